What follows belongs to an exercise in optimizing a design on an open flow for small area and few clock cycles per item; a production flow would make more cautious choices.
Where RTL was checked, it was by simulation tests only, not by an equivalence proof against the original.
Order is by start time. A run may have started before the one above it ended, and the first run may already hold edits.
Some runs may be left out. An edit can pass the tests and still lose a function that they never use.
Only the layout flow was run in runs 2, 7, 13 to 17, 19, 20, 22 and 25 to 28; the RTL was not checked for function there.

--- design.v ---
    module md5(input [63:0] test, input clk, output[127:0] hash, output [0:63]  out
);
localparam h0 = 32'h67452301,
           h1 = 32'hefcdab89,
           h2 = 32'h98badcfe,
           h3 = 32'h10325476;
reg [0:63] w, w0, w1, w2, w3, w4, w5, w6, w7, w8, w9, w10, w11, w12, w13, w14, w15, w16, w17, w18, w19, w20, w21, w22, w23, w24, w25, w26, w27, w28, w29, w30, w31, w32, w33, w34, w35, w36, w37, w38, w39, w40, w41, w42, w43, w44, w45, w46, w47, w48, w49, w50, w51, w52, w53, w54, w55, w56, w57, w58, w59, w60, w61, w62, w63, w64;
reg [0:31]    A0, A1, A2, A3, A4, A5, A6, A7, A8, A9, A10, A11, A12, A13, A14, A15, A16, A17, A18, A19, A20, A21, A22, A23, A24, A25, A26, A27, A28, A29, A30, A31, A32, A33, A34, A35, A36, A37, A38, A39, A40, A41, A42, A43, A44, A45, A46, A47, A48, A49, A50, A51, A52, A53, A54, A55, A56, A57, A58, A59, A60, A61, A62, A63, A64;
reg [0:31]    B0, B1, B2, B3, B4, B5, B6, B7, B8, B9, B10, B11, B12, B13, B14, B15, B16, B17, B18, B19, B20, B21, B22, B23, B24, B25, B26, B27, B28, B29, B30, B31, B32, B33, B34, B35, B36, B37, B38, B39, B40, B41, B42, B43, B44, B45, B46, B47, B48, B49, B50, B51, B52, B53, B54, B55, B56, B57, B58, B59, B60, B61, B62, B63, B64;
reg [0:31]    C0, C1, C2, C3, C4, C5, C6, C7, C8, C9, C10, C11, C12, C13, C14, C15, C16, C17, C18, C19, C20, C21, C22, C23, C24, C25, C26, C27, C28, C29, C30, C31, C32, C33, C34, C35, C36, C37, C38, C39, C40, C41, C42, C43, C44, C45, C46, C47, C48, C49, C50, C51, C52, C53, C54, C55, C56, C57, C58, C59, C60, C61, C62, C63, C64;
reg [0:31]    D0, D1, D2, D3, D4, D5, D6, D7, D8, D9, D10, D11, D12, D13, D14, D15, D16, D17, D18, D19, D20, D21, D22, D23, D24, D25, D26, D27, D28, D29, D30, D31, D32, D33, D34, D35, D36, D37, D38, D39, D40, D41, D42, D43, D44, D45, D46, D47, D48, D49, D50, D51, D52, D53, D54, D55, D56, D57, D58, D59, D60, D61, D62, D63, D64;
reg [127:0] hash_reg;
reg [0:63] out_reg;
assign hash = hash_reg;
assign out = out_reg;
always@(posedge clk)
begin
    w0<=w;  w1<=w0; w2<=w1; w3<=w2; w4<=w3; w5<=w4; w6<=w5; w7<=w6; w8<=w7; w9 <=w8; w10<=w9;  w11<=w10; w12<=w11; w13<=w12; w14<=w13; w15<=w14; w16<=w15; w17<=w16; w18<=w17; w19<=w18; w20<=w19; w21<=w20; w22<=w21; w23<=w22; w24<=w23; w25<=w24; w26<=w25; w27<=w26; w28<=w27; w29<=w28; w30<=w29; w31<=w30; w32<=w31; w33<=w32; w34<=w33; w35<=w34; w36<=w35; w37<=w36; w38<=w37; w39<=w38; w40<=w39; w41<=w40; w42<=w41; w43<=w42; w44<=w43; w45<=w44; w46<=w45; w47<=w46; w48<=w47; w49<=w48; w50<=w49; w51<=w50; w52<=w51; w53<=w52; w54<=w53; w55<=w54; w56<=w55; w57<=w56; w58<=w57; w59<=w58; w60<=w59; w61<=w60; w62<=w61; w63<=w62;
    A3<=D2; A4<=D3; A5<=D4; A6<=D5; A7<=D6; A8<=D7; A9<=D8; A10<=D9; A11<=D10; A12<=D11; A13<=D12; A14<=D13; A15<=D14; A16<=D15; A17<=D16; A18<=D17; A19<=D18; A20<=D19; A21<=D20; A22<=D21; A23<=D22; A24<=D23; A25<=D24; A26<=D25; A27<=D26; A28<=D27; A29<=D28; A30<=D29; A31<=D30; A32<=D31; A33<=D32; A34<=D33; A35<=D34; A36<=D35; A37<=D36; A38<=D37; A39<=D38; A40<=D39; A41<=D40; A42<=D41; A43<=D42; A44<=D43; A45<=D44; A46<=D45; A47<=D46; A48<=D47; A49<=D48; A50<=D49; A51<=D50; A52<=D51; A53<=D52; A54<=D53; A55<=D54; A56<=D55; A57<=D56; A58<=D57; A59<=D58; A60<=D59; A61<=D60; A62<=D61;
    w[0+:8] <= test[32+:8];
    w[8+:8] <= test[40+:8];
   w[16+:8] <= test[48+:8];
   w[24+:8] <= test[56+:8];
   w[32+:8] <= test[0+:8];
   w[40+:8] <= test[8+:8];
   w[48+:8] <= test[16+:8];
   w[56+:8] <= test[24+:8];
    out_reg[56+:8] <= w63[32+:8];
    out_reg[48+:8] <= w63[40+:8];
   out_reg[40+:8] <= w63[48+:8];
   out_reg[32+:8] <= w63[56+:8];
   out_reg[24+:8] <= w63[0+:8];
   out_reg[16+:8] <= w63[8+:8];
   out_reg[8+:8] <= w63[16+:8];
   out_reg[0+:8] <= w63[24+:8];
     A0 <= h0; A1 <= D0; A2 <= D1; A3 <= D2; A4 <= D3; A5 <= D4; A6 <= D5; A7 <= D6; A8 <= D7; A9 <= D8; A10 <= D9; A11 <= D10; A12 <= D11; A13 <= D12; A14 <= D13; A15 <= D14; A16 <= D15; A17 <= D16; A18 <= D17; A19 <= D18; A20 <= D19; A21 <= D20; A22 <= D21; A23 <= D22; A24 <= D23; A25 <= D24; A26 <= D25; A27 <= D26; A28 <= D27; A29 <= D28; A30 <= D29; A31 <= D30; A32 <= D31; A33 <= D32; A34 <= D33; A35 <= D34; A36 <= D35; A37 <= D36; A38 <= D37; A39 <= D38; A40 <= D39; A41 <= D40; A42 <= D41; A43 <= D42; A44 <= D43; A45 <= D44; A46 <= D45; A47 <= D46; A48 <= D47; A49 <= D48; A50 <= D49; A51 <= D50; A52 <= D51; A53 <= D52; A54 <= D53; A55 <= D54; A56 <= D55; A57 <= D56; A58 <= D57; A59 <= D58; A60 <= D59; A61 <= D60; A62 <= D61; A63 <= D62; A64 <= D63+h0;
    B0 <= h1;
    C0 <= h2; C1 <= B0; C2 <= B1; C3 <= B2; C4 <= B3; C5 <= B4; C6 <= B5; C7 <= B6; C8 <= B7; C9 <= B8; C10 <= B9; C11 <= B10; C12 <= B11; C13 <= B12; C14 <= B13; C15 <= B14; C16 <= B15; C17 <= B16; C18 <= B17; C19 <= B18; C20 <= B19; C21 <= B20; C22 <= B21; C23 <= B22; C24 <= B23; C25 <= B24; C26 <= B25; C27 <= B26; C28 <= B27; C29 <= B28; C30 <= B29; C31 <= B30; C32 <= B31; C33 <= B32; C34 <= B33; C35 <= B34; C36 <= B35; C37 <= B36; C38 <= B37; C39 <= B38; C40 <= B39; C41 <= B40; C42 <= B41; C43 <= B42; C44 <= B43; C45 <= B44; C46 <= B45; C47 <= B46; C48 <= B47; C49 <= B48; C50 <= B49; C51 <= B50; C52 <= B51; C53 <= B52; C54 <= B53; C55 <= B54; C56 <= B55; C57 <= B56; C58 <= B57; C59 <= B58; C60 <= B59; C61 <= B60; C62 <= B61; C63 <= B62; C64 <= B63+h2;
    D0 <= h3; D1 <= C0; D2 <= C1; D3 <= C2; D4 <= C3; D5 <= C4; D6 <= C5; D7 <= C6; D8 <= C7; D9 <= C8; D10 <= C9; D11 <= C10; D12 <= C11; D13 <= C12; D14 <= C13; D15 <= C14; D16 <= C15; D17 <= C16; D18 <= C17; D19 <= C18; D20 <= C19; D21 <= C20; D22 <= C21; D23 <= C22; D24 <= C23; D25 <= C24; D26 <= C25; D27 <= C26; D28 <= C27; D29 <= C28; D30 <= C29; D31 <= C30; D32 <= C31; D33 <= C32; D34 <= C33; D35 <= C34; D36 <= C35; D37 <= C36; D38 <= C37; D39 <= C38; D40 <= C39; D41 <= C40; D42 <= C41; D43 <= C42; D44 <= C43; D45 <= C44; D46 <= C45; D47 <= C46; D48 <= C47; D49 <= C48; D50 <= C49; D51 <= C50; D52 <= C51; D53 <= C52; D54 <= C53; D55 <= C54; D56 <= C55; D57 <= C56; D58 <= C57; D59 <= C58; D60 <= C59; D61 <= C60; D62 <= C61; D63 <= C62; D64 <= C63+h3;
    hash_reg <= {A64[24 +: 8], A64[16 +: 8], A64[ 8 +: 8], A64[ 0 +: 8],
                 B64[24 +: 8], B64[16 +: 8], B64[ 8 +: 8], B64[ 0 +: 8],
                 C64[24 +: 8], C64[16 +: 8], C64[ 8 +: 8], C64[ 0 +: 8],
                 D64[24 +: 8], D64[16 +: 8], D64[ 8 +: 8], D64[ 0 +: 8]};
    B1 <= B0+(((A0+((B0&C0)|((~B0)&D0))+32'hd76aa478+w[0+:32])<<7)|((A0+((B0&C0)|((~B0)&D0))+32'hd76aa478+w[0+:32])>>25));
    B2 <= B1+(((A1+((B1&C1)|((~B1)&D1))+32'he8c7b756+w0[32+:32])<<12)|((A1+((B1&C1)|((~B1)&D1))+32'he8c7b756+w0[32+:32])>>20));
    B3 <= B2+(((A2+((B2&C2)|((~B2)&D2))+32'h242070db+32'h00000080)<<17)|((A2+((B2&C2)|((~B2)&D2))+32'h242070db+32'h00000080)>>15));
    B4 <= B3+(((A3+((B3&C3)|((~B3)&D3))+32'hc1bdceee)<<22)|((A3+((B3&C3)|((~B3)&D3))+32'hc1bdceee)>>10));
    B5 <= B4+(((A4+((B4&C4)|((~B4)&D4))+32'hf57c0faf)<<7)|((A4+((B4&C4)|((~B4)&D4))+32'hf57c0faf)>>25));
    B6 <= B5+(((A5+((B5&C5)|((~B5)&D5))+32'h4787c62a)<<12)|((A5+((B5&C5)|((~B5)&D5))+32'h4787c62a)>>20));
    B7 <= B6+(((A6+((B6&C6)|((~B6)&D6))+32'ha8304613)<<17)|((A6+((B6&C6)|((~B6)&D6))+32'ha8304613)>>15));
    B8 <= B7+(((A7+((B7&C7)|((~B7)&D7))+32'hfd469501)<<22)|((A7+((B7&C7)|((~B7)&D7))+32'hfd469501)>>10));
    B9 <= B8+(((A8+((B8&C8)|((~B8)&D8))+32'h698098d8)<<7)|((A8+((B8&C8)|((~B8)&D8))+32'h698098d8)>>25));
    B10 <= B9+(((A9+((B9&C9)|((~B9)&D9))+32'h8b44f7af)<<12)|((A9+((B9&C9)|((~B9)&D9))+32'h8b44f7af)>>20));
    B11 <= B10+(((A10+((B10&C10)|((~B10)&D10))+32'hffff5bb1)<<17)|((A10+((B10&C10)|((~B10)&D10))+32'hffff5bb1)>>15));
    B12 <= B11+(((A11+((B11&C11)|((~B11)&D11))+32'h895cd7be)<<22)|((A11+((B11&C11)|((~B11)&D11))+32'h895cd7be)>>10));
    B13 <= B12+(((A12+((B12&C12)|((~B12)&D12))+32'h6b901122)<<7)|((A12+((B12&C12)|((~B12)&D12))+32'h6b901122)>>25));
    B14 <= B13+(((A13+((B13&C13)|((~B13)&D13))+32'hfd987193)<<12)|((A13+((B13&C13)|((~B13)&D13))+32'hfd987193)>>20));
    B15 <= B14+(((A14+((B14&C14)|((~B14)&D14))+32'ha679438e+32'h00000040)<<17)|((A14+((B14&C14)|((~B14)&D14))+32'ha679438e+32'h00000040)>>15));
    B16 <= B15+(((A15+((B15&C15)|((~B15)&D15))+32'h49b40821)<<22)|((A15+((B15&C15)|((~B15)&D15))+32'h49b40821)>>10));
    B17 <= B16+(((A16+((B16&D16)|((~D16)&C16))+32'hf61e2562+w15[32+:32])<<5)|((A16+((B16&D16)|((~D16)&C16))+32'hf61e2562+w15[32+:32])>>27));
    B18 <= B17+(((A17+((B17&D17)|((~D17)&C17))+32'hc040b340)<<9)|((A17+((B17&D17)|((~D17)&C17))+32'hc040b340)>>23));
    B19 <= B18+(((A18+((B18&D18)|((~D18)&C18))+32'h265e5a51)<<14)|((A18+((B18&D18)|((~D18)&C18))+32'h265e5a51)>>18));
    B20 <= B19+(((A19+((B19&D19)|((~D19)&C19))+32'he9b6c7aa+w18[0+:32])<<20)|((A19+((B19&D19)|((~D19)&C19))+32'he9b6c7aa+w18[0+:32])>>12));
    B21 <= B20+(((A20+((B20&D20)|((~D20)&C20))+32'hd62f105d)<<5)|((A20+((B20&D20)|((~D20)&C20))+32'hd62f105d)>>27));
    B22 <= B21+(((A21+((B21&D21)|((~D21)&C21))+32'h02441453)<<9)|((A21+((B21&D21)|((~D21)&C21))+32'h02441453)>>23));
    B23 <= B22+(((A22+((B22&D22)|((~D22)&C22))+32'hd8a1e681)<<14)|((A22+((B22&D22)|((~D22)&C22))+32'hd8a1e681)>>18));
    B24 <= B23+(((A23+((B23&D23)|((~D23)&C23))+32'he7d3fbc8)<<20)|((A23+((B23&D23)|((~D23)&C23))+32'he7d3fbc8)>>12));
    B25 <= B24+(((A24+((B24&D24)|((~D24)&C24))+32'h21e1cde6)<<5)|((A24+((B24&D24)|((~D24)&C24))+32'h21e1cde6)>>27));
    B26 <= B25+(((A25+((B25&D25)|((~D25)&C25))+32'hc33707d6+32'h00000040)<<9)|((A25+((B25&D25)|((~D25)&C25))+32'hc33707d6+32'h00000040)>>23));
    B27 <= B26+(((A26+((B26&D26)|((~D26)&C26))+32'hf4d50d87)<<14)|((A26+((B26&D26)|((~D26)&C26))+32'hf4d50d87)>>18));
    B28 <= B27+(((A27+((B27&D27)|((~D27)&C27))+32'h455a14ed)<<20)|((A27+((B27&D27)|((~D27)&C27))+32'h455a14ed)>>12));
    B29 <= B28+(((A28+((B28&D28)|((~D28)&C28))+32'ha9e3e905)<<5)|((A28+((B28&D28)|((~D28)&C28))+32'ha9e3e905)>>27));
    B30 <= B29+(((A29+((B29&D29)|((~D29)&C29))+32'hfcefa3f8+32'h00000080)<<9)|((A29+((B29&D29)|((~D29)&C29))+32'hfcefa3f8+32'h00000080)>>23));
    B31 <= B30+(((A30+((B30&D30)|((~D30)&C30))+32'h676f02d9)<<14)|((A30+((B30&D30)|((~D30)&C30))+32'h676f02d9)>>18));
    B32 <= B31+(((A31+((B31&D31)|((~D31)&C31))+32'h8d2a4c8a)<<20)|((A31+((B31&D31)|((~D31)&C31))+32'h8d2a4c8a)>>12));
    B33 <= B32+(((A32+(B32^C32^D32)+32'hfffa3942)<<4)|((A32+(B32^C32^D32)+32'hfffa3942)>>28));
    B34 <= B33+(((A33+(B33^C33^D33)+32'h8771f681)<<11)|((A33+(B33^C33^D33)+32'h8771f681)>>21));
    B35 <= B34+(((A34+(B34^C34^D34)+32'h6d9d6122)<<16)|((A34+(B34^C34^D34)+32'h6d9d6122)>>16));
    B36 <= B35+(((A35+(B35^C35^D35)+32'hfde5380c+32'h00000040)<<23)|((A35+(B35^C35^D35)+32'hfde5380c+32'h00000040)>>9));
    B37 <= B36+(((A36+(B36^C36^D36)+32'ha4beea44+w35[32+:32])<<4)|((A36+(B36^C36^D36)+32'ha4beea44+w35[32+:32])>>28));
    B38 <= B37+(((A37+(B37^C37^D37)+32'h4bdecfa9)<<11)|((A37+(B37^C37^D37)+32'h4bdecfa9)>>21));
    B39 <= B38+(((A38+(B38^C38^D38)+32'hf6bb4b60)<<16)|((A38+(B38^C38^D38)+32'hf6bb4b60)>>16));
    B40 <= B39+(((A39+(B39^C39^D39)+32'hbebfbc70)<<23)|((A39+(B39^C39^D39)+32'hbebfbc70)>>9));
    B41 <= B40+(((A40+(B40^C40^D40)+32'h289b7ec6)<<4)|((A40+(B40^C40^D40)+32'h289b7ec6)>>28));
    B42 <= B41+(((A41+(B41^C41^D41)+32'heaa127fa+w40[0+:32])<<11)|((A41+(B41^C41^D41)+32'heaa127fa+w40[0+:32])>>21));
    B43 <= B42+(((A42+(B42^C42^D42)+32'hd4ef3085)<<16)|((A42+(B42^C42^D42)+32'hd4ef3085)>>16));
    B44 <= B43+(((A43+(B43^C43^D43)+32'h04881d05)<<23)|((A43+(B43^C43^D43)+32'h04881d05)>>9));
    B45 <= B44+(((A44+(B44^C44^D44)+32'hd9d4d039)<<4)|((A44+(B44^C44^D44)+32'hd9d4d039)>>28));
    B46 <= B45+(((A45+(B45^C45^D45)+32'he6db99e5)<<11)|((A45+(B45^C45^D45)+32'he6db99e5)>>21));
    B47 <= B46+(((A46+(B46^C46^D46)+32'h1fa27cf8)<<16)|((A46+(B46^C46^D46)+32'h1fa27cf8)>>16));
    B48 <= B47+(((A47+(B47^C47^D47)+32'hc4ac5665+32'h00000080)<<23)|((A47+(B47^C47^D47)+32'hc4ac5665+32'h00000080)>>9));
    B49 <= B48+(((A48+(C48^(B48|(~D48)))+32'hf4292244+w47[0+:32])<<6)|((A48+(C48^(B48|(~D48)))+32'hf4292244+w47[0+:32])>>26));
    B50 <= B49+(((A49+(C49^(B49|(~D49)))+32'h432aff97)<<10)|((A49+(C49^(B49|(~D49)))+32'h432aff97)>>22));
    B51 <= B50+(((A50+(C50^(B50|(~D50)))+32'hab9423a7+32'h00000040)<<15)|((A50+(C50^(B50|(~D50)))+32'hab9423a7+32'h00000040)>>17));
    B52 <= B51+(((A51+(C51^(B51|(~D51)))+32'hfc93a039)<<21)|((A51+(C51^(B51|(~D51)))+32'hfc93a039)>>11));
    B53 <= B52+(((A52+(C52^(B52|(~D52)))+32'h655b59c3)<<6)|((A52+(C52^(B52|(~D52)))+32'h655b59c3)>>26));
    B54 <= B53+(((A53+(C53^(B53|(~D53)))+32'h8f0ccc92)<<10)|((A53+(C53^(B53|(~D53)))+32'h8f0ccc92)>>22));
    B55 <= B54+(((A54+(C54^(B54|(~D54)))+32'hffeff47d)<<15)|((A54+(C54^(B54|(~D54)))+32'hffeff47d)>>17));
    B56 <= B55+(((A55+(C55^(B55|(~D55)))+32'h85845dd1+w54[32+:32])<<21)|((A55+(C55^(B55|(~D55)))+32'h85845dd1+w54[32+:32])>>11));
    B57 <= B56+(((A56+(C56^(B56|(~D56)))+32'h6fa87e4f)<<6)|((A56+(C56^(B56|(~D56)))+32'h6fa87e4f)>>26));
    B58 <= B57+(((A57+(C57^(B57|(~D57)))+32'hfe2ce6e0)<<10)|((A57+(C57^(B57|(~D57)))+32'hfe2ce6e0)>>22));
    B59 <= B58+(((A58+(C58^(B58|(~D58)))+32'ha3014314)<<15)|((A58+(C58^(B58|(~D58)))+32'ha3014314)>>17));
    B60 <= B59+(((A59+(C59^(B59|(~D59)))+32'h4e0811a1)<<21)|((A59+(C59^(B59|(~D59)))+32'h4e0811a1)>>11));
    B61 <= B60+(((A60+(C60^(B60|(~D60)))+32'hf7537e82)<<6)|((A60+(C60^(B60|(~D60)))+32'hf7537e82)>>26));
    B62 <= B61+(((A61+(C61^(B61|(~D61)))+32'hbd3af235)<<10)|((A61+(C61^(B61|(~D61)))+32'hbd3af235)>>22));
    B63 <= B62+(((A62+(C62^(B62|(~D62)))+32'h2ad7d2bb+32'h00000080)<<15)|((A62+(C62^(B62|(~D62)))+32'h2ad7d2bb+32'h00000080)>>17));
    B64 <= h1+B63+(((A63+(C63^(B63|(~D63)))+32'heb86d391)<<21)|((A63+(C63^(B63|(~D63)))+32'heb86d391)>>11));
end
endmodule
module md5_pipe (
    input          clk,
    input          rst_n,       
    input          in_valid,
    output         in_ready,
    input  [63:0]  msg,         
    output         out_valid,
    output [127:0] hash,        
    output [63:0]  out_msg      
);
localparam LAT = 66;
reg [LAT-1:0] vpipe;
always @(posedge clk) begin
    if (!rst_n) vpipe <= {LAT{1'b0}};
    else        vpipe <= {vpipe[LAT-2:0], in_valid};
end
assign in_ready  = 1'b1;
assign out_valid = vpipe[LAT-1];
md5 core (
    .test(msg),
    .clk (clk),
    .hash(hash),
    .out (out_msg)
);
endmodule
--- config.mk ---
export PLATFORM = sky130hd
export DESIGN_NAME = md5_pipe
export DESIGN_NICKNAME = md5_pipe
export VERILOG_FILES = /design/flow/design.v
export SDC_FILE = /design/flow/constraint.sdc
export NUM_CORES = 8
export LEC_CHECK = 0
export CAP_MARGIN = 20
export CORE_MARGIN = 2
export CORE_UTILIZATION = 50
export SLEW_MARGIN = 20
--- constraint.sdc ---
create_clock -name core_clock -period 12.5 [get_ports {clk}]
set_input_delay 2.5000 -clock core_clock [delete_from_list [all_inputs] [get_ports {clk}]]
set_output_delay 2.5000 -clock core_clock [all_outputs]
set_load 0.01 [all_outputs]
--- run.sh ---
#!/bin/bash
# synth_recipe.tcl (not shown) runs the flow's synth.tcl, then flattens the netlist and writes it again
# the make line also repeats each setting of config.mk as NAME=value (left out here)
make -C /OpenROAD-flow-scripts/flow DESIGN_CONFIG=/design/flow/config.mk WORK_HOME=/design/flow/orfs CLKGATE_MAP_FILE= SYNTH_SCRIPT=/design/flow/synth_recipe.tcl finish
==> impl_metrics.tcl, run 1 <==
set metrics [dict create \
    status "no timing/DRC/antenna violations" \
    start_kind "flip-flop" \
    io_buffers 259 \
    critPathMaxFanout 3 \
    worstMarginPinSlew_ns 1.21 \
    synth_top_area_cell "dfxtp_1" \
    cts_tree "built" \
    start_util_pct 50.1 \
    postCtsHoldBufs 0 \
    grt_antenna_before_repair 197 \
    grt_max_degree 67 \
    hold_violations 0 \
    yosysWarningCount 2 \
    ctsLongestPathBuffers 5 \
    synth_top_cells_by_area "dfxtp_1 (51%), ha_1 (15%), xnor2_1 (7.1%)" \
    period_minus_slack_ns 8.91 \
    yosys.cell_types.count 106 \
    setup_viol 0 \
    dp_hpwl_mm 1280 \
    synth-seq-cells 12418 \
    drv_cap 0 \
    h-tree-depth 7 \
    grt_pass1_wl_mm 2150 \
    gp_congestion 0.988 \
    path_class "reg2reg" \
    fill_cells 82622 \
    hold_slack_ns 0.279 \
    end_kind "flip-flop" \
    syn2layout_area_growth_pct 13.1 \
    synth_edf_count 0 \
    netlist_instances 44403 \
    synth-xor-area-share_pct 9.28 \
    layout.cells.non_filler 60188 \
    clkSinkCount 12418 \
    finalSetupTns_ns 0 \
    firstDrtPassIters 9 \
    grtUsageTotal_pct 30.1 \
    synth_compound_area_share_pct 11.2 \
    grt-ovfl-total 0 \
    placed_cells 57544 \
    cts_resized 0 \
    initialDrtViolationCount 22191 \
    clock.fmax_mhz 112 \
    crit_path_frequent_cell "a21oi_1" \
    stdcell_area_mm2 0.551 \
    rsz0062_at_grt "false" \
    vias 319307 \
    synth_top_family_by_area "adder cells" \
    dr_wl_met3_mm 79.5 \
    rows 362 \
    top_layer "met5" \
    clock-root-buffer "clkbuf_16" \
    critical_path_arrival_ns 9.93 \
    die_h_um 991 \
    synth_adder_area_share_pct 15.9 \
    grt_pass1_vias 311738 \
    critPathRequiredTime_ns 13.52 \
    dr_wl_met2_mm 717 \
    ios 261 \
    clk_latency_ns 1.17 \
    drt-vias-per-instance 5.31 \
    wl_per_cell_um 25.4 \
    synth_ff_type "dfxtp_1" \
    drive_gt1_share_pct 6.07 \
    largest_register_ffs 128 \
    maxSlewHeadroom_pct 18.2 \
    place_area_mm2 0.506 \
    drc 0 \
    drt.antenna.violating_nets 0 \
    cpPeakStageDelay_ns 0.85 \
    netlist.area_leader.share_pct 51.0 \
    avgSynthCellArea_um2 11.0 \
    syn_area_mm2 0.487 \
    cp_slowest_cell "a2111oi_0" \
    min_period_over_period_pct 71.2 \
    wl_met1_mm 625 \
    path_delay_family "compound AO/OA/AOI/OAI gates" \
    synthMuxAreaShare_pct 2.04 \
    cts_inserted_buffers 1265 \
    fp.dieW_um 991 \
    holdCritPathClass "reg2reg" \
    async_flop_share_pct 0 \
    crit_buf_inv 0 \
    dieArea_mm2 0.982 \
    synth_seq_area_share_pct 51.0 \
    synthSimpleGateAreaFrac_pct 7.44 \
    timing.final.max_slew_violations 0 \
    clkTransAtPathRegs_ns 0.07 \
    synth_nets 50471 \
    wl_mm 1530 \
    layout.nets 51957 \
    post_cts_buffers 0 \
    fp.coreArea_mm2 0.972 \
    fin_skew_ns 0.0902 \
]
path summary, 6_finish.rpt:
kind                                           start                   end  slack (ns)  cells after the start
worst max-delay path            core.D24[31]$_DFF_P_   core.B25[1]$_DFF_P_        3.59                     28
worst min-delay path            core.w34[35]$_DFF_P_  core.w35[35]$_DFF_P_        0.28                      0
worst max register to register  core.D24[31]$_DFF_P_   core.B25[1]$_DFF_P_        3.59                     28
worst min register to register  core.w34[35]$_DFF_P_  core.w35[35]$_DFF_P_        0.28                      0
logic make-up (layout without fill, tap and decap cells):
family                     Yosys count  count (layout)
AOI/OAI and AO/OA                 8515            8515
xor gates and xnor gates          5160            5160
adders and majority gates         6001            6001
buffers and inverters             4025            6533
DFF                              12418           12418
muxes                              939             939
other                                1             356
and+or+nand+nor                   7344            7344
stage by stage:
stage | setup WS, ns | utilization [%]
floorplan | 5.28 | -
global placement | 3.45 | 52.1
detailed placement | 3.81 | 52.1
CTS | 3.70 | 56.6
global route | 3.04 | 56.7
finish | 3.59 | 56.7
metal layers:
metal / vias up / global-route usage, %
met2: 9358 / 50.9
met3: 2987 / 4.60
met5: - / 0
met4: 56 / 17.9
met1: 151923 / 36.3
li1: 154983 / -
layout make-up:
class	count	area [µm²]	share of cell area, %
Sequential cell	12418	249000	45.1
Antenna cell	355	888	0.161
Timing Repair Buffer	284	2780	0.504
Tap cell	12922	16200	2.93
Multi-Input combinational cell	27960	223000	40.5
Clock buffer	1671	35300	6.40
Clock inverter	618	9130	1.66
Inverter	3960	14900	2.70
Yosys cell counts, types with 601 or more instances:
cell type      n
inv_1       3960
dfxtp_1    12418
nand2b_1     737
xor2_1      1206
nor2_1      2182
o21ai_0     1495
nand2_1     1301
o21a_1       641
ha_1        5692
nor2b_1      696
a21oi_1     2770
nor3_1       601
xnor2_1     3953
a21o_1      1201
cell usage in the layout (no fill, tap or decap), types with 444 or more instances in the layout:
master / synthesis / routed
dfxtp_1: 12418 / 12418
xor2_1: 1206 / 1206
nand2b_1: 737 / 737
xnor2_1: 3953 / 3953
clkbuf_16: 0 / 1272
o21ai_0: 1495 / 1495
o21bai_1: 444 / 444
inv_1: 3960 / 3960
nand2_1: 1301 / 1301
mux2i_1: 498 / 498
a21o_1: 1201 / 1201
nor3_1: 601 / 601
nor2b_1: 696 / 696
ha_1: 5692 / 5692
nand3_1: 560 / 560
a21oi_1: 2770 / 2770
nor2_1: 2182 / 2182
o21a_1: 641 / 641
Testbench counts, summed over its fixed seeds: cycles 6,396, items 6,000.
Power of run 1 is not shown: default switching activity piles up to over one toggle a cycle in this logic, so the estimate is an artifact.
==> inputs of run 2 (changes only) <==
==> design.v (replaced) <==
module md5 (
    input          clk,
    input          rst_n,
    input          in_valid,
    input  [63:0]  msg,
    output         out_valid,
    output [127:0] hash,
    output [63:0]  out_msg
);
wire [31:0] m0_in = {msg[39:32], msg[47:40], msg[55:48], msg[63:56]};
wire [31:0] m1_in = {msg[7:0], msg[15:8], msg[23:16], msg[31:24]};
wire [31:0] f0 = ((32'hefcdab89 & 32'h98badcfe) | (~32'hefcdab89 & 32'h10325476));
wire [31:0] x0 = 32'h67452301 + 32'hd76aa478 + m0_in;
wire [31:0] t0 = x0 + f0;
wire [31:0] b1 = 32'hefcdab89 + {t0[24:0], t0[31:25]};
wire [31:0] f1 = ((b1 & 32'hefcdab89) | (~b1 & 32'h98badcfe));
wire [31:0] x1 = 32'h10325476 + 32'he8c7b756 + m1_in;
wire [31:0] t1 = x1 + f1;
wire [31:0] b2 = b1 + {t1[19:0], t1[31:20]};
reg [31:0] s1_b1;
reg [31:0] s1_b2;
reg [31:0] s1_m0, s1_m1;
reg        s1_v;
always @(posedge clk) begin
    s1_b1 <= b1;
    s1_b2 <= b2;
    s1_m0 <= m0_in;
    s1_m1 <= m1_in;
    s1_v  <= rst_n & in_valid;
end
wire [31:0] f2 = ((s1_b2 & s1_b1) | (~s1_b2 & 32'hefcdab89));
wire [31:0] x2 = 32'h98badcfe + 32'h2420715b;
wire [31:0] t2 = x2 + f2;
wire [31:0] b3 = s1_b2 + {t2[14:0], t2[31:15]};
wire [31:0] f3 = ((b3 & s1_b2) | (~b3 & s1_b1));
wire [31:0] x3 = 32'hefcdab89 + 32'hc1bdceee;
wire [31:0] t3 = x3 + f3;
wire [31:0] b4 = b3 + {t3[9:0], t3[31:10]};
wire [31:0] f4 = ((b4 & b3) | (~b4 & s1_b2));
wire [31:0] x4 = s1_b1 + 32'hf57c0faf;
wire [31:0] t4 = x4 + f4;
wire [31:0] b5 = b4 + {t4[24:0], t4[31:25]};
reg [31:0] s2_b2;
reg [31:0] s2_b3;
reg [31:0] s2_b4;
reg [31:0] s2_b5;
reg [31:0] s2_m0, s2_m1;
reg        s2_v;
always @(posedge clk) begin
    s2_b2 <= s1_b2;
    s2_b3 <= b3;
    s2_b4 <= b4;
    s2_b5 <= b5;
    s2_m0 <= s1_m0;
    s2_m1 <= s1_m1;
    s2_v  <= rst_n & s1_v;
end
wire [31:0] f5 = ((s2_b5 & s2_b4) | (~s2_b5 & s2_b3));
wire [31:0] x5 = s2_b2 + 32'h4787c62a;
wire [31:0] t5 = x5 + f5;
wire [31:0] b6 = s2_b5 + {t5[19:0], t5[31:20]};
wire [31:0] f6 = ((b6 & s2_b5) | (~b6 & s2_b4));
wire [31:0] x6 = s2_b3 + 32'ha8304613;
wire [31:0] t6 = x6 + f6;
wire [31:0] b7 = b6 + {t6[14:0], t6[31:15]};
wire [31:0] f7 = ((b7 & b6) | (~b7 & s2_b5));
wire [31:0] x7 = s2_b4 + 32'hfd469501;
wire [31:0] t7 = x7 + f7;
wire [31:0] b8 = b7 + {t7[9:0], t7[31:10]};
reg [31:0] s3_b5;
reg [31:0] s3_b6;
reg [31:0] s3_b7;
reg [31:0] s3_b8;
reg [31:0] s3_m0, s3_m1;
reg        s3_v;
always @(posedge clk) begin
    s3_b5 <= s2_b5;
    s3_b6 <= b6;
    s3_b7 <= b7;
    s3_b8 <= b8;
    s3_m0 <= s2_m0;
    s3_m1 <= s2_m1;
    s3_v  <= rst_n & s2_v;
end
wire [31:0] f8 = ((s3_b8 & s3_b7) | (~s3_b8 & s3_b6));
wire [31:0] x8 = s3_b5 + 32'h698098d8;
wire [31:0] t8 = x8 + f8;
wire [31:0] b9 = s3_b8 + {t8[24:0], t8[31:25]};
wire [31:0] f9 = ((b9 & s3_b8) | (~b9 & s3_b7));
wire [31:0] x9 = s3_b6 + 32'h8b44f7af;
wire [31:0] t9 = x9 + f9;
wire [31:0] b10 = b9 + {t9[19:0], t9[31:20]};
wire [31:0] f10 = ((b10 & b9) | (~b10 & s3_b8));
wire [31:0] x10 = s3_b7 + 32'hffff5bb1;
wire [31:0] t10 = x10 + f10;
wire [31:0] b11 = b10 + {t10[14:0], t10[31:15]};
reg [31:0] s4_b8;
reg [31:0] s4_b9;
reg [31:0] s4_b10;
reg [31:0] s4_b11;
reg [31:0] s4_m0, s4_m1;
reg        s4_v;
always @(posedge clk) begin
    s4_b8 <= s3_b8;
    s4_b9 <= b9;
    s4_b10 <= b10;
    s4_b11 <= b11;
    s4_m0 <= s3_m0;
    s4_m1 <= s3_m1;
    s4_v  <= rst_n & s3_v;
end
wire [31:0] f11 = ((s4_b11 & s4_b10) | (~s4_b11 & s4_b9));
wire [31:0] x11 = s4_b8 + 32'h895cd7be;
wire [31:0] t11 = x11 + f11;
wire [31:0] b12 = s4_b11 + {t11[9:0], t11[31:10]};
wire [31:0] f12 = ((b12 & s4_b11) | (~b12 & s4_b10));
wire [31:0] x12 = s4_b9 + 32'h6b901122;
wire [31:0] t12 = x12 + f12;
wire [31:0] b13 = b12 + {t12[24:0], t12[31:25]};
wire [31:0] f13 = ((b13 & b12) | (~b13 & s4_b11));
wire [31:0] x13 = s4_b10 + 32'hfd987193;
wire [31:0] t13 = x13 + f13;
wire [31:0] b14 = b13 + {t13[19:0], t13[31:20]};
reg [31:0] s5_b11;
reg [31:0] s5_b12;
reg [31:0] s5_b13;
reg [31:0] s5_b14;
reg [31:0] s5_m0, s5_m1;
reg        s5_v;
always @(posedge clk) begin
    s5_b11 <= s4_b11;
    s5_b12 <= b12;
    s5_b13 <= b13;
    s5_b14 <= b14;
    s5_m0 <= s4_m0;
    s5_m1 <= s4_m1;
    s5_v  <= rst_n & s4_v;
end
wire [31:0] f14 = ((s5_b14 & s5_b13) | (~s5_b14 & s5_b12));
wire [31:0] x14 = s5_b11 + 32'ha67943ce;
wire [31:0] t14 = x14 + f14;
wire [31:0] b15 = s5_b14 + {t14[14:0], t14[31:15]};
wire [31:0] f15 = ((b15 & s5_b14) | (~b15 & s5_b13));
wire [31:0] x15 = s5_b12 + 32'h49b40821;
wire [31:0] t15 = x15 + f15;
wire [31:0] b16 = b15 + {t15[9:0], t15[31:10]};
wire [31:0] f16 = ((s5_b14 & b16) | (b15 & ~s5_b14));
wire [31:0] x16 = s5_b13 + 32'hf61e2562 + s5_m1;
wire [31:0] t16 = x16 + f16;
wire [31:0] b17 = b16 + {t16[26:0], t16[31:27]};
reg [31:0] s6_b14;
reg [31:0] s6_b15;
reg [31:0] s6_b16;
reg [31:0] s6_b17;
reg [31:0] s6_m0, s6_m1;
reg        s6_v;
always @(posedge clk) begin
    s6_b14 <= s5_b14;
    s6_b15 <= b15;
    s6_b16 <= b16;
    s6_b17 <= b17;
    s6_m0 <= s5_m0;
    s6_m1 <= s5_m1;
    s6_v  <= rst_n & s5_v;
end
wire [31:0] f17 = ((s6_b15 & s6_b17) | (s6_b16 & ~s6_b15));
wire [31:0] x17 = s6_b14 + 32'hc040b340;
wire [31:0] t17 = x17 + f17;
wire [31:0] b18 = s6_b17 + {t17[22:0], t17[31:23]};
wire [31:0] f18 = ((s6_b16 & b18) | (s6_b17 & ~s6_b16));
wire [31:0] x18 = s6_b15 + 32'h265e5a51;
wire [31:0] t18 = x18 + f18;
wire [31:0] b19 = b18 + {t18[17:0], t18[31:18]};
wire [31:0] f19 = ((s6_b17 & b19) | (b18 & ~s6_b17));
wire [31:0] x19 = s6_b16 + 32'he9b6c7aa + s6_m0;
wire [31:0] t19 = x19 + f19;
wire [31:0] b20 = b19 + {t19[11:0], t19[31:12]};
reg [31:0] s7_b17;
reg [31:0] s7_b18;
reg [31:0] s7_b19;
reg [31:0] s7_b20;
reg [31:0] s7_m0, s7_m1;
reg        s7_v;
always @(posedge clk) begin
    s7_b17 <= s6_b17;
    s7_b18 <= b18;
    s7_b19 <= b19;
    s7_b20 <= b20;
    s7_m0 <= s6_m0;
    s7_m1 <= s6_m1;
    s7_v  <= rst_n & s6_v;
end
wire [31:0] f20 = ((s7_b18 & s7_b20) | (s7_b19 & ~s7_b18));
wire [31:0] x20 = s7_b17 + 32'hd62f105d;
wire [31:0] t20 = x20 + f20;
wire [31:0] b21 = s7_b20 + {t20[26:0], t20[31:27]};
wire [31:0] f21 = ((s7_b19 & b21) | (s7_b20 & ~s7_b19));
wire [31:0] x21 = s7_b18 + 32'h02441453;
wire [31:0] t21 = x21 + f21;
wire [31:0] b22 = b21 + {t21[22:0], t21[31:23]};
wire [31:0] f22 = ((s7_b20 & b22) | (b21 & ~s7_b20));
wire [31:0] x22 = s7_b19 + 32'hd8a1e681;
wire [31:0] t22 = x22 + f22;
wire [31:0] b23 = b22 + {t22[17:0], t22[31:18]};
reg [31:0] s8_b20;
reg [31:0] s8_b21;
reg [31:0] s8_b22;
reg [31:0] s8_b23;
reg [31:0] s8_m0, s8_m1;
reg        s8_v;
always @(posedge clk) begin
    s8_b20 <= s7_b20;
    s8_b21 <= b21;
    s8_b22 <= b22;
    s8_b23 <= b23;
    s8_m0 <= s7_m0;
    s8_m1 <= s7_m1;
    s8_v  <= rst_n & s7_v;
end
wire [31:0] f23 = ((s8_b21 & s8_b23) | (s8_b22 & ~s8_b21));
wire [31:0] x23 = s8_b20 + 32'he7d3fbc8;
wire [31:0] t23 = x23 + f23;
wire [31:0] b24 = s8_b23 + {t23[11:0], t23[31:12]};
wire [31:0] f24 = ((s8_b22 & b24) | (s8_b23 & ~s8_b22));
wire [31:0] x24 = s8_b21 + 32'h21e1cde6;
wire [31:0] t24 = x24 + f24;
wire [31:0] b25 = b24 + {t24[26:0], t24[31:27]};
wire [31:0] f25 = ((s8_b23 & b25) | (b24 & ~s8_b23));
wire [31:0] x25 = s8_b22 + 32'hc3370816;
wire [31:0] t25 = x25 + f25;
wire [31:0] b26 = b25 + {t25[22:0], t25[31:23]};
reg [31:0] s9_b23;
reg [31:0] s9_b24;
reg [31:0] s9_b25;
reg [31:0] s9_b26;
reg [31:0] s9_m0, s9_m1;
reg        s9_v;
always @(posedge clk) begin
    s9_b23 <= s8_b23;
    s9_b24 <= b24;
    s9_b25 <= b25;
    s9_b26 <= b26;
    s9_m0 <= s8_m0;
    s9_m1 <= s8_m1;
    s9_v  <= rst_n & s8_v;
end
wire [31:0] f26 = ((s9_b24 & s9_b26) | (s9_b25 & ~s9_b24));
wire [31:0] x26 = s9_b23 + 32'hf4d50d87;
wire [31:0] t26 = x26 + f26;
wire [31:0] b27 = s9_b26 + {t26[17:0], t26[31:18]};
wire [31:0] f27 = ((s9_b25 & b27) | (s9_b26 & ~s9_b25));
wire [31:0] x27 = s9_b24 + 32'h455a14ed;
wire [31:0] t27 = x27 + f27;
wire [31:0] b28 = b27 + {t27[11:0], t27[31:12]};
wire [31:0] f28 = ((s9_b26 & b28) | (b27 & ~s9_b26));
wire [31:0] x28 = s9_b25 + 32'ha9e3e905;
wire [31:0] t28 = x28 + f28;
wire [31:0] b29 = b28 + {t28[26:0], t28[31:27]};
reg [31:0] s10_b26;
reg [31:0] s10_b27;
reg [31:0] s10_b28;
reg [31:0] s10_b29;
reg [31:0] s10_m0, s10_m1;
reg        s10_v;
always @(posedge clk) begin
    s10_b26 <= s9_b26;
    s10_b27 <= b27;
    s10_b28 <= b28;
    s10_b29 <= b29;
    s10_m0 <= s9_m0;
    s10_m1 <= s9_m1;
    s10_v  <= rst_n & s9_v;
end
wire [31:0] f29 = ((s10_b27 & s10_b29) | (s10_b28 & ~s10_b27));
wire [31:0] x29 = s10_b26 + 32'hfcefa478;
wire [31:0] t29 = x29 + f29;
wire [31:0] b30 = s10_b29 + {t29[22:0], t29[31:23]};
wire [31:0] f30 = ((s10_b28 & b30) | (s10_b29 & ~s10_b28));
wire [31:0] x30 = s10_b27 + 32'h676f02d9;
wire [31:0] t30 = x30 + f30;
wire [31:0] b31 = b30 + {t30[17:0], t30[31:18]};
wire [31:0] f31 = ((s10_b29 & b31) | (b30 & ~s10_b29));
wire [31:0] x31 = s10_b28 + 32'h8d2a4c8a;
wire [31:0] t31 = x31 + f31;
wire [31:0] b32 = b31 + {t31[11:0], t31[31:12]};
reg [31:0] s11_b29;
reg [31:0] s11_b30;
reg [31:0] s11_b31;
reg [31:0] s11_b32;
reg [31:0] s11_m0, s11_m1;
reg        s11_v;
always @(posedge clk) begin
    s11_b29 <= s10_b29;
    s11_b30 <= b30;
    s11_b31 <= b31;
    s11_b32 <= b32;
    s11_m0 <= s10_m0;
    s11_m1 <= s10_m1;
    s11_v  <= rst_n & s10_v;
end
wire [31:0] f32 = (s11_b32 ^ s11_b31 ^ s11_b30);
wire [31:0] x32 = s11_b29 + 32'hfffa3942;
wire [31:0] t32 = x32 + f32;
wire [31:0] b33 = s11_b32 + {t32[27:0], t32[31:28]};
wire [31:0] f33 = (b33 ^ s11_b32 ^ s11_b31);
wire [31:0] x33 = s11_b30 + 32'h8771f681;
wire [31:0] t33 = x33 + f33;
wire [31:0] b34 = b33 + {t33[20:0], t33[31:21]};
wire [31:0] f34 = (b34 ^ b33 ^ s11_b32);
wire [31:0] x34 = s11_b31 + 32'h6d9d6122;
wire [31:0] t34 = x34 + f34;
wire [31:0] b35 = b34 + {t34[15:0], t34[31:16]};
reg [31:0] s12_b32;
reg [31:0] s12_b33;
reg [31:0] s12_b34;
reg [31:0] s12_b35;
reg [31:0] s12_m0, s12_m1;
reg        s12_v;
always @(posedge clk) begin
    s12_b32 <= s11_b32;
    s12_b33 <= b33;
    s12_b34 <= b34;
    s12_b35 <= b35;
    s12_m0 <= s11_m0;
    s12_m1 <= s11_m1;
    s12_v  <= rst_n & s11_v;
end
wire [31:0] f35 = (s12_b35 ^ s12_b34 ^ s12_b33);
wire [31:0] x35 = s12_b32 + 32'hfde5384c;
wire [31:0] t35 = x35 + f35;
wire [31:0] b36 = s12_b35 + {t35[8:0], t35[31:9]};
wire [31:0] f36 = (b36 ^ s12_b35 ^ s12_b34);
wire [31:0] x36 = s12_b33 + 32'ha4beea44 + s12_m1;
wire [31:0] t36 = x36 + f36;
wire [31:0] b37 = b36 + {t36[27:0], t36[31:28]};
wire [31:0] f37 = (b37 ^ b36 ^ s12_b35);
wire [31:0] x37 = s12_b34 + 32'h4bdecfa9;
wire [31:0] t37 = x37 + f37;
wire [31:0] b38 = b37 + {t37[20:0], t37[31:21]};
reg [31:0] s13_b35;
reg [31:0] s13_b36;
reg [31:0] s13_b37;
reg [31:0] s13_b38;
reg [31:0] s13_m0, s13_m1;
reg        s13_v;
always @(posedge clk) begin
    s13_b35 <= s12_b35;
    s13_b36 <= b36;
    s13_b37 <= b37;
    s13_b38 <= b38;
    s13_m0 <= s12_m0;
    s13_m1 <= s12_m1;
    s13_v  <= rst_n & s12_v;
end
wire [31:0] f38 = (s13_b38 ^ s13_b37 ^ s13_b36);
wire [31:0] x38 = s13_b35 + 32'hf6bb4b60;
wire [31:0] t38 = x38 + f38;
wire [31:0] b39 = s13_b38 + {t38[15:0], t38[31:16]};
wire [31:0] f39 = (b39 ^ s13_b38 ^ s13_b37);
wire [31:0] x39 = s13_b36 + 32'hbebfbc70;
wire [31:0] t39 = x39 + f39;
wire [31:0] b40 = b39 + {t39[8:0], t39[31:9]};
wire [31:0] f40 = (b40 ^ b39 ^ s13_b38);
wire [31:0] x40 = s13_b37 + 32'h289b7ec6;
wire [31:0] t40 = x40 + f40;
wire [31:0] b41 = b40 + {t40[27:0], t40[31:28]};
reg [31:0] s14_b38;
reg [31:0] s14_b39;
reg [31:0] s14_b40;
reg [31:0] s14_b41;
reg [31:0] s14_m0, s14_m1;
reg        s14_v;
always @(posedge clk) begin
    s14_b38 <= s13_b38;
    s14_b39 <= b39;
    s14_b40 <= b40;
    s14_b41 <= b41;
    s14_m0 <= s13_m0;
    s14_m1 <= s13_m1;
    s14_v  <= rst_n & s13_v;
end
wire [31:0] f41 = (s14_b41 ^ s14_b40 ^ s14_b39);
wire [31:0] x41 = s14_b38 + 32'heaa127fa + s14_m0;
wire [31:0] t41 = x41 + f41;
wire [31:0] b42 = s14_b41 + {t41[20:0], t41[31:21]};
wire [31:0] f42 = (b42 ^ s14_b41 ^ s14_b40);
wire [31:0] x42 = s14_b39 + 32'hd4ef3085;
wire [31:0] t42 = x42 + f42;
wire [31:0] b43 = b42 + {t42[15:0], t42[31:16]};
wire [31:0] f43 = (b43 ^ b42 ^ s14_b41);
wire [31:0] x43 = s14_b40 + 32'h04881d05;
wire [31:0] t43 = x43 + f43;
wire [31:0] b44 = b43 + {t43[8:0], t43[31:9]};
reg [31:0] s15_b41;
reg [31:0] s15_b42;
reg [31:0] s15_b43;
reg [31:0] s15_b44;
reg [31:0] s15_m0, s15_m1;
reg        s15_v;
always @(posedge clk) begin
    s15_b41 <= s14_b41;
    s15_b42 <= b42;
    s15_b43 <= b43;
    s15_b44 <= b44;
    s15_m0 <= s14_m0;
    s15_m1 <= s14_m1;
    s15_v  <= rst_n & s14_v;
end
wire [31:0] f44 = (s15_b44 ^ s15_b43 ^ s15_b42);
wire [31:0] x44 = s15_b41 + 32'hd9d4d039;
wire [31:0] t44 = x44 + f44;
wire [31:0] b45 = s15_b44 + {t44[27:0], t44[31:28]};
wire [31:0] f45 = (b45 ^ s15_b44 ^ s15_b43);
wire [31:0] x45 = s15_b42 + 32'he6db99e5;
wire [31:0] t45 = x45 + f45;
wire [31:0] b46 = b45 + {t45[20:0], t45[31:21]};
wire [31:0] f46 = (b46 ^ b45 ^ s15_b44);
wire [31:0] x46 = s15_b43 + 32'h1fa27cf8;
wire [31:0] t46 = x46 + f46;
wire [31:0] b47 = b46 + {t46[15:0], t46[31:16]};
reg [31:0] s16_b44;
reg [31:0] s16_b45;
reg [31:0] s16_b46;
reg [31:0] s16_b47;
reg [31:0] s16_m0, s16_m1;
reg        s16_v;
always @(posedge clk) begin
    s16_b44 <= s15_b44;
    s16_b45 <= b45;
    s16_b46 <= b46;
    s16_b47 <= b47;
    s16_m0 <= s15_m0;
    s16_m1 <= s15_m1;
    s16_v  <= rst_n & s15_v;
end
wire [31:0] f47 = (s16_b47 ^ s16_b46 ^ s16_b45);
wire [31:0] x47 = s16_b44 + 32'hc4ac56e5;
wire [31:0] t47 = x47 + f47;
wire [31:0] b48 = s16_b47 + {t47[8:0], t47[31:9]};
wire [31:0] f48 = (s16_b47 ^ (b48 | ~s16_b46));
wire [31:0] x48 = s16_b45 + 32'hf4292244 + s16_m0;
wire [31:0] t48 = x48 + f48;
wire [31:0] b49 = b48 + {t48[25:0], t48[31:26]};
wire [31:0] f49 = (b48 ^ (b49 | ~s16_b47));
wire [31:0] x49 = s16_b46 + 32'h432aff97;
wire [31:0] t49 = x49 + f49;
wire [31:0] b50 = b49 + {t49[21:0], t49[31:22]};
reg [31:0] s17_b47;
reg [31:0] s17_b48;
reg [31:0] s17_b49;
reg [31:0] s17_b50;
reg [31:0] s17_m0, s17_m1;
reg        s17_v;
always @(posedge clk) begin
    s17_b47 <= s16_b47;
    s17_b48 <= b48;
    s17_b49 <= b49;
    s17_b50 <= b50;
    s17_m0 <= s16_m0;
    s17_m1 <= s16_m1;
    s17_v  <= rst_n & s16_v;
end
wire [31:0] f50 = (s17_b49 ^ (s17_b50 | ~s17_b48));
wire [31:0] x50 = s17_b47 + 32'hab9423e7;
wire [31:0] t50 = x50 + f50;
wire [31:0] b51 = s17_b50 + {t50[16:0], t50[31:17]};
wire [31:0] f51 = (s17_b50 ^ (b51 | ~s17_b49));
wire [31:0] x51 = s17_b48 + 32'hfc93a039;
wire [31:0] t51 = x51 + f51;
wire [31:0] b52 = b51 + {t51[10:0], t51[31:11]};
wire [31:0] f52 = (b51 ^ (b52 | ~s17_b50));
wire [31:0] x52 = s17_b49 + 32'h655b59c3;
wire [31:0] t52 = x52 + f52;
wire [31:0] b53 = b52 + {t52[25:0], t52[31:26]};
reg [31:0] s18_b50;
reg [31:0] s18_b51;
reg [31:0] s18_b52;
reg [31:0] s18_b53;
reg [31:0] s18_m0, s18_m1;
reg        s18_v;
always @(posedge clk) begin
    s18_b50 <= s17_b50;
    s18_b51 <= b51;
    s18_b52 <= b52;
    s18_b53 <= b53;
    s18_m0 <= s17_m0;
    s18_m1 <= s17_m1;
    s18_v  <= rst_n & s17_v;
end
wire [31:0] f53 = (s18_b52 ^ (s18_b53 | ~s18_b51));
wire [31:0] x53 = s18_b50 + 32'h8f0ccc92;
wire [31:0] t53 = x53 + f53;
wire [31:0] b54 = s18_b53 + {t53[21:0], t53[31:22]};
wire [31:0] f54 = (s18_b53 ^ (b54 | ~s18_b52));
wire [31:0] x54 = s18_b51 + 32'hffeff47d;
wire [31:0] t54 = x54 + f54;
wire [31:0] b55 = b54 + {t54[16:0], t54[31:17]};
wire [31:0] f55 = (b54 ^ (b55 | ~s18_b53));
wire [31:0] x55 = s18_b52 + 32'h85845dd1 + s18_m1;
wire [31:0] t55 = x55 + f55;
wire [31:0] b56 = b55 + {t55[10:0], t55[31:11]};
reg [31:0] s19_b53;
reg [31:0] s19_b54;
reg [31:0] s19_b55;
reg [31:0] s19_b56;
reg [31:0] s19_m0, s19_m1;
reg        s19_v;
always @(posedge clk) begin
    s19_b53 <= s18_b53;
    s19_b54 <= b54;
    s19_b55 <= b55;
    s19_b56 <= b56;
    s19_m0 <= s18_m0;
    s19_m1 <= s18_m1;
    s19_v  <= rst_n & s18_v;
end
wire [31:0] f56 = (s19_b55 ^ (s19_b56 | ~s19_b54));
wire [31:0] x56 = s19_b53 + 32'h6fa87e4f;
wire [31:0] t56 = x56 + f56;
wire [31:0] b57 = s19_b56 + {t56[25:0], t56[31:26]};
wire [31:0] f57 = (s19_b56 ^ (b57 | ~s19_b55));
wire [31:0] x57 = s19_b54 + 32'hfe2ce6e0;
wire [31:0] t57 = x57 + f57;
wire [31:0] b58 = b57 + {t57[21:0], t57[31:22]};
wire [31:0] f58 = (b57 ^ (b58 | ~s19_b56));
wire [31:0] x58 = s19_b55 + 32'ha3014314;
wire [31:0] t58 = x58 + f58;
wire [31:0] b59 = b58 + {t58[16:0], t58[31:17]};
reg [31:0] s20_b56;
reg [31:0] s20_b57;
reg [31:0] s20_b58;
reg [31:0] s20_b59;
reg [31:0] s20_m0, s20_m1;
reg        s20_v;
always @(posedge clk) begin
    s20_b56 <= s19_b56;
    s20_b57 <= b57;
    s20_b58 <= b58;
    s20_b59 <= b59;
    s20_m0 <= s19_m0;
    s20_m1 <= s19_m1;
    s20_v  <= rst_n & s19_v;
end
wire [31:0] f59 = (s20_b58 ^ (s20_b59 | ~s20_b57));
wire [31:0] x59 = s20_b56 + 32'h4e0811a1;
wire [31:0] t59 = x59 + f59;
wire [31:0] b60 = s20_b59 + {t59[10:0], t59[31:11]};
wire [31:0] f60 = (s20_b59 ^ (b60 | ~s20_b58));
wire [31:0] x60 = s20_b57 + 32'hf7537e82;
wire [31:0] t60 = x60 + f60;
wire [31:0] b61 = b60 + {t60[25:0], t60[31:26]};
wire [31:0] f61 = (b60 ^ (b61 | ~s20_b59));
wire [31:0] x61 = s20_b58 + 32'hbd3af235;
wire [31:0] t61 = x61 + f61;
wire [31:0] b62 = b61 + {t61[21:0], t61[31:22]};
reg [31:0] s21_b59;
reg [31:0] s21_b60;
reg [31:0] s21_b61;
reg [31:0] s21_b62;
reg [31:0] s21_m0, s21_m1;
reg        s21_v;
always @(posedge clk) begin
    s21_b59 <= s20_b59;
    s21_b60 <= b60;
    s21_b61 <= b61;
    s21_b62 <= b62;
    s21_m0 <= s20_m0;
    s21_m1 <= s20_m1;
    s21_v  <= rst_n & s20_v;
end
wire [31:0] f62 = (s21_b61 ^ (s21_b62 | ~s21_b60));
wire [31:0] x62 = s21_b59 + 32'h2ad7d33b;
wire [31:0] t62 = x62 + f62;
wire [31:0] b63 = s21_b62 + {t62[16:0], t62[31:17]};
wire [31:0] f63 = (s21_b62 ^ (b63 | ~s21_b61));
wire [31:0] x63 = s21_b60 + 32'heb86d391;
wire [31:0] t63 = x63 + f63;
wire [31:0] b64 = b63 + {t63[10:0], t63[31:11]};
wire [31:0] ha = s21_b61 + 32'h67452301;
wire [31:0] hb = b64 + 32'hefcdab89;
wire [31:0] hc = b63 + 32'h98badcfe;
wire [31:0] hd = s21_b62 + 32'h10325476;
assign hash = {{ha[7:0], ha[15:8], ha[23:16], ha[31:24]}, {hb[7:0], hb[15:8], hb[23:16], hb[31:24]}, {hc[7:0], hc[15:8], hc[23:16], hc[31:24]}, {hd[7:0], hd[15:8], hd[23:16], hd[31:24]}};
assign out_msg = {s21_m0[7:0], s21_m0[15:8], s21_m0[23:16], s21_m0[31:24], s21_m1[7:0], s21_m1[15:8], s21_m1[23:16], s21_m1[31:24]};
assign out_valid = s21_v;
endmodule
module md5_pipe (
    input          clk,
    input          rst_n,       
    input          in_valid,
    output         in_ready,
    input  [63:0]  msg,         
    output         out_valid,
    output [127:0] hash,        
    output [63:0]  out_msg      
);
assign in_ready = 1'b1;
md5 core (
    .clk      (clk),
    .rst_n    (rst_n),
    .in_valid (in_valid),
    .msg      (msg),
    .out_valid(out_valid),
    .hash     (hash),
    .out_msg  (out_msg)
);
endmodule
==> run 2 against run 1 <==
Against the previous run: global-route usage rose by 12 points; via count rose by 1.7%; the layout now fails its checks (setup timing); critical path depth rose by 52; final cell count fell by 2.2%; largest cell class is now multi-input gates; critical endpoint is now core.s12_b35[31]$_DFF_P_; synthesized cell count fell by 19%; setup slack got worse by 7.2 ns; critical path type unchanged; clock skew rose by 0.047 ns; clock-buffer cell count fell by 1134.
==> impl_metrics.tcl, run 2 <==
set metrics [dict create \
    synth_top_cells_by_area "dfxtp_1 (25%), ha_1 (23%), xnor2_1 (10%)" \
    start_kind "flip-flop" \
    synth_compound_area_share_pct 17.5 \
    synth_ff_type "dfxtp_1" \
    dp_hpwl_mm 1170 \
    critPathRequiredTime_ns 13.40 \
    drt.antenna.violating_nets 0 \
    synthSimpleGateAreaFrac_pct 10.8 \
    syn_area_mm2 0.316 \
    synth_nets 41934 \
    clk_latency_ns 1.13 \
    drt-vias-per-instance 5.52 \
    synth_edf_count 0 \
    critPathMaxFanout 5 \
    netlist.area_leader.share_pct 25.3 \
    drc 0 \
    synth_top_family_by_area "adder cells" \
    postCtsHoldBufs 0 \
    holdCritPathClass "reg2reg" \
    finish.utilization_pct 74.0 \
    start_util_pct 50.1 \
    fp.dieW_um 799 \
    synth-xor-area-share_pct 14.1 \
    drv_cap 0 \
    initialDrtViolationCount 26238 \
    rows 292 \
    synth_seq_area_share_pct 25.3 \
    async_flop_share_pct 0 \
    cp_slowest_cell "or4b_4" \
    period_minus_slack_ns 16.13 \
    setup_viol 643 \
    firstDrtPassIters 11 \
    grt_pass1_vias 326598 \
    avgSynthCellArea_um2 8.82 \
    cts_tree "built" \
    layout_common_cells "buf_4 (13,447), ha_1 (5,243), inv_1 (4,228)" \
    grtUsageTotal_pct 41.7 \
    wl_per_cell_um 23.8 \
    seqCellArea_mm2 0.0800 \
    wl_mm 1400 \
    path_class "reg2reg" \
    grt_antenna_before_repair 112 \
    grt-ovfl-total 0 \
    end_kind "flip-flop" \
    fin_skew_ns 0.137 \
    gp_congestion 1.07 \
    io_buffers 259 \
    worst_slack_ns -3.63 \
    fill_cells 46311 \
    so.violations "setup timing" \
    synthMuxAreaShare_pct 2.64 \
    clkTransAtPathRegs_ns 0.07 \
    maxSlewHeadroom_pct 14.5 \
    cpPeakStageDelay_ns 0.58 \
    synthTopCellsByCount "ha_1 (5,693), inv_1 (4,311), dfxtp_1 (3,989)" \
    drive_gt1_share_pct 35.7 \
    status "failed layout checks" \
    min_period_over_period_pct 129 \
    crit_path_frequent_cell "a21oi_2" \
    clkSinkCount 3989 \
    multiInputGateArea_mm2 0.240 \
    fp.coreArea_mm2 0.631 \
    timing.final.max_slew_violations 0 \
    netlist_instances 35865 \
    yosysWarningCount 1 \
    critical_path_arrival_ns 17.03 \
    ctsLongestPathBuffers 4 \
    clock.fmax_mhz 62.0 \
    clock-root-buffer "clkbuf_16" \
    syn2layout_area_growth_pct 47.8 \
    cts_inserted_buffers 424 \
    synth_top_area_cell "dfxtp_1" \
    hold_violations 0 \
    ios 261 \
    worstMarginPinSlew_ns 1.27 \
    grt_max_degree 24 \
    layout_commonest_cell "buf_4" \
    layout.nets 56106 \
    h-tree-depth 5 \
    vias 324823 \
    dieArea_mm2 0.639 \
    synth-seq-cells 3989 \
    yosys.cell_types.count 130 \
    synth_adder_area_share_pct 24.5 \
    synth.most_common_cell "ha_1" \
    die_h_um 799 \
    rsz0062_at_grt "true" \
    grt_pass1_wl_mm 2010 \
]
-- run 2: cell count changes after synthesis, moves of 102 or more --
cell,previous run,this run
dfxtp_1,12418,3989
inv_1,3960,4311
a21o_1,1201,1421
xnor2_1,3953,3740
nor2_1,2182,2021
nand2_1,1301,1458
mux2_2,441,308
o21a_1,641,539
-- run 2: kinds of logic (layout without fill, tap and decap cells) --
logic type | count (synthesis) | after routing
other | 1 | 84
DFF | 3989 | 3989
and+or+nand+nor | 6976 | 6976
xor gates and xnor gates | 5060 | 5060
muxes | 795 | 795
AOI/OAI and AO/OA | 8649 | 8649
adders and majority gates | 6006 | 6006
buffers and inverters | 4389 | 18935
-- run 2: worst max-delay path: cells and delay by family, from the launching register on --
kind	cells	cell delay (ns)
AO/OA/AOI/OAI	45	9.17
adder cells (fa/ha/maj)	9	2.40
XOR/XNOR	10	1.85
AND/OR/NAND/NOR	11	1.66
buffers and inverters	5	0.60
flip-flops	1	0.35
-- run 2: repair_timing --
action,CTS,global route
resized for setup,1369,1244
endpoints found under the setup margin,652,678
pin swaps,1141,1265
hold endpoints to repair,0,0
gates cloned,0,0
buffers inserted,611,283
-- run 2: final timing paths --
path	from	endpoint	slack (ns)	cells after the start
setup / recovery	core.s11_b32[1]$_DFF_P_	core.s12_b35[31]$_DFF_P_	-3.63	80
hold / removal	core.s6_m1[4]$_DFF_P_	core.s7_m1[4]$_DFF_P_	0.23	0
setup reg to reg	core.s11_b32[1]$_DFF_P_	core.s12_b35[31]$_DFF_P_	-3.63	80
hold reg to reg	core.s6_m1[4]$_DFF_P_	core.s7_m1[4]$_DFF_P_	0.23	0
-- run 2: stage by stage --
step / setup TNS (ns) / hold WS [ns] / setup WS, ns / area, µm² / std cells
after global routing: -1576.83 / 0.238 / -4.35 / 467000 / 58828
after floorplan: -195.15 / 0.310 / -1.89 / 323000 / 35865
after CTS: -1038.43 / 0.240 / -3.32 / 459000 / 58534
after global placement: -1241.76 / 0.310 / -3.81 / 432000 / 57145
after detailed placement: -1376.21 / 0.312 / -4.09 / 432000 / 57145
final: -1180.18 / 0.234 / -3.63 / 467000 / 58873
-- run 2: routing by layer --
metal  vias up  track usage [%]  share of wire (%)
li1     152954                -                  -
met3      4659             8.05                8.0
met2     13129             67.1                 44
met5         -                0              0.036
met1    154007             49.2                 39
met4        74             31.8                9.5
-- run 2: area by class of cell --
class	count	area share [%]
clock buffer	537	2.52
clock inverter	263	0.740
antenna	83	0.0444
multi-input combinational	27487	51.3
sequential	3989	17.1
tap	8379	2.24
timing repair buffer	13824	22.5
inverter	4311	3.46
Power of run 2 is left out for the same reason.
==> run 3: too many edits to list; what changed since run 2 <==
design.v: 607 -> 989 lines; modules unchanged: 1
  md5: edited, 586 -> 872 lines, shown in part
  add_pfx: new, 82 lines
  add_const: new, 14 lines
==> module md5, changes in run 3, first 47 of 1284 lines <==
@@ -9,578 +9,864 @@
 );
 wire [31:0] m0_in = {msg[39:32], msg[47:40], msg[55:48], msg[63:56]};
 wire [31:0] m1_in = {msg[7:0], msg[15:8], msg[23:16], msg[31:24]};
-wire [31:0] f0 = ((32'hefcdab89 & 32'h98badcfe) | (~32'hefcdab89 & 32'h10325476));
-wire [31:0] x0 = 32'h67452301 + 32'hd76aa478 + m0_in;
-wire [31:0] t0 = x0 + f0;
+wire [31:0] f0 = (32'hefcdab89 & 32'h98badcfe) | (~32'hefcdab89 & 32'h10325476);
+wire [31:0] x0 = m0_in + 32'h3eafc779;
+wire [31:0] t0;
+add_pfx #(1) u_t0 (.a(x0), .b(f0), .s(t0));
 wire [31:0] b1 = 32'hefcdab89 + {t0[24:0], t0[31:25]};
-wire [31:0] f1 = ((b1 & 32'hefcdab89) | (~b1 & 32'h98badcfe));
-wire [31:0] x1 = 32'h10325476 + 32'he8c7b756 + m1_in;
-wire [31:0] t1 = x1 + f1;
-wire [31:0] b2 = b1 + {t1[19:0], t1[31:20]};
+wire [31:0] px1 = m1_in + 32'hf8fa0bcc;
 reg [31:0] s1_b1;
-reg [31:0] s1_b2;
+reg [31:0] s1_x1;
 reg [31:0] s1_m0, s1_m1;
 reg        s1_v;
 always @(posedge clk) begin
     s1_b1 <= b1;
-    s1_b2 <= b2;
+    s1_x1 <= px1;
     s1_m0 <= m0_in;
     s1_m1 <= m1_in;
     s1_v  <= rst_n & in_valid;
 end
-wire [31:0] f2 = ((s1_b2 & s1_b1) | (~s1_b2 & 32'hefcdab89));
-wire [31:0] x2 = 32'h98badcfe + 32'h2420715b;
-wire [31:0] t2 = x2 + f2;
-wire [31:0] b3 = s1_b2 + {t2[14:0], t2[31:15]};
-wire [31:0] f3 = ((b3 & s1_b2) | (~b3 & s1_b1));
-wire [31:0] x3 = 32'hefcdab89 + 32'hc1bdceee;
-wire [31:0] t3 = x3 + f3;
-wire [31:0] b4 = b3 + {t3[9:0], t3[31:10]};
-wire [31:0] f4 = ((b4 & b3) | (~b4 & s1_b2));
-wire [31:0] x4 = s1_b1 + 32'hf57c0faf;
-wire [31:0] t4 = x4 + f4;
-wire [31:0] b5 = b4 + {t4[24:0], t4[31:25]};
-reg [31:0] s2_b2;
+wire [31:0] f1 = (s1_b1 & 32'hefcdab89) | (~s1_b1 & 32'h98badcfe);
+wire [31:0] t1;
+add_pfx #(1) u_t1 (.a(s1_x1), .b(f1), .s(t1));
+wire [31:0] b2;
==> module add_pfx as of run 3 <==
module add_pfx #(parameter TYPE = 0) (input [31:0] a, input [31:0] b, output [31:0] s);
  wire [31:0] p0 = a ^ b;
  wire [31:0] g0 = a & b;
  wire [31:0] G [0:10];
  wire [31:0] P [0:10];
  assign G[0] = g0;
  assign P[0] = p0;
  genvar l, i;
  generate
    if (TYPE == 2) begin : ks
      for (l = 0; l < 5; l = l + 1) begin : lv
        for (i = 0; i < 32; i = i + 1) begin : b
          if (i >= (1 << l)) begin
            assign G[l+1][i] = G[l][i] | (P[l][i] & G[l][i - (1 << l)]);
            assign P[l+1][i] = P[l][i] & P[l][i - (1 << l)];
          end else begin
            assign G[l+1][i] = G[l][i];
            assign P[l+1][i] = P[l][i];
          end
        end
      end
      assign s = p0 ^ {G[5][30:0], 1'b0};
    end else if (TYPE == 1) begin : sk
      for (l = 0; l < 5; l = l + 1) begin : lv
        for (i = 0; i < 32; i = i + 1) begin : b
          if ((i >> l) & 1) begin
            assign G[l+1][i] = G[l][i] | (P[l][i] & G[l][((i >> l) << l) - 1]);
            assign P[l+1][i] = P[l][i] & P[l][((i >> l) << l) - 1];
          end else begin
            assign G[l+1][i] = G[l][i];
            assign P[l+1][i] = P[l][i];
          end
        end
      end
      assign s = p0 ^ {G[5][30:0], 1'b0};
    end else if (TYPE == 0) begin : bk
      for (l = 0; l < 5; l = l + 1) begin : up
        for (i = 0; i < 32; i = i + 1) begin : b
          if (((i + 1) % (2 << l)) == 0) begin
            assign G[l+1][i] = G[l][i] | (P[l][i] & G[l][i - (1 << l)]);
            assign P[l+1][i] = P[l][i] & P[l][i - (1 << l)];
          end else begin
            assign G[l+1][i] = G[l][i];
            assign P[l+1][i] = P[l][i];
          end
        end
      end
      for (l = 3; l >= 0; l = l - 1) begin : dn
        for (i = 0; i < 32; i = i + 1) begin : b
          if (((i + 1) % (2 << l)) == (1 << l) && i >= (2 << l)) begin
            assign G[9-l][i] = G[8-l][i] | (P[8-l][i] & G[8-l][i - (1 << l)]);
            assign P[9-l][i] = P[8-l][i] & P[8-l][i - (1 << l)];
          end else begin
            assign G[9-l][i] = G[8-l][i];
            assign P[9-l][i] = P[8-l][i];
          end
        end
      end
      assign s = p0 ^ {G[9][30:0], 1'b0};
    end else begin : hc
      for (l = 0; l < 5; l = l + 1) begin : lv
        for (i = 0; i < 32; i = i + 1) begin : b
          if ((i % 2 == 1) && (l == 0 ? 1 : (i >= (1 << l)))) begin
            assign G[l+1][i] = G[l][i] | (P[l][i] & G[l][i - (1 << l)]);
            assign P[l+1][i] = P[l][i] & P[l][i - (1 << l)];
          end else begin
            assign G[l+1][i] = G[l][i];
            assign P[l+1][i] = P[l][i];
          end
        end
      end
      for (i = 0; i < 32; i = i + 1) begin : fin
        if (i % 2 == 0 && i > 0) begin
          assign G[6][i] = G[5][i] | (P[5][i] & G[5][i-1]);
        end else begin
          assign G[6][i] = G[5][i];
        end
      end
      assign s = p0 ^ {G[6][30:0], 1'b0};
    end
  endgenerate
endmodule
==> module add_const as of run 3 <==
module add_const #(parameter [31:0] C = 32'h0) (input [31:0] a, output [31:0] s);
  wire [32:0] c;
  assign c[0] = 1'b0;
  genvar i;
  generate for (i = 0; i < 32; i = i + 1) begin : g
    if (C[i]) begin
      assign s[i] = ~(a[i] ^ c[i]);
      assign c[i+1] = a[i] | c[i];
    end else begin
      assign s[i] = a[i] ^ c[i];
      assign c[i+1] = a[i] & c[i];
    end
  end endgenerate
endmodule
==> run 3 against run 2 <==
Against the previous run: the run now finishes clean; synthesized area is 5.3% higher; highest routed layer unchanged; synthesized cell count shrank 6.5%; clock skew shrank 0.055 ns; sequential cell count grew 2089.
==> impl_metrics.tcl, run 3 <==
set metrics [dict create \
    maxSlewHeadroom_pct 13.0 \
    r2r_slack_ns 0.38 \
    drive_gt1_share_pct 10.9 \
    synth-seq-cells 6078 \
    grt_max_degree 33 \
    hold_violations 0 \
    fill_cells 58012 \
    start_kind "flip-flop" \
    dieArea_mm2 0.673 \
    pre_cts_ws_ns -0.733 \
    synth_edf_count 0 \
    critPathMaxFanout 5 \
    ctsLongestPathBuffers 4 \
    timing.final.max_slew_violations 0 \
    h-tree-depth 6 \
    initialDrtViolationCount 20322 \
    yosysWarningCount 2 \
    syn2layout_area_growth_pct 15.1 \
    end_kind "flip-flop" \
    reg2reg_depth 60 \
    cpPeakStageDelay_ns 0.48 \
    fp.dieW_um 820 \
    drt.antenna.violating_nets 0 \
    drt-vias-per-instance 5.56 \
    layout_common_cells "dfxtp_1 (6,064), ha_1 (4,147), xnor2_1 (4,067)" \
    rows 299 \
    clk_latency_ns 1.17 \
    syn_area_mm2 0.333 \
    clock-root-buffer "clkbuf_16" \
    multiInputGateArea_mm2 0.207 \
    grt_pass1_vias 243352 \
    netlist_instances 33539 \
    path_class "reg2reg" \
    layout_commonest_cell "dfxtp_1" \
    gp_congestion 1.00 \
    min_period_over_period_pct 97.0 \
    synth_ff_type "dfxtp_1" \
    wl_mm 1160 \
    synth.most_common_cell "dfxtp_1" \
    rsz0062_at_grt "true" \
    seqCellArea_mm2 0.122 \
    yosys.cell_types.count 102 \
    status "no timing/DRC/antenna violations" \
    postCtsHoldBufs 0 \
    cts_inserted_buffers 652 \
    netlist.area_leader.share_pct 36.5 \
    regToRegEndpoint "core.s30_b59[31]$_DFF_P_" \
    drc 0 \
    fin_skew_ns 0.0814 \
    layout.nets 40595 \
    worst_slack_ns 0.378 \
    drv_cap 0 \
    synth_top_area_cell "dfxtp_1" \
    clkTransAtPathRegs_ns 0.06 \
    fp.coreArea_mm2 0.663 \
    grt_antenna_before_repair 134 \
    holdCritPathClass "reg2reg" \
    async_flop_share_pct 0 \
    io_buffers 259 \
    crit_path_frequent_cell "buf_4" \
    synth_top_cells_by_area "dfxtp_1 (37%), ha_1 (16%), xnor2_1 (11%)" \
    grtUsageTotal_pct 33.5 \
    crit_start "core.s29_b55[0]$_DFF_P_" \
    grt_pass1_wl_mm 1650 \
    start_util_pct 50.2 \
    die_h_um 820 \
    ios 261 \
    vias 252331 \
    wl_per_cell_um 25.7 \
    r2r_start "core.s29_b55[0]$_DFF_P_" \
    dp_hpwl_mm 995 \
    synthTopCellsByCount "dfxtp_1 (6,078), ha_1 (4,151), xnor2_1 (4,129)" \
    critPathRequiredTime_ns 13.47 \
    avgSynthCellArea_um2 9.93 \
    grt-ovfl-total 0 \
    critical_path_arrival_ns 13.09 \
    setup_viol 0 \
    firstDrtPassIters 6 \
    critPathCapture "core.s30_b59[31]$_DFF_P_" \
    period_minus_slack_ns 12.12 \
    clock.fmax_mhz 82.5 \
    worstMarginPinSlew_ns 1.30 \
    cp_slowest_cell "or4_4" \
    synth_seq_area_share_pct 36.5 \
    synth_nets 38383 \
    cts_tree "built" \
    clkSinkCount 6078 \
]
-- run 3: cell types whose count changed in the layout (fill, tap and decap cells not counted), sizes merged, moves of 324 or more --
cell | before | now
o21ai | 1624 | 990
inv | 4367 | 1893
a21o | 1421 | 939
buf | 13565 | 1379
mux2 | 308 | 741
nor2 | 2022 | 2729
dfxtp | 3989 | 6078
xnor2 | 3748 | 4129
xor2 | 1306 | 1797
nor3 | 541 | 865
a21oi | 2817 | 1621
clkbuf | 537 | 861
ha | 5693 | 4151
mux2i | 487 | 120
-- run 3: how the worst min path moves through the flow --
stage | start | endpoint | slack (ns) | depth (start not counted)
6_report | core.s9_m1[3]$_DFF_P_ | core.s10_m1[3]$_DFF_P_ | 0.25 | 0
5_1_grt | core.s9_m1[3]$_DFF_P_ | core.s10_m1[3]$_DFF_P_ | 0.26 | 0
4_1_cts | core.s9_m1[3]$_DFF_P_ | core.s10_m1[3]$_DFF_P_ | 0.26 | 0
3_5_place_dp | core.s7_m0[27]$_DFF_P_ | core.s8_m0[27]$_DFF_P_ | 0.31 | 0
3_3_place_gp | core.s5_m0[2]$_DFF_P_ | core.s6_m0[2]$_DFF_P_ | 0.31 | 0
2_1_floorplan | core.s9_m1[0]$_DFF_P_ | core.s10_m1[0]$_DFF_P_ | 0.31 | 0
-- run 3: cells by family after synthesis --
logic type / share of synthesized area, %
AND/OR/NAND/NOR: 11.9
flip-flops: 36.5
XOR/XNOR: 15.6
AO/OA/AOI/OAI: 11.5
adder cells (fa/ha/maj): 19.4
buffers and inverters: 2.18
multiplexers: 2.87
other: 0.00113
-- run 3: area by class of cell --
type | instances | share of cell area (%)
inverter | 1847 | 1.81
tap | 8879 | 2.90
antenna | 205 | 0.134
sequential | 6078 | 31.7
multi-input combinational | 25534 | 53.9
timing repair buffer | 1638 | 3.38
clock buffer | 861 | 4.79
clock inverter | 339 | 1.33
-- run 3: through the flow --
stage	setup TNS, ns	area, µm²	hold WS [ns]	instances	utilization (%)
after floorplan	0	333000	0.310	33539	-
after global placement	-3.12	356000	0.310	43940	53.7
after detailed placement	-4.14	356000	0.312	43940	53.7
after CTS	0	380000	0.257	45141	57.3
after global routing	-1.07	383000	0.259	45318	57.8
final	0	383000	0.246	45381	57.8
-- run 3: critical path: cells and delay by family, from the launching register on --
family / cells / cell delay [ns]
fa+ha+maj: 6 / 1.84
xor+xnor: 6 / 0.87
flops: 1 / 0.31
simple gates: 14 / 2.15
buf+inv: 5 / 0.88
compound gates: 29 / 5.95
-- run 3: what timing repair did --
action / 4_1_cts / 5_1_grt
endpoints found under the setup margin: 46 / 349
resized for setup: 48 / 571
gates cloned: 0 / 0
hold endpoints to repair: 0 / 0
pin swaps: 6 / 114
setup buffers: 1 / 36
-- run 3: routing by layer --
metal / track usage [%] / part of all wire (%)
met1: 46.2 / 45
met2: 52.5 / 44
met3: 4.95 / 6.9
met4: 13.8 / 4.6
met5: 0 / 0.020
Testbench counts for the RTL of run 3, summed over its fixed seeds: cycles 6,192, items 6,000.
Power of run 3 is left out for the same reason.
==> inputs of run 4 (changes only) <==
--- a/config.mk
+++ b/config.mk
@@ -5,7 +5,7 @@
 export SDC_FILE = /design/flow/constraint.sdc
 export NUM_CORES = 8
 export LEC_CHECK = 0
-export CAP_MARGIN = 20
+export CAP_MARGIN = 5
 export CORE_MARGIN = 2
 export CORE_UTILIZATION = 50
-export SLEW_MARGIN = 20
+export SLEW_MARGIN = 5
==> run 4 against run 3 <==
Against the previous run: first-iteration DRC count down 0.95%; utilization down 0.066 points; critical path depth down 1; via count about the same; final cell count about the same; wire length up 0.11%; non-clock buffer count unchanged; clock skew down 0.011 ns; synthesized cell count unchanged; worst hold slack better by 0.037 ns; maximum frequency down 0.58%; critical path type unchanged; largest cell class unchanged; highest routed layer unchanged.
==> impl_metrics.tcl, run 4 <==
set metrics [dict create \
    clock.fmax_mhz 82.0 \
    postCtsHoldBufs 0 \
    grt_pass1_wl_mm 1650 \
    maxSlewHeadroom_pct 5.55 \
    critPathMaxFanout 5 \
    placed_cells 43940 \
    regToRegEndpoint "core.s30_b59[31]$_DFF_P_" \
    synth_top_area_cell "dfxtp_1" \
    synth-seq-cells 6078 \
    ctsLongestPathBuffers 4 \
    initialDrtViolationCount 20129 \
    start_kind "flip-flop" \
    min_period_over_period_pct 97.5 \
    grt_antenna_before_repair 138 \
    holdCritPathClass "reg2reg" \
    h-tree-depth 6 \
    async_flop_share_pct 0 \
    rows 299 \
    gp_congestion 1.00 \
    synth_compound_area_share_pct 11.5 \
    synth_ff_type "dfxtp_1" \
    min_to "core.s10_m1[3]$_DFF_P_" \
    firstDrtPassIters 6 \
    drt.antenna.violating_nets 0 \
    synth_seq_area_share_pct 36.5 \
    layout.cells.non_filler 45385 \
    synth_top_family_by_area "adder cells" \
    clkSinkCount 6078 \
    grt_pass1_vias 243067 \
    synthSimpleGateAreaFrac_pct 11.9 \
    synth.most_common_cell "dfxtp_1" \
    netlist_instances 33539 \
    setup_viol 0 \
    cp_slowest_cell "or4_4" \
    synth_top_cells_by_area "dfxtp_1 (37%), ha_1 (16%), xnor2_1 (11%)" \
    clkTransAtPathRegs_ns 0.06 \
    ios 261 \
    layout_commonest_cell "dfxtp_1" \
    die_h_um 820 \
    clock-root-buffer "clkbuf_16" \
    drt-vias-per-instance 5.56 \
    cts_tree "built" \
    worstMarginPinSlew_ns 1.40 \
    finish.utilization_pct 57.7 \
    fill_cells 58046 \
    critical_path_arrival_ns 13.15 \
    synth_adder_area_share_pct 19.4 \
    yosysWarningCount 2 \
    r2r_slack_ns 0.31 \
    grt-ovfl-total 0 \
    vias 252189 \
    avgSynthCellArea_um2 9.93 \
    cpPeakStageDelay_ns 0.48 \
    grt_max_degree 33 \
    drc 0 \
    yosys.cell_types.count 102 \
    dieArea_mm2 0.673 \
    fp.coreArea_mm2 0.663 \
    synthTopCellsByCount "dfxtp_1 (6,078), ha_1 (4,151), xnor2_1 (4,129)" \
    netlist.area_leader.share_pct 36.5 \
    reg2reg_depth 59 \
    grtUsageTotal_pct 33.5 \
    synth_nets 38383 \
    layout.nets 40590 \
    synth_edf_count 0 \
    syn2layout_area_growth_pct 15.0 \
    clk_latency_ns 1.13 \
    timing.final.max_slew_violations 0 \
    path_class "reg2reg" \
    use_met2_pct 52.4 \
    status "no timing/DRC/antenna violations" \
    rsz0062_at_grt "true" \
    synthMuxAreaShare_pct 2.87 \
    hold_violations 0 \
    use_met3_pct 4.82 \
    grt.met1_usage_pct 46.3 \
    crit_path_frequent_cell "buf_4" \
    r2r_start "core.s29_b55[0]$_DFF_P_" \
    drv_cap 0 \
    syn_area_mm2 0.333 \
    hold_start "core.s9_m1[3]$_DFF_P_" \
    layout_common_cells "dfxtp_1 (6,064), ha_1 (4,148), xnor2_1 (4,065)" \
    cts_inserted_buffers 647 \
    holdPathStages 0 \
    period_minus_slack_ns 12.19 \
    fin_skew_ns 0.0708 \
    dp_hpwl_mm 995 \
    synth-xor-area-share_pct 15.6 \
    end_kind "flip-flop" \
    wl_mm 1170 \
    grt-busiest-layer "met2" \
    fp.dieW_um 820 \
    critPathRequiredTime_ns 13.45 \
    wl_per_cell_um 25.7 \
    drive_gt1_share_pct 10.8 \
    start_util_pct 50.2 \
    io_buffers 259 \
]
-- run 4: critical path, delay by kind of cell, from the launching register on --
family,cells,cell delay [ns]
buffers and inverters,4,0.68
flip-flops,1,0.31
XOR/XNOR,6,0.97
AO/OA/AOI/OAI,29,6.17
adder cells (fa/ha/maj),6,1.85
AND/OR/NAND/NOR,14,2.03
-- run 4: how the worst max path moves through the flow --
stage	start	endpoint	slack [ns]	cells after the start
5_1_grt	core.s29_b55[0]$_DFF_P_	core.s30_b59[31]$_DFF_P_	-0.17	59
3_3_place_gp	core.s29_b55[0]$_DFF_P_	core.s30_b59[31]$_DFF_P_	-0.73	60
6_report	core.s29_b55[0]$_DFF_P_	core.s30_b59[31]$_DFF_P_	0.31	59
3_5_place_dp	core.s29_b55[0]$_DFF_P_	core.s30_b59[31]$_DFF_P_	-0.72	60
2_1_floorplan	core.s23_b44[0]$_DFF_P_	core.s24_b47[31]$_DFF_P_	0.80	52
4_1_cts	core.s26_b49[0]$_DFF_P_	core.s27_b53[31]$_DFF_P_	0.008	55
-- run 4: metrics by stage --
stage	setup slack, ns	setup TNS [ns]	hold WS (ns)	instance area (µm²)
after floorplan	0.796	0	0.310	333000
after global placement	-0.729	-3.12	0.310	356000
after detailed placement	-0.719	-4.15	0.312	356000
after CTS	0.00781	0	0.284	380000
after global routing	-0.174	-1.34	0.276	383000
final	0.307	0	0.283	383000
-- run 4: logic make-up after synthesis --
group	after synthesis
AND/OR/NAND/NOR	8135
flip-flops	6078
XOR/XNOR	5935
AO/OA/AOI/OAI	5825
adder cells (fa/ha/maj)	4777
buffers and inverters	1927
multiplexers	861
other	1
-- run 4: final cells by class --
class	instances	area [µm²]	share of cell area (%)
antenna	217	543	0.142
multi-input combinational	25534	207000	54.0
tap	8879	11100	2.90
inverter	1847	6930	1.81
timing repair buffer	1638	13000	3.39
sequential	6078	122000	31.8
clock buffer	856	18200	4.76
clock inverter	336	4780	1.25
-- run 4: timing repair --
| item | 4_1_cts | 5_1_grt |
|---|---|---|
| pin swaps | 6 | 123 |
| buffers inserted | 2 | 35 |
| resized for setup | 49 | 564 |
| setup endpoints to repair | 45 | 335 |
-- run 4: per-layer routing --
| metal | part of all wire, % | up-vias |
|---|---|---|
| li1 | - | 120667 |
| met4 | 4.8 | 38 |
| met3 | 6.8 | 1824 |
| met2 | 43 | 8085 |
| met1 | 45 | 121575 |
| met5 | 0.021 | - |
Power of run 4 is left out for the same reason.
==> inputs of run 5 (changes only) <==
--- a/config.mk
+++ b/config.mk
@@ -5,7 +5,10 @@
 export SDC_FILE = /design/flow/constraint.sdc
 export NUM_CORES = 8
 export LEC_CHECK = 0
-export CAP_MARGIN = 5
+export CAP_MARGIN = 20
 export CORE_MARGIN = 2
 export CORE_UTILIZATION = 50
-export SLEW_MARGIN = 5
+export CTS_BUF_LIST = sky130_fd_sc_hd__clkbuf_8
+export CTS_CLUSTER_DIAMETER = 60
+export CTS_CLUSTER_SIZE = 16
+export SLEW_MARGIN = 20
==> run 5 against run 4 <==
Against the previous run: critical path type unchanged; clock skew grew 0.022 ns; utilization shrank 1.6 points; global-route usage shrank 0.18 points; final area shrank 2.8%; sequential share of layout area grew 0.93 points; critical endpoint unchanged; final cell count shrank 0.61%; non-clock buffer count shrank 1; clock-buffer cell count shrank 250; highest routed layer unchanged; worst hold slack lost 0.017 ns; first-iteration DRC count grew 2.3%.
==> impl_metrics.tcl, run 5 <==
set metrics [dict create \
    status "no timing/DRC/antenna violations" \
    rows 299 \
    top_layer "met5" \
    grt_antenna_before_repair 129 \
    finish.utilization_pct 56.1 \
    worst_slack_ns 0.399 \
    r2r_start "core.s29_b55[0]$_DFF_P_" \
    yosysWarningCount 2 \
    synth-seq-cells 6078 \
    drt-vias-per-instance 5.56 \
    hold_slack_ns 0.267 \
    cts_tree "built" \
    place_area_mm2 0.356 \
    ios 261 \
    crit_start "core.s29_b55[0]$_DFF_P_" \
    clkSinkCount 6078 \
    die_h_um 820 \
    grt-ovfl-total 0 \
    worstMarginPinSlew_ns 1.27 \
    setup_viol 0 \
    netlist_instances 33539 \
    synth_nets 38383 \
    drc 0 \
    dr_wl_met2_mm 505 \
    yosys.cell_types.count 102 \
    layout_common_cells "dfxtp_1 (6,061), ha_1 (4,147), xnor2_1 (4,067)" \
    io_buffers 259 \
    grt_pass1_vias 241710 \
    grt_pass1_wl_mm 1640 \
    clock.fmax_mhz 82.6 \
    rsz0062_at_grt "true" \
    period_minus_slack_ns 12.10 \
    maxSlewHeadroom_pct 15.0 \
    synthSimpleGateAreaFrac_pct 11.9 \
    fp.coreArea_mm2 0.663 \
    layout.nets 40519 \
    syn2layout_area_growth_pct 11.7 \
    dieArea_mm2 0.673 \
    reg2reg_depth 57 \
    synth_edf_count 0 \
    path_class "reg2reg" \
    start_util_pct 50.2 \
    start_kind "flip-flop" \
    clk_latency_ns 1.35 \
    synth_top_area_cell "dfxtp_1" \
    stdcell_area_mm2 0.372 \
    wl_per_cell_um 25.7 \
    cpPeakStageDelay_ns 0.48 \
    critical_path_arrival_ns 13.29 \
    cp_slowest_cell "or4_4" \
    holdPathStages 0 \
    drive_gt1_share_pct 10.4 \
    vias 250949 \
    h-tree-depth 6 \
    layout_commonest_cell "dfxtp_1" \
    synthMuxAreaShare_pct 2.87 \
    synth_top_family_by_area "adder cells" \
    critPathMaxFanout 5 \
    netlist.area_leader.share_pct 36.5 \
    cts_inserted_buffers 577 \
    timing.final.max_slew_violations 0 \
    syn_area_mm2 0.333 \
    synth_top_cells_by_area "dfxtp_1 (37%), ha_1 (16%), xnor2_1 (11%)" \
    wl_met1_mm 521 \
    wl_mm 1160 \
    avgSynthCellArea_um2 9.93 \
    dr_wl_met3_mm 78.9 \
    fin_skew_ns 0.0932 \
    critPathRequiredTime_ns 13.69 \
    drv_cap 0 \
    holdCritPathClass "reg2reg" \
    clock-root-buffer "clkbuf_8" \
    synth_compound_area_share_pct 11.5 \
    firstDrtPassIters 8 \
    initialDrtViolationCount 20600 \
    synth-xor-area-share_pct 15.6 \
    pre_cts_ws_ns -0.733 \
    min_period_over_period_pct 96.8 \
    async_flop_share_pct 0 \
    synth_seq_area_share_pct 36.5 \
    regToRegEndpoint "core.s30_b59[31]$_DFF_P_" \
    synth.most_common_cell "dfxtp_1" \
    hold_violations 0 \
    dp_hpwl_mm 995 \
    ctsLongestPathBuffers 4 \
    postCtsHoldBufs 0 \
    gp_congestion 1.00 \
    critPathCapture "core.s30_b59[31]$_DFF_P_" \
    fp.dieW_um 820 \
    synthTopCellsByCount "dfxtp_1 (6,078), ha_1 (4,151), xnor2_1 (4,129)" \
    grtUsageTotal_pct 33.3 \
    grt_max_degree 33 \
    synth_ff_type "dfxtp_1" \
    drt.antenna.violating_nets 0 \
    end_kind "flip-flop" \
    r2r_slack_ns 0.40 \
    synth_adder_area_share_pct 19.4 \
    clkTransAtPathRegs_ns 0.10 \
]
-- run 5: cell count changes in the layout (fill, tap and decap cells not counted), moves of 24 or more --
cell,before,now
inv_8,6,56
inv_1,1847,1880
bufinv_16,74,25
diode_2,217,193
clkinv_16,25,0
clkbuf_16,653,0
clkbuf_1,91,0
clkinv_2,100,33
clkbuf_8,112,606
clkinv_8,10,49
-- run 5: per-layer routing --
layer / track usage, % / up-vias
met5: 0 / -
met4: 13.4 / 40
met3: 4.71 / 1803
met2: 52.3 / 7877
met1: 46.2 / 120997
li1: - / 120232
-- run 5: repair_timing --
| action | in CTS | in global routing |
|---|---|---|
| pin swaps | 6 | 111 |
| setup buffers | 2 | 34 |
| gates resized for setup | 53 | 584 |
| setup endpoints to repair | 47 | 348 |
-- run 5: worst max-delay path: cells and delay by family, from the launching register on --
family	cells	cell delay [ns]
AO/OA/AOI/OAI	31	6.31
XOR/XNOR	6	1.04
adder cells (fa/ha/maj)	6	1.80
buffers and inverters	3	0.51
flip-flops	1	0.32
AND/OR/NAND/NOR	11	1.99
-- run 5: worst min-delay path by stage --
stage	startpoint	endpoint	slack, ns
2_1_floorplan	core.s9_m1[0]$_DFF_P_	core.s10_m1[0]$_DFF_P_	0.31
3_3_place_gp	core.s5_m0[2]$_DFF_P_	core.s6_m0[2]$_DFF_P_	0.31
3_5_place_dp	core.s7_m0[27]$_DFF_P_	core.s8_m0[27]$_DFF_P_	0.31
4_1_cts	core.s10_m1[30]$_DFF_P_	core.s11_m1[30]$_DFF_P_	0.28
5_1_grt	core.s28_m1[3]$_DFF_P_	core.s29_m1[3]$_DFF_P_	0.30
6_report	core.s17_m1[7]$_DFF_P_	core.s18_m1[7]$_DFF_P_	0.27
-- run 5: logic make-up (layout without fill, tap and decap cells) --
family,count (synthesis),in the layout
xor gates and xnor gates,5935,5935
and+or+nand+nor,8135,8135
DFF,6078,6078
other,1,194
muxes,861,861
AOI/OAI and AO/OA,5825,5825
buffers and inverters,1927,4425
adders and majority gates,4777,4777
-- run 5: stage by stage --
step,TNS [ns],instances
finish,0,45109
detailed placement,-4.14,43940
floorplan,0,33539
CTS,0,44883
global route,-1.22,45051
global placement,-3.12,43940
-- run 5: final cells by class --
cell class	count	area, µm²
fillers	59406	291000
diodes	193	483
clock inverters	335	3770
well taps	8879	11100
flip-flops and latches	6078	122000
multi-input cells	25534	207000
repair buffers	1637	13000
inverters	1847	6930
clock buffers	606	8340
Power of run 5 is left out for the same reason.
==> inputs of run 6 (changes only) <==
--- a/config.mk
+++ b/config.mk
@@ -11,4 +11,5 @@
 export CTS_BUF_LIST = sky130_fd_sc_hd__clkbuf_8
 export CTS_CLUSTER_DIAMETER = 60
 export CTS_CLUSTER_SIZE = 16
+export GPL_TIMING_DRIVEN = 0
 export SLEW_MARGIN = 20
==> run 6 against run 5 <==
Against the previous run: synthesized area did not move; critical endpoint is now core.s10_b19[31]$_DFF_P_; still clean on timing, DRC and antenna; global-route usage fell by 1.7 points; first-iteration DRC count fell by 5.3%; die area did not move.
==> impl_metrics.tcl, run 6 <==
set metrics [dict create \
    wl_per_cell_um 25.1 \
    grt-busiest-layer "met2" \
    grt_pass1_vias 234375 \
    start_kind "flip-flop" \
    grt-ovfl-total 0 \
    ctsLongestPathBuffers 4 \
    grt_antenna_before_repair 158 \
    synthTopCellsByCount "dfxtp_1 (6,078), ha_1 (4,151), xnor2_1 (4,129)" \
    synth_ff_type "dfxtp_1" \
    vias 244813 \
    layout.cells.non_filler 44036 \
    use_met2_pct 49.8 \
    critPathMaxFanout 5 \
    min_period_over_period_pct 97.7 \
    dp_hpwl_mm 942 \
    use_met3_pct 4.75 \
    status "no timing/DRC/antenna violations" \
    clkTransAtPathRegs_ns 0.09 \
    clkSinkCount 6078 \
    synth_nets 38383 \
    avgSynthCellArea_um2 9.93 \
    fp.coreArea_mm2 0.663 \
    maxSlewHeadroom_pct 16.9 \
    synth.most_common_cell "dfxtp_1" \
    drive_gt1_share_pct 9.04 \
    ios 261 \
    worstMarginPinSlew_ns 1.24 \
    setup_viol 0 \
    dieArea_mm2 0.673 \
    fin_skew_ns 0.0811 \
    synth_top_area_cell "dfxtp_1" \
    drt-vias-per-instance 5.56 \
    drv_cap 0 \
    yosysWarningCount 2 \
    layout_commonest_cell "dfxtp_1" \
    synth_edf_count 0 \
    grt_pass1_wl_mm 1570 \
    grt_max_degree 17 \
    crit_path_frequent_cell "a21oi_2" \
    synth-seq-cells 6078 \
    period_minus_slack_ns 12.21 \
    drt.antenna.violating_nets 0 \
    synth_top_cells_by_area "dfxtp_1 (37%), ha_1 (16%), xnor2_1 (11%)" \
    clock-root-buffer "clkbuf_8" \
    timing.final.max_slew_violations 0 \
    cts_inserted_buffers 583 \
    holdCritPathClass "reg2reg" \
    cts_tree "built" \
    h-tree-depth 6 \
    hold_violations 0 \
    yosys.cell_types.count 102 \
    finish.utilization_pct 55.6 \
    layout_common_cells "dfxtp_1 (6,043), ha_1 (4,129), xnor2_1 (3,925)" \
    netlist_instances 33539 \
    crit_buf_inv 2 \
    fp.dieW_um 820 \
    layout.nets 39447 \
    start_util_pct 50.2 \
    async_flop_share_pct 0 \
    rows 299 \
    stdcell_area_mm2 0.369 \
    end_kind "flip-flop" \
    clk_latency_ns 1.34 \
    initialDrtViolationCount 19514 \
    placed_cells 42679 \
    critical_path_arrival_ns 13.40 \
    gp_congestion 1.00 \
    postCtsHoldBufs 0 \
    cpPeakStageDelay_ns 0.44 \
    grtUsageTotal_pct 31.6 \
    wl_mm 1100 \
    synth_seq_area_share_pct 36.5 \
    critPathRequiredTime_ns 13.70 \
    drc 0 \
    die_h_um 820 \
    netlist.area_leader.share_pct 36.5 \
    firstDrtPassIters 8 \
    path_delay_family "compound AO/OA/AOI/OAI gates" \
    io_buffers 259 \
    clock.fmax_mhz 81.9 \
    syn_area_mm2 0.333 \
    grt.met1_usage_pct 44.3 \
    syn2layout_area_growth_pct 10.8 \
    path_class "reg2reg" \
    place_area_mm2 0.347 \
    cp_slowest_cell "a2111oi_2" \
]
==> run 6: cell counts after synthesis <==
Identical to the previous run, type by type.
==> run 6: cell families (layout without fill, tap and decap cells) <==
logic type / count (synthesis) / in the layout / synth area share [%]
adders and majority gates: 4777 / 4777 / 19.4
other: 1 / 200 / 0.00113
DFF: 6078 / 6078 / 36.5
AOI/OAI and AO/OA: 5825 / 5825 / 11.5
and+or+nand+nor: 8135 / 8135 / 11.9
buffers and inverters: 1927 / 3346 / 2.18
muxes: 861 / 861 / 2.87
xor gates and xnor gates: 5935 / 5935 / 15.6
==> run 6: through the flow <==
step	setup TNS [ns]	setup slack, ns	hold WS, ns
global route	-1.30	-0.159	0.291
global placement	-344.97	-2.73	0.309
floorplan	0	0.796	0.310
finish	0	0.293	0.286
detailed placement	-344.11	-2.78	0.312
CTS	0	0.00113	0.282
==> run 6: final cells by class <==
cell class,instances,area (µm²)
fillers,59209,294000
multi-input cells,25534,211000
flip-flops and latches,6078,122000
well taps,8879,11100
clock buffers,619,8520
inverters,1847,6930
repair buffers,482,4310
clock inverters,321,3910
diodes,199,498
plain buffers,77,322
==> run 6: routing by layer <==
layer	up-vias	share of wire, %
met5	-	0.041
met4	68	3.4
met3	1464	6.9
met2	7088	44
met1	118202	46
li1	117991	-
==> run 6: timing repair <==
action,in CTS,in global routing
endpoints found under the setup margin,478,381
setup buffers,55,165
pin swaps,81,299
gates resized for setup,602,786
cloned,0,0
==> run 6: path summary, 6_finish.rpt <==
path                            slack, ns              startpoint  cells after the start                        to
worst max-delay path                 0.29  core.s9_b15[0]$_DFF_P_                     55  core.s10_b19[31]$_DFF_P_
worst min-delay path                 0.29  core.s15_m0[0]$_DFF_P_                      0    core.s16_m0[0]$_DFF_P_
worst max register to register       0.29  core.s9_b15[0]$_DFF_P_                     55  core.s10_b19[31]$_DFF_P_
worst min register to register       0.29  core.s15_m0[0]$_DFF_P_                      0    core.s16_m0[0]$_DFF_P_
==> run 6: worst reg2reg max path, delay by kind of cell, from the launching register on <==
family / cells / cell delay [ns]
AO/OA/AOI/OAI: 30 / 7.14
adder cells (fa/ha/maj): 5 / 1.37
AND/OR/NAND/NOR: 11 / 1.23
XOR/XNOR: 5 / 1.07
multiplexers: 2 / 0.64
flip-flops: 1 / 0.39
buffers and inverters: 2 / 0.26
Power of run 6 is left out for the same reason.
==> inputs of run 7 (changes only) <==
==> design.v (replaced) <==
module md5 (
    input          clk,
    input          rst_n,
    input          in_valid,
    input  [63:0]  msg,
    output         out_valid,
    output [127:0] hash,
    output [63:0]  out_msg
);
wire [31:0] m0_in = {msg[39:32], msg[47:40], msg[55:48], msg[63:56]};
wire [31:0] m1_in = {msg[7:0], msg[15:8], msg[23:16], msg[31:24]};
reg [31:0] s1_b1, s1_x1, s1_m0, s1_m1;
reg [31:0] s2_b3, s2_b2, s2_b1, s2_m0, s2_m1;
reg [31:0] s3_b5, s3_b4, s3_b3, s3_x5, s3_m0, s3_m1;
reg [31:0] s4_b7, s4_b6, s4_b5, s4_x7, s4_m0, s4_m1;
reg [31:0] s5_b9, s5_b8, s5_b7, s5_x9, s5_m0, s5_m1;
reg [31:0] s6_b11, s6_b10, s6_b9, s6_x11, s6_m0, s6_m1;
reg [31:0] s7_b13, s7_b12, s7_b11, s7_x13, s7_m0, s7_m1;
reg [31:0] s8_b15, s8_b14, s8_b13, s8_x15, s8_m0, s8_m1;
reg [31:0] s9_b17, s9_b16, s9_b15, s9_x17, s9_m0, s9_m1;
reg [31:0] s10_b19, s10_b18, s10_b17, s10_x19, s10_m0, s10_m1;
reg [31:0] s11_b21, s11_b20, s11_b19, s11_x21, s11_m0, s11_m1;
reg [31:0] s12_b23, s12_b22, s12_b21, s12_x23, s12_m0, s12_m1;
reg [31:0] s13_b25, s13_b24, s13_b23, s13_x25, s13_m0, s13_m1;
reg [31:0] s14_b27, s14_b26, s14_b25, s14_x27, s14_m0, s14_m1;
reg [31:0] s15_b29, s15_b28, s15_b27, s15_x29, s15_m0, s15_m1;
reg [31:0] s16_b31, s16_b30, s16_b29, s16_x31, s16_m0, s16_m1;
reg [31:0] s17_b33, s17_b32, s17_b31, s17_x33, s17_m0, s17_m1;
reg [31:0] s18_b35, s18_b34, s18_b33, s18_x35, s18_m0, s18_m1;
reg [31:0] s19_b37, s19_b36, s19_b35, s19_x37, s19_m0, s19_m1;
reg [31:0] s20_b39, s20_b38, s20_b37, s20_x39, s20_m0, s20_m1;
reg [31:0] s21_b41, s21_b40, s21_b39, s21_x41, s21_m0, s21_m1;
reg [31:0] s22_b43, s22_b42, s22_b41, s22_x43, s22_m0, s22_m1;
reg [31:0] s23_b45, s23_b44, s23_b43, s23_x45, s23_m0, s23_m1;
reg [31:0] s24_b47, s24_b46, s24_b45, s24_x47, s24_m0, s24_m1;
reg [31:0] s25_b49, s25_b48, s25_b47, s25_x49, s25_m0, s25_m1;
reg [31:0] s26_b51, s26_b50, s26_b49, s26_x51, s26_m0, s26_m1;
reg [31:0] s27_b53, s27_b52, s27_b51, s27_x53, s27_m0, s27_m1;
reg [31:0] s28_b55, s28_b54, s28_b53, s28_x55, s28_m0, s28_m1;
reg [31:0] s29_b57, s29_b56, s29_b55, s29_x57, s29_m0, s29_m1;
reg [31:0] s30_b59, s30_b58, s30_b57, s30_x59, s30_m0, s30_m1;
reg [31:0] s31_b61, s31_b60, s31_b59, s31_x61, s31_m0, s31_m1;
reg [31:0] s32_b63, s32_b62, s32_b61, s32_x63, s32_m0, s32_m1;
reg [32:1] v;
always @(posedge clk) begin
    v <= {v[31:1], in_valid} & {32{rst_n}};
end
wire [31:0] f0 = (32'hefcdab89 & 32'h98badcfe) | (~32'hefcdab89 & 32'h10325476);
wire [31:0] x0 = m0_in + 32'h3eafc779;
wire [31:0] t0 = add32(x0, f0);
wire [31:0] b1 = 32'hefcdab89 + {t0[24:0], t0[31:25]};
wire [31:0] px1 = m1_in + 32'hf8fa0bcc;
always @(posedge clk) begin
    s1_b1 <= b1;
    s1_x1 <= px1;
    s1_m0 <= m0_in;
    s1_m1 <= m1_in;
end
wire [31:0] f1 = (s1_b1 & 32'hefcdab89) | (~s1_b1 & 32'h98badcfe);
wire [31:0] t1 = add32(s1_x1, f1);
wire [31:0] b2 = add32(s1_b1, {t1[19:0], t1[31:20]});
wire [31:0] f2 = (b2 & s1_b1) | (~b2 & 32'hefcdab89);
wire [31:0] t2 = 32'hbcdb4e59 + f2;
wire [31:0] b3 = add32(b2, {t2[14:0], t2[31:15]});
always @(posedge clk) begin
    s2_b3 <= b3;
    s2_b2 <= b2;
    s2_b1 <= s1_b1;
    s2_m0 <= s1_m0;
    s2_m1 <= s1_m1;
end
wire [31:0] f3 = (s2_b3 & s2_b2) | (~s2_b3 & s2_b1);
wire [31:0] t3 = 32'hb18b7a77 + f3;
wire [31:0] b4 = add32(s2_b3, {t3[9:0], t3[31:10]});
wire [31:0] f4 = (b4 & s2_b3) | (~b4 & s2_b2);
wire [31:0] x4 = s2_b1 + 32'hf57c0faf;
wire [31:0] t4 = add32(x4, f4);
wire [31:0] b5 = add32(b4, {t4[24:0], t4[31:25]});
wire [31:0] px5 = s2_b2 + 32'h4787c62a;
always @(posedge clk) begin
    s3_b5 <= b5;
    s3_b4 <= b4;
    s3_b3 <= s2_b3;
    s3_x5 <= px5;
    s3_m0 <= s2_m0;
    s3_m1 <= s2_m1;
end
wire [31:0] f5 = (s3_b5 & s3_b4) | (~s3_b5 & s3_b3);
wire [31:0] t5 = add32(s3_x5, f5);
wire [31:0] b6 = add32(s3_b5, {t5[19:0], t5[31:20]});
wire [31:0] f6 = (b6 & s3_b5) | (~b6 & s3_b4);
wire [31:0] x6 = s3_b3 + 32'ha8304613;
wire [31:0] t6 = add32(x6, f6);
wire [31:0] b7 = add32(b6, {t6[14:0], t6[31:15]});
wire [31:0] px7 = s3_b4 + 32'hfd469501;
always @(posedge clk) begin
    s4_b7 <= b7;
    s4_b6 <= b6;
    s4_b5 <= s3_b5;
    s4_x7 <= px7;
    s4_m0 <= s3_m0;
    s4_m1 <= s3_m1;
end
wire [31:0] f7 = (s4_b7 & s4_b6) | (~s4_b7 & s4_b5);
wire [31:0] t7 = add32(s4_x7, f7);
wire [31:0] b8 = add32(s4_b7, {t7[9:0], t7[31:10]});
wire [31:0] f8 = (b8 & s4_b7) | (~b8 & s4_b6);
wire [31:0] x8 = s4_b5 + 32'h698098d8;
wire [31:0] t8 = add32(x8, f8);
wire [31:0] b9 = add32(b8, {t8[24:0], t8[31:25]});
wire [31:0] px9 = s4_b6 + 32'h8b44f7af;
always @(posedge clk) begin
    s5_b9 <= b9;
    s5_b8 <= b8;
    s5_b7 <= s4_b7;
    s5_x9 <= px9;
    s5_m0 <= s4_m0;
    s5_m1 <= s4_m1;
end
wire [31:0] f9 = (s5_b9 & s5_b8) | (~s5_b9 & s5_b7);
wire [31:0] t9 = add32(s5_x9, f9);
wire [31:0] b10 = add32(s5_b9, {t9[19:0], t9[31:20]});
wire [31:0] f10 = (b10 & s5_b9) | (~b10 & s5_b8);
wire [31:0] x10 = s5_b7 + 32'hffff5bb1;
wire [31:0] t10 = add32(x10, f10);
wire [31:0] b11 = add32(b10, {t10[14:0], t10[31:15]});
wire [31:0] px11 = s5_b8 + 32'h895cd7be;
always @(posedge clk) begin
    s6_b11 <= b11;
    s6_b10 <= b10;
    s6_b9 <= s5_b9;
    s6_x11 <= px11;
    s6_m0 <= s5_m0;
    s6_m1 <= s5_m1;
end
wire [31:0] f11 = (s6_b11 & s6_b10) | (~s6_b11 & s6_b9);
wire [31:0] t11 = add32(s6_x11, f11);
wire [31:0] b12 = add32(s6_b11, {t11[9:0], t11[31:10]});
wire [31:0] f12 = (b12 & s6_b11) | (~b12 & s6_b10);
wire [31:0] x12 = s6_b9 + 32'h6b901122;
wire [31:0] t12 = add32(x12, f12);
wire [31:0] b13 = add32(b12, {t12[24:0], t12[31:25]});
wire [31:0] px13 = s6_b10 + 32'hfd987193;
always @(posedge clk) begin
    s7_b13 <= b13;
    s7_b12 <= b12;
    s7_b11 <= s6_b11;
    s7_x13 <= px13;
    s7_m0 <= s6_m0;
    s7_m1 <= s6_m1;
end
wire [31:0] f13 = (s7_b13 & s7_b12) | (~s7_b13 & s7_b11);
wire [31:0] t13 = add32(s7_x13, f13);
wire [31:0] b14 = add32(s7_b13, {t13[19:0], t13[31:20]});
wire [31:0] f14 = (b14 & s7_b13) | (~b14 & s7_b12);
wire [31:0] x14 = s7_b11 + 32'ha67943ce;
wire [31:0] t14 = add32(x14, f14);
wire [31:0] b15 = add32(b14, {t14[14:0], t14[31:15]});
wire [31:0] px15 = s7_b12 + 32'h49b40821;
always @(posedge clk) begin
    s8_b15 <= b15;
    s8_b14 <= b14;
    s8_b13 <= s7_b13;
    s8_x15 <= px15;
    s8_m0 <= s7_m0;
    s8_m1 <= s7_m1;
end
wire [31:0] f15 = (s8_b15 & s8_b14) | (~s8_b15 & s8_b13);
wire [31:0] t15 = add32(s8_x15, f15);
wire [31:0] b16 = add32(s8_b15, {t15[9:0], t15[31:10]});
wire [31:0] f16 = (s8_b14 & b16) | (s8_b15 & ~s8_b14);
wire [31:0] x16 = s8_b13 + 32'hf61e2562 + s8_m1;
wire [31:0] t16 = add32(x16, f16);
wire [31:0] b17 = add32(b16, {t16[26:0], t16[31:27]});
wire [31:0] px17 = s8_b14 + 32'hc040b340;
always @(posedge clk) begin
    s9_b17 <= b17;
    s9_b16 <= b16;
    s9_b15 <= s8_b15;
    s9_x17 <= px17;
    s9_m0 <= s8_m0;
    s9_m1 <= s8_m1;
end
wire [31:0] f17 = (s9_b15 & s9_b17) | (s9_b16 & ~s9_b15);
wire [31:0] t17 = add32(s9_x17, f17);
wire [31:0] b18 = add32(s9_b17, {t17[22:0], t17[31:23]});
wire [31:0] f18 = (s9_b16 & b18) | (s9_b17 & ~s9_b16);
wire [31:0] x18 = s9_b15 + 32'h265e5a51;
wire [31:0] t18 = add32(x18, f18);
wire [31:0] b19 = add32(b18, {t18[17:0], t18[31:18]});
wire [31:0] px19 = s9_b16 + 32'he9b6c7aa + s9_m0;
always @(posedge clk) begin
    s10_b19 <= b19;
    s10_b18 <= b18;
    s10_b17 <= s9_b17;
    s10_x19 <= px19;
    s10_m0 <= s9_m0;
    s10_m1 <= s9_m1;
end
wire [31:0] f19 = (s10_b17 & s10_b19) | (s10_b18 & ~s10_b17);
wire [31:0] t19 = add32(s10_x19, f19);
wire [31:0] b20 = add32(s10_b19, {t19[11:0], t19[31:12]});
wire [31:0] f20 = (s10_b18 & b20) | (s10_b19 & ~s10_b18);
wire [31:0] x20 = s10_b17 + 32'hd62f105d;
wire [31:0] t20 = add32(x20, f20);
wire [31:0] b21 = add32(b20, {t20[26:0], t20[31:27]});
wire [31:0] px21 = s10_b18 + 32'h02441453;
always @(posedge clk) begin
    s11_b21 <= b21;
    s11_b20 <= b20;
    s11_b19 <= s10_b19;
    s11_x21 <= px21;
    s11_m0 <= s10_m0;
    s11_m1 <= s10_m1;
end
wire [31:0] f21 = (s11_b19 & s11_b21) | (s11_b20 & ~s11_b19);
wire [31:0] t21 = add32(s11_x21, f21);
wire [31:0] b22 = add32(s11_b21, {t21[22:0], t21[31:23]});
wire [31:0] f22 = (s11_b20 & b22) | (s11_b21 & ~s11_b20);
wire [31:0] x22 = s11_b19 + 32'hd8a1e681;
wire [31:0] t22 = add32(x22, f22);
wire [31:0] b23 = add32(b22, {t22[17:0], t22[31:18]});
wire [31:0] px23 = s11_b20 + 32'he7d3fbc8;
always @(posedge clk) begin
    s12_b23 <= b23;
    s12_b22 <= b22;
    s12_b21 <= s11_b21;
    s12_x23 <= px23;
    s12_m0 <= s11_m0;
    s12_m1 <= s11_m1;
end
wire [31:0] f23 = (s12_b21 & s12_b23) | (s12_b22 & ~s12_b21);
wire [31:0] t23 = add32(s12_x23, f23);
wire [31:0] b24 = add32(s12_b23, {t23[11:0], t23[31:12]});
wire [31:0] f24 = (s12_b22 & b24) | (s12_b23 & ~s12_b22);
wire [31:0] x24 = s12_b21 + 32'h21e1cde6;
wire [31:0] t24 = add32(x24, f24);
wire [31:0] b25 = add32(b24, {t24[26:0], t24[31:27]});
wire [31:0] px25 = s12_b22 + 32'hc3370816;
always @(posedge clk) begin
    s13_b25 <= b25;
    s13_b24 <= b24;
    s13_b23 <= s12_b23;
    s13_x25 <= px25;
    s13_m0 <= s12_m0;
    s13_m1 <= s12_m1;
end
wire [31:0] f25 = (s13_b23 & s13_b25) | (s13_b24 & ~s13_b23);
wire [31:0] t25 = add32(s13_x25, f25);
wire [31:0] b26 = add32(s13_b25, {t25[22:0], t25[31:23]});
wire [31:0] f26 = (s13_b24 & b26) | (s13_b25 & ~s13_b24);
wire [31:0] x26 = s13_b23 + 32'hf4d50d87;
wire [31:0] t26 = add32(x26, f26);
wire [31:0] b27 = add32(b26, {t26[17:0], t26[31:18]});
wire [31:0] px27 = s13_b24 + 32'h455a14ed;
always @(posedge clk) begin
    s14_b27 <= b27;
    s14_b26 <= b26;
    s14_b25 <= s13_b25;
    s14_x27 <= px27;
    s14_m0 <= s13_m0;
    s14_m1 <= s13_m1;
end
wire [31:0] f27 = (s14_b25 & s14_b27) | (s14_b26 & ~s14_b25);
wire [31:0] t27 = add32(s14_x27, f27);
wire [31:0] b28 = add32(s14_b27, {t27[11:0], t27[31:12]});
wire [31:0] f28 = (s14_b26 & b28) | (s14_b27 & ~s14_b26);
wire [31:0] x28 = s14_b25 + 32'ha9e3e905;
wire [31:0] t28 = add32(x28, f28);
wire [31:0] b29 = add32(b28, {t28[26:0], t28[31:27]});
wire [31:0] px29 = s14_b26 + 32'hfcefa478;
always @(posedge clk) begin
    s15_b29 <= b29;
    s15_b28 <= b28;
    s15_b27 <= s14_b27;
    s15_x29 <= px29;
    s15_m0 <= s14_m0;
    s15_m1 <= s14_m1;
end
wire [31:0] f29 = (s15_b27 & s15_b29) | (s15_b28 & ~s15_b27);
wire [31:0] t29 = add32(s15_x29, f29);
wire [31:0] b30 = add32(s15_b29, {t29[22:0], t29[31:23]});
wire [31:0] f30 = (s15_b28 & b30) | (s15_b29 & ~s15_b28);
wire [31:0] x30 = s15_b27 + 32'h676f02d9;
wire [31:0] t30 = add32(x30, f30);
wire [31:0] b31 = add32(b30, {t30[17:0], t30[31:18]});
wire [31:0] px31 = s15_b28 + 32'h8d2a4c8a;
always @(posedge clk) begin
    s16_b31 <= b31;
    s16_b30 <= b30;
    s16_b29 <= s15_b29;
    s16_x31 <= px31;
    s16_m0 <= s15_m0;
    s16_m1 <= s15_m1;
end
wire [31:0] f31 = (s16_b29 & s16_b31) | (s16_b30 & ~s16_b29);
wire [31:0] t31 = add32(s16_x31, f31);
wire [31:0] b32 = add32(s16_b31, {t31[11:0], t31[31:12]});
wire [31:0] f32 = b32 ^ s16_b31 ^ s16_b30;
wire [31:0] x32 = s16_b29 + 32'hfffa3942;
wire [31:0] t32 = add32(x32, f32);
wire [31:0] b33 = add32(b32, {t32[27:0], t32[31:28]});
wire [31:0] px33 = s16_b30 + 32'h8771f681;
always @(posedge clk) begin
    s17_b33 <= b33;
    s17_b32 <= b32;
    s17_b31 <= s16_b31;
    s17_x33 <= px33;
    s17_m0 <= s16_m0;
    s17_m1 <= s16_m1;
end
wire [31:0] f33 = s17_b33 ^ s17_b32 ^ s17_b31;
wire [31:0] t33 = add32(s17_x33, f33);
wire [31:0] b34 = add32(s17_b33, {t33[20:0], t33[31:21]});
wire [31:0] f34 = b34 ^ s17_b33 ^ s17_b32;
wire [31:0] x34 = s17_b31 + 32'h6d9d6122;
wire [31:0] t34 = add32(x34, f34);
wire [31:0] b35 = add32(b34, {t34[15:0], t34[31:16]});
wire [31:0] px35 = s17_b32 + 32'hfde5384c;
always @(posedge clk) begin
    s18_b35 <= b35;
    s18_b34 <= b34;
    s18_b33 <= s17_b33;
    s18_x35 <= px35;
    s18_m0 <= s17_m0;
    s18_m1 <= s17_m1;
end
wire [31:0] f35 = s18_b35 ^ s18_b34 ^ s18_b33;
wire [31:0] t35 = add32(s18_x35, f35);
wire [31:0] b36 = add32(s18_b35, {t35[8:0], t35[31:9]});
wire [31:0] f36 = b36 ^ s18_b35 ^ s18_b34;
wire [31:0] x36 = s18_b33 + 32'ha4beea44 + s18_m1;
wire [31:0] t36 = add32(x36, f36);
wire [31:0] b37 = add32(b36, {t36[27:0], t36[31:28]});
wire [31:0] px37 = s18_b34 + 32'h4bdecfa9;
always @(posedge clk) begin
    s19_b37 <= b37;
    s19_b36 <= b36;
    s19_b35 <= s18_b35;
    s19_x37 <= px37;
    s19_m0 <= s18_m0;
    s19_m1 <= s18_m1;
end
wire [31:0] f37 = s19_b37 ^ s19_b36 ^ s19_b35;
wire [31:0] t37 = add32(s19_x37, f37);
wire [31:0] b38 = add32(s19_b37, {t37[20:0], t37[31:21]});
wire [31:0] f38 = b38 ^ s19_b37 ^ s19_b36;
wire [31:0] x38 = s19_b35 + 32'hf6bb4b60;
wire [31:0] t38 = add32(x38, f38);
wire [31:0] b39 = add32(b38, {t38[15:0], t38[31:16]});
wire [31:0] px39 = s19_b36 + 32'hbebfbc70;
always @(posedge clk) begin
    s20_b39 <= b39;
    s20_b38 <= b38;
    s20_b37 <= s19_b37;
    s20_x39 <= px39;
    s20_m0 <= s19_m0;
    s20_m1 <= s19_m1;
end
wire [31:0] f39 = s20_b39 ^ s20_b38 ^ s20_b37;
wire [31:0] t39 = add32(s20_x39, f39);
wire [31:0] b40 = add32(s20_b39, {t39[8:0], t39[31:9]});
wire [31:0] f40 = b40 ^ s20_b39 ^ s20_b38;
wire [31:0] x40 = s20_b37 + 32'h289b7ec6;
wire [31:0] t40 = add32(x40, f40);
wire [31:0] b41 = add32(b40, {t40[27:0], t40[31:28]});
wire [31:0] px41 = s20_b38 + 32'heaa127fa + s20_m0;
always @(posedge clk) begin
    s21_b41 <= b41;
    s21_b40 <= b40;
    s21_b39 <= s20_b39;
    s21_x41 <= px41;
    s21_m0 <= s20_m0;
    s21_m1 <= s20_m1;
end
wire [31:0] f41 = s21_b41 ^ s21_b40 ^ s21_b39;
wire [31:0] t41 = add32(s21_x41, f41);
wire [31:0] b42 = add32(s21_b41, {t41[20:0], t41[31:21]});
wire [31:0] f42 = b42 ^ s21_b41 ^ s21_b40;
wire [31:0] x42 = s21_b39 + 32'hd4ef3085;
wire [31:0] t42 = add32(x42, f42);
wire [31:0] b43 = add32(b42, {t42[15:0], t42[31:16]});
wire [31:0] px43 = s21_b40 + 32'h04881d05;
always @(posedge clk) begin
    s22_b43 <= b43;
    s22_b42 <= b42;
    s22_b41 <= s21_b41;
    s22_x43 <= px43;
    s22_m0 <= s21_m0;
    s22_m1 <= s21_m1;
end
wire [31:0] f43 = s22_b43 ^ s22_b42 ^ s22_b41;
wire [31:0] t43 = add32(s22_x43, f43);
wire [31:0] b44 = add32(s22_b43, {t43[8:0], t43[31:9]});
wire [31:0] f44 = b44 ^ s22_b43 ^ s22_b42;
wire [31:0] x44 = s22_b41 + 32'hd9d4d039;
wire [31:0] t44 = add32(x44, f44);
wire [31:0] b45 = add32(b44, {t44[27:0], t44[31:28]});
wire [31:0] px45 = s22_b42 + 32'he6db99e5;
always @(posedge clk) begin
    s23_b45 <= b45;
    s23_b44 <= b44;
    s23_b43 <= s22_b43;
    s23_x45 <= px45;
    s23_m0 <= s22_m0;
    s23_m1 <= s22_m1;
end
wire [31:0] f45 = s23_b45 ^ s23_b44 ^ s23_b43;
wire [31:0] t45 = add32(s23_x45, f45);
wire [31:0] b46 = add32(s23_b45, {t45[20:0], t45[31:21]});
wire [31:0] f46 = b46 ^ s23_b45 ^ s23_b44;
wire [31:0] x46 = s23_b43 + 32'h1fa27cf8;
wire [31:0] t46 = add32(x46, f46);
wire [31:0] b47 = add32(b46, {t46[15:0], t46[31:16]});
wire [31:0] px47 = s23_b44 + 32'hc4ac56e5;
always @(posedge clk) begin
    s24_b47 <= b47;
    s24_b46 <= b46;
    s24_b45 <= s23_b45;
    s24_x47 <= px47;
    s24_m0 <= s23_m0;
    s24_m1 <= s23_m1;
end
wire [31:0] f47 = s24_b47 ^ s24_b46 ^ s24_b45;
wire [31:0] t47 = add32(s24_x47, f47);
wire [31:0] b48 = add32(s24_b47, {t47[8:0], t47[31:9]});
wire [31:0] f48 = s24_b47 ^ (b48 | ~s24_b46);
wire [31:0] x48 = s24_b45 + 32'hf4292244 + s24_m0;
wire [31:0] t48 = add32(x48, f48);
wire [31:0] b49 = add32(b48, {t48[25:0], t48[31:26]});
wire [31:0] px49 = s24_b46 + 32'h432aff97;
always @(posedge clk) begin
    s25_b49 <= b49;
    s25_b48 <= b48;
    s25_b47 <= s24_b47;
    s25_x49 <= px49;
    s25_m0 <= s24_m0;
    s25_m1 <= s24_m1;
end
wire [31:0] f49 = s25_b48 ^ (s25_b49 | ~s25_b47);
wire [31:0] t49 = add32(s25_x49, f49);
wire [31:0] b50 = add32(s25_b49, {t49[21:0], t49[31:22]});
wire [31:0] f50 = s25_b49 ^ (b50 | ~s25_b48);
wire [31:0] x50 = s25_b47 + 32'hab9423e7;
wire [31:0] t50 = add32(x50, f50);
wire [31:0] b51 = add32(b50, {t50[16:0], t50[31:17]});
wire [31:0] px51 = s25_b48 + 32'hfc93a039;
always @(posedge clk) begin
    s26_b51 <= b51;
    s26_b50 <= b50;
    s26_b49 <= s25_b49;
    s26_x51 <= px51;
    s26_m0 <= s25_m0;
    s26_m1 <= s25_m1;
end
wire [31:0] f51 = s26_b50 ^ (s26_b51 | ~s26_b49);
wire [31:0] t51 = add32(s26_x51, f51);
wire [31:0] b52 = add32(s26_b51, {t51[10:0], t51[31:11]});
wire [31:0] f52 = s26_b51 ^ (b52 | ~s26_b50);
wire [31:0] x52 = s26_b49 + 32'h655b59c3;
wire [31:0] t52 = add32(x52, f52);
wire [31:0] b53 = add32(b52, {t52[25:0], t52[31:26]});
wire [31:0] px53 = s26_b50 + 32'h8f0ccc92;
always @(posedge clk) begin
    s27_b53 <= b53;
    s27_b52 <= b52;
    s27_b51 <= s26_b51;
    s27_x53 <= px53;
    s27_m0 <= s26_m0;
    s27_m1 <= s26_m1;
end
wire [31:0] f53 = s27_b52 ^ (s27_b53 | ~s27_b51);
wire [31:0] t53 = add32(s27_x53, f53);
wire [31:0] b54 = add32(s27_b53, {t53[21:0], t53[31:22]});
wire [31:0] f54 = s27_b53 ^ (b54 | ~s27_b52);
wire [31:0] x54 = s27_b51 + 32'hffeff47d;
wire [31:0] t54 = add32(x54, f54);
wire [31:0] b55 = add32(b54, {t54[16:0], t54[31:17]});
wire [31:0] px55 = s27_b52 + 32'h85845dd1 + s27_m1;
always @(posedge clk) begin
    s28_b55 <= b55;
    s28_b54 <= b54;
    s28_b53 <= s27_b53;
    s28_x55 <= px55;
    s28_m0 <= s27_m0;
    s28_m1 <= s27_m1;
end
wire [31:0] f55 = s28_b54 ^ (s28_b55 | ~s28_b53);
wire [31:0] t55 = add32(s28_x55, f55);
wire [31:0] b56 = add32(s28_b55, {t55[10:0], t55[31:11]});
wire [31:0] f56 = s28_b55 ^ (b56 | ~s28_b54);
wire [31:0] x56 = s28_b53 + 32'h6fa87e4f;
wire [31:0] t56 = add32(x56, f56);
wire [31:0] b57 = add32(b56, {t56[25:0], t56[31:26]});
wire [31:0] px57 = s28_b54 + 32'hfe2ce6e0;
always @(posedge clk) begin
    s29_b57 <= b57;
    s29_b56 <= b56;
    s29_b55 <= s28_b55;
    s29_x57 <= px57;
    s29_m0 <= s28_m0;
    s29_m1 <= s28_m1;
end
wire [31:0] f57 = s29_b56 ^ (s29_b57 | ~s29_b55);
wire [31:0] t57 = add32(s29_x57, f57);
wire [31:0] b58 = add32(s29_b57, {t57[21:0], t57[31:22]});
wire [31:0] f58 = s29_b57 ^ (b58 | ~s29_b56);
wire [31:0] x58 = s29_b55 + 32'ha3014314;
wire [31:0] t58 = add32(x58, f58);
wire [31:0] b59 = add32(b58, {t58[16:0], t58[31:17]});
wire [31:0] px59 = s29_b56 + 32'h4e0811a1;
always @(posedge clk) begin
    s30_b59 <= b59;
    s30_b58 <= b58;
    s30_b57 <= s29_b57;
    s30_x59 <= px59;
    s30_m0 <= s29_m0;
    s30_m1 <= s29_m1;
end
wire [31:0] f59 = s30_b58 ^ (s30_b59 | ~s30_b57);
wire [31:0] t59 = add32(s30_x59, f59);
wire [31:0] b60 = add32(s30_b59, {t59[10:0], t59[31:11]});
wire [31:0] f60 = s30_b59 ^ (b60 | ~s30_b58);
wire [31:0] x60 = s30_b57 + 32'hf7537e82;
wire [31:0] t60 = add32(x60, f60);
wire [31:0] b61 = add32(b60, {t60[25:0], t60[31:26]});
wire [31:0] px61 = s30_b58 + 32'hbd3af235;
always @(posedge clk) begin
    s31_b61 <= b61;
    s31_b60 <= b60;
    s31_b59 <= s30_b59;
    s31_x61 <= px61;
    s31_m0 <= s30_m0;
    s31_m1 <= s30_m1;
end
wire [31:0] f61 = s31_b60 ^ (s31_b61 | ~s31_b59);
wire [31:0] t61 = add32(s31_x61, f61);
wire [31:0] b62 = add32(s31_b61, {t61[21:0], t61[31:22]});
wire [31:0] f62 = s31_b61 ^ (b62 | ~s31_b60);
wire [31:0] x62 = s31_b59 + 32'h2ad7d33b;
wire [31:0] t62 = add32(x62, f62);
wire [31:0] b63 = add32(b62, {t62[16:0], t62[31:17]});
wire [31:0] px63 = s31_b60 + 32'heb86d391;
always @(posedge clk) begin
    s32_b63 <= b63;
    s32_b62 <= b62;
    s32_b61 <= s31_b61;
    s32_x63 <= px63;
    s32_m0 <= s31_m0;
    s32_m1 <= s31_m1;
end
wire [31:0] f63 = s32_b62 ^ (s32_b63 | ~s32_b61);
wire [31:0] t63 = add32(s32_x63, f63);
wire [31:0] b64 = add32(s32_b63, {t63[10:0], t63[31:11]});
wire [31:0] ha = s32_b61 + 32'h67452301;
wire [31:0] hb = b64 + 32'hefcdab89;
wire [31:0] hc = s32_b63 + 32'h98badcfe;
wire [31:0] hd = s32_b62 + 32'h10325476;
assign hash = {{ha[7:0], ha[15:8], ha[23:16], ha[31:24]}, {hb[7:0], hb[15:8], hb[23:16], hb[31:24]}, {hc[7:0], hc[15:8], hc[23:16], hc[31:24]}, {hd[7:0], hd[15:8], hd[23:16], hd[31:24]}};
assign out_msg = {{s32_m0[7:0], s32_m0[15:8], s32_m0[23:16], s32_m0[31:24]}, {s32_m1[7:0], s32_m1[15:8], s32_m1[23:16], s32_m1[31:24]}};
assign out_valid = v[32];
function [31:0] add32;    
    input [31:0] a, b;
    reg [31:0] g, p, gn, pn;
    integer l, i, j;
    begin
        g = a & b; p = a ^ b;
        for (l = 0; l < 5; l = l + 1) begin
            gn = g; pn = p;
            for (i = 0; i < 32; i = i + 1)
                if ((i >> l) & 1) begin
                    j = ((i >> l) << l) - 1;
                    gn[i] = g[i] | (p[i] & g[j]);
                    pn[i] = p[i] & p[j];
                end
            g = gn; p = pn;
        end
        add32 = a ^ b ^ {g[30:0], 1'b0};
    end
endfunction
endmodule
module md5_pipe (
    input          clk,
    input          rst_n,       
    input          in_valid,
    output         in_ready,
    input  [63:0]  msg,         
    output         out_valid,
    output [127:0] hash,        
    output [63:0]  out_msg      
);
assign in_ready = 1'b1;
md5 core (
    .clk      (clk),
    .rst_n    (rst_n),
    .in_valid (in_valid),
    .msg      (msg),
    .out_valid(out_valid),
    .hash     (hash),
    .out_msg  (out_msg)
);
endmodule
--- a/config.mk
+++ b/config.mk
@@ -8,8 +8,8 @@
 export CAP_MARGIN = 20
 export CORE_MARGIN = 2
 export CORE_UTILIZATION = 50
-export CTS_BUF_LIST = sky130_fd_sc_hd__clkbuf_8
-export CTS_CLUSTER_DIAMETER = 60
-export CTS_CLUSTER_SIZE = 16
+export CTS_BUF_LIST = sky130_fd_sc_hd__clkbuf_16
+export CTS_CLUSTER_DIAMETER = 100
+export CTS_CLUSTER_SIZE = 24
 export GPL_TIMING_DRIVEN = 0
 export SLEW_MARGIN = 20
==> run 7 against run 6 <==
Against the previous run: still clean on timing, DRC and antenna; sequential share of layout area grew 0.41 points; die area grew 0.31%; wire length grew 3.0%; global-route usage grew 0.82 points; synthesized cell count grew 0.32%; register-to-register slack lost 0.13 ns; sequential cell count is the same; worst hold slack gained 0.0073 ns; clock-buffer cell count shrank 296; final cell count shrank 1.1%; first-iteration DRC count grew 1.7%; final area shrank 1.2%; critical path type unchanged; critical endpoint unchanged.
==> impl_metrics.tcl, run 7 <==
set metrics [dict create \
    status "no timing/DRC/antenna violations" \
    dieArea_mm2 0.675 \
    synth_seq_area_share_pct 36.4 \
    ios 261 \
    netlist.area_leader.share_pct 36.4 \
    syn2layout_area_growth_pct 9.09 \
    clock.fmax_mhz 81.1 \
    vias 244494 \
    path_delay_family "compound AO/OA/AOI/OAI gates" \
    clkTransAtPathRegs_ns 0.09 \
    async_flop_share_pct 0 \
    synth_nets 38490 \
    die_h_um 821 \
    initialDrtViolationCount 19845 \
    cts_tree "built" \
    drt-vias-per-instance 5.61 \
    h-tree-depth 5 \
    setup_viol 0 \
    finish.utilization_pct 54.7 \
    synth_top_area_cell "dfxtp_1" \
    worstMarginPinSlew_ns 1.11 \
    dp_hpwl_mm 976 \
    ctsLongestPathBuffers 4 \
    holdCritPathClass "reg2reg" \
    drv_cap 0 \
    hold_slack_ns 0.294 \
    fp.dieW_um 821 \
    wl_per_cell_um 26.1 \
    synthTopCellsByCount "dfxtp_1 (6,078), ha_1 (4,151), xnor2_1 (4,094)" \
    synth_ff_type "dfxtp_1" \
    io_buffers 259 \
    critPathMaxFanout 4 \
    postCtsHoldBufs 0 \
    fin_skew_ns 0.0691 \
    synth.most_common_cell "dfxtp_1" \
    hold_violations 0 \
    cp_slowest_cell "or4_4" \
    critical_path_arrival_ns 13.28 \
    path_class "reg2reg" \
    drt.antenna.violating_nets 0 \
    synth-seq-cells 6078 \
    cpPeakStageDelay_ns 0.54 \
    clk_latency_ns 1.07 \
    rsz0062_at_grt "true" \
    layout.nets 39226 \
    grt-ovfl-total 0 \
    maxSlewHeadroom_pct 25.4 \
    avgSynthCellArea_um2 9.93 \
    wl_mm 1140 \
    crit_buf_inv 4 \
    netlist_instances 33646 \
    clock-root-buffer "clkbuf_16" \
    grtUsageTotal_pct 32.4 \
    rows 300 \
    drc 0 \
    syn_area_mm2 0.334 \
    clkSinkCount 6078 \
    firstDrtPassIters 7 \
    grt_antenna_before_repair 116 \
    start_kind "flip-flop" \
    grt_pass1_wl_mm 1610 \
    finalSetupTns_ns 0 \
    synth_top_cells_by_area "dfxtp_1 (36%), ha_1 (16%), xnor2_1 (11%)" \
    synth_edf_count 0 \
    timing.final.max_slew_violations 0 \
    end_kind "flip-flop" \
    grt_max_degree 25 \
    drive_gt1_share_pct 6.87 \
    min_period_over_period_pct 98.7 \
    layout_common_cells "dfxtp_1 (6,029), ha_1 (4,142), xnor2_1 (3,944)" \
    start_util_pct 50.1 \
    cts_inserted_buffers 317 \
    period_minus_slack_ns 12.33 \
    layout_commonest_cell "dfxtp_1" \
    yosys.cell_types.count 104 \
    grt_pass1_vias 234454 \
    gp_congestion 0.994 \
    yosysWarningCount 1 \
    fp.coreArea_mm2 0.667 \
    critPathRequiredTime_ns 13.44 \
]
-- run 7: cell families (layout without fill, tap and decap cells) --
group	count (synthesis)	count (layout)	share of synthesized area [%]
other	1	176	0.00112
XOR/XNOR	5952	5952	15.7
adder cells (fa/ha/maj)	4779	4779	19.3
multiplexers	857	857	2.85
flip-flops	6078	6078	36.4
buffers and inverters	1981	2824	2.24
AO/OA/AOI/OAI	6106	6106	12.0
AND/OR/NAND/NOR	7892	7892	11.5
-- run 7: worst paths after layout --
| kind | slack [ns] | end | cells after the start | startpoint |
|---|---|---|---|---|
| min | 0.29 | core.s27_m1[23]$_DFF_P_ | 0 | core.s26_m1[23]$_DFF_P_ |
| max reg2reg | 0.17 | core.s10_b19[31]$_DFF_P_ | 55 | core.s9_b15[0]$_DFF_P_ |
| max | 0.17 | core.s10_b19[31]$_DFF_P_ | 55 | core.s9_b15[0]$_DFF_P_ |
| min reg2reg | 0.29 | core.s27_m1[23]$_DFF_P_ | 0 | core.s26_m1[23]$_DFF_P_ |
-- run 7: routing by layer --
layer  track usage (%)  up-vias  part of all wire, %
li1                  -   117743                    -
met1              44.6   118554                   45
met2              52.6     6735                   45
met3              3.77     1424                  5.9
met4              11.6       38                  4.3
met5                 0        -                0.019
-- run 7: what timing repair did --
action,in CTS,in global routing
setup endpoints to repair,366,312
pin swaps,58,219
buffers inserted,38,117
gates resized for setup,441,633
-- run 7: cell type report --
cell class / instances / area (µm²)
flip-flops and latches: 6078 / 122000
multi-input cells: 25587 / 210000
fillers: 59924 / 302000
repair buffers: 420 / 3810
well taps: 8909 / 11100
inverters: 1901 / 7140
diodes: 175 / 438
clock inverters: 103 / 1350
plain buffers: 77 / 319
clock buffers: 323 / 8080
-- run 7: stage by stage --
stage          worst slack, ns  area (µm²)  instances
2_1_floorplan            0.415      334000      33646
3_3_place_gp             -3.09      348000      42814
3_5_place_dp             -3.15      348000      42820
4_1_cts                0.00124      360000      43283
5_1_grt                 -0.155      364000      43529
6_report                 0.166      364000      43573
Power of run 7 is left out for the same reason.
==> inputs of run 8 (changes only) <==
==> design.v (replaced) <==
module md5 (
    input          clk,
    input          rst_n,
    input          in_valid,
    input  [63:0]  msg,
    output         out_valid,
    output [127:0] hash,
    output [63:0]  out_msg
);
wire [31:0] m0_in = {msg[39:32], msg[47:40], msg[55:48], msg[63:56]};
wire [31:0] m1_in = {msg[7:0], msg[15:8], msg[23:16], msg[31:24]};
reg [31:0] s1_b2, s1_b1, s1_m0, s1_m1;
reg [31:0] s2_t4, s2_b4, s2_b3, s2_x5, s2_m0, s2_m1;
reg [31:0] s3_t6, s3_b6, s3_b5, s3_x7, s3_m0, s3_m1;
reg [31:0] s4_t8, s4_b8, s4_b7, s4_x9, s4_m0, s4_m1;
reg [31:0] s5_t10, s5_b10, s5_b9, s5_x11, s5_m0, s5_m1;
reg [31:0] s6_t12, s6_b12, s6_b11, s6_x13, s6_m0, s6_m1;
reg [31:0] s7_t14, s7_b14, s7_b13, s7_x15, s7_m0, s7_m1;
reg [31:0] s8_t16, s8_b16, s8_b15, s8_x17, s8_m0, s8_m1;
reg [31:0] s9_t18, s9_b18, s9_b17, s9_x19, s9_m0, s9_m1;
reg [31:0] s10_t20, s10_b20, s10_b19, s10_x21, s10_m0, s10_m1;
reg [31:0] s11_t22, s11_b22, s11_b21, s11_x23, s11_m0, s11_m1;
reg [31:0] s12_t24, s12_b24, s12_b23, s12_x25, s12_m0, s12_m1;
reg [31:0] s13_t26, s13_b26, s13_b25, s13_x27, s13_m0, s13_m1;
reg [31:0] s14_t28, s14_b28, s14_b27, s14_x29, s14_m0, s14_m1;
reg [31:0] s15_t30, s15_b30, s15_b29, s15_x31, s15_m0, s15_m1;
reg [31:0] s16_t32, s16_b32, s16_b31, s16_x33, s16_m0, s16_m1;
reg [31:0] s17_t34, s17_b34, s17_b33, s17_x35, s17_m0, s17_m1;
reg [31:0] s18_t36, s18_b36, s18_b35, s18_x37, s18_m0, s18_m1;
reg [31:0] s19_t38, s19_b38, s19_b37, s19_x39, s19_m0, s19_m1;
reg [31:0] s20_t40, s20_b40, s20_b39, s20_x41, s20_m0, s20_m1;
reg [31:0] s21_t42, s21_b42, s21_b41, s21_x43, s21_m0, s21_m1;
reg [31:0] s22_t44, s22_b44, s22_b43, s22_x45, s22_m0, s22_m1;
reg [31:0] s23_t46, s23_b46, s23_b45, s23_x47, s23_m0, s23_m1;
reg [31:0] s24_t48, s24_b48, s24_b47, s24_x49, s24_m0, s24_m1;
reg [31:0] s25_t50, s25_b50, s25_b49, s25_x51, s25_m0, s25_m1;
reg [31:0] s26_t52, s26_b52, s26_b51, s26_x53, s26_m0, s26_m1;
reg [31:0] s27_t54, s27_b54, s27_b53, s27_x55, s27_m0, s27_m1;
reg [31:0] s28_t56, s28_b56, s28_b55, s28_x57, s28_m0, s28_m1;
reg [31:0] s29_t58, s29_b58, s29_b57, s29_x59, s29_m0, s29_m1;
reg [31:0] s30_t60, s30_b60, s30_b59, s30_x61, s30_m0, s30_m1;
reg [31:0] s31_t62, s31_b62, s31_b61, s31_x63, s31_m0, s31_m1;
reg [31:1] v;
always @(posedge clk) begin
    v <= {v[30:1], in_valid} & {31{rst_n}};
end
wire [31:0] f0 = (32'hefcdab89 & 32'h98badcfe) | (~32'hefcdab89 & 32'h10325476);
wire [31:0] x0 = m0_in + 32'h3eafc779;
wire [31:0] t0 = add32(x0, f0);
wire [31:0] b1 = 32'hefcdab89 + {t0[24:0], t0[31:25]};
wire [31:0] f1 = (b1 & 32'hefcdab89) | (~b1 & 32'h98badcfe);
wire [31:0] x1 = m1_in + 32'hf8fa0bcc;
wire [31:0] t1 = add32(x1, f1);
wire [31:0] b2 = add32(b1, {t1[19:0], t1[31:20]});
always @(posedge clk) begin
    s1_b2 <= b2;
    s1_b1 <= b1;
    s1_m0 <= m0_in;
    s1_m1 <= m1_in;
end
wire [31:0] f2 = (s1_b2 & s1_b1) | (~s1_b2 & 32'hefcdab89);
wire [31:0] t2 = 32'hbcdb4e59 + f2;
wire [31:0] b3 = add32(s1_b2, {t2[14:0], t2[31:15]});
wire [31:0] f3 = (b3 & s1_b2) | (~b3 & s1_b1);
wire [31:0] t3 = 32'hb18b7a77 + f3;
wire [31:0] b4 = add32(b3, {t3[9:0], t3[31:10]});
wire [31:0] f4 = (b4 & b3) | (~b4 & s1_b2);
wire [31:0] x4 = s1_b1 + 32'hf57c0faf;
wire [31:0] t4 = add32(x4, f4);
wire [31:0] px5 = s1_b2 + 32'h4787c62a;
always @(posedge clk) begin
    s2_t4 <= t4;
    s2_b4 <= b4;
    s2_b3 <= b3;
    s2_x5 <= px5;
    s2_m0 <= s1_m0;
    s2_m1 <= s1_m1;
end
wire [31:0] b5 = add32(s2_b4, {s2_t4[24:0], s2_t4[31:25]});
wire [31:0] f5 = (b5 & s2_b4) | (~b5 & s2_b3);
wire [31:0] t5 = add32(s2_x5, f5);
wire [31:0] b6 = add32(b5, {t5[19:0], t5[31:20]});
wire [31:0] f6 = (b6 & b5) | (~b6 & s2_b4);
wire [31:0] x6 = s2_b3 + 32'ha8304613;
wire [31:0] t6 = add32(x6, f6);
wire [31:0] px7 = s2_b4 + 32'hfd469501;
always @(posedge clk) begin
    s3_t6 <= t6;
    s3_b6 <= b6;
    s3_b5 <= b5;
    s3_x7 <= px7;
    s3_m0 <= s2_m0;
    s3_m1 <= s2_m1;
end
wire [31:0] b7 = add32(s3_b6, {s3_t6[14:0], s3_t6[31:15]});
wire [31:0] f7 = (b7 & s3_b6) | (~b7 & s3_b5);
wire [31:0] t7 = add32(s3_x7, f7);
wire [31:0] b8 = add32(b7, {t7[9:0], t7[31:10]});
wire [31:0] f8 = (b8 & b7) | (~b8 & s3_b6);
wire [31:0] x8 = s3_b5 + 32'h698098d8;
wire [31:0] t8 = add32(x8, f8);
wire [31:0] px9 = s3_b6 + 32'h8b44f7af;
always @(posedge clk) begin
    s4_t8 <= t8;
    s4_b8 <= b8;
    s4_b7 <= b7;
    s4_x9 <= px9;
    s4_m0 <= s3_m0;
    s4_m1 <= s3_m1;
end
wire [31:0] b9 = add32(s4_b8, {s4_t8[24:0], s4_t8[31:25]});
wire [31:0] f9 = (b9 & s4_b8) | (~b9 & s4_b7);
wire [31:0] t9 = add32(s4_x9, f9);
wire [31:0] b10 = add32(b9, {t9[19:0], t9[31:20]});
wire [31:0] f10 = (b10 & b9) | (~b10 & s4_b8);
wire [31:0] x10 = s4_b7 + 32'hffff5bb1;
wire [31:0] t10 = add32(x10, f10);
wire [31:0] px11 = s4_b8 + 32'h895cd7be;
always @(posedge clk) begin
    s5_t10 <= t10;
    s5_b10 <= b10;
    s5_b9 <= b9;
    s5_x11 <= px11;
    s5_m0 <= s4_m0;
    s5_m1 <= s4_m1;
end
wire [31:0] b11 = add32(s5_b10, {s5_t10[14:0], s5_t10[31:15]});
wire [31:0] f11 = (b11 & s5_b10) | (~b11 & s5_b9);
wire [31:0] t11 = add32(s5_x11, f11);
wire [31:0] b12 = add32(b11, {t11[9:0], t11[31:10]});
wire [31:0] f12 = (b12 & b11) | (~b12 & s5_b10);
wire [31:0] x12 = s5_b9 + 32'h6b901122;
wire [31:0] t12 = add32(x12, f12);
wire [31:0] px13 = s5_b10 + 32'hfd987193;
always @(posedge clk) begin
    s6_t12 <= t12;
    s6_b12 <= b12;
    s6_b11 <= b11;
    s6_x13 <= px13;
    s6_m0 <= s5_m0;
    s6_m1 <= s5_m1;
end
wire [31:0] b13 = add32(s6_b12, {s6_t12[24:0], s6_t12[31:25]});
wire [31:0] f13 = (b13 & s6_b12) | (~b13 & s6_b11);
wire [31:0] t13 = add32(s6_x13, f13);
wire [31:0] b14 = add32(b13, {t13[19:0], t13[31:20]});
wire [31:0] f14 = (b14 & b13) | (~b14 & s6_b12);
wire [31:0] x14 = s6_b11 + 32'ha67943ce;
wire [31:0] t14 = add32(x14, f14);
wire [31:0] px15 = s6_b12 + 32'h49b40821;
always @(posedge clk) begin
    s7_t14 <= t14;
    s7_b14 <= b14;
    s7_b13 <= b13;
    s7_x15 <= px15;
    s7_m0 <= s6_m0;
    s7_m1 <= s6_m1;
end
wire [31:0] b15 = add32(s7_b14, {s7_t14[14:0], s7_t14[31:15]});
wire [31:0] f15 = (b15 & s7_b14) | (~b15 & s7_b13);
wire [31:0] t15 = add32(s7_x15, f15);
wire [31:0] b16 = add32(b15, {t15[9:0], t15[31:10]});
wire [31:0] f16 = (s7_b14 & b16) | (b15 & ~s7_b14);
wire [31:0] x16 = s7_b13 + 32'hf61e2562 + s7_m1;
wire [31:0] t16 = add32(x16, f16);
wire [31:0] px17 = s7_b14 + 32'hc040b340;
always @(posedge clk) begin
    s8_t16 <= t16;
    s8_b16 <= b16;
    s8_b15 <= b15;
    s8_x17 <= px17;
    s8_m0 <= s7_m0;
    s8_m1 <= s7_m1;
end
wire [31:0] b17 = add32(s8_b16, {s8_t16[26:0], s8_t16[31:27]});
wire [31:0] f17 = (s8_b15 & b17) | (s8_b16 & ~s8_b15);
wire [31:0] t17 = add32(s8_x17, f17);
wire [31:0] b18 = add32(b17, {t17[22:0], t17[31:23]});
wire [31:0] f18 = (s8_b16 & b18) | (b17 & ~s8_b16);
wire [31:0] x18 = s8_b15 + 32'h265e5a51;
wire [31:0] t18 = add32(x18, f18);
wire [31:0] px19 = s8_b16 + 32'he9b6c7aa + s8_m0;
always @(posedge clk) begin
    s9_t18 <= t18;
    s9_b18 <= b18;
    s9_b17 <= b17;
    s9_x19 <= px19;
    s9_m0 <= s8_m0;
    s9_m1 <= s8_m1;
end
wire [31:0] b19 = add32(s9_b18, {s9_t18[17:0], s9_t18[31:18]});
wire [31:0] f19 = (s9_b17 & b19) | (s9_b18 & ~s9_b17);
wire [31:0] t19 = add32(s9_x19, f19);
wire [31:0] b20 = add32(b19, {t19[11:0], t19[31:12]});
wire [31:0] f20 = (s9_b18 & b20) | (b19 & ~s9_b18);
wire [31:0] x20 = s9_b17 + 32'hd62f105d;
wire [31:0] t20 = add32(x20, f20);
wire [31:0] px21 = s9_b18 + 32'h02441453;
always @(posedge clk) begin
    s10_t20 <= t20;
    s10_b20 <= b20;
    s10_b19 <= b19;
    s10_x21 <= px21;
    s10_m0 <= s9_m0;
    s10_m1 <= s9_m1;
end
wire [31:0] b21 = add32(s10_b20, {s10_t20[26:0], s10_t20[31:27]});
wire [31:0] f21 = (s10_b19 & b21) | (s10_b20 & ~s10_b19);
wire [31:0] t21 = add32(s10_x21, f21);
wire [31:0] b22 = add32(b21, {t21[22:0], t21[31:23]});
wire [31:0] f22 = (s10_b20 & b22) | (b21 & ~s10_b20);
wire [31:0] x22 = s10_b19 + 32'hd8a1e681;
wire [31:0] t22 = add32(x22, f22);
wire [31:0] px23 = s10_b20 + 32'he7d3fbc8;
always @(posedge clk) begin
    s11_t22 <= t22;
    s11_b22 <= b22;
    s11_b21 <= b21;
    s11_x23 <= px23;
    s11_m0 <= s10_m0;
    s11_m1 <= s10_m1;
end
wire [31:0] b23 = add32(s11_b22, {s11_t22[17:0], s11_t22[31:18]});
wire [31:0] f23 = (s11_b21 & b23) | (s11_b22 & ~s11_b21);
wire [31:0] t23 = add32(s11_x23, f23);
wire [31:0] b24 = add32(b23, {t23[11:0], t23[31:12]});
wire [31:0] f24 = (s11_b22 & b24) | (b23 & ~s11_b22);
wire [31:0] x24 = s11_b21 + 32'h21e1cde6;
wire [31:0] t24 = add32(x24, f24);
wire [31:0] px25 = s11_b22 + 32'hc3370816;
always @(posedge clk) begin
    s12_t24 <= t24;
    s12_b24 <= b24;
    s12_b23 <= b23;
    s12_x25 <= px25;
    s12_m0 <= s11_m0;
    s12_m1 <= s11_m1;
end
wire [31:0] b25 = add32(s12_b24, {s12_t24[26:0], s12_t24[31:27]});
wire [31:0] f25 = (s12_b23 & b25) | (s12_b24 & ~s12_b23);
wire [31:0] t25 = add32(s12_x25, f25);
wire [31:0] b26 = add32(b25, {t25[22:0], t25[31:23]});
wire [31:0] f26 = (s12_b24 & b26) | (b25 & ~s12_b24);
wire [31:0] x26 = s12_b23 + 32'hf4d50d87;
wire [31:0] t26 = add32(x26, f26);
wire [31:0] px27 = s12_b24 + 32'h455a14ed;
always @(posedge clk) begin
    s13_t26 <= t26;
    s13_b26 <= b26;
    s13_b25 <= b25;
    s13_x27 <= px27;
    s13_m0 <= s12_m0;
    s13_m1 <= s12_m1;
end
wire [31:0] b27 = add32(s13_b26, {s13_t26[17:0], s13_t26[31:18]});
wire [31:0] f27 = (s13_b25 & b27) | (s13_b26 & ~s13_b25);
wire [31:0] t27 = add32(s13_x27, f27);
wire [31:0] b28 = add32(b27, {t27[11:0], t27[31:12]});
wire [31:0] f28 = (s13_b26 & b28) | (b27 & ~s13_b26);
wire [31:0] x28 = s13_b25 + 32'ha9e3e905;
wire [31:0] t28 = add32(x28, f28);
wire [31:0] px29 = s13_b26 + 32'hfcefa478;
always @(posedge clk) begin
    s14_t28 <= t28;
    s14_b28 <= b28;
    s14_b27 <= b27;
    s14_x29 <= px29;
    s14_m0 <= s13_m0;
    s14_m1 <= s13_m1;
end
wire [31:0] b29 = add32(s14_b28, {s14_t28[26:0], s14_t28[31:27]});
wire [31:0] f29 = (s14_b27 & b29) | (s14_b28 & ~s14_b27);
wire [31:0] t29 = add32(s14_x29, f29);
wire [31:0] b30 = add32(b29, {t29[22:0], t29[31:23]});
wire [31:0] f30 = (s14_b28 & b30) | (b29 & ~s14_b28);
wire [31:0] x30 = s14_b27 + 32'h676f02d9;
wire [31:0] t30 = add32(x30, f30);
wire [31:0] px31 = s14_b28 + 32'h8d2a4c8a;
always @(posedge clk) begin
    s15_t30 <= t30;
    s15_b30 <= b30;
    s15_b29 <= b29;
    s15_x31 <= px31;
    s15_m0 <= s14_m0;
    s15_m1 <= s14_m1;
end
wire [31:0] b31 = add32(s15_b30, {s15_t30[17:0], s15_t30[31:18]});
wire [31:0] f31 = (s15_b29 & b31) | (s15_b30 & ~s15_b29);
wire [31:0] t31 = add32(s15_x31, f31);
wire [31:0] b32 = add32(b31, {t31[11:0], t31[31:12]});
wire [31:0] f32 = b32 ^ b31 ^ s15_b30;
wire [31:0] x32 = s15_b29 + 32'hfffa3942;
wire [31:0] t32 = add32(x32, f32);
wire [31:0] px33 = s15_b30 + 32'h8771f681;
always @(posedge clk) begin
    s16_t32 <= t32;
    s16_b32 <= b32;
    s16_b31 <= b31;
    s16_x33 <= px33;
    s16_m0 <= s15_m0;
    s16_m1 <= s15_m1;
end
wire [31:0] b33 = add32(s16_b32, {s16_t32[27:0], s16_t32[31:28]});
wire [31:0] f33 = b33 ^ s16_b32 ^ s16_b31;
wire [31:0] t33 = add32(s16_x33, f33);
wire [31:0] b34 = add32(b33, {t33[20:0], t33[31:21]});
wire [31:0] f34 = b34 ^ b33 ^ s16_b32;
wire [31:0] x34 = s16_b31 + 32'h6d9d6122;
wire [31:0] t34 = add32(x34, f34);
wire [31:0] px35 = s16_b32 + 32'hfde5384c;
always @(posedge clk) begin
    s17_t34 <= t34;
    s17_b34 <= b34;
    s17_b33 <= b33;
    s17_x35 <= px35;
    s17_m0 <= s16_m0;
    s17_m1 <= s16_m1;
end
wire [31:0] b35 = add32(s17_b34, {s17_t34[15:0], s17_t34[31:16]});
wire [31:0] f35 = b35 ^ s17_b34 ^ s17_b33;
wire [31:0] t35 = add32(s17_x35, f35);
wire [31:0] b36 = add32(b35, {t35[8:0], t35[31:9]});
wire [31:0] f36 = b36 ^ b35 ^ s17_b34;
wire [31:0] x36 = s17_b33 + 32'ha4beea44 + s17_m1;
wire [31:0] t36 = add32(x36, f36);
wire [31:0] px37 = s17_b34 + 32'h4bdecfa9;
always @(posedge clk) begin
    s18_t36 <= t36;
    s18_b36 <= b36;
    s18_b35 <= b35;
    s18_x37 <= px37;
    s18_m0 <= s17_m0;
    s18_m1 <= s17_m1;
end
wire [31:0] b37 = add32(s18_b36, {s18_t36[27:0], s18_t36[31:28]});
wire [31:0] f37 = b37 ^ s18_b36 ^ s18_b35;
wire [31:0] t37 = add32(s18_x37, f37);
wire [31:0] b38 = add32(b37, {t37[20:0], t37[31:21]});
wire [31:0] f38 = b38 ^ b37 ^ s18_b36;
wire [31:0] x38 = s18_b35 + 32'hf6bb4b60;
wire [31:0] t38 = add32(x38, f38);
wire [31:0] px39 = s18_b36 + 32'hbebfbc70;
always @(posedge clk) begin
    s19_t38 <= t38;
    s19_b38 <= b38;
    s19_b37 <= b37;
    s19_x39 <= px39;
    s19_m0 <= s18_m0;
    s19_m1 <= s18_m1;
end
wire [31:0] b39 = add32(s19_b38, {s19_t38[15:0], s19_t38[31:16]});
wire [31:0] f39 = b39 ^ s19_b38 ^ s19_b37;
wire [31:0] t39 = add32(s19_x39, f39);
wire [31:0] b40 = add32(b39, {t39[8:0], t39[31:9]});
wire [31:0] f40 = b40 ^ b39 ^ s19_b38;
wire [31:0] x40 = s19_b37 + 32'h289b7ec6;
wire [31:0] t40 = add32(x40, f40);
wire [31:0] px41 = s19_b38 + 32'heaa127fa + s19_m0;
always @(posedge clk) begin
    s20_t40 <= t40;
    s20_b40 <= b40;
    s20_b39 <= b39;
    s20_x41 <= px41;
    s20_m0 <= s19_m0;
    s20_m1 <= s19_m1;
end
wire [31:0] b41 = add32(s20_b40, {s20_t40[27:0], s20_t40[31:28]});
wire [31:0] f41 = b41 ^ s20_b40 ^ s20_b39;
wire [31:0] t41 = add32(s20_x41, f41);
wire [31:0] b42 = add32(b41, {t41[20:0], t41[31:21]});
wire [31:0] f42 = b42 ^ b41 ^ s20_b40;
wire [31:0] x42 = s20_b39 + 32'hd4ef3085;
wire [31:0] t42 = add32(x42, f42);
wire [31:0] px43 = s20_b40 + 32'h04881d05;
always @(posedge clk) begin
    s21_t42 <= t42;
    s21_b42 <= b42;
    s21_b41 <= b41;
    s21_x43 <= px43;
    s21_m0 <= s20_m0;
    s21_m1 <= s20_m1;
end
wire [31:0] b43 = add32(s21_b42, {s21_t42[15:0], s21_t42[31:16]});
wire [31:0] f43 = b43 ^ s21_b42 ^ s21_b41;
wire [31:0] t43 = add32(s21_x43, f43);
wire [31:0] b44 = add32(b43, {t43[8:0], t43[31:9]});
wire [31:0] f44 = b44 ^ b43 ^ s21_b42;
wire [31:0] x44 = s21_b41 + 32'hd9d4d039;
wire [31:0] t44 = add32(x44, f44);
wire [31:0] px45 = s21_b42 + 32'he6db99e5;
always @(posedge clk) begin
    s22_t44 <= t44;
    s22_b44 <= b44;
    s22_b43 <= b43;
    s22_x45 <= px45;
    s22_m0 <= s21_m0;
    s22_m1 <= s21_m1;
end
wire [31:0] b45 = add32(s22_b44, {s22_t44[27:0], s22_t44[31:28]});
wire [31:0] f45 = b45 ^ s22_b44 ^ s22_b43;
wire [31:0] t45 = add32(s22_x45, f45);
wire [31:0] b46 = add32(b45, {t45[20:0], t45[31:21]});
wire [31:0] f46 = b46 ^ b45 ^ s22_b44;
wire [31:0] x46 = s22_b43 + 32'h1fa27cf8;
wire [31:0] t46 = add32(x46, f46);
wire [31:0] px47 = s22_b44 + 32'hc4ac56e5;
always @(posedge clk) begin
    s23_t46 <= t46;
    s23_b46 <= b46;
    s23_b45 <= b45;
    s23_x47 <= px47;
    s23_m0 <= s22_m0;
    s23_m1 <= s22_m1;
end
wire [31:0] b47 = add32(s23_b46, {s23_t46[15:0], s23_t46[31:16]});
wire [31:0] f47 = b47 ^ s23_b46 ^ s23_b45;
wire [31:0] t47 = add32(s23_x47, f47);
wire [31:0] b48 = add32(b47, {t47[8:0], t47[31:9]});
wire [31:0] f48 = b47 ^ (b48 | ~s23_b46);
wire [31:0] x48 = s23_b45 + 32'hf4292244 + s23_m0;
wire [31:0] t48 = add32(x48, f48);
wire [31:0] px49 = s23_b46 + 32'h432aff97;
always @(posedge clk) begin
    s24_t48 <= t48;
    s24_b48 <= b48;
    s24_b47 <= b47;
    s24_x49 <= px49;
    s24_m0 <= s23_m0;
    s24_m1 <= s23_m1;
end
wire [31:0] b49 = add32(s24_b48, {s24_t48[25:0], s24_t48[31:26]});
wire [31:0] f49 = s24_b48 ^ (b49 | ~s24_b47);
wire [31:0] t49 = add32(s24_x49, f49);
wire [31:0] b50 = add32(b49, {t49[21:0], t49[31:22]});
wire [31:0] f50 = b49 ^ (b50 | ~s24_b48);
wire [31:0] x50 = s24_b47 + 32'hab9423e7;
wire [31:0] t50 = add32(x50, f50);
wire [31:0] px51 = s24_b48 + 32'hfc93a039;
always @(posedge clk) begin
    s25_t50 <= t50;
    s25_b50 <= b50;
    s25_b49 <= b49;
    s25_x51 <= px51;
    s25_m0 <= s24_m0;
    s25_m1 <= s24_m1;
end
wire [31:0] b51 = add32(s25_b50, {s25_t50[16:0], s25_t50[31:17]});
wire [31:0] f51 = s25_b50 ^ (b51 | ~s25_b49);
wire [31:0] t51 = add32(s25_x51, f51);
wire [31:0] b52 = add32(b51, {t51[10:0], t51[31:11]});
wire [31:0] f52 = b51 ^ (b52 | ~s25_b50);
wire [31:0] x52 = s25_b49 + 32'h655b59c3;
wire [31:0] t52 = add32(x52, f52);
wire [31:0] px53 = s25_b50 + 32'h8f0ccc92;
always @(posedge clk) begin
    s26_t52 <= t52;
    s26_b52 <= b52;
    s26_b51 <= b51;
    s26_x53 <= px53;
    s26_m0 <= s25_m0;
    s26_m1 <= s25_m1;
end
wire [31:0] b53 = add32(s26_b52, {s26_t52[25:0], s26_t52[31:26]});
wire [31:0] f53 = s26_b52 ^ (b53 | ~s26_b51);
wire [31:0] t53 = add32(s26_x53, f53);
wire [31:0] b54 = add32(b53, {t53[21:0], t53[31:22]});
wire [31:0] f54 = b53 ^ (b54 | ~s26_b52);
wire [31:0] x54 = s26_b51 + 32'hffeff47d;
wire [31:0] t54 = add32(x54, f54);
wire [31:0] px55 = s26_b52 + 32'h85845dd1 + s26_m1;
always @(posedge clk) begin
    s27_t54 <= t54;
    s27_b54 <= b54;
    s27_b53 <= b53;
    s27_x55 <= px55;
    s27_m0 <= s26_m0;
    s27_m1 <= s26_m1;
end
wire [31:0] b55 = add32(s27_b54, {s27_t54[16:0], s27_t54[31:17]});
wire [31:0] f55 = s27_b54 ^ (b55 | ~s27_b53);
wire [31:0] t55 = add32(s27_x55, f55);
wire [31:0] b56 = add32(b55, {t55[10:0], t55[31:11]});
wire [31:0] f56 = b55 ^ (b56 | ~s27_b54);
wire [31:0] x56 = s27_b53 + 32'h6fa87e4f;
wire [31:0] t56 = add32(x56, f56);
wire [31:0] px57 = s27_b54 + 32'hfe2ce6e0;
always @(posedge clk) begin
    s28_t56 <= t56;
    s28_b56 <= b56;
    s28_b55 <= b55;
    s28_x57 <= px57;
    s28_m0 <= s27_m0;
    s28_m1 <= s27_m1;
end
wire [31:0] b57 = add32(s28_b56, {s28_t56[25:0], s28_t56[31:26]});
wire [31:0] f57 = s28_b56 ^ (b57 | ~s28_b55);
wire [31:0] t57 = add32(s28_x57, f57);
wire [31:0] b58 = add32(b57, {t57[21:0], t57[31:22]});
wire [31:0] f58 = b57 ^ (b58 | ~s28_b56);
wire [31:0] x58 = s28_b55 + 32'ha3014314;
wire [31:0] t58 = add32(x58, f58);
wire [31:0] px59 = s28_b56 + 32'h4e0811a1;
always @(posedge clk) begin
    s29_t58 <= t58;
    s29_b58 <= b58;
    s29_b57 <= b57;
    s29_x59 <= px59;
    s29_m0 <= s28_m0;
    s29_m1 <= s28_m1;
end
wire [31:0] b59 = add32(s29_b58, {s29_t58[16:0], s29_t58[31:17]});
wire [31:0] f59 = s29_b58 ^ (b59 | ~s29_b57);
wire [31:0] t59 = add32(s29_x59, f59);
wire [31:0] b60 = add32(b59, {t59[10:0], t59[31:11]});
wire [31:0] f60 = b59 ^ (b60 | ~s29_b58);
wire [31:0] x60 = s29_b57 + 32'hf7537e82;
wire [31:0] t60 = add32(x60, f60);
wire [31:0] px61 = s29_b58 + 32'hbd3af235;
always @(posedge clk) begin
    s30_t60 <= t60;
    s30_b60 <= b60;
    s30_b59 <= b59;
    s30_x61 <= px61;
    s30_m0 <= s29_m0;
    s30_m1 <= s29_m1;
end
wire [31:0] b61 = add32(s30_b60, {s30_t60[25:0], s30_t60[31:26]});
wire [31:0] f61 = s30_b60 ^ (b61 | ~s30_b59);
wire [31:0] t61 = add32(s30_x61, f61);
wire [31:0] b62 = add32(b61, {t61[21:0], t61[31:22]});
wire [31:0] f62 = b61 ^ (b62 | ~s30_b60);
wire [31:0] x62 = s30_b59 + 32'h2ad7d33b;
wire [31:0] t62 = add32(x62, f62);
wire [31:0] px63 = s30_b60 + 32'heb86d391;
always @(posedge clk) begin
    s31_t62 <= t62;
    s31_b62 <= b62;
    s31_b61 <= b61;
    s31_x63 <= px63;
    s31_m0 <= s30_m0;
    s31_m1 <= s30_m1;
end
wire [31:0] b63 = add32(s31_b62, {s31_t62[16:0], s31_t62[31:17]});
wire [31:0] f63 = s31_b62 ^ (b63 | ~s31_b61);
wire [31:0] t63 = add32(s31_x63, f63);
wire [31:0] hb = b63 + {t63[10:0], t63[31:11]} + 32'hefcdab89;
wire [31:0] ha = s31_b61 + 32'h67452301;
wire [31:0] hc = b63 + 32'h98badcfe;
wire [31:0] hd = s31_b62 + 32'h10325476;
assign hash = {{ha[7:0], ha[15:8], ha[23:16], ha[31:24]}, {hb[7:0], hb[15:8], hb[23:16], hb[31:24]}, {hc[7:0], hc[15:8], hc[23:16], hc[31:24]}, {hd[7:0], hd[15:8], hd[23:16], hd[31:24]}};
assign out_msg = {{s31_m0[7:0], s31_m0[15:8], s31_m0[23:16], s31_m0[31:24]}, {s31_m1[7:0], s31_m1[15:8], s31_m1[23:16], s31_m1[31:24]}};
assign out_valid = v[31];
function [31:0] add32;    
    input [31:0] a, b;
    reg [31:0] g, p, gn, pn;
    integer l, i, j;
    begin
        g = a & b; p = a ^ b;
        for (l = 0; l < 5; l = l + 1) begin
            gn = g; pn = p;
            for (i = 0; i < 32; i = i + 1)
                if ((i >> l) & 1) begin
                    j = ((i >> l) << l) - 1;
                    gn[i] = g[i] | (p[i] & g[j]);
                    pn[i] = p[i] & p[j];
                end
            g = gn; p = pn;
        end
        add32 = a ^ b ^ {g[30:0], 1'b0};
    end
endfunction
endmodule
module md5_pipe (
    input          clk,
    input          rst_n,       
    input          in_valid,
    output         in_ready,
    input  [63:0]  msg,         
    output         out_valid,
    output [127:0] hash,        
    output [63:0]  out_msg      
);
assign in_ready = 1'b1;
md5 core (
    .clk      (clk),
    .rst_n    (rst_n),
    .in_valid (in_valid),
    .msg      (msg),
    .out_valid(out_valid),
    .hash     (hash),
    .out_msg  (out_msg)
);
endmodule
==> run 8 against run 7 <==
Against the previous run: still clean; die area about the same; synthesized cell count up 2.0%; maximum frequency up 2.3%; global-route usage down 0.51 points; largest cell class unchanged; setup slack better by 0.27 ns; utilization down 0.68 points.
==> impl_metrics.tcl, run 8 <==
set metrics [dict create \
    drc 0 \
    clkTransAtPathRegs_ns 0.09 \
    layout_common_cells "dfxtp_1 (5,905), ha_1 (4,180), xnor2_1 (3,576)" \
    synthTopCellsByCount "dfxtp_1 (5,919), ha_1 (4,180), xnor2_1 (3,632)" \
    hold_violations 0 \
    layout_commonest_cell "dfxtp_1" \
    clkSinkCount 5919 \
    die_h_um 822 \
    pre_cts_ws_ns -1.87 \
    syn_area_mm2 0.334 \
    dp_hpwl_mm 960 \
    hold_start "core.s16_m1[25]$_DFF_P_" \
    end_kind "flip-flop" \
    layout.cells.non_filler 44080 \
    regToRegEndpoint "core.s2_t4[31]$_DFF_P_" \
    status "no timing/DRC/antenna violations" \
    worstMarginPinSlew_ns 1.30 \
    start_kind "flip-flop" \
    dieArea_mm2 0.675 \
    finish.utilization_pct 54.0 \
    period_minus_slack_ns 12.06 \
    r2r_slack_ns 0.44 \
    h-tree-depth 5 \
    fin_skew_ns 0.0666 \
    critPathMaxFanout 7 \
    setup_viol 0 \
    critical_path_arrival_ns 12.96 \
    wl_per_cell_um 25.4 \
    ios 261 \
    drive_gt1_share_pct 4.89 \
    synth_seq_area_share_pct 35.4 \
    postCtsHoldBufs 0 \
    min_to "core.s17_m1[25]$_DFF_P_" \
    grtUsageTotal_pct 31.9 \
    fill_cells 60687 \
    placed_cells 43475 \
    netlist_instances 34305 \
    cp_slowest_cell "fa_2" \
    synth-seq-cells 5919 \
    grt_pass1_vias 236925 \
    clock-root-buffer "clkbuf_16" \
    syn2layout_area_growth_pct 7.69 \
    grt_max_degree 25 \
    synth.most_common_cell "dfxtp_1" \
    grt_pass1_wl_mm 1600 \
    netlist.area_leader.share_pct 35.4 \
    min_period_over_period_pct 96.5 \
    firstDrtPassIters 6 \
    path_class "reg2reg" \
    holdPathStages 0 \
    ctsLongestPathBuffers 4 \
    synth_top_cells_by_area "dfxtp_1 (35%), ha_1 (16%), xnor2_1 (9.5%)" \
    synth_ff_type "dfxtp_1" \
    cts_inserted_buffers 315 \
    initialDrtViolationCount 19149 \
    grt_antenna_before_repair 132 \
    yosys.cell_types.count 112 \
    reg2reg_depth 45 \
    drv_cap 0 \
    vias 246196 \
    multiInputGateArea_mm2 0.209 \
    async_flop_share_pct 0 \
    start_util_pct 50.1 \
    holdCritPathClass "reg2reg" \
    synth_edf_count 0 \
    maxSlewHeadroom_pct 12.4 \
    avgSynthCellArea_um2 9.75 \
    fp.dieW_um 822 \
    cpPeakStageDelay_ns 0.69 \
    fp.coreArea_mm2 0.667 \
    clk_latency_ns 1.05 \
    r2r_start "core.s1_b2[3]$_DFF_P_" \
    drt.antenna.violating_nets 0 \
    yosysWarningCount 1 \
    synth_top_area_cell "dfxtp_1" \
    grt-ovfl-total 0 \
    worst_slack_ns 0.439 \
    cts_tree "built" \
    drt-vias-per-instance 5.59 \
    layout.nets 39770 \
    clock.fmax_mhz 82.9 \
    critPathRequiredTime_ns 13.40 \
    timing.final.max_slew_violations 0 \
    synth_nets 39174 \
    wl_mm 1120 \
    io_buffers 259 \
    seqCellArea_mm2 0.119 \
    rows 300 \
    gp_congestion 0.973 \
]
-- run 8: changes by cell type in the layout (fill, tap and decap cells not counted), sizes merged, moves of 69 or more --
| cell | before | now |
|---|---|---|
| a21o | 975 | 878 |
| a21oi | 1650 | 1769 |
| inv | 1950 | 2308 |
| dfxtp | 6078 | 5919 |
| nor2b | 840 | 738 |
| xnor2 | 4095 | 3633 |
| nand2 | 1376 | 1538 |
| buf | 168 | 38 |
| xor2 | 1847 | 2282 |
| o21ai | 1082 | 1167 |
| mux2 | 743 | 674 |
-- run 8: worst max path at each step --
stage | start | endpoint | slack, ns
finish | core.s1_b2[3]$_DFF_P_ | core.s2_t4[31]$_DFF_P_ | 0.44
CTS | core.s1_b2[0]$_DFF_P_ | core.s2_t4[31]$_DFF_P_ | -0.04
global route | core.s1_b2[3]$_DFF_P_ | core.s2_t4[31]$_DFF_P_ | -0.03
detailed placement | msg[56] | core.s1_b2[31]$_DFF_P_ | -1.87
global placement | msg[54] | core.s1_b2[31]$_DFF_P_ | -1.91
floorplan | msg[59] | core.s1_b2[22]$_DFF_P_ | 1.59
-- run 8: timing repair --
item	CTS	global route
resized for setup	94	250
hold endpoints to repair	0	0
buffers inserted	1	18
setup endpoints to repair	69	152
pin swaps	4	24
-- run 8: routing by layer --
layer / GRT usage, % / vias to the layer above / share of wire (%)
li1: - / 119326 / -
met1: 44.7 / 118915 / 46
met2: 51.4 / 6591 / 44
met3: 3.66 / 1324 / 6.0
met4: 10.2 / 40 / 3.7
met5: 0 / - / 0.024
-- run 8: cells by family after synthesis --
logic type | share of synthesized area, %
simple gates | 12.0
compound gates | 12.2
xor+xnor | 15.7
flops | 35.4
fa+ha+maj | 19.4
buf+inv | 2.66
mux | 2.61
other cells | 0.00112
-- run 8: layout make-up --
class                   instances  share of cell area, %
clock inverters               113                  0.440
plain buffers                 108                  0.121
inverters                    2254                   2.35
clock buffers                 319                   2.22
multi-input cells           26022                   58.0
diodes                        155                  0.108
flip-flops and latches       5919                   32.9
repair buffers                281                  0.772
well taps                    8909                   3.10
-- run 8: worst max-delay path: cells and delay by family (launching register included) --
kind                       cells  cell delay (ns)
DFF                            1             0.56
muxes                          2             0.68
AOI/OAI and AO/OA             21             5.04
xor gates and xnor gates       4             1.06
adders and majority gates      4             1.65
and+or+nand+nor               14             2.94
-- run 8: metrics by stage --
stage	area, µm²	hold WS, ns	TNS (ns)
final	360000	0.286	0
after global routing	360000	0.281	-0.119
after CTS	358000	0.253	-0.0427
after detailed placement	348000	0.312	-38.48
after global placement	348000	0.309	-42.87
after floorplan	334000	0.310	0
Testbench counts for the RTL of run 8, summed over its fixed seeds: cycles 6,186, items 6,000.
Power of run 8 is left out for the same reason.
==> inputs of run 9 (changes only) <==
==> flow/run.sh (new file) <==
#!/bin/bash
# Own layout flow: the standard ORFS flow (standard.sh, all steps from
# synthesis to the final layout), with one change: synthesis maps the logic
# with the ABC script in flow/abc.script instead of ORFS's abc_speed.script.
# Yosys, register mapping, flattening and renaming are the standard flow's own
# (synth_recipe.tcl), so the registers are the standard synthesis's.
set -euo pipefail
W=$PWD
rm -rf "$W/scripts_mod"
cp -r "$FLOW_HOME/scripts" "$W/scripts_mod"
cp "$W/flow/abc.script" "$W/scripts_mod/abc_speed.script"
bash "$W/standard.sh" SCRIPTS_DIR="$W/scripts_mod" SYNTH_ARGS=-noabc finish > "$W/orfs_make.log" 2>&1
==> flow/abc.script (new file) <==
&get -n
&st
&dch
&nf -R 40
&put
buffer -c
topo
stime -c
upsize -c
dnsize -c
==> standard.sh (new file) <==
#!/bin/bash
# synth_recipe.tcl (not shown) runs the flow's synth.tcl, then flattens the netlist and writes it again
# the make line also repeats each setting of config.mk as NAME=value (left out here)
make -C /OpenROAD-flow-scripts/flow DESIGN_CONFIG=/design/flow/config.mk WORK_HOME=/design/flow/orfs CLKGATE_MAP_FILE= SYNTH_SCRIPT=/design/flow/synth_recipe.tcl "${@:-finish}"
removed: run.sh
==> run 9 against run 8 <==
Against the previous run: final cell count decreased by 7.1%; critical endpoint is now hash[75]; setup slack got worse by 0.014 ns; global-route usage decreased by 1.6 points; sequential share of layout area increased by 1.5 points.
==> impl_metrics.tcl, run 9 <==
set metrics [dict create \
    initialDrtViolationCount 16584 \
    grt-ovfl-total 0 \
    fin_skew_ns 0.0633 \
    vias 223683 \
    synth_seq_area_share_pct 37.3 \
    async_flop_share_pct 0 \
    clkTransAtPathRegs_ns 0.09 \
    r2r_start "core.s18_b36[0]$_DFF_P_" \
    regToRegEndpoint "core.s19_t38[26]$_DFF_P_" \
    maxSlewHeadroom_pct 12.5 \
    crit_path_frequent_cell "buf_4" \
    gp_congestion 0.972 \
    synth_top_area_cell "dfxtp_1" \
    rsz0062_at_grt "true" \
    clock.fmax_mhz 82.8 \
    hold_slack_ns 0.309 \
    yosysWarningCount 1 \
    synth.most_common_cell "dfxtp_1" \
    fill_cells 57157 \
    rows 292 \
    synth_edf_count 0 \
    end_kind "output port" \
    holdPathStages 0 \
    use_met3_pct 3.10 \
    worst_slack_ns 0.425 \
    hold_start "core.s24_m1[28]$_DFF_P_" \
    ctsLongestPathBuffers 4 \
    synth-seq-cells 5919 \
    dieArea_mm2 0.642 \
    cts_tree "built" \
    grt.met1_usage_pct 42.5 \
    drt.antenna.violating_nets 0 \
    postCtsHoldBufs 0 \
    synth_top_cells_by_area "dfxtp_1 (37%), ha_1 (17%), xnor2_1 (11%)" \
    use_met2_pct 50.0 \
    layout_common_cells "dfxtp_1 (5,908), ha_1 (4,195), xnor2_1 (3,722)" \
    synthTopCellsByCount "dfxtp_1 (5,919), ha_1 (4,202), xnor2_1 (3,841)" \
    grtUsageTotal_pct 30.3 \
    avgSynthCellArea_um2 10.0 \
    dp_hpwl_mm 860 \
    worstMarginPinSlew_ns 1.31 \
    cpPeakStageDelay_ns 0.42 \
    finalSetupTns_ns 0 \
    netlist_instances 31646 \
    cts_inserted_buffers 308 \
    period_minus_slack_ns 12.08 \
    setup_viol 0 \
    grt_antenna_before_repair 132 \
    reg2reg_depth 51 \
    h-tree-depth 5 \
    wl_mm 1010 \
    synth_ff_type "dfxtp_1" \
    clock-root-buffer "clkbuf_16" \
    min_to "core.s25_m1[28]$_DFF_P_" \
    fp.coreArea_mm2 0.633 \
    cp_slowest_cell "fa_2" \
    start_util_pct 50.2 \
    syn_area_mm2 0.318 \
    grt_pass1_vias 217306 \
    status "no timing/DRC/antenna violations" \
    firstDrtPassIters 6 \
    fp.dieW_um 801 \
    path_class "reg2out" \
    grt-busiest-layer "met2" \
    layout_commonest_cell "dfxtp_1" \
    synth_nets 36537 \
    grt_pass1_wl_mm 1450 \
    netlist.area_leader.share_pct 37.3 \
    layout.cells.non_filler 40948 \
    placed_cells 40285 \
    clkSinkCount 5919 \
    critical_path_arrival_ns 9.58 \
    critPathMaxFanout 4 \
    critPathRequiredTime_ns 10.00 \
    clk_latency_ns 1.04 \
    drive_gt1_share_pct 4.86 \
    yosys.cell_types.count 97 \
    holdCritPathClass "reg2reg" \
    hold_violations 0 \
    grt_max_degree 25 \
    pre_cts_ws_ns -1.93 \
    r2r_slack_ns 0.57 \
    ios 261 \
    io_buffers 259 \
    min_period_over_period_pct 96.6 \
    drc 0 \
    drv_cap 0 \
    drt-vias-per-instance 5.46 \
    layout.nets 37184 \
    start_kind "flip-flop" \
    syn2layout_area_growth_pct 8.21 \
    timing.final.max_slew_violations 0 \
    die_h_um 801 \
    wl_per_cell_um 24.6 \
]
run 9: cell type report:
class	instances	area [µm²]	share of cell area [%]
multi-input combinational	23895	195000	56.8
sequential	5919	119000	34.4
tap	8379	10500	3.05
clock buffer	313	7830	2.28
inverter	1666	6260	1.82
timing repair buffer	339	3180	0.925
clock inverter	101	1310	0.382
buffer	164	642	0.187
antenna	172	430	0.125
run 9: logic make-up after synthesis:
kind of cell / share of synthesized area (%)
simple gates: 8.95
mux: 1.69
fa+ha+maj: 20.5
buf+inv: 2.17
other cells: 0.00118
compound gates: 11.2
xor+xnor: 18.3
flops: 37.3
run 9: layer usage:
layer	routed length (µm)	up-vias
met4	31000	28
li1	-	109502
met2	457000	5040
met1	465000	108073
met3	54400	1040
met5	219	-
run 9: timing repair:
action,in CTS,in global routing
pin swaps,21,74
setup endpoints to repair,85,235
buffers inserted,24,55
gates resized for setup,136,419
run 9: per-stage QoR:
step,area (µm²),util (%)
final,344000,54.4
after global routing,344000,54.4
after CTS,341000,53.9
after detailed placement,331000,52.3
after global placement,331000,52.3
after floorplan,318000,-
run 9: how the worst max path moves through the flow:
stage,end,depth (start not counted),from,slack (ns)
final,hash[75],47,core.s31_b62[0]$_DFF_P_,0.42
after global routing,hash[75],47,core.s31_b62[0]$_DFF_P_,-0.07
after CTS,hash[71],42,core.s31_b62[0]$_DFF_P_,0.005
after detailed placement,core.s1_b2[31]$_DFF_P_,55,msg[57],-1.93
after global placement,core.s1_b2[29]$_DFF_P_,58,msg[57],-1.95
after floorplan,core.s1_b2[30]$_DFF_P_,54,msg[56],0.65
run 9: worst max-delay path: cells and delay by family, from the launching register on:
| kind | cells | cell delay (ns) |
|---|---|---|
| adders and majority gates | 5 | 1.59 |
| and+or+nand+nor | 6 | 0.91 |
| xor gates and xnor gates | 4 | 0.82 |
| buffers and inverters | 18 | 2.15 |
| AOI/OAI and AO/OA | 14 | 2.71 |
| DFF | 1 | 0.36 |
Power of run 9 is left out for the same reason.
==> inputs of run 10 (changes only) <==
--- a/flow/run.sh
+++ b/flow/run.sh
@@ -9,4 +9,4 @@
 rm -rf "$W/scripts_mod"
 cp -r "$FLOW_HOME/scripts" "$W/scripts_mod"
 cp "$W/flow/abc.script" "$W/scripts_mod/abc_speed.script"
-bash "$W/standard.sh" SCRIPTS_DIR="$W/scripts_mod" SYNTH_ARGS=-noabc finish > "$W/orfs_make.log" 2>&1
+bash "$W/standard.sh" SCRIPTS_DIR="$W/scripts_mod" finish > "$W/orfs_make.log" 2>&1
==> run 10 against run 9 <==
Against the previous run: clock-buffer cell count increased by 6; critical endpoint is now hash[66]; maximum frequency increased by 0.39%; sequential share of layout area decreased by 0.38 points; register-to-register slack got worse by 0.02 ns; utilization decreased by 0.073 points; synthesized cell count increased by 4.1%; worst hold slack got worse by 0.016 ns; non-clock buffer count decreased by 10; setup slack improved by 0.047 ns; clock skew increased by 0.0035 ns; largest cell class unchanged.
==> impl_metrics.tcl, run 10 <==
set metrics [dict create \
    status "no timing/DRC/antenna violations" \
    period_minus_slack_ns 12.03 \
    synth_ff_type "dfxtp_1" \
    io_buffers 259 \
    gp_congestion 0.976 \
    maxSlewHeadroom_pct 15.7 \
    layout_common_cells "dfxtp_1 (5,900), ha_1 (4,180), xnor2_1 (3,556)" \
    min_period_over_period_pct 96.2 \
    regToRegEndpoint "core.s7_t14[31]$_DFF_P_" \
    dieArea_mm2 0.650 \
    synth_nets 37814 \
    synth_top_area_cell "dfxtp_1" \
    cts_inserted_buffers 308 \
    postCtsHoldBufs 0 \
    critPathRequiredTime_ns 10.00 \
    grt-ovfl-total 0 \
    path_delay_family "compound AO/OA/AOI/OAI gates" \
    synth.most_common_cell "dfxtp_1" \
    yosys.cell_types.count 102 \
    synth-seq-cells 5919 \
    wl_per_cell_um 24.3 \
    layout_commonest_cell "dfxtp_1" \
    clkTransAtPathRegs_ns 0.08 \
    async_flop_share_pct 0 \
    cts_tree "built" \
    grtUsageTotal_pct 30.7 \
    critPathMaxFanout 5 \
    fp.dieW_um 806 \
    drv_cap 0 \
    path_class "reg2out" \
    die_h_um 806 \
    dp_hpwl_mm 882 \
    cp_slowest_cell "xor2_1" \
    initialDrtViolationCount 17812 \
    crit_path_frequent_cell "ha_1" \
    grt_antenna_before_repair 144 \
    clk_latency_ns 1.07 \
    r2r_slack_ns 0.55 \
    clkSinkCount 5919 \
    crit_buf_inv 3 \
    drt.antenna.violating_nets 0 \
    firstDrtPassIters 6 \
    hold_slack_ns 0.293 \
    finalSetupTns_ns 0 \
    grt_pass1_vias 222402 \
    setup_viol 0 \
    synth_seq_area_share_pct 36.8 \
    ios 261 \
    wl_mm 1030 \
    synth_edf_count 0 \
    drt-vias-per-instance 5.44 \
    fill_cells 58380 \
    critical_path_arrival_ns 9.53 \
    clock.fmax_mhz 83.1 \
    clock-root-buffer "clkbuf_16" \
    synthTopCellsByCount "dfxtp_1 (5,919), ha_1 (4,180), xnor2_1 (3,688)" \
    h-tree-depth 5 \
    holdCritPathClass "reg2reg" \
    worstMarginPinSlew_ns 1.26 \
    start_kind "flip-flop" \
    yosysWarningCount 1 \
    layout.nets 38455 \
    fin_skew_ns 0.0669 \
    holdPathStages 0 \
    synth_top_cells_by_area "dfxtp_1 (37%), ha_1 (16%), xnor2_1 (10%)" \
    r2r_start "core.s6_b12[0]$_DFF_P_" \
    vias 230169 \
    netlist_instances 32945 \
    timing.final.max_slew_violations 0 \
    reg2reg_depth 47 \
    ctsLongestPathBuffers 4 \
    drc 0 \
    fp.coreArea_mm2 0.641 \
    rows 294 \
    syn_area_mm2 0.322 \
    grt_max_degree 25 \
    min_to "core.s13_m1[26]$_DFF_P_" \
    netlist.area_leader.share_pct 36.8 \
    avgSynthCellArea_um2 9.76 \
    end_kind "output port" \
    cpPeakStageDelay_ns 0.79 \
    hold_start "core.s12_m1[26]$_DFF_P_" \
    start_util_pct 50.2 \
    drive_gt1_share_pct 4.33 \
    grt_pass1_wl_mm 1480 \
    syn2layout_area_growth_pct 8.20 \
    hold_violations 0 \
]
## run 10: cell families (layout without fill, tap and decap cells)
kind of cell,count (synthesis),count (layout),share of synthesized area [%]
mux,483,483,1.65
buf+inv,2585,3320,3.03
xor+xnor,6422,6422,17.5
simple gates,6754,6754,9.83
other cells,1,80,0.00117
compound gates,5979,5979,11.0
fa+ha+maj,4802,4802,20.1
flops,5919,5919,36.8
## run 10: cell type report
class                           instances  area (µm²)  area share, %
Multi-Input combinational cell      24441      196000           56.5
Clock buffer                          319        7980           2.29
Buffer                                161         647          0.186
Clock inverter                         85        1120          0.323
Timing Repair Buffer                  332        3170          0.911
Tap cell                             8584       10700           3.09
Inverter                             2423        9100           2.62
Sequential cell                      5919      119000           34.1
Antenna cell                           79         198         0.0568
## run 10: worst max path at each step
stage                             start  cells past startpoint                  endpoint
5_1_grt        core.s16_t32[29]$_DFF_P_                     55  core.s17_t34[26]$_DFF_P_
2_1_floorplan                   msg[58]                     54    core.s1_b2[30]$_DFF_P_
3_5_place_dp                    msg[56]                     57    core.s1_b2[29]$_DFF_P_
6_report        core.s31_b62[0]$_DFF_P_                     34                  hash[66]
3_3_place_gp    core.s18_b36[0]$_DFF_P_                     53  core.s19_t38[31]$_DFF_P_
4_1_cts          core.s8_b16[0]$_DFF_P_                     49   core.s9_t18[24]$_DFF_P_
## run 10: repair_timing
action,4_1_cts,5_1_grt
resized for setup,215,374
setup endpoints to repair,125,225
pin swaps,23,76
buffers inserted,18,53
## run 10: per-stage QoR
| step | std cells | utilization [%] | instance area (µm²) | setup WS [ns] |
|---|---|---|---|---|
| 6_report | 42343 | 54.3 | 348000 | 0.472 |
| 4_1_cts | 42211 | 53.9 | 345000 | -0.0204 |
| 3_3_place_gp | 41788 | 52.3 | 335000 | -3.11 |
| 5_1_grt | 42299 | 54.3 | 348000 | -0.0614 |
| 2_1_floorplan | 32945 | - | 322000 | 0.558 |
| 3_5_place_dp | 41790 | 52.3 | 335000 | -2.89 |
## run 10: metal layers
| metal | vias up | GRT usage (%) | routed length [µm] |
|---|---|---|---|
| met3 | 1165 | 3.80 | 59000 |
| met5 | - | 0 | 375 |
| met1 | 110736 | 42.7 | 473000 |
| met4 | 60 | 7.65 | 30900 |
| met2 | 5593 | 50.7 | 466000 |
| li1 | 112615 | - | - |
Power of run 10 is left out for the same reason.
==> inputs of run 11 (changes only) <==
--- a/flow/run.sh
+++ b/flow/run.sh
@@ -9,4 +9,4 @@
 rm -rf "$W/scripts_mod"
 cp -r "$FLOW_HOME/scripts" "$W/scripts_mod"
 cp "$W/flow/abc.script" "$W/scripts_mod/abc_speed.script"
-bash "$W/standard.sh" SCRIPTS_DIR="$W/scripts_mod" finish > "$W/orfs_make.log" 2>&1
+bash "$W/standard.sh" SCRIPTS_DIR="$W/scripts_mod" SYNTH_ARGS=-noabc RECOVER_POWER=100 finish > "$W/orfs_make.log" 2>&1
==> run 11 against run 10 <==
Against the previous run: still clean; synthesized area fell by 1.1%; via count is 2.9% lower; utilization grew 0.067 points; maximum frequency decreased by 0.40%; clock-buffer cell count fell by 6; setup slack worse by 0.049 ns; final cell count decreased by 3.3%.
==> impl_metrics.tcl, run 11 <==
set metrics [dict create \
    maxSlewHeadroom_pct 12.1 \
    place_area_mm2 0.331 \
    fp.dieW_um 801 \
    firstDrtPassIters 6 \
    stdcell_area_mm2 0.344 \
    end_kind "output port" \
    multiInputGateArea_mm2 0.195 \
    fill_cells 57145 \
    cp_slowest_cell "fa_2" \
    netlist_instances 31646 \
    status "no timing/DRC/antenna violations" \
    clock.fmax_mhz 82.8 \
    cts_inserted_buffers 308 \
    yosysWarningCount 1 \
    synth_top_cells_by_area "dfxtp_1 (37%), ha_1 (17%), xnor2_1 (11%)" \
    use_met2_pct 50.0 \
    layout.nets 37184 \
    io_buffers 259 \
    hold_slack_ns 0.309 \
    fp.coreArea_mm2 0.633 \
    syn_area_mm2 0.318 \
    dp_hpwl_mm 860 \
    initialDrtViolationCount 16839 \
    layout_common_cells "dfxtp_1 (5,909), ha_1 (4,195), xnor2_1 (3,722)" \
    yosys.cell_types.count 97 \
    die_h_um 801 \
    synth_ff_type "dfxtp_1" \
    grt_pass1_vias 217306 \
    wl_per_cell_um 24.6 \
    path_class "reg2out" \
    h-tree-depth 5 \
    period_minus_slack_ns 12.08 \
    critical_path_arrival_ns 9.58 \
    netlist.area_leader.share_pct 37.3 \
    worstMarginPinSlew_ns 1.32 \
    clk_latency_ns 1.07 \
    drv_cap 0 \
    grt_pass1_wl_mm 1450 \
    setup_viol 0 \
    synth-seq-cells 5919 \
    syn2layout_area_growth_pct 8.20 \
    rows 292 \
    cts_tree "built" \
    grtUsageTotal_pct 30.3 \
    async_flop_share_pct 0 \
    drc 0 \
    critPathRequiredTime_ns 10.00 \
    ios 261 \
    min_period_over_period_pct 96.6 \
    hold_violations 0 \
    avgSynthCellArea_um2 10.0 \
    layout_commonest_cell "dfxtp_1" \
    synth_nets 36537 \
    critPathMaxFanout 4 \
    synthTopCellsByCount "dfxtp_1 (5,919), ha_1 (4,202), xnor2_1 (3,841)" \
    seqCellArea_mm2 0.119 \
    synth_seq_area_share_pct 37.3 \
    finalSetupTns_ns 0 \
    fin_skew_ns 0.0625 \
    wl_mm 1010 \
    clock-root-buffer "clkbuf_16" \
    layout.cells.non_filler 40943 \
    timing.final.max_slew_violations 0 \
    use_met3_pct 3.10 \
    synth_top_area_cell "dfxtp_1" \
    drt-vias-per-instance 5.46 \
    drt.antenna.violating_nets 0 \
    grt_max_degree 25 \
    crit_path_frequent_cell "buf_4" \
    grt-busiest-layer "met2" \
    clkSinkCount 5919 \
    grt-ovfl-total 0 \
    gp_congestion 0.972 \
    grt_antenna_before_repair 132 \
    synth.most_common_cell "dfxtp_1" \
    grt.met1_usage_pct 42.5 \
    drive_gt1_share_pct 4.85 \
    rsz0062_at_grt "true" \
    cpPeakStageDelay_ns 0.42 \
    synth_edf_count 0 \
    clkTransAtPathRegs_ns 0.10 \
    ctsLongestPathBuffers 4 \
    holdCritPathClass "reg2reg" \
    placed_cells 40285 \
    start_kind "flip-flop" \
    start_util_pct 50.2 \
    vias 223481 \
    dieArea_mm2 0.642 \
    postCtsHoldBufs 0 \
]
-- run 11: changes by cell type after synthesis, moves of 60 or more --
cell	delta
nor2b_1	+76
nand3_1	+103
nor2_1	-419
a21o_1	+60
and3_1	-71
nor3_1	-108
o21ai_0	-69
a21oi_1	+92
a31o_2	+89
nand2_1	-294
inv_1	-759
xor2_1	+67
xnor2_1	+153
-- run 11: final timing paths --
| check | startpoint | to | slack [ns] | cells past startpoint |
|---|---|---|---|---|
| worst max-delay path | core.s31_b62[0]$_DFF_P_ | hash[75] | 0.42 | 47 |
| worst min-delay path | core.s16_m1[31]$_DFF_P_ | core.s17_m1[31]$_DFF_P_ | 0.31 | 0 |
| worst max register to register | core.s30_t60[26]$_DFF_P_ | core.s31_t62[31]$_DFF_P_ | 0.57 | 49 |
| worst min register to register | core.s16_m1[31]$_DFF_P_ | core.s17_m1[31]$_DFF_P_ | 0.31 | 0 |
-- run 11: cell families (layout without fill, tap and decap cells) --
family                     after synthesis  in the layout  share of synthesized area (%)
xor gates and xnor gates              6639           6639                           18.3
AOI/OAI and AO/OA                     5982           5982                           11.2
and+or+nand+nor                       5964           5964                           8.95
DFF                                   5919           5919                           37.3
adders and majority gates             4824           4824                           20.5
buffers and inverters                 1832           2583                           2.17
muxes                                  485            485                           1.69
other                                    1            168                        0.00118
-- run 11: worst max-delay path: cells and delay by family, from the launching register on --
family	cells	cell delay, ns
simple gates	6	0.89
fa+ha+maj	5	1.60
flops	1	0.36
compound gates	14	2.73
buf+inv	18	2.15
xor+xnor	4	0.83
-- run 11: final cells by class --
type	count	share of cell area (%)
buffer	164	0.187
inverter	1666	1.82
sequential	5919	34.5
antenna	167	0.121
clock inverter	101	0.382
clock buffer	313	2.28
timing repair buffer	339	0.920
multi-input combinational	23895	56.8
tap	8379	3.05
-- run 11: per-layer routing --
metal	vias up	share of wire [%]
li1	109492	-
met5	-	0.024
met4	26	3.1
met1	107783	46
met3	1025	5.4
met2	5155	45
-- run 11: per-stage QoR --
step | utilization (%) | worst slack, ns
5_1_grt | 54.3 | -0.146
6_report | 54.4 | 0.423
3_3_place_gp | 52.3 | -1.95
4_1_cts | 53.9 | 0.00476
3_5_place_dp | 52.3 | -1.93
2_1_floorplan | - | 0.651
-- run 11: timing repair --
item                       CTS  global route
gates cloned                 0             0
resized for setup          136           419
pin swaps                   21            74
setup endpoints to repair   85           235
buffers inserted            24            55
Power of run 11 is left out for the same reason.
==> inputs of run 12 (changes only) <==
--- a/flow/run.sh
+++ b/flow/run.sh
@@ -9,4 +9,4 @@
 rm -rf "$W/scripts_mod"
 cp -r "$FLOW_HOME/scripts" "$W/scripts_mod"
 cp "$W/flow/abc.script" "$W/scripts_mod/abc_speed.script"
-bash "$W/standard.sh" SCRIPTS_DIR="$W/scripts_mod" SYNTH_ARGS=-noabc RECOVER_POWER=100 finish > "$W/orfs_make.log" 2>&1
+bash "$W/standard.sh" SCRIPTS_DIR="$W/scripts_mod" SYNTH_ARGS=-noabc "CTS_ARGS=-sink_clustering_enable -repair_clock_nets -dont_use_dummy_load -buf_list sky130_fd_sc_hd__clkbuf_8 -sink_clustering_size 15 -sink_clustering_max_diameter 70" finish > "$W/orfs_make.log" 2>&1
==> run 12 against run 11 <==
Against the previous run: clock-buffer cell count rose by 227; utilization down 0.25 points; critical path type unchanged; setup slack better by 0.040 ns; synthesized cell count did not move; final cell count up 0.30%; critical path depth unchanged; register-to-register slack worse by 0.09 ns; maximum frequency rose by 0.33%.
==> impl_metrics.tcl, run 12 <==
set metrics [dict create \
    drv_cap 0 \
    postCtsHoldBufs 0 \
    end_kind "output port" \
    start_kind "flip-flop" \
    grt_antenna_before_repair 131 \
    timing.final.max_slew_violations 0 \
    layout_common_cells "dfxtp_1 (5,908), ha_1 (4,191), xnor2_1 (3,721)" \
    yosysWarningCount 1 \
    vias 224560 \
    synth_ff_type "dfxtp_1" \
    gp_congestion 0.972 \
    layout_commonest_cell "dfxtp_1" \
    synth_top_area_cell "dfxtp_1" \
    synth_seq_area_share_pct 37.3 \
    wl_per_cell_um 24.6 \
    netlist_instances 31646 \
    worstMarginPinSlew_ns 1.20 \
    drive_gt1_share_pct 5.30 \
    io_buffers 259 \
    placed_cells 40285 \
    synth_nets 36537 \
    synth_top_cells_by_area "dfxtp_1 (37%), ha_1 (17%), xnor2_1 (11%)" \
    synthTopCellsByCount "dfxtp_1 (5,919), ha_1 (4,202), xnor2_1 (3,841)" \
    critPathRequiredTime_ns 10.00 \
    worst_slack_ns 0.463 \
    ios 261 \
    layout.cells.non_filler 41066 \
    synth_edf_count 0 \
    grt_max_degree 17 \
    period_minus_slack_ns 12.04 \
    die_h_um 801 \
    drt-vias-per-instance 5.47 \
    cp_slowest_cell "fa_2" \
    fill_cells 57467 \
    layout.nets 37419 \
    hold_violations 0 \
    maxSlewHeadroom_pct 19.6 \
    initialDrtViolationCount 16352 \
    syn2layout_area_growth_pct 7.69 \
    synth.most_common_cell "dfxtp_1" \
    yosys.cell_types.count 97 \
    cts_tree "built" \
    start_util_pct 50.2 \
    pre_cts_ws_ns -1.93 \
    h-tree-depth 6 \
    drt.antenna.violating_nets 0 \
    holdCritPathClass "reg2reg" \
    fp.dieW_um 801 \
    critical_path_arrival_ns 9.54 \
    rows 292 \
    grtUsageTotal_pct 30.4 \
    crit_path_frequent_cell "buf_4" \
    cpPeakStageDelay_ns 0.63 \
    min_period_over_period_pct 96.3 \
    status "no timing/DRC/antenna violations" \
    clkTransAtPathRegs_ns 0.09 \
    avgSynthCellArea_um2 10.0 \
    critPathMaxFanout 3 \
    synth-seq-cells 5919 \
    path_class "reg2out" \
    setup_viol 0 \
    netlist.area_leader.share_pct 37.3 \
    fin_skew_ns 0.138 \
    wl_mm 1010 \
    syn_area_mm2 0.318 \
    drc 0 \
    async_flop_share_pct 0 \
    grt_pass1_wl_mm 1450 \
    clkSinkCount 5919 \
    grt-ovfl-total 0 \
    dieArea_mm2 0.642 \
    grt_pass1_vias 219098 \
    clk_latency_ns 1.34 \
    clock.fmax_mhz 83.1 \
    ctsLongestPathBuffers 4 \
    fp.coreArea_mm2 0.633 \
    clock-root-buffer "clkbuf_8" \
    firstDrtPassIters 6 \
    dp_hpwl_mm 860 \
    hold_slack_ns 0.258 \
    cts_inserted_buffers 540 \
]
[run 12: cell families (layout without fill, tap and decap cells)]
family / Yosys count / in the layout / synth area share [%]
AOI/OAI and AO/OA: 5982 / 5982 / 11.2
xor gates and xnor gates: 6639 / 6639 / 18.3
DFF: 5919 / 5919 / 37.3
other: 1 / 162 / 0.00118
muxes: 485 / 485 / 1.69
buffers and inverters: 1832 / 2712 / 2.17
adders and majority gates: 4824 / 4824 / 20.5
and+or+nand+nor: 5964 / 5964 / 8.95
[run 12: routing by layer]
metal	wire [µm]	vias to the layer above	GRT usage, %
li1	-	109813	-
met1	465000	108295	42.4
met2	457000	5179	49.9
met3	56500	1245	3.54
met4	32400	28	8.38
met5	164	-	0
[run 12: path summary, 6_finish.rpt]
check             depth (start not counted)                  endpoint                    start  slack, ns
hold reg to reg                           0   core.s19_m0[16]$_DFF_P_  core.s18_m0[16]$_DFF_P_       0.26
hold / removal                            0   core.s19_m0[16]$_DFF_P_  core.s18_m0[16]$_DFF_P_       0.26
setup reg to reg                         49  core.s19_t38[26]$_DFF_P_  core.s18_b36[0]$_DFF_P_       0.48
setup / recovery                         47                  hash[75]  core.s31_b62[0]$_DFF_P_       0.46
[run 12: timing repair]
item / 4_1_cts / 5_1_grt
pin swaps: 29 / 83
buffers inserted: 30 / 52
resized for setup: 148 / 407
cloned: 0 / 0
endpoints found under the setup margin: 79 / 236
[run 12: per-stage QoR]
step / setup TNS, ns / util, % / cell area [µm²]
after floorplan: 0 / - / 318000
after global placement: -41.82 / 52.3 / 331000
after detailed placement: -43.58 / 52.3 / 331000
after CTS: 0 / 53.6 / 339000
after global routing: -0.545 / 54.1 / 342000
final: 0 / 54.1 / 342000
[run 12: layout make-up]
class                      count  area (µm²)  share of cell area (%)
inverter                    1666        6260                    1.83
sequential                  5919      119000                    34.6
antenna                      161         403                   0.118
buffer                       164         642                   0.187
timing repair buffer         342        3220                   0.941
tap                         8379       10500                    3.06
clock buffer                 540        7430                    2.17
multi-input combinational  23895      195000                    57.1
[run 12: worst max-delay path: cells and delay by family, from the launching register on]
| kind | cells | cell delay, ns |
|---|---|---|
| compound gates | 17 | 2.63 |
| fa+ha+maj | 7 | 2.32 |
| buf+inv | 14 | 1.71 |
| simple gates | 6 | 0.68 |
| xor+xnor | 3 | 0.56 |
| flops | 1 | 0.35 |
Power of run 12 is left out for the same reason.
==> inputs of run 13 (changes only) <==
==> design.v (replaced) <==
module md5 (
    input          clk,
    input          rst_n,
    input          in_valid,
    input  [63:0]  msg,
    output         out_valid,
    output [127:0] hash,
    output [63:0]  out_msg
);
wire [31:0] m0_in = {msg[39:32], msg[47:40], msg[55:48], msg[63:56]};
wire [31:0] m1_in = {msg[7:0], msg[15:8], msg[23:16], msg[31:24]};
reg [31:0] s1_b2, s1_b1, s1_m0, s1_m1;
reg [31:0] s2_b5, s2_b4, s2_b3, s2_x5, s2_m0, s2_m1;
reg [31:0] s3_t7, s3_b7, s3_b6, s3_x8, s3_m0, s3_m1;
reg [31:0] s4_b10, s4_b9, s4_b8, s4_x10, s4_m0, s4_m1;
reg [31:0] s5_t12, s5_b12, s5_b11, s5_x13, s5_m0, s5_m1;
reg [31:0] s6_b15, s6_b14, s6_b13, s6_x15, s6_m0, s6_m1;
reg [31:0] s7_t17, s7_b17, s7_b16, s7_x18, s7_m0, s7_m1;
reg [31:0] s8_b20, s8_b19, s8_b18, s8_x20, s8_m0, s8_m1;
reg [31:0] s9_t22, s9_b22, s9_b21, s9_x23, s9_m0, s9_m1;
reg [31:0] s10_b25, s10_b24, s10_b23, s10_x25, s10_m0, s10_m1;
reg [31:0] s11_t27, s11_b27, s11_b26, s11_x28, s11_m0, s11_m1;
reg [31:0] s12_b30, s12_b29, s12_b28, s12_x30, s12_m0, s12_m1;
reg [31:0] s13_t32, s13_b32, s13_b31, s13_x33, s13_m0, s13_m1;
reg [31:0] s14_b35, s14_b34, s14_b33, s14_x35, s14_m0, s14_m1;
reg [31:0] s15_t37, s15_b37, s15_b36, s15_x38, s15_m0, s15_m1;
reg [31:0] s16_b40, s16_b39, s16_b38, s16_x40, s16_m0, s16_m1;
reg [31:0] s17_t42, s17_b42, s17_b41, s17_x43, s17_m0, s17_m1;
reg [31:0] s18_b45, s18_b44, s18_b43, s18_x45, s18_m0, s18_m1;
reg [31:0] s19_t47, s19_b47, s19_b46, s19_x48, s19_m0, s19_m1;
reg [31:0] s20_b50, s20_b49, s20_b48, s20_x50, s20_m0, s20_m1;
reg [31:0] s21_t52, s21_b52, s21_b51, s21_x53, s21_m0, s21_m1;
reg [31:0] s22_b55, s22_b54, s22_b53, s22_x55, s22_m0, s22_m1;
reg [31:0] s23_t57, s23_b57, s23_b56, s23_x58, s23_m0, s23_m1;
reg [31:0] s24_b60, s24_b59, s24_b58, s24_x60, s24_m0, s24_m1;
reg [31:0] s25_t62, s25_b62, s25_b61, s25_x63, s25_m0, s25_m1;
reg [25:1] v;
always @(posedge clk) begin
    v <= {v[24:1], in_valid} & {25{rst_n}};
end
wire [31:0] f0 = (32'hefcdab89 & 32'h98badcfe) | (~32'hefcdab89 & 32'h10325476);
wire [31:0] x0 = m0_in + 32'h3eafc779;
wire [31:0] t0 = add32(x0, f0);
wire [31:0] b1 = 32'hefcdab89 + {t0[24:0], t0[31:25]};
wire [31:0] f1 = (b1 & 32'hefcdab89) | (~b1 & 32'h98badcfe);
wire [31:0] x1 = m1_in + 32'hf8fa0bcc;
wire [31:0] t1 = add32(x1, f1);
wire [31:0] b2 = add32(b1, {t1[19:0], t1[31:20]});
always @(posedge clk) begin
    s1_b2 <= b2;
    s1_b1 <= b1;
    s1_m0 <= m0_in;
    s1_m1 <= m1_in;
end
wire [31:0] f2 = (s1_b2 & s1_b1) | (~s1_b2 & 32'hefcdab89);
wire [31:0] t2 = 32'hbcdb4e59 + f2;
wire [31:0] b3 = add32(s1_b2, {t2[14:0], t2[31:15]});
wire [31:0] f3 = (b3 & s1_b2) | (~b3 & s1_b1);
wire [31:0] t3 = 32'hb18b7a77 + f3;
wire [31:0] b4 = add32(b3, {t3[9:0], t3[31:10]});
wire [31:0] f4 = (b4 & b3) | (~b4 & s1_b2);
wire [31:0] x4 = s1_b1 + 32'hf57c0faf;
wire [31:0] t4 = add32(x4, f4);
wire [31:0] b5 = add32(b4, {t4[24:0], t4[31:25]});
wire [31:0] px5 = s1_b2 + 32'h4787c62a;
always @(posedge clk) begin
    s2_b5 <= b5;
    s2_b4 <= b4;
    s2_b3 <= b3;
    s2_x5 <= px5;
    s2_m0 <= s1_m0;
    s2_m1 <= s1_m1;
end
wire [31:0] f5 = (s2_b5 & s2_b4) | (~s2_b5 & s2_b3);
wire [31:0] t5 = add32(s2_x5, f5);
wire [31:0] b6 = add32(s2_b5, {t5[19:0], t5[31:20]});
wire [31:0] f6 = (b6 & s2_b5) | (~b6 & s2_b4);
wire [31:0] x6 = s2_b3 + 32'ha8304613;
wire [31:0] t6 = add32(x6, f6);
wire [31:0] b7 = add32(b6, {t6[14:0], t6[31:15]});
wire [31:0] f7 = (b7 & b6) | (~b7 & s2_b5);
wire [31:0] x7 = s2_b4 + 32'hfd469501;
wire [31:0] t7 = add32(x7, f7);
wire [31:0] px8 = s2_b5 + 32'h698098d8;
always @(posedge clk) begin
    s3_t7 <= t7;
    s3_b7 <= b7;
    s3_b6 <= b6;
    s3_x8 <= px8;
    s3_m0 <= s2_m0;
    s3_m1 <= s2_m1;
end
wire [31:0] b8 = add32(s3_b7, {s3_t7[9:0], s3_t7[31:10]});
wire [31:0] f8 = (b8 & s3_b7) | (~b8 & s3_b6);
wire [31:0] t8 = add32(s3_x8, f8);
wire [31:0] b9 = add32(b8, {t8[24:0], t8[31:25]});
wire [31:0] f9 = (b9 & b8) | (~b9 & s3_b7);
wire [31:0] x9 = s3_b6 + 32'h8b44f7af;
wire [31:0] t9 = add32(x9, f9);
wire [31:0] b10 = add32(b9, {t9[19:0], t9[31:20]});
wire [31:0] px10 = s3_b7 + 32'hffff5bb1;
always @(posedge clk) begin
    s4_b10 <= b10;
    s4_b9 <= b9;
    s4_b8 <= b8;
    s4_x10 <= px10;
    s4_m0 <= s3_m0;
    s4_m1 <= s3_m1;
end
wire [31:0] f10 = (s4_b10 & s4_b9) | (~s4_b10 & s4_b8);
wire [31:0] t10 = add32(s4_x10, f10);
wire [31:0] b11 = add32(s4_b10, {t10[14:0], t10[31:15]});
wire [31:0] f11 = (b11 & s4_b10) | (~b11 & s4_b9);
wire [31:0] x11 = s4_b8 + 32'h895cd7be;
wire [31:0] t11 = add32(x11, f11);
wire [31:0] b12 = add32(b11, {t11[9:0], t11[31:10]});
wire [31:0] f12 = (b12 & b11) | (~b12 & s4_b10);
wire [31:0] x12 = s4_b9 + 32'h6b901122;
wire [31:0] t12 = add32(x12, f12);
wire [31:0] px13 = s4_b10 + 32'hfd987193;
always @(posedge clk) begin
    s5_t12 <= t12;
    s5_b12 <= b12;
    s5_b11 <= b11;
    s5_x13 <= px13;
    s5_m0 <= s4_m0;
    s5_m1 <= s4_m1;
end
wire [31:0] b13 = add32(s5_b12, {s5_t12[24:0], s5_t12[31:25]});
wire [31:0] f13 = (b13 & s5_b12) | (~b13 & s5_b11);
wire [31:0] t13 = add32(s5_x13, f13);
wire [31:0] b14 = add32(b13, {t13[19:0], t13[31:20]});
wire [31:0] f14 = (b14 & b13) | (~b14 & s5_b12);
wire [31:0] x14 = s5_b11 + 32'ha67943ce;
wire [31:0] t14 = add32(x14, f14);
wire [31:0] b15 = add32(b14, {t14[14:0], t14[31:15]});
wire [31:0] px15 = s5_b12 + 32'h49b40821;
always @(posedge clk) begin
    s6_b15 <= b15;
    s6_b14 <= b14;
    s6_b13 <= b13;
    s6_x15 <= px15;
    s6_m0 <= s5_m0;
    s6_m1 <= s5_m1;
end
wire [31:0] f15 = (s6_b15 & s6_b14) | (~s6_b15 & s6_b13);
wire [31:0] t15 = add32(s6_x15, f15);
wire [31:0] b16 = add32(s6_b15, {t15[9:0], t15[31:10]});
wire [31:0] f16 = (s6_b14 & b16) | (s6_b15 & ~s6_b14);
wire [31:0] x16 = s6_b13 + 32'hf61e2562 + s6_m1;
wire [31:0] t16 = add32(x16, f16);
wire [31:0] b17 = add32(b16, {t16[26:0], t16[31:27]});
wire [31:0] f17 = (s6_b15 & b17) | (b16 & ~s6_b15);
wire [31:0] x17 = s6_b14 + 32'hc040b340;
wire [31:0] t17 = add32(x17, f17);
wire [31:0] px18 = s6_b15 + 32'h265e5a51;
always @(posedge clk) begin
    s7_t17 <= t17;
    s7_b17 <= b17;
    s7_b16 <= b16;
    s7_x18 <= px18;
    s7_m0 <= s6_m0;
    s7_m1 <= s6_m1;
end
wire [31:0] b18 = add32(s7_b17, {s7_t17[22:0], s7_t17[31:23]});
wire [31:0] f18 = (s7_b16 & b18) | (s7_b17 & ~s7_b16);
wire [31:0] t18 = add32(s7_x18, f18);
wire [31:0] b19 = add32(b18, {t18[17:0], t18[31:18]});
wire [31:0] f19 = (s7_b17 & b19) | (b18 & ~s7_b17);
wire [31:0] x19 = s7_b16 + 32'he9b6c7aa + s7_m0;
wire [31:0] t19 = add32(x19, f19);
wire [31:0] b20 = add32(b19, {t19[11:0], t19[31:12]});
wire [31:0] px20 = s7_b17 + 32'hd62f105d;
always @(posedge clk) begin
    s8_b20 <= b20;
    s8_b19 <= b19;
    s8_b18 <= b18;
    s8_x20 <= px20;
    s8_m0 <= s7_m0;
    s8_m1 <= s7_m1;
end
wire [31:0] f20 = (s8_b18 & s8_b20) | (s8_b19 & ~s8_b18);
wire [31:0] t20 = add32(s8_x20, f20);
wire [31:0] b21 = add32(s8_b20, {t20[26:0], t20[31:27]});
wire [31:0] f21 = (s8_b19 & b21) | (s8_b20 & ~s8_b19);
wire [31:0] x21 = s8_b18 + 32'h02441453;
wire [31:0] t21 = add32(x21, f21);
wire [31:0] b22 = add32(b21, {t21[22:0], t21[31:23]});
wire [31:0] f22 = (s8_b20 & b22) | (b21 & ~s8_b20);
wire [31:0] x22 = s8_b19 + 32'hd8a1e681;
wire [31:0] t22 = add32(x22, f22);
wire [31:0] px23 = s8_b20 + 32'he7d3fbc8;
always @(posedge clk) begin
    s9_t22 <= t22;
    s9_b22 <= b22;
    s9_b21 <= b21;
    s9_x23 <= px23;
    s9_m0 <= s8_m0;
    s9_m1 <= s8_m1;
end
wire [31:0] b23 = add32(s9_b22, {s9_t22[17:0], s9_t22[31:18]});
wire [31:0] f23 = (s9_b21 & b23) | (s9_b22 & ~s9_b21);
wire [31:0] t23 = add32(s9_x23, f23);
wire [31:0] b24 = add32(b23, {t23[11:0], t23[31:12]});
wire [31:0] f24 = (s9_b22 & b24) | (b23 & ~s9_b22);
wire [31:0] x24 = s9_b21 + 32'h21e1cde6;
wire [31:0] t24 = add32(x24, f24);
wire [31:0] b25 = add32(b24, {t24[26:0], t24[31:27]});
wire [31:0] px25 = s9_b22 + 32'hc3370816;
always @(posedge clk) begin
    s10_b25 <= b25;
    s10_b24 <= b24;
    s10_b23 <= b23;
    s10_x25 <= px25;
    s10_m0 <= s9_m0;
    s10_m1 <= s9_m1;
end
wire [31:0] f25 = (s10_b23 & s10_b25) | (s10_b24 & ~s10_b23);
wire [31:0] t25 = add32(s10_x25, f25);
wire [31:0] b26 = add32(s10_b25, {t25[22:0], t25[31:23]});
wire [31:0] f26 = (s10_b24 & b26) | (s10_b25 & ~s10_b24);
wire [31:0] x26 = s10_b23 + 32'hf4d50d87;
wire [31:0] t26 = add32(x26, f26);
wire [31:0] b27 = add32(b26, {t26[17:0], t26[31:18]});
wire [31:0] f27 = (s10_b25 & b27) | (b26 & ~s10_b25);
wire [31:0] x27 = s10_b24 + 32'h455a14ed;
wire [31:0] t27 = add32(x27, f27);
wire [31:0] px28 = s10_b25 + 32'ha9e3e905;
always @(posedge clk) begin
    s11_t27 <= t27;
    s11_b27 <= b27;
    s11_b26 <= b26;
    s11_x28 <= px28;
    s11_m0 <= s10_m0;
    s11_m1 <= s10_m1;
end
wire [31:0] b28 = add32(s11_b27, {s11_t27[11:0], s11_t27[31:12]});
wire [31:0] f28 = (s11_b26 & b28) | (s11_b27 & ~s11_b26);
wire [31:0] t28 = add32(s11_x28, f28);
wire [31:0] b29 = add32(b28, {t28[26:0], t28[31:27]});
wire [31:0] f29 = (s11_b27 & b29) | (b28 & ~s11_b27);
wire [31:0] x29 = s11_b26 + 32'hfcefa478;
wire [31:0] t29 = add32(x29, f29);
wire [31:0] b30 = add32(b29, {t29[22:0], t29[31:23]});
wire [31:0] px30 = s11_b27 + 32'h676f02d9;
always @(posedge clk) begin
    s12_b30 <= b30;
    s12_b29 <= b29;
    s12_b28 <= b28;
    s12_x30 <= px30;
    s12_m0 <= s11_m0;
    s12_m1 <= s11_m1;
end
wire [31:0] f30 = (s12_b28 & s12_b30) | (s12_b29 & ~s12_b28);
wire [31:0] t30 = add32(s12_x30, f30);
wire [31:0] b31 = add32(s12_b30, {t30[17:0], t30[31:18]});
wire [31:0] f31 = (s12_b29 & b31) | (s12_b30 & ~s12_b29);
wire [31:0] x31 = s12_b28 + 32'h8d2a4c8a;
wire [31:0] t31 = add32(x31, f31);
wire [31:0] b32 = add32(b31, {t31[11:0], t31[31:12]});
wire [31:0] f32 = b32 ^ b31 ^ s12_b30;
wire [31:0] x32 = s12_b29 + 32'hfffa3942;
wire [31:0] t32 = add32(x32, f32);
wire [31:0] px33 = s12_b30 + 32'h8771f681;
always @(posedge clk) begin
    s13_t32 <= t32;
    s13_b32 <= b32;
    s13_b31 <= b31;
    s13_x33 <= px33;
    s13_m0 <= s12_m0;
    s13_m1 <= s12_m1;
end
wire [31:0] b33 = add32(s13_b32, {s13_t32[27:0], s13_t32[31:28]});
wire [31:0] f33 = b33 ^ s13_b32 ^ s13_b31;
wire [31:0] t33 = add32(s13_x33, f33);
wire [31:0] b34 = add32(b33, {t33[20:0], t33[31:21]});
wire [31:0] f34 = b34 ^ b33 ^ s13_b32;
wire [31:0] x34 = s13_b31 + 32'h6d9d6122;
wire [31:0] t34 = add32(x34, f34);
wire [31:0] b35 = add32(b34, {t34[15:0], t34[31:16]});
wire [31:0] px35 = s13_b32 + 32'hfde5384c;
always @(posedge clk) begin
    s14_b35 <= b35;
    s14_b34 <= b34;
    s14_b33 <= b33;
    s14_x35 <= px35;
    s14_m0 <= s13_m0;
    s14_m1 <= s13_m1;
end
wire [31:0] f35 = s14_b35 ^ s14_b34 ^ s14_b33;
wire [31:0] t35 = add32(s14_x35, f35);
wire [31:0] b36 = add32(s14_b35, {t35[8:0], t35[31:9]});
wire [31:0] f36 = b36 ^ s14_b35 ^ s14_b34;
wire [31:0] x36 = s14_b33 + 32'ha4beea44 + s14_m1;
wire [31:0] t36 = add32(x36, f36);
wire [31:0] b37 = add32(b36, {t36[27:0], t36[31:28]});
wire [31:0] f37 = b37 ^ b36 ^ s14_b35;
wire [31:0] x37 = s14_b34 + 32'h4bdecfa9;
wire [31:0] t37 = add32(x37, f37);
wire [31:0] px38 = s14_b35 + 32'hf6bb4b60;
always @(posedge clk) begin
    s15_t37 <= t37;
    s15_b37 <= b37;
    s15_b36 <= b36;
    s15_x38 <= px38;
    s15_m0 <= s14_m0;
    s15_m1 <= s14_m1;
end
wire [31:0] b38 = add32(s15_b37, {s15_t37[20:0], s15_t37[31:21]});
wire [31:0] f38 = b38 ^ s15_b37 ^ s15_b36;
wire [31:0] t38 = add32(s15_x38, f38);
wire [31:0] b39 = add32(b38, {t38[15:0], t38[31:16]});
wire [31:0] f39 = b39 ^ b38 ^ s15_b37;
wire [31:0] x39 = s15_b36 + 32'hbebfbc70;
wire [31:0] t39 = add32(x39, f39);
wire [31:0] b40 = add32(b39, {t39[8:0], t39[31:9]});
wire [31:0] px40 = s15_b37 + 32'h289b7ec6;
always @(posedge clk) begin
    s16_b40 <= b40;
    s16_b39 <= b39;
    s16_b38 <= b38;
    s16_x40 <= px40;
    s16_m0 <= s15_m0;
    s16_m1 <= s15_m1;
end
wire [31:0] f40 = s16_b40 ^ s16_b39 ^ s16_b38;
wire [31:0] t40 = add32(s16_x40, f40);
wire [31:0] b41 = add32(s16_b40, {t40[27:0], t40[31:28]});
wire [31:0] f41 = b41 ^ s16_b40 ^ s16_b39;
wire [31:0] x41 = s16_b38 + 32'heaa127fa + s16_m0;
wire [31:0] t41 = add32(x41, f41);
wire [31:0] b42 = add32(b41, {t41[20:0], t41[31:21]});
wire [31:0] f42 = b42 ^ b41 ^ s16_b40;
wire [31:0] x42 = s16_b39 + 32'hd4ef3085;
wire [31:0] t42 = add32(x42, f42);
wire [31:0] px43 = s16_b40 + 32'h04881d05;
always @(posedge clk) begin
    s17_t42 <= t42;
    s17_b42 <= b42;
    s17_b41 <= b41;
    s17_x43 <= px43;
    s17_m0 <= s16_m0;
    s17_m1 <= s16_m1;
end
wire [31:0] b43 = add32(s17_b42, {s17_t42[15:0], s17_t42[31:16]});
wire [31:0] f43 = b43 ^ s17_b42 ^ s17_b41;
wire [31:0] t43 = add32(s17_x43, f43);
wire [31:0] b44 = add32(b43, {t43[8:0], t43[31:9]});
wire [31:0] f44 = b44 ^ b43 ^ s17_b42;
wire [31:0] x44 = s17_b41 + 32'hd9d4d039;
wire [31:0] t44 = add32(x44, f44);
wire [31:0] b45 = add32(b44, {t44[27:0], t44[31:28]});
wire [31:0] px45 = s17_b42 + 32'he6db99e5;
always @(posedge clk) begin
    s18_b45 <= b45;
    s18_b44 <= b44;
    s18_b43 <= b43;
    s18_x45 <= px45;
    s18_m0 <= s17_m0;
    s18_m1 <= s17_m1;
end
wire [31:0] f45 = s18_b45 ^ s18_b44 ^ s18_b43;
wire [31:0] t45 = add32(s18_x45, f45);
wire [31:0] b46 = add32(s18_b45, {t45[20:0], t45[31:21]});
wire [31:0] f46 = b46 ^ s18_b45 ^ s18_b44;
wire [31:0] x46 = s18_b43 + 32'h1fa27cf8;
wire [31:0] t46 = add32(x46, f46);
wire [31:0] b47 = add32(b46, {t46[15:0], t46[31:16]});
wire [31:0] f47 = b47 ^ b46 ^ s18_b45;
wire [31:0] x47 = s18_b44 + 32'hc4ac56e5;
wire [31:0] t47 = add32(x47, f47);
wire [31:0] px48 = s18_b45 + 32'hf4292244 + s18_m0;
always @(posedge clk) begin
    s19_t47 <= t47;
    s19_b47 <= b47;
    s19_b46 <= b46;
    s19_x48 <= px48;
    s19_m0 <= s18_m0;
    s19_m1 <= s18_m1;
end
wire [31:0] b48 = add32(s19_b47, {s19_t47[8:0], s19_t47[31:9]});
wire [31:0] f48 = s19_b47 ^ (b48 | ~s19_b46);
wire [31:0] t48 = add32(s19_x48, f48);
wire [31:0] b49 = add32(b48, {t48[25:0], t48[31:26]});
wire [31:0] f49 = b48 ^ (b49 | ~s19_b47);
wire [31:0] x49 = s19_b46 + 32'h432aff97;
wire [31:0] t49 = add32(x49, f49);
wire [31:0] b50 = add32(b49, {t49[21:0], t49[31:22]});
wire [31:0] px50 = s19_b47 + 32'hab9423e7;
always @(posedge clk) begin
    s20_b50 <= b50;
    s20_b49 <= b49;
    s20_b48 <= b48;
    s20_x50 <= px50;
    s20_m0 <= s19_m0;
    s20_m1 <= s19_m1;
end
wire [31:0] f50 = s20_b49 ^ (s20_b50 | ~s20_b48);
wire [31:0] t50 = add32(s20_x50, f50);
wire [31:0] b51 = add32(s20_b50, {t50[16:0], t50[31:17]});
wire [31:0] f51 = s20_b50 ^ (b51 | ~s20_b49);
wire [31:0] x51 = s20_b48 + 32'hfc93a039;
wire [31:0] t51 = add32(x51, f51);
wire [31:0] b52 = add32(b51, {t51[10:0], t51[31:11]});
wire [31:0] f52 = b51 ^ (b52 | ~s20_b50);
wire [31:0] x52 = s20_b49 + 32'h655b59c3;
wire [31:0] t52 = add32(x52, f52);
wire [31:0] px53 = s20_b50 + 32'h8f0ccc92;
always @(posedge clk) begin
    s21_t52 <= t52;
    s21_b52 <= b52;
    s21_b51 <= b51;
    s21_x53 <= px53;
    s21_m0 <= s20_m0;
    s21_m1 <= s20_m1;
end
wire [31:0] b53 = add32(s21_b52, {s21_t52[25:0], s21_t52[31:26]});
wire [31:0] f53 = s21_b52 ^ (b53 | ~s21_b51);
wire [31:0] t53 = add32(s21_x53, f53);
wire [31:0] b54 = add32(b53, {t53[21:0], t53[31:22]});
wire [31:0] f54 = b53 ^ (b54 | ~s21_b52);
wire [31:0] x54 = s21_b51 + 32'hffeff47d;
wire [31:0] t54 = add32(x54, f54);
wire [31:0] b55 = add32(b54, {t54[16:0], t54[31:17]});
wire [31:0] px55 = s21_b52 + 32'h85845dd1 + s21_m1;
always @(posedge clk) begin
    s22_b55 <= b55;
    s22_b54 <= b54;
    s22_b53 <= b53;
    s22_x55 <= px55;
    s22_m0 <= s21_m0;
    s22_m1 <= s21_m1;
end
wire [31:0] f55 = s22_b54 ^ (s22_b55 | ~s22_b53);
wire [31:0] t55 = add32(s22_x55, f55);
wire [31:0] b56 = add32(s22_b55, {t55[10:0], t55[31:11]});
wire [31:0] f56 = s22_b55 ^ (b56 | ~s22_b54);
wire [31:0] x56 = s22_b53 + 32'h6fa87e4f;
wire [31:0] t56 = add32(x56, f56);
wire [31:0] b57 = add32(b56, {t56[25:0], t56[31:26]});
wire [31:0] f57 = b56 ^ (b57 | ~s22_b55);
wire [31:0] x57 = s22_b54 + 32'hfe2ce6e0;
wire [31:0] t57 = add32(x57, f57);
wire [31:0] px58 = s22_b55 + 32'ha3014314;
always @(posedge clk) begin
    s23_t57 <= t57;
    s23_b57 <= b57;
    s23_b56 <= b56;
    s23_x58 <= px58;
    s23_m0 <= s22_m0;
    s23_m1 <= s22_m1;
end
wire [31:0] b58 = add32(s23_b57, {s23_t57[21:0], s23_t57[31:22]});
wire [31:0] f58 = s23_b57 ^ (b58 | ~s23_b56);
wire [31:0] t58 = add32(s23_x58, f58);
wire [31:0] b59 = add32(b58, {t58[16:0], t58[31:17]});
wire [31:0] f59 = b58 ^ (b59 | ~s23_b57);
wire [31:0] x59 = s23_b56 + 32'h4e0811a1;
wire [31:0] t59 = add32(x59, f59);
wire [31:0] b60 = add32(b59, {t59[10:0], t59[31:11]});
wire [31:0] px60 = s23_b57 + 32'hf7537e82;
always @(posedge clk) begin
    s24_b60 <= b60;
    s24_b59 <= b59;
    s24_b58 <= b58;
    s24_x60 <= px60;
    s24_m0 <= s23_m0;
    s24_m1 <= s23_m1;
end
wire [31:0] f60 = s24_b59 ^ (s24_b60 | ~s24_b58);
wire [31:0] t60 = add32(s24_x60, f60);
wire [31:0] b61 = add32(s24_b60, {t60[25:0], t60[31:26]});
wire [31:0] f61 = s24_b60 ^ (b61 | ~s24_b59);
wire [31:0] x61 = s24_b58 + 32'hbd3af235;
wire [31:0] t61 = add32(x61, f61);
wire [31:0] b62 = add32(b61, {t61[21:0], t61[31:22]});
wire [31:0] f62 = b61 ^ (b62 | ~s24_b60);
wire [31:0] x62 = s24_b59 + 32'h2ad7d33b;
wire [31:0] t62 = add32(x62, f62);
wire [31:0] px63 = s24_b60 + 32'heb86d391;
always @(posedge clk) begin
    s25_t62 <= t62;
    s25_b62 <= b62;
    s25_b61 <= b61;
    s25_x63 <= px63;
    s25_m0 <= s24_m0;
    s25_m1 <= s24_m1;
end
wire [31:0] b63 = add32(s25_b62, {s25_t62[16:0], s25_t62[31:17]});
wire [31:0] f63 = s25_b62 ^ (b63 | ~s25_b61);
wire [31:0] t63 = add32(s25_x63, f63);
wire [31:0] hb = b63 + {t63[10:0], t63[31:11]} + 32'hefcdab89;
wire [31:0] ha = s25_b61 + 32'h67452301;
wire [31:0] hc = b63 + 32'h98badcfe;
wire [31:0] hd = s25_b62 + 32'h10325476;
assign hash = {{ha[7:0], ha[15:8], ha[23:16], ha[31:24]}, {hb[7:0], hb[15:8], hb[23:16], hb[31:24]}, {hc[7:0], hc[15:8], hc[23:16], hc[31:24]}, {hd[7:0], hd[15:8], hd[23:16], hd[31:24]}};
assign out_msg = {{s25_m0[7:0], s25_m0[15:8], s25_m0[23:16], s25_m0[31:24]}, {s25_m1[7:0], s25_m1[15:8], s25_m1[23:16], s25_m1[31:24]}};
assign out_valid = v[25];
function [31:0] add32;    
    input [31:0] a, b;
    reg [31:0] g, p, gn, pn;
    integer l, i, j;
    begin
        g = a & b; p = a ^ b;
        for (l = 0; l < 5; l = l + 1) begin
            gn = g; pn = p;
            for (i = 0; i < 32; i = i + 1)
                if ((i >> l) & 1) begin
                    j = ((i >> l) << l) - 1;
                    gn[i] = g[i] | (p[i] & g[j]);
                    pn[i] = p[i] & p[j];
                end
            g = gn; p = pn;
        end
        add32 = a ^ b ^ {g[30:0], 1'b0};
    end
endfunction
endmodule
module md5_pipe (
    input          clk,
    input          rst_n,       
    input          in_valid,
    output         in_ready,
    input  [63:0]  msg,         
    output         out_valid,
    output [127:0] hash,        
    output [63:0]  out_msg      
);
assign in_ready = 1'b1;
md5 core (
    .clk      (clk),
    .rst_n    (rst_n),
    .in_valid (in_valid),
    .msg      (msg),
    .out_valid(out_valid),
    .hash     (hash),
    .out_msg  (out_msg)
);
endmodule
--- a/flow/run.sh
+++ b/flow/run.sh
@@ -9,4 +9,4 @@
 rm -rf "$W/scripts_mod"
 cp -r "$FLOW_HOME/scripts" "$W/scripts_mod"
 cp "$W/flow/abc.script" "$W/scripts_mod/abc_speed.script"
-bash "$W/standard.sh" SCRIPTS_DIR="$W/scripts_mod" SYNTH_ARGS=-noabc "CTS_ARGS=-sink_clustering_enable -repair_clock_nets -dont_use_dummy_load -buf_list sky130_fd_sc_hd__clkbuf_8 -sink_clustering_size 15 -sink_clustering_max_diameter 70" finish > "$W/orfs_make.log" 2>&1
+bash "$W/standard.sh" SCRIPTS_DIR="$W/scripts_mod" SYNTH_ARGS=-noabc ADDER_MAP_FILE= "CTS_ARGS=-sink_clustering_enable -repair_clock_nets -dont_use_dummy_load -buf_list sky130_fd_sc_hd__clkbuf_8 -sink_clustering_size 15 -sink_clustering_max_diameter 70" finish > "$W/orfs_make.log" 2>&1
==> run 13 against run 12 <==
Against the previous run: maximum frequency decreased by 4.8%; setup slack got worse by 0.61 ns; critical path depth unchanged; sequential cell count decreased by 1158; largest cell class unchanged; now fails the layout checks on setup timing; final area decreased by 1.4%; synthesized area decreased by 3.6%; register-to-register slack got worse by 0.13 ns; clock-buffer cell count decreased by 105; wire length increased by 4.2%; first-iteration DRC count increased by 25%; via count increased by 12%; highest routed layer unchanged; worst hold slack got worse by 0.038 ns.
==> impl_metrics.tcl, run 13 <==
set metrics [dict create \
    synth_ff_type "dfxtp_1" \
    avgSynthCellArea_um2 8.26 \
    clkSinkCount 4761 \
    cp_slowest_cell "dfxtp_4" \
    grt_antenna_before_repair 98 \
    netlist_instances 37127 \
    r2r_slack_ns 0.35 \
    holdCritPathClass "reg2reg" \
    clock.fmax_mhz 79.1 \
    wl_mm 1050 \
    grtUsageTotal_pct 32.3 \
    path_delay_family "adder cells" \
    dieArea_mm2 0.619 \
    crit_path_frequent_cell "maj3_2" \
    drive_gt1_share_pct 8.45 \
    rsz0062_at_grt "true" \
    cts_inserted_buffers 435 \
    path_class "reg2out" \
    async_flop_share_pct 0 \
    setup_viol 5 \
    ctsLongestPathBuffers 4 \
    clk_latency_ns 1.37 \
    status "failed layout checks" \
    postCtsHoldBufs 0 \
    synthTopCellsByCount "xnor2_1 (6,264), dfxtp_1 (4,761), xor2_1 (4,007)" \
    gp_congestion 0.989 \
    fp.coreArea_mm2 0.611 \
    io_buffers 259 \
    start_kind "flip-flop" \
    cpPeakStageDelay_ns 0.37 \
    drt.antenna.violating_nets 0 \
    fill_cells 57402 \
    drt-vias-per-instance 5.43 \
    so.violations "setup timing" \
    worst_slack_ns -0.146 \
    clkTransAtPathRegs_ns 0.09 \
    end_kind "output port" \
    period_minus_slack_ns 12.65 \
    yosysWarningCount 1 \
    synth_top_cells_by_area "dfxtp_1 (31%), xnor2_1 (18%), xor2_1 (11%)" \
    grt_pass1_vias 233338 \
    ios 261 \
    synth.most_common_cell "xnor2_1" \
    vias 250718 \
    synth_edf_count 0 \
    maxSlewHeadroom_pct 10.9 \
    layout.nets 38143 \
    netlist.area_leader.share_pct 31.1 \
    synth_seq_area_share_pct 31.1 \
    cts_tree "built" \
    grt_pass1_wl_mm 1510 \
    synth_nets 37194 \
    critical_path_arrival_ns 10.15 \
    clock-root-buffer "clkbuf_8" \
    timing.final.max_slew_violations 0 \
    syn2layout_area_growth_pct 10.2 \
    min_period_over_period_pct 101 \
    wl_per_cell_um 22.8 \
    layout_commonest_cell "xnor2_1" \
    h-tree-depth 5 \
    drc 0 \
    start_util_pct 50.2 \
    synth_top_area_cell "dfxtp_1" \
    crit_buf_inv 2 \
    pre_cts_ws_ns -2.83 \
    syn_area_mm2 0.307 \
    layout_common_cells "xnor2_1 (5,825), dfxtp_1 (4,723), nand2_1 (3,807)" \
    grt-ovfl-total 0 \
    hold_violations 0 \
    yosys.cell_types.count 181 \
    grt_max_degree 19 \
    critPathRequiredTime_ns 10.00 \
    rows 287 \
    die_h_um 787 \
    critPathMaxFanout 3 \
    fin_skew_ns 0.211 \
    initialDrtViolationCount 20413 \
    fp.dieW_um 787 \
    synth-seq-cells 4761 \
    worstMarginPinSlew_ns 1.33 \
    firstDrtPassIters 9 \
    dp_hpwl_mm 889 \
    drv_cap 0 \
]
[run 13: changes by cell type after synthesis, moves of 622 or more]
cell / previous run / this run
a21oi_1: 2834 / 1689
fa_1: 622 / 0
xnor2_1: 3841 / 6264
a21o_1: 878 / 203
nand2_1: 2008 / 3815
ha_1: 4202 / 0
nand2b_1: 124 / 866
maj3_1: 0 / 828
nor2_1: 1270 / 3648
xor2_1: 2797 / 4007
dfxtp_1: 5919 / 4761
[run 13: area by class of cell]
cell class                      instances  area (µm²)  area share (%)
Clock buffer                          435        5990            1.77
Inverter                             1880        7060            2.09
Sequential cell                      4761       95400            28.2
Buffer                                647        3030           0.897
Multi-Input combinational cell      29761      211000            62.4
Timing Repair Buffer                  590        5350            1.59
Tap cell                             8092       10100            3.00
Antenna cell                           49         123          0.0363
[run 13: per-layer routing]
metal  up-vias  part of all wire, %  global-route usage [%]
li1     122631                    -                       -
met1    119503                   44                    44.1
met2      7124                   45                    53.2
met3      1440                  7.0                    4.48
met4        20                  3.6                    9.48
met5         -                0.012                       0
[run 13: per-stage QoR]
stage                     hold WS [ns]  instances  util, %  cell area, µm²  setup TNS, ns
after global placement           0.310      45478     52.3          319000        -378.31
final                            0.220      46215     55.3          338000         -0.535
after floorplan                  0.310      37127        -          307000              0
after CTS                        0.221      45993     54.0          330000          -1.94
after detailed placement         0.312      45480     52.3          320000        -321.68
after global routing             0.210      46169     55.3          338000          -7.07
[run 13: cell families (layout without fill, tap and decap cells)]
family / Yosys count / count (layout) / synth area share (%)
fa+ha+maj: 892 / 892 / 2.94
simple gates: 12295 / 12295 / 18.8
other cells: 1 / 50 / 0.00122
flops: 4761 / 4761 / 31.1
mux: 568 / 568 / 1.89
buf+inv: 2605 / 3552 / 3.38
compound gates: 5577 / 5577 / 11.5
xor+xnor: 10428 / 10428 / 30.4
[run 13: repair_timing]
| item | 4_1_cts | 5_1_grt |
|---|---|---|
| endpoints found under the setup margin | 423 | 510 |
| pin swaps | 99 | 196 |
| setup buffers | 110 | 221 |
| gates cloned | 0 | 0 |
| resized for setup | 611 | 910 |
[run 13: path summary, 6_finish.rpt]
| kind | from | to | depth (start not counted) |
|---|---|---|---|
| worst max register to register | core.s5_t12[26]$_DFF_P_ | core.s6_b15[30]$_DFF_P_ | 49 |
| worst min-delay path | core.s22_m0[28]$_DFF_P_ | core.s23_m0[28]$_DFF_P_ | 0 |
| worst max-delay path | core.s25_b62[1]$_DFF_P_ | hash[70] | 47 |
| worst min register to register | core.s22_m0[28]$_DFF_P_ | core.s23_m0[28]$_DFF_P_ | 0 |
[run 13: worst reg2reg max path, delay by kind of cell (launching register included)]
kind            cells  cell delay [ns]
flops               1             0.56
fa+ha+maj           2             0.67
simple gates       11             1.83
mux                 2             0.77
xor+xnor            9             2.20
buf+inv             4             0.68
compound gates     21             5.38
Power of run 13 is left out for the same reason.
==> inputs of run 14 (changes only) <==
==> design.v (replaced) <==
module md5 (
    input          clk,
    input          rst_n,
    input          in_valid,
    input  [63:0]  msg,
    output         out_valid,
    output [127:0] hash,
    output [63:0]  out_msg
);
wire [31:0] m0_in = {msg[39:32], msg[47:40], msg[55:48], msg[63:56]};
wire [31:0] m1_in = {msg[7:0], msg[15:8], msg[23:16], msg[31:24]};
reg [31:0] s1_b2, s1_b1, s1_m0, s1_m1;
reg [31:0] s2_t4, s2_b4, s2_b3, s2_x5, s2_m0, s2_m1;
reg [31:0] s3_b7, s3_b6, s3_b5, s3_x7, s3_m0, s3_m1;
reg [31:0] s4_t9, s4_b9, s4_b8, s4_x10, s4_m0, s4_m1;
reg [31:0] s5_b12, s5_b11, s5_b10, s5_x12, s5_m0, s5_m1;
reg [31:0] s6_t14, s6_b14, s6_b13, s6_x15, s6_m0, s6_m1;
reg [31:0] s7_b17, s7_b16, s7_b15, s7_x17, s7_m0, s7_m1;
reg [31:0] s8_t19, s8_b19, s8_b18, s8_x20, s8_m0, s8_m1;
reg [31:0] s9_b22, s9_b21, s9_b20, s9_x22, s9_m0, s9_m1;
reg [31:0] s10_t24, s10_b24, s10_b23, s10_x25, s10_m0, s10_m1;
reg [31:0] s11_b27, s11_b26, s11_b25, s11_x27, s11_m0, s11_m1;
reg [31:0] s12_t29, s12_b29, s12_b28, s12_x30, s12_m0, s12_m1;
reg [31:0] s13_b32, s13_b31, s13_b30, s13_x32, s13_m0, s13_m1;
reg [31:0] s14_t34, s14_b34, s14_b33, s14_x35, s14_m0, s14_m1;
reg [31:0] s15_b37, s15_b36, s15_b35, s15_x37, s15_m0, s15_m1;
reg [31:0] s16_t39, s16_b39, s16_b38, s16_x40, s16_m0, s16_m1;
reg [31:0] s17_b42, s17_b41, s17_b40, s17_x42, s17_m0, s17_m1;
reg [31:0] s18_t44, s18_b44, s18_b43, s18_x45, s18_m0, s18_m1;
reg [31:0] s19_b47, s19_b46, s19_b45, s19_x47, s19_m0, s19_m1;
reg [31:0] s20_t49, s20_b49, s20_b48, s20_x50, s20_m0, s20_m1;
reg [31:0] s21_b52, s21_b51, s21_b50, s21_x52, s21_m0, s21_m1;
reg [31:0] s22_t54, s22_b54, s22_b53, s22_x55, s22_m0, s22_m1;
reg [31:0] s23_b57, s23_b56, s23_b55, s23_x57, s23_m0, s23_m1;
reg [31:0] s24_t59, s24_b59, s24_b58, s24_x60, s24_m0, s24_m1;
reg [31:0] s25_b62, s25_b61, s25_b60, s25_x62, s25_m0, s25_m1;
reg [31:0] s26_b63, s26_b62, s26_b61, s26_x63, s26_m0, s26_m1;
reg [26:1] v;
always @(posedge clk) begin
    v <= {v[25:1], in_valid} & {26{rst_n}};
end
wire [31:0] f0 = (32'hefcdab89 & 32'h98badcfe) | (~32'hefcdab89 & 32'h10325476);
wire [31:0] x0 = m0_in + 32'h3eafc779;
wire [31:0] t0 = add32(x0, f0);
wire [31:0] b1 = 32'hefcdab89 + {t0[24:0], t0[31:25]};
wire [31:0] f1 = (b1 & 32'hefcdab89) | (~b1 & 32'h98badcfe);
wire [31:0] x1 = m1_in + 32'hf8fa0bcc;
wire [31:0] t1 = add32(x1, f1);
wire [31:0] b2 = add32(b1, {t1[19:0], t1[31:20]});
always @(posedge clk) begin
    s1_b2 <= b2;
    s1_b1 <= b1;
    s1_m0 <= m0_in;
    s1_m1 <= m1_in;
end
wire [31:0] f2 = (s1_b2 & s1_b1) | (~s1_b2 & 32'hefcdab89);
wire [31:0] t2 = 32'hbcdb4e59 + f2;
wire [31:0] b3 = add32(s1_b2, {t2[14:0], t2[31:15]});
wire [31:0] f3 = (b3 & s1_b2) | (~b3 & s1_b1);
wire [31:0] t3 = 32'hb18b7a77 + f3;
wire [31:0] b4 = add32(b3, {t3[9:0], t3[31:10]});
wire [31:0] f4 = (b4 & b3) | (~b4 & s1_b2);
wire [31:0] x4 = s1_b1 + 32'hf57c0faf;
wire [31:0] t4 = add32(x4, f4);
wire [31:0] px5 = s1_b2 + 32'h4787c62a;
always @(posedge clk) begin
    s2_t4 <= t4;
    s2_b4 <= b4;
    s2_b3 <= b3;
    s2_x5 <= px5;
    s2_m0 <= s1_m0;
    s2_m1 <= s1_m1;
end
wire [31:0] b5 = add32(s2_b4, {s2_t4[24:0], s2_t4[31:25]});
wire [31:0] f5 = (b5 & s2_b4) | (~b5 & s2_b3);
wire [31:0] t5 = add32(s2_x5, f5);
wire [31:0] b6 = add32(b5, {t5[19:0], t5[31:20]});
wire [31:0] f6 = (b6 & b5) | (~b6 & s2_b4);
wire [31:0] x6 = s2_b3 + 32'ha8304613;
wire [31:0] t6 = add32(x6, f6);
wire [31:0] b7 = add32(b6, {t6[14:0], t6[31:15]});
wire [31:0] px7 = s2_b4 + 32'hfd469501;
always @(posedge clk) begin
    s3_b7 <= b7;
    s3_b6 <= b6;
    s3_b5 <= b5;
    s3_x7 <= px7;
    s3_m0 <= s2_m0;
    s3_m1 <= s2_m1;
end
wire [31:0] f7 = (s3_b7 & s3_b6) | (~s3_b7 & s3_b5);
wire [31:0] t7 = add32(s3_x7, f7);
wire [31:0] b8 = add32(s3_b7, {t7[9:0], t7[31:10]});
wire [31:0] f8 = (b8 & s3_b7) | (~b8 & s3_b6);
wire [31:0] x8 = s3_b5 + 32'h698098d8;
wire [31:0] t8 = add32(x8, f8);
wire [31:0] b9 = add32(b8, {t8[24:0], t8[31:25]});
wire [31:0] f9 = (b9 & b8) | (~b9 & s3_b7);
wire [31:0] x9 = s3_b6 + 32'h8b44f7af;
wire [31:0] t9 = add32(x9, f9);
wire [31:0] px10 = s3_b7 + 32'hffff5bb1;
always @(posedge clk) begin
    s4_t9 <= t9;
    s4_b9 <= b9;
    s4_b8 <= b8;
    s4_x10 <= px10;
    s4_m0 <= s3_m0;
    s4_m1 <= s3_m1;
end
wire [31:0] b10 = add32(s4_b9, {s4_t9[19:0], s4_t9[31:20]});
wire [31:0] f10 = (b10 & s4_b9) | (~b10 & s4_b8);
wire [31:0] t10 = add32(s4_x10, f10);
wire [31:0] b11 = add32(b10, {t10[14:0], t10[31:15]});
wire [31:0] f11 = (b11 & b10) | (~b11 & s4_b9);
wire [31:0] x11 = s4_b8 + 32'h895cd7be;
wire [31:0] t11 = add32(x11, f11);
wire [31:0] b12 = add32(b11, {t11[9:0], t11[31:10]});
wire [31:0] px12 = s4_b9 + 32'h6b901122;
always @(posedge clk) begin
    s5_b12 <= b12;
    s5_b11 <= b11;
    s5_b10 <= b10;
    s5_x12 <= px12;
    s5_m0 <= s4_m0;
    s5_m1 <= s4_m1;
end
wire [31:0] f12 = (s5_b12 & s5_b11) | (~s5_b12 & s5_b10);
wire [31:0] t12 = add32(s5_x12, f12);
wire [31:0] b13 = add32(s5_b12, {t12[24:0], t12[31:25]});
wire [31:0] f13 = (b13 & s5_b12) | (~b13 & s5_b11);
wire [31:0] x13 = s5_b10 + 32'hfd987193;
wire [31:0] t13 = add32(x13, f13);
wire [31:0] b14 = add32(b13, {t13[19:0], t13[31:20]});
wire [31:0] f14 = (b14 & b13) | (~b14 & s5_b12);
wire [31:0] x14 = s5_b11 + 32'ha67943ce;
wire [31:0] t14 = add32(x14, f14);
wire [31:0] px15 = s5_b12 + 32'h49b40821;
always @(posedge clk) begin
    s6_t14 <= t14;
    s6_b14 <= b14;
    s6_b13 <= b13;
    s6_x15 <= px15;
    s6_m0 <= s5_m0;
    s6_m1 <= s5_m1;
end
wire [31:0] b15 = add32(s6_b14, {s6_t14[14:0], s6_t14[31:15]});
wire [31:0] f15 = (b15 & s6_b14) | (~b15 & s6_b13);
wire [31:0] t15 = add32(s6_x15, f15);
wire [31:0] b16 = add32(b15, {t15[9:0], t15[31:10]});
wire [31:0] f16 = (s6_b14 & b16) | (b15 & ~s6_b14);
wire [31:0] x16 = s6_b13 + 32'hf61e2562 + s6_m1;
wire [31:0] t16 = add32(x16, f16);
wire [31:0] b17 = add32(b16, {t16[26:0], t16[31:27]});
wire [31:0] px17 = s6_b14 + 32'hc040b340;
always @(posedge clk) begin
    s7_b17 <= b17;
    s7_b16 <= b16;
    s7_b15 <= b15;
    s7_x17 <= px17;
    s7_m0 <= s6_m0;
    s7_m1 <= s6_m1;
end
wire [31:0] f17 = (s7_b15 & s7_b17) | (s7_b16 & ~s7_b15);
wire [31:0] t17 = add32(s7_x17, f17);
wire [31:0] b18 = add32(s7_b17, {t17[22:0], t17[31:23]});
wire [31:0] f18 = (s7_b16 & b18) | (s7_b17 & ~s7_b16);
wire [31:0] x18 = s7_b15 + 32'h265e5a51;
wire [31:0] t18 = add32(x18, f18);
wire [31:0] b19 = add32(b18, {t18[17:0], t18[31:18]});
wire [31:0] f19 = (s7_b17 & b19) | (b18 & ~s7_b17);
wire [31:0] x19 = s7_b16 + 32'he9b6c7aa + s7_m0;
wire [31:0] t19 = add32(x19, f19);
wire [31:0] px20 = s7_b17 + 32'hd62f105d;
always @(posedge clk) begin
    s8_t19 <= t19;
    s8_b19 <= b19;
    s8_b18 <= b18;
    s8_x20 <= px20;
    s8_m0 <= s7_m0;
    s8_m1 <= s7_m1;
end
wire [31:0] b20 = add32(s8_b19, {s8_t19[11:0], s8_t19[31:12]});
wire [31:0] f20 = (s8_b18 & b20) | (s8_b19 & ~s8_b18);
wire [31:0] t20 = add32(s8_x20, f20);
wire [31:0] b21 = add32(b20, {t20[26:0], t20[31:27]});
wire [31:0] f21 = (s8_b19 & b21) | (b20 & ~s8_b19);
wire [31:0] x21 = s8_b18 + 32'h02441453;
wire [31:0] t21 = add32(x21, f21);
wire [31:0] b22 = add32(b21, {t21[22:0], t21[31:23]});
wire [31:0] px22 = s8_b19 + 32'hd8a1e681;
always @(posedge clk) begin
    s9_b22 <= b22;
    s9_b21 <= b21;
    s9_b20 <= b20;
    s9_x22 <= px22;
    s9_m0 <= s8_m0;
    s9_m1 <= s8_m1;
end
wire [31:0] f22 = (s9_b20 & s9_b22) | (s9_b21 & ~s9_b20);
wire [31:0] t22 = add32(s9_x22, f22);
wire [31:0] b23 = add32(s9_b22, {t22[17:0], t22[31:18]});
wire [31:0] f23 = (s9_b21 & b23) | (s9_b22 & ~s9_b21);
wire [31:0] x23 = s9_b20 + 32'he7d3fbc8;
wire [31:0] t23 = add32(x23, f23);
wire [31:0] b24 = add32(b23, {t23[11:0], t23[31:12]});
wire [31:0] f24 = (s9_b22 & b24) | (b23 & ~s9_b22);
wire [31:0] x24 = s9_b21 + 32'h21e1cde6;
wire [31:0] t24 = add32(x24, f24);
wire [31:0] px25 = s9_b22 + 32'hc3370816;
always @(posedge clk) begin
    s10_t24 <= t24;
    s10_b24 <= b24;
    s10_b23 <= b23;
    s10_x25 <= px25;
    s10_m0 <= s9_m0;
    s10_m1 <= s9_m1;
end
wire [31:0] b25 = add32(s10_b24, {s10_t24[26:0], s10_t24[31:27]});
wire [31:0] f25 = (s10_b23 & b25) | (s10_b24 & ~s10_b23);
wire [31:0] t25 = add32(s10_x25, f25);
wire [31:0] b26 = add32(b25, {t25[22:0], t25[31:23]});
wire [31:0] f26 = (s10_b24 & b26) | (b25 & ~s10_b24);
wire [31:0] x26 = s10_b23 + 32'hf4d50d87;
wire [31:0] t26 = add32(x26, f26);
wire [31:0] b27 = add32(b26, {t26[17:0], t26[31:18]});
wire [31:0] px27 = s10_b24 + 32'h455a14ed;
always @(posedge clk) begin
    s11_b27 <= b27;
    s11_b26 <= b26;
    s11_b25 <= b25;
    s11_x27 <= px27;
    s11_m0 <= s10_m0;
    s11_m1 <= s10_m1;
end
wire [31:0] f27 = (s11_b25 & s11_b27) | (s11_b26 & ~s11_b25);
wire [31:0] t27 = add32(s11_x27, f27);
wire [31:0] b28 = add32(s11_b27, {t27[11:0], t27[31:12]});
wire [31:0] f28 = (s11_b26 & b28) | (s11_b27 & ~s11_b26);
wire [31:0] x28 = s11_b25 + 32'ha9e3e905;
wire [31:0] t28 = add32(x28, f28);
wire [31:0] b29 = add32(b28, {t28[26:0], t28[31:27]});
wire [31:0] f29 = (s11_b27 & b29) | (b28 & ~s11_b27);
wire [31:0] x29 = s11_b26 + 32'hfcefa478;
wire [31:0] t29 = add32(x29, f29);
wire [31:0] px30 = s11_b27 + 32'h676f02d9;
always @(posedge clk) begin
    s12_t29 <= t29;
    s12_b29 <= b29;
    s12_b28 <= b28;
    s12_x30 <= px30;
    s12_m0 <= s11_m0;
    s12_m1 <= s11_m1;
end
wire [31:0] b30 = add32(s12_b29, {s12_t29[22:0], s12_t29[31:23]});
wire [31:0] f30 = (s12_b28 & b30) | (s12_b29 & ~s12_b28);
wire [31:0] t30 = add32(s12_x30, f30);
wire [31:0] b31 = add32(b30, {t30[17:0], t30[31:18]});
wire [31:0] f31 = (s12_b29 & b31) | (b30 & ~s12_b29);
wire [31:0] x31 = s12_b28 + 32'h8d2a4c8a;
wire [31:0] t31 = add32(x31, f31);
wire [31:0] b32 = add32(b31, {t31[11:0], t31[31:12]});
wire [31:0] px32 = s12_b29 + 32'hfffa3942;
always @(posedge clk) begin
    s13_b32 <= b32;
    s13_b31 <= b31;
    s13_b30 <= b30;
    s13_x32 <= px32;
    s13_m0 <= s12_m0;
    s13_m1 <= s12_m1;
end
wire [31:0] f32 = s13_b32 ^ s13_b31 ^ s13_b30;
wire [31:0] t32 = add32(s13_x32, f32);
wire [31:0] b33 = add32(s13_b32, {t32[27:0], t32[31:28]});
wire [31:0] f33 = b33 ^ s13_b32 ^ s13_b31;
wire [31:0] x33 = s13_b30 + 32'h8771f681;
wire [31:0] t33 = add32(x33, f33);
wire [31:0] b34 = add32(b33, {t33[20:0], t33[31:21]});
wire [31:0] f34 = b34 ^ b33 ^ s13_b32;
wire [31:0] x34 = s13_b31 + 32'h6d9d6122;
wire [31:0] t34 = add32(x34, f34);
wire [31:0] px35 = s13_b32 + 32'hfde5384c;
always @(posedge clk) begin
    s14_t34 <= t34;
    s14_b34 <= b34;
    s14_b33 <= b33;
    s14_x35 <= px35;
    s14_m0 <= s13_m0;
    s14_m1 <= s13_m1;
end
wire [31:0] b35 = add32(s14_b34, {s14_t34[15:0], s14_t34[31:16]});
wire [31:0] f35 = b35 ^ s14_b34 ^ s14_b33;
wire [31:0] t35 = add32(s14_x35, f35);
wire [31:0] b36 = add32(b35, {t35[8:0], t35[31:9]});
wire [31:0] f36 = b36 ^ b35 ^ s14_b34;
wire [31:0] x36 = s14_b33 + 32'ha4beea44 + s14_m1;
wire [31:0] t36 = add32(x36, f36);
wire [31:0] b37 = add32(b36, {t36[27:0], t36[31:28]});
wire [31:0] px37 = s14_b34 + 32'h4bdecfa9;
always @(posedge clk) begin
    s15_b37 <= b37;
    s15_b36 <= b36;
    s15_b35 <= b35;
    s15_x37 <= px37;
    s15_m0 <= s14_m0;
    s15_m1 <= s14_m1;
end
wire [31:0] f37 = s15_b37 ^ s15_b36 ^ s15_b35;
wire [31:0] t37 = add32(s15_x37, f37);
wire [31:0] b38 = add32(s15_b37, {t37[20:0], t37[31:21]});
wire [31:0] f38 = b38 ^ s15_b37 ^ s15_b36;
wire [31:0] x38 = s15_b35 + 32'hf6bb4b60;
wire [31:0] t38 = add32(x38, f38);
wire [31:0] b39 = add32(b38, {t38[15:0], t38[31:16]});
wire [31:0] f39 = b39 ^ b38 ^ s15_b37;
wire [31:0] x39 = s15_b36 + 32'hbebfbc70;
wire [31:0] t39 = add32(x39, f39);
wire [31:0] px40 = s15_b37 + 32'h289b7ec6;
always @(posedge clk) begin
    s16_t39 <= t39;
    s16_b39 <= b39;
    s16_b38 <= b38;
    s16_x40 <= px40;
    s16_m0 <= s15_m0;
    s16_m1 <= s15_m1;
end
wire [31:0] b40 = add32(s16_b39, {s16_t39[8:0], s16_t39[31:9]});
wire [31:0] f40 = b40 ^ s16_b39 ^ s16_b38;
wire [31:0] t40 = add32(s16_x40, f40);
wire [31:0] b41 = add32(b40, {t40[27:0], t40[31:28]});
wire [31:0] f41 = b41 ^ b40 ^ s16_b39;
wire [31:0] x41 = s16_b38 + 32'heaa127fa + s16_m0;
wire [31:0] t41 = add32(x41, f41);
wire [31:0] b42 = add32(b41, {t41[20:0], t41[31:21]});
wire [31:0] px42 = s16_b39 + 32'hd4ef3085;
always @(posedge clk) begin
    s17_b42 <= b42;
    s17_b41 <= b41;
    s17_b40 <= b40;
    s17_x42 <= px42;
    s17_m0 <= s16_m0;
    s17_m1 <= s16_m1;
end
wire [31:0] f42 = s17_b42 ^ s17_b41 ^ s17_b40;
wire [31:0] t42 = add32(s17_x42, f42);
wire [31:0] b43 = add32(s17_b42, {t42[15:0], t42[31:16]});
wire [31:0] f43 = b43 ^ s17_b42 ^ s17_b41;
wire [31:0] x43 = s17_b40 + 32'h04881d05;
wire [31:0] t43 = add32(x43, f43);
wire [31:0] b44 = add32(b43, {t43[8:0], t43[31:9]});
wire [31:0] f44 = b44 ^ b43 ^ s17_b42;
wire [31:0] x44 = s17_b41 + 32'hd9d4d039;
wire [31:0] t44 = add32(x44, f44);
wire [31:0] px45 = s17_b42 + 32'he6db99e5;
always @(posedge clk) begin
    s18_t44 <= t44;
    s18_b44 <= b44;
    s18_b43 <= b43;
    s18_x45 <= px45;
    s18_m0 <= s17_m0;
    s18_m1 <= s17_m1;
end
wire [31:0] b45 = add32(s18_b44, {s18_t44[27:0], s18_t44[31:28]});
wire [31:0] f45 = b45 ^ s18_b44 ^ s18_b43;
wire [31:0] t45 = add32(s18_x45, f45);
wire [31:0] b46 = add32(b45, {t45[20:0], t45[31:21]});
wire [31:0] f46 = b46 ^ b45 ^ s18_b44;
wire [31:0] x46 = s18_b43 + 32'h1fa27cf8;
wire [31:0] t46 = add32(x46, f46);
wire [31:0] b47 = add32(b46, {t46[15:0], t46[31:16]});
wire [31:0] px47 = s18_b44 + 32'hc4ac56e5;
always @(posedge clk) begin
    s19_b47 <= b47;
    s19_b46 <= b46;
    s19_b45 <= b45;
    s19_x47 <= px47;
    s19_m0 <= s18_m0;
    s19_m1 <= s18_m1;
end
wire [31:0] f47 = s19_b47 ^ s19_b46 ^ s19_b45;
wire [31:0] t47 = add32(s19_x47, f47);
wire [31:0] b48 = add32(s19_b47, {t47[8:0], t47[31:9]});
wire [31:0] f48 = s19_b47 ^ (b48 | ~s19_b46);
wire [31:0] x48 = s19_b45 + 32'hf4292244 + s19_m0;
wire [31:0] t48 = add32(x48, f48);
wire [31:0] b49 = add32(b48, {t48[25:0], t48[31:26]});
wire [31:0] f49 = b48 ^ (b49 | ~s19_b47);
wire [31:0] x49 = s19_b46 + 32'h432aff97;
wire [31:0] t49 = add32(x49, f49);
wire [31:0] px50 = s19_b47 + 32'hab9423e7;
always @(posedge clk) begin
    s20_t49 <= t49;
    s20_b49 <= b49;
    s20_b48 <= b48;
    s20_x50 <= px50;
    s20_m0 <= s19_m0;
    s20_m1 <= s19_m1;
end
wire [31:0] b50 = add32(s20_b49, {s20_t49[21:0], s20_t49[31:22]});
wire [31:0] f50 = s20_b49 ^ (b50 | ~s20_b48);
wire [31:0] t50 = add32(s20_x50, f50);
wire [31:0] b51 = add32(b50, {t50[16:0], t50[31:17]});
wire [31:0] f51 = b50 ^ (b51 | ~s20_b49);
wire [31:0] x51 = s20_b48 + 32'hfc93a039;
wire [31:0] t51 = add32(x51, f51);
wire [31:0] b52 = add32(b51, {t51[10:0], t51[31:11]});
wire [31:0] px52 = s20_b49 + 32'h655b59c3;
always @(posedge clk) begin
    s21_b52 <= b52;
    s21_b51 <= b51;
    s21_b50 <= b50;
    s21_x52 <= px52;
    s21_m0 <= s20_m0;
    s21_m1 <= s20_m1;
end
wire [31:0] f52 = s21_b51 ^ (s21_b52 | ~s21_b50);
wire [31:0] t52 = add32(s21_x52, f52);
wire [31:0] b53 = add32(s21_b52, {t52[25:0], t52[31:26]});
wire [31:0] f53 = s21_b52 ^ (b53 | ~s21_b51);
wire [31:0] x53 = s21_b50 + 32'h8f0ccc92;
wire [31:0] t53 = add32(x53, f53);
wire [31:0] b54 = add32(b53, {t53[21:0], t53[31:22]});
wire [31:0] f54 = b53 ^ (b54 | ~s21_b52);
wire [31:0] x54 = s21_b51 + 32'hffeff47d;
wire [31:0] t54 = add32(x54, f54);
wire [31:0] px55 = s21_b52 + 32'h85845dd1 + s21_m1;
always @(posedge clk) begin
    s22_t54 <= t54;
    s22_b54 <= b54;
    s22_b53 <= b53;
    s22_x55 <= px55;
    s22_m0 <= s21_m0;
    s22_m1 <= s21_m1;
end
wire [31:0] b55 = add32(s22_b54, {s22_t54[16:0], s22_t54[31:17]});
wire [31:0] f55 = s22_b54 ^ (b55 | ~s22_b53);
wire [31:0] t55 = add32(s22_x55, f55);
wire [31:0] b56 = add32(b55, {t55[10:0], t55[31:11]});
wire [31:0] f56 = b55 ^ (b56 | ~s22_b54);
wire [31:0] x56 = s22_b53 + 32'h6fa87e4f;
wire [31:0] t56 = add32(x56, f56);
wire [31:0] b57 = add32(b56, {t56[25:0], t56[31:26]});
wire [31:0] px57 = s22_b54 + 32'hfe2ce6e0;
always @(posedge clk) begin
    s23_b57 <= b57;
    s23_b56 <= b56;
    s23_b55 <= b55;
    s23_x57 <= px57;
    s23_m0 <= s22_m0;
    s23_m1 <= s22_m1;
end
wire [31:0] f57 = s23_b56 ^ (s23_b57 | ~s23_b55);
wire [31:0] t57 = add32(s23_x57, f57);
wire [31:0] b58 = add32(s23_b57, {t57[21:0], t57[31:22]});
wire [31:0] f58 = s23_b57 ^ (b58 | ~s23_b56);
wire [31:0] x58 = s23_b55 + 32'ha3014314;
wire [31:0] t58 = add32(x58, f58);
wire [31:0] b59 = add32(b58, {t58[16:0], t58[31:17]});
wire [31:0] f59 = b58 ^ (b59 | ~s23_b57);
wire [31:0] x59 = s23_b56 + 32'h4e0811a1;
wire [31:0] t59 = add32(x59, f59);
wire [31:0] px60 = s23_b57 + 32'hf7537e82;
always @(posedge clk) begin
    s24_t59 <= t59;
    s24_b59 <= b59;
    s24_b58 <= b58;
    s24_x60 <= px60;
    s24_m0 <= s23_m0;
    s24_m1 <= s23_m1;
end
wire [31:0] b60 = add32(s24_b59, {s24_t59[10:0], s24_t59[31:11]});
wire [31:0] f60 = s24_b59 ^ (b60 | ~s24_b58);
wire [31:0] t60 = add32(s24_x60, f60);
wire [31:0] b61 = add32(b60, {t60[25:0], t60[31:26]});
wire [31:0] f61 = b60 ^ (b61 | ~s24_b59);
wire [31:0] x61 = s24_b58 + 32'hbd3af235;
wire [31:0] t61 = add32(x61, f61);
wire [31:0] b62 = add32(b61, {t61[21:0], t61[31:22]});
wire [31:0] px62 = s24_b59 + 32'h2ad7d33b;
always @(posedge clk) begin
    s25_b62 <= b62;
    s25_b61 <= b61;
    s25_b60 <= b60;
    s25_x62 <= px62;
    s25_m0 <= s24_m0;
    s25_m1 <= s24_m1;
end
wire [31:0] f62 = s25_b61 ^ (s25_b62 | ~s25_b60);
wire [31:0] t62 = add32(s25_x62, f62);
wire [31:0] b63 = add32(s25_b62, {t62[16:0], t62[31:17]});
wire [31:0] px63 = s25_b60 + 32'heb86d391;
always @(posedge clk) begin
    s26_b63 <= b63;
    s26_b62 <= s25_b62;
    s26_b61 <= s25_b61;
    s26_x63 <= px63;
    s26_m0 <= s25_m0;
    s26_m1 <= s25_m1;
end
wire [31:0] f63 = s26_b62 ^ (s26_b63 | ~s26_b61);
wire [31:0] t63 = add32(s26_x63, f63);
wire [31:0] hb = s26_b63 + {t63[10:0], t63[31:11]} + 32'hefcdab89;
wire [31:0] ha = s26_b61 + 32'h67452301;
wire [31:0] hc = s26_b63 + 32'h98badcfe;
wire [31:0] hd = s26_b62 + 32'h10325476;
assign hash = {{ha[7:0], ha[15:8], ha[23:16], ha[31:24]}, {hb[7:0], hb[15:8], hb[23:16], hb[31:24]}, {hc[7:0], hc[15:8], hc[23:16], hc[31:24]}, {hd[7:0], hd[15:8], hd[23:16], hd[31:24]}};
assign out_msg = {{s26_m0[7:0], s26_m0[15:8], s26_m0[23:16], s26_m0[31:24]}, {s26_m1[7:0], s26_m1[15:8], s26_m1[23:16], s26_m1[31:24]}};
assign out_valid = v[26];
function [31:0] add32;    
    input [31:0] a, b;
    reg [31:0] g, p, gn, pn;
    integer l, i, j;
    begin
        g = a & b; p = a ^ b;
        for (l = 0; l < 5; l = l + 1) begin
            gn = g; pn = p;
            for (i = 0; i < 32; i = i + 1)
                if ((i >> l) & 1) begin
                    j = ((i >> l) << l) - 1;
                    gn[i] = g[i] | (p[i] & g[j]);
                    pn[i] = p[i] & p[j];
                end
            g = gn; p = pn;
        end
        add32 = a ^ b ^ {g[30:0], 1'b0};
    end
endfunction
endmodule
module md5_pipe (
    input          clk,
    input          rst_n,       
    input          in_valid,
    output         in_ready,
    input  [63:0]  msg,         
    output         out_valid,
    output [127:0] hash,        
    output [63:0]  out_msg      
);
assign in_ready = 1'b1;
md5 core (
    .clk      (clk),
    .rst_n    (rst_n),
    .in_valid (in_valid),
    .msg      (msg),
    .out_valid(out_valid),
    .hash     (hash),
    .out_msg  (out_msg)
);
endmodule
==> run 14 against run 13 <==
Against the previous run: clock-buffer cell count up 11; maximum frequency is 5.8% lower; largest cell class unchanged; highest routed layer unchanged; first-iteration DRC count shrank 9.9%; critical path depth increased by 1; setup slack lost 0.77 ns; register-to-register slack got worse by 0.11 ns; still fails the layout checks on setup timing.
==> impl_metrics.tcl, run 14 <==
set metrics [dict create \
    status "failed layout checks" \
    so.violations "setup timing" \
    grt.met1_usage_pct 43.4 \
    grt-busiest-layer "met2" \
    firstDrtPassIters 8 \
    io_buffers 259 \
    placed_cells 45270 \
    yosysWarningCount 1 \
    multiInputGateArea_mm2 0.209 \
    async_flop_share_pct 0 \
    crit_buf_inv 2 \
    clkSinkCount 4954 \
    crit_path_frequent_cell "maj3_2" \
    clkTransAtPathRegs_ns 0.09 \
    layout.nets 38113 \
    synth_top_area_cell "dfxtp_1" \
    path_class "reg2out" \
    period_minus_slack_ns 13.42 \
    syn_area_mm2 0.305 \
    grt_antenna_before_repair 90 \
    synthTopCellsByCount "xnor2_1 (6,420), dfxtp_1 (4,954), xor2_1 (3,969)" \
    min_period_over_period_pct 107 \
    drt-vias-per-instance 5.36 \
    die_h_um 786 \
    holdCritPathClass "reg2reg" \
    vias 247549 \
    rows 287 \
    clock.fmax_mhz 74.5 \
    synth_seq_area_share_pct 32.5 \
    drt.antenna.violating_nets 0 \
    fp.dieW_um 786 \
    grt_pass1_wl_mm 1470 \
    fin_skew_ns 0.163 \
    critPathMaxFanout 3 \
    finalSetupTns_ns -6.33 \
    use_met3_pct 4.38 \
    initialDrtViolationCount 18388 \
    ios 261 \
    path_delay_family "adder cells" \
    fp.coreArea_mm2 0.610 \
    critPathRequiredTime_ns 10.00 \
    synth.most_common_cell "xnor2_1" \
    drive_gt1_share_pct 8.95 \
    end_kind "output port" \
    layout_commonest_cell "xnor2_1" \
    wl_mm 1030 \
    syn2layout_area_growth_pct 11.6 \
    timing.final.max_slew_violations 0 \
    synth_top_cells_by_area "dfxtp_1 (32%), xnor2_1 (18%), xor2_1 (11%)" \
    grt-ovfl-total 0 \
    use_met2_pct 52.6 \
    layout_common_cells "xnor2_1 (5,859), dfxtp_1 (4,894), nand2_1 (3,812)" \
    layout.cells.non_filler 46183 \
    hold_violations 0 \
    gp_congestion 0.980 \
    synth_ff_type "dfxtp_1" \
    start_util_pct 50.1 \
    ctsLongestPathBuffers 4 \
    synth_nets 36985 \
    synth_edf_count 0 \
    grt_max_degree 24 \
    drc 0 \
    cpPeakStageDelay_ns 0.39 \
    maxSlewHeadroom_pct 13.1 \
    avgSynthCellArea_um2 8.27 \
    critical_path_arrival_ns 10.92 \
    postCtsHoldBufs 0 \
    wl_per_cell_um 22.2 \
    yosys.cell_types.count 137 \
    start_kind "flip-flop" \
    grtUsageTotal_pct 31.7 \
    worst_slack_ns -0.917 \
    cts_inserted_buffers 446 \
    clock-root-buffer "clkbuf_8" \
    fill_cells 56743 \
    h-tree-depth 5 \
    cp_slowest_cell "a221o_1" \
    netlist_instances 36918 \
    synth-seq-cells 4954 \
    clk_latency_ns 1.34 \
    cts_tree "built" \
    grt_pass1_vias 230494 \
    netlist.area_leader.share_pct 32.5 \
    rsz0062_at_grt "true" \
    seqCellArea_mm2 0.0993 \
    drv_cap 0 \
    worstMarginPinSlew_ns 1.29 \
    dieArea_mm2 0.617 \
    setup_viol 10 \
    dp_hpwl_mm 866 \
]
[run 14: cell count changes in the layout (fill, tap and decap cells not counted), sizes merged, moves of 31 or more]
cell and change:
xnor2 +119, nand4 -44, and2 -58, xnor3 -37
dfxtp +193, nor2 -37, xor2 -53, nand2b -64
buf +135, nand3 -53, a21oi -31
[run 14: final timing paths]
kind	startpoint	endpoint	slack, ns	depth (start not counted)
worst min register to register	core.s5_m0[30]$_DFF_P_	core.s6_m0[30]$_DFF_P_	0.25	0
worst max register to register	core.s13_b32[11]$_DFF_P_	core.s14_t34[18]$_DFF_P_	0.24	47
worst max-delay path	core.s26_b61[0]$_DFF_P_	hash[70]	-0.92	48
worst min-delay path	core.s5_m0[30]$_DFF_P_	core.s6_m0[30]$_DFF_P_	0.25	0
[run 14: repair_timing]
action | in CTS | in global routing
buffers inserted | 178 | 333
resized for setup | 746 | 1215
pin swaps | 129 | 298
setup endpoints to repair | 523 | 528
[run 14: metrics by stage]
stage	area [µm²]	worst slack, ns	hold WS [ns]	util (%)
floorplan	306000	-0.00442	0.310	-
global placement	318000	-2.86	0.309	52.2
detailed placement	319000	-2.87	0.312	52.2
CTS	331000	-0.916	0.223	54.3
global route	341000	-1.37	0.244	55.9
finish	341000	-0.917	0.250	55.9
[run 14: final cells by class]
class | count | share of cell area [%]
clock buffers | 446 | 1.80
well taps | 8092 | 2.97
multi-input cells | 29385 | 61.3
flip-flops and latches | 4954 | 29.1
repair buffers | 763 | 2.00
inverters | 1873 | 2.06
plain buffers | 623 | 0.756
diodes | 47 | 0.0345
[run 14: cell families (layout without fill, tap and decap cells)]
kind of cell | count (synthesis) | count (layout) | synth area share [%]
AOI/OAI and AO/OA | 5496 | 5496 | 11.1
xor gates and xnor gates | 10449 | 10449 | 30.2
adders and majority gates | 899 | 899 | 2.96
buffers and inverters | 2579 | 3705 | 3.24
DFF | 4954 | 4954 | 32.5
muxes | 570 | 570 | 1.90
other | 1 | 48 | 0.00123
and+or+nand+nor | 11970 | 11970 | 18.1
[run 14: metal layers]
layer  wire, µm  up-vias
li1           -   121886
met1     463000   118029
met2     468000     6303
met3      65300     1311
met4      30300       20
met5        136        -
[run 14: worst register-to-register path, delay by kind of cell (launching register included)]
kind                       cells  cell delay, ns
DFF                            1            0.33
and+or+nand+nor                7            1.91
xor gates and xnor gates      11            3.05
buffers and inverters          8            1.34
adders and majority gates      2            0.77
AOI/OAI and AO/OA             19            4.66
Power of run 14 is left out for the same reason.
==> inputs of run 15 (changes only) <==
--- a/design.v
+++ b/design.v
@@ -34,7 +34,7 @@
 reg [31:0] s23_b57, s23_b56, s23_b55, s23_x57, s23_m0, s23_m1;
 reg [31:0] s24_t59, s24_b59, s24_b58, s24_x60, s24_m0, s24_m1;
 reg [31:0] s25_b62, s25_b61, s25_b60, s25_x62, s25_m0, s25_m1;
-reg [31:0] s26_b63, s26_b62, s26_b61, s26_x63, s26_m0, s26_m1;
+reg [31:0] s26_ha, s26_hb, s26_hc, s26_hd, s26_m0, s26_m1;
 reg [26:1] v;
 always @(posedge clk) begin
     v <= {v[25:1], in_valid} & {26{rst_n}};
@@ -487,22 +487,22 @@
 wire [31:0] f62 = s25_b61 ^ (s25_b62 | ~s25_b60);
 wire [31:0] t62 = add32(s25_x62, f62);
 wire [31:0] b63 = add32(s25_b62, {t62[16:0], t62[31:17]});
-wire [31:0] px63 = s25_b60 + 32'heb86d391;
-always @(posedge clk) begin
-    s26_b63 <= b63;
-    s26_b62 <= s25_b62;
-    s26_b61 <= s25_b61;
-    s26_x63 <= px63;
+wire [31:0] f63 = s25_b62 ^ (b63 | ~s25_b61);
+wire [31:0] x63 = s25_b60 + 32'heb86d391;
+wire [31:0] t63 = add32(x63, f63);
+wire [31:0] hb = b63 + {t63[10:0], t63[31:11]} + 32'hefcdab89;
+wire [31:0] ha = s25_b61 + 32'h67452301;
+wire [31:0] hc = b63 + 32'h98badcfe;
+wire [31:0] hd = s25_b62 + 32'h10325476;
+always @(posedge clk) begin
+    s26_ha <= ha;
+    s26_hb <= hb;
+    s26_hc <= hc;
+    s26_hd <= hd;
     s26_m0 <= s25_m0;
     s26_m1 <= s25_m1;
 end
-wire [31:0] f63 = s26_b62 ^ (s26_b63 | ~s26_b61);
-wire [31:0] t63 = add32(s26_x63, f63);
-wire [31:0] hb = s26_b63 + {t63[10:0], t63[31:11]} + 32'hefcdab89;
-wire [31:0] ha = s26_b61 + 32'h67452301;
-wire [31:0] hc = s26_b63 + 32'h98badcfe;
-wire [31:0] hd = s26_b62 + 32'h10325476;
-assign hash = {{ha[7:0], ha[15:8], ha[23:16], ha[31:24]}, {hb[7:0], hb[15:8], hb[23:16], hb[31:24]}, {hc[7:0], hc[15:8], hc[23:16], hc[31:24]}, {hd[7:0], hd[15:8], hd[23:16], hd[31:24]}};
+assign hash = {{s26_ha[7:0], s26_ha[15:8], s26_ha[23:16], s26_ha[31:24]}, {s26_hb[7:0], s26_hb[15:8], s26_hb[23:16], s26_hb[31:24]}, {s26_hc[7:0], s26_hc[15:8], s26_hc[23:16], s26_hc[31:24]}, {s26_hd[7:0], s26_hd[15:8], s26_hd[23:16], s26_hd[31:24]}};
 assign out_msg = {{s26_m0[7:0], s26_m0[15:8], s26_m0[23:16], s26_m0[31:24]}, {s26_m1[7:0], s26_m1[15:8], s26_m1[23:16], s26_m1[31:24]}};
 assign out_valid = v[26];
 function [31:0] add32;    
==> flow/abc.script (replaced) <==
strash
dch
amap
buffer -c
topo
stime -c
upsize -c
dnsize -c
==> run 15 against run 14 <==
Against the previous run: still fails the layout checks on setup timing; synthesized area down 5.8%; wire length up 10%; sequential share of layout area up 0.64 points; via count up 24%; die area down 5.7%; register-to-register slack worse by 0.02 ns; non-clock buffer count down 222; critical endpoint is now core.s1_b2[27]$_DFF_P_; largest cell class unchanged.
==> impl_metrics.tcl, run 15 <==
set metrics [dict create \
    status "failed layout checks" \
    so.violations "setup timing" \
    synth_top_cells_by_area "dfxtp_1 (34%), nor2_1 (11%), o21ai_0 (10%)" \
    crit_buf_inv 17 \
    synth_seq_area_share_pct 34.4 \
    grt-ovfl-total 0 \
    synth.most_common_cell "nor2_1" \
    clkTransAtPathRegs_ns 0.09 \
    clock-root-buffer "clkbuf_8" \
    clk_latency_ns 1.34 \
    h-tree-depth 5 \
    dieArea_mm2 0.582 \
    worstMarginPinSlew_ns 1.26 \
    placed_cells 52045 \
    grt_pass1_vias 262497 \
    setup_viol 1 \
    ios 261 \
    min_period_over_period_pct 100 \
    drc 0 \
    syn2layout_area_growth_pct 16.0 \
    synth_nets 44287 \
    grtUsageTotal_pct 35.9 \
    synthTopCellsByCount "nor2_1 (8,115), nand2_1 (6,318), o21ai_0 (5,798)" \
    fin_skew_ns 0.209 \
    end_kind "flip-flop" \
    async_flop_share_pct 0 \
    die_h_um 763 \
    synth_ff_type "dfxtp_1" \
    io_buffers 259 \
    start_kind "input pin" \
    wl_per_cell_um 21.2 \
    rsz0062_at_grt "true" \
    yosysWarningCount 1 \
    netlist.area_leader.share_pct 34.4 \
    drt.antenna.violating_nets 0 \
    r2r_start "core.s24_b59[1]$_DFF_P_" \
    path_delay_family "simple AND/OR/NAND/NOR gates" \
    drive_gt1_share_pct 13.2 \
    dr_wl_met3_mm 102 \
    period_minus_slack_ns 12.53 \
    clock.fmax_mhz 79.8 \
    drt-vias-per-instance 5.76 \
    top_layer "met5" \
    rows 278 \
    dr_wl_met2_mm 492 \
    clkSinkCount 4954 \
    cts_inserted_buffers 443 \
    netlist_instances 44220 \
    critPathRequiredTime_ns 13.70 \
    maxSlewHeadroom_pct 16.1 \
    layout.cells.non_filler 53410 \
    fp.coreArea_mm2 0.574 \
    syn_area_mm2 0.288 \
    wl_mm 1130 \
    finish.utilization_pct 58.2 \
    hold_violations 0 \
    synth_top_area_cell "dfxtp_1" \
    dp_hpwl_mm 932 \
    critPathMaxFanout 8 \
    postCtsHoldBufs 0 \
    fp.dieW_um 763 \
    grt_antenna_before_repair 102 \
    avgSynthCellArea_um2 6.51 \
    wl_met1_mm 477 \
    holdCritPathClass "reg2reg" \
    layout_commonest_cell "nor2_1" \
    timing.final.max_slew_violations 0 \
    vias 307847 \
    grt_pass1_wl_mm 1590 \
    synth-seq-cells 4954 \
    drv_cap 0 \
    worst_slack_ns -0.0339 \
    ctsLongestPathBuffers 4 \
    yosys.cell_types.count 143 \
    synth_edf_count 0 \
    grt_max_degree 23 \
    hold_start "core.s1_m1[29]$_DFF_P_" \
    firstDrtPassIters 12 \
    cpPeakStageDelay_ns 0.45 \
    gp_congestion 1.02 \
    cts_tree "built" \
    crit_path_frequent_cell "nor2_4" \
    path_class "in2reg" \
    layout_common_cells "nor2_1 (7,871), nand2_1 (6,254), inv_1 (5,221)" \
    crit_start "msg[59]" \
    critical_path_arrival_ns 13.73 \
    layout.nets 45861 \
    cp_slowest_cell "o41a_2" \
    start_util_pct 50.2 \
    initialDrtViolationCount 29182 \
]
run 15: cell count changes after synthesis, sizes merged, moves of 1419 or more:
| cell | previous run | this run |
|---|---|---|
| a21oi | 1686 | 5657 |
| inv | 1871 | 5594 |
| nand2 | 3827 | 6354 |
| nor2 | 3632 | 8244 |
| o21ai | 1710 | 6808 |
| o22ai | 58 | 1477 |
| xnor2 | 6435 | 17 |
| xor2 | 3975 | 110 |
run 15: path summary, 6_finish.rpt:
| kind | endpoint | slack (ns) | cells after the start |
|---|---|---|---|
| setup / recovery | core.s1_b2[27]$_DFF_P_ | -0.03 | 88 |
| hold / removal | core.s2_m1[29]$_DFF_P_ | 0.18 | 0 |
| setup reg to reg | core.s25_b62[26]$_DFF_P_ | 0.22 | 65 |
| hold reg to reg | core.s2_m1[29]$_DFF_P_ | 0.18 | 0 |
run 15: repair_timing:
item | in CTS | in global routing
pin swaps | 70 | 679
resized for setup | 908 | 4004
buffers inserted | 108 | 759
endpoints found under the setup margin | 545 | 631
run 15: worst reg2reg max path, delay by kind of cell (launching register included):
| family | cells | cell delay (ns) |
|---|---|---|
| simple gates | 22 | 2.94 |
| flops | 1 | 0.40 |
| buf+inv | 10 | 1.27 |
| compound gates | 33 | 7.49 |
run 15: final cells by class:
cell class              instances  area (µm²)
fillers                     54664      240000
multi-input cells           33631      188000
flip-flops and latches       4954       99300
inverters                    5600       21100
repair buffers               1133        9830
well taps                    7560        9460
clock buffers                 443        6100
plain buffers                  31         220
diodes                         58         145
run 15: metal layers:
| layer | global-route usage, % | up-vias |
|---|---|---|
| li1 | - | 155437 |
| met1 | 48.3 | 138535 |
| met2 | 57.3 | 11484 |
| met3 | 5.78 | 2353 |
| met4 | 15.2 | 38 |
| met5 | 0 | - |
run 15: per-stage QoR:
stage	cell area [µm²]	TNS, ns	hold WS [ns]	worst slack, ns
3_3_place_gp	300000	-461.90	0.310	-2.52
6_report	334000	-0.0339	0.176	-0.0339
3_5_place_dp	300000	-523.85	0.312	-2.85
2_1_floorplan	288000	0	0.310	0.291
5_1_grt	334000	-56.88	0.180	-0.828
4_1_cts	311000	-0.0172	0.178	-0.0172
run 15: logic make-up (layout without fill, tap and decap cells):
group	Yosys count	in the layout	share of synthesized area [%]
AOI/OAI and AO/OA	17042	17042	34.4
and+or+nand+nor	16461	16461	23.4
buffers and inverters	5635	7207	7.38
DFF	4954	4954	34.4
xor gates and xnor gates	127	127	0.394
other	1	59	0.00130
Power of run 15 is left out for the same reason.
==> inputs of run 16 (changes only) <==
==> flow/abc.script (replaced) <==
strash
dc2
dch
amap
buffer -c
topo
stime -c
upsize -c
dnsize -c
==> run 16 against run 15 <==
Against the previous run: setup slack got worse by 5.2 ns; still fails the layout checks on setup timing; clock skew fell by 0.021 ns; wire length fell by 11%; sequential cell count did not move; first-iteration DRC count fell by 20%; critical path depth rose by 46; highest routed layer unchanged; largest cell class unchanged; synthesized area fell by 8.9%.
==> impl_metrics.tcl, run 16 <==
set metrics [dict create \
    synth_ff_type "dfxtp_1" \
    finish.utilization_pct 60.7 \
    critical_path_arrival_ns 18.82 \
    synth-xor-area-share_pct 0.234 \
    synth_adder_area_share_pct 0 \
    drt.antenna.violating_nets 0 \
    r2r_start "core.s8_b19[0]$_DFF_P_" \
    wl_per_cell_um 20.3 \
    grt_max_degree 24 \
    crit_buf_inv 35 \
    start_kind "flip-flop" \
    status "failed layout checks" \
    yosys.cell_types.count 90 \
    min_to "core.s9_m0[8]$_DFF_P_" \
    grt.met1_usage_pct 46.5 \
    period_minus_slack_ns 17.69 \
    path_delay_family "compound AO/OA/AOI/OAI gates" \
    r2r_slack_ns -5.19 \
    timing.final.max_slew_violations 0 \
    netlist_instances 40059 \
    die_h_um 728 \
    layout.nets 42644 \
    clock.fmax_mhz 56.5 \
    crit_start "core.s8_b19[0]$_DFF_P_" \
    drv_cap 0 \
    rows 266 \
    hold_start "core.s8_m0[8]$_DFF_P_" \
    synth_top_area_cell "dfxtp_1" \
    drt-vias-per-instance 5.52 \
    worstMarginPinSlew_ns 1.38 \
    synth_nets 40126 \
    crit_path_frequent_cell "buf_4" \
    hold_violations 0 \
    clk_latency_ns 1.32 \
    synth_seq_area_share_pct 37.8 \
    maxSlewHeadroom_pct 7.00 \
    path_class "reg2reg" \
    syn2layout_area_growth_pct 21.1 \
    use_met2_pct 59.0 \
    netlist.area_leader.share_pct 37.8 \
    avgSynthCellArea_um2 6.55 \
    setup_viol 869 \
    synth_top_cells_by_area "dfxtp_1 (38%), nor2_1 (12%), o21ai_0 (9.8%)" \
    holdCritPathClass "reg2reg" \
    synth_top_family_by_area "compound AO/OA/AOI/OAI gates" \
    reg2reg_depth 134 \
    cts_tree "built" \
    place_area_mm2 0.280 \
    clkSinkCount 4954 \
    drive_gt1_share_pct 17.4 \
    critPathMaxFanout 7 \
    so.violations "setup timing" \
    io_buffers 259 \
    grtUsageTotal_pct 35.5 \
    yosysWarningCount 1 \
    synthTopCellsByCount "nor2_1 (8,194), nand2_1 (6,648), o21ai_0 (5,147)" \
    grt_pass1_wl_mm 1420 \
    layout_common_cells "nor2_1 (7,749), nand2_1 (6,155), dfxtp_1 (4,875)" \
    wl_mm 1010 \
    grt_pass1_vias 235902 \
    fp.dieW_um 728 \
    cp.depth 134 \
    end_kind "flip-flop" \
    regToRegEndpoint "core.s9_b22[12]$_DFF_P_" \
    start_util_pct 50.1 \
    dp_hpwl_mm 820 \
    cpPeakStageDelay_ns 0.37 \
    h-tree-depth 5 \
    holdPathStages 0 \
    pre_cts_ws_ns -7.22 \
    synth.most_common_cell "nor2_1" \
    initialDrtViolationCount 23389 \
    ios 261 \
    min_period_over_period_pct 141 \
    firstDrtPassIters 11 \
    use_met3_pct 5.11 \
    dieArea_mm2 0.531 \
    clock-root-buffer "clkbuf_8" \
    finalSetupTns_ns -1877.02 \
    postCtsHoldBufs 0 \
    synthMuxAreaShare_pct 0 \
    grt-busiest-layer "met2" \
    vias 274120 \
    synth-seq-cells 4954 \
    gp_congestion 1.00 \
    drc 0 \
    synth_compound_area_share_pct 31.5 \
    grt-ovfl-total 0 \
    async_flop_share_pct 0 \
    fp.coreArea_mm2 0.524 \
    cts_inserted_buffers 427 \
    critPathRequiredTime_ns 13.63 \
    synthSimpleGateAreaFrac_pct 23.9 \
    worst_slack_ns -5.19 \
    layout_commonest_cell "nor2_1" \
    stdcell_area_mm2 0.318 \
    rsz0062_at_grt "true" \
    cp_slowest_cell "dfxtp_2" \
    clkTransAtPathRegs_ns 0.09 \
    grt_antenna_before_repair 105 \
    fin_skew_ns 0.187 \
    ctsLongestPathBuffers 4 \
    syn_area_mm2 0.262 \
    synth_edf_count 0 \
]
-- run 16: how the worst max path moves through the flow --
stage | to
floorplan | core.s14_t34[31]$_DFF_P_
global placement | core.s17_b42[31]$_DFF_P_
detailed placement | core.s17_b42[31]$_DFF_P_
CTS | core.s17_b42[31]$_DFF_P_
global route | core.s9_b22[31]$_DFF_P_
finish | core.s9_b22[12]$_DFF_P_
-- run 16: area by class of cell --
cell class	instances	area, µm²
flip-flops and latches	4954	99400
fillers	48080	206000
clock buffers	427	5880
repair buffers	2089	17100
well taps	6968	8720
inverters	4536	17100
multi-input cells	30535	169000
diodes	89	223
plain buffers	34	193
-- run 16: cell families (layout without fill, tap and decap cells) --
family / after synthesis / in the layout
AOI/OAI and AO/OA: 14542 / 14542
DFF: 4954 / 4954
other: 1 / 90
buffers and inverters: 4570 / 7086
and+or+nand+nor: 15922 / 15922
xor gates and xnor gates: 70 / 70
-- run 16: stage by stage --
stage / hold slack (ns) / cells
floorplan: 0.310 / 40059
global placement: 0.310 / 47286
detailed placement: 0.312 / 47296
CTS: 0.171 / 48944
global route: 0.162 / 49597
finish: 0.182 / 49632
-- run 16: timing repair --
item,4_1_cts,5_1_grt
setup endpoints to repair,999,1239
buffers inserted,1221,600
resized for setup,1896,2772
pin swaps,803,915
-- run 16: per-layer routing --
layer / part of all wire, % / wire, µm / vias up
met5: 0.023 / 228 / -
met4: 4.9 / 49100 / 31
met3: 7.8 / 78800 / 2161
met2: 45 / 455000 / 8969
met1: 42 / 424000 / 122925
li1: - / - / 140034
-- run 16: worst register-to-register path: cells and delay by family (launching register included) --
family	cells	cell delay, ns
flops	1	0.37
compound gates	54	7.94
simple gates	45	5.11
buf+inv	35	4.17
Power of run 16 is left out for the same reason.
==> inputs of run 17 (changes only) <==
==> flow/abc.script (replaced) <==
&get -n
&st
&dch
&nf -R 40
&put
buffer -c
topo
stime -c
upsize -c
dnsize -c
==> run 17 against run 16 <==
Against the previous run: now clean on timing, DRC and antenna; synthesized area increased by 17%; largest cell class unchanged; final cell count shrank 6.6%; global-route usage down 3.6 points; register-to-register slack better by 5.6 ns; synthesized cell count fell by 7.2%; highest routed layer unchanged; critical path depth is 81 lower; clock skew decreased by 0.033 ns; critical path type is now in2reg; final area is 7.1% higher; clock-buffer cell count rose by 16; utilization is 5.3 points lower; die area increased by 17%.
==> impl_metrics.tcl, run 17 <==
set metrics [dict create \
    wl_per_cell_um 22.4 \
    drc 0 \
    start_kind "input pin" \
    end_kind "flip-flop" \
    use_met3_pct 4.30 \
    status "no timing/DRC/antenna violations" \
    grtUsageTotal_pct 31.8 \
    synth_compound_area_share_pct 11.1 \
    start_util_pct 50.1 \
    vias 249093 \
    fp.dieW_um 789 \
    worstMarginPinSlew_ns 1.29 \
    fill_cells 57371 \
    use_met2_pct 52.2 \
    layout_commonest_cell "xnor2_1" \
    grt_max_degree 21 \
    io_buffers 259 \
    initialDrtViolationCount 19498 \
    synthSimpleGateAreaFrac_pct 18.5 \
    place_area_mm2 0.321 \
    drv_cap 0 \
    netlist_instances 37189 \
    die_h_um 789 \
    clkTransAtPathRegs_ns 0.11 \
    ios 261 \
    synth_top_family_by_area "XOR/XNOR gates" \
    synth_ff_type "dfxtp_1" \
    cp_slowest_cell "o41ai_4" \
    synth_top_cells_by_area "dfxtp_1 (32%), xnor2_1 (18%), xor2_1 (11%)" \
    fp.coreArea_mm2 0.615 \
    yosys.cell_types.count 167 \
    syn_area_mm2 0.308 \
    synth_adder_area_share_pct 2.88 \
    critPathRequiredTime_ns 13.69 \
    cts_tree "built" \
    critPathMaxFanout 8 \
    clock-root-buffer "clkbuf_8" \
    cts_inserted_buffers 443 \
    layout.nets 38219 \
    gp_congestion 0.985 \
    period_minus_slack_ns 12.06 \
    async_flop_share_pct 0 \
    firstDrtPassIters 6 \
    layout_common_cells "xnor2_1 (5,930), dfxtp_1 (4,924), nand2_1 (3,886)" \
    synth_top_area_cell "dfxtp_1" \
    cpPeakStageDelay_ns 0.45 \
    rows 288 \
    min_period_over_period_pct 96.5 \
    stdcell_area_mm2 0.340 \
    yosysWarningCount 1 \
    critical_path_arrival_ns 13.25 \
    grt_antenna_before_repair 109 \
    holdCritPathClass "reg2reg" \
    netlist.area_leader.share_pct 32.2 \
    path_class "in2reg" \
    dieArea_mm2 0.623 \
    clkSinkCount 4954 \
    synthTopCellsByCount "xnor2_1 (6,394), dfxtp_1 (4,954), xor2_1 (3,938)" \
    grt.met1_usage_pct 43.9 \
    drt.antenna.violating_nets 0 \
    syn2layout_area_growth_pct 10.5 \
    reg2reg_depth 51 \
    synth-xor-area-share_pct 30.1 \
    avgSynthCellArea_um2 8.29 \
    drive_gt1_share_pct 7.97 \
    crit_path_frequent_cell "nand2_1" \
    dp_hpwl_mm 880 \
    drt-vias-per-instance 5.37 \
    synth-seq-cells 4954 \
    h-tree-depth 5 \
    grt_pass1_wl_mm 1490 \
    synth_edf_count 0 \
    maxSlewHeadroom_pct 13.7 \
    synth_nets 37256 \
    grt-busiest-layer "met2" \
    wl_mm 1040 \
    seqCellArea_mm2 0.0992 \
    clk_latency_ns 1.34 \
    holdPathStages 0 \
    clock.fmax_mhz 82.9 \
    grt_pass1_vias 232317 \
    synth_seq_area_share_pct 32.2 \
    synthMuxAreaShare_pct 1.88 \
    hold_violations 0 \
    grt-ovfl-total 0 \
    synth.most_common_cell "xnor2_1" \
    multiInputGateArea_mm2 0.209 \
    hold_slack_ns 0.248 \
    timing.final.max_slew_violations 0 \
    fin_skew_ns 0.154 \
    setup_viol 0 \
    ctsLongestPathBuffers 4 \
]
run 17: worst paths after layout:
path / slack (ns) / startpoint / end
worst max-delay path: 0.44 / msg[60] / core.s1_b2[27]$_DFF_P_
worst max register to register: 0.46 / core.s8_b19[0]$_DFF_P_ / core.s9_b22[31]$_DFF_P_
worst min-delay path: 0.25 / core.s9_m0[20]$_DFF_P_ / core.s10_m0[20]$_DFF_P_
worst min register to register: 0.25 / core.s9_m0[20]$_DFF_P_ / core.s10_m0[20]$_DFF_P_
run 17: kinds of logic after synthesis:
| family | count (synthesis) |
|---|---|
| compound gates | 5494 |
| xor+xnor | 10450 |
| fa+ha+maj | 878 |
| buf+inv | 2591 |
| flops | 4954 |
| mux | 570 |
| other cells | 1 |
| simple gates | 12251 |
run 17: timing repair:
| action | in CTS | in global routing |
|---|---|---|
| setup buffers | 56 | 287 |
| pin swaps | 31 | 205 |
| setup endpoints to repair | 435 | 527 |
| hold endpoints to repair | 0 | 0 |
| resized for setup | 519 | 982 |
| hold buffers | 0 | 0 |
| cloned | 0 | 0 |
run 17: metrics by stage:
step	util (%)	cells	worst slack [ns]	TNS, ns
floorplan	-	37189	0.364	0
global placement	52.2	45568	-2.40	-367.88
detailed placement	52.2	45570	-2.36	-374.37
CTS	53.9	46053	0.000377	0
global route	55.4	46286	-0.154	-3.57
finish	55.4	46344	0.441	0
run 17: area by class of cell:
type                    count  area share [%]
plain buffers             644           0.819
well taps                8120            2.98
diodes                     74          0.0544
multi-input cells       29644            61.5
clock buffers             443            1.79
inverters                1861            2.05
flip-flops and latches   4954            29.1
repair buffers            604            1.68
run 17: metal layers:
metal  vias up  share of wire (%)
met2      6808                 45
met5         -              0.010
met4        18                3.4
li1     122689                  -
met1    118269                 45
met3      1309                7.0
run 17: worst max-delay path, delay by kind of cell:
kind            cells  cell delay, ns
simple gates       27            4.92
compound gates     16            3.11
fa+ha+maj           3            1.19
xor+xnor            4            0.84
buf+inv             3            0.68
Power of run 17 is left out for the same reason.
==> inputs of run 18 (changes only) <==
==> design.v: back to that of run 8 <==
==> flow/abc.script (replaced) <==
strash
dch
amap
buffer -c
topo
stime -c
upsize -c
dnsize -c
==> run 18 against run 17 <==
Against the previous run: highest routed layer unchanged; clock skew fell by 0.012 ns; sequential share of layout area is 7.2 points higher; still clean; setup slack improved by 0.030 ns; largest cell class unchanged; global-route usage up 2.3 points; final cell count grew 17%; sequential cell count rose by 965; wire length rose by 6.1%.
==> impl_metrics.tcl, run 18 <==
set metrics [dict create \
    setup_viol 0 \
    synth_ff_type "dfxtp_1" \
    gp_congestion 1.03 \
    critical_path_arrival_ns 9.53 \
    cpPeakStageDelay_ns 0.56 \
    min_period_over_period_pct 96.2 \
    grt_antenna_before_repair 133 \
    clock.fmax_mhz 83.1 \
    pre_cts_ws_ns -1.08 \
    end_kind "output port" \
    layout_commonest_cell "nor2_1" \
    synth_nets 45072 \
    async_flop_share_pct 0 \
    worst_slack_ns 0.471 \
    initialDrtViolationCount 30363 \
    holdPathStages 0 \
    synth_edf_count 0 \
    dieArea_mm2 0.611 \
    status "no timing/DRC/antenna violations" \
    grt_pass1_vias 260792 \
    grtUsageTotal_pct 34.2 \
    drt.antenna.violating_nets 0 \
    ios 261 \
    layout.cells.non_filler 54041 \
    drv_cap 0 \
    path_class "reg2out" \
    netlist.area_leader.share_pct 39.2 \
    fp.coreArea_mm2 0.602 \
    syn_area_mm2 0.302 \
    rsz0062_at_grt "true" \
    regToRegEndpoint "core.s8_t16[31]$_DFF_P_" \
    yosysWarningCount 1 \
    clkTransAtPathRegs_ns 0.10 \
    start_kind "flip-flop" \
    r2r_slack_ns 0.52 \
    critPathMaxFanout 6 \
    synthTopCellsByCount "nor2_1 (8,102), o21ai_0 (6,477), nand2_1 (6,376)" \
    period_minus_slack_ns 12.03 \
    critPathRequiredTime_ns 10.00 \
    hold_violations 0 \
    rows 285 \
    crit_path_frequent_cell "a21oi_2" \
    cts_inserted_buffers 537 \
    vias 302260 \
    reg2reg_depth 47 \
    hold_start "core.s9_m1[29]$_DFF_P_" \
    synth_top_area_cell "dfxtp_1" \
    start_util_pct 50.2 \
    grt-ovfl-total 0 \
    clock-root-buffer "clkbuf_8" \
    clkSinkCount 5919 \
    drt-vias-per-instance 5.59 \
    firstDrtPassIters 9 \
    synth_top_cells_by_area "dfxtp_1 (39%), o21ai_0 (11%), nor2_1 (10%)" \
    netlist_instances 45005 \
    synth_seq_area_share_pct 39.2 \
    fp.dieW_um 782 \
    finalSetupTns_ns 0 \
    syn2layout_area_growth_pct 7.76 \
    drc 0 \
    synth-seq-cells 5919 \
    yosys.cell_types.count 116 \
    layout.nets 45951 \
    placed_cells 53307 \
    min_to "core.s10_m1[29]$_DFF_P_" \
    stdcell_area_mm2 0.326 \
    ctsLongestPathBuffers 4 \
    timing.final.max_slew_violations 0 \
    clk_latency_ns 1.29 \
    wl_per_cell_um 20.4 \
    path_delay_family "compound AO/OA/AOI/OAI gates" \
    h-tree-depth 6 \
    wl_mm 1100 \
    avgSynthCellArea_um2 6.72 \
    maxSlewHeadroom_pct 11.0 \
    worstMarginPinSlew_ns 1.32 \
    synth.most_common_cell "nor2_1" \
    fin_skew_ns 0.142 \
    r2r_start "core.s7_b14[1]$_DFF_P_" \
    io_buffers 259 \
    grt_pass1_wl_mm 1580 \
    holdCritPathClass "reg2reg" \
    place_area_mm2 0.315 \
    cp_slowest_cell "clkdlybuf4s50_1" \
    drive_gt1_share_pct 3.61 \
    cts_tree "built" \
    die_h_um 782 \
    crit_buf_inv 10 \
    grt_max_degree 17 \
    dp_hpwl_mm 930 \
    layout_common_cells "nor2_1 (8,081), nand2_1 (6,371), o21ai_0 (6,338)" \
]
==> run 18: timing repair <==
| action | 4_1_cts | 5_1_grt |
|---|---|---|
| hold buffers | 0 | 0 |
| setup buffers | 16 | 56 |
| gates resized for setup | 127 | 492 |
| cloned | 0 | 0 |
| pin swaps | 13 | 47 |
| setup endpoints to repair | 61 | 334 |
==> run 18: through the flow <==
step / hold WS [ns] / utilization [%]
after global placement: 0.310 / 52.3
after CTS: 0.274 / 53.6
after floorplan: 0.310 / -
after detailed placement: 0.312 / 52.3
final: 0.272 / 54.1
after global routing: 0.265 / 54.1
==> run 18: cell type report <==
class / instances / area (µm²)
fillers: 58493 / 276000
multi-input cells: 33622 / 166000
flip-flops and latches: 5919 / 118000
inverters: 5442 / 20400
well taps: 8036 / 10100
clock buffers: 537 / 7390
repair buffers: 340 / 3210
diodes: 123 / 308
plain buffers: 22 / 108
==> run 18: worst max path at each step <==
stage | slack [ns] | end | from | depth (start not counted)
detailed placement | -1.08 | core.s1_b2[26]$_DFF_P_ | msg[58] | 81
floorplan | 1.60 | core.s1_b2[20]$_DFF_P_ | msg[56] | 84
global placement | -0.97 | core.s1_b2[29]$_DFF_P_ | msg[58] | 72
global route | -0.23 | core.s19_t38[31]$_DFF_P_ | core.s18_b36[1]$_DFF_P_ | 54
finish | 0.47 | hash[66] | core.s31_b62[1]$_DFF_P_ | 53
CTS | 0.004 | hash[71] | core.s31_b62[0]$_DFF_P_ | 51
==> run 18: kinds of logic after synthesis <==
kind of cell / after synthesis / share of synthesized area (%)
DFF: 5919 / 39.2
AOI/OAI and AO/OA: 17022 / 31.6
xor gates and xnor gates: 159 / 0.461
and+or+nand+nor: 16440 / 21.9
other: 1 / 0.00124
buffers and inverters: 5464 / 6.79
==> run 18: per-layer routing <==
layer	up-vias	wire, µm	track usage [%]
met2	10605	476000	54.4
met5	-	230	0
met3	1961	94200	4.63
li1	156277	-	-
met4	34	55400	14.7
met1	133383	476000	46.5
Testbench counts for the RTL of run 18, summed over its fixed seeds: cycles 6,186, items 6,000.
Power of run 18 is left out for the same reason.
==> inputs of run 19 (changes only) <==
--- a/design.v
+++ b/design.v
@@ -46,12 +46,12 @@
 end
 wire [31:0] f0 = (32'hefcdab89 & 32'h98badcfe) | (~32'hefcdab89 & 32'h10325476);
 wire [31:0] x0 = m0_in + 32'h3eafc779;
-wire [31:0] t0 = add32(x0, f0);
+wire [31:0] t0 = add32_io(x0, f0);
 wire [31:0] b1 = 32'hefcdab89 + {t0[24:0], t0[31:25]};
 wire [31:0] f1 = (b1 & 32'hefcdab89) | (~b1 & 32'h98badcfe);
 wire [31:0] x1 = m1_in + 32'hf8fa0bcc;
-wire [31:0] t1 = add32(x1, f1);
-wire [31:0] b2 = add32(b1, {t1[19:0], t1[31:20]});
+wire [31:0] t1 = add32_io(x1, f1);
+wire [31:0] b2 = add32_io(b1, {t1[19:0], t1[31:20]});
 always @(posedge clk) begin
     s1_b2 <= b2;
     s1_b1 <= b1;
@@ -540,9 +540,9 @@
     s31_m0 <= s30_m0;
     s31_m1 <= s30_m1;
 end
-wire [31:0] b63 = add32(s31_b62, {s31_t62[16:0], s31_t62[31:17]});
+wire [31:0] b63 = add32_io(s31_b62, {s31_t62[16:0], s31_t62[31:17]});
 wire [31:0] f63 = s31_b62 ^ (b63 | ~s31_b61);
-wire [31:0] t63 = add32(s31_x63, f63);
+wire [31:0] t63 = add32_io(s31_x63, f63);
 wire [31:0] hb = b63 + {t63[10:0], t63[31:11]} + 32'hefcdab89;
 wire [31:0] ha = s31_b61 + 32'h67452301;
 wire [31:0] hc = b63 + 32'h98badcfe;
@@ -553,6 +553,33 @@
 function [31:0] add32;    
     input [31:0] a, b;
     reg [31:0] g, p, gn, pn;
+    integer l, i;
+    begin
+        g = a & b; p = a ^ b;
+        for (l = 0; l < 5; l = l + 1) begin
+            gn = g; pn = p;
+            for (i = 0; i < 32; i = i + 1)
+                if (((i + 1) % (2 << l)) == 0) begin
+                    gn[i] = g[i] | (p[i] & g[i - (1 << l)]);
+                    pn[i] = p[i] & p[i - (1 << l)];
+                end
+            g = gn; p = pn;
+        end
+        for (l = 3; l >= 0; l = l - 1) begin
+            gn = g; pn = p;
+            for (i = 0; i < 32; i = i + 1)
+                if (((i + 1) % (2 << l)) == (1 << l) && i >= (2 << l)) begin
+                    gn[i] = g[i] | (p[i] & g[i - (1 << l)]);
+                    pn[i] = p[i] & p[i - (1 << l)];
+                end
+            g = gn; p = pn;
+        end
+        add32 = a ^ b ^ {g[30:0], 1'b0};
+    end
+endfunction
+function [31:0] add32_io;    
+    input [31:0] a, b;
+    reg [31:0] g, p, gn, pn;
     integer l, i, j;
     begin
         g = a & b; p = a ^ b;
@@ -566,7 +593,7 @@
                 end
             g = gn; p = pn;
         end
-        add32 = a ^ b ^ {g[30:0], 1'b0};
+        add32_io = a ^ b ^ {g[30:0], 1'b0};
     end
 endfunction
 endmodule
==> run 19 against run 18 <==
Against the previous run: now fails the layout checks on setup timing; critical path depth grew 15; clock-buffer cell count increased by 3; utilization up 0.62 points; critical path type unchanged; largest cell class unchanged.
==> impl_metrics.tcl, run 19 <==
set metrics [dict create \
    status "failed layout checks" \
    so.violations "setup timing" \
    synth-seq-cells 5919 \
    initialDrtViolationCount 27064 \
    async_flop_share_pct 0 \
    avgSynthCellArea_um2 6.78 \
    yosysWarningCount 1 \
    fp.coreArea_mm2 0.578 \
    fin_skew_ns 0.150 \
    worstMarginPinSlew_ns 1.23 \
    clock-root-buffer "clkbuf_8" \
    stdcell_area_mm2 0.316 \
    reg2reg_depth 83 \
    drt-vias-per-instance 5.53 \
    grt_pass1_wl_mm 1480 \
    ios 261 \
    drive_gt1_share_pct 4.37 \
    synth_seq_area_share_pct 40.8 \
    drt.antenna.violating_nets 0 \
    grt_max_degree 17 \
    cp_slowest_cell "dfxtp_4" \
    worst_slack_ns -0.107 \
    dp_hpwl_mm 869 \
    netlist_instances 42858 \
    synth.most_common_cell "nor2_1" \
    cpPeakStageDelay_ns 0.39 \
    ctsLongestPathBuffers 4 \
    firstDrtPassIters 15 \
    synth_nets 42925 \
    start_util_pct 50.3 \
    holdPathStages 0 \
    rows 279 \
    synth_edf_count 0 \
    grt_pass1_vias 245382 \
    gp_congestion 1.01 \
    critical_path_arrival_ns 10.11 \
    synthTopCellsByCount "nor2_1 (7,426), nand2_1 (6,762), o21ai_0 (6,344)" \
    vias 286203 \
    fill_cells 56359 \
    layout.cells.non_filler 51738 \
    end_kind "output port" \
    synth_top_cells_by_area "dfxtp_1 (41%), o21ai_0 (11%), a21oi_1 (9.8%)" \
    critPathMaxFanout 5 \
    crit_path_frequent_cell "a21oi_2" \
    layout_common_cells "nor2_1 (7,361), nand2_1 (6,732), o21ai_0 (6,119)" \
    wl_per_cell_um 20.0 \
    hold_violations 0 \
    clkSinkCount 5919 \
    fp.dieW_um 766 \
    clkTransAtPathRegs_ns 0.09 \
    drc 0 \
    seqCellArea_mm2 0.119 \
    synth_ff_type "dfxtp_1" \
    period_minus_slack_ns 12.61 \
    critPathRequiredTime_ns 10.00 \
    multiInputGateArea_mm2 0.157 \
    place_area_mm2 0.303 \
    clock.fmax_mhz 79.3 \
    path_class "reg2out" \
    min_period_over_period_pct 101 \
    syn_area_mm2 0.290 \
    rsz0062_at_grt "true" \
    start_kind "flip-flop" \
    syn2layout_area_growth_pct 8.89 \
    layout_commonest_cell "nor2_1" \
    postCtsHoldBufs 0 \
    io_buffers 259 \
    cts_inserted_buffers 540 \
    placed_cells 50846 \
    drv_cap 0 \
    grt_antenna_before_repair 142 \
    synth_top_area_cell "dfxtp_1" \
    grt-ovfl-total 0 \
    setup_viol 2 \
    wl_mm 1040 \
    grtUsageTotal_pct 33.2 \
    maxSlewHeadroom_pct 17.1 \
    clk_latency_ns 1.31 \
    dieArea_mm2 0.587 \
    holdCritPathClass "reg2reg" \
    netlist.area_leader.share_pct 40.8 \
    cts_tree "built" \
    pre_cts_ws_ns -1.91 \
    timing.final.max_slew_violations 0 \
    yosys.cell_types.count 98 \
    finalSetupTns_ns -0.208 \
    layout.nets 43916 \
    die_h_um 766 \
    h-tree-depth 6 \
]
run 19: cell count changes in the layout (fill, tap and decap cells not counted), sizes merged, moves of 191 or more:
cell	before	now
o31ai	338	138
a31oi	431	646
inv	5441	5023
nor3	490	205
o21a	758	968
o22ai	1318	1127
nand2	6441	6810
o21ai	6817	6573
nor2	8156	7469
run 19: final timing paths:
| check | from | endpoint | slack, ns |
|---|---|---|---|
| max reg2reg | core.s1_b2[0]$_DFF_P_ | core.s2_t4[29]$_DFF_P_ | 0.62 |
| min reg2reg | core.s5_m1[7]$_DFF_P_ | core.s6_m1[7]$_DFF_P_ | 0.23 |
| min | core.s5_m1[7]$_DFF_P_ | core.s6_m1[7]$_DFF_P_ | 0.23 |
| max | core.s31_b62[1]$_DFF_P_ | hash[71] | -0.11 |
run 19: kinds of logic after synthesis:
logic type	synth area share (%)
buf+inv	6.53
compound gates	31.4
simple gates	20.9
flops	40.8
other cells	0.00129
xor+xnor	0.453
run 19: what timing repair did:
| item | 4_1_cts | 5_1_grt |
|---|---|---|
| pin swaps | 58 | 156 |
| setup endpoints to repair | 81 | 310 |
| resized for setup | 286 | 921 |
| setup buffers | 67 | 122 |
run 19: worst max-delay path: cells and delay by family (launching register included):
family,cells,cell delay (ns)
compound gates,33,4.97
buf+inv,11,1.43
flops,1,0.39
simple gates,24,1.97
run 19: final cells by class:
type / instances / share of cell area (%)
Clock buffer: 540 / 2.35
Sequential cell: 5919 / 37.5
Multi-Input combinational cell: 31889 / 49.7
Inverter: 5026 / 5.97
Tap cell: 7727 / 3.06
Buffer: 24 / 0.0320
Antenna cell: 164 / 0.130
Timing Repair Buffer: 449 / 1.28
run 19: per-stage QoR:
step	hold WS [ns]	util [%]
after floorplan	0.310	-
after global placement	0.309	52.4
after detailed placement	0.312	52.4
after CTS	0.217	53.9
after global routing	0.234	54.7
final	0.226	54.7
run 19: routing by layer:
metal	routed length [µm]	global-route usage [%]
met2	459000	54.1
met4	43800	12.4
met3	84300	4.22
met1	448000	45.0
met5	158	0
Power of run 19 is left out for the same reason.
==> inputs of run 20 (changes only) <==
==> design.v (replaced) <==
module md5 (
    input          clk,
    input          rst_n,
    input          in_valid,
    input  [63:0]  msg,
    output         out_valid,
    output [127:0] hash,
    output [63:0]  out_msg
);
wire [31:0] m0_in = {msg[39:32], msg[47:40], msg[55:48], msg[63:56]};
wire [31:0] m1_in = {msg[7:0], msg[15:8], msg[23:16], msg[31:24]};
reg [31:0] s1_b2, s1_b1, s1_m0, s1_m1;
reg [31:0] s2_b4, s2_b3, s2_b2, s2_x4, s2_m0, s2_m1;
reg [31:0] s3_b6, s3_b5, s3_b4, s3_x6, s3_m0, s3_m1;
reg [31:0] s4_b8, s4_b7, s4_b6, s4_x8, s4_m0, s4_m1;
reg [31:0] s5_b10, s5_b9, s5_b8, s5_x10, s5_m0, s5_m1;
reg [31:0] s6_b12, s6_b11, s6_b10, s6_x12, s6_m0, s6_m1;
reg [31:0] s7_b14, s7_b13, s7_b12, s7_x14, s7_m0, s7_m1;
reg [31:0] s8_b16, s8_b15, s8_b14, s8_x16, s8_m0, s8_m1;
reg [31:0] s9_b18, s9_b17, s9_b16, s9_x18, s9_m0, s9_m1;
reg [31:0] s10_b20, s10_b19, s10_b18, s10_x20, s10_m0, s10_m1;
reg [31:0] s11_b22, s11_b21, s11_b20, s11_x22, s11_m0, s11_m1;
reg [31:0] s12_b24, s12_b23, s12_b22, s12_x24, s12_m0, s12_m1;
reg [31:0] s13_b26, s13_b25, s13_b24, s13_x26, s13_m0, s13_m1;
reg [31:0] s14_b28, s14_b27, s14_b26, s14_x28, s14_m0, s14_m1;
reg [31:0] s15_b30, s15_b29, s15_b28, s15_x30, s15_m0, s15_m1;
reg [31:0] s16_b32, s16_b31, s16_b30, s16_x32, s16_m0, s16_m1;
reg [31:0] s17_b34, s17_b33, s17_b32, s17_x34, s17_m0, s17_m1;
reg [31:0] s18_b36, s18_b35, s18_b34, s18_x36, s18_m0, s18_m1;
reg [31:0] s19_b38, s19_b37, s19_b36, s19_x38, s19_m0, s19_m1;
reg [31:0] s20_b40, s20_b39, s20_b38, s20_x40, s20_m0, s20_m1;
reg [31:0] s21_b42, s21_b41, s21_b40, s21_x42, s21_m0, s21_m1;
reg [31:0] s22_b44, s22_b43, s22_b42, s22_x44, s22_m0, s22_m1;
reg [31:0] s23_b46, s23_b45, s23_b44, s23_x46, s23_m0, s23_m1;
reg [31:0] s24_b48, s24_b47, s24_b46, s24_x48, s24_m0, s24_m1;
reg [31:0] s25_b50, s25_b49, s25_b48, s25_x50, s25_m0, s25_m1;
reg [31:0] s26_b52, s26_b51, s26_b50, s26_x52, s26_m0, s26_m1;
reg [31:0] s27_b54, s27_b53, s27_b52, s27_x54, s27_m0, s27_m1;
reg [31:0] s28_b56, s28_b55, s28_b54, s28_x56, s28_m0, s28_m1;
reg [31:0] s29_b58, s29_b57, s29_b56, s29_x58, s29_m0, s29_m1;
reg [31:0] s30_b60, s30_b59, s30_b58, s30_x60, s30_m0, s30_m1;
reg [31:0] s31_b62, s31_b61, s31_b60, s31_x62, s31_m0, s31_m1;
reg [31:0] s32_ha, s32_hb, s32_hc, s32_hd, s32_m0, s32_m1;
reg [32:1] v;
always @(posedge clk) begin
    v <= {v[31:1], in_valid} & {32{rst_n}};
end
wire [31:0] f0 = (32'hefcdab89 & 32'h98badcfe) | (~32'hefcdab89 & 32'h10325476);
wire [31:0] x0 = m0_in + 32'h3eafc779;
wire [31:0] t0 = add32_io(x0, f0);
wire [31:0] b1 = 32'hefcdab89 + {t0[24:0], t0[31:25]};
wire [31:0] f1 = (b1 & 32'hefcdab89) | (~b1 & 32'h98badcfe);
wire [31:0] x1 = m1_in + 32'hf8fa0bcc;
wire [31:0] t1 = add32_io(x1, f1);
wire [31:0] b2 = add32_io(b1, {t1[19:0], t1[31:20]});
always @(posedge clk) begin
    s1_b2 <= b2;
    s1_b1 <= b1;
    s1_m0 <= m0_in;
    s1_m1 <= m1_in;
end
wire [31:0] f2 = (s1_b2 & s1_b1) | (~s1_b2 & 32'hefcdab89);
wire [31:0] t2 = 32'hbcdb4e59 + f2;
wire [31:0] b3 = add32(s1_b2, {t2[14:0], t2[31:15]});
wire [31:0] f3 = (b3 & s1_b2) | (~b3 & s1_b1);
wire [31:0] t3 = 32'hb18b7a77 + f3;
wire [31:0] b4 = add32(b3, {t3[9:0], t3[31:10]});
wire [31:0] px4 = s1_b1 + 32'hf57c0faf;
always @(posedge clk) begin
    s2_b4 <= b4;
    s2_b3 <= b3;
    s2_b2 <= s1_b2;
    s2_x4 <= px4;
    s2_m0 <= s1_m0;
    s2_m1 <= s1_m1;
end
wire [31:0] f4 = (s2_b4 & s2_b3) | (~s2_b4 & s2_b2);
wire [31:0] t4 = add32(s2_x4, f4);
wire [31:0] b5 = add32(s2_b4, {t4[24:0], t4[31:25]});
wire [31:0] f5 = (b5 & s2_b4) | (~b5 & s2_b3);
wire [31:0] x5 = s2_b2 + 32'h4787c62a;
wire [31:0] t5 = add32(x5, f5);
wire [31:0] b6 = add32(b5, {t5[19:0], t5[31:20]});
wire [31:0] px6 = s2_b3 + 32'ha8304613;
always @(posedge clk) begin
    s3_b6 <= b6;
    s3_b5 <= b5;
    s3_b4 <= s2_b4;
    s3_x6 <= px6;
    s3_m0 <= s2_m0;
    s3_m1 <= s2_m1;
end
wire [31:0] f6 = (s3_b6 & s3_b5) | (~s3_b6 & s3_b4);
wire [31:0] t6 = add32(s3_x6, f6);
wire [31:0] b7 = add32(s3_b6, {t6[14:0], t6[31:15]});
wire [31:0] f7 = (b7 & s3_b6) | (~b7 & s3_b5);
wire [31:0] x7 = s3_b4 + 32'hfd469501;
wire [31:0] t7 = add32(x7, f7);
wire [31:0] b8 = add32(b7, {t7[9:0], t7[31:10]});
wire [31:0] px8 = s3_b5 + 32'h698098d8;
always @(posedge clk) begin
    s4_b8 <= b8;
    s4_b7 <= b7;
    s4_b6 <= s3_b6;
    s4_x8 <= px8;
    s4_m0 <= s3_m0;
    s4_m1 <= s3_m1;
end
wire [31:0] f8 = (s4_b8 & s4_b7) | (~s4_b8 & s4_b6);
wire [31:0] t8 = add32(s4_x8, f8);
wire [31:0] b9 = add32(s4_b8, {t8[24:0], t8[31:25]});
wire [31:0] f9 = (b9 & s4_b8) | (~b9 & s4_b7);
wire [31:0] x9 = s4_b6 + 32'h8b44f7af;
wire [31:0] t9 = add32(x9, f9);
wire [31:0] b10 = add32(b9, {t9[19:0], t9[31:20]});
wire [31:0] px10 = s4_b7 + 32'hffff5bb1;
always @(posedge clk) begin
    s5_b10 <= b10;
    s5_b9 <= b9;
    s5_b8 <= s4_b8;
    s5_x10 <= px10;
    s5_m0 <= s4_m0;
    s5_m1 <= s4_m1;
end
wire [31:0] f10 = (s5_b10 & s5_b9) | (~s5_b10 & s5_b8);
wire [31:0] t10 = add32(s5_x10, f10);
wire [31:0] b11 = add32(s5_b10, {t10[14:0], t10[31:15]});
wire [31:0] f11 = (b11 & s5_b10) | (~b11 & s5_b9);
wire [31:0] x11 = s5_b8 + 32'h895cd7be;
wire [31:0] t11 = add32(x11, f11);
wire [31:0] b12 = add32(b11, {t11[9:0], t11[31:10]});
wire [31:0] px12 = s5_b9 + 32'h6b901122;
always @(posedge clk) begin
    s6_b12 <= b12;
    s6_b11 <= b11;
    s6_b10 <= s5_b10;
    s6_x12 <= px12;
    s6_m0 <= s5_m0;
    s6_m1 <= s5_m1;
end
wire [31:0] f12 = (s6_b12 & s6_b11) | (~s6_b12 & s6_b10);
wire [31:0] t12 = add32(s6_x12, f12);
wire [31:0] b13 = add32(s6_b12, {t12[24:0], t12[31:25]});
wire [31:0] f13 = (b13 & s6_b12) | (~b13 & s6_b11);
wire [31:0] x13 = s6_b10 + 32'hfd987193;
wire [31:0] t13 = add32(x13, f13);
wire [31:0] b14 = add32(b13, {t13[19:0], t13[31:20]});
wire [31:0] px14 = s6_b11 + 32'ha67943ce;
always @(posedge clk) begin
    s7_b14 <= b14;
    s7_b13 <= b13;
    s7_b12 <= s6_b12;
    s7_x14 <= px14;
    s7_m0 <= s6_m0;
    s7_m1 <= s6_m1;
end
wire [31:0] f14 = (s7_b14 & s7_b13) | (~s7_b14 & s7_b12);
wire [31:0] t14 = add32(s7_x14, f14);
wire [31:0] b15 = add32(s7_b14, {t14[14:0], t14[31:15]});
wire [31:0] f15 = (b15 & s7_b14) | (~b15 & s7_b13);
wire [31:0] x15 = s7_b12 + 32'h49b40821;
wire [31:0] t15 = add32(x15, f15);
wire [31:0] b16 = add32(b15, {t15[9:0], t15[31:10]});
wire [31:0] px16 = s7_b13 + 32'hf61e2562 + s7_m1;
always @(posedge clk) begin
    s8_b16 <= b16;
    s8_b15 <= b15;
    s8_b14 <= s7_b14;
    s8_x16 <= px16;
    s8_m0 <= s7_m0;
    s8_m1 <= s7_m1;
end
wire [31:0] f16 = (s8_b14 & s8_b16) | (s8_b15 & ~s8_b14);
wire [31:0] t16 = add32(s8_x16, f16);
wire [31:0] b17 = add32(s8_b16, {t16[26:0], t16[31:27]});
wire [31:0] f17 = (s8_b15 & b17) | (s8_b16 & ~s8_b15);
wire [31:0] x17 = s8_b14 + 32'hc040b340;
wire [31:0] t17 = add32(x17, f17);
wire [31:0] b18 = add32(b17, {t17[22:0], t17[31:23]});
wire [31:0] px18 = s8_b15 + 32'h265e5a51;
always @(posedge clk) begin
    s9_b18 <= b18;
    s9_b17 <= b17;
    s9_b16 <= s8_b16;
    s9_x18 <= px18;
    s9_m0 <= s8_m0;
    s9_m1 <= s8_m1;
end
wire [31:0] f18 = (s9_b16 & s9_b18) | (s9_b17 & ~s9_b16);
wire [31:0] t18 = add32(s9_x18, f18);
wire [31:0] b19 = add32(s9_b18, {t18[17:0], t18[31:18]});
wire [31:0] f19 = (s9_b17 & b19) | (s9_b18 & ~s9_b17);
wire [31:0] x19 = s9_b16 + 32'he9b6c7aa + s9_m0;
wire [31:0] t19 = add32(x19, f19);
wire [31:0] b20 = add32(b19, {t19[11:0], t19[31:12]});
wire [31:0] px20 = s9_b17 + 32'hd62f105d;
always @(posedge clk) begin
    s10_b20 <= b20;
    s10_b19 <= b19;
    s10_b18 <= s9_b18;
    s10_x20 <= px20;
    s10_m0 <= s9_m0;
    s10_m1 <= s9_m1;
end
wire [31:0] f20 = (s10_b18 & s10_b20) | (s10_b19 & ~s10_b18);
wire [31:0] t20 = add32(s10_x20, f20);
wire [31:0] b21 = add32(s10_b20, {t20[26:0], t20[31:27]});
wire [31:0] f21 = (s10_b19 & b21) | (s10_b20 & ~s10_b19);
wire [31:0] x21 = s10_b18 + 32'h02441453;
wire [31:0] t21 = add32(x21, f21);
wire [31:0] b22 = add32(b21, {t21[22:0], t21[31:23]});
wire [31:0] px22 = s10_b19 + 32'hd8a1e681;
always @(posedge clk) begin
    s11_b22 <= b22;
    s11_b21 <= b21;
    s11_b20 <= s10_b20;
    s11_x22 <= px22;
    s11_m0 <= s10_m0;
    s11_m1 <= s10_m1;
end
wire [31:0] f22 = (s11_b20 & s11_b22) | (s11_b21 & ~s11_b20);
wire [31:0] t22 = add32(s11_x22, f22);
wire [31:0] b23 = add32(s11_b22, {t22[17:0], t22[31:18]});
wire [31:0] f23 = (s11_b21 & b23) | (s11_b22 & ~s11_b21);
wire [31:0] x23 = s11_b20 + 32'he7d3fbc8;
wire [31:0] t23 = add32(x23, f23);
wire [31:0] b24 = add32(b23, {t23[11:0], t23[31:12]});
wire [31:0] px24 = s11_b21 + 32'h21e1cde6;
always @(posedge clk) begin
    s12_b24 <= b24;
    s12_b23 <= b23;
    s12_b22 <= s11_b22;
    s12_x24 <= px24;
    s12_m0 <= s11_m0;
    s12_m1 <= s11_m1;
end
wire [31:0] f24 = (s12_b22 & s12_b24) | (s12_b23 & ~s12_b22);
wire [31:0] t24 = add32(s12_x24, f24);
wire [31:0] b25 = add32(s12_b24, {t24[26:0], t24[31:27]});
wire [31:0] f25 = (s12_b23 & b25) | (s12_b24 & ~s12_b23);
wire [31:0] x25 = s12_b22 + 32'hc3370816;
wire [31:0] t25 = add32(x25, f25);
wire [31:0] b26 = add32(b25, {t25[22:0], t25[31:23]});
wire [31:0] px26 = s12_b23 + 32'hf4d50d87;
always @(posedge clk) begin
    s13_b26 <= b26;
    s13_b25 <= b25;
    s13_b24 <= s12_b24;
    s13_x26 <= px26;
    s13_m0 <= s12_m0;
    s13_m1 <= s12_m1;
end
wire [31:0] f26 = (s13_b24 & s13_b26) | (s13_b25 & ~s13_b24);
wire [31:0] t26 = add32(s13_x26, f26);
wire [31:0] b27 = add32(s13_b26, {t26[17:0], t26[31:18]});
wire [31:0] f27 = (s13_b25 & b27) | (s13_b26 & ~s13_b25);
wire [31:0] x27 = s13_b24 + 32'h455a14ed;
wire [31:0] t27 = add32(x27, f27);
wire [31:0] b28 = add32(b27, {t27[11:0], t27[31:12]});
wire [31:0] px28 = s13_b25 + 32'ha9e3e905;
always @(posedge clk) begin
    s14_b28 <= b28;
    s14_b27 <= b27;
    s14_b26 <= s13_b26;
    s14_x28 <= px28;
    s14_m0 <= s13_m0;
    s14_m1 <= s13_m1;
end
wire [31:0] f28 = (s14_b26 & s14_b28) | (s14_b27 & ~s14_b26);
wire [31:0] t28 = add32(s14_x28, f28);
wire [31:0] b29 = add32(s14_b28, {t28[26:0], t28[31:27]});
wire [31:0] f29 = (s14_b27 & b29) | (s14_b28 & ~s14_b27);
wire [31:0] x29 = s14_b26 + 32'hfcefa478;
wire [31:0] t29 = add32(x29, f29);
wire [31:0] b30 = add32(b29, {t29[22:0], t29[31:23]});
wire [31:0] px30 = s14_b27 + 32'h676f02d9;
always @(posedge clk) begin
    s15_b30 <= b30;
    s15_b29 <= b29;
    s15_b28 <= s14_b28;
    s15_x30 <= px30;
    s15_m0 <= s14_m0;
    s15_m1 <= s14_m1;
end
wire [31:0] f30 = (s15_b28 & s15_b30) | (s15_b29 & ~s15_b28);
wire [31:0] t30 = add32(s15_x30, f30);
wire [31:0] b31 = add32(s15_b30, {t30[17:0], t30[31:18]});
wire [31:0] f31 = (s15_b29 & b31) | (s15_b30 & ~s15_b29);
wire [31:0] x31 = s15_b28 + 32'h8d2a4c8a;
wire [31:0] t31 = add32(x31, f31);
wire [31:0] b32 = add32(b31, {t31[11:0], t31[31:12]});
wire [31:0] px32 = s15_b29 + 32'hfffa3942;
always @(posedge clk) begin
    s16_b32 <= b32;
    s16_b31 <= b31;
    s16_b30 <= s15_b30;
    s16_x32 <= px32;
    s16_m0 <= s15_m0;
    s16_m1 <= s15_m1;
end
wire [31:0] f32 = s16_b32 ^ s16_b31 ^ s16_b30;
wire [31:0] t32 = add32(s16_x32, f32);
wire [31:0] b33 = add32(s16_b32, {t32[27:0], t32[31:28]});
wire [31:0] f33 = b33 ^ s16_b32 ^ s16_b31;
wire [31:0] x33 = s16_b30 + 32'h8771f681;
wire [31:0] t33 = add32(x33, f33);
wire [31:0] b34 = add32(b33, {t33[20:0], t33[31:21]});
wire [31:0] px34 = s16_b31 + 32'h6d9d6122;
always @(posedge clk) begin
    s17_b34 <= b34;
    s17_b33 <= b33;
    s17_b32 <= s16_b32;
    s17_x34 <= px34;
    s17_m0 <= s16_m0;
    s17_m1 <= s16_m1;
end
wire [31:0] f34 = s17_b34 ^ s17_b33 ^ s17_b32;
wire [31:0] t34 = add32(s17_x34, f34);
wire [31:0] b35 = add32(s17_b34, {t34[15:0], t34[31:16]});
wire [31:0] f35 = b35 ^ s17_b34 ^ s17_b33;
wire [31:0] x35 = s17_b32 + 32'hfde5384c;
wire [31:0] t35 = add32(x35, f35);
wire [31:0] b36 = add32(b35, {t35[8:0], t35[31:9]});
wire [31:0] px36 = s17_b33 + 32'ha4beea44 + s17_m1;
always @(posedge clk) begin
    s18_b36 <= b36;
    s18_b35 <= b35;
    s18_b34 <= s17_b34;
    s18_x36 <= px36;
    s18_m0 <= s17_m0;
    s18_m1 <= s17_m1;
end
wire [31:0] f36 = s18_b36 ^ s18_b35 ^ s18_b34;
wire [31:0] t36 = add32(s18_x36, f36);
wire [31:0] b37 = add32(s18_b36, {t36[27:0], t36[31:28]});
wire [31:0] f37 = b37 ^ s18_b36 ^ s18_b35;
wire [31:0] x37 = s18_b34 + 32'h4bdecfa9;
wire [31:0] t37 = add32(x37, f37);
wire [31:0] b38 = add32(b37, {t37[20:0], t37[31:21]});
wire [31:0] px38 = s18_b35 + 32'hf6bb4b60;
always @(posedge clk) begin
    s19_b38 <= b38;
    s19_b37 <= b37;
    s19_b36 <= s18_b36;
    s19_x38 <= px38;
    s19_m0 <= s18_m0;
    s19_m1 <= s18_m1;
end
wire [31:0] f38 = s19_b38 ^ s19_b37 ^ s19_b36;
wire [31:0] t38 = add32(s19_x38, f38);
wire [31:0] b39 = add32(s19_b38, {t38[15:0], t38[31:16]});
wire [31:0] f39 = b39 ^ s19_b38 ^ s19_b37;
wire [31:0] x39 = s19_b36 + 32'hbebfbc70;
wire [31:0] t39 = add32(x39, f39);
wire [31:0] b40 = add32(b39, {t39[8:0], t39[31:9]});
wire [31:0] px40 = s19_b37 + 32'h289b7ec6;
always @(posedge clk) begin
    s20_b40 <= b40;
    s20_b39 <= b39;
    s20_b38 <= s19_b38;
    s20_x40 <= px40;
    s20_m0 <= s19_m0;
    s20_m1 <= s19_m1;
end
wire [31:0] f40 = s20_b40 ^ s20_b39 ^ s20_b38;
wire [31:0] t40 = add32(s20_x40, f40);
wire [31:0] b41 = add32(s20_b40, {t40[27:0], t40[31:28]});
wire [31:0] f41 = b41 ^ s20_b40 ^ s20_b39;
wire [31:0] x41 = s20_b38 + 32'heaa127fa + s20_m0;
wire [31:0] t41 = add32(x41, f41);
wire [31:0] b42 = add32(b41, {t41[20:0], t41[31:21]});
wire [31:0] px42 = s20_b39 + 32'hd4ef3085;
always @(posedge clk) begin
    s21_b42 <= b42;
    s21_b41 <= b41;
    s21_b40 <= s20_b40;
    s21_x42 <= px42;
    s21_m0 <= s20_m0;
    s21_m1 <= s20_m1;
end
wire [31:0] f42 = s21_b42 ^ s21_b41 ^ s21_b40;
wire [31:0] t42 = add32(s21_x42, f42);
wire [31:0] b43 = add32(s21_b42, {t42[15:0], t42[31:16]});
wire [31:0] f43 = b43 ^ s21_b42 ^ s21_b41;
wire [31:0] x43 = s21_b40 + 32'h04881d05;
wire [31:0] t43 = add32(x43, f43);
wire [31:0] b44 = add32(b43, {t43[8:0], t43[31:9]});
wire [31:0] px44 = s21_b41 + 32'hd9d4d039;
always @(posedge clk) begin
    s22_b44 <= b44;
    s22_b43 <= b43;
    s22_b42 <= s21_b42;
    s22_x44 <= px44;
    s22_m0 <= s21_m0;
    s22_m1 <= s21_m1;
end
wire [31:0] f44 = s22_b44 ^ s22_b43 ^ s22_b42;
wire [31:0] t44 = add32(s22_x44, f44);
wire [31:0] b45 = add32(s22_b44, {t44[27:0], t44[31:28]});
wire [31:0] f45 = b45 ^ s22_b44 ^ s22_b43;
wire [31:0] x45 = s22_b42 + 32'he6db99e5;
wire [31:0] t45 = add32(x45, f45);
wire [31:0] b46 = add32(b45, {t45[20:0], t45[31:21]});
wire [31:0] px46 = s22_b43 + 32'h1fa27cf8;
always @(posedge clk) begin
    s23_b46 <= b46;
    s23_b45 <= b45;
    s23_b44 <= s22_b44;
    s23_x46 <= px46;
    s23_m0 <= s22_m0;
    s23_m1 <= s22_m1;
end
wire [31:0] f46 = s23_b46 ^ s23_b45 ^ s23_b44;
wire [31:0] t46 = add32(s23_x46, f46);
wire [31:0] b47 = add32(s23_b46, {t46[15:0], t46[31:16]});
wire [31:0] f47 = b47 ^ s23_b46 ^ s23_b45;
wire [31:0] x47 = s23_b44 + 32'hc4ac56e5;
wire [31:0] t47 = add32(x47, f47);
wire [31:0] b48 = add32(b47, {t47[8:0], t47[31:9]});
wire [31:0] px48 = s23_b45 + 32'hf4292244 + s23_m0;
always @(posedge clk) begin
    s24_b48 <= b48;
    s24_b47 <= b47;
    s24_b46 <= s23_b46;
    s24_x48 <= px48;
    s24_m0 <= s23_m0;
    s24_m1 <= s23_m1;
end
wire [31:0] f48 = s24_b47 ^ (s24_b48 | ~s24_b46);
wire [31:0] t48 = add32(s24_x48, f48);
wire [31:0] b49 = add32(s24_b48, {t48[25:0], t48[31:26]});
wire [31:0] f49 = s24_b48 ^ (b49 | ~s24_b47);
wire [31:0] x49 = s24_b46 + 32'h432aff97;
wire [31:0] t49 = add32(x49, f49);
wire [31:0] b50 = add32(b49, {t49[21:0], t49[31:22]});
wire [31:0] px50 = s24_b47 + 32'hab9423e7;
always @(posedge clk) begin
    s25_b50 <= b50;
    s25_b49 <= b49;
    s25_b48 <= s24_b48;
    s25_x50 <= px50;
    s25_m0 <= s24_m0;
    s25_m1 <= s24_m1;
end
wire [31:0] f50 = s25_b49 ^ (s25_b50 | ~s25_b48);
wire [31:0] t50 = add32(s25_x50, f50);
wire [31:0] b51 = add32(s25_b50, {t50[16:0], t50[31:17]});
wire [31:0] f51 = s25_b50 ^ (b51 | ~s25_b49);
wire [31:0] x51 = s25_b48 + 32'hfc93a039;
wire [31:0] t51 = add32(x51, f51);
wire [31:0] b52 = add32(b51, {t51[10:0], t51[31:11]});
wire [31:0] px52 = s25_b49 + 32'h655b59c3;
always @(posedge clk) begin
    s26_b52 <= b52;
    s26_b51 <= b51;
    s26_b50 <= s25_b50;
    s26_x52 <= px52;
    s26_m0 <= s25_m0;
    s26_m1 <= s25_m1;
end
wire [31:0] f52 = s26_b51 ^ (s26_b52 | ~s26_b50);
wire [31:0] t52 = add32(s26_x52, f52);
wire [31:0] b53 = add32(s26_b52, {t52[25:0], t52[31:26]});
wire [31:0] f53 = s26_b52 ^ (b53 | ~s26_b51);
wire [31:0] x53 = s26_b50 + 32'h8f0ccc92;
wire [31:0] t53 = add32(x53, f53);
wire [31:0] b54 = add32(b53, {t53[21:0], t53[31:22]});
wire [31:0] px54 = s26_b51 + 32'hffeff47d;
always @(posedge clk) begin
    s27_b54 <= b54;
    s27_b53 <= b53;
    s27_b52 <= s26_b52;
    s27_x54 <= px54;
    s27_m0 <= s26_m0;
    s27_m1 <= s26_m1;
end
wire [31:0] f54 = s27_b53 ^ (s27_b54 | ~s27_b52);
wire [31:0] t54 = add32(s27_x54, f54);
wire [31:0] b55 = add32(s27_b54, {t54[16:0], t54[31:17]});
wire [31:0] f55 = s27_b54 ^ (b55 | ~s27_b53);
wire [31:0] x55 = s27_b52 + 32'h85845dd1 + s27_m1;
wire [31:0] t55 = add32(x55, f55);
wire [31:0] b56 = add32(b55, {t55[10:0], t55[31:11]});
wire [31:0] px56 = s27_b53 + 32'h6fa87e4f;
always @(posedge clk) begin
    s28_b56 <= b56;
    s28_b55 <= b55;
    s28_b54 <= s27_b54;
    s28_x56 <= px56;
    s28_m0 <= s27_m0;
    s28_m1 <= s27_m1;
end
wire [31:0] f56 = s28_b55 ^ (s28_b56 | ~s28_b54);
wire [31:0] t56 = add32(s28_x56, f56);
wire [31:0] b57 = add32(s28_b56, {t56[25:0], t56[31:26]});
wire [31:0] f57 = s28_b56 ^ (b57 | ~s28_b55);
wire [31:0] x57 = s28_b54 + 32'hfe2ce6e0;
wire [31:0] t57 = add32(x57, f57);
wire [31:0] b58 = add32(b57, {t57[21:0], t57[31:22]});
wire [31:0] px58 = s28_b55 + 32'ha3014314;
always @(posedge clk) begin
    s29_b58 <= b58;
    s29_b57 <= b57;
    s29_b56 <= s28_b56;
    s29_x58 <= px58;
    s29_m0 <= s28_m0;
    s29_m1 <= s28_m1;
end
wire [31:0] f58 = s29_b57 ^ (s29_b58 | ~s29_b56);
wire [31:0] t58 = add32(s29_x58, f58);
wire [31:0] b59 = add32(s29_b58, {t58[16:0], t58[31:17]});
wire [31:0] f59 = s29_b58 ^ (b59 | ~s29_b57);
wire [31:0] x59 = s29_b56 + 32'h4e0811a1;
wire [31:0] t59 = add32(x59, f59);
wire [31:0] b60 = add32(b59, {t59[10:0], t59[31:11]});
wire [31:0] px60 = s29_b57 + 32'hf7537e82;
always @(posedge clk) begin
    s30_b60 <= b60;
    s30_b59 <= b59;
    s30_b58 <= s29_b58;
    s30_x60 <= px60;
    s30_m0 <= s29_m0;
    s30_m1 <= s29_m1;
end
wire [31:0] f60 = s30_b59 ^ (s30_b60 | ~s30_b58);
wire [31:0] t60 = add32(s30_x60, f60);
wire [31:0] b61 = add32(s30_b60, {t60[25:0], t60[31:26]});
wire [31:0] f61 = s30_b60 ^ (b61 | ~s30_b59);
wire [31:0] x61 = s30_b58 + 32'hbd3af235;
wire [31:0] t61 = add32(x61, f61);
wire [31:0] b62 = add32(b61, {t61[21:0], t61[31:22]});
wire [31:0] px62 = s30_b59 + 32'h2ad7d33b;
always @(posedge clk) begin
    s31_b62 <= b62;
    s31_b61 <= b61;
    s31_b60 <= s30_b60;
    s31_x62 <= px62;
    s31_m0 <= s30_m0;
    s31_m1 <= s30_m1;
end
wire [31:0] f62 = s31_b61 ^ (s31_b62 | ~s31_b60);
wire [31:0] t62 = add32(s31_x62, f62);
wire [31:0] b63 = add32(s31_b62, {t62[16:0], t62[31:17]});
wire [31:0] f63 = s31_b62 ^ (b63 | ~s31_b61);
wire [31:0] x63 = s31_b60 + 32'heb86d391;
wire [31:0] t63 = add32(x63, f63);
wire [31:0] hb = b63 + {t63[10:0], t63[31:11]} + 32'hefcdab89;
wire [31:0] ha = s31_b61 + 32'h67452301;
wire [31:0] hc = b63 + 32'h98badcfe;
wire [31:0] hd = s31_b62 + 32'h10325476;
always @(posedge clk) begin
    s32_ha <= ha;
    s32_hb <= hb;
    s32_hc <= hc;
    s32_hd <= hd;
    s32_m0 <= s31_m0;
    s32_m1 <= s31_m1;
end
assign hash = {{s32_ha[7:0], s32_ha[15:8], s32_ha[23:16], s32_ha[31:24]}, {s32_hb[7:0], s32_hb[15:8], s32_hb[23:16], s32_hb[31:24]}, {s32_hc[7:0], s32_hc[15:8], s32_hc[23:16], s32_hc[31:24]}, {s32_hd[7:0], s32_hd[15:8], s32_hd[23:16], s32_hd[31:24]}};
assign out_msg = {{s32_m0[7:0], s32_m0[15:8], s32_m0[23:16], s32_m0[31:24]}, {s32_m1[7:0], s32_m1[15:8], s32_m1[23:16], s32_m1[31:24]}};
assign out_valid = v[32];
function [31:0] add32;    
    input [31:0] a, b;
    reg [31:0] g, p, gn, pn;
    integer l, i;
    begin
        g = a & b; p = a ^ b;
        for (l = 0; l < 5; l = l + 1) begin
            gn = g; pn = p;
            for (i = 0; i < 32; i = i + 1)
                if (((i + 1) % (2 << l)) == 0) begin
                    gn[i] = g[i] | (p[i] & g[i - (1 << l)]);
                    pn[i] = p[i] & p[i - (1 << l)];
                end
            g = gn; p = pn;
        end
        for (l = 3; l >= 0; l = l - 1) begin
            gn = g; pn = p;
            for (i = 0; i < 32; i = i + 1)
                if (((i + 1) % (2 << l)) == (1 << l) && i >= (2 << l)) begin
                    gn[i] = g[i] | (p[i] & g[i - (1 << l)]);
                    pn[i] = p[i] & p[i - (1 << l)];
                end
            g = gn; p = pn;
        end
        add32 = a ^ b ^ {g[30:0], 1'b0};
    end
endfunction
function [31:0] add32_io;    
    input [31:0] a, b;
    reg [31:0] g, p, gn, pn;
    integer l, i, j;
    begin
        g = a & b; p = a ^ b;
        for (l = 0; l < 5; l = l + 1) begin
            gn = g; pn = p;
            for (i = 0; i < 32; i = i + 1)
                if ((i >> l) & 1) begin
                    j = ((i >> l) << l) - 1;
                    gn[i] = g[i] | (p[i] & g[j]);
                    pn[i] = p[i] & p[j];
                end
            g = gn; p = pn;
        end
        add32_io = a ^ b ^ {g[30:0], 1'b0};
    end
endfunction
endmodule
module md5_pipe (
    input          clk,
    input          rst_n,       
    input          in_valid,
    output         in_ready,
    input  [63:0]  msg,         
    output         out_valid,
    output [127:0] hash,        
    output [63:0]  out_msg      
);
assign in_ready = 1'b1;
md5 core (
    .clk      (clk),
    .rst_n    (rst_n),
    .in_valid (in_valid),
    .msg      (msg),
    .out_valid(out_valid),
    .hash     (hash),
    .out_msg  (out_msg)
);
endmodule
==> run 20 against run 19 <==
Against the previous run: the run now finishes clean; largest cell class unchanged; utilization up 0.69 points; sequential share of layout area down 0.24 points; register-to-register slack worse by 0.15 ns.
==> impl_metrics.tcl, run 20 <==
set metrics [dict create \
    die_h_um 776 \
    layout_common_cells "nor2_1 (7,176), nand2_1 (6,853), dfxtp_1 (6,062)" \
    drive_gt1_share_pct 6.07 \
    clkSinkCount 6112 \
    netlist_instances 43332 \
    drv_cap 0 \
    drc 0 \
    crit_buf_inv 20 \
    dieArea_mm2 0.602 \
    end_kind "flip-flop" \
    start_kind "input pin" \
    firstDrtPassIters 8 \
    initialDrtViolationCount 26176 \
    vias 292663 \
    period_minus_slack_ns 12.15 \
    synth_top_area_cell "dfxtp_1" \
    grt_antenna_before_repair 69 \
    cpPeakStageDelay_ns 0.42 \
    critical_path_arrival_ns 13.35 \
    min_period_over_period_pct 97.2 \
    cp_slowest_cell "a222oi_1" \
    synth_edf_count 0 \
    critPathRequiredTime_ns 13.70 \
    grt-ovfl-total 0 \
    synth_nets 43399 \
    layout_commonest_cell "nor2_1" \
    cts_tree "built" \
    layout.nets 44426 \
    fp.coreArea_mm2 0.593 \
    hold_start "core.s10_m0[23]$_DFF_P_" \
    maxSlewHeadroom_pct 12.6 \
    grtUsageTotal_pct 33.6 \
    synthTopCellsByCount "nor2_1 (7,223), nand2_1 (6,878), o21ai_0 (6,131)" \
    synth_seq_area_share_pct 41.1 \
    fp.dieW_um 776 \
    synth.most_common_cell "nor2_1" \
    fin_skew_ns 0.120 \
    postCtsHoldBufs 0 \
    min_to "core.s11_m0[23]$_DFF_P_" \
    grt_pass1_vias 250573 \
    clock-root-buffer "clkbuf_8" \
    path_delay_family "simple AND/OR/NAND/NOR gates" \
    layout.cells.non_filler 52326 \
    gp_congestion 1.02 \
    dp_hpwl_mm 901 \
    rows 283 \
    io_buffers 259 \
    r2r_slack_ns 0.47 \
    syn_area_mm2 0.298 \
    drt.antenna.violating_nets 0 \
    grt_max_degree 17 \
    r2r_start "core.s9_b17[1]$_DFF_P_" \
    status "no timing/DRC/antenna violations" \
    grt_pass1_wl_mm 1520 \
    setup_viol 0 \
    cts_inserted_buffers 544 \
    hold_violations 0 \
    drt-vias-per-instance 5.59 \
    ios 261 \
    placed_cells 51432 \
    async_flop_share_pct 0 \
    holdPathStages 0 \
    yosysWarningCount 1 \
    worstMarginPinSlew_ns 1.30 \
    synth_top_cells_by_area "dfxtp_1 (41%), o21ai_0 (10%), nor2_1 (9.1%)" \
    synth_ff_type "dfxtp_1" \
    h-tree-depth 6 \
    wl_mm 1080 \
    avgSynthCellArea_um2 6.87 \
    synth-seq-cells 6112 \
    wl_per_cell_um 20.6 \
    clk_latency_ns 1.31 \
    crit_path_frequent_cell "nor2_4" \
    regToRegEndpoint "core.s10_b20[31]$_DFF_P_" \
    netlist.area_leader.share_pct 41.1 \
    timing.final.max_slew_violations 0 \
    critPathMaxFanout 7 \
    holdCritPathClass "reg2reg" \
    start_util_pct 50.2 \
    clock.fmax_mhz 82.3 \
    rsz0062_at_grt "true" \
    reg2reg_depth 57 \
    path_class "in2reg" \
    clkTransAtPathRegs_ns 0.09 \
    syn2layout_area_growth_pct 10.5 \
    ctsLongestPathBuffers 4 \
    yosys.cell_types.count 110 \
]
## run 20: cell types whose count changed after synthesis, moves of 45 or more
cell	previous run	this run
inv_1	4963	5089
dfxtp_1	5919	6112
a31oi_1	646	691
o31ai_1	135	189
nor2b_1	135	245
xor2_1	135	48
o21ai_0	6344	6131
nand2_1	6762	6878
o21ai_1	214	334
a21o_1	366	436
a21oi_1	5677	5379
a22oi_1	66	120
nor2_1	7426	7223
## run 20: how the worst max path moves through the flow
stage | from | to | cells after the start | slack, ns
after floorplan | msg[56] | core.s1_b2[26]$_DFF_P_ | 89 | 1.02
after global placement | core.s20_b40[1]$_DFF_P_ | core.s21_b42[31]$_DFF_P_ | 52 | -2.87
after detailed placement | core.s20_b40[6]$_DFF_P_ | core.s21_b42[31]$_DFF_P_ | 53 | -2.86
after CTS | core.s20_b40[6]$_DFF_P_ | core.s21_b42[31]$_DFF_P_ | 59 | -0.05
after global routing | msg[56] | core.s1_b2[31]$_DFF_P_ | 93 | -0.31
final | msg[56] | core.s1_b2[31]$_DFF_P_ | 95 | 0.35
## run 20: layout make-up
class	instances	area, µm²
antenna	132	330
buffer	4	18.8
clock buffer	544	7490
fill	56869	265000
inverter	5134	19300
multi-input combinational	32082	165000
sequential	6112	122000
tap	7837	9810
timing repair buffer	481	4480
## run 20: routing by layer
metal | global-route usage, % | routed length, µm | vias up
met5 | 0 | 202 | -
met4 | 12.1 | 46900 | 30
met1 | 46.2 | 468000 | 130579
li1 | - | - | 150862
met3 | 4.57 | 90700 | 1744
met2 | 53.9 | 470000 | 9448
## run 20: logic make-up after synthesis
family	Yosys count	synth area share, %
AND/OR/NAND/NOR	15529	20.8
AO/OA/AOI/OAI	16489	31.5
XOR/XNOR	63	0.185
buffers and inverters	5138	6.48
other	1	0.00126
flip-flops	6112	41.1
## run 20: timing repair
| action | 4_1_cts | 5_1_grt |
|---|---|---|
| resized for setup | 332 | 1710 |
| pin swaps | 19 | 261 |
| endpoints found under the hold margin | 0 | 0 |
| endpoints found under the setup margin | 301 | 543 |
| buffers inserted | 15 | 202 |
| gates cloned | 0 | 0 |
## run 20: stage by stage
stage	worst slack [ns]	TNS [ns]	hold slack (ns)	instance area, µm²	utilization, %
6_report	0.348	0	0.273	329000	55.4
3_5_place_dp	-2.86	-216.04	0.312	310000	52.3
3_3_place_gp	-2.87	-189.52	0.310	310000	52.3
2_1_floorplan	1.02	0	0.310	298000	-
5_1_grt	-0.308	-5.15	0.273	329000	55.4
4_1_cts	-0.0510	-0.0510	0.272	319000	53.8
Power of run 20 is left out for the same reason.
==> inputs of run 21 (changes only) <==
==> design.v (replaced) <==
module md5 (
    input          clk,
    input          rst_n,
    input          in_valid,
    input  [63:0]  msg,
    output         out_valid,
    output [127:0] hash,
    output [63:0]  out_msg
);
wire [31:0] m0_in = {msg[39:32], msg[47:40], msg[55:48], msg[63:56]};
wire [31:0] m1_in = {msg[7:0], msg[15:8], msg[23:16], msg[31:24]};
reg [31:0] s1_b2, s1_b1, s1_m0, s1_m1;
reg [31:0] s2_t4, s2_b4, s2_b3, s2_x5, s2_m0, s2_m1;
reg [31:0] s3_t6, s3_b6, s3_b5, s3_x7, s3_m0, s3_m1;
reg [31:0] s4_t8, s4_b8, s4_b7, s4_x9, s4_m0, s4_m1;
reg [31:0] s5_t10, s5_b10, s5_b9, s5_x11, s5_m0, s5_m1;
reg [31:0] s6_t12, s6_b12, s6_b11, s6_x13, s6_m0, s6_m1;
reg [31:0] s7_t14, s7_b14, s7_b13, s7_x15, s7_m0, s7_m1;
reg [31:0] s8_t16, s8_b16, s8_b15, s8_x17, s8_m0, s8_m1;
reg [31:0] s9_t18, s9_b18, s9_b17, s9_x19, s9_m0, s9_m1;
reg [31:0] s10_t20, s10_b20, s10_b19, s10_x21, s10_m0, s10_m1;
reg [31:0] s11_t22, s11_b22, s11_b21, s11_x23, s11_m0, s11_m1;
reg [31:0] s12_t24, s12_b24, s12_b23, s12_x25, s12_m0, s12_m1;
reg [31:0] s13_t26, s13_b26, s13_b25, s13_x27, s13_m0, s13_m1;
reg [31:0] s14_t28, s14_b28, s14_b27, s14_x29, s14_m0, s14_m1;
reg [31:0] s15_t30, s15_b30, s15_b29, s15_x31, s15_m0, s15_m1;
reg [31:0] s16_t32, s16_b32, s16_b31, s16_x33, s16_m0, s16_m1;
reg [31:0] s17_t34, s17_b34, s17_b33, s17_x35, s17_m0, s17_m1;
reg [31:0] s18_t36, s18_b36, s18_b35, s18_x37, s18_m0, s18_m1;
reg [31:0] s19_t38, s19_b38, s19_b37, s19_x39, s19_m0, s19_m1;
reg [31:0] s20_t40, s20_b40, s20_b39, s20_x41, s20_m0, s20_m1;
reg [31:0] s21_t42, s21_b42, s21_b41, s21_x43, s21_m0, s21_m1;
reg [31:0] s22_t44, s22_b44, s22_b43, s22_x45, s22_m0, s22_m1;
reg [31:0] s23_t46, s23_b46, s23_b45, s23_x47, s23_m0, s23_m1;
reg [31:0] s24_t48, s24_b48, s24_b47, s24_x49, s24_m0, s24_m1;
reg [31:0] s25_t50, s25_b50, s25_b49, s25_x51, s25_m0, s25_m1;
reg [31:0] s26_t52, s26_b52, s26_b51, s26_x53, s26_m0, s26_m1;
reg [31:0] s27_t54, s27_b54, s27_b53, s27_x55, s27_m0, s27_m1;
reg [31:0] s28_t56, s28_b56, s28_b55, s28_x57, s28_m0, s28_m1;
reg [31:0] s29_t58, s29_b58, s29_b57, s29_x59, s29_m0, s29_m1;
reg [31:0] s30_t60, s30_b60, s30_b59, s30_x61, s30_m0, s30_m1;
reg [31:0] s31_t62, s31_b62, s31_b61, s31_x63, s31_m0, s31_m1;
reg [31:1] v;
always @(posedge clk) begin
    v <= {v[30:1], in_valid} & {31{rst_n}};
end
wire [31:0] f0 = (32'hefcdab89 & 32'h98badcfe) | (~32'hefcdab89 & 32'h10325476);
wire [31:0] x0 = m0_in + 32'h3eafc779;
wire [31:0] t0 = add32_io(x0, f0);
wire [31:0] b1 = 32'hefcdab89 + {t0[24:0], t0[31:25]};
wire [31:0] f1 = (b1 & 32'hefcdab89) | (~b1 & 32'h98badcfe);
wire [31:0] x1 = m1_in + 32'hf8fa0bcc;
wire [31:0] t1 = add32_io(x1, f1);
wire [31:0] b2 = add32_io(b1, {t1[19:0], t1[31:20]});
always @(posedge clk) begin
    s1_b2 <= b2;
    s1_b1 <= b1;
    s1_m0 <= m0_in;
    s1_m1 <= m1_in;
end
wire [31:0] f2 = (s1_b2 & s1_b1) | (~s1_b2 & 32'hefcdab89);
wire [31:0] t2 = 32'hbcdb4e59 + f2;
wire [31:0] b3 = add32(s1_b2, {t2[14:0], t2[31:15]});
wire [31:0] f3 = (b3 & s1_b2) | (~b3 & s1_b1);
wire [31:0] t3 = 32'hb18b7a77 + f3;
wire [31:0] b4 = add32(b3, {t3[9:0], t3[31:10]});
wire [31:0] f4 = (b4 & b3) | (~b4 & s1_b2);
wire [31:0] x4 = s1_b1 + 32'hf57c0faf;
wire [31:0] t4 = add32(x4, f4);
wire [31:0] px5 = s1_b2 + 32'h4787c62a;
always @(posedge clk) begin
    s2_t4 <= t4;
    s2_b4 <= b4;
    s2_b3 <= b3;
    s2_x5 <= px5;
    s2_m0 <= s1_m0;
    s2_m1 <= s1_m1;
end
wire [31:0] b5 = add32(s2_b4, {s2_t4[24:0], s2_t4[31:25]});
wire [31:0] f5 = (b5 & s2_b4) | (~b5 & s2_b3);
wire [31:0] t5 = add32(s2_x5, f5);
wire [31:0] b6 = add32(b5, {t5[19:0], t5[31:20]});
wire [31:0] f6 = (b6 & b5) | (~b6 & s2_b4);
wire [31:0] x6 = s2_b3 + 32'ha8304613;
wire [31:0] t6 = add32(x6, f6);
wire [31:0] px7 = s2_b4 + 32'hfd469501;
always @(posedge clk) begin
    s3_t6 <= t6;
    s3_b6 <= b6;
    s3_b5 <= b5;
    s3_x7 <= px7;
    s3_m0 <= s2_m0;
    s3_m1 <= s2_m1;
end
wire [31:0] b7 = add32(s3_b6, {s3_t6[14:0], s3_t6[31:15]});
wire [31:0] f7 = (b7 & s3_b6) | (~b7 & s3_b5);
wire [31:0] t7 = add32(s3_x7, f7);
wire [31:0] b8 = add32(b7, {t7[9:0], t7[31:10]});
wire [31:0] f8 = (b8 & b7) | (~b8 & s3_b6);
wire [31:0] x8 = s3_b5 + 32'h698098d8;
wire [31:0] t8 = add32(x8, f8);
wire [31:0] px9 = s3_b6 + 32'h8b44f7af;
always @(posedge clk) begin
    s4_t8 <= t8;
    s4_b8 <= b8;
    s4_b7 <= b7;
    s4_x9 <= px9;
    s4_m0 <= s3_m0;
    s4_m1 <= s3_m1;
end
wire [31:0] b9 = add32(s4_b8, {s4_t8[24:0], s4_t8[31:25]});
wire [31:0] f9 = (b9 & s4_b8) | (~b9 & s4_b7);
wire [31:0] t9 = add32(s4_x9, f9);
wire [31:0] b10 = add32(b9, {t9[19:0], t9[31:20]});
wire [31:0] f10 = (b10 & b9) | (~b10 & s4_b8);
wire [31:0] x10 = s4_b7 + 32'hffff5bb1;
wire [31:0] t10 = add32(x10, f10);
wire [31:0] px11 = s4_b8 + 32'h895cd7be;
always @(posedge clk) begin
    s5_t10 <= t10;
    s5_b10 <= b10;
    s5_b9 <= b9;
    s5_x11 <= px11;
    s5_m0 <= s4_m0;
    s5_m1 <= s4_m1;
end
wire [31:0] b11 = add32(s5_b10, {s5_t10[14:0], s5_t10[31:15]});
wire [31:0] f11 = (b11 & s5_b10) | (~b11 & s5_b9);
wire [31:0] t11 = add32(s5_x11, f11);
wire [31:0] b12 = add32(b11, {t11[9:0], t11[31:10]});
wire [31:0] f12 = (b12 & b11) | (~b12 & s5_b10);
wire [31:0] x12 = s5_b9 + 32'h6b901122;
wire [31:0] t12 = add32(x12, f12);
wire [31:0] px13 = s5_b10 + 32'hfd987193;
always @(posedge clk) begin
    s6_t12 <= t12;
    s6_b12 <= b12;
    s6_b11 <= b11;
    s6_x13 <= px13;
    s6_m0 <= s5_m0;
    s6_m1 <= s5_m1;
end
wire [31:0] b13 = add32(s6_b12, {s6_t12[24:0], s6_t12[31:25]});
wire [31:0] f13 = (b13 & s6_b12) | (~b13 & s6_b11);
wire [31:0] t13 = add32(s6_x13, f13);
wire [31:0] b14 = add32(b13, {t13[19:0], t13[31:20]});
wire [31:0] f14 = (b14 & b13) | (~b14 & s6_b12);
wire [31:0] x14 = s6_b11 + 32'ha67943ce;
wire [31:0] t14 = add32(x14, f14);
wire [31:0] px15 = s6_b12 + 32'h49b40821;
always @(posedge clk) begin
    s7_t14 <= t14;
    s7_b14 <= b14;
    s7_b13 <= b13;
    s7_x15 <= px15;
    s7_m0 <= s6_m0;
    s7_m1 <= s6_m1;
end
wire [31:0] b15 = add32(s7_b14, {s7_t14[14:0], s7_t14[31:15]});
wire [31:0] f15 = (b15 & s7_b14) | (~b15 & s7_b13);
wire [31:0] t15 = add32(s7_x15, f15);
wire [31:0] b16 = add32(b15, {t15[9:0], t15[31:10]});
wire [31:0] f16 = (s7_b14 & b16) | (b15 & ~s7_b14);
wire [31:0] x16 = s7_b13 + 32'hf61e2562 + s7_m1;
wire [31:0] t16 = add32(x16, f16);
wire [31:0] px17 = s7_b14 + 32'hc040b340;
always @(posedge clk) begin
    s8_t16 <= t16;
    s8_b16 <= b16;
    s8_b15 <= b15;
    s8_x17 <= px17;
    s8_m0 <= s7_m0;
    s8_m1 <= s7_m1;
end
wire [31:0] b17 = add32(s8_b16, {s8_t16[26:0], s8_t16[31:27]});
wire [31:0] f17 = (s8_b15 & b17) | (s8_b16 & ~s8_b15);
wire [31:0] t17 = add32(s8_x17, f17);
wire [31:0] b18 = add32(b17, {t17[22:0], t17[31:23]});
wire [31:0] f18 = (s8_b16 & b18) | (b17 & ~s8_b16);
wire [31:0] x18 = s8_b15 + 32'h265e5a51;
wire [31:0] t18 = add32(x18, f18);
wire [31:0] px19 = s8_b16 + 32'he9b6c7aa + s8_m0;
always @(posedge clk) begin
    s9_t18 <= t18;
    s9_b18 <= b18;
    s9_b17 <= b17;
    s9_x19 <= px19;
    s9_m0 <= s8_m0;
    s9_m1 <= s8_m1;
end
wire [31:0] b19 = add32(s9_b18, {s9_t18[17:0], s9_t18[31:18]});
wire [31:0] f19 = (s9_b17 & b19) | (s9_b18 & ~s9_b17);
wire [31:0] t19 = add32(s9_x19, f19);
wire [31:0] b20 = add32(b19, {t19[11:0], t19[31:12]});
wire [31:0] f20 = (s9_b18 & b20) | (b19 & ~s9_b18);
wire [31:0] x20 = s9_b17 + 32'hd62f105d;
wire [31:0] t20 = add32(x20, f20);
wire [31:0] px21 = s9_b18 + 32'h02441453;
always @(posedge clk) begin
    s10_t20 <= t20;
    s10_b20 <= b20;
    s10_b19 <= b19;
    s10_x21 <= px21;
    s10_m0 <= s9_m0;
    s10_m1 <= s9_m1;
end
wire [31:0] b21 = add32(s10_b20, {s10_t20[26:0], s10_t20[31:27]});
wire [31:0] f21 = (s10_b19 & b21) | (s10_b20 & ~s10_b19);
wire [31:0] t21 = add32(s10_x21, f21);
wire [31:0] b22 = add32(b21, {t21[22:0], t21[31:23]});
wire [31:0] f22 = (s10_b20 & b22) | (b21 & ~s10_b20);
wire [31:0] x22 = s10_b19 + 32'hd8a1e681;
wire [31:0] t22 = add32(x22, f22);
wire [31:0] px23 = s10_b20 + 32'he7d3fbc8;
always @(posedge clk) begin
    s11_t22 <= t22;
    s11_b22 <= b22;
    s11_b21 <= b21;
    s11_x23 <= px23;
    s11_m0 <= s10_m0;
    s11_m1 <= s10_m1;
end
wire [31:0] b23 = add32(s11_b22, {s11_t22[17:0], s11_t22[31:18]});
wire [31:0] f23 = (s11_b21 & b23) | (s11_b22 & ~s11_b21);
wire [31:0] t23 = add32(s11_x23, f23);
wire [31:0] b24 = add32(b23, {t23[11:0], t23[31:12]});
wire [31:0] f24 = (s11_b22 & b24) | (b23 & ~s11_b22);
wire [31:0] x24 = s11_b21 + 32'h21e1cde6;
wire [31:0] t24 = add32(x24, f24);
wire [31:0] px25 = s11_b22 + 32'hc3370816;
always @(posedge clk) begin
    s12_t24 <= t24;
    s12_b24 <= b24;
    s12_b23 <= b23;
    s12_x25 <= px25;
    s12_m0 <= s11_m0;
    s12_m1 <= s11_m1;
end
wire [31:0] b25 = add32(s12_b24, {s12_t24[26:0], s12_t24[31:27]});
wire [31:0] f25 = (s12_b23 & b25) | (s12_b24 & ~s12_b23);
wire [31:0] t25 = add32(s12_x25, f25);
wire [31:0] b26 = add32(b25, {t25[22:0], t25[31:23]});
wire [31:0] f26 = (s12_b24 & b26) | (b25 & ~s12_b24);
wire [31:0] x26 = s12_b23 + 32'hf4d50d87;
wire [31:0] t26 = add32(x26, f26);
wire [31:0] px27 = s12_b24 + 32'h455a14ed;
always @(posedge clk) begin
    s13_t26 <= t26;
    s13_b26 <= b26;
    s13_b25 <= b25;
    s13_x27 <= px27;
    s13_m0 <= s12_m0;
    s13_m1 <= s12_m1;
end
wire [31:0] b27 = add32(s13_b26, {s13_t26[17:0], s13_t26[31:18]});
wire [31:0] f27 = (s13_b25 & b27) | (s13_b26 & ~s13_b25);
wire [31:0] t27 = add32(s13_x27, f27);
wire [31:0] b28 = add32(b27, {t27[11:0], t27[31:12]});
wire [31:0] f28 = (s13_b26 & b28) | (b27 & ~s13_b26);
wire [31:0] x28 = s13_b25 + 32'ha9e3e905;
wire [31:0] t28 = add32(x28, f28);
wire [31:0] px29 = s13_b26 + 32'hfcefa478;
always @(posedge clk) begin
    s14_t28 <= t28;
    s14_b28 <= b28;
    s14_b27 <= b27;
    s14_x29 <= px29;
    s14_m0 <= s13_m0;
    s14_m1 <= s13_m1;
end
wire [31:0] b29 = add32(s14_b28, {s14_t28[26:0], s14_t28[31:27]});
wire [31:0] f29 = (s14_b27 & b29) | (s14_b28 & ~s14_b27);
wire [31:0] t29 = add32(s14_x29, f29);
wire [31:0] b30 = add32(b29, {t29[22:0], t29[31:23]});
wire [31:0] f30 = (s14_b28 & b30) | (b29 & ~s14_b28);
wire [31:0] x30 = s14_b27 + 32'h676f02d9;
wire [31:0] t30 = add32(x30, f30);
wire [31:0] px31 = s14_b28 + 32'h8d2a4c8a;
always @(posedge clk) begin
    s15_t30 <= t30;
    s15_b30 <= b30;
    s15_b29 <= b29;
    s15_x31 <= px31;
    s15_m0 <= s14_m0;
    s15_m1 <= s14_m1;
end
wire [31:0] b31 = add32(s15_b30, {s15_t30[17:0], s15_t30[31:18]});
wire [31:0] f31 = (s15_b29 & b31) | (s15_b30 & ~s15_b29);
wire [31:0] t31 = add32(s15_x31, f31);
wire [31:0] b32 = add32(b31, {t31[11:0], t31[31:12]});
wire [31:0] f32 = b32 ^ b31 ^ s15_b30;
wire [31:0] x32 = s15_b29 + 32'hfffa3942;
wire [31:0] t32 = add32(x32, f32);
wire [31:0] px33 = s15_b30 + 32'h8771f681;
always @(posedge clk) begin
    s16_t32 <= t32;
    s16_b32 <= b32;
    s16_b31 <= b31;
    s16_x33 <= px33;
    s16_m0 <= s15_m0;
    s16_m1 <= s15_m1;
end
wire [31:0] b33 = add32(s16_b32, {s16_t32[27:0], s16_t32[31:28]});
wire [31:0] f33 = b33 ^ s16_b32 ^ s16_b31;
wire [31:0] t33 = add32(s16_x33, f33);
wire [31:0] b34 = add32(b33, {t33[20:0], t33[31:21]});
wire [31:0] f34 = b34 ^ b33 ^ s16_b32;
wire [31:0] x34 = s16_b31 + 32'h6d9d6122;
wire [31:0] t34 = add32(x34, f34);
wire [31:0] px35 = s16_b32 + 32'hfde5384c;
always @(posedge clk) begin
    s17_t34 <= t34;
    s17_b34 <= b34;
    s17_b33 <= b33;
    s17_x35 <= px35;
    s17_m0 <= s16_m0;
    s17_m1 <= s16_m1;
end
wire [31:0] b35 = add32(s17_b34, {s17_t34[15:0], s17_t34[31:16]});
wire [31:0] f35 = b35 ^ s17_b34 ^ s17_b33;
wire [31:0] t35 = add32(s17_x35, f35);
wire [31:0] b36 = add32(b35, {t35[8:0], t35[31:9]});
wire [31:0] f36 = b36 ^ b35 ^ s17_b34;
wire [31:0] x36 = s17_b33 + 32'ha4beea44 + s17_m1;
wire [31:0] t36 = add32(x36, f36);
wire [31:0] px37 = s17_b34 + 32'h4bdecfa9;
always @(posedge clk) begin
    s18_t36 <= t36;
    s18_b36 <= b36;
    s18_b35 <= b35;
    s18_x37 <= px37;
    s18_m0 <= s17_m0;
    s18_m1 <= s17_m1;
end
wire [31:0] b37 = add32(s18_b36, {s18_t36[27:0], s18_t36[31:28]});
wire [31:0] f37 = b37 ^ s18_b36 ^ s18_b35;
wire [31:0] t37 = add32(s18_x37, f37);
wire [31:0] b38 = add32(b37, {t37[20:0], t37[31:21]});
wire [31:0] f38 = b38 ^ b37 ^ s18_b36;
wire [31:0] x38 = s18_b35 + 32'hf6bb4b60;
wire [31:0] t38 = add32(x38, f38);
wire [31:0] px39 = s18_b36 + 32'hbebfbc70;
always @(posedge clk) begin
    s19_t38 <= t38;
    s19_b38 <= b38;
    s19_b37 <= b37;
    s19_x39 <= px39;
    s19_m0 <= s18_m0;
    s19_m1 <= s18_m1;
end
wire [31:0] b39 = add32(s19_b38, {s19_t38[15:0], s19_t38[31:16]});
wire [31:0] f39 = b39 ^ s19_b38 ^ s19_b37;
wire [31:0] t39 = add32(s19_x39, f39);
wire [31:0] b40 = add32(b39, {t39[8:0], t39[31:9]});
wire [31:0] f40 = b40 ^ b39 ^ s19_b38;
wire [31:0] x40 = s19_b37 + 32'h289b7ec6;
wire [31:0] t40 = add32(x40, f40);
wire [31:0] px41 = s19_b38 + 32'heaa127fa + s19_m0;
always @(posedge clk) begin
    s20_t40 <= t40;
    s20_b40 <= b40;
    s20_b39 <= b39;
    s20_x41 <= px41;
    s20_m0 <= s19_m0;
    s20_m1 <= s19_m1;
end
wire [31:0] b41 = add32(s20_b40, {s20_t40[27:0], s20_t40[31:28]});
wire [31:0] f41 = b41 ^ s20_b40 ^ s20_b39;
wire [31:0] t41 = add32(s20_x41, f41);
wire [31:0] b42 = add32(b41, {t41[20:0], t41[31:21]});
wire [31:0] f42 = b42 ^ b41 ^ s20_b40;
wire [31:0] x42 = s20_b39 + 32'hd4ef3085;
wire [31:0] t42 = add32(x42, f42);
wire [31:0] px43 = s20_b40 + 32'h04881d05;
always @(posedge clk) begin
    s21_t42 <= t42;
    s21_b42 <= b42;
    s21_b41 <= b41;
    s21_x43 <= px43;
    s21_m0 <= s20_m0;
    s21_m1 <= s20_m1;
end
wire [31:0] b43 = add32(s21_b42, {s21_t42[15:0], s21_t42[31:16]});
wire [31:0] f43 = b43 ^ s21_b42 ^ s21_b41;
wire [31:0] t43 = add32(s21_x43, f43);
wire [31:0] b44 = add32(b43, {t43[8:0], t43[31:9]});
wire [31:0] f44 = b44 ^ b43 ^ s21_b42;
wire [31:0] x44 = s21_b41 + 32'hd9d4d039;
wire [31:0] t44 = add32(x44, f44);
wire [31:0] px45 = s21_b42 + 32'he6db99e5;
always @(posedge clk) begin
    s22_t44 <= t44;
    s22_b44 <= b44;
    s22_b43 <= b43;
    s22_x45 <= px45;
    s22_m0 <= s21_m0;
    s22_m1 <= s21_m1;
end
wire [31:0] b45 = add32(s22_b44, {s22_t44[27:0], s22_t44[31:28]});
wire [31:0] f45 = b45 ^ s22_b44 ^ s22_b43;
wire [31:0] t45 = add32(s22_x45, f45);
wire [31:0] b46 = add32(b45, {t45[20:0], t45[31:21]});
wire [31:0] f46 = b46 ^ b45 ^ s22_b44;
wire [31:0] x46 = s22_b43 + 32'h1fa27cf8;
wire [31:0] t46 = add32(x46, f46);
wire [31:0] px47 = s22_b44 + 32'hc4ac56e5;
always @(posedge clk) begin
    s23_t46 <= t46;
    s23_b46 <= b46;
    s23_b45 <= b45;
    s23_x47 <= px47;
    s23_m0 <= s22_m0;
    s23_m1 <= s22_m1;
end
wire [31:0] b47 = add32(s23_b46, {s23_t46[15:0], s23_t46[31:16]});
wire [31:0] f47 = b47 ^ s23_b46 ^ s23_b45;
wire [31:0] t47 = add32(s23_x47, f47);
wire [31:0] b48 = add32(b47, {t47[8:0], t47[31:9]});
wire [31:0] f48 = b47 ^ (b48 | ~s23_b46);
wire [31:0] x48 = s23_b45 + 32'hf4292244 + s23_m0;
wire [31:0] t48 = add32(x48, f48);
wire [31:0] px49 = s23_b46 + 32'h432aff97;
always @(posedge clk) begin
    s24_t48 <= t48;
    s24_b48 <= b48;
    s24_b47 <= b47;
    s24_x49 <= px49;
    s24_m0 <= s23_m0;
    s24_m1 <= s23_m1;
end
wire [31:0] b49 = add32(s24_b48, {s24_t48[25:0], s24_t48[31:26]});
wire [31:0] f49 = s24_b48 ^ (b49 | ~s24_b47);
wire [31:0] t49 = add32(s24_x49, f49);
wire [31:0] b50 = add32(b49, {t49[21:0], t49[31:22]});
wire [31:0] f50 = b49 ^ (b50 | ~s24_b48);
wire [31:0] x50 = s24_b47 + 32'hab9423e7;
wire [31:0] t50 = add32(x50, f50);
wire [31:0] px51 = s24_b48 + 32'hfc93a039;
always @(posedge clk) begin
    s25_t50 <= t50;
    s25_b50 <= b50;
    s25_b49 <= b49;
    s25_x51 <= px51;
    s25_m0 <= s24_m0;
    s25_m1 <= s24_m1;
end
wire [31:0] b51 = add32(s25_b50, {s25_t50[16:0], s25_t50[31:17]});
wire [31:0] f51 = s25_b50 ^ (b51 | ~s25_b49);
wire [31:0] t51 = add32(s25_x51, f51);
wire [31:0] b52 = add32(b51, {t51[10:0], t51[31:11]});
wire [31:0] f52 = b51 ^ (b52 | ~s25_b50);
wire [31:0] x52 = s25_b49 + 32'h655b59c3;
wire [31:0] t52 = add32(x52, f52);
wire [31:0] px53 = s25_b50 + 32'h8f0ccc92;
always @(posedge clk) begin
    s26_t52 <= t52;
    s26_b52 <= b52;
    s26_b51 <= b51;
    s26_x53 <= px53;
    s26_m0 <= s25_m0;
    s26_m1 <= s25_m1;
end
wire [31:0] b53 = add32(s26_b52, {s26_t52[25:0], s26_t52[31:26]});
wire [31:0] f53 = s26_b52 ^ (b53 | ~s26_b51);
wire [31:0] t53 = add32(s26_x53, f53);
wire [31:0] b54 = add32(b53, {t53[21:0], t53[31:22]});
wire [31:0] f54 = b53 ^ (b54 | ~s26_b52);
wire [31:0] x54 = s26_b51 + 32'hffeff47d;
wire [31:0] t54 = add32(x54, f54);
wire [31:0] px55 = s26_b52 + 32'h85845dd1 + s26_m1;
always @(posedge clk) begin
    s27_t54 <= t54;
    s27_b54 <= b54;
    s27_b53 <= b53;
    s27_x55 <= px55;
    s27_m0 <= s26_m0;
    s27_m1 <= s26_m1;
end
wire [31:0] b55 = add32(s27_b54, {s27_t54[16:0], s27_t54[31:17]});
wire [31:0] f55 = s27_b54 ^ (b55 | ~s27_b53);
wire [31:0] t55 = add32(s27_x55, f55);
wire [31:0] b56 = add32(b55, {t55[10:0], t55[31:11]});
wire [31:0] f56 = b55 ^ (b56 | ~s27_b54);
wire [31:0] x56 = s27_b53 + 32'h6fa87e4f;
wire [31:0] t56 = add32(x56, f56);
wire [31:0] px57 = s27_b54 + 32'hfe2ce6e0;
always @(posedge clk) begin
    s28_t56 <= t56;
    s28_b56 <= b56;
    s28_b55 <= b55;
    s28_x57 <= px57;
    s28_m0 <= s27_m0;
    s28_m1 <= s27_m1;
end
wire [31:0] b57 = add32(s28_b56, {s28_t56[25:0], s28_t56[31:26]});
wire [31:0] f57 = s28_b56 ^ (b57 | ~s28_b55);
wire [31:0] t57 = add32(s28_x57, f57);
wire [31:0] b58 = add32(b57, {t57[21:0], t57[31:22]});
wire [31:0] f58 = b57 ^ (b58 | ~s28_b56);
wire [31:0] x58 = s28_b55 + 32'ha3014314;
wire [31:0] t58 = add32(x58, f58);
wire [31:0] px59 = s28_b56 + 32'h4e0811a1;
always @(posedge clk) begin
    s29_t58 <= t58;
    s29_b58 <= b58;
    s29_b57 <= b57;
    s29_x59 <= px59;
    s29_m0 <= s28_m0;
    s29_m1 <= s28_m1;
end
wire [31:0] b59 = add32(s29_b58, {s29_t58[16:0], s29_t58[31:17]});
wire [31:0] f59 = s29_b58 ^ (b59 | ~s29_b57);
wire [31:0] t59 = add32(s29_x59, f59);
wire [31:0] b60 = add32(b59, {t59[10:0], t59[31:11]});
wire [31:0] f60 = b59 ^ (b60 | ~s29_b58);
wire [31:0] x60 = s29_b57 + 32'hf7537e82;
wire [31:0] t60 = add32(x60, f60);
wire [31:0] px61 = s29_b58 + 32'hbd3af235;
always @(posedge clk) begin
    s30_t60 <= t60;
    s30_b60 <= b60;
    s30_b59 <= b59;
    s30_x61 <= px61;
    s30_m0 <= s29_m0;
    s30_m1 <= s29_m1;
end
wire [31:0] b61 = add32(s30_b60, {s30_t60[25:0], s30_t60[31:26]});
wire [31:0] f61 = s30_b60 ^ (b61 | ~s30_b59);
wire [31:0] t61 = add32(s30_x61, f61);
wire [31:0] b62 = add32(b61, {t61[21:0], t61[31:22]});
wire [31:0] f62 = b61 ^ (b62 | ~s30_b60);
wire [31:0] x62 = s30_b59 + 32'h2ad7d33b;
wire [31:0] t62 = add32(x62, f62);
wire [31:0] px63 = s30_b60 + 32'heb86d391;
always @(posedge clk) begin
    s31_t62 <= t62;
    s31_b62 <= b62;
    s31_b61 <= b61;
    s31_x63 <= px63;
    s31_m0 <= s30_m0;
    s31_m1 <= s30_m1;
end
wire [31:0] b63 = add32_io(s31_b62, {s31_t62[16:0], s31_t62[31:17]});
wire [31:0] f63 = s31_b62 ^ (b63 | ~s31_b61);
wire [31:0] t63 = add32_io(s31_x63, f63);
wire [31:0] hb = b63 + {t63[10:0], t63[31:11]} + 32'hefcdab89;
wire [31:0] ha = s31_b61 + 32'h67452301;
wire [31:0] hc = b63 + 32'h98badcfe;
wire [31:0] hd = s31_b62 + 32'h10325476;
assign hash = {{ha[7:0], ha[15:8], ha[23:16], ha[31:24]}, {hb[7:0], hb[15:8], hb[23:16], hb[31:24]}, {hc[7:0], hc[15:8], hc[23:16], hc[31:24]}, {hd[7:0], hd[15:8], hd[23:16], hd[31:24]}};
assign out_msg = {{s31_m0[7:0], s31_m0[15:8], s31_m0[23:16], s31_m0[31:24]}, {s31_m1[7:0], s31_m1[15:8], s31_m1[23:16], s31_m1[31:24]}};
assign out_valid = v[31];
function [31:0] add32;    
    input [31:0] a, b;
    reg [31:0] g, p;
    reg [15:0] G, P, Gn, Pn;
    reg [32:0] c;
    integer l, i;
    begin
        g = a & b; p = a ^ b;
        for (i = 0; i < 16; i = i + 1) begin
            G[i] = g[2*i+1] | (p[2*i+1] & g[2*i]);
            P[i] = p[2*i+1] & p[2*i];
        end
        for (l = 0; l < 4; l = l + 1) begin
            Gn = G; Pn = P;
            for (i = 0; i < 16; i = i + 1)
                if (((i + 1) % (2 << l)) == 0) begin
                    Gn[i] = G[i] | (P[i] & G[i - (1 << l)]);
                    Pn[i] = P[i] & P[i - (1 << l)];
                end
            G = Gn; P = Pn;
        end
        for (l = 2; l >= 0; l = l - 1) begin
            Gn = G; Pn = P;
            for (i = 0; i < 16; i = i + 1)
                if (((i + 1) % (2 << l)) == (1 << l) && i >= (2 << l)) begin
                    Gn[i] = G[i] | (P[i] & G[i - (1 << l)]);
                    Pn[i] = P[i] & P[i - (1 << l)];
                end
            G = Gn; P = Pn;
        end
        c[0] = 1'b0;
        for (i = 0; i < 16; i = i + 1) begin
            c[2*i+1] = g[2*i] | (p[2*i] & c[2*i]);
            c[2*i+2] = G[i];
        end
        add32 = a ^ b ^ c[31:0];
    end
endfunction
function [31:0] add32_io;    
    input [31:0] a, b;
    reg [31:0] g, p, gn, pn;
    integer l, i, j;
    begin
        g = a & b; p = a ^ b;
        for (l = 0; l < 5; l = l + 1) begin
            gn = g; pn = p;
            for (i = 0; i < 32; i = i + 1)
                if ((i >> l) & 1) begin
                    j = ((i >> l) << l) - 1;
                    gn[i] = g[i] | (p[i] & g[j]);
                    pn[i] = p[i] & p[j];
                end
            g = gn; p = pn;
        end
        add32_io = a ^ b ^ {g[30:0], 1'b0};
    end
endfunction
endmodule
module md5_pipe (
    input          clk,
    input          rst_n,       
    input          in_valid,
    output         in_ready,
    input  [63:0]  msg,         
    output         out_valid,
    output [127:0] hash,        
    output [63:0]  out_msg      
);
assign in_ready = 1'b1;
md5 core (
    .clk      (clk),
    .rst_n    (rst_n),
    .in_valid (in_valid),
    .msg      (msg),
    .out_valid(out_valid),
    .hash     (hash),
    .out_msg  (out_msg)
);
endmodule
==> run 21 against run 20 <==
Against the previous run: wire length down 3.2%; global-route usage down 0.14 points; first-iteration DRC count up 3.1%; utilization down 1.2 points; sequential cell count down 193; worst hold slack worse by 0.035 ns; non-clock buffer count down 98; setup slack worse by 0.36 ns; final area down 4.2%; die area down 2.2%; the layout now fails its checks (setup timing); critical endpoint is now hash[70]; highest routed layer unchanged.
==> impl_metrics.tcl, run 21 <==
set metrics [dict create \
    layout.nets 43801 \
    die_h_um 767 \
    synth_top_cells_by_area "dfxtp_1 (41%), o21ai_0 (11%), a21oi_1 (9.9%)" \
    avgSynthCellArea_um2 6.80 \
    r2r_start "core.s1_b2[11]$_DFF_P_" \
    grt-busiest-layer "met2" \
    layout_commonest_cell "nor2_1" \
    layout.cells.non_filler 51651 \
    critical_path_arrival_ns 10.01 \
    yosys.cell_types.count 110 \
    clkSinkCount 5919 \
    rows 280 \
    hold_start "core.s9_m1[8]$_DFF_P_" \
    worstMarginPinSlew_ns 1.36 \
    synthMuxAreaShare_pct 0 \
    wl_mm 1040 \
    setup_viol 1 \
    fin_skew_ns 0.132 \
    critPathRequiredTime_ns 10.00 \
    async_flop_share_pct 0 \
    synthTopCellsByCount "nor2_1 (7,478), nand2_1 (6,806), o21ai_0 (6,139)" \
    maxSlewHeadroom_pct 8.14 \
    use_met3_pct 4.73 \
    firstDrtPassIters 10 \
    netlist_instances 42840 \
    rsz0062_at_grt "true" \
    stdcell_area_mm2 0.315 \
    fp.coreArea_mm2 0.581 \
    h-tree-depth 6 \
    grt_pass1_wl_mm 1490 \
    worst_slack_ns -0.0148 \
    ios 261 \
    drc 0 \
    synth-seq-cells 5919 \
    path_delay_family "compound AO/OA/AOI/OAI gates" \
    synth_nets 42907 \
    synth_compound_area_share_pct 31.5 \
    timing.final.max_slew_violations 0 \
    clk_latency_ns 1.30 \
    grt.met1_usage_pct 45.3 \
    cpPeakStageDelay_ns 0.37 \
    drt.antenna.violating_nets 0 \
    yosysWarningCount 1 \
    clock-root-buffer "clkbuf_8" \
    crit_buf_inv 6 \
    grt_antenna_before_repair 136 \
    synth_edf_count 0 \
    clkTransAtPathRegs_ns 0.10 \
    ctsLongestPathBuffers 4 \
    clock.fmax_mhz 79.9 \
    cts_inserted_buffers 537 \
    grt_pass1_vias 247205 \
    vias 285910 \
    place_area_mm2 0.304 \
    io_buffers 259 \
    so.violations "setup timing" \
    use_met2_pct 54.0 \
    cp_slowest_cell "dfxtp_4" \
    fp.dieW_um 767 \
    synth.most_common_cell "nor2_1" \
    dieArea_mm2 0.589 \
    synth_top_area_cell "dfxtp_1" \
    initialDrtViolationCount 26985 \
    postCtsHoldBufs 0 \
    period_minus_slack_ns 12.51 \
    path_class "reg2out" \
    hold_violations 0 \
    min_period_over_period_pct 100 \
    crit_start "core.s31_t62[18]$_DFF_P_" \
    drive_gt1_share_pct 3.95 \
    drt-vias-per-instance 5.54 \
    synth_ff_type "dfxtp_1" \
    crit_path_frequent_cell "a21oi_2" \
    placed_cells 50857 \
    gp_congestion 1.01 \
    start_kind "flip-flop" \
    status "failed layout checks" \
    grt-ovfl-total 0 \
    dp_hpwl_mm 877 \
    critPathMaxFanout 5 \
    wl_per_cell_um 20.1 \
    start_util_pct 50.1 \
    drv_cap 0 \
    synth_adder_area_share_pct 0 \
    cts_tree "built" \
    holdCritPathClass "reg2reg" \
    synth_seq_area_share_pct 40.7 \
    layout_common_cells "nor2_1 (7,445), nand2_1 (6,791), o21ai_0 (5,969)" \
    synth-xor-area-share_pct 0.439 \
    syn_area_mm2 0.291 \
    synth_top_family_by_area "compound AO/OA/AOI/OAI gates" \
    syn2layout_area_growth_pct 8.21 \
    synthSimpleGateAreaFrac_pct 21.1 \
    grtUsageTotal_pct 33.4 \
    end_kind "output port" \
    grt_max_degree 17 \
    netlist.area_leader.share_pct 40.7 \
]
-- run 21: cell count changes in the layout (fill, tap and decap cells not counted), moves of 79 or more --
cell / delta
a21oi_1: +624
nor2_1: +269
inv_1: -244
a21oi_2: -186
o21ai_0: +169
dfxtp_1: -154
nor2b_1: -118
buf_4: -112
o21ai_2: -93
o21ai_1: -92
xor2_1: +85
o22ai_1: -79
-- run 21: layout make-up --
type,count,area (µm²)
inverters,4883,18300
multi-input cells,32006,157000
flip-flops and latches,5919,119000
well taps,7755,9700
repair buffers,355,3300
diodes,164,410
clock buffers,537,7390
fillers,56568,266000
plain buffers,32,139
-- run 21: metal layers --
| metal | vias up | part of all wire (%) |
|---|---|---|
| met1 | 126593 | 44 |
| li1 | 148367 | - |
| met5 | - | 0.018 |
| met4 | 28 | 4.4 |
| met2 | 9264 | 44 |
| met3 | 1658 | 8.2 |
-- run 21: kinds of logic after synthesis --
kind of cell           count (synthesis)
buffers and inverters               4915
AND/OR/NAND/NOR                    15514
AO/OA/AOI/OAI                      16345
flip-flops                          5919
XOR/XNOR                             146
other                                  1
-- run 21: path summary, 6_finish.rpt --
check                           depth (start not counted)                endpoint  slack, ns
worst max register to register                         65  core.s2_t4[29]$_DFF_P_       0.72
worst min register to register                          0  core.s10_m1[8]$_DFF_P_       0.24
worst max-delay path                                   65                hash[70]      -0.01
worst min-delay path                                    0  core.s10_m1[8]$_DFF_P_       0.24
-- run 21: per-stage QoR --
step / util [%] / worst slack [ns] / TNS [ns] / hold WS, ns
floorplan: - / 1.44 / 0 / 0.310
global placement: 52.2 / -1.51 / -23.89 / 0.309
detailed placement: 52.3 / -1.61 / -28.77 / 0.312
CTS: 53.7 / -0.0410 / -0.0478 / 0.217
global route: 54.2 / -0.892 / -8.96 / 0.220
finish: 54.2 / -0.0148 / -0.0148 / 0.239
-- run 21: timing repair --
item,CTS,global route
buffers inserted,32,60
resized for setup,196,651
endpoints found under the setup margin,33,274
pin swaps,29,71
Testbench counts for the RTL of run 21, summed over its fixed seeds: cycles 6,186, items 6,000.
Power of run 21 is left out for the same reason.
## Run 22: large edit since run 21, in outline
design.v: 631 -> 640 lines; modules unchanged: 1
  md5: edited, 610 -> 619 lines, shown in part
==> module md5 as of run 22, first 35 of 619 lines <==
module md5 (
    input          clk,
    input          rst_n,
    input          in_valid,
    input  [63:0]  msg,
    output         out_valid,
    output [127:0] hash,
    output [63:0]  out_msg
);
wire [31:0] m0_in = {msg[39:32], msg[47:40], msg[55:48], msg[63:56]};
wire [31:0] m1_in = {msg[7:0], msg[15:8], msg[23:16], msg[31:24]};
reg [31:0] s1_b2, s1_b1, s1_m0, s1_m1;
reg [31:0] s2_b4, s2_b3, s2_b2, s2_x4, s2_m0, s2_m1;
reg [31:0] s3_b6, s3_b5, s3_b4, s3_x6, s3_m0, s3_m1;
reg [31:0] s4_b8, s4_b7, s4_b6, s4_x8, s4_m0, s4_m1;
reg [31:0] s5_b10, s5_b9, s5_b8, s5_x10, s5_m0, s5_m1;
reg [31:0] s6_b12, s6_b11, s6_b10, s6_x12, s6_m0, s6_m1;
reg [31:0] s7_b14, s7_b13, s7_b12, s7_x14, s7_m0, s7_m1;
reg [31:0] s8_b16, s8_b15, s8_b14, s8_x16, s8_m0, s8_m1;
reg [31:0] s9_b18, s9_b17, s9_b16, s9_x18, s9_m0, s9_m1;
reg [31:0] s10_b20, s10_b19, s10_b18, s10_x20, s10_m0, s10_m1;
reg [31:0] s11_b22, s11_b21, s11_b20, s11_x22, s11_m0, s11_m1;
reg [31:0] s12_b24, s12_b23, s12_b22, s12_x24, s12_m0, s12_m1;
reg [31:0] s13_b26, s13_b25, s13_b24, s13_x26, s13_m0, s13_m1;
reg [31:0] s14_b28, s14_b27, s14_b26, s14_x28, s14_m0, s14_m1;
reg [31:0] s15_b30, s15_b29, s15_b28, s15_x30, s15_m0, s15_m1;
reg [31:0] s16_b32, s16_b31, s16_b30, s16_x32, s16_m0, s16_m1;
reg [31:0] s17_b34, s17_b33, s17_b32, s17_x34, s17_m0, s17_m1;
reg [31:0] s18_b36, s18_b35, s18_b34, s18_x36, s18_m0, s18_m1;
reg [31:0] s19_b38, s19_b37, s19_b36, s19_x38, s19_m0, s19_m1;
reg [31:0] s20_b40, s20_b39, s20_b38, s20_x40, s20_m0, s20_m1;
reg [31:0] s21_b42, s21_b41, s21_b40, s21_x42, s21_m0, s21_m1;
reg [31:0] s22_b44, s22_b43, s22_b42, s22_x44, s22_m0, s22_m1;
reg [31:0] s23_b46, s23_b45, s23_b44, s23_x46, s23_m0, s23_m1;
reg [31:0] s24_b48, s24_b47, s24_b46, s24_x48, s24_m0, s24_m1;
==> flow/run.sh (replaced) <==
#!/bin/bash
set -euo pipefail
W=$PWD
rm -rf "$W/scripts_mod"
cp -r "$FLOW_HOME/scripts" "$W/scripts_mod"
cp "$W/flow/abc.script" "$W/scripts_mod/abc_speed.script"
bash "$W/standard.sh" SCRIPTS_DIR="$W/scripts_mod" SYNTH_ARGS=-noabc ADDER_MAP_FILE= \
  "CTS_ARGS=-sink_clustering_enable -repair_clock_nets -dont_use_dummy_load -buf_list sky130_fd_sc_hd__clkbuf_8 -sink_clustering_size 15 -sink_clustering_max_diameter 70" \
  finish > "$W/orfs_make.log" 2>&1
==> run 22 against run 21 <==
Against the previous run: the run now finishes clean; synthesized cell count up 1.1%; final cell count up 1.5%; synthesized area grew 3.6%; maximum frequency grew 4.8%; critical path type is now reg2reg; sequential share of layout area is 0.18 points lower; via count grew 1.8%; global-route usage is 0.13 points lower; die area grew 3.6%; sequential cell count is 193 higher.
==> impl_metrics.tcl, run 22 <==
set metrics [dict create \
    dieArea_mm2 0.610 \
    drt.antenna.violating_nets 0 \
    vias 290958 \
    async_flop_share_pct 0 \
    layout_common_cells "nor2_1 (7,209), nand2_1 (6,864), dfxtp_1 (6,094)" \
    holdPathStages 0 \
    grt-ovfl-total 0 \
    setup_viol 0 \
    cts_tree "built" \
    crit_buf_inv 5 \
    netlist_instances 43332 \
    maxSlewHeadroom_pct 15.1 \
    initialDrtViolationCount 27038 \
    grtUsageTotal_pct 33.3 \
    fin_skew_ns 0.148 \
    die_h_um 781 \
    min_period_over_period_pct 95.6 \
    layout_commonest_cell "nor2_1" \
    synth_nets 43399 \
    synthMuxAreaShare_pct 0 \
    fp.dieW_um 781 \
    pre_cts_ws_ns -0.982 \
    synth_adder_area_share_pct 0 \
    drc 0 \
    worstMarginPinSlew_ns 1.27 \
    postCtsHoldBufs 0 \
    io_buffers 259 \
    firstDrtPassIters 10 \
    crit_path_frequent_cell "nor2_1" \
    synth_compound_area_share_pct 31.9 \
    grt_pass1_wl_mm 1530 \
    timing.final.max_slew_violations 0 \
    clkTransAtPathRegs_ns 0.10 \
    synthTopCellsByCount "nor2_1 (7,213), nand2_1 (6,868), dfxtp_1 (6,112)" \
    hold_start "core.s15_m1[21]$_DFF_P_" \
    rsz0062_at_grt "true" \
    end_kind "flip-flop" \
    wl_per_cell_um 20.5 \
    yosys.cell_types.count 138 \
    path_class "reg2reg" \
    synth_top_family_by_area "compound AO/OA/AOI/OAI gates" \
    synth_ff_type "dfxtp_1" \
    dp_hpwl_mm 908 \
    wl_mm 1070 \
    grt_antenna_before_repair 95 \
    status "no timing/DRC/antenna violations" \
    fill_cells 58326 \
    critical_path_arrival_ns 13.07 \
    holdCritPathClass "reg2reg" \
    cp_slowest_cell "o21ai_0" \
    avgSynthCellArea_um2 6.96 \
    synthSimpleGateAreaFrac_pct 21.0 \
    synth-xor-area-share_pct 0.215 \
    worst_slack_ns 0.556 \
    grt_max_degree 17 \
    synth_top_area_cell "dfxtp_1" \
    regToRegEndpoint "core.s12_b24[31]$_DFF_P_" \
    drv_cap 0 \
    drive_gt1_share_pct 6.04 \
    hold_violations 0 \
    fp.coreArea_mm2 0.602 \
    synth_seq_area_share_pct 40.5 \
    yosysWarningCount 1 \
    h-tree-depth 6 \
    drt-vias-per-instance 5.55 \
    syn_area_mm2 0.302 \
    gp_congestion 1.02 \
    clk_latency_ns 1.28 \
    period_minus_slack_ns 11.94 \
    critPathMaxFanout 7 \
    ios 261 \
    start_util_pct 50.1 \
    reg2reg_depth 55 \
    r2r_slack_ns 0.56 \
    start_kind "flip-flop" \
    grt_pass1_vias 251465 \
    layout.nets 44281 \
    r2r_start "core.s11_b20[3]$_DFF_P_" \
    clock.fmax_mhz 83.7 \
    netlist.area_leader.share_pct 40.5 \
    critPathRequiredTime_ns 13.62 \
    clkSinkCount 6112 \
    clock-root-buffer "clkbuf_8" \
    synth.most_common_cell "nor2_1" \
    ctsLongestPathBuffers 4 \
    cpPeakStageDelay_ns 0.73 \
    synth_edf_count 0 \
    rows 285 \
    finish.utilization_pct 54.3 \
    syn2layout_area_growth_pct 8.33 \
    cts_inserted_buffers 547 \
    synth_top_cells_by_area "dfxtp_1 (41%), o21ai_0 (9.3%), nor2_1 (9.0%)" \
    path_delay_family "compound AO/OA/AOI/OAI gates" \
    min_to "core.s16_m1[21]$_DFF_P_" \
    synth-seq-cells 6112 \
]
-- run 22: area by class of cell --
cell class	count	area [µm²]	share of cell area (%)
multi-input combinational	32111	164000	50.2
clock buffer	547	7530	2.30
antenna	202	505	0.155
tap	8036	10100	3.08
sequential	6112	122000	37.4
inverter	5105	19200	5.86
buffer	4	18.8	0.00574
timing repair buffer	333	3280	1.00
-- run 22: cell families (layout without fill, tap and decap cells) --
| group | Yosys count | in the layout |
|---|---|---|
| AND/OR/NAND/NOR | 15616 | 15616 |
| XOR/XNOR | 74 | 74 |
| buffers and inverters | 5109 | 5989 |
| other | 1 | 203 |
| flip-flops | 6112 | 6112 |
| AO/OA/AOI/OAI | 16420 | 16420 |
-- run 22: how the worst max path moves through the flow --
| stage | start | end | slack, ns | cells past startpoint |
|---|---|---|---|---|
| after floorplan | msg[56] | core.s1_b2[25]$_DFF_P_ | 1.52 | 93 |
| after global placement | msg[56] | core.s1_b2[25]$_DFF_P_ | -1.32 | 86 |
| after detailed placement | core.s11_b20[1]$_DFF_P_ | core.s12_b24[31]$_DFF_P_ | -0.98 | 57 |
| after CTS | core.s20_b40[13]$_DFF_P_ | core.s21_b42[31]$_DFF_P_ | 0.001 | 59 |
| after global routing | core.s6_b12[1]$_DFF_P_ | core.s7_b14[31]$_DFF_P_ | -0.18 | 70 |
| final | core.s11_b20[3]$_DFF_P_ | core.s12_b24[31]$_DFF_P_ | 0.56 | 55 |
-- run 22: stage by stage --
step	hold WS, ns	instances	area (µm²)	TNS, ns
global route	0.227	52391	327000	-1.66
floorplan	0.310	43332	302000	0
global placement	0.309	51627	314000	-43.98
CTS	0.217	52186	322000	0
detailed placement	0.312	51639	315000	-31.47
finish	0.226	52450	327000	0
-- run 22: repair_timing --
action                                 4_1_cts  5_1_grt
setup endpoints to repair                   75      407
endpoints found under the hold margin        0        0
buffers inserted                             0       61
gates resized for setup                     77      689
pin swaps                                    2       66
-- run 22: per-layer routing --
metal	vias to the layer above	global-route usage, %	wire length, µm
li1	150607	-	-
met1	129563	45.5	472000
met2	9139	53.7	471000
met3	1615	5.00	86400
met4	34	11.7	42600
met5	-	0.125	322
Power of run 22 is left out for the same reason.
==> inputs of run 23 (changes only) <==
==> design.v: back to that of run 21 <==
--- a/config.mk
+++ b/config.mk
@@ -8,8 +8,5 @@
 export CAP_MARGIN = 20
 export CORE_MARGIN = 2
 export CORE_UTILIZATION = 50
-export CTS_BUF_LIST = sky130_fd_sc_hd__clkbuf_16
-export CTS_CLUSTER_DIAMETER = 100
-export CTS_CLUSTER_SIZE = 24
-export GPL_TIMING_DRIVEN = 0
+export GPL_TIMING_DRIVEN = 1
 export SLEW_MARGIN = 20
==> run 23 against run 22 <==
Against the previous run: sequential cell count shrank 193; clock skew shrank 0.034 ns; critical path depth grew 12; utilization grew 0.45 points; wire length shrank 1.5%; synthesized area shrank 3.5%; setup slack lost 0.20 ns; final area shrank 2.7%; sequential share of layout area shrank 0.18 points; final cell count shrank 0.54%; worst hold slack gained 0.044 ns; first-iteration DRC count grew 0.90%; highest routed layer unchanged.
==> impl_metrics.tcl, run 23 <==
set metrics [dict create \
    syn2layout_area_growth_pct 9.25 \
    yosysWarningCount 1 \
    reg2reg_depth 52 \
    synthMuxAreaShare_pct 0 \
    grt-busiest-layer "met2" \
    cts_inserted_buffers 543 \
    yosys.cell_types.count 110 \
    start_kind "flip-flop" \
    maxSlewHeadroom_pct 10.2 \
    die_h_um 767 \
    grtUsageTotal_pct 34.1 \
    synth_nets 42907 \
    start_util_pct 50.1 \
    layout_commonest_cell "nor2_1" \
    clock-root-buffer "clkbuf_8" \
    crit_path_frequent_cell "a21oi_2" \
    setup_viol 0 \
    synth_compound_area_share_pct 31.5 \
    io_buffers 259 \
    grt.met1_usage_pct 45.9 \
    drt.antenna.violating_nets 0 \
    synth_top_cells_by_area "dfxtp_1 (41%), o21ai_0 (11%), a21oi_1 (9.9%)" \
    worstMarginPinSlew_ns 1.35 \
    synth.most_common_cell "nor2_1" \
    synth_top_area_cell "dfxtp_1" \
    drive_gt1_share_pct 4.79 \
    use_met3_pct 4.78 \
    dieArea_mm2 0.589 \
    rsz0062_at_grt "true" \
    holdPathStages 0 \
    fill_cells 56502 \
    wl_per_cell_um 20.3 \
    period_minus_slack_ns 12.14 \
    syn_area_mm2 0.291 \
    rows 280 \
    ios 261 \
    ctsLongestPathBuffers 4 \
    netlist_instances 42840 \
    clkSinkCount 5919 \
    fp.coreArea_mm2 0.581 \
    min_period_over_period_pct 97.1 \
    layout.nets 44357 \
    holdCritPathClass "reg2reg" \
    cpPeakStageDelay_ns 0.35 \
    hold_slack_ns 0.270 \
    drt-vias-per-instance 5.54 \
    critPathRequiredTime_ns 10.00 \
    synthSimpleGateAreaFrac_pct 21.1 \
    end_kind "output port" \
    timing.final.max_slew_violations 0 \
    grt_max_degree 32 \
    synth-xor-area-share_pct 0.439 \
    netlist.area_leader.share_pct 40.7 \
    status "no timing/DRC/antenna violations" \
    cp_slowest_cell "dfxtp_2" \
    initialDrtViolationCount 27281 \
    firstDrtPassIters 9 \
    grt_antenna_before_repair 132 \
    synthTopCellsByCount "nor2_1 (7,478), nand2_1 (6,806), o21ai_0 (6,139)" \
    grt_pass1_wl_mm 1520 \
    layout_common_cells "nor2_1 (7,436), nand2_1 (6,793), o21ai_0 (6,032)" \
    synth_top_family_by_area "compound AO/OA/AOI/OAI gates" \
    postCtsHoldBufs 0 \
    use_met2_pct 55.3 \
    clkTransAtPathRegs_ns 0.10 \
    synth-seq-cells 5919 \
    clk_latency_ns 1.29 \
    drc 0 \
    fin_skew_ns 0.114 \
    critical_path_arrival_ns 9.64 \
    synth_seq_area_share_pct 40.7 \
    avgSynthCellArea_um2 6.80 \
    grt-ovfl-total 0 \
    synth_ff_type "dfxtp_1" \
    vias 289230 \
    grt_pass1_vias 251235 \
    gp_congestion 1.00 \
    fp.dieW_um 767 \
    synth_adder_area_share_pct 0 \
    h-tree-depth 6 \
    dp_hpwl_mm 892 \
    synth_edf_count 0 \
    async_flop_share_pct 0 \
    path_class "reg2out" \
    drv_cap 0 \
    wl_mm 1060 \
    r2r_slack_ns 0.81 \
    hold_violations 0 \
    cts_tree "built" \
    clock.fmax_mhz 82.4 \
    critPathMaxFanout 3 \
]
run 23: cell count changes after synthesis, sizes merged, moves of 46 or more:
cell,change
a21o,-75
a21oi,+301
a22oi,-73
a31o,-48
dfxtp,-193
inv,-217
nand2,-66
nor2,+210
nor2b,-87
nor4,-62
o21ai,+99
o22ai,-100
o31ai,-46
xor2,+78
run 23: path summary, 6_finish.rpt:
check	endpoint	startpoint
max	hash[69]	core.s31_t62[18]$_DFF_P_
min	core.s3_m1[4]$_DFF_P_	core.s2_m1[4]$_DFF_P_
max reg2reg	core.s10_t20[30]$_DFF_P_	core.s9_b18[1]$_DFF_P_
min reg2reg	core.s3_m1[4]$_DFF_P_	core.s2_m1[4]$_DFF_P_
run 23: per-stage QoR:
step           area [µm²]  TNS (ns)  cells  setup WS, ns  util [%]
6_report           318000         0  52169         0.358      54.8
5_1_grt            318000     -2.98  52132        -0.397      54.8
4_1_cts            316000    -0.109  52004       -0.0476      54.4
3_5_place_dp       308000   -0.0311  51402       -0.0311      53.0
3_3_place_gp       308000     -1.36  51401        -0.301      53.0
2_1_floorplan      291000         0  42840          1.44         -
run 23: layout make-up:
cell class              instances  area, µm²  area share, %
diodes                        126        315         0.0991
inverters                    4883      18300           5.76
well taps                    7755       9700           3.05
flip-flops and latches       5919     118000           37.2
clock buffers                 543       7470           2.35
multi-input cells           32006     156000           49.1
repair buffers                937       7690           2.42
run 23: critical path: cells and delay by family (launching register included):
| kind | cells | cell delay [ns] |
|---|---|---|
| AO/OA/AOI/OAI | 31 | 3.78 |
| buffers and inverters | 6 | 0.81 |
| flip-flops | 1 | 0.35 |
| AND/OR/NAND/NOR | 30 | 3.43 |
run 23: logic make-up after synthesis:
logic type                count (synthesis)
and+or+nand+nor                       15514
xor gates and xnor gates                146
AOI/OAI and AO/OA                     16345
other                                     1
DFF                                    5919
buffers and inverters                  4915
run 23: repair_timing:
item | 4_1_cts | 5_1_grt
setup endpoints to repair | 18 | 154
gates resized for setup | 127 | 451
pin swaps | 21 | 102
hold endpoints to repair | 0 | 0
setup buffers | 59 | 42
run 23: layer usage:
layer	share of wire [%]	vias to the layer above
met1	43	128153
met4	4.4	46
met3	8.1	1798
met5	0.030	-
met2	44	9832
li1	-	149401
Testbench counts for the RTL of run 23, summed over its fixed seeds: cycles 6,186, items 6,000.
Power of run 23 is left out for the same reason.
==> inputs of run 24 (changes only) <==
==> flow/abc.script (replaced) <==
strash
dch
amap
strash
dch
amap
buffer -c
topo
stime -c
upsize -c
dnsize -c
==> run 24 against run 23 <==
Against the previous run: now fails the layout checks on setup timing; critical path depth rose by 5; synthesized area fell by 2.8%; maximum frequency fell by 3.1%; final cell count rose by 0.64%; die area fell by 2.8%; first-iteration DRC count fell by 5.5%; non-clock buffer count rose by 2548; sequential share of layout area fell by 2.2 points; setup slack got worse by 0.39 ns; sequential cell count did not move; utilization rose by 5.3 points.
==> impl_metrics.tcl, run 24 <==
set metrics [dict create \
    netlist.area_leader.share_pct 41.9 \
    vias 286143 \
    cpPeakStageDelay_ns 0.46 \
    clk_latency_ns 1.33 \
    io_buffers 259 \
    path_delay_family "compound AO/OA/AOI/OAI gates" \
    clock-root-buffer "clkbuf_8" \
    status "failed layout checks" \
    synth_nets 40950 \
    place_area_mm2 0.317 \
    yosys.cell_types.count 120 \
    path_class "reg2out" \
    synth_top_area_cell "dfxtp_1" \
    drv_cap 0 \
    period_minus_slack_ns 12.53 \
    end_kind "output port" \
    ctsLongestPathBuffers 4 \
    dp_hpwl_mm 890 \
    grtUsageTotal_pct 35.0 \
    gp_congestion 1.01 \
    crit_buf_inv 7 \
    worstMarginPinSlew_ns 1.34 \
    synthTopCellsByCount "nand2_1 (7,040), nor2_1 (6,993), dfxtp_1 (5,919)" \
    cts_inserted_buffers 539 \
    setup_viol 2 \
    maxSlewHeadroom_pct 9.76 \
    grt_max_degree 32 \
    fp.coreArea_mm2 0.564 \
    clock.fmax_mhz 79.8 \
    postCtsHoldBufs 0 \
    layout.nets 44928 \
    critPathRequiredTime_ns 10.00 \
    firstDrtPassIters 9 \
    avgSynthCellArea_um2 6.92 \
    initialDrtViolationCount 25774 \
    holdCritPathClass "reg2reg" \
    rows 276 \
    timing.final.max_slew_violations 0 \
    synth_edf_count 0 \
    hold_violations 0 \
    grt_pass1_vias 248986 \
    synth_ff_type "dfxtp_1" \
    yosysWarningCount 1 \
    fp.dieW_um 756 \
    so.violations "setup timing" \
    critPathMaxFanout 4 \
    netlist_instances 40883 \
    wl_per_cell_um 20.3 \
    drive_gt1_share_pct 15.2 \
    drt.antenna.violating_nets 0 \
    fin_skew_ns 0.137 \
    cp_slowest_cell "or4_4" \
    worst_slack_ns -0.0318 \
    drt-vias-per-instance 5.45 \
    layout_commonest_cell "nand2_1" \
    grt_antenna_before_repair 124 \
    async_flop_share_pct 0 \
    synth.most_common_cell "nand2_1" \
    fill_cells 52616 \
    syn_area_mm2 0.283 \
    crit_path_frequent_cell "nand2_2" \
    min_period_over_period_pct 100 \
    synth-seq-cells 5919 \
    synth_seq_area_share_pct 41.9 \
    synth_top_cells_by_area "dfxtp_1 (42%), o21ai_0 (9.3%), nand2_1 (9.3%)" \
    cts_tree "built" \
    stdcell_area_mm2 0.339 \
    syn2layout_area_growth_pct 19.7 \
    grt-ovfl-total 0 \
    start_kind "flip-flop" \
    die_h_um 756 \
    seqCellArea_mm2 0.119 \
    wl_mm 1070 \
    multiInputGateArea_mm2 0.159 \
    grt_pass1_wl_mm 1510 \
    clkSinkCount 5919 \
    drc 0 \
    critical_path_arrival_ns 10.03 \
    clkTransAtPathRegs_ns 0.09 \
    dieArea_mm2 0.572 \
    start_util_pct 50.2 \
    layout_common_cells "nand2_1 (6,864), nor2_1 (6,754), dfxtp_1 (5,853)" \
    h-tree-depth 6 \
    rsz0062_at_grt "true" \
    ios 261 \
]
==> run 24: final timing paths <==
kind / startpoint / end / slack, ns / cells past startpoint
setup / recovery: core.s31_b62[1]$_DFF_P_ / hash[69] / -0.03 / 72
hold / removal: core.s11_m0[8]$_DFF_P_ / core.s12_m0[8]$_DFF_P_ / 0.26 / 0
setup reg to reg: core.s24_b48[0]$_DFF_P_ / core.s25_t50[31]$_DFF_P_ / 0.17 / 79
hold reg to reg: core.s11_m0[8]$_DFF_P_ / core.s12_m0[8]$_DFF_P_ / 0.26 / 0
==> run 24: stage by stage <==
step | utilization (%) | setup TNS, ns | worst slack, ns | hold slack, ns | cells
floorplan | - | 0 | 0.340 | 0.310 | 40883
global placement | 56.1 | -51.06 | -2.60 | 0.310 | 51488
detailed placement | 56.1 | -50.13 | -2.37 | 0.312 | 51489
CTS | 57.7 | -1.21 | -0.256 | 0.241 | 52104
global route | 60.0 | -30.47 | -0.763 | 0.253 | 52450
finish | 60.0 | -0.0320 | -0.0318 | 0.263 | 52501
==> run 24: cell type report <==
class                           count  share of cell area (%)
Sequential cell                  5919                    35.0
Tap cell                         7506                    2.77
Timing Repair Buffer             3485                    7.94
Clock buffer                      539                    2.19
Inverter                         4619                    5.12
Antenna cell                      136                   0.100
Multi-Input combinational cell  30297                    46.9
==> run 24: worst register-to-register path, delay by kind of cell, from the launching register on <==
| family | cells | cell delay (ns) |
|---|---|---|
| AO/OA/AOI/OAI | 35 | 6.47 |
| buffers and inverters | 7 | 0.84 |
| flip-flops | 1 | 0.37 |
| AND/OR/NAND/NOR | 37 | 4.53 |
==> run 24: metal layers <==
| layer | global-route usage, % | up-vias | part of all wire (%) |
|---|---|---|---|
| met5 | 0 | - | 0.040 |
| met4 | 13.6 | 42 | 4.6 |
| met3 | 4.74 | 1909 | 7.9 |
| met2 | 57.5 | 9479 | 45 |
| met1 | 46.8 | 128078 | 43 |
| li1 | - | 146635 | - |
==> run 24: what timing repair did <==
item,CTS,global route
buffers inserted,77,265
gates cloned,0,0
pin swaps,117,703
resized for setup,366,3291
setup endpoints to repair,92,456
==> run 24: kinds of logic (layout without fill, tap and decap cells) <==
group	after synthesis	in the layout	share of synthesized area (%)
flip-flops	5919	5919	41.9
buffers and inverters	4667	8643	6.20
other	1	137	0.00133
AO/OA/AOI/OAI	14985	14985	30.4
XOR/XNOR	68	68	0.210
AND/OR/NAND/NOR	15243	15243	21.4
Power of run 24 is left out for the same reason.
==> inputs of run 25 (changes only) <==
--- a/design.v
+++ b/design.v
@@ -553,37 +553,30 @@
 function [31:0] add32;    
     input [31:0] a, b;
     reg [31:0] g, p;
-    reg [15:0] G, P, Gn, Pn;
+    reg [7:0] G, P, Gn, Pn;
     reg [32:0] c;
-    integer l, i;
+    integer l, i, j, k;
     begin
         g = a & b; p = a ^ b;
-        for (i = 0; i < 16; i = i + 1) begin
-            G[i] = g[2*i+1] | (p[2*i+1] & g[2*i]);
-            P[i] = p[2*i+1] & p[2*i];
+        for (i = 0; i < 8; i = i + 1) begin
+            G[i] = g[4*i+3] | (p[4*i+3] & (g[4*i+2] | (p[4*i+2] & (g[4*i+1] | (p[4*i+1] & g[4*i])))));
+            P[i] = p[4*i+3] & p[4*i+2] & p[4*i+1] & p[4*i];
         end
-        for (l = 0; l < 4; l = l + 1) begin
+        for (l = 0; l < 3; l = l + 1) begin
             Gn = G; Pn = P;
-            for (i = 0; i < 16; i = i + 1)
-                if (((i + 1) % (2 << l)) == 0) begin
-                    Gn[i] = G[i] | (P[i] & G[i - (1 << l)]);
-                    Pn[i] = P[i] & P[i - (1 << l)];
-                end
-            G = Gn; P = Pn;
-        end
-        for (l = 2; l >= 0; l = l - 1) begin
-            Gn = G; Pn = P;
-            for (i = 0; i < 16; i = i + 1)
-                if (((i + 1) % (2 << l)) == (1 << l) && i >= (2 << l)) begin
-                    Gn[i] = G[i] | (P[i] & G[i - (1 << l)]);
-                    Pn[i] = P[i] & P[i - (1 << l)];
+            for (i = 0; i < 8; i = i + 1)
+                if ((i >> l) & 1) begin
+                    j = ((i >> l) << l) - 1;
+                    Gn[i] = G[i] | (P[i] & G[j]);
+                    Pn[i] = P[i] & P[j];
                 end
             G = Gn; P = Pn;
         end
         c[0] = 1'b0;
-        for (i = 0; i < 16; i = i + 1) begin
-            c[2*i+1] = g[2*i] | (p[2*i] & c[2*i]);
-            c[2*i+2] = G[i];
+        for (i = 0; i < 8; i = i + 1) begin
+            for (k = 0; k < 3; k = k + 1)
+                c[4*i+k+1] = g[4*i+k] | (p[4*i+k] & c[4*i+k]);
+            c[4*i+4] = G[i];
         end
         add32 = a ^ b ^ c[31:0];
     end
==> flow/abc.script (replaced) <==
strash
dch
amap
buffer -c
topo
stime -c
upsize -c
dnsize -c
==> run 25 against run 24 <==
Against the previous run: the layout still fails its checks (setup timing); global-route usage decreased by 0.42 points; synthesized cell count rose by 2.3%; worst hold slack worse by 0.019 ns; clock skew is 0.016 ns lower; die area rose by 2.1%; critical path depth is 5 higher; first-iteration DRC count grew 7.7%; setup slack got worse by 0.91 ns; via count increased by 0.30%; final cell count shrank 1.6%; clock-buffer cell count down 3; final area decreased by 4.6%.
==> impl_metrics.tcl, run 25 <==
set metrics [dict create \
    status "failed layout checks" \
    so.violations "setup timing" \
    io_buffers 259 \
    cts_tree "built" \
    r2r_slack_ns 0.76 \
    wl_mm 1070 \
    clk_latency_ns 1.31 \
    synthSimpleGateAreaFrac_pct 19.0 \
    synth-xor-area-share_pct 0.170 \
    layout_common_cells "nor2_1 (6,714), a21oi_1 (5,900), dfxtp_1 (5,881)" \
    hold_slack_ns 0.245 \
    clock-root-buffer "clkbuf_8" \
    dieArea_mm2 0.584 \
    layout.nets 43913 \
    critPathMaxFanout 4 \
    drive_gt1_share_pct 7.90 \
    yosys.cell_types.count 112 \
    drv_cap 0 \
    synth-seq-cells 5919 \
    stdcell_area_mm2 0.323 \
    ios 261 \
    dp_hpwl_mm 893 \
    syn_area_mm2 0.289 \
    vias 286996 \
    setup_viol 12 \
    finish.utilization_pct 56.1 \
    holdPathStages 0 \
    holdCritPathClass "reg2reg" \
    synth_top_area_cell "dfxtp_1" \
    firstDrtPassIters 30 \
    cp.depth 77 \
    drt.antenna.violating_nets 0 \
    r2r_start "core.s1_b2[0]$_DFF_P_" \
    rsz0062_at_grt "true" \
    synth_edf_count 0 \
    hold_start "core.s4_m0[16]$_DFF_P_" \
    cpPeakStageDelay_ns 0.34 \
    clock.fmax_mhz 74.4 \
    crit_path_frequent_cell "buf_4" \
    fin_skew_ns 0.121 \
    yosysWarningCount 1 \
    netlist.area_leader.share_pct 41.0 \
    clkSinkCount 5919 \
    clkTransAtPathRegs_ns 0.08 \
    hold_violations 0 \
    drt-vias-per-instance 5.56 \
    synth_seq_area_share_pct 41.0 \
    min_to "core.s5_m0[16]$_DFF_P_" \
    grt_max_degree 32 \
    grt_antenna_before_repair 107 \
    layout_commonest_cell "nor2_1" \
    synthTopCellsByCount "nor2_1 (6,823), a21oi_1 (6,347), dfxtp_1 (5,919)" \
    regToRegEndpoint "core.s2_t4[30]$_DFF_P_" \
    period_minus_slack_ns 13.44 \
    grt_pass1_wl_mm 1530 \
    critical_path_arrival_ns 10.94 \
    fill_cells 55196 \
    start_util_pct 50.1 \
    reg2reg_depth 89 \
    synth_adder_area_share_pct 0 \
    synth_compound_area_share_pct 33.4 \
    seqCellArea_mm2 0.119 \
    synth.most_common_cell "nor2_1" \
    drc 0 \
    async_flop_share_pct 0 \
    synth_ff_type "dfxtp_1" \
    path_delay_family "buffers and inverters" \
    fp.coreArea_mm2 0.577 \
    die_h_um 764 \
    placed_cells 50714 \
    synth_top_cells_by_area "dfxtp_1 (41%), a21oi_1 (11%), o21ai_0 (9.5%)" \
    synth_top_family_by_area "compound AO/OA/AOI/OAI gates" \
    min_period_over_period_pct 107 \
    start_kind "flip-flop" \
    worst_slack_ns -0.937 \
    rows 279 \
    cts_inserted_buffers 536 \
    worstMarginPinSlew_ns 1.22 \
    wl_per_cell_um 20.7 \
    multiInputGateArea_mm2 0.157 \
    end_kind "output port" \
    gp_congestion 1.01 \
    synth_nets 41896 \
    h-tree-depth 6 \
    maxSlewHeadroom_pct 18.0 \
    avgSynthCellArea_um2 6.91 \
    initialDrtViolationCount 27768 \
    ctsLongestPathBuffers 4 \
    timing.final.max_slew_violations 0 \
    syn2layout_area_growth_pct 11.8 \
    path_class "reg2out" \
    layout.cells.non_filler 51635 \
    crit_buf_inv 45 \
    fp.dieW_um 764 \
    grtUsageTotal_pct 34.6 \
    critPathRequiredTime_ns 10.00 \
    cp_slowest_cell "dfxtp_2" \
    place_area_mm2 0.308 \
    netlist_instances 41829 \
    grt_pass1_vias 249958 \
    synthMuxAreaShare_pct 0 \
    grt-ovfl-total 0 \
]
[run 25: worst reg2reg max path: cells and delay by family, from the launching register on]
kind | cells | cell delay (ns)
AO/OA/AOI/OAI | 25 | 4.48
buffers and inverters | 18 | 1.87
AND/OR/NAND/NOR | 46 | 4.89
flip-flops | 1 | 0.38
[run 25: routing by layer]
| layer | vias up | part of all wire, % | GRT usage [%] |
|---|---|---|---|
| li1 | 147796 | - | - |
| met1 | 127415 | 43 | 45.6 |
| met2 | 9763 | 44 | 56.1 |
| met3 | 1982 | 8.3 | 5.39 |
| met4 | 40 | 5.3 | 15.4 |
| met5 | - | 0.049 | 0.284 |
[run 25: how the worst max path moves through the flow]
stage / startpoint / endpoint / slack (ns)
after floorplan: core.s31_b62[1]$_DFF_P_ / hash[70] / 0.86
after global placement: core.s31_t62[18]$_DFF_P_ / hash[70] / -1.42
after detailed placement: core.s31_t62[18]$_DFF_P_ / hash[70] / -0.95
after CTS: core.s31_b62[1]$_DFF_P_ / hash[70] / -0.95
after global routing: core.s31_b62[1]$_DFF_P_ / hash[70] / -1.66
final: core.s31_b62[1]$_DFF_P_ / hash[71] / -0.94
[run 25: layout make-up]
class	count	share of cell area, %
Multi-Input combinational cell	30918	48.5
Timing Repair Buffer	1505	3.72
Clock buffer	536	2.28
Tap cell	7727	2.99
Antenna cell	64	0.0495
Sequential cell	5919	36.7
Inverter	4966	5.77
[run 25: kinds of logic after synthesis]
kind of cell	after synthesis
XOR/XNOR	56
buffers and inverters	4992
other	1
AND/OR/NAND/NOR	13858
AO/OA/AOI/OAI	17003
flip-flops	5919
[run 25: through the flow]
stage / setup TNS (ns) / setup slack [ns]
floorplan: 0 / 0.862
global placement: -14.36 / -1.42
detailed placement: -13.78 / -0.955
CTS: -8.59 / -0.948
global route: -19.87 / -1.66
finish: -7.18 / -0.937
[run 25: repair_timing]
item	4_1_cts	5_1_grt
pin swaps	66	181
hold buffers	0	0
buffers inserted	188	145
resized for setup	190	1243
setup endpoints to repair	19	318
Power of run 25 is left out for the same reason.
==> inputs of run 26 (changes only) <==
--- a/design.v
+++ b/design.v
@@ -46,12 +46,12 @@
 end
 wire [31:0] f0 = (32'hefcdab89 & 32'h98badcfe) | (~32'hefcdab89 & 32'h10325476);
 wire [31:0] x0 = m0_in + 32'h3eafc779;
-wire [31:0] t0 = add32_io(x0, f0);
+wire [31:0] t0 = add32(x0, f0);
 wire [31:0] b1 = 32'hefcdab89 + {t0[24:0], t0[31:25]};
 wire [31:0] f1 = (b1 & 32'hefcdab89) | (~b1 & 32'h98badcfe);
 wire [31:0] x1 = m1_in + 32'hf8fa0bcc;
-wire [31:0] t1 = add32_io(x1, f1);
-wire [31:0] b2 = add32_io(b1, {t1[19:0], t1[31:20]});
+wire [31:0] t1 = add32(x1, f1);
+wire [31:0] b2 = add32(b1, {t1[19:0], t1[31:20]});
 always @(posedge clk) begin
     s1_b2 <= b2;
     s1_b1 <= b1;
@@ -540,9 +540,9 @@
     s31_m0 <= s30_m0;
     s31_m1 <= s30_m1;
 end
-wire [31:0] b63 = add32_io(s31_b62, {s31_t62[16:0], s31_t62[31:17]});
+wire [31:0] b63 = add32(s31_b62, {s31_t62[16:0], s31_t62[31:17]});
 wire [31:0] f63 = s31_b62 ^ (b63 | ~s31_b61);
-wire [31:0] t63 = add32_io(s31_x63, f63);
+wire [31:0] t63 = add32(s31_x63, f63);
 wire [31:0] hb = b63 + {t63[10:0], t63[31:11]} + 32'hefcdab89;
 wire [31:0] ha = s31_b61 + 32'h67452301;
 wire [31:0] hc = b63 + 32'h98badcfe;
@@ -553,53 +553,41 @@
 function [31:0] add32;    
     input [31:0] a, b;
     reg [31:0] g, p;
-    reg [7:0] G, P, Gn, Pn;
+    reg [15:0] G, P, Gn, Pn;
     reg [32:0] c;
-    integer l, i, j, k;
+    integer l, i;
     begin
         g = a & b; p = a ^ b;
-        for (i = 0; i < 8; i = i + 1) begin
-            G[i] = g[4*i+3] | (p[4*i+3] & (g[4*i+2] | (p[4*i+2] & (g[4*i+1] | (p[4*i+1] & g[4*i])))));
-            P[i] = p[4*i+3] & p[4*i+2] & p[4*i+1] & p[4*i];
+        for (i = 0; i < 16; i = i + 1) begin
+            G[i] = g[2*i+1] | (p[2*i+1] & g[2*i]);
+            P[i] = p[2*i+1] & p[2*i];
         end
-        for (l = 0; l < 3; l = l + 1) begin
+        for (l = 0; l < 4; l = l + 1) begin
             Gn = G; Pn = P;
-            for (i = 0; i < 8; i = i + 1)
-                if ((i >> l) & 1) begin
-                    j = ((i >> l) << l) - 1;
-                    Gn[i] = G[i] | (P[i] & G[j]);
-                    Pn[i] = P[i] & P[j];
+            for (i = 0; i < 16; i = i + 1)
+                if (((i + 1) % (2 << l)) == 0) begin
+                    Gn[i] = G[i] | (P[i] & G[i - (1 << l)]);
+                    Pn[i] = P[i] & P[i - (1 << l)];
+                end
+            G = Gn; P = Pn;
+        end
+        for (l = 2; l >= 0; l = l - 1) begin
+            Gn = G; Pn = P;
+            for (i = 0; i < 16; i = i + 1)
+                if (((i + 1) % (2 << l)) == (1 << l) && i >= (2 << l)) begin
+                    Gn[i] = G[i] | (P[i] & G[i - (1 << l)]);
+                    Pn[i] = P[i] & P[i - (1 << l)];
                 end
             G = Gn; P = Pn;
         end
         c[0] = 1'b0;
-        for (i = 0; i < 8; i = i + 1) begin
-            for (k = 0; k < 3; k = k + 1)
-                c[4*i+k+1] = g[4*i+k] | (p[4*i+k] & c[4*i+k]);
-            c[4*i+4] = G[i];
+        for (i = 0; i < 16; i = i + 1) begin
+            c[2*i+1] = g[2*i] | (p[2*i] & c[2*i]);
+            c[2*i+2] = G[i];
         end
         add32 = a ^ b ^ c[31:0];
     end
 endfunction
-function [31:0] add32_io;    
-    input [31:0] a, b;
-    reg [31:0] g, p, gn, pn;
-    integer l, i, j;
-    begin
-        g = a & b; p = a ^ b;
-        for (l = 0; l < 5; l = l + 1) begin
-            gn = g; pn = p;
-            for (i = 0; i < 32; i = i + 1)
-                if ((i >> l) & 1) begin
-                    j = ((i >> l) << l) - 1;
-                    gn[i] = g[i] | (p[i] & g[j]);
-                    pn[i] = p[i] & p[j];
-                end
-            g = gn; p = pn;
-        end
-        add32_io = a ^ b ^ {g[30:0], 1'b0};
-    end
-endfunction
 endmodule
 module md5_pipe (
     input          clk,
==> run 26 against run 25 <==
Against the previous run: the run now finishes clean; synthesized area rose by 0.33%; via count rose by 1.1%; setup slack gained 1.6 ns; clock skew grew 0.019 ns; register-to-register slack better by 0.09 ns; worst hold slack improved by 0.016 ns; utilization shrank 0.90 points; final area shrank 1.4%; global-route usage about the same; critical path depth is 14 lower; critical path type unchanged; highest routed layer unchanged.
==> impl_metrics.tcl, run 26 <==
set metrics [dict create \
    synth_top_family_by_area "compound AO/OA/AOI/OAI gates" \
    maxSlewHeadroom_pct 13.2 \
    grt_pass1_vias 251488 \
    synth.most_common_cell "nor2_1" \
    clkTransAtPathRegs_ns 0.09 \
    fp.coreArea_mm2 0.578 \
    worstMarginPinSlew_ns 1.29 \
    postCtsHoldBufs 0 \
    cts_tree "built" \
    min_period_over_period_pct 95.0 \
    syn_area_mm2 0.290 \
    synthMuxAreaShare_pct 0 \
    status "no timing/DRC/antenna violations" \
    yosysWarningCount 1 \
    layout.nets 44413 \
    synth_edf_count 0 \
    grtUsageTotal_pct 34.7 \
    clock-root-buffer "clkbuf_8" \
    die_h_um 766 \
    io_buffers 259 \
    h-tree-depth 6 \
    drt.antenna.violating_nets 0 \
    cp_slowest_cell "dfxtp_4" \
    drv_cap 0 \
    synth_compound_area_share_pct 31.4 \
    syn2layout_area_growth_pct 9.89 \
    synth_nets 42844 \
    drc 0 \
    cpPeakStageDelay_ns 0.36 \
    clkSinkCount 5919 \
    clk_latency_ns 1.33 \
    ctsLongestPathBuffers 4 \
    start_kind "flip-flop" \
    firstDrtPassIters 7 \
    synth_top_area_cell "dfxtp_1" \
    dieArea_mm2 0.586 \
    top_layer "met5" \
    vias 290122 \
    drive_gt1_share_pct 5.16 \
    synth-xor-area-share_pct 0.390 \
    start_util_pct 50.2 \
    finish.utilization_pct 55.2 \
    initialDrtViolationCount 28104 \
    synthSimpleGateAreaFrac_pct 20.9 \
    grt-ovfl-total 0 \
    fill_cells 55658 \
    cts_inserted_buffers 538 \
    netlist.area_leader.share_pct 40.9 \
    synthTopCellsByCount "nor2_1 (7,378), nand2_1 (6,797), o21ai_0 (6,485)" \
    synth_ff_type "dfxtp_1" \
    holdCritPathClass "reg2reg" \
    clock.fmax_mhz 84.2 \
    grt_pass1_wl_mm 1530 \
    critPathMaxFanout 3 \
    synth_top_cells_by_area "dfxtp_1 (41%), o21ai_0 (11%), a21oi_1 (9.8%)" \
    dp_hpwl_mm 903 \
    critical_path_arrival_ns 9.37 \
    worst_slack_ns 0.628 \
    synth-seq-cells 5919 \
    yosys.cell_types.count 90 \
    fin_skew_ns 0.140 \
    setup_viol 0 \
    grt_antenna_before_repair 136 \
    critPathRequiredTime_ns 10.00 \
    ios 261 \
    synth_adder_area_share_pct 0 \
    netlist_instances 42777 \
    dr_wl_met3_mm 91.8 \
    hold_slack_ns 0.261 \
    wl_met1_mm 455 \
    rows 279 \
    layout_common_cells "nor2_1 (7,319), nand2_1 (6,766), o21ai_0 (6,283)" \
    holdPathStages 0 \
    gp_congestion 1.00 \
    hold_violations 0 \
    drt-vias-per-instance 5.56 \
    multiInputGateArea_mm2 0.156 \
    grt_max_degree 32 \
    finalSetupTns_ns 0 \
    path_class "reg2out" \
    timing.final.max_slew_violations 0 \
    pre_cts_ws_ns -0.983 \
    synth_seq_area_share_pct 40.9 \
    crit_path_frequent_cell "a21oi_2" \
    fp.dieW_um 766 \
    wl_mm 1070 \
    avgSynthCellArea_um2 6.78 \
    period_minus_slack_ns 11.87 \
    end_kind "output port" \
    dr_wl_met2_mm 472 \
    async_flop_share_pct 0 \
    wl_per_cell_um 20.5 \
    seqCellArea_mm2 0.119 \
    reg2reg_depth 56 \
    layout_commonest_cell "nor2_1" \
]
run 26: cells by family after synthesis:
kind of cell | after synthesis
AOI/OAI and AO/OA | 16388
and+or+nand+nor | 15356
DFF | 5919
buffers and inverters | 4984
xor gates and xnor gates | 129
other | 1
run 26: worst max-delay path: cells and delay by family (launching register included):
| kind | cells | cell delay [ns] |
|---|---|---|
| buf+inv | 8 | 0.92 |
| flops | 1 | 0.36 |
| compound gates | 31 | 4.79 |
| simple gates | 24 | 2.03 |
run 26: layout make-up:
type	instances	area share, %
multi-input cells	31874	48.9
flip-flops and latches	5919	37.2
inverters	4962	5.84
well taps	7727	3.03
repair buffers	1051	2.68
clock buffers	538	2.32
diodes	90	0.0707
run 26: metrics by stage:
stage,cell area (µm²),std cells
global route,319000,52103
CTS,315000,52020
detailed placement,308000,51479
finish,319000,52161
global placement,308000,51478
floorplan,290000,42777
run 26: layer usage:
metal,global-route usage [%],up-vias
li1,-,149461
met1,45.9,128092
met2,56.5,10543
met3,5.59,1971
met4,13.8,55
met5,0,-
run 26: repair_timing:
| item | CTS | global route |
|---|---|---|
| resized for setup | 73 | 805 |
| pin swaps | 16 | 116 |
| setup endpoints to repair | 13 | 262 |
| buffers inserted | 4 | 50 |
run 26: final timing paths:
check                                 from                       to  slack (ns)
setup / recovery  core.s31_t62[18]$_DFF_P_                 hash[71]        0.63
setup reg to reg    core.s7_b14[1]$_DFF_P_  core.s8_t16[30]$_DFF_P_        0.85
hold / removal      core.s4_m0[21]$_DFF_P_   core.s5_m0[21]$_DFF_P_        0.26
hold reg to reg     core.s4_m0[21]$_DFF_P_   core.s5_m0[21]$_DFF_P_        0.26
Power of run 26 is left out for the same reason.
==> inputs of run 27 (changes only) <==
--- a/design.v
+++ b/design.v
@@ -46,12 +46,12 @@
 end
 wire [31:0] f0 = (32'hefcdab89 & 32'h98badcfe) | (~32'hefcdab89 & 32'h10325476);
 wire [31:0] x0 = m0_in + 32'h3eafc779;
-wire [31:0] t0 = add32(x0, f0);
+wire [31:0] t0 = add32_io(x0, f0);
 wire [31:0] b1 = 32'hefcdab89 + {t0[24:0], t0[31:25]};
 wire [31:0] f1 = (b1 & 32'hefcdab89) | (~b1 & 32'h98badcfe);
 wire [31:0] x1 = m1_in + 32'hf8fa0bcc;
-wire [31:0] t1 = add32(x1, f1);
-wire [31:0] b2 = add32(b1, {t1[19:0], t1[31:20]});
+wire [31:0] t1 = add32_io(x1, f1);
+wire [31:0] b2 = add32_io(b1, {t1[19:0], t1[31:20]});
 always @(posedge clk) begin
     s1_b2 <= b2;
     s1_b1 <= b1;
@@ -540,10 +540,11 @@
     s31_m0 <= s30_m0;
     s31_m1 <= s30_m1;
 end
-wire [31:0] b63 = add32(s31_b62, {s31_t62[16:0], s31_t62[31:17]});
+wire [31:0] b63 = add32_io(s31_b62, {s31_t62[16:0], s31_t62[31:17]});
 wire [31:0] f63 = s31_b62 ^ (b63 | ~s31_b61);
-wire [31:0] t63 = add32(s31_x63, f63);
-wire [31:0] hb = b63 + {t63[10:0], t63[31:11]} + 32'hefcdab89;
+wire [31:0] t63 = add32_io(s31_x63, f63);
+wire [31:0] bh1 = b63 + 32'hefcdab89;
+wire [31:0] hb = add32_io(bh1, {t63[10:0], t63[31:11]});
 wire [31:0] ha = s31_b61 + 32'h67452301;
 wire [31:0] hc = b63 + 32'h98badcfe;
 wire [31:0] hd = s31_b62 + 32'h10325476;
@@ -588,6 +589,25 @@
         add32 = a ^ b ^ c[31:0];
     end
 endfunction
+function [31:0] add32_io;    
+    input [31:0] a, b;
+    reg [31:0] g, p, gn, pn;
+    integer l, i, j;
+    begin
+        g = a & b; p = a ^ b;
+        for (l = 0; l < 5; l = l + 1) begin
+            gn = g; pn = p;
+            for (i = 0; i < 32; i = i + 1)
+                if ((i >> l) & 1) begin
+                    j = ((i >> l) << l) - 1;
+                    gn[i] = g[i] | (p[i] & g[j]);
+                    pn[i] = p[i] & p[j];
+                end
+            g = gn; p = pn;
+        end
+        add32_io = a ^ b ^ {g[30:0], 1'b0};
+    end
+endfunction
 endmodule
 module md5_pipe (
     input          clk,
--- a/config.mk
+++ b/config.mk
@@ -8,5 +8,5 @@
 export CAP_MARGIN = 20
 export CORE_MARGIN = 2
 export CORE_UTILIZATION = 50
-export GPL_TIMING_DRIVEN = 1
+export GPL_TIMING_DRIVEN = 0
 export SLEW_MARGIN = 20
==> run 27 against run 26 <==
Against the previous run: the layout now fails its checks (setup timing); sequential share of layout area up 0.29 points; wire length down 2.8%; non-clock buffer count down 573; synthesized cell count up 0.16%; critical path depth up 4; global-route usage down 1.2 points; final area down 0.74%; first-iteration DRC count down 3.9%; register-to-register slack worse by 0.34 ns; critical path type unchanged; critical endpoint is now hash[68].
==> impl_metrics.tcl, run 27 <==
set metrics [dict create \
    ctsLongestPathBuffers 4 \
    synth_adder_area_share_pct 0 \
    synth_top_area_cell "dfxtp_1" \
    synth_edf_count 0 \
    io_buffers 259 \
    critPathCapture "hash[68]" \
    synth_top_family_by_area "compound AO/OA/AOI/OAI gates" \
    synth_nets 42912 \
    clock.fmax_mhz 78.8 \
    synth.most_common_cell "nor2_1" \
    grt_antenna_before_repair 144 \
    synth-seq-cells 5919 \
    clock-root-buffer "clkbuf_8" \
    synthTopCellsByCount "nor2_1 (7,416), nand2_1 (6,751), o21ai_0 (6,421)" \
    syn2layout_area_growth_pct 8.92 \
    cpPeakStageDelay_ns 0.39 \
    synth-xor-area-share_pct 0.461 \
    crit_start "core.s31_b62[1]$_DFF_P_" \
    grt_pass1_vias 246782 \
    hold_slack_ns 0.266 \
    syn_area_mm2 0.290 \
    r2r_start "core.s1_b2[0]$_DFF_P_" \
    cts_inserted_buffers 543 \
    gp_congestion 1.01 \
    netlist.area_leader.share_pct 40.8 \
    finalSetupTns_ns -0.842 \
    layout_common_cells "nor2_1 (7,364), nand2_1 (6,720), o21ai_0 (6,194)" \
    end_kind "output port" \
    critical_path_arrival_ns 10.19 \
    layout_commonest_cell "nor2_1" \
    ios 261 \
    grtUsageTotal_pct 33.4 \
    grt_pass1_wl_mm 1490 \
    holdCritPathClass "reg2reg" \
    reg2reg_depth 97 \
    critPathRequiredTime_ns 10.00 \
    regToRegEndpoint "core.s2_t4[31]$_DFF_P_" \
    synthSimpleGateAreaFrac_pct 20.8 \
    wl_per_cell_um 20.1 \
    fin_skew_ns 0.159 \
    synth_seq_area_share_pct 40.8 \
    period_minus_slack_ns 12.69 \
    min_period_over_period_pct 102 \
    h-tree-depth 6 \
    synth_compound_area_share_pct 31.3 \
    cp_slowest_cell "dfxtp_4" \
    start_kind "flip-flop" \
    synthMuxAreaShare_pct 0 \
    grt-ovfl-total 0 \
    wl_mm 1040 \
    dieArea_mm2 0.587 \
    status "failed layout checks" \
    yosysWarningCount 1 \
    crit_path_frequent_cell "nor2_2" \
    clk_latency_ns 1.37 \
    r2r_slack_ns 0.51 \
    fp.coreArea_mm2 0.578 \
    clkSinkCount 5919 \
    netlist_instances 42845 \
    synth_top_cells_by_area "dfxtp_1 (41%), o21ai_0 (11%), a21oi_1 (9.8%)" \
    drive_gt1_share_pct 4.41 \
    start_util_pct 50.2 \
    dp_hpwl_mm 871 \
    worstMarginPinSlew_ns 1.30 \
    holdPathStages 0 \
    layout.nets 43912 \
    cts_tree "built" \
    async_flop_share_pct 0 \
    hold_violations 0 \
    timing.final.max_slew_violations 0 \
    drc 0 \
    firstDrtPassIters 8 \
    grt_max_degree 17 \
    avgSynthCellArea_um2 6.78 \
    so.violations "setup timing" \
    drv_cap 0 \
    fp.dieW_um 766 \
    drt.antenna.violating_nets 0 \
    rsz0062_at_grt "true" \
    path_class "reg2out" \
    drt-vias-per-instance 5.54 \
    die_h_um 766 \
    synth_ff_type "dfxtp_1" \
    rows 279 \
    initialDrtViolationCount 27003 \
    setup_viol 9 \
    critPathMaxFanout 4 \
    worst_slack_ns -0.193 \
    clkTransAtPathRegs_ns 0.10 \
    yosys.cell_types.count 96 \
    vias 286243 \
    maxSlewHeadroom_pct 12.4 \
]
[run 27: cell types whose count changed after synthesis, moves of 28 or more]
cell,before,now
o21ai_1,97,125
nor2_1,7378,7416
nand2_1,6797,6751
inv_1,4934,4997
o21ai_0,6485,6421
o22ai_1,1076,1118
[run 27: timing repair]
action,in CTS,in global routing
buffers inserted,91,102
gates resized for setup,218,971
setup endpoints to repair,91,333
pin swaps,29,149
hold buffers,0,0
[run 27: critical path: cells and delay by family (launching register included)]
kind | cells | cell delay (ns)
AOI/OAI and AO/OA | 33 | 4.87
DFF | 1 | 0.39
buffers and inverters | 7 | 0.99
and+or+nand+nor | 26 | 2.43
xor gates and xnor gates | 1 | 0.19
[run 27: logic make-up (layout without fill, tap and decap cells)]
family                    Yosys count  count (layout)
DFF                              5919            5919
other                               1             128
buffers and inverters            5065            6063
AOI/OAI and AO/OA               16343           16343
xor gates and xnor gates          153             153
and+or+nand+nor                 15364           15364
[run 27: per-layer routing]
metal | up-vias | share of wire [%] | track usage [%] | wire length (µm)
met5 | - | 0.025 | 0 | 262
met4 | 38 | 4.1 | 11.7 | 42700
met2 | 9403 | 44 | 54.2 | 457000
met3 | 1662 | 8.5 | 5.02 | 88600
met1 | 126717 | 43 | 45.3 | 451000
li1 | 148423 | - | - | -
[run 27: worst min-delay path by stage]
stage / from / endpoint / slack [ns]
detailed placement: core.s9_m0[11]$_DFF_P_ / core.s10_m0[11]$_DFF_P_ / 0.31
finish: core.s27_m1[12]$_DFF_P_ / core.s28_m1[12]$_DFF_P_ / 0.27
global placement: core.s14_m0[31]$_DFF_P_ / core.s15_m0[31]$_DFF_P_ / 0.31
floorplan: core.s9_m0[0]$_DFF_P_ / core.s10_m0[0]$_DFF_P_ / 0.31
global route: core.s19_m1[0]$_DFF_P_ / core.s20_m1[0]$_DFF_P_ / 0.29
CTS: core.s7_m0[9]$_DFF_P_ / core.s8_m0[9]$_DFF_P_ / 0.27
[run 27: stage by stage]
| stage | utilization [%] | setup WS, ns | cells | cell area [µm²] |
|---|---|---|---|---|
| 2_1_floorplan | - | 0.870 | 42845 | 290000 |
| 3_3_place_gp | 52.4 | -1.82 | 50831 | 303000 |
| 3_5_place_dp | 52.4 | -1.90 | 50837 | 303000 |
| 4_1_cts | 53.9 | -0.0826 | 51471 | 312000 |
| 5_1_grt | 54.7 | -0.784 | 51643 | 316000 |
| 6_report | 54.7 | -0.193 | 51697 | 316000 |
[run 27: area by class of cell]
type	instances	area (µm²)
fill	55924	262000
multi-input combinational	31861	157000
sequential	5919	119000
inverter	5042	18900
tap	7727	9670
clock buffer	543	7470
timing repair buffer	455	4060
antenna	127	318
buffer	23	97.6
Power of run 27 is left out for the same reason.
==> inputs of run 28 (changes only) <==
--- a/config.mk
+++ b/config.mk
@@ -7,6 +7,7 @@
 export LEC_CHECK = 0
 export CAP_MARGIN = 20
 export CORE_MARGIN = 2
-export CORE_UTILIZATION = 50
-export GPL_TIMING_DRIVEN = 0
+export CORE_UTILIZATION = 57
+export GPL_TIMING_DRIVEN = 1
+export PLACE_DENSITY = 0.66
 export SLEW_MARGIN = 20
==> run 28 against run 27 <==
Against the previous run: the layout still fails its checks (setup timing); global-route usage up 6.0 points; synthesized cell count unchanged; final cell count shrank 0.61%; setup slack improved by 0.19 ns; synthesized area stayed put; critical path type unchanged; highest routed layer unchanged; final area is 0.74% higher; sequential cell count unchanged; largest cell class unchanged; clock-buffer cell count fell by 22; first-iteration DRC count up 22%; register-to-register slack improved by 0.14 ns.
==> impl_metrics.tcl, run 28 <==
set metrics [dict create \
    status "failed layout checks" \
    so.violations "setup timing" \
    die_h_um 718 \
    synthMuxAreaShare_pct 0 \
    period_minus_slack_ns 12.50 \
    h-tree-depth 6 \
    layout.nets 44642 \
    crit_path_frequent_cell "buf_4" \
    crit_buf_inv 50 \
    drive_gt1_share_pct 5.43 \
    clock.fmax_mhz 80.0 \
    grt_antenna_before_repair 139 \
    timing.final.max_slew_violations 0 \
    fill_cells 45818 \
    synth_compound_area_share_pct 31.3 \
    grt_pass1_vias 262074 \
    gp_congestion 1.06 \
    setup_viol 1 \
    clk_latency_ns 1.29 \
    io_buffers 259 \
    path_delay_family "buffers and inverters" \
    worst_slack_ns -0.00210 \
    synthTopCellsByCount "nor2_1 (7,416), nand2_1 (6,751), o21ai_0 (6,421)" \
    rows 262 \
    ios 261 \
    start_kind "flip-flop" \
    synth_seq_area_share_pct 40.8 \
    hold_slack_ns 0.263 \
    avgSynthCellArea_um2 6.78 \
    layout_common_cells "nor2_1 (7,372), nand2_1 (6,726), o21ai_0 (6,282)" \
    seqCellArea_mm2 0.119 \
    critPathRequiredTime_ns 10.00 \
    stdcell_area_mm2 0.319 \
    wl_mm 1070 \
    syn2layout_area_growth_pct 9.73 \
    drt.antenna.violating_nets 0 \
    drv_cap 0 \
    layout.cells.non_filler 51381 \
    place_area_mm2 0.307 \
    fp.dieW_um 718 \
    clkSinkCount 5919 \
    synth-seq-cells 5919 \
    fp.coreArea_mm2 0.508 \
    netlist_instances 42845 \
    cpPeakStageDelay_ns 0.37 \
    synth_top_cells_by_area "dfxtp_1 (41%), o21ai_0 (11%), a21oi_1 (9.8%)" \
    async_flop_share_pct 0 \
    dp_hpwl_mm 895 \
    grt_max_degree 32 \
    syn_area_mm2 0.290 \
    synth_nets 42912 \
    synth_edf_count 0 \
    ctsLongestPathBuffers 4 \
    yosysWarningCount 1 \
    synth_top_family_by_area "compound AO/OA/AOI/OAI gates" \
    postCtsHoldBufs 0 \
    pre_cts_ws_ns -1.01 \
    grt-ovfl-total 0 \
    synth-xor-area-share_pct 0.461 \
    crit_start "core.s31_t62[18]$_DFF_P_" \
    critical_path_arrival_ns 10.00 \
    clock-root-buffer "clkbuf_8" \
    hold_violations 0 \
    cts_inserted_buffers 521 \
    critPathMaxFanout 5 \
    initialDrtViolationCount 32882 \
    start_util_pct 57.1 \
    min_period_over_period_pct 100 \
    holdCritPathClass "reg2reg" \
    synth_ff_type "dfxtp_1" \
    hold_start "core.s8_m1[2]$_DFF_P_" \
    path_class "reg2out" \
    cp.depth 67 \
    drc 0 \
    rsz0062_at_grt "true" \
    grtUsageTotal_pct 39.4 \
    clkTransAtPathRegs_ns 0.10 \
    reg2reg_depth 56 \
    netlist.area_leader.share_pct 40.8 \
    layout_commonest_cell "nor2_1" \
    dieArea_mm2 0.515 \
    drt-vias-per-instance 5.80 \
    wl_per_cell_um 20.9 \
    vias 298156 \
    synth_adder_area_share_pct 0 \
    fin_skew_ns 0.127 \
    worstMarginPinSlew_ns 1.24 \
    placed_cells 50590 \
    firstDrtPassIters 12 \
    maxSlewHeadroom_pct 16.6 \
    cts_tree "built" \
    holdPathStages 0 \
    end_kind "output port" \
    yosys.cell_types.count 96 \
    synth_top_area_cell "dfxtp_1" \
    cp_slowest_cell "dfxtp_4" \
    synthSimpleGateAreaFrac_pct 20.8 \
    multiInputGateArea_mm2 0.156 \
    synth.most_common_cell "nor2_1" \
    grt_pass1_wl_mm 1550 \
    r2r_start "core.s8_b16[1]$_DFF_P_" \
]
[run 28: what timing repair did]
item                       4_1_cts  5_1_grt
setup endpoints to repair       17      258
gates resized for setup        110      662
pin swaps                       35       88
buffers inserted               146       52
[run 28: routing by layer]
layer | track usage [%] | part of all wire, % | vias to the layer above
met2 | 63.0 | 43 | 13609
met5 | 0 | 0.057 | -
li1 | - | - | 149774
met3 | 7.94 | 10 | 3079
met1 | 49.9 | 40 | 131630
met4 | 21.6 | 6.7 | 64
[run 28: logic make-up after synthesis]
| logic type | Yosys count |
|---|---|
| AO/OA/AOI/OAI | 16343 |
| AND/OR/NAND/NOR | 15364 |
| flip-flops | 5919 |
| buffers and inverters | 5065 |
| XOR/XNOR | 153 |
| other | 1 |
[run 28: final timing paths]
kind                             endpoint  slack [ns]
hold reg to reg     core.s9_m1[2]$_DFF_P_        0.26
setup / recovery                 hash[66]      -0.002
hold / removal      core.s9_m1[2]$_DFF_P_        0.26
setup reg to reg  core.s9_t18[31]$_DFF_P_        0.65
[run 28: stage by stage]
step | utilization (%) | setup TNS (ns)
2_1_floorplan | - | 0
3_3_place_gp | 60.4 | -17.22
3_5_place_dp | 60.4 | -15.04
4_1_cts | 62.1 | -0.186
5_1_grt | 62.7 | -3.56
6_report | 62.7 | -0.00210
[run 28: cell type report]
class / count / share of cell area, %
clock buffer: 521 / 2.25
multi-input combinational: 31861 / 48.8
timing repair buffer: 1230 / 3.10
inverter: 5042 / 5.94
antenna: 76 / 0.0597
sequential: 5919 / 37.2
tap: 6732 / 2.64
Power of run 28 is left out for the same reason.
==> inputs of run 29 (changes only) <==
--- a/design.v
+++ b/design.v
@@ -543,8 +543,7 @@
 wire [31:0] b63 = add32_io(s31_b62, {s31_t62[16:0], s31_t62[31:17]});
 wire [31:0] f63 = s31_b62 ^ (b63 | ~s31_b61);
 wire [31:0] t63 = add32_io(s31_x63, f63);
-wire [31:0] bh1 = b63 + 32'hefcdab89;
-wire [31:0] hb = add32_io(bh1, {t63[10:0], t63[31:11]});
+wire [31:0] hb = b63 + {t63[10:0], t63[31:11]} + 32'hefcdab89;
 wire [31:0] ha = s31_b61 + 32'h67452301;
 wire [31:0] hc = b63 + 32'h98badcfe;
 wire [31:0] hd = s31_b62 + 32'h10325476;
==> run 29 against run 28 <==
Against the previous run: the run now finishes clean; non-clock buffer count fell by 441; utilization fell by 0.89 points; sequential share of layout area rose by 0.48 points; register-to-register slack got worse by 0.10 ns.
==> impl_metrics.tcl, run 29 <==
set metrics [dict create \
    status "no timing/DRC/antenna violations" \
    syn2layout_area_growth_pct 8.04 \
    setup_viol 0 \
    synth-seq-cells 5919 \
    io_buffers 259 \
    netlist.area_leader.share_pct 40.7 \
    yosysWarningCount 1 \
    fp.dieW_um 719 \
    hold_start "core.s5_m1[3]$_DFF_P_" \
    synth_top_area_cell "dfxtp_1" \
    clock.fmax_mhz 82.2 \
    wl_per_cell_um 20.8 \
    critPathRequiredTime_ns 10.00 \
    regToRegEndpoint "core.s13_t26[31]$_DFF_P_" \
    min_to "core.s6_m1[3]$_DFF_P_" \
    cts_inserted_buffers 481 \
    drt.antenna.violating_nets 0 \
    reg2reg_depth 57 \
    grt_pass1_wl_mm 1530 \
    grt_pass1_vias 259212 \
    firstDrtPassIters 9 \
    drt-vias-per-instance 5.81 \
    dieArea_mm2 0.517 \
    grt_max_degree 32 \
    drive_gt1_share_pct 4.25 \
    grtUsageTotal_pct 38.8 \
    postCtsHoldBufs 0 \
    worstMarginPinSlew_ns 1.24 \
    grt-busiest-layer "met2" \
    layout_common_cells "nor2_1 (7,438), nand2_1 (6,802), o21ai_0 (6,029)" \
    vias 295932 \
    synthTopCellsByCount "nor2_1 (7,478), nand2_1 (6,806), o21ai_0 (6,139)" \
    worst_slack_ns 0.338 \
    ctsLongestPathBuffers 4 \
    synth_edf_count 0 \
    holdCritPathClass "reg2reg" \
    cpPeakStageDelay_ns 0.38 \
    timing.final.max_slew_violations 0 \
    path_delay_family "compound AO/OA/AOI/OAI gates" \
    crit_buf_inv 7 \
    critical_path_arrival_ns 9.66 \
    rsz0062_at_grt "true" \
    fin_skew_ns 0.199 \
    r2r_slack_ns 0.55 \
    fp.coreArea_mm2 0.509 \
    grt-ovfl-total 0 \
    hold_violations 0 \
    fill_cells 46424 \
    synth_seq_area_share_pct 40.7 \
    clkSinkCount 5919 \
    pre_cts_ws_ns -0.0342 \
    cp_slowest_cell "dfxtp_4" \
    r2r_start "core.s12_b24[1]$_DFF_P_" \
    drc 0 \
    drv_cap 0 \
    finalSetupTns_ns 0 \
    end_kind "output port" \
    synth_nets 42907 \
    clk_latency_ns 1.34 \
    synth_top_cells_by_area "dfxtp_1 (41%), o21ai_0 (11%), a21oi_1 (9.9%)" \
    use_met2_pct 61.8 \
    layout.nets 44147 \
    cts_tree "built" \
    grt.met1_usage_pct 50.1 \
    initialDrtViolationCount 32482 \
    yosys.cell_types.count 110 \
    wl_mm 1060 \
    start_util_pct 57.2 \
    die_h_um 719 \
    h-tree-depth 5 \
    maxSlewHeadroom_pct 16.3 \
    rows 262 \
    grt_antenna_before_repair 113 \
    gp_congestion 1.04 \
    min_period_over_period_pct 97.3 \
    seqCellArea_mm2 0.119 \
    async_flop_share_pct 0 \
    netlist_instances 42840 \
    ios 261 \
    period_minus_slack_ns 12.16 \
    holdPathStages 0 \
    avgSynthCellArea_um2 6.80 \
    multiInputGateArea_mm2 0.156 \
    clock-root-buffer "clkbuf_8" \
    synth_ff_type "dfxtp_1" \
    clkTransAtPathRegs_ns 0.09 \
    use_met3_pct 6.72 \
    layout_commonest_cell "nor2_1" \
    dp_hpwl_mm 886 \
    syn_area_mm2 0.291 \
    synth.most_common_cell "nor2_1" \
    path_class "reg2out" \
    finish.utilization_pct 61.8 \
    start_kind "flip-flop" \
    critPathMaxFanout 4 \
]
## run 29: cell count changes after synthesis, sizes merged, moves of 50 or more
cell,before,now
o21ai,6560,6457
o22ai,1119,1058
inv,5041,4881
a21oi,5693,5768
nand2,6792,6878
o21a,976,1026
nor2,7466,7534
## run 29: metrics by stage
| stage | hold slack [ns] | area [µm²] | cells |
|---|---|---|---|
| floorplan | 0.310 | 291000 | 42840 |
| global placement | 0.310 | 306000 | 50292 |
| detailed placement | 0.312 | 306000 | 50292 |
| CTS | 0.225 | 313000 | 50782 |
| global route | 0.239 | 315000 | 50875 |
| finish | 0.223 | 315000 | 50916 |
## run 29: worst max-delay path by stage
| stage | cells after the start | to | start |
|---|---|---|---|
| 4_1_cts | 69 | hash[68] | core.s31_b62[1]$_DFF_P_ |
| 3_3_place_gp | 63 | hash[69] | core.s31_b62[1]$_DFF_P_ |
| 3_5_place_dp | 88 | core.s1_b2[25]$_DFF_P_ | msg[56] |
| 5_1_grt | 67 | hash[69] | core.s31_t62[18]$_DFF_P_ |
| 6_report | 68 | hash[69] | core.s31_t62[18]$_DFF_P_ |
| 2_1_floorplan | 84 | core.s1_b2[26]$_DFF_P_ | msg[57] |
## run 29: kinds of logic after synthesis
| logic type | Yosys count | synth area share (%) |
|---|---|---|
| simple gates | 15514 | 21.1 |
| flops | 5919 | 40.7 |
| compound gates | 16345 | 31.5 |
| xor+xnor | 146 | 0.439 |
| buf+inv | 4915 | 6.34 |
| other cells | 1 | 0.00129 |
## run 29: layout make-up
class                           instances  share of cell area [%]
Multi-Input combinational cell      32006                    49.6
Sequential cell                      5919                    37.7
Tap cell                             6732                    2.68
Clock buffer                          481                    2.10
Inverter                             4883                    5.83
Timing Repair Buffer                  789                    2.08
Antenna cell                          106                  0.0843
## run 29: timing repair
| item | in CTS | in global routing |
|---|---|---|
| endpoints found under the setup margin | 18 | 152 |
| hold endpoints to repair | 0 | 0 |
| pin swaps | 13 | 72 |
| resized for setup | 96 | 424 |
| setup buffers | 9 | 30 |
## run 29: layer usage
metal,routed length [µm],vias up
met1,427000,131235
li1,-,149049
met4,68100,48
met3,105000,2688
met5,340,-
met2,457000,12912
Testbench counts for the RTL of run 29, summed over its fixed seeds: cycles 6,186, items 6,000.
Power of run 29 is left out for the same reason.
==> inputs of run 30 (changes only) <==
--- a/config.mk
+++ b/config.mk
@@ -7,7 +7,7 @@
 export LEC_CHECK = 0
 export CAP_MARGIN = 20
 export CORE_MARGIN = 2
-export CORE_UTILIZATION = 57
+export CORE_UTILIZATION = 54
 export GPL_TIMING_DRIVEN = 1
-export PLACE_DENSITY = 0.66
+export PLACE_DENSITY = 0.63
 export SLEW_MARGIN = 20
==> run 30 against run 29 <==
Against the previous run: wire length up 0.45%; first-iteration DRC count is 4.6% lower; final cell count increased by 1.2%; largest cell class unchanged; die area rose by 5.5%; utilization is 2.8 points lower; final area rose by 0.74%; clock-buffer cell count rose by 48; non-clock buffer count up 120; highest routed layer unchanged; worst hold slack improved by 0.051 ns; critical endpoint is now hash[76].
==> impl_metrics.tcl, run 30 <==
set metrics [dict create \
    status "no timing/DRC/antenna violations" \
    clkTransAtPathRegs_ns 0.09 \
    hold_violations 0 \
    worstMarginPinSlew_ns 1.27 \
    fp.coreArea_mm2 0.537 \
    grt_pass1_wl_mm 1540 \
    maxSlewHeadroom_pct 14.3 \
    synth.most_common_cell "nor2_1" \
    crit_start "core.s31_b62[1]$_DFF_P_" \
    drc 0 \
    grt_pass1_vias 256845 \
    regToRegEndpoint "core.s27_t54[31]$_DFF_P_" \
    drv_cap 0 \
    layout.nets 44315 \
    drive_gt1_share_pct 4.74 \
    path_class "reg2out" \
    layout_common_cells "nor2_1 (7,438), nand2_1 (6,795), o21ai_0 (6,023)" \
    critPathCapture "hash[76]" \
    placed_cells 50824 \
    reg2reg_depth 58 \
    holdCritPathClass "reg2reg" \
    crit_path_frequent_cell "a21oi_2" \
    start_util_pct 54.2 \
    yosysWarningCount 1 \
    syn_area_mm2 0.291 \
    netlist_instances 42840 \
    clock-root-buffer "clkbuf_8" \
    period_minus_slack_ns 12.02 \
    critPathMaxFanout 3 \
    grt-ovfl-total 0 \
    critical_path_arrival_ns 9.52 \
    wl_mm 1060 \
    cts_inserted_buffers 529 \
    synth_top_cells_by_area "dfxtp_1 (41%), o21ai_0 (11%), a21oi_1 (9.9%)" \
    die_h_um 738 \
    wl_per_cell_um 20.6 \
    grt_antenna_before_repair 129 \
    firstDrtPassIters 19 \
    use_met3_pct 6.54 \
    h-tree-depth 6 \
    fin_skew_ns 0.132 \
    synth_nets 42907 \
    start_kind "flip-flop" \
    vias 293644 \
    timing.final.max_slew_violations 0 \
    hold_slack_ns 0.274 \
    clock.fmax_mhz 83.2 \
    avgSynthCellArea_um2 6.80 \
    use_met2_pct 58.9 \
    clk_latency_ns 1.32 \
    initialDrtViolationCount 30984 \
    synth-seq-cells 5919 \
    grt_max_degree 32 \
    netlist.area_leader.share_pct 40.7 \
    syn2layout_area_growth_pct 8.84 \
    r2r_slack_ns 0.78 \
    ios 261 \
    critPathRequiredTime_ns 10.00 \
    fp.dieW_um 738 \
    yosys.cell_types.count 110 \
    gp_congestion 1.03 \
    min_period_over_period_pct 96.2 \
    drt.antenna.violating_nets 0 \
    cts_tree "built" \
    grt.met1_usage_pct 48.1 \
    cp_slowest_cell "clkdlybuf4s50_1" \
    synth_ff_type "dfxtp_1" \
    dp_hpwl_mm 892 \
    grt-busiest-layer "met2" \
    synth_edf_count 0 \
    r2r_start "core.s26_b52[1]$_DFF_P_" \
    end_kind "output port" \
    io_buffers 259 \
    synth_seq_area_share_pct 40.7 \
    setup_viol 0 \
    synth_top_area_cell "dfxtp_1" \
    async_flop_share_pct 0 \
    layout_commonest_cell "nor2_1" \
    drt-vias-per-instance 5.70 \
    cpPeakStageDelay_ns 0.55 \
    ctsLongestPathBuffers 4 \
    dieArea_mm2 0.545 \
    clkSinkCount 5919 \
    synthTopCellsByCount "nor2_1 (7,478), nand2_1 (6,806), o21ai_0 (6,139)" \
    layout.cells.non_filler 51518 \
    postCtsHoldBufs 0 \
    rows 269 \
    grtUsageTotal_pct 36.9 \
]
run 30: cell counts after synthesis:
No cell type changed its count.
run 30: through the flow:
stage | util (%) | setup WS [ns] | cell area, µm² | setup TNS (ns)
final | 59.0 | 0.481 | 317000 | 0
after CTS | 58.6 | 0.000755 | 315000 | 0
after detailed placement | 57.2 | -0.0323 | 307000 | -0.0323
after floorplan | - | 1.44 | 291000 | 0
after global placement | 57.2 | -0.183 | 307000 | -0.539
after global routing | 59.0 | -0.191 | 317000 | -1.89
run 30: cell type report:
type | instances | area (µm²)
Fill cell | 50298 | 220000
Inverter | 4883 | 18300
Sequential cell | 5919 | 118000
Tap cell | 7181 | 8980
Clock buffer | 529 | 7280
Timing Repair Buffer | 909 | 7480
Multi-Input combinational cell | 32006 | 156000
Antenna cell | 91 | 228
run 30: logic make-up after synthesis:
kind of cell,share of synthesized area (%)
AO/OA/AOI/OAI,31.5
AND/OR/NAND/NOR,21.1
flip-flops,40.7
buffers and inverters,6.34
XOR/XNOR,0.439
other,0.00129
run 30: routing by layer:
layer / routed length (µm) / up-vias
met5: 333 / -
met4: 61800 / 46
met3: 101000 / 2412
met2: 460000 / 11800
met1: 439000 / 130111
li1: - / 149275
run 30: how the worst min path moves through the flow:
| stage | from | end | slack (ns) | cells after the start |
|---|---|---|---|---|
| after CTS | core.s12_m0[6]$_DFF_P_ | core.s13_m0[6]$_DFF_P_ | 0.27 | 0 |
| after detailed placement | core.s1_m1[30]$_DFF_P_ | core.s2_m1[30]$_DFF_P_ | 0.31 | 0 |
| after global routing | core.s18_m0[2]$_DFF_P_ | core.s19_m0[2]$_DFF_P_ | 0.28 | 0 |
| after floorplan | core.s9_m0[0]$_DFF_P_ | core.s10_m0[0]$_DFF_P_ | 0.31 | 0 |
| final | core.s12_m0[6]$_DFF_P_ | core.s13_m0[6]$_DFF_P_ | 0.27 | 0 |
| after global placement | core.s27_m0[28]$_DFF_P_ | core.s28_m0[28]$_DFF_P_ | 0.31 | 0 |
run 30: critical path, delay by kind of cell (launching register included):
| kind | cells | cell delay, ns |
|---|---|---|
| AO/OA/AOI/OAI | 30 | 3.48 |
| AND/OR/NAND/NOR | 27 | 2.90 |
| flip-flops | 1 | 0.35 |
| buffers and inverters | 9 | 1.55 |
run 30: repair_timing:
item / CTS / global route
buffers inserted: 37 / 37
pin swaps: 30 / 90
endpoints found under the hold margin: 0 / 0
setup endpoints to repair: 17 / 183
resized for setup: 116 / 461
Power of run 30 is left out for the same reason.

[re-timing with driven ports]
The flow's constraints put no driver on any port. The routed layouts listed below were extracted and timed again, unchanged, in two steps.
Step 1 (the two cells are an assumption about what drives the block):
set clk [get_ports {clk}]
set_driving_cell -lib_cell sky130_fd_sc_hd__clkbuf_16 $clk
set_driving_cell -lib_cell sky130_fd_sc_hd__buf_2 [delete_from_list [all_inputs] $clk]
Step 2 times the ports against the registers' clock, not the clock port: input delays grow and output delays shrink by t, the midpoint of the rising clock arrivals with the driver on.
Slacks: ideal / step 1 / step 2; pairs: ideal / step 1.
| run | shift t [ns] | slack for setup (ns) | worst hold slack (ns) | clock arrival spread, ns | worst register clock-pin slew, ns |
|---|---|---|---|---|---|
| run 1 | 1.308 | 3.595 / 3.595 / 3.595 | 0.279 / 0.279 / 0.279 | 0.101 / 0.101 | 0.07 / 0.07 |
| run 2 | 1.205 | -3.630 / -3.630 / -3.630 | 0.234 / 0.234 / 0.234 | 0.144 / 0.143 | 0.08 / 0.08 |
| run 3 | 1.268 | 0.378 / 0.378 / 0.378 | 0.246 / 0.246 / 0.246 | 0.110 / 0.111 | 0.07 / 0.07 |
| run 4 | 1.260 | 0.307 / 0.307 / 0.307 | 0.283 / 0.283 / 0.283 | 0.112 / 0.111 | 0.07 / 0.07 |
| run 5 | 1.464 | 0.399 / 0.399 / 0.399 | 0.267 / 0.267 / 0.267 | 0.138 / 0.137 | 0.11 / 0.11 |
| run 6 | 1.453 | 0.293 / 0.293 / 0.293 | 0.286 / 0.286 / 0.286 | 0.089 / 0.089 | 0.11 / 0.11 |
| run 7 | 1.179 | 0.166 / 0.166 / 0.166 | 0.294 / 0.294 / 0.294 | 0.093 / 0.093 | 0.11 / 0.11 |
| run 8 | 1.152 | 0.439 / 0.374 / -0.568 | 0.286 / 0.286 / 0.286 | 0.078 / 0.078 | 0.11 / 0.11 |
| run 9 | 1.155 | 0.425 / 0.292 / -0.348 | 0.309 / 0.309 / 0.309 | 0.095 / 0.096 | 0.11 / 0.11 |
| run 10 | 1.175 | 0.472 / 0.335 / -0.494 | 0.293 / 0.293 / 0.293 | 0.104 / 0.105 | 0.11 / 0.11 |
| run 11 | 1.158 | 0.423 / 0.290 / -0.375 | 0.309 / 0.309 / 0.309 | 0.093 / 0.094 | 0.11 / 0.11 |
| run 12 | 1.417 | 0.463 / 0.307 / -0.610 | 0.258 / 0.258 / 0.258 | 0.159 / 0.159 | 0.10 / 0.10 |
| run 13 | 1.382 | -0.146 / -0.278 / -0.854 | 0.220 / 0.220 / 0.220 | 0.240 / 0.240 | 0.11 / 0.11 |
| run 14 | 1.376 | -0.917 / -1.044 / -0.777 | 0.250 / 0.250 / 0.250 | 0.189 / 0.190 | 0.11 / 0.11 |
| run 15 | 1.365 | -0.034 / 0.053 / -1.312 | 0.176 / 0.176 / 0.176 | 0.217 / 0.218 | 0.11 / 0.11 |
| run 16 | 1.343 | -5.186 / -5.186 / -5.186 | 0.182 / 0.182 / 0.182 | 0.230 / 0.229 | 0.11 / 0.11 |
| run 17 | 1.381 | 0.441 / 0.455 / -0.834 | 0.248 / 0.248 / 0.248 | 0.166 / 0.165 | 0.11 / 0.11 |
| run 18 | 1.379 | 0.471 / 0.335 / -0.588 | 0.272 / 0.272 / 0.272 | 0.216 / 0.216 | 0.11 / 0.11 |
| run 19 | 1.370 | -0.107 / -0.246 / -0.591 | 0.226 / 0.226 / 0.226 | 0.179 / 0.178 | 0.11 / 0.11 |
| run 20 | 1.398 | 0.348 / 0.433 / -0.965 | 0.273 / 0.273 / 0.273 | 0.154 / 0.154 | 0.11 / 0.11 |
| run 21 | 1.372 | -0.015 / -0.164 / -0.418 | 0.239 / 0.239 / 0.239 | 0.160 / 0.160 | 0.11 / 0.11 |
| run 22 | 1.357 | 0.556 / 0.556 / -0.339 | 0.226 / 0.226 / 0.226 | 0.187 / 0.187 | 0.11 / 0.11 |
| run 23 | 1.367 | 0.358 / 0.216 / -0.090 | 0.270 / 0.270 / 0.270 | 0.141 / 0.141 | 0.11 / 0.11 |
| run 24 | 1.385 | -0.032 / -0.159 / -0.552 | 0.263 / 0.263 / 0.263 | 0.148 / 0.147 | 0.11 / 0.11 |
| run 25 | 1.375 | -0.937 / -1.067 / -0.458 | 0.245 / 0.245 / 0.245 | 0.138 / 0.138 | 0.11 / 0.11 |
| run 26 | 1.388 | 0.628 / 0.496 / -0.607 | 0.261 / 0.261 / 0.261 | 0.164 / 0.164 | 0.11 / 0.11 |
| run 27 | 1.424 | -0.193 / -0.331 / -0.633 | 0.266 / 0.266 / 0.266 | 0.160 / 0.160 | 0.11 / 0.11 |
| run 28 | 1.374 | -0.002 / -0.133 / -0.640 | 0.263 / 0.263 / 0.263 | 0.163 / 0.163 | 0.11 / 0.11 |
| run 29 | 1.371 | 0.338 / 0.212 / -0.135 | 0.223 / 0.223 / 0.223 | 0.205 / 0.205 | 0.12 / 0.12 |
| run 30 | 1.375 | 0.481 / 0.350 / -0.164 | 0.274 / 0.274 / 0.274 | 0.161 / 0.161 | 0.11 / 0.11 |
With both steps, setup timing fails in 13 of these runs, where it was met with ideal ports. For run 20, which loses most, drivers alone change the setup slack by +0.085 ns; drivers and shift together by -1.313 ns.
